What follows belongs to an exercise in optimizing a design on an open flow for small area, a short achievable clock period and few clock cycles per item; a production flow would make more cautious choices. RTL that was checked went through simulation tests only; none was proved equivalent to the original. Runs are listed by start time; runs that overlapped did not see each other's results, and the first one shown may already differ from the original design. Not every run is shown, and edits may drop behaviour that the tests do not exercise. The RTL of run 5 was laid out without a check of its function. Power is estimated from default activity; no workload was simulated.

==> flow/run.sh <==
#!/bin/bash
# synth_recipe.tcl (not shown) runs the flow's synth.tcl, then flattens the netlist and writes it again
# the make line also repeats each setting of config.mk as NAME=value (left out here)
make -C /OpenROAD-flow-scripts/flow DESIGN_CONFIG=/design/flow/config.mk WORK_HOME=/design/flow/orfs CLKGATE_MAP_FILE= SYNTH_SCRIPT=/design/flow/synth_recipe.tcl finish
==> flow/config.mk <==
export PLATFORM = sky130hd
export DESIGN_NAME = conv_top
export DESIGN_NICKNAME = conv_top
export VERILOG_FILES = /design/flow/design.v
export SDC_FILE = /design/flow/constraint.sdc
export NUM_CORES = 4
export LEC_CHECK = 0
export CAP_MARGIN = 20
export CORE_MARGIN = 2
export CORE_UTILIZATION = 40
export SLEW_MARGIN = 20
==> flow/constraint.sdc <==
create_clock -name core_clock -period 10.0 [get_ports {clk}]
set_input_delay 2.0000 -clock core_clock [delete_from_list [all_inputs] [get_ports {clk}]]
set_output_delay 2.0000 -clock core_clock [all_outputs]
set_load 0.01 [all_outputs]
==> flow/design.v <==
module conv_top(
    input           clk,
    input           rst_n,
    input           start,
    input   [127:0] feature,
    input   [71:0]  weight,
    output          ready,
    output          done,
    output  [7:0]   c11_sa,
    output  [7:0]   c12_sa,
    output  [7:0]   c21_sa,
    output  [7:0]   c22_sa,
    output  [7:0]   c11_custom,
    output  [7:0]   c12_custom,
    output  [7:0]   c21_custom,
    output  [7:0]   c22_custom,
    output  [7:0]   c11_serial,
    output  [7:0]   c12_serial,
    output  [7:0]   c21_serial,
    output  [7:0]   c22_serial
);
    reg       done_r;
    reg [7:0] top_l, top_r;    
    wire sel = done_r;
    wire [95:0] fwin = sel ? feature[127:32] : feature[95:0];
    wire [7:0] sum_l, sum_r;
    conv_dot3x3 #(.C(0)) dot_l(.f(fwin), .w(weight), .s(sum_l));
    conv_dot3x3 #(.C(1)) dot_r(.f(fwin), .w(weight), .s(sum_r));
    always @(posedge clk) begin
        done_r <= rst_n & start & ~done_r;
        top_l  <= sum_l;
        top_r  <= sum_r;
    end
    assign ready = ~done_r;
    assign done  = done_r;
    assign c11_sa = top_l;     assign c11_custom = top_l;     assign c11_serial = top_l;
    assign c12_sa = top_r;     assign c12_custom = top_r;     assign c12_serial = top_r;
    assign c21_sa = sum_l;     assign c21_custom = sum_l;     assign c21_serial = sum_l;
    assign c22_sa = sum_r;     assign c22_custom = sum_r;     assign c22_serial = sum_r;
endmodule
module conv_dot3x3 #(parameter C = 0) (
    input  [95:0] f,
    input  [71:0] w,
    output [7:0]  s
);
    wire [7:0] p [0:8];
    genvar i, j;
    generate
        for (i = 0; i < 3; i = i + 1) begin : g_r
            for (j = 0; j < 3; j = j + 1) begin : g_c
                assign p[3*i+j] = f[8*(4*i+j+C) +: 8] * w[8*(3*i+j) +: 8];
            end
        end
    endgenerate
    assign s = p[0] + p[1] + p[2] + p[3] + p[4] + p[5] + p[6] + p[7] + p[8];
endmodule
==> run summary, run 1 <==
clk buf depth 2; XOR/XNOR Fraction of Synth Area 12.1%; count of cell types in the netlist 39; Antenna Violating Nets Remaining 0; final setup fails 30; CTS H-tree lvls 1; Synth area leaders fa_1 33%, ha_1 17%, xnor2_1 9.7%; FF+latch count, synth 17; Synth async-reset ratio 0%; cell area after synthesis 0.0208 mm²; Mapped Cells 2327; status complete, but fails checks; ys flop type dfxtp_1; chip height 232 µm; num ports 301; fmax 83.7 MHz; Post-Synth Simple-Gate Area 16.2%; CTS hold repair buffers 0; max-slew violations 0; unrepaired setup endpoints after global routing true; DR pass1 iterations 5; CORE AREA 0.0513 mm²; adder-cell share of the synthesized area 50.4%; final net count 3776; first-pass GRT wire length 126 mm; Final WS setup -1.95 ns; vias in the first global route 19.5k; cts bufs inserted 3; Clk Latency, worst-skew pair 0.26 ns; final instance area 0.0290 mm²; CP startpoint kind input port; Detailed Place HPWL 77.6 mm; Fail Reasons setup timing; I/O Buffers 300; via count 17.9k; placed inst area 0.0265 mm²; WL per Instance 24.3 µm; CTS tree done; Slew @ Worst Pin 0.766 ns; CTS clk-pin slew, worst paths 0.05 ns; multiplexer share of the synthesized area 5.68%; Worst Path Buf+Inv 8; Worst Setup End Kind output port; Worst path top cell family by delay adder cells; Area Overhead vs Synth 39.6%; Hold WC Path Type reg2reg; Slowest cell on crit path fa_1; min Tclk post-route 11.95 ns; Final Hold Fails 0; skew final 0.00434 ns; Max-Cap Viols 0; proportion of layout cells with a drive suffix above 1 29.7%; drt total wl 88.0 mm; Crit path arrival time 9.95 ns; top-area cell type share of the netlist area 33.1%; GP Congestion 1.00; Crit Path Max Fanout 3; Crit path top cell by count fa_1; most frequent cell after synthesis inv_1; die area 0.0538 mm²; Sum Neg Setup Slack -28.49 ns; Avg Cell Area, Syn 8.93 µm²; initial antenna violation count 0; max_slew headroom 48.9%; DRC 0; Via density 4.94; Post-synth EDFFs 0; Synth area leader fa_1; root buf cell clkbuf_16; DR iter-0 viols 1155; Initial Util 40.5%; Max stage delay on crit path 0.60 ns; DIE WIDTH 232 µm; WS Path Type in2out; sequential share of the synthesized area 1.64%; Critical Path RT 8.00 ns; largest net degree at the start of global routing 21; main combinational cell family by area after synthesis adder cells; gr ovfl total 0; final period utilization 120%; YS warnings 3; post-synthesis compound-gate area fraction 1.38%; Fill cells 4700; GR Util All Layers 33.0%; FP Rows 83; Commonest cells post-synth 472 x inv_1, 344 x fa_1, 306 x nand2_1; # clock sinks 17
## state kept, by name, indices dropped and copies added, names as in the netlist
| name | flops |
|---|---|
| done_r | 1 |
| top_l | 8 |
| top_r | 8 |
## logic make-up after synthesis
| family | count (synthesis) |
|---|---|
| muxes | 103 |
| DFF | 17 |
| buffers and inverters | 604 |
| xor gates and xnor gates | 274 |
| AOI/OAI and AO/OA | 39 |
| adders and majority gates | 630 |
| and+or+nand+nor | 660 |
## per-stage QoR
| stage | util [%] | setup WS, ns | std cells | hold WS, ns |
|---|---|---|---|---|
| floorplan | - | -1.18 | 2327 | 1.44 |
| global placement | 51.6 | -2.69 | 3496 | 1.36 |
| detailed placement | 51.6 | -2.75 | 3496 | 1.35 |
| CTS | 55.3 | -1.90 | 3600 | 1.38 |
| global route | 56.5 | -2.08 | 3622 | 1.42 |
| finish | 56.6 | -1.95 | 3623 | 1.40 |
## what timing repair did
| action | in CTS | in global routing |
|---|---|---|
| setup buffers | 100 | 28 |
| pin swaps | 196 | 107 |
| endpoints found under the setup margin | 37 | 35 |
| gates resized for setup | 691 | 169 |
## routing by layer
metal	routed length (µm)	GRT usage (%)
met2	41400	55.9
met5	0	0
met1	35400	40.9
met4	5250	16.5
met3	5880	4.75
## layout by cell type (no fill, tap or decap), drive strengths merged, types with 20 or more instances in the layout
cell / synthesis / final
mux2: 83 / 83
fa: 344 / 344
dlygate4sd2: 0 / 64
and2: 234 / 234
nand2: 306 / 306
buf: 80 / 494
mux2i: 20 / 20
xor2: 36 / 36
clkdlybuf4s50: 0 / 137
inv: 473 / 473
xnor2: 230 / 230
nor2b: 91 / 91
ha: 286 / 286
## worst reg2reg max path, delay by kind of cell, from the launching register on
| family | cells | cell delay, ns |
|---|---|---|
| compound gates | 2 | 0.31 |
| xor+xnor | 4 | 0.99 |
| fa+ha+maj | 11 | 5.23 |
| buf+inv | 9 | 1.18 |
| flops | 1 | 0.45 |
| mux | 1 | 0.28 |
| simple gates | 1 | 0.05 |
## layout make-up
cell class	count	area, µm²	share of cell area [%]
sequential	17	344	1.19
tap	680	851	2.93
timing repair buffer	742	6880	23.7
inverter	473	1780	6.14
antenna	1	2.50	0.00863
multi-input combinational	1706	19100	65.8
clock buffer	4	78.8	0.272
## worst paths after layout
check               from             to  slack (ns)  depth (start not counted)
max          feature[41]  c22_serial[7]       -1.95                         27
min               done_r         done_r        1.40                          5
max reg2reg       done_r       top_r[7]        1.40                         28
min reg2reg       done_r         done_r        1.40                          5
Testbench counts, summed over its fixed seeds: cycles 512, items 256.
Power of run 1 is left out: the tool's default activity adds up to more than one toggle a clock period on the data nets, which glitch-free logic cannot reach.
## Run 2: large edit since run 1, in outline
flow/design.v: 56 -> 4189 lines; modules unchanged: 0
  conv_top: edited, 40 -> 4178 lines, shown in part
  conv_fa: new, 4 lines
  conv_ha: new, 4 lines
  conv_xor2: new, 3 lines
  removed: conv_dot3x3
==> module conv_top, changes in run 2, first 109 of 4173 lines <==
@@ -20,21 +20,4159 @@
     output  [7:0]   c22_serial
 );
-    reg       done_r;
-    reg [7:0] top_l, top_r;    
-    wire sel = done_r;
-    wire [95:0] fwin = sel ? feature[127:32] : feature[95:0];
-    wire [7:0] sum_l, sum_r;
-    conv_dot3x3 #(.C(0)) dot_l(.f(fwin), .w(weight), .s(sum_l));
-    conv_dot3x3 #(.C(1)) dot_r(.f(fwin), .w(weight), .s(sum_r));
+    reg        done_r;
+    wire       sel = done_r;
+    wire [7:0] r11, r12, r21, r22;
+    reg q0;
+    reg q1;
+    reg q2;
+    reg q3;
+    reg q4;
+    reg q5;
+    reg q6;
+    reg q7;
+    reg q8;
+    reg q9;
+    reg q10;
+    reg q11;
+    reg q12;
+    reg q13;
+    reg q14;
+    reg q15;
+    reg q16;
+    reg q17;
+    reg q18;
+    reg q19;
+    reg q20;
+    reg q21;
+    reg q22;
+    reg q23;
+    reg q24;
+    reg q25;
+    reg q26;
+    reg q27;
+    reg q28;
+    reg q29;
+    reg q30;
+    reg q31;
+    reg q32;
+    reg q33;
+    reg q34;
+    reg q35;
+    reg q36;
+    reg q37;
+    reg q38;
+    reg q39;
+    reg q40;
+    reg q41;
+    reg q42;
+    reg q43;
+    reg q44;
+    reg q45;
+    reg q46;
+    reg q47;
+    reg q48;
+    reg q49;
+    reg q50;
+    reg q51;
+    reg q52;
+    reg q53;
+    reg q54;
+    reg q55;
+    reg q56;
+    reg q57;
+    reg q58;
+    reg q59;
+    reg q60;
+    reg q61;
+    reg q62;
+    reg q63;
+    reg q64;
+    reg q65;
+    reg q66;
+    reg q67;
+    reg q68;
+    reg q69;
+    reg q70;
+    reg q71;
+    reg q72;
+    reg q73;
+    reg q74;
+    reg q75;
+    reg q76;
+    reg q77;
+    reg q78;
+    reg q79;
+    reg q80;
+    reg q81;
+    reg q82;
+    reg q83;
+    reg q84;
+    reg q85;
+    reg q86;
+    reg q87;
+    reg q88;
+    reg q89;
+    reg q90;
+    reg q91;
+    reg q92;
+    reg q93;
+    reg q94;
+    reg q95;
==> module conv_fa as of run 2 <==
module conv_fa(input a, input b, input c, output s, output co);
    assign s  = a ^ b ^ c;
    assign co = (a & b) | (a & c) | (b & c);
endmodule
==> module conv_ha as of run 2 <==
module conv_ha(input a, input b, output s, output co);
    assign s  = a ^ b;
    assign co = a & b;
endmodule
==> module conv_xor2 as of run 2 <==
module conv_xor2(input a, input b, output y);
    assign y = a ^ b;
endmodule
--- a/flow/config.mk
+++ b/flow/config.mk
@@ -10,2 +10,4 @@
 export CORE_UTILIZATION = 40
 export SLEW_MARGIN = 20
+export SYNTH_HIERARCHICAL = 1
+export SYNTH_MINIMUM_KEEP_SIZE = 0
==> run 2 against run 1 <==
Effect of this change:
- the run now finishes clean
- synthesized area up 44%
- via count increased by 36%
- first-iteration DRC count increased to 3.0 times the previous value
- cell area increased by 15%
- worst setup slack better by 6.2 ns
- synthesized cell count grew 35%
- sequential share of layout area is 7.5 points higher
- utilization fell by 12 points
==> run summary, run 2 <==
status finished clean; vias in the first global route 25.9k (+33%); Antenna Violating Nets Remaining 0 (unchanged); Max stage delay on crit path 0.60 ns (about the same); chip height 277 µm (+20%); Detailed Place HPWL 86.3 mm (+11%); Hold WC Path Type reg2reg; Max-Cap Viols 0 (unchanged); Synth async-reset ratio 0% (unchanged); Critical Path RT 8.00 ns (about the same); DRC 0 (unchanged); placed inst area 0.0328 mm² (+24%); CTS hold repair buffers 0 (unchanged); initial antenna violation count 6 (+6); CTS tree done; worst hold margin 0.527 ns (-0.868 ns); die area 0.0769 mm² (+43%); Mapped Cells 3130 (+35%); sequential share of the synthesized area 9.72% (+8.1 points); proportion of layout cells with a drive suffix above 1 3.12% (-27 points); top-area cell type share of the netlist area 51.5% (+18 points); I/O Buffers 300 (unchanged); FP Rows 100 (+20%); DIE WIDTH 277 µm (+20%); Initial Util 40.2% (-0.26 points); most common cell after layout, fill and taps aside nand2_1; skew final 0 ns (-0.00434 ns); count of cell types in the netlist 24 (-38%); Post-CTS Setup Inserts 0 (-100%); clk buf depth 2 (unchanged); most frequent cell after synthesis nand2_1; min Tclk post-route 5.78 ns (-6.17 ns); gr ovfl total 0 (unchanged); cts bufs inserted 17 (+14); max_slew headroom 9.96% (-39 points); Area Overhead vs Synth 11.8%; YS warnings 7 (+4); Worst path top cell family by delay adder cells; largest net degree at the start of global routing 33 (+57%); ys flop type dfxtp_1; cell area after synthesis 0.0299 mm² (+44%); # clock sinks 145 (+128); Worst Path Buf+Inv 1 (-7); CP startpoint kind flop; via count 24.3k (+36%); Crit path top cell by count fa_1; final instance area 0.0334 mm² (+15%); first-pass GRT wire length 179 mm (+42%); GR Util All Layers 32.9% (-0.091 points); FF+latch count, synth 145 (+128); Final Hold Fails 0 (unchanged); Sum Neg Setup Slack 0 ns (+28.49 ns); Avg Cell Area, Syn 9.54 µm² (+6.8%); Worst Setup End Kind output port; WS Path Type reg2out; CTS resizes 0 (-100%); WL per Instance 29.7 µm (+23%); unrepaired setup endpoints after global routing false; Slew @ Worst Pin 1.35 ns (+0.581 ns); Crit path arrival time 3.78 ns (-6.17 ns); GP Congestion 0.946 (-5.6%); Slowest cell on crit path clkdlybuf4s50_1; Post-synth EDFFs 0 (unchanged); Commonest cells post-synth 1292 x nand2_1, 768 x fa_1, 505 x xor2_1; max-slew violations 0 (unchanged); CTS clk-pin slew, worst paths 0.06 ns (about the same); final period utilization 57.8% (-62 points); Synth area leader fa_1; Via density 5.82 (+18%); root buf cell clkbuf_16; Clk Latency, worst-skew pair 0.49 ns (+0.23 ns); drt total wl 124 mm (+41%); fmax 173 MHz (+110%); CTS H-tree lvls 4 (+3); CORE AREA 0.0742 mm² (+45%); final setup fails 0 (-100%); Crit Path Max Fanout 5 (+2); Synth area leaders fa_1 51%, nand2_1 16%, xor2_1 15%; final net count 4189 (+11%); DR iter-0 viols 3505 (+200%); cells along the critical path fa_1, fa_1, fa_1, ha_1, a211oi_1, a21oi_1, xnor2_1, clkdlybuf4s50_1; most frequent cells in the layout 1292 x nand2_1, 768 x fa_1, 505 x xor2_1, 277 x clkdlybuf4s50_1, 145 x dfxtp_1; Fill cells 7098 (+51%); num ports 301 (unchanged); DR pass1 iterations 9 (+4)
## run 2: cell types whose count changed in the layout (fill, tap and decap cells not counted), sizes merged, moves of 230 or more
cell   delta
nand2   +986
xor2    +469
inv     -429
buf     -428
fa      +424
ha      -266
and2    -230
## run 2: kinds of logic after synthesis
family | after synthesis | share of synthesized area, %
AND/OR/NAND/NOR | 1322 | 16.8
adder cells (fa/ha/maj) | 788 | 52.3
XOR/XNOR | 520 | 15.3
buffers and inverters | 337 | 5.50
flip-flops | 145 | 9.72
AO/OA/AOI/OAI | 18 | 0.390
## run 2: path summary, 6_finish.rpt
| path | slack [ns] | from | endpoint | cells past startpoint |
|---|---|---|---|---|
| setup reg to reg | 9.39 | done_r | done_r | 2 |
| hold reg to reg | 0.53 | done_r | done_r | 2 |
| setup / recovery | 4.22 | q82 | c21_serial[7] | 8 |
| hold / removal | 0.53 | done_r | done_r | 2 |
## run 2: layout make-up
type / instances / area, µm² / share of cell area (%)
inverters: 42 / 158 / 0.472
repair buffers: 344 / 3220 / 9.64
clock buffers: 19 / 443 / 1.33
well taps: 969 / 1210 / 3.63
clock inverters: 12 / 134 / 0.401
multi-input cells: 2648 / 25300 / 75.8
flip-flops and latches: 145 / 2900 / 8.69
diodes: 3 / 7.51 / 0.0225
## run 2: worst register-to-register path, cell delays in order, from the launching register on
cell and delay (ns):
dfxtp_1 0.33, inv_1 0.05, and3_1 0.13
## run 2: metal layers
metal | up-vias | global-route usage, % | part of all wire (%) | wire [µm]
met4 | 4 | 18.4 | 6.8 | 8490
li1 | 9273 | - | - | -
met3 | 581 | 13.3 | 16 | 19500
met5 | - | 0 | 0.028 | 35
met2 | 2249 | 48.7 | 43 | 53000
met1 | 12200 | 40.8 | 35 | 43400
## run 2: per-stage QoR
| stage | worst slack, ns | cells | util (%) |
|---|---|---|---|
| after CTS | 4.14 | 4179 | 45.0 |
| after floorplan | 5.21 | 3130 | - |
| final | 4.22 | 4182 | 45.0 |
| after global routing | 4.05 | 4181 | 45.0 |
| after global placement | 4.24 | 4148 | 44.2 |
| after detailed placement | 4.23 | 4148 | 44.2 |
## run 2: modules after synthesis, one instance, submodules excluded
module / cells / flops+latches
conv_fa: 1 / 0
conv_top: 1866 / 145
conv_xor2: 1 / 0
Testbench counts for the RTL of run 2, summed over its fixed seeds: cycles 512, items 256.
Power of run 2 is not shown: the default activity estimate is doubtful for this run.
==> run 3: too many edits to list; what changed since run 2 <==
flow/design.v: 4189 -> 1990 lines; modules unchanged: 3
  conv_top: edited, 4178 -> 1979 lines, shown in part
==> module conv_top as of run 3, first 44 of 1979 lines <==
module conv_top(
    input           clk,
    input           rst_n,
    input           start,
    input   [127:0] feature,
    input   [71:0]  weight,
    output          ready,
    output          done,
    output  [7:0]   c11_sa,
    output  [7:0]   c12_sa,
    output  [7:0]   c21_sa,
    output  [7:0]   c22_sa,
    output  [7:0]   c11_custom,
    output  [7:0]   c12_custom,
    output  [7:0]   c21_custom,
    output  [7:0]   c22_custom,
    output  [7:0]   c11_serial,
    output  [7:0]   c12_serial,
    output  [7:0]   c21_serial,
    output  [7:0]   c22_serial
);
    reg        done_r;
    wire       sel = done_r;
    wire [7:0] r11, r12, r21, r22;
    reg  [7:0] top_l, top_r;    
    wire [7:0] fw_0_0 = sel ? feature[32 +: 8] : feature[0 +: 8];
    wire [7:0] fw_0_1 = sel ? feature[40 +: 8] : feature[8 +: 8];
    wire [7:0] fw_0_2 = sel ? feature[48 +: 8] : feature[16 +: 8];
    wire [7:0] fw_0_3 = sel ? feature[56 +: 8] : feature[24 +: 8];
    wire [7:0] fw_1_0 = sel ? feature[64 +: 8] : feature[32 +: 8];
    wire [7:0] fw_1_1 = sel ? feature[72 +: 8] : feature[40 +: 8];
    wire [7:0] fw_1_2 = sel ? feature[80 +: 8] : feature[48 +: 8];
    wire [7:0] fw_1_3 = sel ? feature[88 +: 8] : feature[56 +: 8];
    wire [7:0] fw_2_0 = sel ? feature[96 +: 8] : feature[64 +: 8];
    wire [7:0] fw_2_1 = sel ? feature[104 +: 8] : feature[72 +: 8];
    wire [7:0] fw_2_2 = sel ? feature[112 +: 8] : feature[80 +: 8];
    wire [7:0] fw_2_3 = sel ? feature[120 +: 8] : feature[88 +: 8];
    wire pp0 = ~(fw_0_0[0] & weight[0]);
    wire pp1 = ~(fw_0_0[0] & weight[1]);
    wire pp2 = ~(fw_0_0[0] & weight[2]);
    wire pp3 = ~(fw_0_0[0] & weight[3]);
    wire pp4 = ~(fw_0_0[0] & weight[4]);
    wire pp5 = ~(fw_0_0[0] & weight[5]);
    wire pp6 = ~(fw_0_0[0] & weight[6]);
==> run 3 against run 2 <==
Effect of this change:
- largest cell class unchanged
- first-iteration DRC count fell by 62%
- clock skew rose by 0.0021 ns
- global-route usage up 0.25 points
- via count down 46%
- register-to-register slack worse by 5.6 ns
- worst setup slack got worse by 4.1 ns
- non-clock buffer count grew 67
- synthesized cell count decreased by 49%
- die area fell by 48%
- cell area decreased by 42%
- hold slack better by 0.57 ns
- routed wire length fell by 48%
==> run summary, run 3 <==
status finished clean; I/O Buffers 300 (unchanged); Via density 5.48 (-5.8%); # clock sinks 17 (-88%); FF+latch count, synth 17 (-88%); most common cell after layout, fill and taps aside nand2_1; Clk Latency, worst-skew pair 0.26 ns (-0.23 ns); ys flop type dfxtp_1; top flop regs top_l (8), top_r (8), done_r (1); root buf cell clkbuf_16; Max-Cap Viols 0 (unchanged); Synth area leader fa_1; Mapped Cells 1606 (-49%); CTS hold repair buffers 0 (unchanged); Crit path arrival time 7.90 ns (+4.12 ns); Slew @ Worst Pin 0.542 ns (-0.805 ns); vias in the first global route 14.1k (-45%); clk buf depth 2 (unchanged); max-slew violations 0 (unchanged); cts bufs inserted 3 (-14); initial antenna violation count 0 (-6); final setup fails 0 (unchanged); cell area after synthesis 0.0153 mm² (-49%); first-pass GRT wire length 92.4 mm (-48%); CORE AREA 0.0377 mm² (-49%); die area 0.0397 mm² (-48%); # diodes 0 (-3); final period utilization 99.0% (+41 points); CTS tree done; Detailed Place HPWL 52.4 mm (-39%); DIE WIDTH 199 µm (-28%); placed inst area 0.0192 mm² (-41%); Inst Count DP 2374 (-43%); GP Congestion 1.00 (+5.9%); YS warnings 7 (unchanged); met2 Use GR 52.5% (+3.8 points); Post-synth EDFFs 0 (unchanged); most frequent cell after synthesis nand2_1; unrepaired setup endpoints after global routing true; Most Crowded Layer GR met2; chip height 199 µm (-28%); Worst Setup End Kind output port; Synth async-reset ratio 0% (unchanged); Worst R2R Setup Slack 3.78 ns (-5.61 ns); Area Overhead vs Synth 27.6%; largest net degree at the start of global routing 30 (-9.1%); Commonest cells post-synth 646 x nand2_1, 384 x fa_1, 253 x xor2_1; gr ovfl total 0 (unchanged); DRC 0 (unchanged); Crit Path Max Fanout 14 (+9); CTS H-tree lvls 1 (-3); drt total wl 64.6 mm (-48%); met1 Use GR 44.0% (+3.3 points); WL per Instance 27.1 µm (-8.9%); CP startpoint kind input port; DR pass1 iterations 6 (-3); Antenna Violating Nets Remaining 0 (unchanged); max_slew headroom 63.9% (+54 points); Hold WC Path Type reg2reg; Final Hold Fails 0 (unchanged); met3 Use GR 7.65% (-5.6 points); top-area cell type share of the netlist area 50.4% (-1.1 points); num ports 301 (unchanged); final net count 2473 (-41%); final instance area 0.0195 mm² (-42%); WS Path Type in2out; GR Util All Layers 33.1% (+0.25 points); FP Rows 71 (-29%); fmax 101 MHz (-42%); Critical Path RT 8.00 ns (about the same); most frequent cells in the layout 645 x nand2_1, 381 x fa_1, 294 x clkdlybuf4s50_1, 250 x xor2_1, 70 x buf_4; count of cell types in the netlist 29 (+21%); CTS clk-pin slew, worst paths 0.05 ns (about the same); skew final 0.00213 ns (+0.00213 ns); Synth area leaders fa_1 50%, nand2_1 16%, xor2_1 15%; proportion of layout cells with a drive suffix above 1 11.9% (+8.8 points); via count 13.1k (-46%); sequential share of the synthesized area 2.23% (-7.5 points); Cell Count, Final, Fillers Out 2386 (-43%); Avg Cell Area, Syn 9.51 µm² (-0.37%); DR iter-0 viols 1329 (-62%); Initial Util 40.5% (+0.28 points); min Tclk post-route 9.90 ns (+4.12 ns)
==> run 3: changes by cell type in the layout (fill, tap and decap cells not counted), sizes merged, moves of 6 or more <==
cell and change:
dfxtp -128, clkbuf -16, nand2 -646, fa -384, clkinv -6, dlymetal6s2s +6
inv -22, clkdlybuf4s50 +17, mux2 +97, buf +45, xnor2 -8, xor2 -252
ha -10
==> run 3: through the flow <==
step / utilization [%] / hold slack, ns / setup WS (ns) / setup TNS, ns
2_1_floorplan: - / 1.01 / 1.05 / 0
3_3_place_gp: 51.0 / 1.04 / -0.0000249 / -0.0000249
3_5_place_dp: 51.0 / 1.03 / -0.0196 / -0.0734
4_1_cts: 51.3 / 1.05 / 0.0123 / 0
5_1_grt: 51.7 / 1.11 / -0.0610 / -0.199
6_report: 51.7 / 1.09 / 0.0978 / 0
==> run 3: repair_timing <==
action,CTS,global route
gates resized for setup,2,28
endpoints found under the setup margin,7,15
buffers inserted,2,5
endpoints found under the hold margin,0,0
gates cloned,0,1
pin swaps,2,6
==> run 3: final timing paths <==
| path | from | endpoint | depth (start not counted) |
|---|---|---|---|
| min | done_r | done_r | 2 |
| max reg2reg | done_r | top_r[7] | 15 |
| min reg2reg | done_r | done_r | 2 |
| max | feature[72] | c22_sa[7] | 16 |
==> run 3: area by class of cell <==
| cell class | count | area, µm² |
|---|---|---|
| fillers | 3543 | 18200 |
| multi-input cells | 1421 | 14000 |
| repair buffers | 411 | 4360 |
| well taps | 511 | 639 |
| flip-flops and latches | 17 | 344 |
| inverters | 22 | 82.6 |
| clock buffers | 4 | 78.8 |
==> run 3: per-module statistics from Yosys, one instance, submodules excluded <==
module | flip-flops and latches | cells | times used | cell area (µm²)
conv_top | 17 | 974 | 1 | 5430
conv_fa | 0 | 1 | 382 | 20.0
conv_xor2 | 0 | 1 | 250 | 8.76
==> run 3: logic make-up (layout without fill, tap and decap cells) <==
| kind of cell | after synthesis | in the layout | synth area share [%] |
|---|---|---|---|
| buf+inv | 169 | 437 | 7.00 |
| fa+ha+maj | 394 | 394 | 51.2 |
| simple gates | 660 | 660 | 16.4 |
| flops | 17 | 17 | 2.23 |
| mux | 96 | 97 | 7.89 |
| xor+xnor | 260 | 260 | 14.9 |
| compound gates | 10 | 10 | 0.369 |
==> run 3: critical path, cell delays in order <==
cell and delay, ns:
clkdlybuf4s50_1 0.49, mux2_4 0.36, nand2_1 0.15, fa_1 0.52, fa_1 0.55, fa_1 0.47, fa_1 0.44, fa_1 0.53
fa_1 0.55, fa_1 0.42, ha_1 0.32, nor2_1 0.06, a211oi_2 0.23, xnor2_1 0.14, buf_4 0.14, clkdlybuf4s50_1 0.53
==> run 3: routing by layer <==
layer | routed length [µm] | vias to the layer above
li1 | - | 5335
met5 | 0 | -
met1 | 24600 | 6516
met2 | 28300 | 1051
met3 | 8610 | 162
met4 | 3160 | 0
Testbench counts for the RTL of run 3, summed over its fixed seeds: cycles 512, items 256.
Power of run 3 is not shown: default switching activity piles up to over one toggle a cycle in this logic, so the estimate is an artifact.
==> inputs of run 4 (changes only) <==
==> flow/design.v: back to that of run 2 <==
--- a/flow/config.mk
+++ b/flow/config.mk
@@ -9,4 +9,5 @@
 export CORE_MARGIN = 2
 export CORE_UTILIZATION = 40
+export SETUP_SLACK_MARGIN = 5.0
 export SLEW_MARGIN = 20
 export SYNTH_HIERARCHICAL = 1
==> run 4 against run 3 <==
Effect of this change:
- still clean on timing, DRC and antenna
- sequential share of layout area rose by 6.8 points
- synthesized area rose by 96%
- register-to-register slack improved by 5.6 ns
- utilization fell by 5.8 points
- flip-flop and latch count rose by 128
- clock-buffer cell count rose by 15
- non-clock buffer count fell by 57
- fmax rose by 87%
- clock skew fell by 0.0021 ns
- via count rose by 87%
- routed wire length rose by 94%
- worst setup slack improved by 4.6 ns
- critical endpoint is now c12_custom[6]
==> run summary, run 4 <==
YS warnings 7 (unchanged); Post-synth EDFFs 0 (unchanged); Max-Cap Viols 0 (unchanged); GR Util All Layers 33.0% (-0.11 points); drt total wl 125 mm (+94%); clk buf depth 2 (unchanged); max-slew violations 0 (unchanged); I/O Buffers 300 (unchanged); initial antenna violation count 6 (+6); CTS hold repair buffers 0 (unchanged); final net count 4199 (+70%); vias in the first global route 26.0k (+84%); skew final 0 ns (-0.00213 ns); Via density 5.83 (+6.5%); cts bufs inserted 17 (+14); CTS clk-pin slew, worst paths 0.06 ns (about the same); num ports 301 (unchanged); Initial Util 40.2% (-0.28 points); Crit path top cell by count fa_1; Clk Latency, worst-skew pair 0.49 ns (+0.23 ns); Slew @ Worst Pin 1.17 ns (+0.630 ns); Commonest cells post-synth 1292 x nand2_1, 768 x fa_1, 505 x xor2_1; chip height 277 µm (+39%); Detailed Place HPWL 86.3 mm (+65%); final period utilization 52.8% (-46 points); Worst Path Buf+Inv 4 (+1); FF+latch count, synth 145 (+128); Synth async-reset ratio 0% (unchanged); max_slew headroom 21.9% (-42 points); DRC 0 (unchanged); sequential share of the synthesized area 9.72% (+7.5 points); via count 24.4k (+87%); WL per Instance 29.8 µm (+10%); GP Congestion 0.946 (-5.6%); Slowest cell on crit path fa_1; Worst Setup End Kind output port; Synth area leaders fa_1 51%, nand2_1 16%, xor2_1 15%; DIE WIDTH 277 µm (+39%); largest net degree at the start of global routing 33 (+10%); Crit path arrival time 3.28 ns (-4.62 ns); placed inst area 0.0328 mm² (+71%); first-pass GRT wire length 180 mm (+94%); min Tclk post-route 5.28 ns (-4.62 ns); Hold WC Path Type reg2reg; DR pass1 iterations 8 (+2); root buf cell clkbuf_16; Antenna Violating Nets Remaining 0 (unchanged); # clock sinks 145 (+128); Avg Cell Area, Syn 9.54 µm² (+0.37%); status finished clean; final setup fails 0 (unchanged); Area Overhead vs Synth 14.1%; cell area after synthesis 0.0299 mm² (+96%); WS Path Type reg2out; final instance area 0.0341 mm² (+75%); proportion of layout cells with a drive suffix above 1 7.33% (-4.6 points); Max stage delay on crit path 0.58 ns (+0.03 ns); CORE AREA 0.0742 mm² (+97%); fmax 189 MHz (+87%); count of cell types in the netlist 24 (-17%); most frequent cell after synthesis nand2_1; most frequent cells in the layout 1292 x nand2_1, 764 x fa_1, 500 x xor2_1, 174 x clkdlybuf4s50_1, 130 x dfxtp_1; top-area cell type share of the netlist area 51.5% (+1.1 points); die area 0.0769 mm² (+93%); FP Rows 100 (+41%); DR iter-0 viols 3359 (+150%); unrepaired setup endpoints after global routing true; CTS H-tree lvls 4 (+3); CTS tree done; Worst R2R Setup Slack 9.39 ns (+5.61 ns); Final Hold Fails 0 (unchanged); Crit Path Max Fanout 3 (-11); most common cell after layout, fill and taps aside nand2_1; ys flop type dfxtp_1; Critical Path RT 8.00 ns (about the same); Synth area leader fa_1; gr ovfl total 0 (unchanged); cells along the critical path fa_1, fa_1, fa_1, ha_4, buf_4, xnor2_4, buf_4, buf_6, buf_6; Sum Neg Setup Slack 0 ns (unchanged); Mapped Cells 3130 (+95%); CP startpoint kind flop; Worst path top cell family by delay adder cells
## run 4: changes by cell type after synthesis, sizes merged, moves of 20 or more
cell    delta
buf       +55
clkbuf    +93
dfxtp    +128
fa       +384
inv       +20
mux2      -96
nand2    +646
xor2     +252
## run 4: cell families (layout without fill, tap and decap cells)
group           Yosys count  after routing  synth area share (%)
compound gates           18             18                 0.390
xor+xnor                520            520                  15.3
fa+ha+maj               788            788                  52.3
buf+inv                 337            427                  5.50
flops                   145            145                  9.72
other cells               0              3                     0
simple gates           1322           1322                  16.8
## run 4: area by class of cell
| type | instances | area (µm²) |
|---|---|---|
| sequential | 145 | 2920 |
| clock buffer | 19 | 443 |
| fill | 7038 | 40100 |
| tap | 969 | 1210 |
| clock inverter | 12 | 134 |
| timing repair buffer | 354 | 3330 |
| antenna | 3 | 7.51 |
| inverter | 42 | 158 |
| multi-input combinational | 2648 | 25900 |
## run 4: worst paths after layout
check        startpoint            end  cells after the start
max                 q61  c12_custom[6]                      9
min              done_r         done_r                      2
max reg2reg      done_r         done_r                      2
min reg2reg      done_r         done_r                      2
## run 4: layer usage
layer	routed length (µm)	global-route usage, %
met2	53300	49.1
met3	19800	13.3
met5	41	0
met4	8580	18.1
met1	43300	40.9
## run 4: timing repair
item | 4_1_cts | 5_1_grt
cloned | 0 | 0
resized for setup | 227 | 181
pin swaps | 39 | 38
setup endpoints to repair | 79 | 57
setup buffers | 6 | 4
## run 4: worst register-to-register path: cells and delay by family (launching register included)
kind	cells	cell delay, ns
flops	1	0.33
buf+inv	1	0.05
simple gates	1	0.13
## run 4: modules after synthesis (local to each module, per instance)
module / times used / cells
conv_fa: 764 / 1
conv_top: 1 / 1866
conv_xor2: 500 / 1
## run 4: per-stage QoR
| stage | hold slack, ns | util, % | cells | setup slack, ns |
|---|---|---|---|---|
| 2_1_floorplan | 0.599 | - | 3130 | 5.21 |
| 3_3_place_gp | 0.520 | 44.2 | 4148 | 4.24 |
| 3_5_place_dp | 0.517 | 44.2 | 4148 | 4.23 |
| 4_1_cts | 0.531 | 45.3 | 4185 | 4.64 |
| 5_1_grt | 0.560 | 45.9 | 4191 | 4.59 |
| 6_report | 0.527 | 45.9 | 4192 | 4.72 |
Testbench counts for the RTL of run 4, summed over its fixed seeds: cycles 512, items 256.
Power of run 4 is not shown: the default activity estimate is doubtful for this run.
--- run 5: outline of the changes from run 4 ---
flow/design.v: 4189 -> 1642 lines; modules unchanged: 3
  conv_top: edited, 4178 -> 1628 lines, shown in part
  conv_pp3: new, 3 lines
==> module conv_top as of run 5, first 44 of 1628 lines <==
module conv_top(
    input           clk,
    input           rst_n,
    input           start,
    input   [127:0] feature,
    input   [71:0]  weight,
    output          ready,
    output          done,
    output  [7:0]   c11_sa,
    output  [7:0]   c12_sa,
    output  [7:0]   c21_sa,
    output  [7:0]   c22_sa,
    output  [7:0]   c11_custom,
    output  [7:0]   c12_custom,
    output  [7:0]   c21_custom,
    output  [7:0]   c22_custom,
    output  [7:0]   c11_serial,
    output  [7:0]   c12_serial,
    output  [7:0]   c21_serial,
    output  [7:0]   c22_serial
);
    reg        done_r;
    wire       sel = done_r;
    wire [7:0] r11, r12, r21, r22;
    reg  [7:0] top_l, top_r;    
    wire [7:0] fw_0_0 = sel ? feature[32 +: 8] : feature[0 +: 8];
    wire [7:0] fw_0_1 = sel ? feature[40 +: 8] : feature[8 +: 8];
    wire [7:0] fw_0_2 = sel ? feature[48 +: 8] : feature[16 +: 8];
    wire [7:0] fw_0_3 = sel ? feature[56 +: 8] : feature[24 +: 8];
    wire [7:0] fw_1_0 = sel ? feature[64 +: 8] : feature[32 +: 8];
    wire [7:0] fw_1_1 = sel ? feature[72 +: 8] : feature[40 +: 8];
    wire [7:0] fw_1_2 = sel ? feature[80 +: 8] : feature[48 +: 8];
    wire [7:0] fw_1_3 = sel ? feature[88 +: 8] : feature[56 +: 8];
    wire [7:0] fw_2_0 = sel ? feature[96 +: 8] : feature[64 +: 8];
    wire [7:0] fw_2_1 = sel ? feature[104 +: 8] : feature[72 +: 8];
    wire [7:0] fw_2_2 = sel ? feature[112 +: 8] : feature[80 +: 8];
    wire [7:0] fw_2_3 = sel ? feature[120 +: 8] : feature[88 +: 8];
    wire [7:0] w3_0 = weight[0 +: 8] + {weight[0 +: 7], 1'b0};
    wire d0 = fw_0_0[0] & ~fw_0_0[1];
    wire d1 = ~fw_0_0[0] & fw_0_0[1];
    wire d2 = fw_0_0[0] & fw_0_0[1];
    wire pp3;
    conv_pp3 upp3(.s1(d0), .a(weight[0]), .s2(d1), .b(1'b0), .s3(d2), .c(w3_0[0]), .y(pp3));
    wire pp4;
==> module conv_pp3 as of run 5 <==
module conv_pp3(input s1, input a, input s2, input b, input s3, input c, output y);
    assign y = ~((s1 & a) | (s2 & b) | (s3 & c));
endmodule
removed: flow/run.sh
==> flow/flow/run.sh (new file) <==
#!/bin/bash
# Own flow: the standard layout (standard.sh) unchanged, except that the
# port buffers are plain buffers (buf_2) rather than the cell buffer_ports
# picks by default (clkdlybuf4s50_1, a slow delay cell).
set -euo pipefail
bash standard.sh synth > synth.log 2>&1
bash standard.sh BUFFER_PORTS_ARGS="-buffer_cell sky130_fd_sc_hd__buf_2" finish > layout.log 2>&1
==> flow/standard.sh (new file) <==
#!/bin/bash
# synth_recipe.tcl (not shown) runs the flow's synth.tcl, then flattens the netlist and writes it again
# the make line also repeats each setting of config.mk as NAME=value (left out here)
make -C /OpenROAD-flow-scripts/flow DESIGN_CONFIG=/design/flow/config.mk WORK_HOME=/design/flow/orfs CLKGATE_MAP_FILE= SYNTH_SCRIPT=/design/flow/synth_recipe.tcl "${@:-finish}"
--- a/flow/config.mk
+++ b/flow/config.mk
@@ -9,5 +9,4 @@
 export CORE_MARGIN = 2
 export CORE_UTILIZATION = 40
-export SETUP_SLACK_MARGIN = 5.0
 export SLEW_MARGIN = 20
 export SYNTH_HIERARCHICAL = 1
==> run 5 against run 4 <==
Effect of this change:
- critical path depth is 10 higher
- cell area is 49% lower
- worst setup slack worse by 4.5 ns
- synthesized cell count is 53% lower
- non-clock buffer count is 86 higher
- global-route usage is 4.4 points higher
- via count is 32% lower
- still clean on timing, DRC and antenna
==> run summary, run 5 <==
CTS tree done; fmax 102 MHz (-46%); top-area cell type share of the netlist area 31.2% (-20 points); WL per Instance 31.1 µm (+4.1%); Commonest cells post-synth 358 x a222oi_1, 225 x fa_1, 154 x xor2_1; DRC 0 (unchanged); first-pass GRT wire length 104 mm (-42%); WS Path Type in2out; cts bufs inserted 3 (-14); GR Util All Layers 37.4% (+4.4 points); max_slew headroom 22.0% (+0.15 points); chip height 194 µm (-30%); Antenna Violating Nets Remaining 0 (unchanged); final net count 2385 (-43%); most frequent cells in the layout 358 x a222oi_1, 300 x buf_2, 225 x fa_1, 153 x xor2_1, 138 x buf_4; final setup fails 0 (unchanged); Critical Path RT 8.00 ns (about the same); cell area after synthesis 0.0144 mm² (-52%); ys flop type dfxtp_1; YS warnings 7 (unchanged); CP startpoint kind input port; Crit Path Max Fanout 5 (+2); Final Hold Fails 0 (unchanged); worst hold margin 1.64 ns (+1.11 ns); # clock sinks 17 (-88%); Mapped Cells 1472 (-53%); min Tclk post-route 9.78 ns (+4.50 ns); Hold Path Sink done_r; final period utilization 97.8% (+45 points); num ports 301 (unchanged); Cell Count, Final, Fillers Out 2353 (-44%); I/O Buffers 300 (unchanged); DR pass1 iterations 15 (+7); via count 16.5k (-32%); Worst Hold Depth 4 (+2); CTS clk-pin slew, worst paths 0.05 ns (about the same); Slew @ Worst Pin 1.16 ns (-0.0144 ns); Inst Count DP 2349 (-43%); Initial Util 40.6% (+0.32 points); Avg Cell Area, Syn 9.80 µm² (+2.7%); Via density 7.02 (+20%); most common cell after layout, fill and taps aside a222oi_1; gr ovfl total 0 (unchanged); sequential share of the synthesized area 2.36% (-7.4 points); initial antenna violation count 0 (-6); FF+latch count, synth 17 (-88%); unrepaired setup endpoints after global routing false; # diodes 0 (-3); Detailed Place HPWL 60.3 mm (-30%); Sum Neg Setup Slack 0 ns (unchanged); count of cell types in the netlist 37 (+54%); DIE WIDTH 194 µm (-30%); largest net degree at the start of global routing 115 (+250%); skew final 0.00557 ns (+0.00557 ns); drt total wl 73.1 mm (-42%); max-slew violations 0 (unchanged); CORE AREA 0.0356 mm² (-52%); Worst R2R Setup Slack 3.23 ns (-6.16 ns); status finished clean; top flop regs top_l (8), top_r (8), done_r (1); Synth area leader fa_1; root buf cell clkbuf_16; Max-Cap Viols 0 (unchanged); Synth area leaders fa_1 31%, a222oi_1 25%, xor2_1 9.3%; proportion of layout cells with a drive suffix above 1 24.3% (+17 points); Area Overhead vs Synth 20.4%; Crit Reg-Reg Endpoint top_r[7]; worst reg2reg path depth 13 (+11); CTS hold repair buffers 0 (unchanged); Hold WC Path Type reg2reg; die area 0.0376 mm² (-51%); CTS H-tree lvls 1 (-3); Util after Layout 48.8% (+2.9 points); Crit path arrival time 7.78 ns (+4.50 ns); FP Rows 69 (-31%); Post-synth EDFFs 0 (unchanged); clk buf depth 2 (unchanged); most frequent cell after synthesis a222oi_1; DR iter-0 viols 4206 (+25%); hold_sp done_r; Worst Setup End Kind output port; Synth async-reset ratio 0% (unchanged); RR Startpoint done_r; Clk Latency, worst-skew pair 0.26 ns (-0.23 ns); Post-CTS Setup Inserts 0 (-6); vias in the first global route 15.7k (-40%); GP Congestion 1.04 (+9.9%)
[run 5: cell families after synthesis]
| group | after synthesis | synth area share (%) |
|---|---|---|
| other cells | 1 | 0.0260 |
| xor+xnor | 192 | 11.7 |
| flops | 17 | 2.36 |
| simple gates | 200 | 6.73 |
| mux | 13 | 1.01 |
| buf+inv | 166 | 6.16 |
| compound gates | 594 | 35.3 |
| fa+ha+maj | 289 | 36.8 |
[run 5: through the flow]
stage | instance area (µm²) | worst slack, ns
2_1_floorplan | 14700 | 0.753
4_1_cts | 17300 | 0.274
6_report | 17400 | 0.217
5_1_grt | 17400 | 0.0422
3_5_place_dp | 17300 | 0.287
3_3_place_gp | 17300 | 0.360
[run 5: cell type report]
type | instances | area [µm²]
tap | 461 | 577
inverter | 71 | 268
sequential | 17 | 344
multi-input combinational | 1360 | 13500
clock buffer | 4 | 78.8
fill | 3411 | 18200
timing repair buffer | 440 | 2580
[run 5: per-layer routing]
metal,vias up,track usage (%),part of all wire [%]
li1,6988,-,-
met1,7951,50.1,37
met2,1366,57.3,43
met3,203,6.49,13
met4,0,20.8,7.0
met5,-,0,0
[run 5: worst max path at each step]
stage / depth (start not counted) / from / endpoint
after floorplan: 14 / feature[42] / c22_sa[7]
after global placement: 16 / weight[0] / c22_custom[7]
after detailed placement: 16 / weight[0] / c22_custom[7]
after CTS: 16 / weight[0] / c22_custom[7]
after global routing: 25 / weight[49] / c22_serial[7]
final: 19 / weight[25] / c22_custom[7]
[run 5: worst max-delay path, stage by stage]
cell and delay (ns):
buf_2 0.18, ha_1 0.24, fa_1 0.41, a21o_1 0.18
a21oi_1 0.24, xnor2_1 0.19, a222oi_1 0.51, buf_4 0.21
fa_1 0.47, fa_1 0.54, fa_1 0.44, fa_1 0.57
fa_1 0.46, ha_1 0.31, inv_1 0.09, o21bai_1 0.08
a21oi_1 0.17, xor2_1 0.28, buf_2 0.19
[run 5: repair_timing]
action	4_1_cts	5_1_grt
gates resized for setup	0	2
endpoints found under the hold margin	0	0
endpoints found under the setup margin	0	3
[run 5: per-module statistics from Yosys, one instance, submodules excluded]
module,copies in the design,cells inside
conv_xor2,130,1
conv_top,1,770
conv_fa,214,1
conv_pp3,358,1
Power of run 5 is not shown: default switching activity piles up to over one toggle a cycle in this logic, so the estimate is an artifact.
==> run 6: too many edits to list; what changed since run 5 <==
flow/design.v: 1642 -> 1993 lines; modules unchanged: 4
  conv_top: edited, 1628 -> 1979 lines, shown in part
==> module conv_top as of run 6, first 44 of 1979 lines <==
module conv_top(
    input           clk,
    input           rst_n,
    input           start,
    input   [127:0] feature,
    input   [71:0]  weight,
    output          ready,
    output          done,
    output  [7:0]   c11_sa,
    output  [7:0]   c12_sa,
    output  [7:0]   c21_sa,
    output  [7:0]   c22_sa,
    output  [7:0]   c11_custom,
    output  [7:0]   c12_custom,
    output  [7:0]   c21_custom,
    output  [7:0]   c22_custom,
    output  [7:0]   c11_serial,
    output  [7:0]   c12_serial,
    output  [7:0]   c21_serial,
    output  [7:0]   c22_serial
);
    reg        done_r;
    wire       sel = done_r;
    wire [7:0] r11, r12, r21, r22;
    reg  [7:0] top_l, top_r;    
    wire [7:0] fw_0_0 = sel ? feature[32 +: 8] : feature[0 +: 8];
    wire [7:0] fw_0_1 = sel ? feature[40 +: 8] : feature[8 +: 8];
    wire [7:0] fw_0_2 = sel ? feature[48 +: 8] : feature[16 +: 8];
    wire [7:0] fw_0_3 = sel ? feature[56 +: 8] : feature[24 +: 8];
    wire [7:0] fw_1_0 = sel ? feature[64 +: 8] : feature[32 +: 8];
    wire [7:0] fw_1_1 = sel ? feature[72 +: 8] : feature[40 +: 8];
    wire [7:0] fw_1_2 = sel ? feature[80 +: 8] : feature[48 +: 8];
    wire [7:0] fw_1_3 = sel ? feature[88 +: 8] : feature[56 +: 8];
    wire [7:0] fw_2_0 = sel ? feature[96 +: 8] : feature[64 +: 8];
    wire [7:0] fw_2_1 = sel ? feature[104 +: 8] : feature[72 +: 8];
    wire [7:0] fw_2_2 = sel ? feature[112 +: 8] : feature[80 +: 8];
    wire [7:0] fw_2_3 = sel ? feature[120 +: 8] : feature[88 +: 8];
    wire pp0 = ~(fw_0_0[0] & weight[0]);
    wire pp1 = ~(fw_0_0[0] & weight[1]);
    wire pp2 = ~(fw_0_0[0] & weight[2]);
    wire pp3 = ~(fw_0_0[0] & weight[3]);
    wire pp4 = ~(fw_0_0[0] & weight[4]);
    wire pp5 = ~(fw_0_0[0] & weight[5]);
    wire pp6 = ~(fw_0_0[0] & weight[6]);
==> run 6 against run 5 <==
Effect of this change:
- still clean on timing, DRC and antenna
- routed wire length is 14% lower
- global-route usage decreased by 5.1 points
- register-to-register slack better by 0.23 ns
- worst setup slack improved by 0.51 ns
- critical path depth is 3 lower
- via count is 22% lower
- synthesized area grew 5.8%
- cell area fell by 4.5%
- die area rose by 5.7%
- highest routed layer unchanged
==> run summary, run 6 <==
drt total wl 63.1 mm (-14%); Post-synth EDFFs 0 (unchanged); top-area cell type share of the netlist area 50.4% (+19 points); final setup fails 0 (unchanged); DR pass1 iterations 6 (-9); # clock sinks 17 (unchanged); Synth area leader fa_1; CORE AREA 0.0377 mm² (+5.9%); root buf cell clkbuf_16; fmax 108 MHz (+5.5%); CTS clk-pin slew, worst paths 0.05 ns (about the same); cell area after synthesis 0.0153 mm² (+5.8%); Final Hold Fails 0 (unchanged); max-slew violations 0 (unchanged); YS warnings 7 (unchanged); hold_sp done_r; Max-Cap Viols 0 (unchanged); via count 12.9k (-22%); Hold WC Path Type reg2reg; Fill cells 3741 (+9.7%); Antenna Violating Nets Remaining 0 (unchanged); WL per Instance 27.6 µm (-11%); status finished clean; Worst Hold Depth 3 (-1); top flop regs top_l (8), top_r (8), done_r (1); DR iter-0 viols 1453 (-65%); most common cell after layout, fill and taps aside nand2_1; Hold Path Sink done_r; Avg Cell Area, Syn 9.51 µm² (-3.0%); vias in the first global route 13.7k (-12%); first-pass GRT wire length 90.2 mm (-14%); Crit Path Max Fanout 10 (+5); final net count 2372 (-0.55%); Detailed Place HPWL 49.8 mm (-17%); Crit path arrival time 7.27 ns (-0.51 ns); I/O Buffers 300 (unchanged); Clk Latency, worst-skew pair 0.26 ns (about the same); CTS resizes 0 (unchanged); unrepaired setup endpoints after global routing false; count of cell types in the netlist 29 (-22%); Synth area leaders fa_1 50%, nand2_1 16%, xor2_1 15%; GR Util All Layers 32.3% (-5.1 points); Synth async-reset ratio 0% (unchanged); initial antenna violation count 1 (+1); Worst Setup End Kind output port; most frequent cells in the layout 646 x nand2_1, 384 x fa_1, 300 x buf_2, 253 x xor2_1, 63 x mux2_2; die area 0.0397 mm² (+5.7%); Post-Synth Simple-Gate Area 16.4% (+9.7 points); ys flop type dfxtp_1; DRC 0 (unchanged); clk buf depth 2 (unchanged); max_slew headroom 28.1% (+6.1 points); WS Path Type in2out; min Tclk post-route 9.27 ns (-0.509 ns); final period utilization 92.7% (-5.1 points); num ports 301 (unchanged); Sum Neg Setup Slack 0 ns (unchanged); cts bufs inserted 3 (unchanged); RR Startpoint done_r; DIE WIDTH 199 µm (+2.8%); post-synthesis compound-gate area fraction 0.369% (-35 points); sequential share of the synthesized area 2.23% (-0.13 points); main combinational cell family by area after synthesis adder cells; Initial Util 40.5% (about the same); footprint of the multi-input gates 0.0139 mm² (+2.5%); Commonest cells post-synth 646 x nand2_1, 384 x fa_1, 253 x xor2_1; Worst R2R Setup Slack 3.46 ns (+0.23 ns); Post-CTS Setup Inserts 0 (unchanged); gr ovfl total 0 (unchanged); CTS tree done; chip height 199 µm (+2.8%); multiplexer share of the synthesized area 7.89% (+6.9 points); Mapped Cells 1606 (+9.1%); GP Congestion 0.971 (-6.6%); most frequent cell after synthesis nand2_1; skew final 0.00340 ns (-0.00218 ns); Critical Path RT 8.00 ns (about the same); Slew @ Worst Pin 1.08 ns (-0.0795 ns); FP Rows 71 (+2.9%); CTS hold repair buffers 0 (unchanged); Crit Reg-Reg Endpoint top_l[7]; proportion of layout cells with a drive suffix above 1 23.2% (-1.1 points); Seq. cell area 344 µm² (unchanged); CP startpoint kind input port; worst reg2reg path depth 22 (+9); CTS H-tree lvls 1 (unchanged); Area Overhead vs Synth 8.66%; adder-cell share of the synthesized area 51.2% (+14 points); largest net degree at the start of global routing 72 (-37%); FF+latch count, synth 17 (unchanged); Via density 5.63 (-20%); XOR/XNOR Fraction of Synth Area 14.9% (+3.3 points)
-- run 6: stage by stage --
step	std cells	area [µm²]	setup slack (ns)	util [%]	hold WS, ns
floorplan	1606	15300	1.05	-	1.01
global placement	2281	16500	0.803	43.8	1.54
detailed placement	2281	16500	0.714	43.8	1.54
CTS	2285	16600	0.713	44.0	1.55
global route	2285	16600	0.424	44.0	1.66
finish	2286	16600	0.726	44.0	1.61
-- run 6: logic make-up after synthesis --
| kind of cell | count (synthesis) |
|---|---|
| AOI/OAI and AO/OA | 10 |
| DFF | 17 |
| buffers and inverters | 169 |
| and+or+nand+nor | 660 |
| muxes | 96 |
| adders and majority gates | 394 |
| xor gates and xnor gates | 260 |
-- run 6: how the worst max path moves through the flow --
stage,start,end,slack [ns],cells after the start
2_1_floorplan,weight[40],c22_sa[7],1.05,15
3_3_place_gp,weight[0],c22_custom[7],0.80,14
3_5_place_dp,feature[80],c21_serial[7],0.71,16
4_1_cts,feature[80],c21_serial[7],0.71,16
5_1_grt,feature[80],c21_serial[7],0.42,16
6_report,feature[80],c21_serial[7],0.73,16
-- run 6: critical path, cell delays in order --
cell and delay (ns):
buf_2 0.09, mux2_2 0.38, buf_4 0.25, nand2_1 0.10
fa_1 0.51, fa_1 0.44, fa_1 0.43, fa_1 0.55
fa_1 0.44, fa_1 0.51, fa_1 0.42, ha_1 0.36
a211oi_1 0.27, a21oi_1 0.11, xnor2_1 0.23, buf_2 0.18
-- run 6: layout make-up --
type                            instances  area share, %
Timing Repair Buffer                  311           9.55
Sequential cell                        17           2.07
Tap cell                              511           3.85
Inverter                               22          0.498
Clock buffer                            4          0.475
Antenna cell                            1         0.0151
Multi-Input combinational cell       1420           83.5
-- run 6: modules after synthesis, one instance, submodules excluded --
module	area, µm²	copies in the design
conv_top	5430	1
conv_fa	20.0	382
conv_xor2	8.76	250
-- run 6: per-layer routing --
layer  vias to the layer above  share of wire (%)  global-route usage [%]
met4                         0                5.2                    13.7
met5                         -                  0                       0
met3                       221                 15                    10.6
met2                      1174                 42                    48.4
met1                      6351                 37                    43.0
li1                       5120                  -                       -
Testbench counts for the RTL of run 6, summed over its fixed seeds: cycles 512, items 256.
Power of run 6 is left out for the same reason.
==> inputs of run 7 (changes only) <==
--- a/flow/config.mk
+++ b/flow/config.mk
@@ -8,5 +8,5 @@
 export CAP_MARGIN = 20
 export CORE_MARGIN = 2
-export CORE_UTILIZATION = 40
+export CORE_UTILIZATION = 60
 export SLEW_MARGIN = 20
 export SYNTH_HIERARCHICAL = 1
==> run 7 against run 6 <==
Effect of this change:
- worst setup slack lost 0.024 ns
- die area decreased by 33%
- synthesized area unchanged
- hold slack lost 0.75 ns
- clock skew decreased by 0.0012 ns
- global-route usage grew 12 points
- routed wire length is 8.1% lower
- critical path depth decreased by 1
- cell count fell by 8.1%
- critical endpoint is now c22_serial[7]
==> run summary, run 7 <==
Max-Cap Viols 0 (unchanged); Area Overhead vs Synth 7.03%; Max stage delay on crit path 0.62 ns (+0.07 ns); max_slew headroom 56.1% (+28 points); CTS H-tree lvls 1 (unchanged); Via density 6.13 (+8.9%); first-pass GRT wire length 83.5 mm (-7.4%); most common cell after layout, fill and taps aside nand2_1; ys flop type dfxtp_1; Clk Latency, worst-skew pair 0.25 ns (about the same); Mapped Cells 1606 (unchanged); Crit Path Max Fanout 12 (+2); status finished clean; FP Rows 58 (-18%); Sum Neg Setup Slack 0 ns (unchanged); DRC 0 (unchanged); Synth area leader fa_1; sequential share of the synthesized area 2.23% (unchanged); initial antenna violation count 2 (+1); final period utilization 93.0% (+0.24 points); Final Hold Fails 0 (unchanged); I/O Buffers 300 (unchanged); crit path launch feature[74]; Hold WC Path Type reg2reg; Synth async-reset ratio 0% (unchanged); CORE AREA 0.0251 mm² (-33%); WS Path Type in2out; Post-synth EDFFs 0 (unchanged); GR Util All Layers 44.5% (+12 points); Worst path top cell family by delay adder cells; hold_sp done_r; Detailed Place HPWL 45.1 mm (-9.5%); Slew @ Worst Pin 0.659 ns (-0.419 ns); skew final 0.00220 ns (-0.00120 ns); count of cell types in the netlist 29 (unchanged); GP Congestion 1.00 (+3.3%); gr ovfl total 0 (unchanged); min Tclk post-route 9.30 ns (+0.0236 ns); Critical Path RT 8.00 ns (about the same); proportion of layout cells with a drive suffix above 1 23.0% (-0.22 points); Antenna Violating Nets Remaining 0 (unchanged); Worst Path Buf+Inv 2 (-1); top-area cell type share of the netlist area 50.4% (unchanged); cell area after synthesis 0.0153 mm² (unchanged); CP startpoint kind input port; CTS hold repair buffers 0 (unchanged); DR pass1 iterations 6 (unchanged); clk buf depth 2 (unchanged); most frequent cells in the layout 646 x nand2_1, 384 x fa_1, 300 x buf_2, 253 x xor2_1, 63 x mux2_2; final net count 2367 (-0.21%); unrepaired setup endpoints after global routing false; largest net degree at the start of global routing 48 (-33%); Crit path arrival time 7.30 ns (+0.03 ns); YS warnings 7 (unchanged); Slowest cell on crit path fa_1; top flop regs top_l (8), top_r (8), done_r (1); final setup fails 0 (unchanged); Post-CTS Setup Inserts 0 (unchanged); chip height 164 µm (-18%); max-slew violations 0 (unchanged); CTS tree done; WL per Instance 27.6 µm (about the same); CTS clk-pin slew, worst paths 0.05 ns (about the same); via count 12.9k (+0.047%); die area 0.0267 mm² (-33%); DR iter-0 viols 1452 (-0.069%); cts bufs inserted 3 (unchanged); Initial Util 60.8% (+20 points); Avg Cell Area, Syn 9.51 µm² (unchanged); Synth area leaders fa_1 50%, nand2_1 16%, xor2_1 15%; Crit path top cell by count fa_1; DIE WIDTH 164 µm (-18%); # clock sinks 17 (unchanged); Worst Setup End Kind output port; cells along the critical path buf_2, mux2_2, nand2_1, fa_1, fa_1, fa_1, fa_1, fa_1, fa_1, fa_1, ha_1, nor2_1, a211oi_1, xnor2_1, buf_2; FF+latch count, synth 17 (unchanged); most frequent cell after synthesis nand2_1; vias in the first global route 13.6k (-0.44%); CTS resizes 0 (unchanged); root buf cell clkbuf_16; Commonest cells post-synth 646 x nand2_1, 384 x fa_1, 253 x xor2_1; RR Startpoint done_r; num ports 301 (unchanged); fmax 108 MHz (-0.25%); drt total wl 58.0 mm (-8.1%)
[run 7: cell count changes in the layout (fill, tap and decap cells not counted), sizes merged]
cell,delta
buf,-5
diode,+1
[run 7: path summary, 6_finish.rpt]
path	slack (ns)	end	cells after the start
hold reg to reg	0.85	done_r	2
setup / recovery	0.70	c22_serial[7]	15
hold / removal	0.85	done_r	2
setup reg to reg	3.70	top_r[7]	14
[run 7: modules after synthesis (local to each module, per instance)]
| module | flops+latches | cell area (µm²) |
|---|---|---|
| conv_fa | 0 | 20.0 |
| conv_xor2 | 0 | 8.76 |
| conv_top | 17 | 5430 |
[run 7: cell families (layout without fill, tap and decap cells)]
group           count (synthesis)  count (layout)  synth area share (%)
mux                            96              96                  7.89
other cells                     0               2                     0
simple gates                  660             660                  16.4
xor+xnor                      260             260                  14.9
flops                          17              17                  2.23
compound gates                 10              10                 0.369
fa+ha+maj                     394             394                  51.2
buf+inv                       169             332                  7.00
[run 7: worst reg2reg max path: stages (launching register included)]
cell	delay [ns]
dfxtp_4	0.77
buf_12	0.33
mux2_2	0.57
nand2_1	0.16
fa_1	0.50
fa_1	0.55
fa_1	0.46
fa_1	0.47
fa_1	0.62
fa_1	0.46
fa_1	0.45
ha_1	0.34
nor2_1	0.05
a211oi_1	0.26
xnor2_1	0.21
[run 7: layout make-up]
type | instances | area, µm²
diodes | 2 | 5.00
clock buffers | 4 | 78.8
fillers | 2197 | 8770
inverters | 22 | 82.6
multi-input cells | 1420 | 13900
flip-flops and latches | 17 | 344
well taps | 330 | 413
repair buffers | 306 | 1560
[run 7: stage by stage]
step | hold slack (ns) | instance area, µm² | utilization [%] | instances | setup WS [ns]
detailed placement | 0.836 | 16300 | 64.7 | 2095 | 0.776
global route | 0.904 | 16300 | 65.1 | 2101 | 0.525
finish | 0.854 | 16300 | 65.1 | 2101 | 0.702
floorplan | 1.01 | 15300 | - | 1606 | 1.05
global placement | 0.841 | 16300 | 64.7 | 2095 | 0.829
CTS | 0.863 | 16300 | 65.1 | 2099 | 0.775
[run 7: metal layers]
| metal | GRT usage, % | share of wire (%) | vias up |
|---|---|---|---|
| li1 | - | - | 5113 |
| met3 | 13.8 | 15 | 259 |
| met4 | 26.2 | 7.5 | 0 |
| met2 | 68.8 | 43 | 1267 |
| met1 | 55.5 | 34 | 6233 |
| met5 | 0 | 0 | - |
Power of run 7 is left out for the same reason.
## Run 8: large edit since run 7, in outline
flow/design.v: 1993 -> 2061 lines; modules unchanged: 4
  conv_top: edited, 1979 -> 2035 lines, shown in part
  conv_pp2: new, 3 lines
  conv_bpp: new, 3 lines
  conv_bpp0: new, 3 lines
  conv_cy: new, 3 lines
==> module conv_top, changes in run 8, first 36 of 1859 lines <==
@@ -482,521 +482,549 @@
     wire fs57, fc57;
     conv_fa fa57(.a(fs53), .b(fs54), .c(fs55), .s(fs57), .co(fc57));
-    wire fs58, fc58;
-    conv_fa fa58(.a(fc31), .b(fs56), .c(fs57), .s(fs58), .co(fc58));
-    wire fs59, fc59;
-    conv_fa fa59(.a(pp11), .b(pp112), .c(pp119), .s(fs59), .co(fc59));
-    wire fs60, fc60;
-    conv_fa fa60(.a(pp125), .b(pp130), .c(pp134), .s(fs60), .co(fc60));
+    wire xo58;
+    conv_xor2 xr58(.a(fc31), .b(fs56), .y(xo58));
+    wire xo59;
+    conv_xor2 xr59(.a(xo58), .b(fs57), .y(xo59));
+    wire cy60;
+    conv_cy ucy60(.a(fc31), .b(fs56), .t(xo58), .c(fs57), .co(cy60));
     wire fs61, fc61;
-    conv_fa fa61(.a(pp148), .b(pp155), .c(pp161), .s(fs61), .co(fc61));
+    conv_fa fa61(.a(pp11), .b(pp112), .c(pp119), .s(fs61), .co(fc61));
     wire fs62, fc62;
-    conv_fa fa62(.a(pp166), .b(pp17), .c(pp170), .s(fs62), .co(fc62));
+    conv_fa fa62(.a(pp125), .b(pp130), .c(pp134), .s(fs62), .co(fc62));
     wire fs63, fc63;
-    conv_fa fa63(.a(pp184), .b(pp191), .c(pp197), .s(fs63), .co(fc63));
+    conv_fa fa63(.a(pp148), .b(pp155), .c(pp161), .s(fs63), .co(fc63));
     wire fs64, fc64;
-    conv_fa fa64(.a(pp202), .b(pp206), .c(pp22), .s(fs64), .co(fc64));
+    conv_fa fa64(.a(pp166), .b(pp17), .c(pp170), .s(fs64), .co(fc64));
     wire fs65, fc65;
-    conv_fa fa65(.a(pp220), .b(pp227), .c(pp233), .s(fs65), .co(fc65));
+    conv_fa fa65(.a(pp184), .b(pp191), .c(pp197), .s(fs65), .co(fc65));
     wire fs66, fc66;
-    conv_fa fa66(.a(pp238), .b(pp242), .c(pp256), .s(fs66), .co(fc66));
+    conv_fa fa66(.a(pp202), .b(pp206), .c(pp22), .s(fs66), .co(fc66));
     wire fs67, fc67;
-    conv_fa fa67(.a(pp26), .b(pp263), .c(pp269), .s(fs67), .co(fc67));
+    conv_fa fa67(.a(pp220), .b(pp227), .c(pp233), .s(fs67), .co(fc67));
==> module conv_pp2 as of run 8 <==
module conv_pp2(input s1, input a, input s3, input c, output y);
    assign y = ~((s1 & a) | (s3 & c));
endmodule
==> module conv_bpp as of run 8 <==
module conv_bpp(input one, input two, input neg, input a, input b, output y);
    assign y = ((a & one) | (b & two)) ^ neg;
endmodule
==> module conv_bpp0 as of run 8 <==
module conv_bpp0(input one, input neg, input a, output y);
    assign y = (a & one) ^ neg;
endmodule
==> module conv_cy as of run 8 <==
module conv_cy(input a, input b, input t, input c, output co);
    assign co = (a & b) | (t & c);
endmodule
==> run 8 against run 7 <==
Effect of this change:
- register-to-register slack better by 0.14 ns
- clock-buffer cell count unchanged
- utilization up 0.071 points
- cell count up 1.2%
- critical path depth up 6
- routed wire length up 1.2%
- worst setup slack better by 0.22 ns
- fmax up 2.4%
- cell area up 0.40%
- die area up 0.56%
- global-route usage up 0.49 points
- via count up 2.0%
- largest cell class unchanged
==> run summary, run 8 <==
status finished clean; Crit Reg-Reg Endpoint top_l[7]; Post-synth EDFFs 0 (unchanged); Slew @ Worst Pin 0.689 ns (+0.0304 ns); Initial Util 61.0% (+0.17 points); CTS tree done; Fill cells 2165 (-1.5%); footprint of the multi-input gates 0.0139 mm² (+0.63%); CTS clk-pin slew, worst paths 0.05 ns (about the same); ys flop type dfxtp_1; root buf cell clkbuf_16; chip height 164 µm (+0.28%); Synth async-reset ratio 0% (unchanged); Crit Path Max Fanout 12 (unchanged); die area 0.0269 mm² (+0.56%); CORE AREA 0.0252 mm² (+0.29%); sequential share of the synthesized area 2.22% (-0.013 points); Synth area leader fa_1; Max stage delay on crit path 0.50 ns (-0.12 ns); Seq. cell area 344 µm² (unchanged); most common cell after layout, fill and taps aside nand2_1; Crit path top cell by count xor2_1; cts bufs inserted 3 (unchanged); Worst path top cell family by delay XOR/XNOR gates; most frequent cell after synthesis nand2_1; max-slew violations 0 (unchanged); FP Rows 58 (unchanged); final net count 2378 (+0.46%); # clock sinks 17 (unchanged); CTS hold repair buffers 0 (unchanged); proportion of layout cells with a drive suffix above 1 22.5% (-0.49 points); Sum Neg Setup Slack 0 ns (unchanged); Mapped Cells 1634 (+1.7%); Worst Hold Depth 3 (+1); final setup fails 0 (unchanged); via count 13.1k (+2.0%); hold_sp done_r; RR Startpoint done_r; Hold WC Path Type reg2reg; largest net degree at the start of global routing 42 (-13%); worst hold margin 1.12 ns (+0.261 ns); max_slew headroom 54.1% (-2.0 points); vias in the first global route 13.8k (+0.97%); Final Hold Fails 0 (unchanged); WL per Instance 27.6 µm (about the same); Commonest cells post-synth 646 x nand2_1, 370 x fa_1, 281 x xor2_1; skew final 0.00100 ns (-0.00120 ns); top-area cell type share of the netlist area 48.2% (-2.1 points); Synth area leaders fa_1 48%, xor2_1 16%, nand2_1 16%; worst reg2reg path depth 20 (+6); GP Congestion 1.02 (+1.7%); I/O Buffers 300 (unchanged); Critical Path RT 8.00 ns (about the same); Detailed Place HPWL 45.1 mm (+0.20%); final period utilization 90.8% (-2.2 points); Crit path arrival time 7.08 ns (-0.22 ns); Hold Path Sink done_r; cell area after synthesis 0.0154 mm² (+0.57%); Area Overhead vs Synth 6.85%; CP startpoint kind input port; Post-CTS Setup Inserts 0 (unchanged); WS Path Type in2out; Max-Cap Viols 0 (unchanged); top flop regs top_l (8), top_r (8), done_r (1); most frequent cells in the layout 646 x nand2_1, 370 x fa_1, 300 x buf_2, 281 x xor2_1, 63 x mux2_2; count of cell types in the netlist 30 (+3.4%); Clk Latency, worst-skew pair 0.26 ns (about the same); DR pass1 iterations 7 (+1); unrepaired setup endpoints after global routing false; Avg Cell Area, Syn 9.40 µm² (-1.1%); cells along the critical path buf_2, mux2_2, nand2_1, fa_1, xor2_1, xor2_1, xor2_1, xor2_1, xor2_1, xor2_1, xor2_1, xor2_1, xor2_1, xor2_1, xor2_1, xor2_1, xor2_1, xor2_1, xor2_1, xnor2_1, buf_2; Util after Layout 65.1% (+0.071 points); CTS H-tree lvls 1 (unchanged); Via density 6.18 (+0.84%); fmax 110 MHz (+2.4%); Worst Path Buf+Inv 2 (unchanged); min Tclk post-route 9.08 ns (-0.219 ns); num ports 301 (unchanged); DIE WIDTH 164 µm (+0.28%); YS warnings 7 (unchanged); DP Worst Slack 1.04 ns (+0.260 ns); initial antenna violation count 3 (+1); drt total wl 58.7 mm (+1.2%); first-pass GRT wire length 84.8 mm (+1.6%); GR Util All Layers 45.0% (+0.49 points); Slowest cell on crit path mux2_2; Worst R2R Setup Slack 3.84 ns (+0.14 ns); clk buf depth 2 (unchanged); Antenna Violating Nets Remaining 0 (unchanged); CTS resizes 0 (unchanged); Worst Setup End Kind output port; DR iter-0 viols 1420 (-2.2%); Final WS setup 0.921 ns (+0.219 ns); DRC 0 (unchanged); gr ovfl total 0 (unchanged); FF+latch count, synth 17 (unchanged)
[run 8: cell type report]
cell class              count  share of cell area, %
flip-flops and latches     17                   2.10
clock buffers               4                  0.481
inverters                  22                  0.503
repair buffers            303                   9.37
diodes                      2                 0.0305
multi-input cells        1448                   85.0
well taps                 330                   2.52
[run 8: cells by family after synthesis]
group                    count (synthesis)  share of synthesized area [%]
multiplexers                            96                           7.85
XOR/XNOR                               288                           16.4
AND/OR/NAND/NOR                        660                           16.3
AO/OA/AOI/OAI                           24                           1.17
flip-flops                              17                           2.22
buffers and inverters                  169                           6.96
adder cells (fa/ha/maj)                380                           49.1
[run 8: Yosys stat by module, one instance, submodules excluded]
module	flip-flops and latches	area, µm²	cells	times used
conv_top	17	5430	974	1
conv_fa	0	20.0	1	368
conv_xor2	0	8.76	1	278
conv_cy	0	8.76	1	14
[run 8: metrics by stage]
stage / cell area, µm² / instances
global placement: 16300 / 2120
floorplan: 15400 / 1634
detailed placement: 16300 / 2120
finish: 16400 / 2126
global route: 16400 / 2126
CTS: 16400 / 2124
[run 8: worst max-delay path by stage]
stage | slack, ns | to | cells past startpoint | start
floorplan | 1.35 | c22_sa[7] | 17 | weight[40]
global route | 0.71 | c21_serial[7] | 21 | feature[74]
finish | 0.92 | c21_custom[7] | 21 | feature[74]
CTS | 1.04 | c22_custom[7] | 17 | feature[50]
detailed placement | 1.04 | c22_custom[7] | 17 | feature[50]
global placement | 1.18 | c22_custom[7] | 17 | feature[50]
[run 8: per-layer routing]
layer / routed length [µm] / vias to the layer above / track usage, %
li1: - / 5226 / -
met1: 20900 / 6483 / 57.6
met2: 25300 / 1151 / 68.3
met3: 8270 / 270 / 13.5
met4: 4060 / 4 / 26.1
met5: 43 / - / 0.947
[run 8: worst reg2reg max path: stages (launching register included)]
cell and delay (ns):
dfxtp_4 0.77, buf_4 0.42, mux2_2 0.56, nand2_1 0.19, fa_1 0.45, xor2_1 0.22
xor2_1 0.33, xor2_1 0.25, xor2_1 0.24, xor2_1 0.26, xor2_1 0.20, xor2_1 0.20
xor2_1 0.20, xor2_1 0.20, xor2_1 0.19, xor2_1 0.18, xor2_1 0.32, xor2_1 0.31
xor2_1 0.21, xor2_1 0.19, xnor2_1 0.18
Testbench counts for the RTL of run 8, summed over its fixed seeds: cycles 512, items 256.
Power of run 8 is left out for the same reason.
==> inputs of run 9 (changes only) <==
--- a/flow/config.mk
+++ b/flow/config.mk
@@ -8,5 +8,5 @@
 export CAP_MARGIN = 20
 export CORE_MARGIN = 2
-export CORE_UTILIZATION = 60
+export CORE_UTILIZATION = 70
 export SLEW_MARGIN = 20
 export SYNTH_HIERARCHICAL = 1
==> run 9 against run 8 <==
Effect of this change:
- register-to-register slack lost 0.03 ns
- sequential share of layout area about the same
- hold slack improved by 0.15 ns
- highest routed layer unchanged
==> run summary, run 9 <==
status finished clean; cell area after synthesis 0.0154 mm² (unchanged); max_slew headroom 43.0% (-11 points); cells along the critical path buf_2, mux2_2, nand2_1, fa_1, fa_1, fa_1, fa_1, fa_1, xor2_1, xor2_1, xor2_1, xor2_1, ha_1, nor3_1, a211oi_1, xnor2_1, buf_2; Via density 6.48 (+4.8%); via count 13.5k (+2.5%); most frequent cell after synthesis nand2_1; count of cell types in the netlist 30 (unchanged); RR Startpoint done_r; Final Hold Fails 0 (unchanged); Slew @ Worst Pin 0.856 ns (+0.166 ns); chip height 152 µm (-7.2%); DIE WIDTH 152 µm (-7.2%); skew final 0.00316 ns (+0.00216 ns); Crit path arrival time 7.13 ns (+0.05 ns); hold_sp done_r; Sum Neg Setup Slack 0 ns (unchanged); Avg Cell Area, Syn 9.40 µm² (unchanged); Crit Path Max Fanout 12 (unchanged); Post-CTS Setup Inserts 0 (unchanged); CP startpoint kind input port; # clock sinks 17 (unchanged); CORE AREA 0.0217 mm² (-14%); largest net degree at the start of global routing 50 (+19%); WS Path Type in2out; clk buf depth 2 (unchanged); fmax 110 MHz (-0.58%); vias in the first global route 14.5k (+5.3%); die area 0.0231 mm² (-14%); Area Overhead vs Synth 6.44%; FP Rows 54 (-6.9%); Slowest cell on crit path fa_1; Max-Cap Viols 0 (unchanged); final net count 2379 (+0.042%); most frequent cells in the layout 646 x nand2_1, 370 x fa_1, 300 x buf_2, 281 x xor2_1, 63 x mux2_2; I/O Buffers 300 (unchanged); ys flop type dfxtp_1; unrepaired setup endpoints after global routing false; drt total wl 57.5 mm (-2.0%); Initial Util 70.8% (+9.8 points); DR iter-0 viols 1637 (+15%); Critical Path RT 8.00 ns (about the same); top-area cell type share of the netlist area 48.2% (unchanged); Worst Path Buf+Inv 2 (unchanged); Worst path top cell family by delay adder cells; Util after Layout 75.3% (+10 points); FF+latch count, synth 17 (unchanged); Max stage delay on crit path 0.53 ns (+0.03 ns); Detailed Place HPWL 44.0 mm (-2.5%); Hold WC Path Type reg2reg; num ports 301 (unchanged); Worst Setup End Kind output port; Antenna Violating Nets Remaining 0 (unchanged); YS warnings 7 (unchanged); most common cell after layout, fill and taps aside nand2_1; DRC 0 (unchanged); GR Util All Layers 50.1% (+5.1 points); min Tclk post-route 9.13 ns (+0.0534 ns); Clk Latency, worst-skew pair 0.25 ns (about the same); CTS tree done; top flop regs top_l (8), top_r (8), done_r (1); Mapped Cells 1634 (unchanged); CTS clk-pin slew, worst paths 0.05 ns (about the same); crit path launch feature[50]; final setup fails 0 (unchanged); gr ovfl total 0 (unchanged); GP Congestion 1.05 (+3.2%); Crit path top cell by count fa_1; Synth area leaders fa_1 48%, xor2_1 16%, nand2_1 16%; CTS resizes 0 (unchanged); Commonest cells post-synth 646 x nand2_1, 370 x fa_1, 281 x xor2_1; DP Worst Slack 0.979 ns (-0.0568 ns); Final WS setup 0.868 ns (-0.0534 ns); Synth area leader fa_1; max-slew violations 0 (unchanged); Post-synth EDFFs 0 (unchanged); CTS H-tree lvls 1 (unchanged); final period utilization 91.3% (+0.53 points); sequential share of the synthesized area 2.22% (unchanged); initial antenna violation count 5 (+2); proportion of layout cells with a drive suffix above 1 22.5% (+0.043 points); root buf cell clkbuf_16; cts bufs inserted 3 (unchanged); first-pass GRT wire length 84.7 mm (about the same); DR pass1 iterations 5 (-2); WL per Instance 27.6 µm (+0.18%); Synth async-reset ratio 0% (unchanged); CTS hold repair buffers 0 (unchanged)
-- run 9: cell counts after synthesis --
Identical to the previous run, type by type.
-- run 9: worst paths after layout --
kind | endpoint | slack [ns] | cells after the start
hold reg to reg | done_r | 1.26 | 2
setup / recovery | c22_custom[7] | 0.87 | 17
setup reg to reg | top_r[7] | 3.81 | 16
hold / removal | done_r | 1.26 | 2
-- run 9: kinds of logic after synthesis --
group,Yosys count,share of synthesized area (%)
simple gates,660,16.3
fa+ha+maj,380,49.1
xor+xnor,288,16.4
buf+inv,169,6.96
mux,96,7.85
compound gates,24,1.17
flops,17,2.22
-- run 9: per-module statistics from Yosys (local to each module, per instance) --
| module | flops+latches | cells |
|---|---|---|
| conv_xor2 | 0 | 1 |
| conv_cy | 0 | 1 |
| conv_top | 17 | 974 |
| conv_fa | 0 | 1 |
-- run 9: through the flow --
step | cell area [µm²] | hold WS (ns) | cells
global placement | 16300 | 1.23 | 2071
CTS | 16300 | 1.24 | 2075
finish | 16300 | 1.26 | 2079
detailed placement | 16300 | 1.23 | 2071
floorplan | 15400 | 1.01 | 1634
global route | 16300 | 1.32 | 2078
-- run 9: routing by layer --
layer  GRT usage (%)  vias to the layer above  wire [µm]
met5               0                        -         19
met4            37.5                        2       5720
met3            21.1                      418       9890
met2            74.5                     1419      24200
met1            58.2                     6395      17600
li1                -                     5232          -
-- run 9: layout make-up --
class | instances | area, µm²
clock buffer | 4 | 78.8
multi-input combinational | 1448 | 13900
sequential | 17 | 344
antenna | 4 | 10.0
tap | 280 | 350
inverter | 22 | 82.6
timing repair buffer | 304 | 1530
fill | 1675 | 5350
-- run 9: worst register-to-register path, cell delays in order (launching register included) --
cell and delay, ns:
dfxtp_4 0.90, buf_4 0.39, mux2_2 0.51, nand2_1 0.15
fa_1 0.45, fa_1 0.43, fa_1 0.47, fa_1 0.49
fa_1 0.45, xor2_1 0.28, xor2_1 0.29, xor2_1 0.28
xor2_1 0.22, ha_1 0.22, nor3_1 0.06, a211oi_1 0.28
xnor2_1 0.20
Power of run 9 is left out for the same reason.
==> inputs of run 10 (changes only) <==
--- a/flow/design.v
+++ b/flow/design.v
@@ -885,43 +885,43 @@
     conv_xor2 xr258(.a(xo238), .b(xo239), .y(xo258));
     wire xo259;
-    conv_xor2 xr259(.a(xo240), .b(xo241), .y(xo259));
+    conv_xor2 xr259(.a(xo240), .b(fc146), .y(xo259));
     wire xo260;
-    conv_xor2 xr260(.a(xo242), .b(xo243), .y(xo260));
+    conv_xor2 xr260(.a(fc147), .b(fc148), .y(xo260));
     wire xo261;
-    conv_xor2 xr261(.a(xo244), .b(xo245), .y(xo261));
+    conv_xor2 xr261(.a(fc149), .b(fc150), .y(xo261));
     wire xo262;
-    conv_xor2 xr262(.a(xo246), .b(xo247), .y(xo262));
+    conv_xor2 xr262(.a(fc151), .b(fc152), .y(xo262));
     wire xo263;
-    conv_xor2 xr263(.a(xo248), .b(xo249), .y(xo263));
+    conv_xor2 xr263(.a(fc153), .b(fc154), .y(xo263));
     wire xo264;
-    conv_xor2 xr264(.a(xo250), .b(xo251), .y(xo264));
+    conv_xor2 xr264(.a(fc155), .b(fc156), .y(xo264));
     wire xo265;
-    conv_xor2 xr265(.a(xo252), .b(xo253), .y(xo265));
+    conv_xor2 xr265(.a(fc157), .b(fc158), .y(xo265));
     wire xo266;
-    conv_xor2 xr266(.a(xo254), .b(xo255), .y(xo266));
+    conv_xor2 xr266(.a(fc159), .b(fc160), .y(xo266));
     wire xo267;
-    conv_xor2 xr267(.a(xo256), .b(xo257), .y(xo267));
+    conv_xor2 xr267(.a(fc161), .b(fc162), .y(xo267));
     wire xo268;
-    conv_xor2 xr268(.a(xo258), .b(fc146), .y(xo268));
+    conv_xor2 xr268(.a(fc163), .b(fc164), .y(xo268));
     wire xo269;
-    conv_xor2 xr269(.a(fc147), .b(fc148), .y(xo269));
+    conv_xor2 xr269(.a(fc165), .b(fc166), .y(xo269));
     wire xo270;
-    conv_xor2 xr270(.a(fc149), .b(fc150), .y(xo270));
+    conv_xor2 xr270(.a(xo241), .b(xo242), .y(xo270));
     wire xo271;
-    conv_xor2 xr271(.a(fc151), .b(fc152), .y(xo271));
+    conv_xor2 xr271(.a(xo243), .b(xo244), .y(xo271));
     wire xo272;
-    conv_xor2 xr272(.a(fc153), .b(fc154), .y(xo272));
+    conv_xor2 xr272(.a(xo245), .b(xo246), .y(xo272));
     wire xo273;
-    conv_xor2 xr273(.a(fc155), .b(fc156), .y(xo273));
+    conv_xor2 xr273(.a(xo247), .b(xo248), .y(xo273));
     wire xo274;
-    conv_xor2 xr274(.a(fc157), .b(fc158), .y(xo274));
+    conv_xor2 xr274(.a(xo249), .b(xo250), .y(xo274));
     wire xo275;
-    conv_xor2 xr275(.a(fc159), .b(fc160), .y(xo275));
+    conv_xor2 xr275(.a(xo251), .b(xo252), .y(xo275));
     wire xo276;
-    conv_xor2 xr276(.a(fc161), .b(fc162), .y(xo276));
+    conv_xor2 xr276(.a(xo253), .b(xo254), .y(xo276));
     wire xo277;
-    conv_xor2 xr277(.a(fc163), .b(fc164), .y(xo277));
+    conv_xor2 xr277(.a(xo255), .b(xo256), .y(xo277));
     wire xo278;
-    conv_xor2 xr278(.a(fc165), .b(fc166), .y(xo278));
+    conv_xor2 xr278(.a(xo257), .b(xo258), .y(xo278));
     wire xo279;
     conv_xor2 xr279(.a(xo259), .b(xo260), .y(xo279));
@@ -945,29 +945,29 @@
     conv_xor2 xr288(.a(xo277), .b(xo278), .y(xo288));
     wire xo289;
-    conv_xor2 xr289(.a(xo279), .b(xo280), .y(xo289));
+    conv_xor2 xr289(.a(fc167), .b(fc168), .y(xo289));
     wire xo290;
-    conv_xor2 xr290(.a(xo281), .b(xo282), .y(xo290));
+    conv_xor2 xr290(.a(fc169), .b(fc170), .y(xo290));
     wire xo291;
-    conv_xor2 xr291(.a(xo283), .b(xo284), .y(xo291));
+    conv_xor2 xr291(.a(fc171), .b(fc172), .y(xo291));
     wire xo292;
-    conv_xor2 xr292(.a(xo285), .b(xo286), .y(xo292));
+    conv_xor2 xr292(.a(fc173), .b(fc174), .y(xo292));
     wire xo293;
-    conv_xor2 xr293(.a(xo287), .b(xo288), .y(xo293));
+    conv_xor2 xr293(.a(fc175), .b(fc176), .y(xo293));
     wire xo294;
-    conv_xor2 xr294(.a(fc167), .b(fc168), .y(xo294));
+    conv_xor2 xr294(.a(fc177), .b(fc178), .y(xo294));
     wire xo295;
-    conv_xor2 xr295(.a(fc169), .b(fc170), .y(xo295));
+    conv_xor2 xr295(.a(fc179), .b(xo279), .y(xo295));
     wire xo296;
-    conv_xor2 xr296(.a(fc171), .b(fc172), .y(xo296));
+    conv_xor2 xr296(.a(xo280), .b(xo281), .y(xo296));
     wire xo297;
-    conv_xor2 xr297(.a(xo289), .b(xo290), .y(xo297));
+    conv_xor2 xr297(.a(xo282), .b(xo283), .y(xo297));
     wire xo298;
-    conv_xor2 xr298(.a(fc173), .b(fc174), .y(xo298));
+    conv_xor2 xr298(.a(xo284), .b(xo285), .y(xo298));
     wire xo299;
-    conv_xor2 xr299(.a(fc175), .b(fc176), .y(xo299));
+    conv_xor2 xr299(.a(xo286), .b(xo287), .y(xo299));
     wire xo300;
-    conv_xor2 xr300(.a(fc177), .b(fc178), .y(xo300));
+    conv_xor2 xr300(.a(xo288), .b(xo289), .y(xo300));
     wire xo301;
-    conv_xor2 xr301(.a(fc179), .b(xo291), .y(xo301));
+    conv_xor2 xr301(.a(xo290), .b(xo291), .y(xo301));
     wire xo302;
     conv_xor2 xr302(.a(xo292), .b(xo293), .y(xo302));
@@ -979,19 +979,19 @@
     conv_xor2 xr305(.a(xo298), .b(xo299), .y(xo305));
     wire xo306;
-    conv_xor2 xr306(.a(xo300), .b(xo301), .y(xo306));
+    conv_xor2 xr306(.a(fc180), .b(fc181), .y(xo306));
     wire xo307;
-    conv_xor2 xr307(.a(xo302), .b(xo303), .y(xo307));
+    conv_xor2 xr307(.a(fc182), .b(fc183), .y(xo307));
     wire xo308;
-    conv_xor2 xr308(.a(xo304), .b(fc180), .y(xo308));
+    conv_xor2 xr308(.a(fc184), .b(fc185), .y(xo308));
     wire xo309;
-    conv_xor2 xr309(.a(fc181), .b(xo305), .y(xo309));
+    conv_xor2 xr309(.a(xo300), .b(xo301), .y(xo309));
     wire xo310;
-    conv_xor2 xr310(.a(xo306), .b(fc182), .y(xo310));
+    conv_xor2 xr310(.a(fc186), .b(fc187), .y(xo310));
     wire xo311;
-    conv_xor2 xr311(.a(fc183), .b(fc184), .y(xo311));
+    conv_xor2 xr311(.a(xo302), .b(xo303), .y(xo311));
     wire xo312;
-    conv_xor2 xr312(.a(fc185), .b(xo307), .y(xo312));
+    conv_xor2 xr312(.a(xo304), .b(xo305), .y(xo312));
     wire xo313;
-    conv_xor2 xr313(.a(fc186), .b(fc187), .y(xo313));
+    conv_xor2 xr313(.a(xo306), .b(xo307), .y(xo313));
     wire xo314;
     conv_xor2 xr314(.a(xo308), .b(xo309), .y(xo314));
@@ -999,27 +999,27 @@
     conv_xor2 xr315(.a(xo310), .b(xo311), .y(xo315));
     wire xo316;
-    conv_xor2 xr316(.a(xo312), .b(xo313), .y(xo316));
+    conv_xor2 xr316(.a(xo312), .b(fc188), .y(xo316));
     wire xo317;
-    conv_xor2 xr317(.a(xo314), .b(xo315), .y(xo317));
+    conv_xor2 xr317(.a(fc189), .b(xo313), .y(xo317));
     wire xo318;
-    conv_xor2 xr318(.a(fc188), .b(fc189), .y(xo318));
+    conv_xor2 xr318(.a(xo314), .b(fc190), .y(xo318));
     wire xo319;
-    conv_xor2 xr319(.a(xo316), .b(fc190), .y(xo319));
+    conv_xor2 xr319(.a(fc191), .b(fc192), .y(xo319));
     wire xo320;
-    conv_xor2 xr320(.a(fc191), .b(xo317), .y(xo320));
+    conv_xor2 xr320(.a(xo315), .b(xo316), .y(xo320));
     wire xo321;
-    conv_xor2 xr321(.a(fc192), .b(xo318), .y(xo321));
+    conv_xor2 xr321(.a(xo317), .b(xo318), .y(xo321));
     wire xo322;
-    conv_xor2 xr322(.a(xo319), .b(xo320), .y(xo322));
+    conv_xor2 xr322(.a(xo319), .b(fc193), .y(xo322));
     wire xo323;
-    conv_xor2 xr323(.a(xo321), .b(xo322), .y(xo323));
+    conv_xor2 xr323(.a(fc194), .b(xo320), .y(xo323));
     wire xo324;
-    conv_xor2 xr324(.a(fc193), .b(fc194), .y(xo324));
+    conv_xor2 xr324(.a(fc195), .b(xo321), .y(xo324));
     wire xo325;
-    conv_xor2 xr325(.a(fc195), .b(xo323), .y(xo325));
+    conv_xor2 xr325(.a(xo322), .b(xo323), .y(xo325));
     wire xo326;
-    conv_xor2 xr326(.a(xo324), .b(xo325), .y(xo326));
+    conv_xor2 xr326(.a(xo324), .b(cy198), .y(xo326));
     wire xo327;
-    conv_xor2 xr327(.a(cy198), .b(cy201), .y(xo327));
+    conv_xor2 xr327(.a(cy201), .b(xo325), .y(xo327));
     wire xo328;
     conv_xor2 xr328(.a(xo326), .b(xo327), .y(xo328));
@@ -1876,43 +1876,43 @@
     conv_xor2 xr589(.a(xo569), .b(xo570), .y(xo589));
     wire xo590;
-    conv_xor2 xr590(.a(xo571), .b(xo572), .y(xo590));
+    conv_xor2 xr590(.a(xo571), .b(fc477), .y(xo590));
     wire xo591;
-    conv_xor2 xr591(.a(xo573), .b(xo574), .y(xo591));
+    conv_xor2 xr591(.a(fc478), .b(fc479), .y(xo591));
     wire xo592;
-    conv_xor2 xr592(.a(xo575), .b(xo576), .y(xo592));
+    conv_xor2 xr592(.a(fc480), .b(fc481), .y(xo592));
     wire xo593;
-    conv_xor2 xr593(.a(xo577), .b(xo578), .y(xo593));
+    conv_xor2 xr593(.a(fc482), .b(fc483), .y(xo593));
     wire xo594;
-    conv_xor2 xr594(.a(xo579), .b(xo580), .y(xo594));
+    conv_xor2 xr594(.a(fc484), .b(fc485), .y(xo594));
     wire xo595;
-    conv_xor2 xr595(.a(xo581), .b(xo582), .y(xo595));
+    conv_xor2 xr595(.a(fc486), .b(fc487), .y(xo595));
     wire xo596;
-    conv_xor2 xr596(.a(xo583), .b(xo584), .y(xo596));
+    conv_xor2 xr596(.a(fc488), .b(fc489), .y(xo596));
     wire xo597;
-    conv_xor2 xr597(.a(xo585), .b(xo586), .y(xo597));
+    conv_xor2 xr597(.a(fc490), .b(fc491), .y(xo597));
     wire xo598;
-    conv_xor2 xr598(.a(xo587), .b(xo588), .y(xo598));
+    conv_xor2 xr598(.a(fc492), .b(fc493), .y(xo598));
     wire xo599;
-    conv_xor2 xr599(.a(xo589), .b(fc477), .y(xo599));
+    conv_xor2 xr599(.a(fc494), .b(fc495), .y(xo599));
     wire xo600;
-    conv_xor2 xr600(.a(fc478), .b(fc479), .y(xo600));
+    conv_xor2 xr600(.a(fc496), .b(fc497), .y(xo600));
     wire xo601;
-    conv_xor2 xr601(.a(fc480), .b(fc481), .y(xo601));
+    conv_xor2 xr601(.a(xo572), .b(xo573), .y(xo601));
     wire xo602;
-    conv_xor2 xr602(.a(fc482), .b(fc483), .y(xo602));
+    conv_xor2 xr602(.a(xo574), .b(xo575), .y(xo602));
     wire xo603;
-    conv_xor2 xr603(.a(fc484), .b(fc485), .y(xo603));
+    conv_xor2 xr603(.a(xo576), .b(xo577), .y(xo603));
     wire xo604;
-    conv_xor2 xr604(.a(fc486), .b(fc487), .y(xo604));
+    conv_xor2 xr604(.a(xo578), .b(xo579), .y(xo604));
     wire xo605;
-    conv_xor2 xr605(.a(fc488), .b(fc489), .y(xo605));
+    conv_xor2 xr605(.a(xo580), .b(xo581), .y(xo605));
     wire xo606;
-    conv_xor2 xr606(.a(fc490), .b(fc491), .y(xo606));
+    conv_xor2 xr606(.a(xo582), .b(xo583), .y(xo606));
     wire xo607;
-    conv_xor2 xr607(.a(fc492), .b(fc493), .y(xo607));
+    conv_xor2 xr607(.a(xo584), .b(xo585), .y(xo607));
     wire xo608;
-    conv_xor2 xr608(.a(fc494), .b(fc495), .y(xo608));
+    conv_xor2 xr608(.a(xo586), .b(xo587), .y(xo608));
     wire xo609;
-    conv_xor2 xr609(.a(fc496), .b(fc497), .y(xo609));
+    conv_xor2 xr609(.a(xo588), .b(xo589), .y(xo609));
     wire xo610;
     conv_xor2 xr610(.a(xo590), .b(xo591), .y(xo610));
@@ -1936,29 +1936,29 @@
     conv_xor2 xr619(.a(xo608), .b(xo609), .y(xo619));
     wire xo620;
-    conv_xor2 xr620(.a(xo610), .b(xo611), .y(xo620));
+    conv_xor2 xr620(.a(fc498), .b(fc499), .y(xo620));
     wire xo621;
-    conv_xor2 xr621(.a(xo612), .b(xo613), .y(xo621));
+    conv_xor2 xr621(.a(fc500), .b(fc501), .y(xo621));
     wire xo622;
-    conv_xor2 xr622(.a(xo614), .b(xo615), .y(xo622));
+    conv_xor2 xr622(.a(fc502), .b(fc503), .y(xo622));
     wire xo623;
-    conv_xor2 xr623(.a(xo616), .b(xo617), .y(xo623));
+    conv_xor2 xr623(.a(fc504), .b(fc505), .y(xo623));
     wire xo624;
-    conv_xor2 xr624(.a(xo618), .b(xo619), .y(xo624));
+    conv_xor2 xr624(.a(fc506), .b(fc507), .y(xo624));
     wire xo625;
-    conv_xor2 xr625(.a(fc498), .b(fc499), .y(xo625));
+    conv_xor2 xr625(.a(fc508), .b(fc509), .y(xo625));
     wire xo626;
-    conv_xor2 xr626(.a(fc500), .b(fc501), .y(xo626));
+    conv_xor2 xr626(.a(fc510), .b(xo610), .y(xo626));
     wire xo627;
-    conv_xor2 xr627(.a(fc502), .b(fc503), .y(xo627));
+    conv_xor2 xr627(.a(xo611), .b(xo612), .y(xo627));
     wire xo628;
-    conv_xor2 xr628(.a(xo620), .b(xo621), .y(xo628));
+    conv_xor2 xr628(.a(xo613), .b(xo614), .y(xo628));
     wire xo629;
-    conv_xor2 xr629(.a(fc504), .b(fc505), .y(xo629));
+    conv_xor2 xr629(.a(xo615), .b(xo616), .y(xo629));
     wire xo630;
-    conv_xor2 xr630(.a(fc506), .b(fc507), .y(xo630));
+    conv_xor2 xr630(.a(xo617), .b(xo618), .y(xo630));
     wire xo631;
-    conv_xor2 xr631(.a(fc508), .b(fc509), .y(xo631));
+    conv_xor2 xr631(.a(xo619), .b(xo620), .y(xo631));
     wire xo632;
-    conv_xor2 xr632(.a(fc510), .b(xo622), .y(xo632));
+    conv_xor2 xr632(.a(xo621), .b(xo622), .y(xo632));
     wire xo633;
     conv_xor2 xr633(.a(xo623), .b(xo624), .y(xo633));
@@ -1970,19 +1970,19 @@
     conv_xor2 xr636(.a(xo629), .b(xo630), .y(xo636));
     wire xo637;
-    conv_xor2 xr637(.a(xo631), .b(xo632), .y(xo637));
+    conv_xor2 xr637(.a(fc511), .b(fc512), .y(xo637));
     wire xo638;
-    conv_xor2 xr638(.a(xo633), .b(xo634), .y(xo638));
+    conv_xor2 xr638(.a(fc513), .b(fc514), .y(xo638));
     wire xo639;
-    conv_xor2 xr639(.a(xo635), .b(fc511), .y(xo639));
+    conv_xor2 xr639(.a(fc515), .b(fc516), .y(xo639));
     wire xo640;
-    conv_xor2 xr640(.a(fc512), .b(xo636), .y(xo640));
+    conv_xor2 xr640(.a(xo631), .b(xo632), .y(xo640));
     wire xo641;
-    conv_xor2 xr641(.a(xo637), .b(fc513), .y(xo641));
+    conv_xor2 xr641(.a(fc517), .b(fc518), .y(xo641));
     wire xo642;
-    conv_xor2 xr642(.a(fc514), .b(fc515), .y(xo642));
+    conv_xor2 xr642(.a(xo633), .b(xo634), .y(xo642));
     wire xo643;
-    conv_xor2 xr643(.a(fc516), .b(xo638), .y(xo643));
+    conv_xor2 xr643(.a(xo635), .b(xo636), .y(xo643));
     wire xo644;
-    conv_xor2 xr644(.a(fc517), .b(fc518), .y(xo644));
+    conv_xor2 xr644(.a(xo637), .b(xo638), .y(xo644));
     wire xo645;
     conv_xor2 xr645(.a(xo639), .b(xo640), .y(xo645));
@@ -1990,27 +1990,27 @@
     conv_xor2 xr646(.a(xo641), .b(xo642), .y(xo646));
     wire xo647;
-    conv_xor2 xr647(.a(xo643), .b(xo644), .y(xo647));
+    conv_xor2 xr647(.a(xo643), .b(fc519), .y(xo647));
     wire xo648;
-    conv_xor2 xr648(.a(xo645), .b(xo646), .y(xo648));
+    conv_xor2 xr648(.a(fc520), .b(xo644), .y(xo648));
     wire xo649;
-    conv_xor2 xr649(.a(fc519), .b(fc520), .y(xo649));
+    conv_xor2 xr649(.a(xo645), .b(fc521), .y(xo649));
     wire xo650;
-    conv_xor2 xr650(.a(xo647), .b(fc521), .y(xo650));
+    conv_xor2 xr650(.a(fc522), .b(fc523), .y(xo650));
     wire xo651;
-    conv_xor2 xr651(.a(fc522), .b(xo648), .y(xo651));
+    conv_xor2 xr651(.a(xo646), .b(xo647), .y(xo651));
     wire xo652;
-    conv_xor2 xr652(.a(fc523), .b(xo649), .y(xo652));
+    conv_xor2 xr652(.a(xo648), .b(xo649), .y(xo652));
     wire xo653;
-    conv_xor2 xr653(.a(xo650), .b(xo651), .y(xo653));
+    conv_xor2 xr653(.a(xo650), .b(fc524), .y(xo653));
     wire xo654;
-    conv_xor2 xr654(.a(xo652), .b(xo653), .y(xo654));
+    conv_xor2 xr654(.a(fc525), .b(xo651), .y(xo654));
     wire xo655;
-    conv_xor2 xr655(.a(fc524), .b(fc525), .y(xo655));
+    conv_xor2 xr655(.a(fc526), .b(xo652), .y(xo655));
     wire xo656;
-    conv_xor2 xr656(.a(fc526), .b(xo654), .y(xo656));
+    conv_xor2 xr656(.a(xo653), .b(xo654), .y(xo656));
     wire xo657;
-    conv_xor2 xr657(.a(xo655), .b(xo656), .y(xo657));
+    conv_xor2 xr657(.a(xo655), .b(cy529), .y(xo657));
     wire xo658;
-    conv_xor2 xr658(.a(cy529), .b(cy532), .y(xo658));
+    conv_xor2 xr658(.a(cy532), .b(xo656), .y(xo658));
     wire xo659;
     conv_xor2 xr659(.a(xo657), .b(xo658), .y(xo659));
--- a/flow/config.mk
+++ b/flow/config.mk
@@ -8,5 +8,5 @@
 export CAP_MARGIN = 20
 export CORE_MARGIN = 2
-export CORE_UTILIZATION = 70
+export CORE_UTILIZATION = 60
 export SLEW_MARGIN = 20
 export SYNTH_HIERARCHICAL = 1
==> run 10 against run 9 <==
Effect of this change:
- clock-buffer cell count stayed put
- still clean
- highest routed layer is now met4
- first-iteration DRC count is 26% lower
- utilization is 10 points lower
- synthesized cell count stayed put
- fmax is 1.4% higher
- largest cell class unchanged
- flip-flop and latch count stayed put
==> run summary, run 10 <==
status finished clean; final period utilization 90.0% (-1.3 points); via count 13.0k (-3.4%); CTS hold repair buffers 0 (unchanged); Crit path top cell by count fa_1; cts bufs inserted 3 (unchanged); Worst path top cell family by delay adder cells; final setup fails 0 (unchanged); cell area after synthesis 0.0154 mm² (unchanged); Slowest cell on crit path fa_1; chip height 164 µm (+7.8%); DP Worst Slack 1.06 ns (+0.0851 ns); DIE WIDTH 164 µm (+7.8%); clk buf depth 2 (unchanged); post-synthesis compound-gate area fraction 1.17% (unchanged); Commonest cells post-synth 646 x nand2_1, 370 x fa_1, 281 x xor2_1; Synth area leader fa_1; FP Rows 58 (+7.4%); most common cell after layout, fill and taps aside nand2_1; Post-synth EDFFs 0 (unchanged); first-pass GRT wire length 84.2 mm (-0.57%); Mapped Cells 1634 (unchanged); Crit Path Max Fanout 16 (+4); DRC 0 (unchanged); Post-Synth Simple-Gate Area 16.3% (unchanged); Clk Latency, worst-skew pair 0.25 ns (about the same); CTS H-tree lvls 1 (unchanged); CP startpoint kind input port; num ports 301 (unchanged); largest net degree at the start of global routing 55 (+10%); Final Hold Fails 0 (unchanged); DR pass1 iterations 5 (unchanged); multiplexer share of the synthesized area 7.85% (unchanged); top flop regs top_l (8), top_r (8), done_r (1); WL per Instance 27.6 µm (-0.17%); proportion of layout cells with a drive suffix above 1 22.5% (-0.043 points); GR Util All Layers 44.9% (-5.3 points); Antenna Violating Nets Remaining 0 (unchanged); FF+latch count, synth 17 (unchanged); Max stage delay on crit path 0.58 ns (+0.05 ns); Crit path arrival time 7.00 ns (-0.13 ns); GP Congestion 1.01 (-4.0%); CTS resizes 0 (unchanged); unrepaired setup endpoints after global routing false; Slew @ Worst Pin 0.813 ns (-0.0424 ns); root buf cell clkbuf_16; I/O Buffers 300 (unchanged); Hold WC Path Type reg2reg; final net count 2378 (-0.042%); Initial Util 61.0% (-9.8 points); Max-Cap Viols 0 (unchanged); Synth area leaders fa_1 48%, xor2_1 16%, nand2_1 16%; Final WS setup 0.996 ns (+0.128 ns); CTS clk-pin slew, worst paths 0.05 ns (about the same); min Tclk post-route 9.00 ns (-0.128 ns); initial antenna violation count 3 (-2); max_slew headroom 45.8% (+2.8 points); adder-cell share of the synthesized area 49.1% (unchanged); Worst Path Buf+Inv 2 (unchanged); main combinational cell family by area after synthesis adder cells; Post-CTS Setup Inserts 0 (unchanged); Synth async-reset ratio 0% (unchanged); Avg Cell Area, Syn 9.40 µm² (unchanged); skew final 0.00109 ns (-0.00207 ns); WS Path Type in2out; drt total wl 58.7 mm (+2.1%); Critical Path RT 8.00 ns (about the same); # clock sinks 17 (unchanged); CORE AREA 0.0252 mm² (+16%); Sum Neg Setup Slack 0 ns (unchanged); Worst Setup End Kind output port; CTS tree done; die area 0.0269 mm² (+16%); sequential share of the synthesized area 2.22% (unchanged); most frequent cells in the layout 646 x nand2_1, 370 x fa_1, 300 x buf_2, 281 x xor2_1, 63 x mux2_2; count of cell types in the netlist 30 (unchanged); Via density 6.12 (-5.5%); Detailed Place HPWL 45.0 mm (+2.1%); gr ovfl total 0 (unchanged); Util after Layout 65.1% (-10 points); most frequent cell after synthesis nand2_1; fmax 111 MHz (+1.4%); max-slew violations 0 (unchanged); ys flop type dfxtp_1; YS warnings 7 (unchanged); DR iter-0 viols 1208 (-26%); Area Overhead vs Synth 6.78%; vias in the first global route 13.6k (-6.3%); top-area cell type share of the netlist area 48.2% (unchanged); XOR/XNOR Fraction of Synth Area 16.4% (unchanged); cells along the critical path buf_2, mux2_2, nand2_1, fa_1, fa_1, fa_1, fa_1, fa_1, xor2_1, xor2_1, xor2_1, ha_1, nor3_1, a211oi_1, xnor2_1, buf_2
-- run 10: cell counts after synthesis --
No cell type changed its count.
-- run 10: worst paths after layout --
path	startpoint	end	slack [ns]	depth (start not counted)
worst max-delay path	feature[48]	c22_custom[7]	1.0	16
worst max register to register	done_r	top_r[7]	3.88	15
worst min-delay path	done_r	done_r	1.17	3
worst min register to register	done_r	done_r	1.17	3
-- run 10: cell type report --
| cell class | count | area [µm²] |
|---|---|---|
| repair buffers | 303 | 1520 |
| fillers | 2181 | 8790 |
| diodes | 3 | 7.51 |
| flip-flops and latches | 17 | 344 |
| well taps | 330 | 413 |
| inverters | 22 | 82.6 |
| multi-input cells | 1448 | 13900 |
| clock buffers | 4 | 78.8 |
-- run 10: cell families (layout without fill, tap and decap cells) --
| logic type | Yosys count | after routing |
|---|---|---|
| adder cells (fa/ha/maj) | 380 | 380 |
| AND/OR/NAND/NOR | 660 | 660 |
| buffers and inverters | 169 | 329 |
| AO/OA/AOI/OAI | 24 | 24 |
| XOR/XNOR | 288 | 288 |
| other | 0 | 3 |
| multiplexers | 96 | 96 |
| flip-flops | 17 | 17 |
-- run 10: worst reg2reg max path: cells and delay by family (launching register included) --
family	cells	cell delay (ns)
fa+ha+maj	6	2.78
xor+xnor	4	0.94
flops	1	0.84
buf+inv	1	0.49
mux	1	0.49
compound gates	1	0.28
simple gates	2	0.22
-- run 10: through the flow --
stage | instance area, µm² | hold WS, ns | cells
floorplan | 15400 | 1.01 | 1634
global placement | 16300 | 1.17 | 2120
detailed placement | 16300 | 1.16 | 2120
CTS | 16400 | 1.19 | 2124
global route | 16400 | 1.25 | 2126
finish | 16400 | 1.17 | 2127
-- run 10: routing by layer --
layer  wire length (µm)  global-route usage [%]  vias up
met3               9040                    14.1      240
met1              20100                    56.9     6346
li1                   -                       -     5229
met5                  0                       0        -
met4               4640                    28.6        0
met2              24900                    66.9     1199
-- run 10: per-module statistics from Yosys (local to each module, per instance) --
| module | times used | cells | flops+latches | area (µm²) |
|---|---|---|---|---|
| conv_xor2 | 278 | 1 | 0 | 8.76 |
| conv_cy | 14 | 1 | 0 | 8.76 |
| conv_top | 1 | 974 | 17 | 5430 |
| conv_fa | 368 | 1 | 0 | 20.0 |
Testbench counts for the RTL of run 10, summed over its fixed seeds: cycles 512, items 256.
Power of run 10 is left out for the same reason.
--- run 11: outline of the changes from run 10 ---
flow/design.v: 2061 -> 2111 lines; modules unchanged: 8
  conv_top: edited, 2035 -> 2085 lines, shown in part
==> module conv_top, changes in run 11, first 79 of 2017 lines <==
@@ -21,7 +21,60 @@
 );
     reg        done_r;
-    wire       sel = done_r;
     wire [7:0] r11, r12, r21, r22;
+    reg        busy_r;           
+    wire       sel = busy_r;
     reg  [7:0] top_l, top_r;    
+    reg q0;
+    reg q1;
+    reg q2;
+    reg q3;
+    reg q4;
+    reg q5;
+    reg q6;
+    reg q7;
+    reg q8;
+    reg q9;
+    reg q10;
+    reg q11;
+    reg q12;
+    reg q13;
+    reg q14;
+    reg q15;
+    reg q16;
+    reg q17;
+    reg q18;
+    reg q19;
+    reg q20;
+    reg q21;
+    reg q22;
+    reg q23;
+    reg q24;
+    reg q25;
+    reg q26;
+    reg q27;
+    reg q28;
+    reg q29;
+    reg q30;
+    reg q31;
+    reg q32;
+    reg q33;
+    reg q34;
+    reg q35;
+    reg q36;
+    reg q37;
+    reg q38;
+    reg q39;
+    reg q40;
+    reg q41;
+    reg q42;
+    reg q43;
+    reg q44;
+    reg q45;
+    reg q46;
+    reg q47;
+    reg q48;
+    reg q49;
+    reg q50;
+    reg q51;
     wire [7:0] fw_0_0 = sel ? feature[32 +: 8] : feature[0 +: 8];
     wire [7:0] fw_0_1 = sel ? feature[40 +: 8] : feature[8 +: 8];
@@ -482,549 +535,521 @@
     wire fs57, fc57;
     conv_fa fa57(.a(fs53), .b(fs54), .c(fs55), .s(fs57), .co(fc57));
-    wire xo58;
-    conv_xor2 xr58(.a(fc31), .b(fs56), .y(xo58));
-    wire xo59;
-    conv_xor2 xr59(.a(xo58), .b(fs57), .y(xo59));
-    wire cy60;
-    conv_cy ucy60(.a(fc31), .b(fs56), .t(xo58), .c(fs57), .co(cy60));
+    wire fs58, fc58;
+    conv_fa fa58(.a(pp11), .b(pp112), .c(pp119), .s(fs58), .co(fc58));
+    wire fs59, fc59;
+    conv_fa fa59(.a(pp125), .b(pp130), .c(pp134), .s(fs59), .co(fc59));
+    wire fs60, fc60;
+    conv_fa fa60(.a(pp148), .b(pp155), .c(pp161), .s(fs60), .co(fc60));
     wire fs61, fc61;
-    conv_fa fa61(.a(pp11), .b(pp112), .c(pp119), .s(fs61), .co(fc61));
==> run 11 against run 10 <==
Effect of this change:
- die area is 6.1% higher
- critical path depth decreased by 7
- clock-buffer cell count increased by 5
- non-clock buffer count decreased by 2
- sequential share of layout area rose by 5.9 points
- utilization rose by 0.65 points
- routed wire length increased by 2.8%
- highest routed layer is now met5
==> run summary, run 11 <==
top-area cell type share of the netlist area 47.1% (-1.1 points); GR Util All Layers 43.5% (-1.3 points); most common cell after layout, fill and taps aside nand2_1; Synth async-reset ratio 0% (unchanged); min Tclk post-route 5.16 ns (-3.85 ns); die area 0.0285 mm² (+6.1%); GP Congestion 1.02 (+0.98%); most frequent cells in the layout 646 x nand2_1, 384 x fa_1, 300 x buf_2, 253 x xor2_1, 69 x dfxtp_1; Crit Path Max Fanout 16 (unchanged); initial antenna violation count 2 (-1); footprint of the multi-input gates 0.0139 mm² (-0.58%); Final WS setup 4.84 ns (+3.85 ns); Peak VDD IR 0.396 mV; CTS tree done; I/O Buffers 300 (unchanged); proportion of layout cells with a drive suffix above 1 22.6% (+0.12 points); FP Rows 60 (+3.4%); Via density 6.13 (+0.18%); first-pass GRT wire length 87.8 mm (+4.2%); WL per Instance 27.8 µm (+0.71%); Inst Count DP 2155 (+1.7%); CORE AREA 0.0268 mm² (+6.4%); most frequent cell after synthesis nand2_1; drt total wl 60.3 mm (+2.8%); total power 6.06 mW; DRC 0 (unchanged); via count 13.3k (+2.3%); placed inst area 0.0173 mm² (+6.0%); # clock sinks 70 (+53); chip height 169 µm (+3.0%); vias in the first global route 14.1k (+4.0%); Crit path top cell by count fa_1; WS Path Type in2reg; root buf cell clkbuf_16; cts bufs inserted 9 (+6); Seq. cell area 0.00141 mm² (+310%); status finished clean; Pleak 7.23 nW; clk buf depth 2 (unchanged); CTS hold repair buffers 0 (unchanged); final instance area 0.0176 mm² (+7.5%); Max-Cap Viols 0 (unchanged); top flop regs top_l (8), top_r (8); cells along the critical path buf_2, mux2_2, nand2_1, fa_1, fa_1, fa_1, fa_1, fa_1, xor2_1; final net count 2422 (+1.9%); ys flop type dfxtp_1; Worst Path Buf+Inv 1 (-1); largest net degree at the start of global routing 67 (+22%); Sum Neg Setup Slack 0 ns (unchanged); worst hold margin 0.407 ns (-0.765 ns); Crit path arrival time 5.39 ns (-1.61 ns); CTS resizes 0 (unchanged); Avg Cell Area, Syn 9.83 µm² (+4.6%); Max stage delay on crit path 0.57 ns (about the same); Post-CTS Setup Inserts 0 (unchanged); sequential share of the synthesized area 8.59% (+6.4 points); CP startpoint kind input port; fmax 194 MHz (+75%); skew final 0.0136 ns (+0.0126 ns); Hold WC Path Type reg2reg; Mapped Cells 1660 (+1.6%); Post-synth EDFFs 0 (unchanged); Clk Latency, worst-skew pair 0.35 ns (+0.10 ns); num ports 301 (unchanged); DP Worst Slack 4.54 ns (+3.47 ns); Detailed Place HPWL 46.5 mm (+3.5%); DR iter-0 viols 1669 (+38%); Synth area leaders fa_1 47%, nand2_1 15%, xor2_1 14%; Final Hold Fails 0 (unchanged); FF+latch count, synth 70 (+53); DIE WIDTH 169 µm (+3.0%); Synth area leader fa_1; Worst Setup End Kind flop; Area Overhead vs Synth 8.01%; Commonest cells post-synth 646 x nand2_1, 384 x fa_1, 253 x xor2_1; Cell Count, Final, Fillers Out 2172 (+2.1%); unrepaired setup endpoints after global routing false; gr ovfl total 0 (unchanged); max_slew headroom 39.0% (-6.8 points); final setup fails 0 (unchanged); Slew @ Worst Pin 0.915 ns (+0.102 ns); YS warnings 7 (unchanged); final period utilization 51.6% (-38 points); CTS clk-pin slew, worst paths 0.07 ns (+0.02 ns); Util after Layout 65.8% (+0.65 points); cell area after synthesis 0.0163 mm² (+6.3%); Critical Path RT 10.23 ns (+2.23 ns); CTS H-tree lvls 3 (+2); Worst path top cell family by delay adder cells; count of cell types in the netlist 28 (-6.7%); Antenna Violating Nets Remaining 0 (unchanged); Slowest cell on crit path mux2_2; Fill cells 2239 (+2.7%); Initial Util 60.9% (-0.089 points); PwrDens 344 mW/mm²; max-slew violations 0 (unchanged); DR pass1 iterations 7 (+2)
==> run 11: layout make-up <==
cell class | count | share of cell area [%]
antenna | 2 | 0.0284
clock buffer | 9 | 1.28
clock inverter | 6 | 0.625
inverter | 21 | 0.447
multi-input combinational | 1422 | 78.7
sequential | 70 | 7.97
tap | 341 | 2.42
timing repair buffer | 301 | 8.56
==> run 11: per-module statistics from Yosys (local to each module, per instance) <==
module     area [µm²]  cells
conv_xor2        8.76      1
conv_fa          20.0      1
conv_top         6480   1028
==> run 11: cells by family after synthesis <==
| kind of cell | after synthesis | share of synthesized area (%) |
|---|---|---|
| simple gates | 662 | 15.4 |
| mux | 96 | 7.36 |
| xor+xnor | 260 | 14.0 |
| buf+inv | 168 | 6.45 |
| fa+ha+maj | 394 | 47.9 |
| compound gates | 10 | 0.345 |
| flops | 70 | 8.59 |
==> run 11: report_power, final <==
part | leakage [nW] | internal, mW | switching (mW) | total, mW
Clock | 0.166 | 0.243 | 0.150 | 0.393
Combinational | 6.47 | 2.22 | 2.86 | 5.07
Sequential | 0.591 | 0.510 | 0.0780 | 0.588
==> run 11: worst reg2reg max path, stage by stage (launching register included) <==
cell,delay [ns]
dfxtp_4,0.65
buf_4,0.78
mux2_2,0.62
nand2_1,0.17
xor2_1,0.21
xor2_1,0.20
xor2_1,0.33
xor2_1,0.21
xor2_1,0.26
xor2_1,0.20
xor2_1,0.19
xor2_1,0.20
xor2_1,0.19
xor2_1,0.20
xor2_1,0.19
xor2_1,0.19
xor2_1,0.16
==> run 11: final timing paths <==
| check | cells after the start | slack [ns] | endpoint | start |
|---|---|---|---|---|
| worst max-delay path | 9 | 4.84 | q51 | feature[40] |
| worst min-delay path | 1 | 0.41 | top_l[0] | q0 |
| worst max register to register | 16 | 4.99 | q50 | busy_r |
| worst min register to register | 1 | 0.41 | top_l[0] | q0 |
==> run 11: metal layers <==
| layer | global-route usage (%) | part of all wire [%] | vias up |
|---|---|---|---|
| li1 | - | - | 5288 |
| met1 | 56.3 | 35 | 6552 |
| met2 | 65.9 | 43 | 1200 |
| met3 | 11.5 | 14 | 271 |
| met4 | 26.9 | 8.0 | 2 |
| met5 | 0 | 0.022 | - |
Testbench counts for the RTL of run 11, summed over its fixed seeds: cycles 768, items 256.
==> inputs of run 12 (changes only) <==
--- a/flow/design.v
+++ b/flow/design.v
@@ -77,4 +77,12 @@
     reg q50;
     reg q51;
+    reg q52;
+    reg q53;
+    reg q54;
+    reg q55;
+    reg q56;
+    reg q57;
+    reg q58;
+    reg q59;
     wire [7:0] fw_0_0 = sel ? feature[32 +: 8] : feature[0 +: 8];
     wire [7:0] fw_0_1 = sel ? feature[40 +: 8] : feature[8 +: 8];
@@ -684,372 +692,372 @@
     conv_fa fa131(.a(fc87), .b(fs127), .c(fc88), .s(fs131), .co(fc131));
     wire fs132, fc132;
-    conv_fa fa132(.a(fc89), .b(fs128), .c(fs129), .s(fs132), .co(fc132));
+    conv_fa fa132(.a(pp100), .b(pp103), .c(pp105), .s(fs132), .co(fc132));
     wire fs133, fc133;
-    conv_fa fa133(.a(pp100), .b(pp103), .c(pp105), .s(fs133), .co(fc133));
+    conv_fa fa133(.a(pp114), .b(pp121), .c(pp127), .s(fs133), .co(fc133));
     wire fs134, fc134;
-    conv_fa fa134(.a(pp114), .b(pp121), .c(pp127), .s(fs134), .co(fc134));
+    conv_fa fa134(.a(pp13), .b(pp132), .c(pp136), .s(fs134), .co(fc134));
     wire fs135, fc135;
-    conv_fa fa135(.a(pp13), .b(pp132), .c(pp136), .s(fs135), .co(fc135));
+    conv_fa fa135(.a(pp139), .b(pp141), .c(pp150), .s(fs135), .co(fc135));
     wire fs136, fc136;
-    conv_fa fa136(.a(pp139), .b(pp141), .c(pp150), .s(fs136), .co(fc136));
+    conv_fa fa136(.a(pp157), .b(pp163), .c(pp168), .s(fs136), .co(fc136));
     wire fs137, fc137;
-    conv_fa fa137(.a(pp157), .b(pp163), .c(pp168), .s(fs137), .co(fc137));
+    conv_fa fa137(.a(pp172), .b(pp175), .c(pp177), .s(fs137), .co(fc137));
     wire fs138, fc138;
-    conv_fa fa138(.a(pp172), .b(pp175), .c(pp177), .s(fs138), .co(fc138));
+    conv_fa fa138(.a(pp186), .b(pp19), .c(pp193), .s(fs138), .co(fc138));
     wire fs139, fc139;
-    conv_fa fa139(.a(pp186), .b(pp19), .c(pp193), .s(fs139), .co(fc139));
+    conv_fa fa139(.a(pp199), .b(pp204), .c(pp208), .s(fs139), .co(fc139));
     wire fs140, fc140;
-    conv_fa fa140(.a(pp199), .b(pp204), .c(pp208), .s(fs140), .co(fc140));
+    conv_fa fa140(.a(pp211), .b(pp213), .c(pp222), .s(fs140), .co(fc140));
     wire fs141, fc141;
-    conv_fa fa141(.a(pp211), .b(pp213), .c(pp222), .s(fs141), .co(fc141));
+    conv_fa fa141(.a(pp229), .b(pp235), .c(pp24), .s(fs141), .co(fc141));
     wire fs142, fc142;
-    conv_fa fa142(.a(pp229), .b(pp235), .c(pp24), .s(fs142), .co(fc142));
+    conv_fa fa142(.a(pp240), .b(pp244), .c(pp247), .s(fs142), .co(fc142));
     wire fs143, fc143;
-    conv_fa fa143(.a(pp240), .b(pp244), .c(pp247), .s(fs143), .co(fc143));
+    conv_fa fa143(.a(pp249), .b(pp258), .c(pp265), .s(fs143), .co(fc143));
     wire fs144, fc144;
-    conv_fa fa144(.a(pp249), .b(pp258), .c(pp265), .s(fs144), .co(fc144));
+    conv_fa fa144(.a(pp271), .b(pp276), .c(pp28), .s(fs144), .co(fc144));
     wire fs145, fc145;
-    conv_fa fa145(.a(pp271), .b(pp276), .c(pp28), .s(fs145), .co(fc145));
+    conv_fa fa145(.a(pp280), .b(pp283), .c(pp285), .s(fs145), .co(fc145));
     wire fs146, fc146;
-    conv_fa fa146(.a(pp280), .b(pp283), .c(pp285), .s(fs146), .co(fc146));
+    conv_fa fa146(.a(pp294), .b(pp301), .c(pp307), .s(fs146), .co(fc146));
     wire fs147, fc147;
-    conv_fa fa147(.a(pp294), .b(pp301), .c(pp307), .s(fs147), .co(fc147));
+    conv_fa fa147(.a(pp31), .b(pp312), .c(pp316), .s(fs147), .co(fc147));
     wire fs148, fc148;
-    conv_fa fa148(.a(pp31), .b(pp312), .c(pp316), .s(fs148), .co(fc148));
+    conv_fa fa148(.a(pp319), .b(pp321), .c(pp328), .s(fs148), .co(fc148));
     wire fs149, fc149;
-    conv_fa fa149(.a(pp319), .b(pp321), .c(pp328), .s(fs149), .co(fc149));
+    conv_fa fa149(.a(pp33), .b(pp42), .c(pp49), .s(fs149), .co(fc149));
     wire fs150, fc150;
-    conv_fa fa150(.a(pp33), .b(pp42), .c(pp49), .s(fs150), .co(fc150));
+    conv_fa fa150(.a(pp5), .b(pp55), .c(pp60), .s(fs150), .co(fc150));
     wire fs151, fc151;
-    conv_fa fa151(.a(pp5), .b(pp55), .c(pp60), .s(fs151), .co(fc151));
+    conv_fa fa151(.a(pp64), .b(pp67), .c(pp69), .s(fs151), .co(fc151));
     wire fs152, fc152;
-    conv_fa fa152(.a(pp64), .b(pp67), .c(pp69), .s(fs152), .co(fc152));
+    conv_fa fa152(.a(pp78), .b(pp85), .c(pp91), .s(fs152), .co(fc152));
     wire fs153, fc153;
-    conv_fa fa153(.a(pp78), .b(pp85), .c(pp91), .s(fs153), .co(fc153));
+    conv_fa fa153(.a(pp96), .b(fc100), .c(fc101), .s(fs153), .co(fc153));
     wire fs154, fc154;
-    conv_fa fa154(.a(pp96), .b(fc100), .c(fc101), .s(fs154), .co(fc154));
+    conv_fa fa154(.a(fc102), .b(fc103), .c(fc104), .s(fs154), .co(fc154));
     wire fs155, fc155;
-    conv_fa fa155(.a(fc102), .b(fc103), .c(fc104), .s(fs155), .co(fc155));
+    conv_fa fa155(.a(fc105), .b(fc106), .c(fc107), .s(fs155), .co(fc155));
     wire fs156, fc156;
-    conv_fa fa156(.a(fc105), .b(fc106), .c(fc107), .s(fs156), .co(fc156));
+    conv_fa fa156(.a(fc108), .b(fc91), .c(fc92), .s(fs156), .co(fc156));
     wire fs157, fc157;
-    conv_fa fa157(.a(fc108), .b(fc91), .c(fc92), .s(fs157), .co(fc157));
+    conv_fa fa157(.a(fc93), .b(fc94), .c(fc95), .s(fs157), .co(fc157));
     wire fs158, fc158;
-    conv_fa fa158(.a(fc93), .b(fc94), .c(fc95), .s(fs158), .co(fc158));
+    conv_fa fa158(.a(fc96), .b(fc97), .c(fc98), .s(fs158), .co(fc158));
     wire fs159, fc159;
-    conv_fa fa159(.a(fc96), .b(fc97), .c(fc98), .s(fs159), .co(fc159));
+    conv_fa fa159(.a(fc99), .b(fs132), .c(fs133), .s(fs159), .co(fc159));
     wire fs160, fc160;
-    conv_fa fa160(.a(fc99), .b(fs133), .c(fs134), .s(fs160), .co(fc160));
+    conv_fa fa160(.a(fs134), .b(fs135), .c(fs136), .s(fs160), .co(fc160));
     wire fs161, fc161;
-    conv_fa fa161(.a(fs135), .b(fs136), .c(fs137), .s(fs161), .co(fc161));
+    conv_fa fa161(.a(fs137), .b(fs138), .c(fs139), .s(fs161), .co(fc161));
     wire fs162, fc162;
-    conv_fa fa162(.a(fs138), .b(fs139), .c(fs140), .s(fs162), .co(fc162));
+    conv_fa fa162(.a(fs140), .b(fs141), .c(fs142), .s(fs162), .co(fc162));
     wire fs163, fc163;
-    conv_fa fa163(.a(fs141), .b(fs142), .c(fs143), .s(fs163), .co(fc163));
+    conv_fa fa163(.a(fs143), .b(fs144), .c(fs145), .s(fs163), .co(fc163));
     wire fs164, fc164;
-    conv_fa fa164(.a(fs144), .b(fs145), .c(fs146), .s(fs164), .co(fc164));
+    conv_fa fa164(.a(fs146), .b(fs147), .c(fs148), .s(fs164), .co(fc164));
     wire fs165, fc165;
-    conv_fa fa165(.a(fs147), .b(fs148), .c(fs149), .s(fs165), .co(fc165));
+    conv_fa fa165(.a(fs149), .b(fs150), .c(fs151), .s(fs165), .co(fc165));
     wire fs166, fc166;
-    conv_fa fa166(.a(fs150), .b(fs151), .c(fs152), .s(fs166), .co(fc166));
+    conv_fa fa166(.a(fs152), .b(fc109), .c(fc110), .s(fs166), .co(fc166));
     wire fs167, fc167;
-    conv_fa fa167(.a(fs153), .b(fc109), .c(fc110), .s(fs167), .co(fc167));
+    conv_fa fa167(.a(fc111), .b(fc112), .c(fc113), .s(fs167), .co(fc167));
     wire fs168, fc168;
-    conv_fa fa168(.a(fc111), .b(fc112), .c(fc113), .s(fs168), .co(fc168));
+    conv_fa fa168(.a(fc114), .b(fc115), .c(fc116), .s(fs168), .co(fc168));
     wire fs169, fc169;
-    conv_fa fa169(.a(fc114), .b(fc115), .c(fc116), .s(fs169), .co(fc169));
+    conv_fa fa169(.a(fc117), .b(fc118), .c(fc119), .s(fs169), .co(fc169));
     wire fs170, fc170;
-    conv_fa fa170(.a(fc117), .b(fc118), .c(fc119), .s(fs170), .co(fc170));
+    conv_fa fa170(.a(fs153), .b(fs154), .c(fs155), .s(fs170), .co(fc170));
     wire fs171, fc171;
-    conv_fa fa171(.a(fs154), .b(fs155), .c(fs156), .s(fs171), .co(fc171));
+    conv_fa fa171(.a(fs156), .b(fs157), .c(fs158), .s(fs171), .co(fc171));
     wire fs172, fc172;
-    conv_fa fa172(.a(fs157), .b(fs158), .c(fs159), .s(fs172), .co(fc172));
+    conv_fa fa172(.a(fs159), .b(fs160), .c(fs161), .s(fs172), .co(fc172));
     wire fs173, fc173;
-    conv_fa fa173(.a(fs160), .b(fs161), .c(fs162), .s(fs173), .co(fc173));
+    conv_fa fa173(.a(fs162), .b(fs163), .c(fs164), .s(fs173), .co(fc173));
     wire fs174, fc174;
-    conv_fa fa174(.a(fs163), .b(fs164), .c(fs165), .s(fs174), .co(fc174));
+    conv_fa fa174(.a(fs165), .b(fc120), .c(fc121), .s(fs174), .co(fc174));
     wire fs175, fc175;
-    conv_fa fa175(.a(fs166), .b(fc120), .c(fc121), .s(fs175), .co(fc175));
+    conv_fa fa175(.a(fc122), .b(fc123), .c(fc124), .s(fs175), .co(fc175));
     wire fs176, fc176;
-    conv_fa fa176(.a(fc122), .b(fc123), .c(fc124), .s(fs176), .co(fc176));
+    conv_fa fa176(.a(fs166), .b(fs167), .c(fc125), .s(fs176), .co(fc176));
     wire fs177, fc177;
-    conv_fa fa177(.a(fs167), .b(fs168), .c(fc125), .s(fs177), .co(fc177));
+    conv_fa fa177(.a(fc126), .b(fs168), .c(fs169), .s(fs177), .co(fc177));
     wire fs178, fc178;
-    conv_fa fa178(.a(fc126), .b(fs169), .c(fs170), .s(fs178), .co(fc178));
+    conv_fa fa178(.a(fs170), .b(fs171), .c(fs172), .s(fs178), .co(fc178));
     wire fs179, fc179;
-    conv_fa fa179(.a(fs171), .b(fs172), .c(fs173), .s(fs179), .co(fc179));
+    conv_fa fa179(.a(fs173), .b(fc127), .c(fs174), .s(fs179), .co(fc179));
     wire fs180, fc180;
-    conv_fa fa180(.a(fs174), .b(fc127), .c(fs175), .s(fs180), .co(fc180));
-    wire fs181, fc181;
-    conv_fa fa181(.a(fs176), .b(fc128), .c(fc129), .s(fs181), .co(fc181));
-    wire fs182, fc182;
-    conv_fa fa182(.a(fc130), .b(fs177), .c(fs178), .s(fs182), .co(fc182));
+    conv_fa fa180(.a(fs175), .b(fc128), .c(fc129), .s(fs180), .co(fc180));
+    wire xo181;
+    conv_xor2 xr181(.a(pp101), .b(pp104), .y(xo181));
+    wire xo182;
+    conv_xor2 xr182(.a(pp106), .b(pp107), .y(xo182));
     wire xo183;
-    conv_xor2 xr183(.a(pp101), .b(pp104), .y(xo183));
+    conv_xor2 xr183(.a(pp115), .b(pp122), .y(xo183));
     wire xo184;
-    conv_xor2 xr184(.a(pp106), .b(pp107), .y(xo184));
+    conv_xor2 xr184(.a(pp128), .b(pp133), .y(xo184));
     wire xo185;
-    conv_xor2 xr185(.a(pp115), .b(pp122), .y(xo185));
+    conv_xor2 xr185(.a(pp137), .b(pp14), .y(xo185));
     wire xo186;
-    conv_xor2 xr186(.a(pp128), .b(pp133), .y(xo186));
+    conv_xor2 xr186(.a(pp140), .b(pp142), .y(xo186));
     wire xo187;
-    conv_xor2 xr187(.a(pp137), .b(pp14), .y(xo187));
+    conv_xor2 xr187(.a(pp143), .b(pp151), .y(xo187));
     wire xo188;
-    conv_xor2 xr188(.a(pp140), .b(pp142), .y(xo188));
+    conv_xor2 xr188(.a(pp158), .b(pp164), .y(xo188));
     wire xo189;
-    conv_xor2 xr189(.a(pp143), .b(pp151), .y(xo189));
+    conv_xor2 xr189(.a(pp169), .b(pp173), .y(xo189));
     wire xo190;
-    conv_xor2 xr190(.a(pp158), .b(pp164), .y(xo190));
+    conv_xor2 xr190(.a(pp176), .b(pp178), .y(xo190));
     wire xo191;
-    conv_xor2 xr191(.a(pp169), .b(pp173), .y(xo191));
+    conv_xor2 xr191(.a(pp179), .b(pp187), .y(xo191));
     wire xo192;
-    conv_xor2 xr192(.a(pp176), .b(pp178), .y(xo192));
+    conv_xor2 xr192(.a(pp194), .b(pp20), .y(xo192));
     wire xo193;
-    conv_xor2 xr193(.a(pp179), .b(pp187), .y(xo193));
+    conv_xor2 xr193(.a(pp200), .b(pp205), .y(xo193));
     wire xo194;
-    conv_xor2 xr194(.a(pp194), .b(pp20), .y(xo194));
+    conv_xor2 xr194(.a(pp209), .b(pp212), .y(xo194));
     wire xo195;
-    conv_xor2 xr195(.a(pp200), .b(pp205), .y(xo195));
+    conv_xor2 xr195(.a(pp214), .b(pp215), .y(xo195));
     wire xo196;
-    conv_xor2 xr196(.a(pp209), .b(pp212), .y(xo196));
+    conv_xor2 xr196(.a(pp223), .b(pp230), .y(xo196));
     wire xo197;
-    conv_xor2 xr197(.a(pp214), .b(pp215), .y(xo197));
+    conv_xor2 xr197(.a(pp236), .b(pp241), .y(xo197));
     wire xo198;
-    conv_xor2 xr198(.a(pp223), .b(pp230), .y(xo198));
+    conv_xor2 xr198(.a(pp245), .b(pp248), .y(xo198));
     wire xo199;
-    conv_xor2 xr199(.a(pp236), .b(pp241), .y(xo199));
+    conv_xor2 xr199(.a(pp25), .b(pp250), .y(xo199));
     wire xo200;
-    conv_xor2 xr200(.a(pp245), .b(pp248), .y(xo200));
+    conv_xor2 xr200(.a(pp251), .b(pp259), .y(xo200));
     wire xo201;
-    conv_xor2 xr201(.a(pp25), .b(pp250), .y(xo201));
+    conv_xor2 xr201(.a(pp266), .b(pp272), .y(xo201));
     wire xo202;
-    conv_xor2 xr202(.a(pp251), .b(pp259), .y(xo202));
+    conv_xor2 xr202(.a(pp277), .b(pp281), .y(xo202));
     wire xo203;
-    conv_xor2 xr203(.a(pp266), .b(pp272), .y(xo203));
+    conv_xor2 xr203(.a(pp284), .b(pp286), .y(xo203));
     wire xo204;
-    conv_xor2 xr204(.a(pp277), .b(pp281), .y(xo204));
+    conv_xor2 xr204(.a(pp287), .b(pp29), .y(xo204));
     wire xo205;
-    conv_xor2 xr205(.a(pp284), .b(pp286), .y(xo205));
+    conv_xor2 xr205(.a(pp295), .b(pp302), .y(xo205));
     wire xo206;
-    conv_xor2 xr206(.a(pp287), .b(pp29), .y(xo206));
+    conv_xor2 xr206(.a(pp308), .b(pp313), .y(xo206));
     wire xo207;
-    conv_xor2 xr207(.a(pp295), .b(pp302), .y(xo207));
+    conv_xor2 xr207(.a(pp317), .b(pp32), .y(xo207));
     wire xo208;
-    conv_xor2 xr208(.a(pp308), .b(pp313), .y(xo208));
+    conv_xor2 xr208(.a(pp320), .b(pp322), .y(xo208));
     wire xo209;
-    conv_xor2 xr209(.a(pp317), .b(pp32), .y(xo209));
+    conv_xor2 xr209(.a(pp323), .b(pp329), .y(xo209));
     wire xo210;
-    conv_xor2 xr210(.a(pp320), .b(pp322), .y(xo210));
+    conv_xor2 xr210(.a(pp34), .b(pp35), .y(xo210));
     wire xo211;
-    conv_xor2 xr211(.a(pp323), .b(pp329), .y(xo211));
+    conv_xor2 xr211(.a(pp43), .b(pp50), .y(xo211));
     wire xo212;
-    conv_xor2 xr212(.a(pp34), .b(pp35), .y(xo212));
+    conv_xor2 xr212(.a(pp56), .b(pp6), .y(xo212));
     wire xo213;
-    conv_xor2 xr213(.a(pp43), .b(pp50), .y(xo213));
+    conv_xor2 xr213(.a(pp61), .b(pp65), .y(xo213));
     wire xo214;
-    conv_xor2 xr214(.a(pp56), .b(pp6), .y(xo214));
+    conv_xor2 xr214(.a(pp68), .b(pp70), .y(xo214));
     wire xo215;
-    conv_xor2 xr215(.a(pp61), .b(pp65), .y(xo215));
+    conv_xor2 xr215(.a(pp71), .b(pp79), .y(xo215));
     wire xo216;
-    conv_xor2 xr216(.a(pp68), .b(pp70), .y(xo216));
+    conv_xor2 xr216(.a(pp86), .b(pp92), .y(xo216));
     wire xo217;
-    conv_xor2 xr217(.a(pp71), .b(pp79), .y(xo217));
+    conv_xor2 xr217(.a(pp97), .b(xo181), .y(xo217));
     wire xo218;
-    conv_xor2 xr218(.a(pp86), .b(pp92), .y(xo218));
+    conv_xor2 xr218(.a(xo182), .b(xo183), .y(xo218));
     wire xo219;
-    conv_xor2 xr219(.a(pp97), .b(xo183), .y(xo219));
+    conv_xor2 xr219(.a(xo184), .b(xo185), .y(xo219));
     wire xo220;
-    conv_xor2 xr220(.a(xo184), .b(xo185), .y(xo220));
+    conv_xor2 xr220(.a(xo186), .b(xo187), .y(xo220));
     wire xo221;
-    conv_xor2 xr221(.a(xo186), .b(xo187), .y(xo221));
+    conv_xor2 xr221(.a(xo188), .b(xo189), .y(xo221));
     wire xo222;
-    conv_xor2 xr222(.a(xo188), .b(xo189), .y(xo222));
+    conv_xor2 xr222(.a(xo190), .b(xo191), .y(xo222));
     wire xo223;
-    conv_xor2 xr223(.a(xo190), .b(xo191), .y(xo223));
+    conv_xor2 xr223(.a(xo192), .b(xo193), .y(xo223));
     wire xo224;
-    conv_xor2 xr224(.a(xo192), .b(xo193), .y(xo224));
+    conv_xor2 xr224(.a(xo194), .b(xo195), .y(xo224));
     wire xo225;
-    conv_xor2 xr225(.a(xo194), .b(xo195), .y(xo225));
+    conv_xor2 xr225(.a(xo196), .b(xo197), .y(xo225));
     wire xo226;
-    conv_xor2 xr226(.a(xo196), .b(xo197), .y(xo226));
+    conv_xor2 xr226(.a(xo198), .b(xo199), .y(xo226));
     wire xo227;
-    conv_xor2 xr227(.a(xo198), .b(xo199), .y(xo227));
+    conv_xor2 xr227(.a(xo200), .b(xo201), .y(xo227));
     wire xo228;
-    conv_xor2 xr228(.a(xo200), .b(xo201), .y(xo228));
+    conv_xor2 xr228(.a(xo202), .b(xo203), .y(xo228));
     wire xo229;
-    conv_xor2 xr229(.a(xo202), .b(xo203), .y(xo229));
+    conv_xor2 xr229(.a(xo204), .b(xo205), .y(xo229));
     wire xo230;
-    conv_xor2 xr230(.a(xo204), .b(xo205), .y(xo230));
+    conv_xor2 xr230(.a(xo206), .b(xo207), .y(xo230));
     wire xo231;
-    conv_xor2 xr231(.a(xo206), .b(xo207), .y(xo231));
+    conv_xor2 xr231(.a(xo208), .b(xo209), .y(xo231));
     wire xo232;
-    conv_xor2 xr232(.a(xo208), .b(xo209), .y(xo232));
+    conv_xor2 xr232(.a(xo210), .b(xo211), .y(xo232));
     wire xo233;
-    conv_xor2 xr233(.a(xo210), .b(xo211), .y(xo233));
+    conv_xor2 xr233(.a(xo212), .b(xo213), .y(xo233));
     wire xo234;
-    conv_xor2 xr234(.a(xo212), .b(xo213), .y(xo234));
+    conv_xor2 xr234(.a(xo214), .b(xo215), .y(xo234));
     wire xo235;
-    conv_xor2 xr235(.a(xo214), .b(xo215), .y(xo235));
+    conv_xor2 xr235(.a(xo216), .b(xo217), .y(xo235));
     wire xo236;
-    conv_xor2 xr236(.a(xo216), .b(xo217), .y(xo236));
+    conv_xor2 xr236(.a(xo218), .b(xo219), .y(xo236));
     wire xo237;
-    conv_xor2 xr237(.a(xo218), .b(xo219), .y(xo237));
+    conv_xor2 xr237(.a(xo220), .b(xo221), .y(xo237));
     wire xo238;
-    conv_xor2 xr238(.a(xo220), .b(xo221), .y(xo238));
+    conv_xor2 xr238(.a(xo222), .b(xo223), .y(xo238));
     wire xo239;
-    conv_xor2 xr239(.a(xo222), .b(xo223), .y(xo239));
+    conv_xor2 xr239(.a(xo224), .b(xo225), .y(xo239));
     wire xo240;
-    conv_xor2 xr240(.a(xo224), .b(xo225), .y(xo240));
+    conv_xor2 xr240(.a(xo226), .b(xo227), .y(xo240));
     wire xo241;
-    conv_xor2 xr241(.a(xo226), .b(xo227), .y(xo241));
+    conv_xor2 xr241(.a(xo228), .b(xo229), .y(xo241));
     wire xo242;
-    conv_xor2 xr242(.a(xo228), .b(xo229), .y(xo242));
+    conv_xor2 xr242(.a(xo230), .b(xo231), .y(xo242));
     wire xo243;
-    conv_xor2 xr243(.a(xo230), .b(xo231), .y(xo243));
+    conv_xor2 xr243(.a(xo232), .b(xo233), .y(xo243));
     wire xo244;
-    conv_xor2 xr244(.a(xo232), .b(xo233), .y(xo244));
+    conv_xor2 xr244(.a(xo234), .b(fc132), .y(xo244));
     wire xo245;
-    conv_xor2 xr245(.a(xo234), .b(xo235), .y(xo245));
+    conv_xor2 xr245(.a(fc133), .b(fc134), .y(xo245));
     wire xo246;
-    conv_xor2 xr246(.a(xo236), .b(fc133), .y(xo246));
+    conv_xor2 xr246(.a(fc135), .b(fc136), .y(xo246));
     wire xo247;
-    conv_xor2 xr247(.a(fc134), .b(fc135), .y(xo247));
+    conv_xor2 xr247(.a(fc137), .b(fc138), .y(xo247));
     wire xo248;
-    conv_xor2 xr248(.a(fc136), .b(fc137), .y(xo248));
+    conv_xor2 xr248(.a(fc139), .b(fc140), .y(xo248));
     wire xo249;
-    conv_xor2 xr249(.a(fc138), .b(fc139), .y(xo249));
+    conv_xor2 xr249(.a(fc141), .b(fc142), .y(xo249));
     wire xo250;
-    conv_xor2 xr250(.a(fc140), .b(fc141), .y(xo250));
+    conv_xor2 xr250(.a(fc143), .b(fc144), .y(xo250));
     wire xo251;
-    conv_xor2 xr251(.a(fc142), .b(fc143), .y(xo251));
+    conv_xor2 xr251(.a(fc145), .b(fc146), .y(xo251));
     wire xo252;
-    conv_xor2 xr252(.a(fc144), .b(fc145), .y(xo252));
+    conv_xor2 xr252(.a(fc147), .b(fc148), .y(xo252));
     wire xo253;
-    conv_xor2 xr253(.a(fc146), .b(fc147), .y(xo253));
+    conv_xor2 xr253(.a(fc149), .b(fc150), .y(xo253));
     wire xo254;
-    conv_xor2 xr254(.a(fc148), .b(fc149), .y(xo254));
+    conv_xor2 xr254(.a(fc151), .b(fc152), .y(xo254));
     wire xo255;
-    conv_xor2 xr255(.a(fc150), .b(fc151), .y(xo255));
+    conv_xor2 xr255(.a(xo235), .b(xo236), .y(xo255));
     wire xo256;
-    conv_xor2 xr256(.a(fc152), .b(fc153), .y(xo256));
+    conv_xor2 xr256(.a(xo237), .b(xo238), .y(xo256));
     wire xo257;
-    conv_xor2 xr257(.a(xo237), .b(xo238), .y(xo257));
+    conv_xor2 xr257(.a(xo239), .b(xo240), .y(xo257));
     wire xo258;
-    conv_xor2 xr258(.a(xo239), .b(xo240), .y(xo258));
+    conv_xor2 xr258(.a(xo241), .b(xo242), .y(xo258));
     wire xo259;
-    conv_xor2 xr259(.a(xo241), .b(xo242), .y(xo259));
+    conv_xor2 xr259(.a(xo243), .b(xo244), .y(xo259));
     wire xo260;
-    conv_xor2 xr260(.a(xo243), .b(xo244), .y(xo260));
+    conv_xor2 xr260(.a(xo245), .b(xo246), .y(xo260));
     wire xo261;
-    conv_xor2 xr261(.a(xo245), .b(xo246), .y(xo261));
+    conv_xor2 xr261(.a(xo247), .b(xo248), .y(xo261));
     wire xo262;
-    conv_xor2 xr262(.a(xo247), .b(xo248), .y(xo262));
+    conv_xor2 xr262(.a(xo249), .b(xo250), .y(xo262));
     wire xo263;
-    conv_xor2 xr263(.a(xo249), .b(xo250), .y(xo263));
+    conv_xor2 xr263(.a(xo251), .b(xo252), .y(xo263));
     wire xo264;
-    conv_xor2 xr264(.a(xo251), .b(xo252), .y(xo264));
+    conv_xor2 xr264(.a(xo253), .b(xo254), .y(xo264));
     wire xo265;
-    conv_xor2 xr265(.a(xo253), .b(xo254), .y(xo265));
+    conv_xor2 xr265(.a(xo255), .b(xo256), .y(xo265));
     wire xo266;
-    conv_xor2 xr266(.a(xo255), .b(xo256), .y(xo266));
+    conv_xor2 xr266(.a(xo257), .b(xo258), .y(xo266));
     wire xo267;
-    conv_xor2 xr267(.a(xo257), .b(xo258), .y(xo267));
+    conv_xor2 xr267(.a(xo259), .b(xo260), .y(xo267));
     wire xo268;
-    conv_xor2 xr268(.a(xo259), .b(xo260), .y(xo268));
+    conv_xor2 xr268(.a(xo261), .b(xo262), .y(xo268));
     wire xo269;
-    conv_xor2 xr269(.a(xo261), .b(xo262), .y(xo269));
+    conv_xor2 xr269(.a(xo263), .b(xo264), .y(xo269));
     wire xo270;
-    conv_xor2 xr270(.a(xo263), .b(xo264), .y(xo270));
+    conv_xor2 xr270(.a(fc153), .b(fc154), .y(xo270));
     wire xo271;
-    conv_xor2 xr271(.a(xo265), .b(xo266), .y(xo271));
+    conv_xor2 xr271(.a(fc155), .b(fc156), .y(xo271));
     wire xo272;
-    conv_xor2 xr272(.a(fc154), .b(fc155), .y(xo272));
+    conv_xor2 xr272(.a(fc157), .b(fc158), .y(xo272));
     wire xo273;
-    conv_xor2 xr273(.a(fc156), .b(fc157), .y(xo273));
+    conv_xor2 xr273(.a(xo265), .b(xo266), .y(xo273));
     wire xo274;
-    conv_xor2 xr274(.a(fc158), .b(fc159), .y(xo274));
+    conv_xor2 xr274(.a(fc159), .b(fc160), .y(xo274));
     wire xo275;
-    conv_xor2 xr275(.a(xo267), .b(xo268), .y(xo275));
+    conv_xor2 xr275(.a(fc161), .b(fc162), .y(xo275));
     wire xo276;
-    conv_xor2 xr276(.a(fc160), .b(fc161), .y(xo276));
+    conv_xor2 xr276(.a(fc163), .b(fc164), .y(xo276));
     wire xo277;
-    conv_xor2 xr277(.a(fc162), .b(fc163), .y(xo277));
+    conv_xor2 xr277(.a(fc165), .b(xo267), .y(xo277));
     wire xo278;
-    conv_xor2 xr278(.a(fc164), .b(fc165), .y(xo278));
+    conv_xor2 xr278(.a(xo268), .b(xo269), .y(xo278));
     wire xo279;
-    conv_xor2 xr279(.a(fc166), .b(xo269), .y(xo279));
+    conv_xor2 xr279(.a(xo270), .b(xo271), .y(xo279));
     wire xo280;
-    conv_xor2 xr280(.a(xo270), .b(xo271), .y(xo280));
+    conv_xor2 xr280(.a(xo272), .b(xo273), .y(xo280));
     wire xo281;
-    conv_xor2 xr281(.a(xo272), .b(xo273), .y(xo281));
+    conv_xor2 xr281(.a(xo274), .b(xo275), .y(xo281));
     wire xo282;
-    conv_xor2 xr282(.a(xo274), .b(xo275), .y(xo282));
+    conv_xor2 xr282(.a(xo276), .b(xo277), .y(xo282));
     wire xo283;
-    conv_xor2 xr283(.a(xo276), .b(xo277), .y(xo283));
+    conv_xor2 xr283(.a(xo278), .b(xo279), .y(xo283));
     wire xo284;
-    conv_xor2 xr284(.a(xo278), .b(xo279), .y(xo284));
+    conv_xor2 xr284(.a(xo280), .b(fc166), .y(xo284));
     wire xo285;
-    conv_xor2 xr285(.a(xo280), .b(xo281), .y(xo285));
+    conv_xor2 xr285(.a(fc167), .b(xo281), .y(xo285));
     wire xo286;
-    conv_xor2 xr286(.a(xo282), .b(fc167), .y(xo286));
+    conv_xor2 xr286(.a(xo282), .b(fc168), .y(xo286));
     wire xo287;
-    conv_xor2 xr287(.a(fc168), .b(xo283), .y(xo287));
+    conv_xor2 xr287(.a(fc169), .b(fc170), .y(xo287));
     wire xo288;
-    conv_xor2 xr288(.a(xo284), .b(fc169), .y(xo288));
+    conv_xor2 xr288(.a(fc171), .b(xo283), .y(xo288));
     wire xo289;
-    conv_xor2 xr289(.a(fc170), .b(fc171), .y(xo289));
+    conv_xor2 xr289(.a(fc172), .b(fc173), .y(xo289));
     wire xo290;
-    conv_xor2 xr290(.a(fc172), .b(xo285), .y(xo290));
+    conv_xor2 xr290(.a(xo284), .b(xo285), .y(xo290));
     wire xo291;
-    conv_xor2 xr291(.a(fc173), .b(fc174), .y(xo291));
+    conv_xor2 xr291(.a(xo286), .b(xo287), .y(xo291));
     wire xo292;
-    conv_xor2 xr292(.a(xo286), .b(xo287), .y(xo292));
+    conv_xor2 xr292(.a(xo288), .b(xo289), .y(xo292));
     wire xo293;
-    conv_xor2 xr293(.a(xo288), .b(xo289), .y(xo293));
+    conv_xor2 xr293(.a(xo290), .b(xo291), .y(xo293));
     wire xo294;
-    conv_xor2 xr294(.a(xo290), .b(xo291), .y(xo294));
+    conv_xor2 xr294(.a(fc174), .b(fc175), .y(xo294));
     wire xo295;
-    conv_xor2 xr295(.a(xo292), .b(xo293), .y(xo295));
+    conv_xor2 xr295(.a(xo292), .b(fc176), .y(xo295));
     wire xo296;
-    conv_xor2 xr296(.a(fc175), .b(fc176), .y(xo296));
+    conv_xor2 xr296(.a(fc177), .b(xo293), .y(xo296));
     wire xo297;
-    conv_xor2 xr297(.a(xo294), .b(fc177), .y(xo297));
+    conv_xor2 xr297(.a(fc178), .b(xo294), .y(xo297));
     wire xo298;
-    conv_xor2 xr298(.a(fc178), .b(xo295), .y(xo298));
-    wire xo299;
-    conv_xor2 xr299(.a(fc179), .b(xo296), .y(xo299));
-    wire xo300;
-    conv_xor2 xr300(.a(xo297), .b(xo298), .y(xo300));
-    wire xo301;
-    conv_xor2 xr301(.a(xo299), .b(xo300), .y(xo301));
-    wire xo302;
-    conv_xor2 xr302(.a(fc180), .b(fc181), .y(xo302));
+    conv_xor2 xr298(.a(xo295), .b(xo296), .y(xo298));
+    wire fs299, fc299;
+    conv_fa fa299(.a(q5), .b(q6), .c(q7), .s(fs299), .co(fc299));
+    wire fs300, fc300;
+    conv_fa fa300(.a(q10), .b(q11), .c(q12), .s(fs300), .co(fc300));
+    wire fs301, fc301;
+    conv_fa fa301(.a(q8), .b(q9), .c(fc299), .s(fs301), .co(fc301));
+    wire fs302, fc302;
+    conv_fa fa302(.a(q13), .b(q14), .c(q15), .s(fs302), .co(fc302));
     wire fs303, fc303;
-    conv_fa fa303(.a(q5), .b(q6), .c(q7), .s(fs303), .co(fc303));
+    conv_fa fa303(.a(q16), .b(q17), .c(q18), .s(fs303), .co(fc303));
     wire fs304, fc304;
-    conv_fa fa304(.a(q10), .b(q11), .c(q12), .s(fs304), .co(fc304));
+    conv_fa fa304(.a(fc300), .b(fs302), .c(fs303), .s(fs304), .co(fc304));
     wire fs305, fc305;
-    conv_fa fa305(.a(q8), .b(q9), .c(fc303), .s(fs305), .co(fc305));
+    conv_fa fa305(.a(q19), .b(q20), .c(q21), .s(fs305), .co(fc305));
     wire fs306, fc306;
-    conv_fa fa306(.a(q13), .b(q14), .c(q15), .s(fs306), .co(fc306));
+    conv_fa fa306(.a(q22), .b(q23), .c(q24), .s(fs306), .co(fc306));
     wire fs307, fc307;
-    conv_fa fa307(.a(q16), .b(fc304), .c(fs306), .s(fs307), .co(fc307));
+    conv_fa fa307(.a(q25), .b(fc302), .c(fc303), .s(fs307), .co(fc307));
     wire fs308, fc308;
-    conv_fa fa308(.a(q17), .b(q18), .c(q19), .s(fs308), .co(fc308));
-    wire fs309, fc309;
-    conv_fa fa309(.a(q20), .b(q21), .c(q22), .s(fs309), .co(fc309));
-    wire fs310, fc310;
-    conv_fa fa310(.a(fc306), .b(fs308), .c(fs309), .s(fs310), .co(fc310));
+    conv_fa fa308(.a(fs305), .b(fs306), .c(fc304), .s(fs308), .co(fc308));
+    wire xo309;
+    conv_xor2 xr309(.a(q26), .b(q27), .y(xo309));
+    wire xo310;
+    conv_xor2 xr310(.a(q28), .b(q29), .y(xo310));
     wire xo311;
-    conv_xor2 xr311(.a(q23), .b(q24), .y(xo311));
+    conv_xor2 xr311(.a(xo309), .b(xo310), .y(xo311));
     wire xo312;
-    conv_xor2 xr312(.a(q25), .b(xo311), .y(xo312));
+    conv_xor2 xr312(.a(xo311), .b(fc305), .y(xo312));
     wire xo313;
-    conv_xor2 xr313(.a(xo312), .b(fc308), .y(xo313));
+    conv_xor2 xr313(.a(fc306), .b(xo312), .y(xo313));
     wire xo314;
-    conv_xor2 xr314(.a(fc309), .b(xo313), .y(xo314));
+    conv_xor2 xr314(.a(xo313), .b(fc307), .y(xo314));
     wire xo315;
-    conv_xor2 xr315(.a(xo314), .b(fc310), .y(xo315));
-    wire [7:0] fin330 = ~({xo315, fc307, fc305, fs304, fs303, q3, q1, q0} + {1'b0, fs310, fs307, fs305, 1'b0, q4, q2, 1'b0});
+    conv_xor2 xr315(.a(xo314), .b(fc308), .y(xo315));
+    wire [7:0] fin330 = ~({xo315, fs307, fc301, fs300, fs299, q3, q1, q0} + {1'b0, fs308, fs304, fs301, 1'b0, q4, q2, 1'b0});
     wire pp331 = ~(fw_0_1[0] & weight[0]);
     wire pp332 = ~(fw_0_1[0] & weight[1]);
@@ -1647,372 +1655,372 @@
     conv_fa fa448(.a(fc404), .b(fs444), .c(fc405), .s(fs448), .co(fc448));
     wire fs449, fc449;
-    conv_fa fa449(.a(fc406), .b(fs445), .c(fs446), .s(fs449), .co(fc449));
+    conv_fa fa449(.a(pp336), .b(pp344), .c(pp350), .s(fs449), .co(fc449));
     wire fs450, fc450;
-    conv_fa fa450(.a(pp336), .b(pp344), .c(pp350), .s(fs450), .co(fc450));
+    conv_fa fa450(.a(pp355), .b(pp359), .c(pp362), .s(fs450), .co(fc450));
     wire fs451, fc451;
-    conv_fa fa451(.a(pp355), .b(pp359), .c(pp362), .s(fs451), .co(fc451));
+    conv_fa fa451(.a(pp364), .b(pp373), .c(pp380), .s(fs451), .co(fc451));
     wire fs452, fc452;
-    conv_fa fa452(.a(pp364), .b(pp373), .c(pp380), .s(fs452), .co(fc452));
+    conv_fa fa452(.a(pp386), .b(pp391), .c(pp395), .s(fs452), .co(fc452));
     wire fs453, fc453;
-    conv_fa fa453(.a(pp386), .b(pp391), .c(pp395), .s(fs453), .co(fc453));
+    conv_fa fa453(.a(pp398), .b(pp400), .c(pp409), .s(fs453), .co(fc453));
     wire fs454, fc454;
-    conv_fa fa454(.a(pp398), .b(pp400), .c(pp409), .s(fs454), .co(fc454));
+    conv_fa fa454(.a(pp416), .b(pp422), .c(pp427), .s(fs454), .co(fc454));
     wire fs455, fc455;
-    conv_fa fa455(.a(pp416), .b(pp422), .c(pp427), .s(fs455), .co(fc455));
+    conv_fa fa455(.a(pp431), .b(pp434), .c(pp436), .s(fs455), .co(fc455));
     wire fs456, fc456;
-    conv_fa fa456(.a(pp431), .b(pp434), .c(pp436), .s(fs456), .co(fc456));
+    conv_fa fa456(.a(pp445), .b(pp452), .c(pp458), .s(fs456), .co(fc456));
     wire fs457, fc457;
-    conv_fa fa457(.a(pp445), .b(pp452), .c(pp458), .s(fs457), .co(fc457));
+    conv_fa fa457(.a(pp463), .b(pp467), .c(pp470), .s(fs457), .co(fc457));
     wire fs458, fc458;
-    conv_fa fa458(.a(pp463), .b(pp467), .c(pp470), .s(fs458), .co(fc458));
+    conv_fa fa458(.a(pp472), .b(pp481), .c(pp488), .s(fs458), .co(fc458));
     wire fs459, fc459;
-    conv_fa fa459(.a(pp472), .b(pp481), .c(pp488), .s(fs459), .co(fc459));
+    conv_fa fa459(.a(pp494), .b(pp499), .c(pp503), .s(fs459), .co(fc459));
     wire fs460, fc460;
-    conv_fa fa460(.a(pp494), .b(pp499), .c(pp503), .s(fs460), .co(fc460));
+    conv_fa fa460(.a(pp506), .b(pp508), .c(pp517), .s(fs460), .co(fc460));
     wire fs461, fc461;
-    conv_fa fa461(.a(pp506), .b(pp508), .c(pp517), .s(fs461), .co(fc461));
+    conv_fa fa461(.a(pp524), .b(pp530), .c(pp535), .s(fs461), .co(fc461));
     wire fs462, fc462;
-    conv_fa fa462(.a(pp524), .b(pp530), .c(pp535), .s(fs462), .co(fc462));
+    conv_fa fa462(.a(pp539), .b(pp542), .c(pp544), .s(fs462), .co(fc462));
     wire fs463, fc463;
-    conv_fa fa463(.a(pp539), .b(pp542), .c(pp544), .s(fs463), .co(fc463));
+    conv_fa fa463(.a(pp553), .b(pp560), .c(pp566), .s(fs463), .co(fc463));
     wire fs464, fc464;
-    conv_fa fa464(.a(pp553), .b(pp560), .c(pp566), .s(fs464), .co(fc464));
+    conv_fa fa464(.a(pp571), .b(pp575), .c(pp578), .s(fs464), .co(fc464));
     wire fs465, fc465;
-    conv_fa fa465(.a(pp571), .b(pp575), .c(pp578), .s(fs465), .co(fc465));
+    conv_fa fa465(.a(pp580), .b(pp589), .c(pp596), .s(fs465), .co(fc465));
     wire fs466, fc466;
-    conv_fa fa466(.a(pp580), .b(pp589), .c(pp596), .s(fs466), .co(fc466));
+    conv_fa fa466(.a(pp602), .b(pp607), .c(pp611), .s(fs466), .co(fc466));
     wire fs467, fc467;
-    conv_fa fa467(.a(pp602), .b(pp607), .c(pp611), .s(fs467), .co(fc467));
+    conv_fa fa467(.a(pp614), .b(pp616), .c(pp625), .s(fs467), .co(fc467));
     wire fs468, fc468;
-    conv_fa fa468(.a(pp614), .b(pp616), .c(pp625), .s(fs468), .co(fc468));
+    conv_fa fa468(.a(pp632), .b(pp638), .c(pp643), .s(fs468), .co(fc468));
     wire fs469, fc469;
-    conv_fa fa469(.a(pp632), .b(pp638), .c(pp643), .s(fs469), .co(fc469));
+    conv_fa fa469(.a(pp647), .b(pp650), .c(pp652), .s(fs469), .co(fc469));
     wire fs470, fc470;
-    conv_fa fa470(.a(pp647), .b(pp650), .c(pp652), .s(fs470), .co(fc470));
+    conv_fa fa470(.a(pp659), .b(fc408), .c(fc409), .s(fs470), .co(fc470));
     wire fs471, fc471;
-    conv_fa fa471(.a(pp659), .b(fc408), .c(fc409), .s(fs471), .co(fc471));
+    conv_fa fa471(.a(fc410), .b(fc411), .c(fc412), .s(fs471), .co(fc471));
     wire fs472, fc472;
-    conv_fa fa472(.a(fc410), .b(fc411), .c(fc412), .s(fs472), .co(fc472));
+    conv_fa fa472(.a(fc413), .b(fc414), .c(fc415), .s(fs472), .co(fc472));
     wire fs473, fc473;
-    conv_fa fa473(.a(fc413), .b(fc414), .c(fc415), .s(fs473), .co(fc473));
+    conv_fa fa473(.a(fc416), .b(fc417), .c(fc418), .s(fs473), .co(fc473));
     wire fs474, fc474;
-    conv_fa fa474(.a(fc416), .b(fc417), .c(fc418), .s(fs474), .co(fc474));
+    conv_fa fa474(.a(fc419), .b(fc420), .c(fc421), .s(fs474), .co(fc474));
     wire fs475, fc475;
-    conv_fa fa475(.a(fc419), .b(fc420), .c(fc421), .s(fs475), .co(fc475));
+    conv_fa fa475(.a(fc422), .b(fc423), .c(fc424), .s(fs475), .co(fc475));
     wire fs476, fc476;
-    conv_fa fa476(.a(fc422), .b(fc423), .c(fc424), .s(fs476), .co(fc476));
+    conv_fa fa476(.a(fc425), .b(fs449), .c(fs450), .s(fs476), .co(fc476));
     wire fs477, fc477;
-    conv_fa fa477(.a(fc425), .b(fs450), .c(fs451), .s(fs477), .co(fc477));
+    conv_fa fa477(.a(fs451), .b(fs452), .c(fs453), .s(fs477), .co(fc477));
     wire fs478, fc478;
-    conv_fa fa478(.a(fs452), .b(fs453), .c(fs454), .s(fs478), .co(fc478));
+    conv_fa fa478(.a(fs454), .b(fs455), .c(fs456), .s(fs478), .co(fc478));
     wire fs479, fc479;
-    conv_fa fa479(.a(fs455), .b(fs456), .c(fs457), .s(fs479), .co(fc479));
+    conv_fa fa479(.a(fs457), .b(fs458), .c(fs459), .s(fs479), .co(fc479));
     wire fs480, fc480;
-    conv_fa fa480(.a(fs458), .b(fs459), .c(fs460), .s(fs480), .co(fc480));
+    conv_fa fa480(.a(fs460), .b(fs461), .c(fs462), .s(fs480), .co(fc480));
     wire fs481, fc481;
-    conv_fa fa481(.a(fs461), .b(fs462), .c(fs463), .s(fs481), .co(fc481));
+    conv_fa fa481(.a(fs463), .b(fs464), .c(fs465), .s(fs481), .co(fc481));
     wire fs482, fc482;
-    conv_fa fa482(.a(fs464), .b(fs465), .c(fs466), .s(fs482), .co(fc482));
+    conv_fa fa482(.a(fs466), .b(fs467), .c(fs468), .s(fs482), .co(fc482));
     wire fs483, fc483;
-    conv_fa fa483(.a(fs467), .b(fs468), .c(fs469), .s(fs483), .co(fc483));
+    conv_fa fa483(.a(fs469), .b(fc426), .c(fc427), .s(fs483), .co(fc483));
     wire fs484, fc484;
-    conv_fa fa484(.a(fs470), .b(fc426), .c(fc427), .s(fs484), .co(fc484));
+    conv_fa fa484(.a(fc428), .b(fc429), .c(fc430), .s(fs484), .co(fc484));
     wire fs485, fc485;
-    conv_fa fa485(.a(fc428), .b(fc429), .c(fc430), .s(fs485), .co(fc485));
+    conv_fa fa485(.a(fc431), .b(fc432), .c(fc433), .s(fs485), .co(fc485));
     wire fs486, fc486;
-    conv_fa fa486(.a(fc431), .b(fc432), .c(fc433), .s(fs486), .co(fc486));
+    conv_fa fa486(.a(fc434), .b(fc435), .c(fc436), .s(fs486), .co(fc486));
     wire fs487, fc487;
-    conv_fa fa487(.a(fc434), .b(fc435), .c(fc436), .s(fs487), .co(fc487));
+    conv_fa fa487(.a(fs470), .b(fs471), .c(fs472), .s(fs487), .co(fc487));
     wire fs488, fc488;
-    conv_fa fa488(.a(fs471), .b(fs472), .c(fs473), .s(fs488), .co(fc488));
+    conv_fa fa488(.a(fs473), .b(fs474), .c(fs475), .s(fs488), .co(fc488));
     wire fs489, fc489;
-    conv_fa fa489(.a(fs474), .b(fs475), .c(fs476), .s(fs489), .co(fc489));
+    conv_fa fa489(.a(fs476), .b(fs477), .c(fs478), .s(fs489), .co(fc489));
     wire fs490, fc490;
-    conv_fa fa490(.a(fs477), .b(fs478), .c(fs479), .s(fs490), .co(fc490));
+    conv_fa fa490(.a(fs479), .b(fs480), .c(fs481), .s(fs490), .co(fc490));
     wire fs491, fc491;
-    conv_fa fa491(.a(fs480), .b(fs481), .c(fs482), .s(fs491), .co(fc491));
+    conv_fa fa491(.a(fs482), .b(fc437), .c(fc438), .s(fs491), .co(fc491));
     wire fs492, fc492;
-    conv_fa fa492(.a(fs483), .b(fc437), .c(fc438), .s(fs492), .co(fc492));
+    conv_fa fa492(.a(fc439), .b(fc440), .c(fc441), .s(fs492), .co(fc492));
     wire fs493, fc493;
-    conv_fa fa493(.a(fc439), .b(fc440), .c(fc441), .s(fs493), .co(fc493));
+    conv_fa fa493(.a(fs483), .b(fs484), .c(fc442), .s(fs493), .co(fc493));
     wire fs494, fc494;
-    conv_fa fa494(.a(fs484), .b(fs485), .c(fc442), .s(fs494), .co(fc494));
+    conv_fa fa494(.a(fc443), .b(fs485), .c(fs486), .s(fs494), .co(fc494));
     wire fs495, fc495;
-    conv_fa fa495(.a(fc443), .b(fs486), .c(fs487), .s(fs495), .co(fc495));
+    conv_fa fa495(.a(fs487), .b(fs488), .c(fs489), .s(fs495), .co(fc495));
     wire fs496, fc496;
-    conv_fa fa496(.a(fs488), .b(fs489), .c(fs490), .s(fs496), .co(fc496));
+    conv_fa fa496(.a(fs490), .b(fc444), .c(fs491), .s(fs496), .co(fc496));
     wire fs497, fc497;
-    conv_fa fa497(.a(fs491), .b(fc444), .c(fs492), .s(fs497), .co(fc497));
-    wire fs498, fc498;
-    conv_fa fa498(.a(fs493), .b(fc445), .c(fc446), .s(fs498), .co(fc498));
-    wire fs499, fc499;
-    conv_fa fa499(.a(fc447), .b(fs494), .c(fs495), .s(fs499), .co(fc499));
+    conv_fa fa497(.a(fs492), .b(fc445), .c(fc446), .s(fs497), .co(fc497));
+    wire xo498;
+    conv_xor2 xr498(.a(pp337), .b(pp345), .y(xo498));
+    wire xo499;
+    conv_xor2 xr499(.a(pp351), .b(pp356), .y(xo499));
     wire xo500;
-    conv_xor2 xr500(.a(pp337), .b(pp345), .y(xo500));
+    conv_xor2 xr500(.a(pp360), .b(pp363), .y(xo500));
     wire xo501;
-    conv_xor2 xr501(.a(pp351), .b(pp356), .y(xo501));
+    conv_xor2 xr501(.a(pp365), .b(pp366), .y(xo501));
     wire xo502;
-    conv_xor2 xr502(.a(pp360), .b(pp363), .y(xo502));
+    conv_xor2 xr502(.a(pp374), .b(pp381), .y(xo502));
     wire xo503;
-    conv_xor2 xr503(.a(pp365), .b(pp366), .y(xo503));
+    conv_xor2 xr503(.a(pp387), .b(pp392), .y(xo503));
     wire xo504;
-    conv_xor2 xr504(.a(pp374), .b(pp381), .y(xo504));
+    conv_xor2 xr504(.a(pp396), .b(pp399), .y(xo504));
     wire xo505;
-    conv_xor2 xr505(.a(pp387), .b(pp392), .y(xo505));
+    conv_xor2 xr505(.a(pp401), .b(pp402), .y(xo505));
     wire xo506;
-    conv_xor2 xr506(.a(pp396), .b(pp399), .y(xo506));
+    conv_xor2 xr506(.a(pp410), .b(pp417), .y(xo506));
     wire xo507;
-    conv_xor2 xr507(.a(pp401), .b(pp402), .y(xo507));
+    conv_xor2 xr507(.a(pp423), .b(pp428), .y(xo507));
     wire xo508;
-    conv_xor2 xr508(.a(pp410), .b(pp417), .y(xo508));
+    conv_xor2 xr508(.a(pp432), .b(pp435), .y(xo508));
     wire xo509;
-    conv_xor2 xr509(.a(pp423), .b(pp428), .y(xo509));
+    conv_xor2 xr509(.a(pp437), .b(pp438), .y(xo509));
     wire xo510;
-    conv_xor2 xr510(.a(pp432), .b(pp435), .y(xo510));
+    conv_xor2 xr510(.a(pp446), .b(pp453), .y(xo510));
     wire xo511;
-    conv_xor2 xr511(.a(pp437), .b(pp438), .y(xo511));
+    conv_xor2 xr511(.a(pp459), .b(pp464), .y(xo511));
     wire xo512;
-    conv_xor2 xr512(.a(pp446), .b(pp453), .y(xo512));
+    conv_xor2 xr512(.a(pp468), .b(pp471), .y(xo512));
     wire xo513;
-    conv_xor2 xr513(.a(pp459), .b(pp464), .y(xo513));
+    conv_xor2 xr513(.a(pp473), .b(pp474), .y(xo513));
     wire xo514;
-    conv_xor2 xr514(.a(pp468), .b(pp471), .y(xo514));
+    conv_xor2 xr514(.a(pp482), .b(pp489), .y(xo514));
     wire xo515;
-    conv_xor2 xr515(.a(pp473), .b(pp474), .y(xo515));
+    conv_xor2 xr515(.a(pp495), .b(pp500), .y(xo515));
     wire xo516;
-    conv_xor2 xr516(.a(pp482), .b(pp489), .y(xo516));
+    conv_xor2 xr516(.a(pp504), .b(pp507), .y(xo516));
     wire xo517;
-    conv_xor2 xr517(.a(pp495), .b(pp500), .y(xo517));
+    conv_xor2 xr517(.a(pp509), .b(pp510), .y(xo517));
     wire xo518;
-    conv_xor2 xr518(.a(pp504), .b(pp507), .y(xo518));
+    conv_xor2 xr518(.a(pp518), .b(pp525), .y(xo518));
     wire xo519;
-    conv_xor2 xr519(.a(pp509), .b(pp510), .y(xo519));
+    conv_xor2 xr519(.a(pp531), .b(pp536), .y(xo519));
     wire xo520;
-    conv_xor2 xr520(.a(pp518), .b(pp525), .y(xo520));
+    conv_xor2 xr520(.a(pp540), .b(pp543), .y(xo520));
     wire xo521;
-    conv_xor2 xr521(.a(pp531), .b(pp536), .y(xo521));
+    conv_xor2 xr521(.a(pp545), .b(pp546), .y(xo521));
     wire xo522;
-    conv_xor2 xr522(.a(pp540), .b(pp543), .y(xo522));
+    conv_xor2 xr522(.a(pp554), .b(pp561), .y(xo522));
     wire xo523;
-    conv_xor2 xr523(.a(pp545), .b(pp546), .y(xo523));
+    conv_xor2 xr523(.a(pp567), .b(pp572), .y(xo523));
     wire xo524;
-    conv_xor2 xr524(.a(pp554), .b(pp561), .y(xo524));
+    conv_xor2 xr524(.a(pp576), .b(pp579), .y(xo524));
     wire xo525;
-    conv_xor2 xr525(.a(pp567), .b(pp572), .y(xo525));
+    conv_xor2 xr525(.a(pp581), .b(pp582), .y(xo525));
     wire xo526;
-    conv_xor2 xr526(.a(pp576), .b(pp579), .y(xo526));
+    conv_xor2 xr526(.a(pp590), .b(pp597), .y(xo526));
     wire xo527;
-    conv_xor2 xr527(.a(pp581), .b(pp582), .y(xo527));
+    conv_xor2 xr527(.a(pp603), .b(pp608), .y(xo527));
     wire xo528;
-    conv_xor2 xr528(.a(pp590), .b(pp597), .y(xo528));
+    conv_xor2 xr528(.a(pp612), .b(pp615), .y(xo528));
     wire xo529;
-    conv_xor2 xr529(.a(pp603), .b(pp608), .y(xo529));
+    conv_xor2 xr529(.a(pp617), .b(pp618), .y(xo529));
     wire xo530;
-    conv_xor2 xr530(.a(pp612), .b(pp615), .y(xo530));
+    conv_xor2 xr530(.a(pp626), .b(pp633), .y(xo530));
     wire xo531;
-    conv_xor2 xr531(.a(pp617), .b(pp618), .y(xo531));
+    conv_xor2 xr531(.a(pp639), .b(pp644), .y(xo531));
     wire xo532;
-    conv_xor2 xr532(.a(pp626), .b(pp633), .y(xo532));
+    conv_xor2 xr532(.a(pp648), .b(pp651), .y(xo532));
     wire xo533;
-    conv_xor2 xr533(.a(pp639), .b(pp644), .y(xo533));
+    conv_xor2 xr533(.a(pp653), .b(pp654), .y(xo533));
     wire xo534;
-    conv_xor2 xr534(.a(pp648), .b(pp651), .y(xo534));
+    conv_xor2 xr534(.a(pp660), .b(xo498), .y(xo534));
     wire xo535;
-    conv_xor2 xr535(.a(pp653), .b(pp654), .y(xo535));
+    conv_xor2 xr535(.a(xo499), .b(xo500), .y(xo535));
     wire xo536;
-    conv_xor2 xr536(.a(pp660), .b(xo500), .y(xo536));
+    conv_xor2 xr536(.a(xo501), .b(xo502), .y(xo536));
     wire xo537;
-    conv_xor2 xr537(.a(xo501), .b(xo502), .y(xo537));
+    conv_xor2 xr537(.a(xo503), .b(xo504), .y(xo537));
     wire xo538;
-    conv_xor2 xr538(.a(xo503), .b(xo504), .y(xo538));
+    conv_xor2 xr538(.a(xo505), .b(xo506), .y(xo538));
     wire xo539;
-    conv_xor2 xr539(.a(xo505), .b(xo506), .y(xo539));
+    conv_xor2 xr539(.a(xo507), .b(xo508), .y(xo539));
     wire xo540;
-    conv_xor2 xr540(.a(xo507), .b(xo508), .y(xo540));
+    conv_xor2 xr540(.a(xo509), .b(xo510), .y(xo540));
     wire xo541;
-    conv_xor2 xr541(.a(xo509), .b(xo510), .y(xo541));
+    conv_xor2 xr541(.a(xo511), .b(xo512), .y(xo541));
     wire xo542;
-    conv_xor2 xr542(.a(xo511), .b(xo512), .y(xo542));
+    conv_xor2 xr542(.a(xo513), .b(xo514), .y(xo542));
     wire xo543;
-    conv_xor2 xr543(.a(xo513), .b(xo514), .y(xo543));
+    conv_xor2 xr543(.a(xo515), .b(xo516), .y(xo543));
     wire xo544;
-    conv_xor2 xr544(.a(xo515), .b(xo516), .y(xo544));
+    conv_xor2 xr544(.a(xo517), .b(xo518), .y(xo544));
     wire xo545;
-    conv_xor2 xr545(.a(xo517), .b(xo518), .y(xo545));
+    conv_xor2 xr545(.a(xo519), .b(xo520), .y(xo545));
     wire xo546;
-    conv_xor2 xr546(.a(xo519), .b(xo520), .y(xo546));
+    conv_xor2 xr546(.a(xo521), .b(xo522), .y(xo546));
     wire xo547;
-    conv_xor2 xr547(.a(xo521), .b(xo522), .y(xo547));
+    conv_xor2 xr547(.a(xo523), .b(xo524), .y(xo547));
     wire xo548;
-    conv_xor2 xr548(.a(xo523), .b(xo524), .y(xo548));
+    conv_xor2 xr548(.a(xo525), .b(xo526), .y(xo548));
     wire xo549;
-    conv_xor2 xr549(.a(xo525), .b(xo526), .y(xo549));
+    conv_xor2 xr549(.a(xo527), .b(xo528), .y(xo549));
     wire xo550;
-    conv_xor2 xr550(.a(xo527), .b(xo528), .y(xo550));
+    conv_xor2 xr550(.a(xo529), .b(xo530), .y(xo550));
     wire xo551;
-    conv_xor2 xr551(.a(xo529), .b(xo530), .y(xo551));
+    conv_xor2 xr551(.a(xo531), .b(xo532), .y(xo551));
     wire xo552;
-    conv_xor2 xr552(.a(xo531), .b(xo532), .y(xo552));
+    conv_xor2 xr552(.a(xo533), .b(xo534), .y(xo552));
     wire xo553;
-    conv_xor2 xr553(.a(xo533), .b(xo534), .y(xo553));
+    conv_xor2 xr553(.a(xo535), .b(xo536), .y(xo553));
     wire xo554;
-    conv_xor2 xr554(.a(xo535), .b(xo536), .y(xo554));
+    conv_xor2 xr554(.a(xo537), .b(xo538), .y(xo554));
     wire xo555;
-    conv_xor2 xr555(.a(xo537), .b(xo538), .y(xo555));
+    conv_xor2 xr555(.a(xo539), .b(xo540), .y(xo555));
     wire xo556;
-    conv_xor2 xr556(.a(xo539), .b(xo540), .y(xo556));
+    conv_xor2 xr556(.a(xo541), .b(xo542), .y(xo556));
     wire xo557;
-    conv_xor2 xr557(.a(xo541), .b(xo542), .y(xo557));
+    conv_xor2 xr557(.a(xo543), .b(xo544), .y(xo557));
     wire xo558;
-    conv_xor2 xr558(.a(xo543), .b(xo544), .y(xo558));
+    conv_xor2 xr558(.a(xo545), .b(xo546), .y(xo558));
     wire xo559;
-    conv_xor2 xr559(.a(xo545), .b(xo546), .y(xo559));
+    conv_xor2 xr559(.a(xo547), .b(xo548), .y(xo559));
     wire xo560;
-    conv_xor2 xr560(.a(xo547), .b(xo548), .y(xo560));
+    conv_xor2 xr560(.a(xo549), .b(xo550), .y(xo560));
     wire xo561;
-    conv_xor2 xr561(.a(xo549), .b(xo550), .y(xo561));
+    conv_xor2 xr561(.a(xo551), .b(fc449), .y(xo561));
     wire xo562;
-    conv_xor2 xr562(.a(xo551), .b(xo552), .y(xo562));
+    conv_xor2 xr562(.a(fc450), .b(fc451), .y(xo562));
     wire xo563;
-    conv_xor2 xr563(.a(xo553), .b(fc450), .y(xo563));
+    conv_xor2 xr563(.a(fc452), .b(fc453), .y(xo563));
     wire xo564;
-    conv_xor2 xr564(.a(fc451), .b(fc452), .y(xo564));
+    conv_xor2 xr564(.a(fc454), .b(fc455), .y(xo564));
     wire xo565;
-    conv_xor2 xr565(.a(fc453), .b(fc454), .y(xo565));
+    conv_xor2 xr565(.a(fc456), .b(fc457), .y(xo565));
     wire xo566;
-    conv_xor2 xr566(.a(fc455), .b(fc456), .y(xo566));
+    conv_xor2 xr566(.a(fc458), .b(fc459), .y(xo566));
     wire xo567;
-    conv_xor2 xr567(.a(fc457), .b(fc458), .y(xo567));
+    conv_xor2 xr567(.a(fc460), .b(fc461), .y(xo567));
     wire xo568;
-    conv_xor2 xr568(.a(fc459), .b(fc460), .y(xo568));
+    conv_xor2 xr568(.a(fc462), .b(fc463), .y(xo568));
     wire xo569;
-    conv_xor2 xr569(.a(fc461), .b(fc462), .y(xo569));
+    conv_xor2 xr569(.a(fc464), .b(fc465), .y(xo569));
     wire xo570;
-    conv_xor2 xr570(.a(fc463), .b(fc464), .y(xo570));
+    conv_xor2 xr570(.a(fc466), .b(fc467), .y(xo570));
     wire xo571;
-    conv_xor2 xr571(.a(fc465), .b(fc466), .y(xo571));
+    conv_xor2 xr571(.a(fc468), .b(fc469), .y(xo571));
     wire xo572;
-    conv_xor2 xr572(.a(fc467), .b(fc468), .y(xo572));
+    conv_xor2 xr572(.a(xo552), .b(xo553), .y(xo572));
     wire xo573;
-    conv_xor2 xr573(.a(fc469), .b(fc470), .y(xo573));
+    conv_xor2 xr573(.a(xo554), .b(xo555), .y(xo573));
     wire xo574;
-    conv_xor2 xr574(.a(xo554), .b(xo555), .y(xo574));
+    conv_xor2 xr574(.a(xo556), .b(xo557), .y(xo574));
     wire xo575;
-    conv_xor2 xr575(.a(xo556), .b(xo557), .y(xo575));
+    conv_xor2 xr575(.a(xo558), .b(xo559), .y(xo575));
     wire xo576;
-    conv_xor2 xr576(.a(xo558), .b(xo559), .y(xo576));
+    conv_xor2 xr576(.a(xo560), .b(xo561), .y(xo576));
     wire xo577;
-    conv_xor2 xr577(.a(xo560), .b(xo561), .y(xo577));
+    conv_xor2 xr577(.a(xo562), .b(xo563), .y(xo577));
     wire xo578;
-    conv_xor2 xr578(.a(xo562), .b(xo563), .y(xo578));
+    conv_xor2 xr578(.a(xo564), .b(xo565), .y(xo578));
     wire xo579;
-    conv_xor2 xr579(.a(xo564), .b(xo565), .y(xo579));
+    conv_xor2 xr579(.a(xo566), .b(xo567), .y(xo579));
     wire xo580;
-    conv_xor2 xr580(.a(xo566), .b(xo567), .y(xo580));
+    conv_xor2 xr580(.a(xo568), .b(xo569), .y(xo580));
     wire xo581;
-    conv_xor2 xr581(.a(xo568), .b(xo569), .y(xo581));
+    conv_xor2 xr581(.a(xo570), .b(xo571), .y(xo581));
     wire xo582;
-    conv_xor2 xr582(.a(xo570), .b(xo571), .y(xo582));
+    conv_xor2 xr582(.a(xo572), .b(xo573), .y(xo582));
     wire xo583;
-    conv_xor2 xr583(.a(xo572), .b(xo573), .y(xo583));
+    conv_xor2 xr583(.a(xo574), .b(xo575), .y(xo583));
     wire xo584;
-    conv_xor2 xr584(.a(xo574), .b(xo575), .y(xo584));
+    conv_xor2 xr584(.a(xo576), .b(xo577), .y(xo584));
     wire xo585;
-    conv_xor2 xr585(.a(xo576), .b(xo577), .y(xo585));
+    conv_xor2 xr585(.a(xo578), .b(xo579), .y(xo585));
     wire xo586;
-    conv_xor2 xr586(.a(xo578), .b(xo579), .y(xo586));
+    conv_xor2 xr586(.a(xo580), .b(xo581), .y(xo586));
     wire xo587;
-    conv_xor2 xr587(.a(xo580), .b(xo581), .y(xo587));
+    conv_xor2 xr587(.a(fc470), .b(fc471), .y(xo587));
     wire xo588;
-    conv_xor2 xr588(.a(xo582), .b(xo583), .y(xo588));
+    conv_xor2 xr588(.a(fc472), .b(fc473), .y(xo588));
     wire xo589;
-    conv_xor2 xr589(.a(fc471), .b(fc472), .y(xo589));
+    conv_xor2 xr589(.a(fc474), .b(fc475), .y(xo589));
     wire xo590;
-    conv_xor2 xr590(.a(fc473), .b(fc474), .y(xo590));
+    conv_xor2 xr590(.a(xo582), .b(xo583), .y(xo590));
     wire xo591;
-    conv_xor2 xr591(.a(fc475), .b(fc476), .y(xo591));
+    conv_xor2 xr591(.a(fc476), .b(fc477), .y(xo591));
     wire xo592;
-    conv_xor2 xr592(.a(xo584), .b(xo585), .y(xo592));
+    conv_xor2 xr592(.a(fc478), .b(fc479), .y(xo592));
     wire xo593;
-    conv_xor2 xr593(.a(fc477), .b(fc478), .y(xo593));
+    conv_xor2 xr593(.a(fc480), .b(fc481), .y(xo593));
     wire xo594;
-    conv_xor2 xr594(.a(fc479), .b(fc480), .y(xo594));
+    conv_xor2 xr594(.a(fc482), .b(xo584), .y(xo594));
     wire xo595;
-    conv_xor2 xr595(.a(fc481), .b(fc482), .y(xo595));
+    conv_xor2 xr595(.a(xo585), .b(xo586), .y(xo595));
     wire xo596;
-    conv_xor2 xr596(.a(fc483), .b(xo586), .y(xo596));
+    conv_xor2 xr596(.a(xo587), .b(xo588), .y(xo596));
     wire xo597;
-    conv_xor2 xr597(.a(xo587), .b(xo588), .y(xo597));
+    conv_xor2 xr597(.a(xo589), .b(xo590), .y(xo597));
     wire xo598;
-    conv_xor2 xr598(.a(xo589), .b(xo590), .y(xo598));
+    conv_xor2 xr598(.a(xo591), .b(xo592), .y(xo598));
     wire xo599;
-    conv_xor2 xr599(.a(xo591), .b(xo592), .y(xo599));
+    conv_xor2 xr599(.a(xo593), .b(xo594), .y(xo599));
     wire xo600;
-    conv_xor2 xr600(.a(xo593), .b(xo594), .y(xo600));
+    conv_xor2 xr600(.a(xo595), .b(xo596), .y(xo600));
     wire xo601;
-    conv_xor2 xr601(.a(xo595), .b(xo596), .y(xo601));
+    conv_xor2 xr601(.a(xo597), .b(fc483), .y(xo601));
     wire xo602;
-    conv_xor2 xr602(.a(xo597), .b(xo598), .y(xo602));
+    conv_xor2 xr602(.a(fc484), .b(xo598), .y(xo602));
     wire xo603;
-    conv_xor2 xr603(.a(xo599), .b(fc484), .y(xo603));
+    conv_xor2 xr603(.a(xo599), .b(fc485), .y(xo603));
     wire xo604;
-    conv_xor2 xr604(.a(fc485), .b(xo600), .y(xo604));
+    conv_xor2 xr604(.a(fc486), .b(fc487), .y(xo604));
     wire xo605;
-    conv_xor2 xr605(.a(xo601), .b(fc486), .y(xo605));
+    conv_xor2 xr605(.a(fc488), .b(xo600), .y(xo605));
     wire xo606;
-    conv_xor2 xr606(.a(fc487), .b(fc488), .y(xo606));
+    conv_xor2 xr606(.a(fc489), .b(fc490), .y(xo606));
     wire xo607;
-    conv_xor2 xr607(.a(fc489), .b(xo602), .y(xo607));
+    conv_xor2 xr607(.a(xo601), .b(xo602), .y(xo607));
     wire xo608;
-    conv_xor2 xr608(.a(fc490), .b(fc491), .y(xo608));
+    conv_xor2 xr608(.a(xo603), .b(xo604), .y(xo608));
     wire xo609;
-    conv_xor2 xr609(.a(xo603), .b(xo604), .y(xo609));
+    conv_xor2 xr609(.a(xo605), .b(xo606), .y(xo609));
     wire xo610;
-    conv_xor2 xr610(.a(xo605), .b(xo606), .y(xo610));
+    conv_xor2 xr610(.a(xo607), .b(xo608), .y(xo610));
     wire xo611;
-    conv_xor2 xr611(.a(xo607), .b(xo608), .y(xo611));
+    conv_xor2 xr611(.a(fc491), .b(fc492), .y(xo611));
     wire xo612;
-    conv_xor2 xr612(.a(xo609), .b(xo610), .y(xo612));
+    conv_xor2 xr612(.a(xo609), .b(fc493), .y(xo612));
     wire xo613;
-    conv_xor2 xr613(.a(fc492), .b(fc493), .y(xo613));
+    conv_xor2 xr613(.a(fc494), .b(xo610), .y(xo613));
     wire xo614;
-    conv_xor2 xr614(.a(xo611), .b(fc494), .y(xo614));
+    conv_xor2 xr614(.a(fc495), .b(xo611), .y(xo614));
     wire xo615;
-    conv_xor2 xr615(.a(fc495), .b(xo612), .y(xo615));
-    wire xo616;
-    conv_xor2 xr616(.a(fc496), .b(xo613), .y(xo616));
-    wire xo617;
-    conv_xor2 xr617(.a(xo614), .b(xo615), .y(xo617));
-    wire xo618;
-    conv_xor2 xr618(.a(xo616), .b(xo617), .y(xo618));
-    wire xo619;
-    conv_xor2 xr619(.a(fc497), .b(fc498), .y(xo619));
+    conv_xor2 xr615(.a(xo612), .b(xo613), .y(xo615));
+    wire fs616, fc616;
+    conv_fa fa616(.a(q35), .b(q36), .c(q37), .s(fs616), .co(fc616));
+    wire fs617, fc617;
+    conv_fa fa617(.a(q38), .b(q39), .c(q40), .s(fs617), .co(fc617));
+    wire fs618, fc618;
+    conv_fa fa618(.a(q41), .b(q42), .c(fc616), .s(fs618), .co(fc618));
+    wire fs619, fc619;
+    conv_fa fa619(.a(q43), .b(q44), .c(q45), .s(fs619), .co(fc619));
     wire fs620, fc620;
-    conv_fa fa620(.a(q31), .b(q32), .c(q33), .s(fs620), .co(fc620));
+    conv_fa fa620(.a(q46), .b(q47), .c(q48), .s(fs620), .co(fc620));
     wire fs621, fc621;
-    conv_fa fa621(.a(q34), .b(q35), .c(q36), .s(fs621), .co(fc621));
+    conv_fa fa621(.a(fc617), .b(fs619), .c(fs620), .s(fs621), .co(fc621));
     wire fs622, fc622;
-    conv_fa fa622(.a(q37), .b(q38), .c(fc620), .s(fs622), .co(fc622));
+    conv_fa fa622(.a(q49), .b(q50), .c(q51), .s(fs622), .co(fc622));
     wire fs623, fc623;
-    conv_fa fa623(.a(q39), .b(q40), .c(q41), .s(fs623), .co(fc623));
+    conv_fa fa623(.a(q52), .b(q53), .c(q54), .s(fs623), .co(fc623));
     wire fs624, fc624;
-    conv_fa fa624(.a(q42), .b(fc621), .c(fs623), .s(fs624), .co(fc624));
+    conv_fa fa624(.a(q55), .b(fc619), .c(fc620), .s(fs624), .co(fc624));
     wire fs625, fc625;
-    conv_fa fa625(.a(q43), .b(q44), .c(q45), .s(fs625), .co(fc625));
-    wire fs626, fc626;
-    conv_fa fa626(.a(q46), .b(q47), .c(q48), .s(fs626), .co(fc626));
-    wire fs627, fc627;
-    conv_fa fa627(.a(fc623), .b(fs625), .c(fs626), .s(fs627), .co(fc627));
+    conv_fa fa625(.a(fs622), .b(fs623), .c(fc621), .s(fs625), .co(fc625));
+    wire xo626;
+    conv_xor2 xr626(.a(q56), .b(q57), .y(xo626));
+    wire xo627;
+    conv_xor2 xr627(.a(q58), .b(q59), .y(xo627));
     wire xo628;
-    conv_xor2 xr628(.a(q49), .b(q50), .y(xo628));
+    conv_xor2 xr628(.a(xo626), .b(xo627), .y(xo628));
     wire xo629;
-    conv_xor2 xr629(.a(q51), .b(xo628), .y(xo629));
+    conv_xor2 xr629(.a(xo628), .b(fc622), .y(xo629));
     wire xo630;
-    conv_xor2 xr630(.a(xo629), .b(fc625), .y(xo630));
+    conv_xor2 xr630(.a(fc623), .b(xo629), .y(xo630));
     wire xo631;
-    conv_xor2 xr631(.a(fc626), .b(xo630), .y(xo631));
+    conv_xor2 xr631(.a(xo630), .b(fc624), .y(xo631));
     wire xo632;
-    conv_xor2 xr632(.a(xo631), .b(fc627), .y(xo632));
-    wire [7:0] fin661 = ~({xo632, fc624, fc622, fs621, fs620, q29, q27, q26} + {1'b0, fs627, fs624, fs622, 1'b0, q30, q28, 1'b0});
+    conv_xor2 xr632(.a(xo631), .b(fc625), .y(xo632));
+    wire [7:0] fin661 = ~({xo632, fs624, fc618, fs617, fs616, q33, q31, q30} + {1'b0, fs625, fs621, fs618, 1'b0, q34, q32, 1'b0});
     always @(posedge clk) begin
         busy_r <= rst_n & start & ready;
@@ -2031,43 +2039,51 @@
         q11 <= fc57;
         q12 <= fs90;
-        q13 <= fs130;
-        q14 <= fc90;
-        q15 <= fs131;
-        q16 <= fs132;
-        q17 <= fs179;
-        q18 <= fc132;
-        q19 <= fc131;
-        q20 <= fs180;
-        q21 <= fs181;
-        q22 <= fs182;
-        q23 <= fc182;
-        q24 <= xo301;
-        q25 <= xo302;
-        q26 <= fs320;
-        q27 <= fs329;
-        q28 <= fs330;
-        q29 <= fs347;
-        q30 <= fs348;
-        q31 <= fc348;
-        q32 <= fs373;
-        q33 <= fs374;
-        q34 <= fc373;
-        q35 <= fs406;
-        q36 <= fs405;
-        q37 <= fc374;
-        q38 <= fs407;
-        q39 <= fs447;
-        q40 <= fc407;
-        q41 <= fs448;
-        q42 <= fs449;
-        q43 <= fs496;
-        q44 <= fc449;
-        q45 <= fc448;
-        q46 <= fs497;
-        q47 <= fs498;
-        q48 <= fs499;
-        q49 <= fc499;
-        q50 <= xo618;
-        q51 <= xo619;
+        q13 <= fc89;
+        q14 <= fs129;
+        q15 <= fs128;
+        q16 <= fc90;
+        q17 <= fs130;
+        q18 <= fs131;
+        q19 <= fc130;
+        q20 <= fs177;
+        q21 <= fs176;
+        q22 <= fs178;
+        q23 <= fc131;
+        q24 <= fs179;
+        q25 <= fs180;
+        q26 <= xo297;
+        q27 <= xo298;
+        q28 <= fc179;
+        q29 <= fc180;
+        q30 <= fs320;
+        q31 <= fs329;
+        q32 <= fs330;
+        q33 <= fs347;
+        q34 <= fs348;
+        q35 <= fc348;
+        q36 <= fs373;
+        q37 <= fs374;
+        q38 <= fc373;
+        q39 <= fs406;
+        q40 <= fs405;
+        q41 <= fc374;
+        q42 <= fs407;
+        q43 <= fc406;
+        q44 <= fs446;
+        q45 <= fs445;
+        q46 <= fc407;
+        q47 <= fs447;
+        q48 <= fs448;
+        q49 <= fc447;
+        q50 <= fs494;
+        q51 <= fs493;
+        q52 <= fs495;
+        q53 <= fc448;
+        q54 <= fs496;
+        q55 <= fs497;
+        q56 <= xo614;
+        q57 <= xo615;
+        q58 <= fc496;
+        q59 <= fc497;
         top_l  <= {fin330[7], fin330[6], fin330[5], fin330[4], fin330[3], fin330[2], fin330[1], fin330[0]};
         top_r  <= {fin661[7], fin661[6], fin661[5], fin661[4], fin661[3], fin661[2], fin661[1], fin661[0]};
==> run 12 against run 11 <==
Effect of this change:
- still clean on timing, DRC and antenna
- clock-buffer cell count grew 1
- non-clock buffer count unchanged
- first-iteration DRC count decreased by 12%
- critical path type is now reg2out
- largest cell class unchanged
==> run summary, run 12 <==
status finished clean; Clk Latency, worst-skew pair 0.36 ns (about the same); Hold WC Path Type reg2reg; Post-synth EDFFs 0 (unchanged); PwrDens 363 mW/mm² (+5.5%); Max-Cap Viols 0 (unchanged); most frequent cell after synthesis nand2_1; top-area cell type share of the netlist area 46.7% (-0.46 points); initial antenna violation count 1 (-1); proportion of layout cells with a drive suffix above 1 22.5% (-0.11 points); Critical Path RT 8.00 ns (-2.23 ns); Final Hold Fails 0 (unchanged); FF+latch count, synth 78 (+11%); GR Util All Layers 43.2% (-0.29 points); final period utilization 51.4% (-0.20 points); clk buf depth 2 (unchanged); Worst path top cell family by delay adder cells; Commonest cells post-synth 646 x nand2_1, 384 x fa_1, 253 x xor2_1; drt total wl 60.5 mm (+0.17%); top flop regs top_l (8), top_r (8); GP Congestion 1.02 (-0.28%); via count 13.4k (+0.76%); max-slew violations 0 (unchanged); root buf cell clkbuf_16; Worst Setup End Kind output port; Via density 6.15 (+0.39%); Peak VDD IR 0.597 mV (+51%); CTS clk-pin slew, worst paths 0.08 ns (about the same); cell area after synthesis 0.0165 mm² (+0.98%); CTS hold repair buffers 0 (unchanged); first-pass GRT wire length 87.9 mm (+0.10%); met3 Use GR 12.8% (+1.3 points); YS warnings 7 (unchanged); WL per Instance 27.7 µm (-0.20%); vias in the first global route 14.2k (+0.40%); Crit path top cell by count fa_1; cts bufs inserted 9 (unchanged); min Tclk post-route 5.14 ns (-0.0203 ns); FP Rows 60 (unchanged); CTS H-tree lvls 3 (unchanged); I/O Buffers 300 (unchanged); largest net degree at the start of global routing 71 (+6.0%); count of cell types in the netlist 28 (unchanged); Sum Neg Setup Slack 0 ns (unchanged); met2 Use GR 66.6% (+0.76 points); # clock sinks 78 (+11%); Post-Synth Simple-Gate Area 15.3% (-0.15 points); cells along the critical path fa_1, fa_1, fa_1, ha_1, nor2_1, a211oi_1, xnor2_1, buf_2; Worst Hold Depth 1 (unchanged); Avg Cell Area, Syn 9.88 µm² (+0.50%); multiplexer share of the synthesized area 7.29% (-0.072 points); final net count 2430 (+0.33%); DR pass1 iterations 7 (unchanged); CTS resizes 0 (unchanged); main combinational cell family by area after synthesis adder cells; Area Overhead vs Synth 7.69%; CP startpoint kind flop; most common cell after layout, fill and taps aside nand2_1; Synth async-reset ratio 0% (unchanged); Detailed Place HPWL 46.4 mm (-0.23%); Crit path arrival time 3.14 ns (-2.25 ns); skew final 0.00954 ns (-0.00410 ns); fmax 195 MHz (+0.40%); adder-cell share of the synthesized area 47.4% (-0.47 points); Synth area leader fa_1; chip height 170 µm (+0.48%); Synth area leaders fa_1 47%, nand2_1 15%, xor2_1 13%; Post-CTS Setup Inserts 0 (unchanged); sequential share of the synthesized area 9.48% (+0.89 points); Initial Util 61.1% (+0.26 points); Util after Layout 65.8% (+0.084 points); Pleak 7.26 nW (+0.53%); Crit Path Max Fanout 4 (-12); Worst Path Buf+Inv 1 (unchanged); Slew @ Worst Pin 1.04 ns (+0.122 ns); CTS tree done; post-synthesis compound-gate area fraction 0.342% (-0.0034 points); Max stage delay on crit path 0.51 ns (-0.06 ns); die area 0.0288 mm² (+0.96%); met1 Use GR 55.8% (-0.48 points); CORE AREA 0.0270 mm² (+0.56%); Worst path depth 8 (-1); DIE WIDTH 170 µm (+0.48%); gr ovfl total 0 (unchanged); WS Path Type reg2out; DRC 0 (unchanged); most frequent cells in the layout 646 x nand2_1, 384 x fa_1, 300 x buf_2, 253 x xor2_1, 77 x dfxtp_1; worst hold margin 0.412 ns (+0.00516 ns); Antenna Violating Nets Remaining 0 (unchanged); XOR/XNOR Fraction of Synth Area 13.8% (-0.14 points); final setup fails 0 (unchanged); DR iter-0 viols 1465 (-12%); Mapped Cells 1668 (+0.48%); max_slew headroom 30.9% (-8.1 points); worst reg2reg path depth 8 (-8); Slowest cell on crit path fa_1; num ports 301 (unchanged); unrepaired setup endpoints after global routing false; Most Crowded Layer GR met2; ys flop type dfxtp_1
run 12: layer usage:
metal / part of all wire [%] / up-vias
met2: 43 / 1244
met4: 6.6 / 0
met1: 36 / 6592
met5: 0 / -
li1: - / 5313
met3: 14 / 265
run 12: worst paths after layout:
kind	start	endpoint	slack [ns]
setup / recovery	q43	c22_serial[7]	4.86
hold / removal	q0	top_l[0]	0.41
setup reg to reg	busy_r	q55	4.98
hold reg to reg	q0	top_l[0]	0.41
run 12: kinds of logic (layout without fill, tap and decap cells):
kind of cell               Yosys count  after routing
xor gates and xnor gates           260            260
buffers and inverters              168            338
and+or+nand+nor                    662            662
other                                0              1
muxes                               96             96
AOI/OAI and AO/OA                   10             10
adders and majority gates          394            394
DFF                                 78             78
run 12: cell type report:
cell class                 count  area (µm²)
sequential                    78        1570
clock inverter                 6        70.1
timing repair buffer         301        1510
antenna                        1        2.50
fill                        2241        9210
multi-input combinational   1422       13900
clock buffer                  10         229
tap                          341         427
inverter                      21        78.8
run 12: per-module statistics from Yosys, one instance, submodules excluded:
module     flip-flops and latches  copies in the design  area (µm²)
conv_fa                         0                   382        20.0
conv_top                       78                     1        6640
conv_xor2                       0                   250        8.76
run 12: through the flow:
step	cells	instance area (µm²)	setup slack [ns]	total power, mW
after floorplan	1668	16500	4.93	5.13
after global placement	2163	17400	4.70	5.94
after detailed placement	2163	17400	4.63	6.07
after CTS	2179	17700	4.81	6.44
after global routing	2180	17700	4.67	7.04
final	2180	17700	4.86	6.43
run 12: power breakdown:
part           internal (mW)  total, mW  switching (mW)
registers              0.559      0.645          0.0866
logic                   2.35       5.43            3.08
clock network          0.196      0.359           0.163
Testbench counts for the RTL of run 12, summed over its fixed seeds: cycles 768, items 256.
==> inputs of run 13 (changes only) <==
--- a/flow/config.mk
+++ b/flow/config.mk
@@ -8,5 +8,5 @@
 export CAP_MARGIN = 20
 export CORE_MARGIN = 2
-export CORE_UTILIZATION = 60
+export CORE_UTILIZATION = 70
 export SLEW_MARGIN = 20
 export SYNTH_HIERARCHICAL = 1
==> run 13 against run 12 <==
Effect of this change:
- hold slack improved by 0.014 ns
- synthesized cell count unchanged
- combinational power increased by 2%
- flip-flop and latch count unchanged
- clock power increased by 6.1%
- critical path depth unchanged
- global-route usage increased by 7.8 points
- utilization increased by 10 points
- clock skew increased by 0.0013 ns
- critical path type unchanged
- critical endpoint is now c22_custom[7]
- highest routed layer is now met5
==> run summary, run 13 <==
Final WS setup 4.90 ns (+0.0419 ns); cts bufs inserted 9 (unchanged); Seq. cell area 0.00157 mm² (unchanged); max_slew headroom 35.9% (+5.0 points); max-slew violations 0 (unchanged); Hold WC Path Type reg2reg; most frequent cells in the layout 646 x nand2_1, 384 x fa_1, 300 x buf_2, 253 x xor2_1, 77 x dfxtp_1; YS warnings 7 (unchanged); proportion of layout cells with a drive suffix above 1 22.5% (unchanged); count of cell types in the netlist 28 (unchanged); DR iter-0 viols 1739 (+19%); CTS tree done; Sum Neg Setup Slack 0 ns (unchanged); most frequent cell after synthesis nand2_1; chip height 157 µm (-7.2%); combinational fraction of design power 84.2% (-0.2 points); cell area after synthesis 0.0165 mm² (unchanged); ys flop type dfxtp_1; die area 0.0248 mm² (-14%); Antenna Violating Nets Remaining 0 (unchanged); DRC 0 (unchanged); Synth area leaders fa_1 47%, nand2_1 15%, xor2_1 13%; Detailed Place HPWL 46.1 mm (-0.82%); WS Path Type reg2out; Worst Hold Depth 1 (unchanged); top-area cell type share of the netlist area 46.7% (unchanged); Synth async-reset ratio 0% (unchanged); final period utilization 51.0% (-0.42 points); # clock sinks 78 (unchanged); GR Util All Layers 51.0% (+7.8 points); CTS clk-pin slew, worst paths 0.07 ns (about the same); vias in the first global route 14.8k (+4.6%); Area Overhead vs Synth 7.68% (about the same); via count 13.9k (+3.8%); unrepaired setup endpoints after global routing false; fmax 196 MHz (+0.82%); CTS resizes 0 (unchanged); num ports 301 (unchanged); PwrDens 370 mW/mm² (+2.2%); Sw Share 52.1% (+0.34 points); Pleak 7.28 nW (+0.19%); skew final 0.0109 ns (+0.00135 ns); first-pass GRT wire length 88.2 mm (+0.29%); FF+latch count, synth 78 (unchanged); Clk Latency, worst-skew pair 0.36 ns (about the same); Critical Path RT 8.00 ns (about the same); initial antenna violation count 2 (+1); Crit Path Max Fanout 4 (unchanged); I/O Buffers 300 (unchanged); Avg Cell Area, Syn 9.88 µm² (unchanged); Util after Layout 76.3% (+10 points); worst reg2reg path depth 8 (unchanged); gr ovfl total 0 (unchanged); Mapped Cells 1668 (unchanged); Commonest cells post-synth 646 x nand2_1, 384 x fa_1, 253 x xor2_1; DIE WIDTH 157 µm (-7.2%); DR pass1 iterations 6 (-1); CTS hold repair buffers 0 (unchanged); GP Congestion 1.04 (+1.7%); final setup fails 0 (unchanged); Post-synth EDFFs 0 (unchanged); Post-CTS Setup Inserts 0 (unchanged); sequential share of the synthesized area 9.48% (unchanged); clk buf depth 2 (unchanged); CP startpoint kind flop; DP Worst Slack 4.66 ns (+0.0235 ns); final net count 2430 (unchanged); status finished clean; Max-Cap Viols 0 (unchanged); footprint of the multi-input gates 0.0139 mm² (unchanged); part of the power in registers 10.0% (about the same); Fill cells 1633 (-27%); top flop regs top_l (8), top_r (8); Initial Util 70.8% (+9.7 points); Crit path arrival time 3.10 ns (-0.04 ns); Synth area leader fa_1; root buf cell clkbuf_16; min Tclk post-route 5.10 ns (-0.0419 ns); Final Hold Fails 0 (unchanged); WL per Instance 28.3 µm (+2.0%); Int Pwr 3.15 mW (+1.4%); Via density 6.45 (+4.8%); NetSw 3.43 mW (+2.8%); drt total wl 61.1 mm (+1.1%); Worst Setup End Kind output port; Slew @ Worst Pin 0.962 ns (-0.0754 ns); largest net degree at the start of global routing 70 (-1.4%); CTS H-tree lvls 3 (unchanged); Clk pwr share 5.8% (+0.2 points); CORE AREA 0.0233 mm² (-14%); FP Rows 56 (-6.7%); Peak VDD IR 0.890 mV (+49%); most common cell after layout, fill and taps aside nand2_1
==> run 13: cell count changes in the layout (fill, tap and decap cells not counted) <==
cell,change
bufinv_16,+1
clkinvlp_4,-1
diode_2,+1
==> run 13: final cells by class <==
type / instances / area share, %
Clock inverter: 6 / 0.522
Antenna cell: 2 / 0.0282
Timing Repair Buffer: 301 / 8.50
Sequential cell: 78 / 8.82
Clock buffer: 10 / 1.29
Multi-Input combinational cell: 1422 / 78.1
Tap cell: 319 / 2.25
Inverter: 21 / 0.444
==> run 13: cells by family after synthesis <==
logic type,count (synthesis),synth area share (%)
buf+inv,168,6.39
flops,78,9.48
xor+xnor,260,13.8
simple gates,662,15.3
mux,96,7.29
compound gates,10,0.342
fa+ha+maj,394,47.4
==> run 13: final timing paths <==
path	start	to	slack, ns
hold reg to reg	q0	top_l[0]	0.43
hold / removal	q0	top_l[0]	0.43
setup / recovery	q43	c22_custom[7]	4.90
setup reg to reg	busy_r	q25	5.01
==> run 13: per-layer routing <==
metal,global-route usage (%),up-vias,routed length [µm]
met5,0,-,12
met4,35.1,2,5560
met3,23.0,426,10500
met2,75.2,1514,25600
met1,59.8,6665,19400
li1,-,5319,-
==> run 13: critical path, stage by stage, from the launching register on <==
cell and delay, ns:
dfxtp_1 0.32, fa_1 0.51, fa_1 0.42, fa_1 0.45
ha_1 0.33, nor2_1 0.05, a211oi_1 0.26, xnor2_1 0.21
buf_2 0.19
==> run 13: Yosys stat by module (local to each module, per instance) <==
module	flops+latches	cell area (µm²)	times used
conv_xor2	0	8.76	250
conv_fa	0	20.0	382
conv_top	78	6640	1
==> run 13: power groups by stage <==
stage	registers [mW]	logic (mW)	clock network (mW)
2_1_floorplan	0.658	4.47	0
3_3_place_gp	0.649	5.24	0
3_5_place_dp	0.663	5.49	0
4_1_cts	0.657	5.51	0.381
5_1_grt	0.677	6.05	0.393
6_report	0.655	5.54	0.381
==> run 13: stage by stage <==
step | hold slack [ns] | cells | instance area (µm²) | power [mW]
finish | 0.426 | 2159 | 17700 | 6.57
global route | 0.439 | 2157 | 17700 | 7.12
CTS | 0.419 | 2157 | 17700 | 6.54
detailed placement | 0.410 | 2141 | 17400 | 6.15
global placement | 0.393 | 2141 | 17400 | 5.89
floorplan | 0.436 | 1668 | 16500 | 5.13
==> inputs of run 14 (changes only) <==
--- a/flow/design.v
+++ b/flow/design.v
@@ -85,4 +85,6 @@
     reg q58;
     reg q59;
+    reg q60;
+    reg q61;
     wire [7:0] fw_0_0 = sel ? feature[32 +: 8] : feature[0 +: 8];
     wire [7:0] fw_0_1 = sel ? feature[40 +: 8] : feature[8 +: 8];
@@ -898,43 +900,43 @@
     conv_xor2 xr234(.a(xo214), .b(xo215), .y(xo234));
     wire xo235;
-    conv_xor2 xr235(.a(xo216), .b(xo217), .y(xo235));
+    conv_xor2 xr235(.a(xo216), .b(fc132), .y(xo235));
     wire xo236;
-    conv_xor2 xr236(.a(xo218), .b(xo219), .y(xo236));
+    conv_xor2 xr236(.a(fc133), .b(fc134), .y(xo236));
     wire xo237;
-    conv_xor2 xr237(.a(xo220), .b(xo221), .y(xo237));
+    conv_xor2 xr237(.a(fc135), .b(fc136), .y(xo237));
     wire xo238;
-    conv_xor2 xr238(.a(xo222), .b(xo223), .y(xo238));
+    conv_xor2 xr238(.a(fc137), .b(fc138), .y(xo238));
     wire xo239;
-    conv_xor2 xr239(.a(xo224), .b(xo225), .y(xo239));
+    conv_xor2 xr239(.a(fc139), .b(fc140), .y(xo239));
     wire xo240;
-    conv_xor2 xr240(.a(xo226), .b(xo227), .y(xo240));
+    conv_xor2 xr240(.a(fc141), .b(fc142), .y(xo240));
     wire xo241;
-    conv_xor2 xr241(.a(xo228), .b(xo229), .y(xo241));
+    conv_xor2 xr241(.a(fc143), .b(fc144), .y(xo241));
     wire xo242;
-    conv_xor2 xr242(.a(xo230), .b(xo231), .y(xo242));
+    conv_xor2 xr242(.a(fc145), .b(fc146), .y(xo242));
     wire xo243;
-    conv_xor2 xr243(.a(xo232), .b(xo233), .y(xo243));
+    conv_xor2 xr243(.a(fc147), .b(fc148), .y(xo243));
     wire xo244;
-    conv_xor2 xr244(.a(xo234), .b(fc132), .y(xo244));
+    conv_xor2 xr244(.a(fc149), .b(fc150), .y(xo244));
     wire xo245;
-    conv_xor2 xr245(.a(fc133), .b(fc134), .y(xo245));
+    conv_xor2 xr245(.a(fc151), .b(fc152), .y(xo245));
     wire xo246;
-    conv_xor2 xr246(.a(fc135), .b(fc136), .y(xo246));
+    conv_xor2 xr246(.a(xo217), .b(xo218), .y(xo246));
     wire xo247;
-    conv_xor2 xr247(.a(fc137), .b(fc138), .y(xo247));
+    conv_xor2 xr247(.a(xo219), .b(xo220), .y(xo247));
     wire xo248;
-    conv_xor2 xr248(.a(fc139), .b(fc140), .y(xo248));
+    conv_xor2 xr248(.a(xo221), .b(xo222), .y(xo248));
     wire xo249;
-    conv_xor2 xr249(.a(fc141), .b(fc142), .y(xo249));
+    conv_xor2 xr249(.a(xo223), .b(xo224), .y(xo249));
     wire xo250;
-    conv_xor2 xr250(.a(fc143), .b(fc144), .y(xo250));
+    conv_xor2 xr250(.a(xo225), .b(xo226), .y(xo250));
     wire xo251;
-    conv_xor2 xr251(.a(fc145), .b(fc146), .y(xo251));
+    conv_xor2 xr251(.a(xo227), .b(xo228), .y(xo251));
     wire xo252;
-    conv_xor2 xr252(.a(fc147), .b(fc148), .y(xo252));
+    conv_xor2 xr252(.a(xo229), .b(xo230), .y(xo252));
     wire xo253;
-    conv_xor2 xr253(.a(fc149), .b(fc150), .y(xo253));
+    conv_xor2 xr253(.a(xo231), .b(xo232), .y(xo253));
     wire xo254;
-    conv_xor2 xr254(.a(fc151), .b(fc152), .y(xo254));
+    conv_xor2 xr254(.a(xo233), .b(xo234), .y(xo254));
     wire xo255;
     conv_xor2 xr255(.a(xo235), .b(xo236), .y(xo255));
@@ -958,29 +960,29 @@
     conv_xor2 xr264(.a(xo253), .b(xo254), .y(xo264));
     wire xo265;
-    conv_xor2 xr265(.a(xo255), .b(xo256), .y(xo265));
+    conv_xor2 xr265(.a(fc153), .b(fc154), .y(xo265));
     wire xo266;
-    conv_xor2 xr266(.a(xo257), .b(xo258), .y(xo266));
+    conv_xor2 xr266(.a(fc155), .b(fc156), .y(xo266));
     wire xo267;
-    conv_xor2 xr267(.a(xo259), .b(xo260), .y(xo267));
+    conv_xor2 xr267(.a(fc157), .b(fc158), .y(xo267));
     wire xo268;
-    conv_xor2 xr268(.a(xo261), .b(xo262), .y(xo268));
+    conv_xor2 xr268(.a(fc159), .b(fc160), .y(xo268));
     wire xo269;
-    conv_xor2 xr269(.a(xo263), .b(xo264), .y(xo269));
+    conv_xor2 xr269(.a(fc161), .b(fc162), .y(xo269));
     wire xo270;
-    conv_xor2 xr270(.a(fc153), .b(fc154), .y(xo270));
+    conv_xor2 xr270(.a(fc163), .b(fc164), .y(xo270));
     wire xo271;
-    conv_xor2 xr271(.a(fc155), .b(fc156), .y(xo271));
+    conv_xor2 xr271(.a(fc165), .b(xo255), .y(xo271));
     wire xo272;
-    conv_xor2 xr272(.a(fc157), .b(fc158), .y(xo272));
+    conv_xor2 xr272(.a(xo256), .b(xo257), .y(xo272));
     wire xo273;
-    conv_xor2 xr273(.a(xo265), .b(xo266), .y(xo273));
+    conv_xor2 xr273(.a(xo258), .b(xo259), .y(xo273));
     wire xo274;
-    conv_xor2 xr274(.a(fc159), .b(fc160), .y(xo274));
+    conv_xor2 xr274(.a(xo260), .b(xo261), .y(xo274));
     wire xo275;
-    conv_xor2 xr275(.a(fc161), .b(fc162), .y(xo275));
+    conv_xor2 xr275(.a(xo262), .b(xo263), .y(xo275));
     wire xo276;
-    conv_xor2 xr276(.a(fc163), .b(fc164), .y(xo276));
+    conv_xor2 xr276(.a(xo264), .b(xo265), .y(xo276));
     wire xo277;
-    conv_xor2 xr277(.a(fc165), .b(xo267), .y(xo277));
+    conv_xor2 xr277(.a(xo266), .b(xo267), .y(xo277));
     wire xo278;
     conv_xor2 xr278(.a(xo268), .b(xo269), .y(xo278));
@@ -992,19 +994,19 @@
     conv_xor2 xr281(.a(xo274), .b(xo275), .y(xo281));
     wire xo282;
-    conv_xor2 xr282(.a(xo276), .b(xo277), .y(xo282));
+    conv_xor2 xr282(.a(fc166), .b(fc167), .y(xo282));
     wire xo283;
-    conv_xor2 xr283(.a(xo278), .b(xo279), .y(xo283));
+    conv_xor2 xr283(.a(fc168), .b(fc169), .y(xo283));
     wire xo284;
-    conv_xor2 xr284(.a(xo280), .b(fc166), .y(xo284));
+    conv_xor2 xr284(.a(fc170), .b(fc171), .y(xo284));
     wire xo285;
-    conv_xor2 xr285(.a(fc167), .b(xo281), .y(xo285));
+    conv_xor2 xr285(.a(xo276), .b(xo277), .y(xo285));
     wire xo286;
-    conv_xor2 xr286(.a(xo282), .b(fc168), .y(xo286));
+    conv_xor2 xr286(.a(fc172), .b(fc173), .y(xo286));
     wire xo287;
-    conv_xor2 xr287(.a(fc169), .b(fc170), .y(xo287));
+    conv_xor2 xr287(.a(xo278), .b(xo279), .y(xo287));
     wire xo288;
-    conv_xor2 xr288(.a(fc171), .b(xo283), .y(xo288));
+    conv_xor2 xr288(.a(xo280), .b(xo281), .y(xo288));
     wire xo289;
-    conv_xor2 xr289(.a(fc172), .b(fc173), .y(xo289));
+    conv_xor2 xr289(.a(xo282), .b(xo283), .y(xo289));
     wire xo290;
     conv_xor2 xr290(.a(xo284), .b(xo285), .y(xo290));
@@ -1012,52 +1014,52 @@
     conv_xor2 xr291(.a(xo286), .b(xo287), .y(xo291));
     wire xo292;
-    conv_xor2 xr292(.a(xo288), .b(xo289), .y(xo292));
+    conv_xor2 xr292(.a(xo288), .b(fc174), .y(xo292));
     wire xo293;
-    conv_xor2 xr293(.a(xo290), .b(xo291), .y(xo293));
+    conv_xor2 xr293(.a(fc175), .b(xo289), .y(xo293));
     wire xo294;
-    conv_xor2 xr294(.a(fc174), .b(fc175), .y(xo294));
+    conv_xor2 xr294(.a(xo290), .b(fc176), .y(xo294));
     wire xo295;
-    conv_xor2 xr295(.a(xo292), .b(fc176), .y(xo295));
+    conv_xor2 xr295(.a(fc177), .b(fc178), .y(xo295));
     wire xo296;
-    conv_xor2 xr296(.a(fc177), .b(xo293), .y(xo296));
+    conv_xor2 xr296(.a(xo291), .b(xo292), .y(xo296));
     wire xo297;
-    conv_xor2 xr297(.a(fc178), .b(xo294), .y(xo297));
-    wire xo298;
-    conv_xor2 xr298(.a(xo295), .b(xo296), .y(xo298));
+    conv_xor2 xr297(.a(xo293), .b(xo294), .y(xo297));
+    wire fs298, fc298;
+    conv_fa fa298(.a(q5), .b(q6), .c(q7), .s(fs298), .co(fc298));
     wire fs299, fc299;
-    conv_fa fa299(.a(q5), .b(q6), .c(q7), .s(fs299), .co(fc299));
+    conv_fa fa299(.a(q10), .b(q11), .c(q12), .s(fs299), .co(fc299));
     wire fs300, fc300;
-    conv_fa fa300(.a(q10), .b(q11), .c(q12), .s(fs300), .co(fc300));
+    conv_fa fa300(.a(q8), .b(q9), .c(fc298), .s(fs300), .co(fc300));
     wire fs301, fc301;
-    conv_fa fa301(.a(q8), .b(q9), .c(fc299), .s(fs301), .co(fc301));
+    conv_fa fa301(.a(q13), .b(q14), .c(q15), .s(fs301), .co(fc301));
     wire fs302, fc302;
-    conv_fa fa302(.a(q13), .b(q14), .c(q15), .s(fs302), .co(fc302));
+    conv_fa fa302(.a(q16), .b(q17), .c(q18), .s(fs302), .co(fc302));
     wire fs303, fc303;
-    conv_fa fa303(.a(q16), .b(q17), .c(q18), .s(fs303), .co(fc303));
+    conv_fa fa303(.a(fc299), .b(fs301), .c(fs302), .s(fs303), .co(fc303));
     wire fs304, fc304;
-    conv_fa fa304(.a(fc300), .b(fs302), .c(fs303), .s(fs304), .co(fc304));
+    conv_fa fa304(.a(q19), .b(q20), .c(q21), .s(fs304), .co(fc304));
     wire fs305, fc305;
-    conv_fa fa305(.a(q19), .b(q20), .c(q21), .s(fs305), .co(fc305));
+    conv_fa fa305(.a(q22), .b(q23), .c(q24), .s(fs305), .co(fc305));
     wire fs306, fc306;
-    conv_fa fa306(.a(q22), .b(q23), .c(q24), .s(fs306), .co(fc306));
+    conv_fa fa306(.a(q25), .b(fc301), .c(fc302), .s(fs306), .co(fc306));
     wire fs307, fc307;
-    conv_fa fa307(.a(q25), .b(fc302), .c(fc303), .s(fs307), .co(fc307));
-    wire fs308, fc308;
-    conv_fa fa308(.a(fs305), .b(fs306), .c(fc304), .s(fs308), .co(fc308));
+    conv_fa fa307(.a(fs304), .b(fs305), .c(fc303), .s(fs307), .co(fc307));
+    wire xo308;
+    conv_xor2 xr308(.a(q26), .b(q27), .y(xo308));
     wire xo309;
-    conv_xor2 xr309(.a(q26), .b(q27), .y(xo309));
+    conv_xor2 xr309(.a(q28), .b(q29), .y(xo309));
     wire xo310;
-    conv_xor2 xr310(.a(q28), .b(q29), .y(xo310));
+    conv_xor2 xr310(.a(q30), .b(xo308), .y(xo310));
     wire xo311;
-    conv_xor2 xr311(.a(xo309), .b(xo310), .y(xo311));
+    conv_xor2 xr311(.a(xo309), .b(fc304), .y(xo311));
     wire xo312;
-    conv_xor2 xr312(.a(xo311), .b(fc305), .y(xo312));
+    conv_xor2 xr312(.a(fc305), .b(xo310), .y(xo312));
     wire xo313;
-    conv_xor2 xr313(.a(fc306), .b(xo312), .y(xo313));
+    conv_xor2 xr313(.a(xo311), .b(xo312), .y(xo313));
     wire xo314;
-    conv_xor2 xr314(.a(xo313), .b(fc307), .y(xo314));
+    conv_xor2 xr314(.a(fc306), .b(xo313), .y(xo314));
     wire xo315;
-    conv_xor2 xr315(.a(xo314), .b(fc308), .y(xo315));
-    wire [7:0] fin330 = ~({xo315, fs307, fc301, fs300, fs299, q3, q1, q0} + {1'b0, fs308, fs304, fs301, 1'b0, q4, q2, 1'b0});
+    conv_xor2 xr315(.a(xo314), .b(fc307), .y(xo315));
+    wire [7:0] fin330 = ~({xo315, fs306, fc300, fs299, fs298, q3, q1, q0} + {1'b0, fs307, fs303, fs300, 1'b0, q4, q2, 1'b0});
     wire pp331 = ~(fw_0_1[0] & weight[0]);
     wire pp332 = ~(fw_0_1[0] & weight[1]);
@@ -1861,43 +1863,43 @@
     conv_xor2 xr551(.a(xo531), .b(xo532), .y(xo551));
     wire xo552;
-    conv_xor2 xr552(.a(xo533), .b(xo534), .y(xo552));
+    conv_xor2 xr552(.a(xo533), .b(fc449), .y(xo552));
     wire xo553;
-    conv_xor2 xr553(.a(xo535), .b(xo536), .y(xo553));
+    conv_xor2 xr553(.a(fc450), .b(fc451), .y(xo553));
     wire xo554;
-    conv_xor2 xr554(.a(xo537), .b(xo538), .y(xo554));
+    conv_xor2 xr554(.a(fc452), .b(fc453), .y(xo554));
     wire xo555;
-    conv_xor2 xr555(.a(xo539), .b(xo540), .y(xo555));
+    conv_xor2 xr555(.a(fc454), .b(fc455), .y(xo555));
     wire xo556;
-    conv_xor2 xr556(.a(xo541), .b(xo542), .y(xo556));
+    conv_xor2 xr556(.a(fc456), .b(fc457), .y(xo556));
     wire xo557;
-    conv_xor2 xr557(.a(xo543), .b(xo544), .y(xo557));
+    conv_xor2 xr557(.a(fc458), .b(fc459), .y(xo557));
     wire xo558;
-    conv_xor2 xr558(.a(xo545), .b(xo546), .y(xo558));
+    conv_xor2 xr558(.a(fc460), .b(fc461), .y(xo558));
     wire xo559;
-    conv_xor2 xr559(.a(xo547), .b(xo548), .y(xo559));
+    conv_xor2 xr559(.a(fc462), .b(fc463), .y(xo559));
     wire xo560;
-    conv_xor2 xr560(.a(xo549), .b(xo550), .y(xo560));
+    conv_xor2 xr560(.a(fc464), .b(fc465), .y(xo560));
     wire xo561;
-    conv_xor2 xr561(.a(xo551), .b(fc449), .y(xo561));
+    conv_xor2 xr561(.a(fc466), .b(fc467), .y(xo561));
     wire xo562;
-    conv_xor2 xr562(.a(fc450), .b(fc451), .y(xo562));
+    conv_xor2 xr562(.a(fc468), .b(fc469), .y(xo562));
     wire xo563;
-    conv_xor2 xr563(.a(fc452), .b(fc453), .y(xo563));
+    conv_xor2 xr563(.a(xo534), .b(xo535), .y(xo563));
     wire xo564;
-    conv_xor2 xr564(.a(fc454), .b(fc455), .y(xo564));
+    conv_xor2 xr564(.a(xo536), .b(xo537), .y(xo564));
     wire xo565;
-    conv_xor2 xr565(.a(fc456), .b(fc457), .y(xo565));
+    conv_xor2 xr565(.a(xo538), .b(xo539), .y(xo565));
     wire xo566;
-    conv_xor2 xr566(.a(fc458), .b(fc459), .y(xo566));
+    conv_xor2 xr566(.a(xo540), .b(xo541), .y(xo566));
     wire xo567;
-    conv_xor2 xr567(.a(fc460), .b(fc461), .y(xo567));
+    conv_xor2 xr567(.a(xo542), .b(xo543), .y(xo567));
     wire xo568;
-    conv_xor2 xr568(.a(fc462), .b(fc463), .y(xo568));
+    conv_xor2 xr568(.a(xo544), .b(xo545), .y(xo568));
     wire xo569;
-    conv_xor2 xr569(.a(fc464), .b(fc465), .y(xo569));
+    conv_xor2 xr569(.a(xo546), .b(xo547), .y(xo569));
     wire xo570;
-    conv_xor2 xr570(.a(fc466), .b(fc467), .y(xo570));
+    conv_xor2 xr570(.a(xo548), .b(xo549), .y(xo570));
     wire xo571;
-    conv_xor2 xr571(.a(fc468), .b(fc469), .y(xo571));
+    conv_xor2 xr571(.a(xo550), .b(xo551), .y(xo571));
     wire xo572;
     conv_xor2 xr572(.a(xo552), .b(xo553), .y(xo572));
@@ -1921,29 +1923,29 @@
     conv_xor2 xr581(.a(xo570), .b(xo571), .y(xo581));
     wire xo582;
-    conv_xor2 xr582(.a(xo572), .b(xo573), .y(xo582));
+    conv_xor2 xr582(.a(fc470), .b(fc471), .y(xo582));
     wire xo583;
-    conv_xor2 xr583(.a(xo574), .b(xo575), .y(xo583));
+    conv_xor2 xr583(.a(fc472), .b(fc473), .y(xo583));
     wire xo584;
-    conv_xor2 xr584(.a(xo576), .b(xo577), .y(xo584));
+    conv_xor2 xr584(.a(fc474), .b(fc475), .y(xo584));
     wire xo585;
-    conv_xor2 xr585(.a(xo578), .b(xo579), .y(xo585));
+    conv_xor2 xr585(.a(fc476), .b(fc477), .y(xo585));
     wire xo586;
-    conv_xor2 xr586(.a(xo580), .b(xo581), .y(xo586));
+    conv_xor2 xr586(.a(fc478), .b(fc479), .y(xo586));
     wire xo587;
-    conv_xor2 xr587(.a(fc470), .b(fc471), .y(xo587));
+    conv_xor2 xr587(.a(fc480), .b(fc481), .y(xo587));
     wire xo588;
-    conv_xor2 xr588(.a(fc472), .b(fc473), .y(xo588));
+    conv_xor2 xr588(.a(fc482), .b(xo572), .y(xo588));
     wire xo589;
-    conv_xor2 xr589(.a(fc474), .b(fc475), .y(xo589));
+    conv_xor2 xr589(.a(xo573), .b(xo574), .y(xo589));
     wire xo590;
-    conv_xor2 xr590(.a(xo582), .b(xo583), .y(xo590));
+    conv_xor2 xr590(.a(xo575), .b(xo576), .y(xo590));
     wire xo591;
-    conv_xor2 xr591(.a(fc476), .b(fc477), .y(xo591));
+    conv_xor2 xr591(.a(xo577), .b(xo578), .y(xo591));
     wire xo592;
-    conv_xor2 xr592(.a(fc478), .b(fc479), .y(xo592));
+    conv_xor2 xr592(.a(xo579), .b(xo580), .y(xo592));
     wire xo593;
-    conv_xor2 xr593(.a(fc480), .b(fc481), .y(xo593));
+    conv_xor2 xr593(.a(xo581), .b(xo582), .y(xo593));
     wire xo594;
-    conv_xor2 xr594(.a(fc482), .b(xo584), .y(xo594));
+    conv_xor2 xr594(.a(xo583), .b(xo584), .y(xo594));
     wire xo595;
     conv_xor2 xr595(.a(xo585), .b(xo586), .y(xo595));
@@ -1955,19 +1957,19 @@
     conv_xor2 xr598(.a(xo591), .b(xo592), .y(xo598));
     wire xo599;
-    conv_xor2 xr599(.a(xo593), .b(xo594), .y(xo599));
+    conv_xor2 xr599(.a(fc483), .b(fc484), .y(xo599));
     wire xo600;
-    conv_xor2 xr600(.a(xo595), .b(xo596), .y(xo600));
+    conv_xor2 xr600(.a(fc485), .b(fc486), .y(xo600));
     wire xo601;
-    conv_xor2 xr601(.a(xo597), .b(fc483), .y(xo601));
+    conv_xor2 xr601(.a(fc487), .b(fc488), .y(xo601));
     wire xo602;
-    conv_xor2 xr602(.a(fc484), .b(xo598), .y(xo602));
+    conv_xor2 xr602(.a(xo593), .b(xo594), .y(xo602));
     wire xo603;
-    conv_xor2 xr603(.a(xo599), .b(fc485), .y(xo603));
+    conv_xor2 xr603(.a(fc489), .b(fc490), .y(xo603));
     wire xo604;
-    conv_xor2 xr604(.a(fc486), .b(fc487), .y(xo604));
+    conv_xor2 xr604(.a(xo595), .b(xo596), .y(xo604));
     wire xo605;
-    conv_xor2 xr605(.a(fc488), .b(xo600), .y(xo605));
+    conv_xor2 xr605(.a(xo597), .b(xo598), .y(xo605));
     wire xo606;
-    conv_xor2 xr606(.a(fc489), .b(fc490), .y(xo606));
+    conv_xor2 xr606(.a(xo599), .b(xo600), .y(xo606));
     wire xo607;
     conv_xor2 xr607(.a(xo601), .b(xo602), .y(xo607));
@@ -1975,52 +1977,52 @@
     conv_xor2 xr608(.a(xo603), .b(xo604), .y(xo608));
     wire xo609;
-    conv_xor2 xr609(.a(xo605), .b(xo606), .y(xo609));
+    conv_xor2 xr609(.a(xo605), .b(fc491), .y(xo609));
     wire xo610;
-    conv_xor2 xr610(.a(xo607), .b(xo608), .y(xo610));
+    conv_xor2 xr610(.a(fc492), .b(xo606), .y(xo610));
     wire xo611;
-    conv_xor2 xr611(.a(fc491), .b(fc492), .y(xo611));
+    conv_xor2 xr611(.a(xo607), .b(fc493), .y(xo611));
     wire xo612;
-    conv_xor2 xr612(.a(xo609), .b(fc493), .y(xo612));
+    conv_xor2 xr612(.a(fc494), .b(fc495), .y(xo612));
     wire xo613;
-    conv_xor2 xr613(.a(fc494), .b(xo610), .y(xo613));
+    conv_xor2 xr613(.a(xo608), .b(xo609), .y(xo613));
     wire xo614;
-    conv_xor2 xr614(.a(fc495), .b(xo611), .y(xo614));
-    wire xo615;
-    conv_xor2 xr615(.a(xo612), .b(xo613), .y(xo615));
+    conv_xor2 xr614(.a(xo610), .b(xo611), .y(xo614));
+    wire fs615, fc615;
+    conv_fa fa615(.a(q36), .b(q37), .c(q38), .s(fs615), .co(fc615));
     wire fs616, fc616;
-    conv_fa fa616(.a(q35), .b(q36), .c(q37), .s(fs616), .co(fc616));
+    conv_fa fa616(.a(q39), .b(q40), .c(q41), .s(fs616), .co(fc616));
     wire fs617, fc617;
-    conv_fa fa617(.a(q38), .b(q39), .c(q40), .s(fs617), .co(fc617));
+    conv_fa fa617(.a(q42), .b(q43), .c(fc615), .s(fs617), .co(fc617));
     wire fs618, fc618;
-    conv_fa fa618(.a(q41), .b(q42), .c(fc616), .s(fs618), .co(fc618));
+    conv_fa fa618(.a(q44), .b(q45), .c(q46), .s(fs618), .co(fc618));
     wire fs619, fc619;
-    conv_fa fa619(.a(q43), .b(q44), .c(q45), .s(fs619), .co(fc619));
+    conv_fa fa619(.a(q47), .b(q48), .c(q49), .s(fs619), .co(fc619));
     wire fs620, fc620;
-    conv_fa fa620(.a(q46), .b(q47), .c(q48), .s(fs620), .co(fc620));
+    conv_fa fa620(.a(fc616), .b(fs618), .c(fs619), .s(fs620), .co(fc620));
     wire fs621, fc621;
-    conv_fa fa621(.a(fc617), .b(fs619), .c(fs620), .s(fs621), .co(fc621));
+    conv_fa fa621(.a(q50), .b(q51), .c(q52), .s(fs621), .co(fc621));
     wire fs622, fc622;
-    conv_fa fa622(.a(q49), .b(q50), .c(q51), .s(fs622), .co(fc622));
+    conv_fa fa622(.a(q53), .b(q54), .c(q55), .s(fs622), .co(fc622));
     wire fs623, fc623;
-    conv_fa fa623(.a(q52), .b(q53), .c(q54), .s(fs623), .co(fc623));
+    conv_fa fa623(.a(q56), .b(fc618), .c(fc619), .s(fs623), .co(fc623));
     wire fs624, fc624;
-    conv_fa fa624(.a(q55), .b(fc619), .c(fc620), .s(fs624), .co(fc624));
-    wire fs625, fc625;
-    conv_fa fa625(.a(fs622), .b(fs623), .c(fc621), .s(fs625), .co(fc625));
+    conv_fa fa624(.a(fs621), .b(fs622), .c(fc620), .s(fs624), .co(fc624));
+    wire xo625;
+    conv_xor2 xr625(.a(q57), .b(q58), .y(xo625));
     wire xo626;
-    conv_xor2 xr626(.a(q56), .b(q57), .y(xo626));
+    conv_xor2 xr626(.a(q59), .b(q60), .y(xo626));
     wire xo627;
-    conv_xor2 xr627(.a(q58), .b(q59), .y(xo627));
+    conv_xor2 xr627(.a(q61), .b(xo625), .y(xo627));
     wire xo628;
-    conv_xor2 xr628(.a(xo626), .b(xo627), .y(xo628));
+    conv_xor2 xr628(.a(xo626), .b(fc621), .y(xo628));
     wire xo629;
-    conv_xor2 xr629(.a(xo628), .b(fc622), .y(xo629));
+    conv_xor2 xr629(.a(fc622), .b(xo627), .y(xo629));
     wire xo630;
-    conv_xor2 xr630(.a(fc623), .b(xo629), .y(xo630));
+    conv_xor2 xr630(.a(xo628), .b(xo629), .y(xo630));
     wire xo631;
-    conv_xor2 xr631(.a(xo630), .b(fc624), .y(xo631));
+    conv_xor2 xr631(.a(fc623), .b(xo630), .y(xo631));
     wire xo632;
-    conv_xor2 xr632(.a(xo631), .b(fc625), .y(xo632));
-    wire [7:0] fin661 = ~({xo632, fs624, fc618, fs617, fs616, q33, q31, q30} + {1'b0, fs625, fs621, fs618, 1'b0, q34, q32, 1'b0});
+    conv_xor2 xr632(.a(xo631), .b(fc624), .y(xo632));
+    wire [7:0] fin661 = ~({xo632, fs623, fc617, fs616, fs615, q34, q32, q31} + {1'b0, fs624, fs620, fs617, 1'b0, q35, q33, 1'b0});
     always @(posedge clk) begin
         busy_r <= rst_n & start & ready;
@@ -2052,38 +2054,40 @@
         q24 <= fs179;
         q25 <= fs180;
-        q26 <= xo297;
-        q27 <= xo298;
+        q26 <= xo295;
+        q27 <= fc180;
         q28 <= fc179;
-        q29 <= fc180;
-        q30 <= fs320;
-        q31 <= fs329;
-        q32 <= fs330;
-        q33 <= fs347;
-        q34 <= fs348;
-        q35 <= fc348;
-        q36 <= fs373;
-        q37 <= fs374;
-        q38 <= fc373;
-        q39 <= fs406;
-        q40 <= fs405;
-        q41 <= fc374;
-        q42 <= fs407;
-        q43 <= fc406;
-        q44 <= fs446;
-        q45 <= fs445;
-        q46 <= fc407;
-        q47 <= fs447;
-        q48 <= fs448;
-        q49 <= fc447;
-        q50 <= fs494;
-        q51 <= fs493;
-        q52 <= fs495;
-        q53 <= fc448;
-        q54 <= fs496;
-        q55 <= fs497;
-        q56 <= xo614;
-        q57 <= xo615;
-        q58 <= fc496;
-        q59 <= fc497;
+        q29 <= xo296;
+        q30 <= xo297;
+        q31 <= fs320;
+        q32 <= fs329;
+        q33 <= fs330;
+        q34 <= fs347;
+        q35 <= fs348;
+        q36 <= fc348;
+        q37 <= fs373;
+        q38 <= fs374;
+        q39 <= fc373;
+        q40 <= fs406;
+        q41 <= fs405;
+        q42 <= fc374;
+        q43 <= fs407;
+        q44 <= fc406;
+        q45 <= fs446;
+        q46 <= fs445;
+        q47 <= fc407;
+        q48 <= fs447;
+        q49 <= fs448;
+        q50 <= fc447;
+        q51 <= fs494;
+        q52 <= fs493;
+        q53 <= fs495;
+        q54 <= fc448;
+        q55 <= fs496;
+        q56 <= fs497;
+        q57 <= xo612;
+        q58 <= fc497;
+        q59 <= fc496;
+        q60 <= xo613;
+        q61 <= xo614;
         top_l  <= {fin330[7], fin330[6], fin330[5], fin330[4], fin330[3], fin330[2], fin330[1], fin330[0]};
         top_r  <= {fin661[7], fin661[6], fin661[5], fin661[4], fin661[3], fin661[2], fin661[1], fin661[0]};
--- a/flow/config.mk
+++ b/flow/config.mk
@@ -8,5 +8,6 @@
 export CAP_MARGIN = 20
 export CORE_MARGIN = 2
-export CORE_UTILIZATION = 70
+export CORE_UTILIZATION = 60
+export SETUP_SLACK_MARGIN = 5.0
 export SLEW_MARGIN = 20
 export SYNTH_HIERARCHICAL = 1
==> run 14 against run 13 <==
Effect of this change:
- clock power barely moved
- first-iteration DRC count decreased by 13%
- synthesized cell count rose by 0.12%
- combinational power increased by 2%
- routed wire length is 1.2% lower
- flip-flop and latch count grew 2
- worst setup slack better by 0.16 ns
- utilization decreased by 10 points
- die area grew 16%
- fmax is 3.2% higher
- sequential share of layout area up 0.15 points
==> run summary, run 14 <==
Sw Share 51.0% (-1.1 points); most frequent cell after synthesis nand2_1; PwrDens 375 mW/mm² (+1.1%); skew final 0.00829 ns (-0.00260 ns); WL per Instance 27.6 µm (-2.3%); Sum Neg Setup Slack 0 ns (unchanged); top-area cell type share of the netlist area 46.5% (-0.11 points); sequential share of the synthesized area 9.70% (+0.22 points); Crit Path Max Fanout 16 (+12); Mapped Cells 1670 (+0.12%); most common cell after layout, fill and taps aside nand2_1; Slew @ Worst Pin 0.672 ns (-0.289 ns); Util after Layout 66.3% (-10 points); CP startpoint kind input port; Avg Cell Area, Syn 9.89 µm² (+0.12%); min Tclk post-route 4.94 ns (-0.159 ns); gr ovfl total 0 (unchanged); DIE WIDTH 170 µm (+7.9%); max-slew violations 0 (unchanged); YS warnings 7 (unchanged); GP Congestion 0.977 (-5.7%); Antenna Violating Nets Remaining 0 (unchanged); combinational fraction of design power 84.4% (+0.2 points); die area 0.0289 mm² (+16%); Final Hold Fails 0 (unchanged); CTS clk-pin slew, worst paths 0.07 ns (about the same); DR iter-0 viols 1520 (-13%); Crit path arrival time 5.16 ns (+2.06 ns); Commonest cells post-synth 646 x nand2_1, 384 x fa_1, 253 x xor2_1; root buf cell clkbuf_16; FF+latch count, synth 80 (+2.6%); drt total wl 60.4 mm (-1.2%); first-pass GRT wire length 87.2 mm (-1.1%); most frequent cells in the layout 646 x nand2_1, 382 x fa_1, 300 x buf_2, 253 x xor2_1, 77 x dfxtp_1; via count 13.2k (-5.0%); largest net degree at the start of global routing 66 (-5.7%); Peak VDD IR 0.705 mV (-21%); Area Overhead vs Synth 8.43%; final instance area 0.0179 mm² (+0.95%); fmax 203 MHz (+3.2%); Max stage delay on crit path 0.52 ns (about the same); clk buf depth 2 (unchanged); count of cell types in the netlist 28 (unchanged); I/O Buffers 300 (unchanged); Inst Count DP 2165 (+1.1%); status finished clean; Clk Latency, worst-skew pair 0.35 ns (about the same); FP Rows 60 (+7.1%); part of the power in registers 9.9% (about the same); WS Path Type in2reg; cts bufs inserted 9 (unchanged); CTS hold repair buffers 0 (unchanged); Int Pwr 3.29 mW (+4.4%); vias in the first global route 14.0k (-5.8%); Slowest cell on crit path fa_1; Post-synth EDFFs 0 (unchanged); proportion of layout cells with a drive suffix above 1 23.3% (+0.79 points); Detailed Place HPWL 46.1 mm (about the same); Worst Setup End Kind flop; ys flop type dfxtp_1; placed inst area 0.0175 mm² (+0.39%); max_slew headroom 55.2% (+19 points); cells along the critical path buf_2, mux2_2, nand2_1, fa_1, fa_1, fa_1, fa_1, fa_1; Clk pwr share 5.7% (about the same); initial antenna violation count 0 (-2); final net count 2432 (+0.082%); CTS H-tree lvls 3 (unchanged); CORE AREA 0.0270 mm² (+16%); Max-Cap Viols 0 (unchanged); Crit path top cell by count fa_1; Hold WC Path Type reg2reg; final setup fails 0 (unchanged); cell area after synthesis 0.0165 mm² (+0.24%); top flop regs top_l (8), top_r (8); Via density 6.06 (-6.1%); unrepaired setup endpoints after global routing true; # clock sinks 80 (+2.6%); Cell Count, Final, Fillers Out 2184 (+1.2%); Pleak 7.32 nW (+0.62%); final period utilization 49.4% (-1.6 points); chip height 170 µm (+7.9%); Post-CTS Setup Inserts 0 (unchanged); Critical Path RT 10.23 ns (+2.23 ns); DRC 0 (unchanged); Synth async-reset ratio 0% (unchanged); GR Util All Layers 43.0% (-8.0 points); NetSw 3.43 mW (about the same); DR pass1 iterations 6 (unchanged); num ports 301 (unchanged); Initial Util 61.1% (-9.7 points); Synth area leader fa_1; Synth area leaders fa_1 47%, nand2_1 15%, xor2_1 13%; CTS tree done
[run 14: changes by cell type in the layout (fill, tap and decap cells not counted), sizes merged]
cell    before  now
inv         23   22
diode        2    3
dfxtp       78   80
clkinv       0    1
[run 14: path summary, 6_finish.rpt]
| kind | start | to | slack (ns) | depth (start not counted) |
|---|---|---|---|---|
| setup / recovery | feature[72] | q49 | 5.06 | 8 |
| hold / removal | q31 | top_r[0] | 0.41 | 1 |
| setup reg to reg | busy_r | q56 | 5.34 | 8 |
| hold reg to reg | q31 | top_r[0] | 0.41 | 1 |
[run 14: cell type report]
class | count | area [µm²]
Sequential cell | 80 | 1610
Inverter | 21 | 78.8
Multi-Input combinational cell | 1422 | 14000
Fill cell | 2258 | 9120
Antenna cell | 3 | 7.51
Clock buffer | 10 | 229
Timing Repair Buffer | 301 | 1510
Clock inverter | 6 | 92.6
Tap cell | 341 | 427
[run 14: modules after synthesis, one instance, submodules excluded]
module | area (µm²) | flip-flops and latches
conv_top | 6680 | 80
conv_fa | 20.0 | 0
conv_xor2 | 8.76 | 0
[run 14: cell families after synthesis]
logic type / after synthesis / share of synthesized area (%)
and+or+nand+nor: 662 / 15.2
adders and majority gates: 394 / 47.3
xor gates and xnor gates: 260 / 13.8
buffers and inverters: 168 / 6.37
muxes: 96 / 7.27
DFF: 80 / 9.70
AOI/OAI and AO/OA: 10 / 0.341
[run 14: repair_timing]
| item | 4_1_cts | 5_1_grt |
|---|---|---|
| gates resized for setup | 6 | 15 |
| hold endpoints to repair | 0 | 0 |
| endpoints found under the setup margin | 4 | 17 |
| pin swaps | 3 | 7 |
[run 14: worst max-delay path: cells and delay by family]
kind                       cells  cell delay, ns
adders and majority gates      5            2.40
buffers and inverters          1            0.10
muxes                          1            0.50
and+or+nand+nor                1            0.15
[run 14: power groups by stage]
stage | clock, mW | sequential (mW) | combinational [mW]
2_1_floorplan | 0 | 0.672 | 4.36
3_3_place_gp | 0 | 0.667 | 5.18
3_5_place_dp | 0 | 0.672 | 5.27
4_1_cts | 0.388 | 0.665 | 5.35
5_1_grt | 0.401 | 0.687 | 6.26
6_report | 0.383 | 0.663 | 5.67
[run 14: per-layer routing]
metal	GRT usage (%)	routed length, µm	vias up
met4	26.5	4410	0
li1	-	-	5325
met2	64.3	25900	1170
met1	54.1	21400	6510
met3	14.9	8670	226
met5	0	0	-
[run 14: stage by stage]
| stage | total power [mW] | hold WS, ns | setup WS, ns |
|---|---|---|---|
| floorplan | 5.03 | 0.436 | 5.02 |
| global placement | 5.84 | 0.391 | 4.70 |
| detailed placement | 5.94 | 0.399 | 4.66 |
| CTS | 6.40 | 0.411 | 5.03 |
| global route | 7.34 | 0.424 | 4.96 |
| finish | 6.71 | 0.408 | 5.06 |
Testbench counts for the RTL of run 14, summed over its fixed seeds: cycles 768, items 256.
==> inputs of run 15 (changes only) <==
--- a/flow/design.v
+++ b/flow/design.v
@@ -2108,23 +2108,4 @@
     assign co = (a & b) | (a & c) | (b & c);
 endmodule
-module conv_ha(input a, input b, output s, output co);
-    assign s  = a ^ b;
-    assign co = a & b;
-endmodule
-module conv_pp3(input s1, input a, input s2, input b, input s3, input c, output y);
-    assign y = ~((s1 & a) | (s2 & b) | (s3 & c));
-endmodule
-module conv_pp2(input s1, input a, input s3, input c, output y);
-    assign y = ~((s1 & a) | (s3 & c));
-endmodule
-module conv_bpp(input one, input two, input neg, input a, input b, output y);
-    assign y = ((a & one) | (b & two)) ^ neg;
-endmodule
-module conv_bpp0(input one, input neg, input a, output y);
-    assign y = (a & one) ^ neg;
-endmodule
-module conv_cy(input a, input b, input t, input c, output co);
-    assign co = (a & b) | (t & c);
-endmodule
 module conv_xor2(input a, input b, output y);
     assign y = a ^ b;
==> run 15 against run 14 <==
Effect of this change:
- still clean on timing, DRC and antenna
- synthesized cell count unchanged
- worst setup slack unchanged
- critical path depth unchanged
- critical path type unchanged
- largest power group unchanged
==> run summary, run 15 <==
Max-Cap Viols 0 (unchanged); min Tclk post-route 4.94 ns (unchanged); most frequent cell after synthesis nand2_1; Initial Util 61.1% (unchanged); drt total wl 60.4 mm (unchanged); num ports 301 (unchanged); final period utilization 49.4% (unchanged); GP Congestion 0.977 (unchanged); Slew @ Worst Pin 0.672 ns (unchanged); FF+latch count, synth 80 (unchanged); Sum Neg Setup Slack 0 ns (unchanged); crit path launch feature[72]; first-pass GRT wire length 87.2 mm (unchanged); CORE AREA 0.0270 mm² (unchanged); CTS clk-pin slew, worst paths 0.07 ns (about the same); chip height 170 µm (unchanged); ys flop type dfxtp_1; cts bufs inserted 9 (unchanged); I/O Buffers 300 (unchanged); max-slew violations 0 (unchanged); CTS hold repair buffers 0 (unchanged); Post-synth EDFFs 0 (unchanged); hold_sp q31; CP startpoint kind input port; Crit Path Max Fanout 16 (unchanged); final setup fails 0 (unchanged); worst hold margin 0.408 ns (unchanged); Commonest cells post-synth 646 x nand2_1, 384 x fa_1, 253 x xor2_1; top-area cell type share of the netlist area 46.5% (unchanged); DIE WIDTH 170 µm (unchanged); Crit path arrival time 5.16 ns (about the same); most frequent cells in the layout 646 x nand2_1, 382 x fa_1, 300 x buf_2, 253 x xor2_1, 77 x dfxtp_1; # clock sinks 80 (unchanged); WL per Instance 27.6 µm (unchanged); sequential share of the synthesized area 9.70% (unchanged); Final Hold Fails 0 (unchanged); Antenna Violating Nets Remaining 0 (unchanged); Clk Latency, worst-skew pair 0.35 ns (about the same); Detailed Place HPWL 46.1 mm (unchanged); Hold WC Path Type reg2reg; Post-CTS Setup Inserts 0 (unchanged); vias in the first global route 14.0k (unchanged); Synth area leader fa_1; Critical Path RT 10.23 ns (about the same); initial antenna violation count 0 (unchanged); DR iter-0 viols 1520 (unchanged); fmax 203 MHz (unchanged); clk buf depth 2 (unchanged); final net count 2432 (unchanged); proportion of layout cells with a drive suffix above 1 23.3% (unchanged); RR Startpoint busy_r; largest net degree at the start of global routing 66 (unchanged); GR Util All Layers 43.0% (unchanged); Area Overhead vs Synth 8.43% (unchanged); DR pass1 iterations 6 (unchanged); FP Rows 60 (unchanged); skew final 0.00829 ns (unchanged); PwrDens 375 mW/mm² (unchanged); most common cell after layout, fill and taps aside nand2_1; Avg Cell Area, Syn 9.89 µm² (unchanged); Synth async-reset ratio 0% (unchanged); count of cell types in the netlist 28 (unchanged); CTS tree done; Via density 6.06 (unchanged); Pleak 7.32 nW (unchanged); unrepaired setup endpoints after global routing true; max_slew headroom 55.2% (unchanged); CTS H-tree lvls 3 (unchanged); die area 0.0289 mm² (unchanged); status finished clean; top flop regs top_l (8), top_r (8); gr ovfl total 0 (unchanged); Synth area leaders fa_1 47%, nand2_1 15%, xor2_1 13%; root buf cell clkbuf_16; Peak VDD IR 0.705 mV (unchanged); YS warnings 7 (unchanged); cell area after synthesis 0.0165 mm² (unchanged); via count 13.2k (unchanged); Worst Setup End Kind flop; Mapped Cells 1670 (unchanged); WS Path Type in2reg; DRC 0 (unchanged)
[run 15: metal layers]
| metal | wire [µm] | vias to the layer above | share of wire [%] | track usage [%] |
|---|---|---|---|---|
| met4 | 4410 | 0 | 7.3 | 26.5 |
| met1 | 21400 | 6510 | 35 | 54.1 |
| li1 | - | 5325 | - | - |
| met3 | 8670 | 226 | 14 | 14.9 |
| met5 | 0 | - | 0 | 0 |
| met2 | 25900 | 1170 | 43 | 64.3 |
[run 15: per-stage QoR]
step	std cells	cell area [µm²]	power (mW)	util (%)	setup WS, ns
after floorplan	1670	16500	5.03	-	5.02
after global placement	2165	17500	5.84	64.7	4.70
after detailed placement	2165	17500	5.94	64.7	4.66
after CTS	2181	17800	6.40	66.0	5.03
after global routing	2181	17900	7.34	66.2	4.96
final	2184	17900	6.71	66.3	5.06
[run 15: cell type report]
type | count | area [µm²]
Timing Repair Buffer | 301 | 1510
Fill cell | 2258 | 9120
Clock inverter | 6 | 92.6
Inverter | 21 | 78.8
Antenna cell | 3 | 7.51
Sequential cell | 80 | 1610
Tap cell | 341 | 427
Clock buffer | 10 | 229
Multi-Input combinational cell | 1422 | 14000
[run 15: what timing repair did]
item | in CTS | in global routing
setup endpoints to repair | 4 | 17
pin swaps | 3 | 7
resized for setup | 6 | 15
[run 15: worst paths after layout]
kind	end	slack, ns	cells after the start
min reg2reg	top_r[0]	0.41	1
max	q49	5.06	8
min	top_r[0]	0.41	1
max reg2reg	q56	5.34	8
[run 15: logic make-up (layout without fill, tap and decap cells)]
kind of cell | count (synthesis) | after routing | synth area share, %
XOR/XNOR | 260 | 260 | 13.8
adder cells (fa/ha/maj) | 394 | 394 | 47.3
flip-flops | 80 | 80 | 9.70
multiplexers | 96 | 96 | 7.27
buffers and inverters | 168 | 338 | 6.37
AND/OR/NAND/NOR | 662 | 662 | 15.2
AO/OA/AOI/OAI | 10 | 10 | 0.341
other | 0 | 3 | 0
[run 15: Yosys stat by module, one instance, submodules excluded]
module	cell area [µm²]	times used	cells inside	flip-flops and latches
conv_xor2	8.76	250	1	0
conv_top	6680	1	1038	80
conv_fa	20.0	382	1	0
[run 15: report_power, final]
group / switching, mW / internal, mW / leakage (nW)
registers: 0.0909 / 0.572 / 0.675
logic: 3.17 / 2.49 / 6.50
clock network: 0.162 / 0.221 / 0.149
total: 3.43 / 3.29 / 7.32
[run 15: critical path, stage by stage]
cell	delay (ns)
buf_2	0.10
mux2_2	0.50
nand2_1	0.15
fa_1	0.51
fa_1	0.49
fa_1	0.46
fa_1	0.52
fa_1	0.42
Testbench counts for the RTL of run 15, summed over its fixed seeds: cycles 768, items 256.
==> inputs of run 16 (changes only) <==
--- a/flow/design.v
+++ b/flow/design.v
@@ -83,8 +83,4 @@
     reg q56;
     reg q57;
-    reg q58;
-    reg q59;
-    reg q60;
-    reg q61;
     wire [7:0] fw_0_0 = sel ? feature[32 +: 8] : feature[0 +: 8];
     wire [7:0] fw_0_1 = sel ? feature[40 +: 8] : feature[8 +: 8];
@@ -694,372 +690,372 @@
     conv_fa fa131(.a(fc87), .b(fs127), .c(fc88), .s(fs131), .co(fc131));
     wire fs132, fc132;
-    conv_fa fa132(.a(pp100), .b(pp103), .c(pp105), .s(fs132), .co(fc132));
+    conv_fa fa132(.a(fc89), .b(fs128), .c(fs129), .s(fs132), .co(fc132));
     wire fs133, fc133;
-    conv_fa fa133(.a(pp114), .b(pp121), .c(pp127), .s(fs133), .co(fc133));
+    conv_fa fa133(.a(pp100), .b(pp103), .c(pp105), .s(fs133), .co(fc133));
     wire fs134, fc134;
-    conv_fa fa134(.a(pp13), .b(pp132), .c(pp136), .s(fs134), .co(fc134));
+    conv_fa fa134(.a(pp114), .b(pp121), .c(pp127), .s(fs134), .co(fc134));
     wire fs135, fc135;
-    conv_fa fa135(.a(pp139), .b(pp141), .c(pp150), .s(fs135), .co(fc135));
+    conv_fa fa135(.a(pp13), .b(pp132), .c(pp136), .s(fs135), .co(fc135));
     wire fs136, fc136;
-    conv_fa fa136(.a(pp157), .b(pp163), .c(pp168), .s(fs136), .co(fc136));
+    conv_fa fa136(.a(pp139), .b(pp141), .c(pp150), .s(fs136), .co(fc136));
     wire fs137, fc137;
-    conv_fa fa137(.a(pp172), .b(pp175), .c(pp177), .s(fs137), .co(fc137));
+    conv_fa fa137(.a(pp157), .b(pp163), .c(pp168), .s(fs137), .co(fc137));
     wire fs138, fc138;
-    conv_fa fa138(.a(pp186), .b(pp19), .c(pp193), .s(fs138), .co(fc138));
+    conv_fa fa138(.a(pp172), .b(pp175), .c(pp177), .s(fs138), .co(fc138));
     wire fs139, fc139;
-    conv_fa fa139(.a(pp199), .b(pp204), .c(pp208), .s(fs139), .co(fc139));
+    conv_fa fa139(.a(pp186), .b(pp19), .c(pp193), .s(fs139), .co(fc139));
     wire fs140, fc140;
-    conv_fa fa140(.a(pp211), .b(pp213), .c(pp222), .s(fs140), .co(fc140));
+    conv_fa fa140(.a(pp199), .b(pp204), .c(pp208), .s(fs140), .co(fc140));
     wire fs141, fc141;
-    conv_fa fa141(.a(pp229), .b(pp235), .c(pp24), .s(fs141), .co(fc141));
+    conv_fa fa141(.a(pp211), .b(pp213), .c(pp222), .s(fs141), .co(fc141));
     wire fs142, fc142;
-    conv_fa fa142(.a(pp240), .b(pp244), .c(pp247), .s(fs142), .co(fc142));
+    conv_fa fa142(.a(pp229), .b(pp235), .c(pp24), .s(fs142), .co(fc142));
     wire fs143, fc143;
-    conv_fa fa143(.a(pp249), .b(pp258), .c(pp265), .s(fs143), .co(fc143));
+    conv_fa fa143(.a(pp240), .b(pp244), .c(pp247), .s(fs143), .co(fc143));
     wire fs144, fc144;
-    conv_fa fa144(.a(pp271), .b(pp276), .c(pp28), .s(fs144), .co(fc144));
+    conv_fa fa144(.a(pp249), .b(pp258), .c(pp265), .s(fs144), .co(fc144));
     wire fs145, fc145;
-    conv_fa fa145(.a(pp280), .b(pp283), .c(pp285), .s(fs145), .co(fc145));
+    conv_fa fa145(.a(pp271), .b(pp276), .c(pp28), .s(fs145), .co(fc145));
     wire fs146, fc146;
-    conv_fa fa146(.a(pp294), .b(pp301), .c(pp307), .s(fs146), .co(fc146));
+    conv_fa fa146(.a(pp280), .b(pp283), .c(pp285), .s(fs146), .co(fc146));
     wire fs147, fc147;
-    conv_fa fa147(.a(pp31), .b(pp312), .c(pp316), .s(fs147), .co(fc147));
+    conv_fa fa147(.a(pp294), .b(pp301), .c(pp307), .s(fs147), .co(fc147));
     wire fs148, fc148;
-    conv_fa fa148(.a(pp319), .b(pp321), .c(pp328), .s(fs148), .co(fc148));
+    conv_fa fa148(.a(pp31), .b(pp312), .c(pp316), .s(fs148), .co(fc148));
     wire fs149, fc149;
-    conv_fa fa149(.a(pp33), .b(pp42), .c(pp49), .s(fs149), .co(fc149));
+    conv_fa fa149(.a(pp319), .b(pp321), .c(pp328), .s(fs149), .co(fc149));
     wire fs150, fc150;
-    conv_fa fa150(.a(pp5), .b(pp55), .c(pp60), .s(fs150), .co(fc150));
+    conv_fa fa150(.a(pp33), .b(pp42), .c(pp49), .s(fs150), .co(fc150));
     wire fs151, fc151;
-    conv_fa fa151(.a(pp64), .b(pp67), .c(pp69), .s(fs151), .co(fc151));
+    conv_fa fa151(.a(pp5), .b(pp55), .c(pp60), .s(fs151), .co(fc151));
     wire fs152, fc152;
-    conv_fa fa152(.a(pp78), .b(pp85), .c(pp91), .s(fs152), .co(fc152));
+    conv_fa fa152(.a(pp64), .b(pp67), .c(pp69), .s(fs152), .co(fc152));
     wire fs153, fc153;
-    conv_fa fa153(.a(pp96), .b(fc100), .c(fc101), .s(fs153), .co(fc153));
+    conv_fa fa153(.a(pp78), .b(pp85), .c(pp91), .s(fs153), .co(fc153));
     wire fs154, fc154;
-    conv_fa fa154(.a(fc102), .b(fc103), .c(fc104), .s(fs154), .co(fc154));
+    conv_fa fa154(.a(pp96), .b(fc100), .c(fc101), .s(fs154), .co(fc154));
     wire fs155, fc155;
-    conv_fa fa155(.a(fc105), .b(fc106), .c(fc107), .s(fs155), .co(fc155));
+    conv_fa fa155(.a(fc102), .b(fc103), .c(fc104), .s(fs155), .co(fc155));
     wire fs156, fc156;
-    conv_fa fa156(.a(fc108), .b(fc91), .c(fc92), .s(fs156), .co(fc156));
+    conv_fa fa156(.a(fc105), .b(fc106), .c(fc107), .s(fs156), .co(fc156));
     wire fs157, fc157;
-    conv_fa fa157(.a(fc93), .b(fc94), .c(fc95), .s(fs157), .co(fc157));
+    conv_fa fa157(.a(fc108), .b(fc91), .c(fc92), .s(fs157), .co(fc157));
     wire fs158, fc158;
-    conv_fa fa158(.a(fc96), .b(fc97), .c(fc98), .s(fs158), .co(fc158));
+    conv_fa fa158(.a(fc93), .b(fc94), .c(fc95), .s(fs158), .co(fc158));
     wire fs159, fc159;
-    conv_fa fa159(.a(fc99), .b(fs132), .c(fs133), .s(fs159), .co(fc159));
+    conv_fa fa159(.a(fc96), .b(fc97), .c(fc98), .s(fs159), .co(fc159));
     wire fs160, fc160;
-    conv_fa fa160(.a(fs134), .b(fs135), .c(fs136), .s(fs160), .co(fc160));
+    conv_fa fa160(.a(fc99), .b(fs133), .c(fs134), .s(fs160), .co(fc160));
     wire fs161, fc161;
-    conv_fa fa161(.a(fs137), .b(fs138), .c(fs139), .s(fs161), .co(fc161));
+    conv_fa fa161(.a(fs135), .b(fs136), .c(fs137), .s(fs161), .co(fc161));
     wire fs162, fc162;
-    conv_fa fa162(.a(fs140), .b(fs141), .c(fs142), .s(fs162), .co(fc162));
+    conv_fa fa162(.a(fs138), .b(fs139), .c(fs140), .s(fs162), .co(fc162));
     wire fs163, fc163;
-    conv_fa fa163(.a(fs143), .b(fs144), .c(fs145), .s(fs163), .co(fc163));
+    conv_fa fa163(.a(fs141), .b(fs142), .c(fs143), .s(fs163), .co(fc163));
     wire fs164, fc164;
-    conv_fa fa164(.a(fs146), .b(fs147), .c(fs148), .s(fs164), .co(fc164));
+    conv_fa fa164(.a(fs144), .b(fs145), .c(fs146), .s(fs164), .co(fc164));
     wire fs165, fc165;
-    conv_fa fa165(.a(fs149), .b(fs150), .c(fs151), .s(fs165), .co(fc165));
+    conv_fa fa165(.a(fs147), .b(fs148), .c(fs149), .s(fs165), .co(fc165));
     wire fs166, fc166;
-    conv_fa fa166(.a(fs152), .b(fc109), .c(fc110), .s(fs166), .co(fc166));
+    conv_fa fa166(.a(fs150), .b(fs151), .c(fs152), .s(fs166), .co(fc166));
     wire fs167, fc167;
-    conv_fa fa167(.a(fc111), .b(fc112), .c(fc113), .s(fs167), .co(fc167));
+    conv_fa fa167(.a(fs153), .b(fc109), .c(fc110), .s(fs167), .co(fc167));
     wire fs168, fc168;
-    conv_fa fa168(.a(fc114), .b(fc115), .c(fc116), .s(fs168), .co(fc168));
+    conv_fa fa168(.a(fc111), .b(fc112), .c(fc113), .s(fs168), .co(fc168));
     wire fs169, fc169;
-    conv_fa fa169(.a(fc117), .b(fc118), .c(fc119), .s(fs169), .co(fc169));
+    conv_fa fa169(.a(fc114), .b(fc115), .c(fc116), .s(fs169), .co(fc169));
     wire fs170, fc170;
-    conv_fa fa170(.a(fs153), .b(fs154), .c(fs155), .s(fs170), .co(fc170));
+    conv_fa fa170(.a(fc117), .b(fc118), .c(fc119), .s(fs170), .co(fc170));
     wire fs171, fc171;
-    conv_fa fa171(.a(fs156), .b(fs157), .c(fs158), .s(fs171), .co(fc171));
+    conv_fa fa171(.a(fs154), .b(fs155), .c(fs156), .s(fs171), .co(fc171));
     wire fs172, fc172;
-    conv_fa fa172(.a(fs159), .b(fs160), .c(fs161), .s(fs172), .co(fc172));
+    conv_fa fa172(.a(fs157), .b(fs158), .c(fs159), .s(fs172), .co(fc172));
     wire fs173, fc173;
-    conv_fa fa173(.a(fs162), .b(fs163), .c(fs164), .s(fs173), .co(fc173));
+    conv_fa fa173(.a(fs160), .b(fs161), .c(fs162), .s(fs173), .co(fc173));
     wire fs174, fc174;
-    conv_fa fa174(.a(fs165), .b(fc120), .c(fc121), .s(fs174), .co(fc174));
+    conv_fa fa174(.a(fs163), .b(fs164), .c(fs165), .s(fs174), .co(fc174));
     wire fs175, fc175;
-    conv_fa fa175(.a(fc122), .b(fc123), .c(fc124), .s(fs175), .co(fc175));
+    conv_fa fa175(.a(fs166), .b(fc120), .c(fc121), .s(fs175), .co(fc175));
     wire fs176, fc176;
-    conv_fa fa176(.a(fs166), .b(fs167), .c(fc125), .s(fs176), .co(fc176));
+    conv_fa fa176(.a(fc122), .b(fc123), .c(fc124), .s(fs176), .co(fc176));
     wire fs177, fc177;
-    conv_fa fa177(.a(fc126), .b(fs168), .c(fs169), .s(fs177), .co(fc177));
+    conv_fa fa177(.a(fs167), .b(fs168), .c(fc125), .s(fs177), .co(fc177));
     wire fs178, fc178;
-    conv_fa fa178(.a(fs170), .b(fs171), .c(fs172), .s(fs178), .co(fc178));
+    conv_fa fa178(.a(fc126), .b(fs169), .c(fs170), .s(fs178), .co(fc178));
     wire fs179, fc179;
-    conv_fa fa179(.a(fs173), .b(fc127), .c(fs174), .s(fs179), .co(fc179));
+    conv_fa fa179(.a(fs171), .b(fs172), .c(fs173), .s(fs179), .co(fc179));
     wire fs180, fc180;
-    conv_fa fa180(.a(fs175), .b(fc128), .c(fc129), .s(fs180), .co(fc180));
-    wire xo181;
-    conv_xor2 xr181(.a(pp101), .b(pp104), .y(xo181));
-    wire xo182;
-    conv_xor2 xr182(.a(pp106), .b(pp107), .y(xo182));
+    conv_fa fa180(.a(fs174), .b(fc127), .c(fs175), .s(fs180), .co(fc180));
+    wire fs181, fc181;
+    conv_fa fa181(.a(fs176), .b(fc128), .c(fc129), .s(fs181), .co(fc181));
+    wire fs182, fc182;
+    conv_fa fa182(.a(fc130), .b(fs177), .c(fs178), .s(fs182), .co(fc182));
     wire xo183;
-    conv_xor2 xr183(.a(pp115), .b(pp122), .y(xo183));
+    conv_xor2 xr183(.a(pp101), .b(pp104), .y(xo183));
     wire xo184;
-    conv_xor2 xr184(.a(pp128), .b(pp133), .y(xo184));
+    conv_xor2 xr184(.a(pp106), .b(pp107), .y(xo184));
     wire xo185;
-    conv_xor2 xr185(.a(pp137), .b(pp14), .y(xo185));
+    conv_xor2 xr185(.a(pp115), .b(pp122), .y(xo185));
     wire xo186;
-    conv_xor2 xr186(.a(pp140), .b(pp142), .y(xo186));
+    conv_xor2 xr186(.a(pp128), .b(pp133), .y(xo186));
     wire xo187;
-    conv_xor2 xr187(.a(pp143), .b(pp151), .y(xo187));
+    conv_xor2 xr187(.a(pp137), .b(pp14), .y(xo187));
     wire xo188;
-    conv_xor2 xr188(.a(pp158), .b(pp164), .y(xo188));
+    conv_xor2 xr188(.a(pp140), .b(pp142), .y(xo188));
     wire xo189;
-    conv_xor2 xr189(.a(pp169), .b(pp173), .y(xo189));
+    conv_xor2 xr189(.a(pp143), .b(pp151), .y(xo189));
     wire xo190;
-    conv_xor2 xr190(.a(pp176), .b(pp178), .y(xo190));
+    conv_xor2 xr190(.a(pp158), .b(pp164), .y(xo190));
     wire xo191;
-    conv_xor2 xr191(.a(pp179), .b(pp187), .y(xo191));
+    conv_xor2 xr191(.a(pp169), .b(pp173), .y(xo191));
     wire xo192;
-    conv_xor2 xr192(.a(pp194), .b(pp20), .y(xo192));
+    conv_xor2 xr192(.a(pp176), .b(pp178), .y(xo192));
     wire xo193;
-    conv_xor2 xr193(.a(pp200), .b(pp205), .y(xo193));
+    conv_xor2 xr193(.a(pp179), .b(pp187), .y(xo193));
     wire xo194;
-    conv_xor2 xr194(.a(pp209), .b(pp212), .y(xo194));
+    conv_xor2 xr194(.a(pp194), .b(pp20), .y(xo194));
     wire xo195;
-    conv_xor2 xr195(.a(pp214), .b(pp215), .y(xo195));
+    conv_xor2 xr195(.a(pp200), .b(pp205), .y(xo195));
     wire xo196;
-    conv_xor2 xr196(.a(pp223), .b(pp230), .y(xo196));
+    conv_xor2 xr196(.a(pp209), .b(pp212), .y(xo196));
     wire xo197;
-    conv_xor2 xr197(.a(pp236), .b(pp241), .y(xo197));
+    conv_xor2 xr197(.a(pp214), .b(pp215), .y(xo197));
     wire xo198;
-    conv_xor2 xr198(.a(pp245), .b(pp248), .y(xo198));
+    conv_xor2 xr198(.a(pp223), .b(pp230), .y(xo198));
     wire xo199;
-    conv_xor2 xr199(.a(pp25), .b(pp250), .y(xo199));
+    conv_xor2 xr199(.a(pp236), .b(pp241), .y(xo199));
     wire xo200;
-    conv_xor2 xr200(.a(pp251), .b(pp259), .y(xo200));
+    conv_xor2 xr200(.a(pp245), .b(pp248), .y(xo200));
     wire xo201;
-    conv_xor2 xr201(.a(pp266), .b(pp272), .y(xo201));
+    conv_xor2 xr201(.a(pp25), .b(pp250), .y(xo201));
     wire xo202;
-    conv_xor2 xr202(.a(pp277), .b(pp281), .y(xo202));
+    conv_xor2 xr202(.a(pp251), .b(pp259), .y(xo202));
     wire xo203;
-    conv_xor2 xr203(.a(pp284), .b(pp286), .y(xo203));
+    conv_xor2 xr203(.a(pp266), .b(pp272), .y(xo203));
     wire xo204;
-    conv_xor2 xr204(.a(pp287), .b(pp29), .y(xo204));
+    conv_xor2 xr204(.a(pp277), .b(pp281), .y(xo204));
     wire xo205;
-    conv_xor2 xr205(.a(pp295), .b(pp302), .y(xo205));
+    conv_xor2 xr205(.a(pp284), .b(pp286), .y(xo205));
     wire xo206;
-    conv_xor2 xr206(.a(pp308), .b(pp313), .y(xo206));
+    conv_xor2 xr206(.a(pp287), .b(pp29), .y(xo206));
     wire xo207;
-    conv_xor2 xr207(.a(pp317), .b(pp32), .y(xo207));
+    conv_xor2 xr207(.a(pp295), .b(pp302), .y(xo207));
     wire xo208;
-    conv_xor2 xr208(.a(pp320), .b(pp322), .y(xo208));
+    conv_xor2 xr208(.a(pp308), .b(pp313), .y(xo208));
     wire xo209;
-    conv_xor2 xr209(.a(pp323), .b(pp329), .y(xo209));
+    conv_xor2 xr209(.a(pp317), .b(pp32), .y(xo209));
     wire xo210;
-    conv_xor2 xr210(.a(pp34), .b(pp35), .y(xo210));
+    conv_xor2 xr210(.a(pp320), .b(pp322), .y(xo210));
     wire xo211;
-    conv_xor2 xr211(.a(pp43), .b(pp50), .y(xo211));
+    conv_xor2 xr211(.a(pp323), .b(pp329), .y(xo211));
     wire xo212;
-    conv_xor2 xr212(.a(pp56), .b(pp6), .y(xo212));
+    conv_xor2 xr212(.a(pp34), .b(pp35), .y(xo212));
     wire xo213;
-    conv_xor2 xr213(.a(pp61), .b(pp65), .y(xo213));
+    conv_xor2 xr213(.a(pp43), .b(pp50), .y(xo213));
     wire xo214;
-    conv_xor2 xr214(.a(pp68), .b(pp70), .y(xo214));
+    conv_xor2 xr214(.a(pp56), .b(pp6), .y(xo214));
     wire xo215;
-    conv_xor2 xr215(.a(pp71), .b(pp79), .y(xo215));
+    conv_xor2 xr215(.a(pp61), .b(pp65), .y(xo215));
     wire xo216;
-    conv_xor2 xr216(.a(pp86), .b(pp92), .y(xo216));
+    conv_xor2 xr216(.a(pp68), .b(pp70), .y(xo216));
     wire xo217;
-    conv_xor2 xr217(.a(pp97), .b(xo181), .y(xo217));
+    conv_xor2 xr217(.a(pp71), .b(pp79), .y(xo217));
     wire xo218;
-    conv_xor2 xr218(.a(xo182), .b(xo183), .y(xo218));
+    conv_xor2 xr218(.a(pp86), .b(pp92), .y(xo218));
     wire xo219;
-    conv_xor2 xr219(.a(xo184), .b(xo185), .y(xo219));
+    conv_xor2 xr219(.a(pp97), .b(xo183), .y(xo219));
     wire xo220;
-    conv_xor2 xr220(.a(xo186), .b(xo187), .y(xo220));
+    conv_xor2 xr220(.a(xo184), .b(xo185), .y(xo220));
     wire xo221;
-    conv_xor2 xr221(.a(xo188), .b(xo189), .y(xo221));
+    conv_xor2 xr221(.a(xo186), .b(xo187), .y(xo221));
     wire xo222;
-    conv_xor2 xr222(.a(xo190), .b(xo191), .y(xo222));
+    conv_xor2 xr222(.a(xo188), .b(xo189), .y(xo222));
     wire xo223;
-    conv_xor2 xr223(.a(xo192), .b(xo193), .y(xo223));
+    conv_xor2 xr223(.a(xo190), .b(xo191), .y(xo223));
     wire xo224;
-    conv_xor2 xr224(.a(xo194), .b(xo195), .y(xo224));
+    conv_xor2 xr224(.a(xo192), .b(xo193), .y(xo224));
     wire xo225;
-    conv_xor2 xr225(.a(xo196), .b(xo197), .y(xo225));
+    conv_xor2 xr225(.a(xo194), .b(xo195), .y(xo225));
     wire xo226;
-    conv_xor2 xr226(.a(xo198), .b(xo199), .y(xo226));
+    conv_xor2 xr226(.a(xo196), .b(xo197), .y(xo226));
     wire xo227;
-    conv_xor2 xr227(.a(xo200), .b(xo201), .y(xo227));
+    conv_xor2 xr227(.a(xo198), .b(xo199), .y(xo227));
     wire xo228;
-    conv_xor2 xr228(.a(xo202), .b(xo203), .y(xo228));
+    conv_xor2 xr228(.a(xo200), .b(xo201), .y(xo228));
     wire xo229;
-    conv_xor2 xr229(.a(xo204), .b(xo205), .y(xo229));
+    conv_xor2 xr229(.a(xo202), .b(xo203), .y(xo229));
     wire xo230;
-    conv_xor2 xr230(.a(xo206), .b(xo207), .y(xo230));
+    conv_xor2 xr230(.a(xo204), .b(xo205), .y(xo230));
     wire xo231;
-    conv_xor2 xr231(.a(xo208), .b(xo209), .y(xo231));
+    conv_xor2 xr231(.a(xo206), .b(xo207), .y(xo231));
     wire xo232;
-    conv_xor2 xr232(.a(xo210), .b(xo211), .y(xo232));
+    conv_xor2 xr232(.a(xo208), .b(xo209), .y(xo232));
     wire xo233;
-    conv_xor2 xr233(.a(xo212), .b(xo213), .y(xo233));
+    conv_xor2 xr233(.a(xo210), .b(xo211), .y(xo233));
     wire xo234;
-    conv_xor2 xr234(.a(xo214), .b(xo215), .y(xo234));
+    conv_xor2 xr234(.a(xo212), .b(xo213), .y(xo234));
     wire xo235;
-    conv_xor2 xr235(.a(xo216), .b(fc132), .y(xo235));
+    conv_xor2 xr235(.a(xo214), .b(xo215), .y(xo235));
     wire xo236;
-    conv_xor2 xr236(.a(fc133), .b(fc134), .y(xo236));
+    conv_xor2 xr236(.a(xo216), .b(xo217), .y(xo236));
     wire xo237;
-    conv_xor2 xr237(.a(fc135), .b(fc136), .y(xo237));
+    conv_xor2 xr237(.a(xo218), .b(fc133), .y(xo237));
     wire xo238;
-    conv_xor2 xr238(.a(fc137), .b(fc138), .y(xo238));
+    conv_xor2 xr238(.a(fc134), .b(fc135), .y(xo238));
     wire xo239;
-    conv_xor2 xr239(.a(fc139), .b(fc140), .y(xo239));
+    conv_xor2 xr239(.a(fc136), .b(fc137), .y(xo239));
     wire xo240;
-    conv_xor2 xr240(.a(fc141), .b(fc142), .y(xo240));
+    conv_xor2 xr240(.a(fc138), .b(fc139), .y(xo240));
     wire xo241;
-    conv_xor2 xr241(.a(fc143), .b(fc144), .y(xo241));
+    conv_xor2 xr241(.a(fc140), .b(fc141), .y(xo241));
     wire xo242;
-    conv_xor2 xr242(.a(fc145), .b(fc146), .y(xo242));
+    conv_xor2 xr242(.a(fc142), .b(fc143), .y(xo242));
     wire xo243;
-    conv_xor2 xr243(.a(fc147), .b(fc148), .y(xo243));
+    conv_xor2 xr243(.a(fc144), .b(fc145), .y(xo243));
     wire xo244;
-    conv_xor2 xr244(.a(fc149), .b(fc150), .y(xo244));
+    conv_xor2 xr244(.a(fc146), .b(fc147), .y(xo244));
     wire xo245;
-    conv_xor2 xr245(.a(fc151), .b(fc152), .y(xo245));
+    conv_xor2 xr245(.a(fc148), .b(fc149), .y(xo245));
     wire xo246;
-    conv_xor2 xr246(.a(xo217), .b(xo218), .y(xo246));
+    conv_xor2 xr246(.a(fc150), .b(fc151), .y(xo246));
     wire xo247;
-    conv_xor2 xr247(.a(xo219), .b(xo220), .y(xo247));
+    conv_xor2 xr247(.a(fc152), .b(fc153), .y(xo247));
     wire xo248;
-    conv_xor2 xr248(.a(xo221), .b(xo222), .y(xo248));
+    conv_xor2 xr248(.a(xo219), .b(xo220), .y(xo248));
     wire xo249;
-    conv_xor2 xr249(.a(xo223), .b(xo224), .y(xo249));
+    conv_xor2 xr249(.a(xo221), .b(xo222), .y(xo249));
     wire xo250;
-    conv_xor2 xr250(.a(xo225), .b(xo226), .y(xo250));
+    conv_xor2 xr250(.a(xo223), .b(xo224), .y(xo250));
     wire xo251;
-    conv_xor2 xr251(.a(xo227), .b(xo228), .y(xo251));
+    conv_xor2 xr251(.a(xo225), .b(xo226), .y(xo251));
     wire xo252;
-    conv_xor2 xr252(.a(xo229), .b(xo230), .y(xo252));
+    conv_xor2 xr252(.a(xo227), .b(xo228), .y(xo252));
     wire xo253;
-    conv_xor2 xr253(.a(xo231), .b(xo232), .y(xo253));
+    conv_xor2 xr253(.a(xo229), .b(xo230), .y(xo253));
     wire xo254;
-    conv_xor2 xr254(.a(xo233), .b(xo234), .y(xo254));
+    conv_xor2 xr254(.a(xo231), .b(xo232), .y(xo254));
     wire xo255;
-    conv_xor2 xr255(.a(xo235), .b(xo236), .y(xo255));
+    conv_xor2 xr255(.a(xo233), .b(xo234), .y(xo255));
     wire xo256;
-    conv_xor2 xr256(.a(xo237), .b(xo238), .y(xo256));
+    conv_xor2 xr256(.a(xo235), .b(xo236), .y(xo256));
     wire xo257;
-    conv_xor2 xr257(.a(xo239), .b(xo240), .y(xo257));
+    conv_xor2 xr257(.a(xo237), .b(xo238), .y(xo257));
     wire xo258;
-    conv_xor2 xr258(.a(xo241), .b(xo242), .y(xo258));
+    conv_xor2 xr258(.a(xo239), .b(xo240), .y(xo258));
     wire xo259;
-    conv_xor2 xr259(.a(xo243), .b(xo244), .y(xo259));
+    conv_xor2 xr259(.a(xo241), .b(xo242), .y(xo259));
     wire xo260;
-    conv_xor2 xr260(.a(xo245), .b(xo246), .y(xo260));
+    conv_xor2 xr260(.a(xo243), .b(xo244), .y(xo260));
     wire xo261;
-    conv_xor2 xr261(.a(xo247), .b(xo248), .y(xo261));
+    conv_xor2 xr261(.a(xo245), .b(xo246), .y(xo261));
     wire xo262;
-    conv_xor2 xr262(.a(xo249), .b(xo250), .y(xo262));
+    conv_xor2 xr262(.a(xo247), .b(xo248), .y(xo262));
     wire xo263;
-    conv_xor2 xr263(.a(xo251), .b(xo252), .y(xo263));
+    conv_xor2 xr263(.a(xo249), .b(xo250), .y(xo263));
     wire xo264;
-    conv_xor2 xr264(.a(xo253), .b(xo254), .y(xo264));
+    conv_xor2 xr264(.a(xo251), .b(xo252), .y(xo264));
     wire xo265;
-    conv_xor2 xr265(.a(fc153), .b(fc154), .y(xo265));
+    conv_xor2 xr265(.a(xo253), .b(xo254), .y(xo265));
     wire xo266;
-    conv_xor2 xr266(.a(fc155), .b(fc156), .y(xo266));
+    conv_xor2 xr266(.a(xo255), .b(xo256), .y(xo266));
     wire xo267;
-    conv_xor2 xr267(.a(fc157), .b(fc158), .y(xo267));
+    conv_xor2 xr267(.a(fc154), .b(fc155), .y(xo267));
     wire xo268;
-    conv_xor2 xr268(.a(fc159), .b(fc160), .y(xo268));
+    conv_xor2 xr268(.a(fc156), .b(fc157), .y(xo268));
     wire xo269;
-    conv_xor2 xr269(.a(fc161), .b(fc162), .y(xo269));
+    conv_xor2 xr269(.a(fc158), .b(fc159), .y(xo269));
     wire xo270;
-    conv_xor2 xr270(.a(fc163), .b(fc164), .y(xo270));
+    conv_xor2 xr270(.a(fc160), .b(fc161), .y(xo270));
     wire xo271;
-    conv_xor2 xr271(.a(fc165), .b(xo255), .y(xo271));
+    conv_xor2 xr271(.a(fc162), .b(fc163), .y(xo271));
     wire xo272;
-    conv_xor2 xr272(.a(xo256), .b(xo257), .y(xo272));
+    conv_xor2 xr272(.a(fc164), .b(fc165), .y(xo272));
     wire xo273;
-    conv_xor2 xr273(.a(xo258), .b(xo259), .y(xo273));
+    conv_xor2 xr273(.a(fc166), .b(xo257), .y(xo273));
     wire xo274;
-    conv_xor2 xr274(.a(xo260), .b(xo261), .y(xo274));
+    conv_xor2 xr274(.a(xo258), .b(xo259), .y(xo274));
     wire xo275;
-    conv_xor2 xr275(.a(xo262), .b(xo263), .y(xo275));
+    conv_xor2 xr275(.a(xo260), .b(xo261), .y(xo275));
     wire xo276;
-    conv_xor2 xr276(.a(xo264), .b(xo265), .y(xo276));
+    conv_xor2 xr276(.a(xo262), .b(xo263), .y(xo276));
     wire xo277;
-    conv_xor2 xr277(.a(xo266), .b(xo267), .y(xo277));
+    conv_xor2 xr277(.a(xo264), .b(xo265), .y(xo277));
     wire xo278;
-    conv_xor2 xr278(.a(xo268), .b(xo269), .y(xo278));
+    conv_xor2 xr278(.a(xo266), .b(xo267), .y(xo278));
     wire xo279;
-    conv_xor2 xr279(.a(xo270), .b(xo271), .y(xo279));
+    conv_xor2 xr279(.a(xo268), .b(xo269), .y(xo279));
     wire xo280;
-    conv_xor2 xr280(.a(xo272), .b(xo273), .y(xo280));
+    conv_xor2 xr280(.a(xo270), .b(xo271), .y(xo280));
     wire xo281;
-    conv_xor2 xr281(.a(xo274), .b(xo275), .y(xo281));
+    conv_xor2 xr281(.a(xo272), .b(xo273), .y(xo281));
     wire xo282;
-    conv_xor2 xr282(.a(fc166), .b(fc167), .y(xo282));
+    conv_xor2 xr282(.a(xo274), .b(xo275), .y(xo282));
     wire xo283;
-    conv_xor2 xr283(.a(fc168), .b(fc169), .y(xo283));
+    conv_xor2 xr283(.a(xo276), .b(xo277), .y(xo283));
     wire xo284;
-    conv_xor2 xr284(.a(fc170), .b(fc171), .y(xo284));
+    conv_xor2 xr284(.a(fc167), .b(fc168), .y(xo284));
     wire xo285;
-    conv_xor2 xr285(.a(xo276), .b(xo277), .y(xo285));
+    conv_xor2 xr285(.a(fc169), .b(fc170), .y(xo285));
     wire xo286;
-    conv_xor2 xr286(.a(fc172), .b(fc173), .y(xo286));
+    conv_xor2 xr286(.a(fc171), .b(fc172), .y(xo286));
     wire xo287;
     conv_xor2 xr287(.a(xo278), .b(xo279), .y(xo287));
     wire xo288;
-    conv_xor2 xr288(.a(xo280), .b(xo281), .y(xo288));
+    conv_xor2 xr288(.a(fc173), .b(fc174), .y(xo288));
     wire xo289;
-    conv_xor2 xr289(.a(xo282), .b(xo283), .y(xo289));
+    conv_xor2 xr289(.a(xo280), .b(xo281), .y(xo289));
     wire xo290;
-    conv_xor2 xr290(.a(xo284), .b(xo285), .y(xo290));
+    conv_xor2 xr290(.a(xo282), .b(xo283), .y(xo290));
     wire xo291;
-    conv_xor2 xr291(.a(xo286), .b(xo287), .y(xo291));
+    conv_xor2 xr291(.a(xo284), .b(xo285), .y(xo291));
     wire xo292;
-    conv_xor2 xr292(.a(xo288), .b(fc174), .y(xo292));
+    conv_xor2 xr292(.a(xo286), .b(xo287), .y(xo292));
     wire xo293;
-    conv_xor2 xr293(.a(fc175), .b(xo289), .y(xo293));
+    conv_xor2 xr293(.a(xo288), .b(xo289), .y(xo293));
     wire xo294;
-    conv_xor2 xr294(.a(xo290), .b(fc176), .y(xo294));
+    conv_xor2 xr294(.a(xo290), .b(fc175), .y(xo294));
     wire xo295;
-    conv_xor2 xr295(.a(fc177), .b(fc178), .y(xo295));
+    conv_xor2 xr295(.a(fc176), .b(xo291), .y(xo295));
     wire xo296;
-    conv_xor2 xr296(.a(xo291), .b(xo292), .y(xo296));
+    conv_xor2 xr296(.a(xo292), .b(fc177), .y(xo296));
     wire xo297;
-    conv_xor2 xr297(.a(xo293), .b(xo294), .y(xo297));
-    wire fs298, fc298;
-    conv_fa fa298(.a(q5), .b(q6), .c(q7), .s(fs298), .co(fc298));
-    wire fs299, fc299;
-    conv_fa fa299(.a(q10), .b(q11), .c(q12), .s(fs299), .co(fc299));
+    conv_xor2 xr297(.a(fc178), .b(fc179), .y(xo297));
+    wire xo298;
+    conv_xor2 xr298(.a(xo293), .b(xo294), .y(xo298));
+    wire xo299;
+    conv_xor2 xr299(.a(xo295), .b(xo296), .y(xo299));
     wire fs300, fc300;
-    conv_fa fa300(.a(q8), .b(q9), .c(fc298), .s(fs300), .co(fc300));
+    conv_fa fa300(.a(q5), .b(q6), .c(q7), .s(fs300), .co(fc300));
     wire fs301, fc301;
-    conv_fa fa301(.a(q13), .b(q14), .c(q15), .s(fs301), .co(fc301));
+    conv_fa fa301(.a(q10), .b(q11), .c(q12), .s(fs301), .co(fc301));
     wire fs302, fc302;
-    conv_fa fa302(.a(q16), .b(q17), .c(q18), .s(fs302), .co(fc302));
+    conv_fa fa302(.a(q8), .b(q9), .c(fc300), .s(fs302), .co(fc302));
     wire fs303, fc303;
-    conv_fa fa303(.a(fc299), .b(fs301), .c(fs302), .s(fs303), .co(fc303));
+    conv_fa fa303(.a(q13), .b(q14), .c(q15), .s(fs303), .co(fc303));
     wire fs304, fc304;
-    conv_fa fa304(.a(q19), .b(q20), .c(q21), .s(fs304), .co(fc304));
+    conv_fa fa304(.a(q16), .b(fc301), .c(fs303), .s(fs304), .co(fc304));
     wire fs305, fc305;
-    conv_fa fa305(.a(q22), .b(q23), .c(q24), .s(fs305), .co(fc305));
+    conv_fa fa305(.a(q17), .b(q18), .c(q19), .s(fs305), .co(fc305));
     wire fs306, fc306;
-    conv_fa fa306(.a(q25), .b(fc301), .c(fc302), .s(fs306), .co(fc306));
+    conv_fa fa306(.a(q20), .b(q21), .c(q22), .s(fs306), .co(fc306));
     wire fs307, fc307;
-    conv_fa fa307(.a(fs304), .b(fs305), .c(fc303), .s(fs307), .co(fc307));
+    conv_fa fa307(.a(fc303), .b(fs305), .c(fs306), .s(fs307), .co(fc307));
     wire xo308;
-    conv_xor2 xr308(.a(q26), .b(q27), .y(xo308));
+    conv_xor2 xr308(.a(q23), .b(q24), .y(xo308));
     wire xo309;
-    conv_xor2 xr309(.a(q28), .b(q29), .y(xo309));
+    conv_xor2 xr309(.a(q25), .b(q26), .y(xo309));
     wire xo310;
-    conv_xor2 xr310(.a(q30), .b(xo308), .y(xo310));
+    conv_xor2 xr310(.a(q27), .b(q28), .y(xo310));
     wire xo311;
-    conv_xor2 xr311(.a(xo309), .b(fc304), .y(xo311));
+    conv_xor2 xr311(.a(xo308), .b(xo309), .y(xo311));
     wire xo312;
-    conv_xor2 xr312(.a(fc305), .b(xo310), .y(xo312));
+    conv_xor2 xr312(.a(xo310), .b(fc305), .y(xo312));
     wire xo313;
-    conv_xor2 xr313(.a(xo311), .b(xo312), .y(xo313));
+    conv_xor2 xr313(.a(fc306), .b(xo311), .y(xo313));
     wire xo314;
-    conv_xor2 xr314(.a(fc306), .b(xo313), .y(xo314));
+    conv_xor2 xr314(.a(xo312), .b(xo313), .y(xo314));
     wire xo315;
-    conv_xor2 xr315(.a(xo314), .b(fc307), .y(xo315));
-    wire [7:0] fin330 = ~({xo315, fs306, fc300, fs299, fs298, q3, q1, q0} + {1'b0, fs307, fs303, fs300, 1'b0, q4, q2, 1'b0});
+    conv_xor2 xr315(.a(fc307), .b(xo314), .y(xo315));
+    wire [7:0] fin330 = ~({xo315, fc304, fc302, fs301, fs300, q3, q1, q0} + {1'b0, fs307, fs304, fs302, 1'b0, q4, q2, 1'b0});
     wire pp331 = ~(fw_0_1[0] & weight[0]);
     wire pp332 = ~(fw_0_1[0] & weight[1]);
@@ -1657,372 +1653,372 @@
     conv_fa fa448(.a(fc404), .b(fs444), .c(fc405), .s(fs448), .co(fc448));
     wire fs449, fc449;
-    conv_fa fa449(.a(pp336), .b(pp344), .c(pp350), .s(fs449), .co(fc449));
+    conv_fa fa449(.a(fc406), .b(fs445), .c(fs446), .s(fs449), .co(fc449));
     wire fs450, fc450;
-    conv_fa fa450(.a(pp355), .b(pp359), .c(pp362), .s(fs450), .co(fc450));
+    conv_fa fa450(.a(pp336), .b(pp344), .c(pp350), .s(fs450), .co(fc450));
     wire fs451, fc451;
-    conv_fa fa451(.a(pp364), .b(pp373), .c(pp380), .s(fs451), .co(fc451));
+    conv_fa fa451(.a(pp355), .b(pp359), .c(pp362), .s(fs451), .co(fc451));
     wire fs452, fc452;
-    conv_fa fa452(.a(pp386), .b(pp391), .c(pp395), .s(fs452), .co(fc452));
+    conv_fa fa452(.a(pp364), .b(pp373), .c(pp380), .s(fs452), .co(fc452));
     wire fs453, fc453;
-    conv_fa fa453(.a(pp398), .b(pp400), .c(pp409), .s(fs453), .co(fc453));
+    conv_fa fa453(.a(pp386), .b(pp391), .c(pp395), .s(fs453), .co(fc453));
     wire fs454, fc454;
-    conv_fa fa454(.a(pp416), .b(pp422), .c(pp427), .s(fs454), .co(fc454));
+    conv_fa fa454(.a(pp398), .b(pp400), .c(pp409), .s(fs454), .co(fc454));
     wire fs455, fc455;
-    conv_fa fa455(.a(pp431), .b(pp434), .c(pp436), .s(fs455), .co(fc455));
+    conv_fa fa455(.a(pp416), .b(pp422), .c(pp427), .s(fs455), .co(fc455));
     wire fs456, fc456;
-    conv_fa fa456(.a(pp445), .b(pp452), .c(pp458), .s(fs456), .co(fc456));
+    conv_fa fa456(.a(pp431), .b(pp434), .c(pp436), .s(fs456), .co(fc456));
     wire fs457, fc457;
-    conv_fa fa457(.a(pp463), .b(pp467), .c(pp470), .s(fs457), .co(fc457));
+    conv_fa fa457(.a(pp445), .b(pp452), .c(pp458), .s(fs457), .co(fc457));
     wire fs458, fc458;
-    conv_fa fa458(.a(pp472), .b(pp481), .c(pp488), .s(fs458), .co(fc458));
+    conv_fa fa458(.a(pp463), .b(pp467), .c(pp470), .s(fs458), .co(fc458));
     wire fs459, fc459;
-    conv_fa fa459(.a(pp494), .b(pp499), .c(pp503), .s(fs459), .co(fc459));
+    conv_fa fa459(.a(pp472), .b(pp481), .c(pp488), .s(fs459), .co(fc459));
     wire fs460, fc460;
-    conv_fa fa460(.a(pp506), .b(pp508), .c(pp517), .s(fs460), .co(fc460));
+    conv_fa fa460(.a(pp494), .b(pp499), .c(pp503), .s(fs460), .co(fc460));
     wire fs461, fc461;
-    conv_fa fa461(.a(pp524), .b(pp530), .c(pp535), .s(fs461), .co(fc461));
+    conv_fa fa461(.a(pp506), .b(pp508), .c(pp517), .s(fs461), .co(fc461));
     wire fs462, fc462;
-    conv_fa fa462(.a(pp539), .b(pp542), .c(pp544), .s(fs462), .co(fc462));
+    conv_fa fa462(.a(pp524), .b(pp530), .c(pp535), .s(fs462), .co(fc462));
     wire fs463, fc463;
-    conv_fa fa463(.a(pp553), .b(pp560), .c(pp566), .s(fs463), .co(fc463));
+    conv_fa fa463(.a(pp539), .b(pp542), .c(pp544), .s(fs463), .co(fc463));
     wire fs464, fc464;
-    conv_fa fa464(.a(pp571), .b(pp575), .c(pp578), .s(fs464), .co(fc464));
+    conv_fa fa464(.a(pp553), .b(pp560), .c(pp566), .s(fs464), .co(fc464));
     wire fs465, fc465;
-    conv_fa fa465(.a(pp580), .b(pp589), .c(pp596), .s(fs465), .co(fc465));
+    conv_fa fa465(.a(pp571), .b(pp575), .c(pp578), .s(fs465), .co(fc465));
     wire fs466, fc466;
-    conv_fa fa466(.a(pp602), .b(pp607), .c(pp611), .s(fs466), .co(fc466));
+    conv_fa fa466(.a(pp580), .b(pp589), .c(pp596), .s(fs466), .co(fc466));
     wire fs467, fc467;
-    conv_fa fa467(.a(pp614), .b(pp616), .c(pp625), .s(fs467), .co(fc467));
+    conv_fa fa467(.a(pp602), .b(pp607), .c(pp611), .s(fs467), .co(fc467));
     wire fs468, fc468;
-    conv_fa fa468(.a(pp632), .b(pp638), .c(pp643), .s(fs468), .co(fc468));
+    conv_fa fa468(.a(pp614), .b(pp616), .c(pp625), .s(fs468), .co(fc468));
     wire fs469, fc469;
-    conv_fa fa469(.a(pp647), .b(pp650), .c(pp652), .s(fs469), .co(fc469));
+    conv_fa fa469(.a(pp632), .b(pp638), .c(pp643), .s(fs469), .co(fc469));
     wire fs470, fc470;
-    conv_fa fa470(.a(pp659), .b(fc408), .c(fc409), .s(fs470), .co(fc470));
+    conv_fa fa470(.a(pp647), .b(pp650), .c(pp652), .s(fs470), .co(fc470));
     wire fs471, fc471;
-    conv_fa fa471(.a(fc410), .b(fc411), .c(fc412), .s(fs471), .co(fc471));
+    conv_fa fa471(.a(pp659), .b(fc408), .c(fc409), .s(fs471), .co(fc471));
     wire fs472, fc472;
-    conv_fa fa472(.a(fc413), .b(fc414), .c(fc415), .s(fs472), .co(fc472));
+    conv_fa fa472(.a(fc410), .b(fc411), .c(fc412), .s(fs472), .co(fc472));
     wire fs473, fc473;
-    conv_fa fa473(.a(fc416), .b(fc417), .c(fc418), .s(fs473), .co(fc473));
+    conv_fa fa473(.a(fc413), .b(fc414), .c(fc415), .s(fs473), .co(fc473));
     wire fs474, fc474;
-    conv_fa fa474(.a(fc419), .b(fc420), .c(fc421), .s(fs474), .co(fc474));
+    conv_fa fa474(.a(fc416), .b(fc417), .c(fc418), .s(fs474), .co(fc474));
     wire fs475, fc475;
-    conv_fa fa475(.a(fc422), .b(fc423), .c(fc424), .s(fs475), .co(fc475));
+    conv_fa fa475(.a(fc419), .b(fc420), .c(fc421), .s(fs475), .co(fc475));
     wire fs476, fc476;
-    conv_fa fa476(.a(fc425), .b(fs449), .c(fs450), .s(fs476), .co(fc476));
+    conv_fa fa476(.a(fc422), .b(fc423), .c(fc424), .s(fs476), .co(fc476));
     wire fs477, fc477;
-    conv_fa fa477(.a(fs451), .b(fs452), .c(fs453), .s(fs477), .co(fc477));
+    conv_fa fa477(.a(fc425), .b(fs450), .c(fs451), .s(fs477), .co(fc477));
     wire fs478, fc478;
-    conv_fa fa478(.a(fs454), .b(fs455), .c(fs456), .s(fs478), .co(fc478));
+    conv_fa fa478(.a(fs452), .b(fs453), .c(fs454), .s(fs478), .co(fc478));
     wire fs479, fc479;
-    conv_fa fa479(.a(fs457), .b(fs458), .c(fs459), .s(fs479), .co(fc479));
+    conv_fa fa479(.a(fs455), .b(fs456), .c(fs457), .s(fs479), .co(fc479));
     wire fs480, fc480;
-    conv_fa fa480(.a(fs460), .b(fs461), .c(fs462), .s(fs480), .co(fc480));
+    conv_fa fa480(.a(fs458), .b(fs459), .c(fs460), .s(fs480), .co(fc480));
     wire fs481, fc481;
-    conv_fa fa481(.a(fs463), .b(fs464), .c(fs465), .s(fs481), .co(fc481));
+    conv_fa fa481(.a(fs461), .b(fs462), .c(fs463), .s(fs481), .co(fc481));
     wire fs482, fc482;
-    conv_fa fa482(.a(fs466), .b(fs467), .c(fs468), .s(fs482), .co(fc482));
+    conv_fa fa482(.a(fs464), .b(fs465), .c(fs466), .s(fs482), .co(fc482));
     wire fs483, fc483;
-    conv_fa fa483(.a(fs469), .b(fc426), .c(fc427), .s(fs483), .co(fc483));
+    conv_fa fa483(.a(fs467), .b(fs468), .c(fs469), .s(fs483), .co(fc483));
     wire fs484, fc484;
-    conv_fa fa484(.a(fc428), .b(fc429), .c(fc430), .s(fs484), .co(fc484));
+    conv_fa fa484(.a(fs470), .b(fc426), .c(fc427), .s(fs484), .co(fc484));
     wire fs485, fc485;
-    conv_fa fa485(.a(fc431), .b(fc432), .c(fc433), .s(fs485), .co(fc485));
+    conv_fa fa485(.a(fc428), .b(fc429), .c(fc430), .s(fs485), .co(fc485));
     wire fs486, fc486;
-    conv_fa fa486(.a(fc434), .b(fc435), .c(fc436), .s(fs486), .co(fc486));
+    conv_fa fa486(.a(fc431), .b(fc432), .c(fc433), .s(fs486), .co(fc486));
     wire fs487, fc487;
-    conv_fa fa487(.a(fs470), .b(fs471), .c(fs472), .s(fs487), .co(fc487));
+    conv_fa fa487(.a(fc434), .b(fc435), .c(fc436), .s(fs487), .co(fc487));
     wire fs488, fc488;
-    conv_fa fa488(.a(fs473), .b(fs474), .c(fs475), .s(fs488), .co(fc488));
+    conv_fa fa488(.a(fs471), .b(fs472), .c(fs473), .s(fs488), .co(fc488));
     wire fs489, fc489;
-    conv_fa fa489(.a(fs476), .b(fs477), .c(fs478), .s(fs489), .co(fc489));
+    conv_fa fa489(.a(fs474), .b(fs475), .c(fs476), .s(fs489), .co(fc489));
     wire fs490, fc490;
-    conv_fa fa490(.a(fs479), .b(fs480), .c(fs481), .s(fs490), .co(fc490));
+    conv_fa fa490(.a(fs477), .b(fs478), .c(fs479), .s(fs490), .co(fc490));
     wire fs491, fc491;
-    conv_fa fa491(.a(fs482), .b(fc437), .c(fc438), .s(fs491), .co(fc491));
+    conv_fa fa491(.a(fs480), .b(fs481), .c(fs482), .s(fs491), .co(fc491));
     wire fs492, fc492;
-    conv_fa fa492(.a(fc439), .b(fc440), .c(fc441), .s(fs492), .co(fc492));
+    conv_fa fa492(.a(fs483), .b(fc437), .c(fc438), .s(fs492), .co(fc492));
     wire fs493, fc493;
-    conv_fa fa493(.a(fs483), .b(fs484), .c(fc442), .s(fs493), .co(fc493));
+    conv_fa fa493(.a(fc439), .b(fc440), .c(fc441), .s(fs493), .co(fc493));
     wire fs494, fc494;
-    conv_fa fa494(.a(fc443), .b(fs485), .c(fs486), .s(fs494), .co(fc494));
+    conv_fa fa494(.a(fs484), .b(fs485), .c(fc442), .s(fs494), .co(fc494));
     wire fs495, fc495;
-    conv_fa fa495(.a(fs487), .b(fs488), .c(fs489), .s(fs495), .co(fc495));
+    conv_fa fa495(.a(fc443), .b(fs486), .c(fs487), .s(fs495), .co(fc495));
     wire fs496, fc496;
-    conv_fa fa496(.a(fs490), .b(fc444), .c(fs491), .s(fs496), .co(fc496));
+    conv_fa fa496(.a(fs488), .b(fs489), .c(fs490), .s(fs496), .co(fc496));
     wire fs497, fc497;
-    conv_fa fa497(.a(fs492), .b(fc445), .c(fc446), .s(fs497), .co(fc497));
-    wire xo498;
-    conv_xor2 xr498(.a(pp337), .b(pp345), .y(xo498));
-    wire xo499;
-    conv_xor2 xr499(.a(pp351), .b(pp356), .y(xo499));
+    conv_fa fa497(.a(fs491), .b(fc444), .c(fs492), .s(fs497), .co(fc497));
+    wire fs498, fc498;
+    conv_fa fa498(.a(fs493), .b(fc445), .c(fc446), .s(fs498), .co(fc498));
+    wire fs499, fc499;
+    conv_fa fa499(.a(fc447), .b(fs494), .c(fs495), .s(fs499), .co(fc499));
     wire xo500;
-    conv_xor2 xr500(.a(pp360), .b(pp363), .y(xo500));
+    conv_xor2 xr500(.a(pp337), .b(pp345), .y(xo500));
     wire xo501;
-    conv_xor2 xr501(.a(pp365), .b(pp366), .y(xo501));
+    conv_xor2 xr501(.a(pp351), .b(pp356), .y(xo501));
     wire xo502;
-    conv_xor2 xr502(.a(pp374), .b(pp381), .y(xo502));
+    conv_xor2 xr502(.a(pp360), .b(pp363), .y(xo502));
     wire xo503;
-    conv_xor2 xr503(.a(pp387), .b(pp392), .y(xo503));
+    conv_xor2 xr503(.a(pp365), .b(pp366), .y(xo503));
     wire xo504;
-    conv_xor2 xr504(.a(pp396), .b(pp399), .y(xo504));
+    conv_xor2 xr504(.a(pp374), .b(pp381), .y(xo504));
     wire xo505;
-    conv_xor2 xr505(.a(pp401), .b(pp402), .y(xo505));
+    conv_xor2 xr505(.a(pp387), .b(pp392), .y(xo505));
     wire xo506;
-    conv_xor2 xr506(.a(pp410), .b(pp417), .y(xo506));
+    conv_xor2 xr506(.a(pp396), .b(pp399), .y(xo506));
     wire xo507;
-    conv_xor2 xr507(.a(pp423), .b(pp428), .y(xo507));
+    conv_xor2 xr507(.a(pp401), .b(pp402), .y(xo507));
     wire xo508;
-    conv_xor2 xr508(.a(pp432), .b(pp435), .y(xo508));
+    conv_xor2 xr508(.a(pp410), .b(pp417), .y(xo508));
     wire xo509;
-    conv_xor2 xr509(.a(pp437), .b(pp438), .y(xo509));
+    conv_xor2 xr509(.a(pp423), .b(pp428), .y(xo509));
     wire xo510;
-    conv_xor2 xr510(.a(pp446), .b(pp453), .y(xo510));
+    conv_xor2 xr510(.a(pp432), .b(pp435), .y(xo510));
     wire xo511;
-    conv_xor2 xr511(.a(pp459), .b(pp464), .y(xo511));
+    conv_xor2 xr511(.a(pp437), .b(pp438), .y(xo511));
     wire xo512;
-    conv_xor2 xr512(.a(pp468), .b(pp471), .y(xo512));
+    conv_xor2 xr512(.a(pp446), .b(pp453), .y(xo512));
     wire xo513;
-    conv_xor2 xr513(.a(pp473), .b(pp474), .y(xo513));
+    conv_xor2 xr513(.a(pp459), .b(pp464), .y(xo513));
     wire xo514;
-    conv_xor2 xr514(.a(pp482), .b(pp489), .y(xo514));
+    conv_xor2 xr514(.a(pp468), .b(pp471), .y(xo514));
     wire xo515;
-    conv_xor2 xr515(.a(pp495), .b(pp500), .y(xo515));
+    conv_xor2 xr515(.a(pp473), .b(pp474), .y(xo515));
     wire xo516;
-    conv_xor2 xr516(.a(pp504), .b(pp507), .y(xo516));
+    conv_xor2 xr516(.a(pp482), .b(pp489), .y(xo516));
     wire xo517;
-    conv_xor2 xr517(.a(pp509), .b(pp510), .y(xo517));
+    conv_xor2 xr517(.a(pp495), .b(pp500), .y(xo517));
     wire xo518;
-    conv_xor2 xr518(.a(pp518), .b(pp525), .y(xo518));
+    conv_xor2 xr518(.a(pp504), .b(pp507), .y(xo518));
     wire xo519;
-    conv_xor2 xr519(.a(pp531), .b(pp536), .y(xo519));
+    conv_xor2 xr519(.a(pp509), .b(pp510), .y(xo519));
     wire xo520;
-    conv_xor2 xr520(.a(pp540), .b(pp543), .y(xo520));
+    conv_xor2 xr520(.a(pp518), .b(pp525), .y(xo520));
     wire xo521;
-    conv_xor2 xr521(.a(pp545), .b(pp546), .y(xo521));
+    conv_xor2 xr521(.a(pp531), .b(pp536), .y(xo521));
     wire xo522;
-    conv_xor2 xr522(.a(pp554), .b(pp561), .y(xo522));
+    conv_xor2 xr522(.a(pp540), .b(pp543), .y(xo522));
     wire xo523;
-    conv_xor2 xr523(.a(pp567), .b(pp572), .y(xo523));
+    conv_xor2 xr523(.a(pp545), .b(pp546), .y(xo523));
     wire xo524;
-    conv_xor2 xr524(.a(pp576), .b(pp579), .y(xo524));
+    conv_xor2 xr524(.a(pp554), .b(pp561), .y(xo524));
     wire xo525;
-    conv_xor2 xr525(.a(pp581), .b(pp582), .y(xo525));
+    conv_xor2 xr525(.a(pp567), .b(pp572), .y(xo525));
     wire xo526;
-    conv_xor2 xr526(.a(pp590), .b(pp597), .y(xo526));
+    conv_xor2 xr526(.a(pp576), .b(pp579), .y(xo526));
     wire xo527;
-    conv_xor2 xr527(.a(pp603), .b(pp608), .y(xo527));
+    conv_xor2 xr527(.a(pp581), .b(pp582), .y(xo527));
     wire xo528;
-    conv_xor2 xr528(.a(pp612), .b(pp615), .y(xo528));
+    conv_xor2 xr528(.a(pp590), .b(pp597), .y(xo528));
     wire xo529;
-    conv_xor2 xr529(.a(pp617), .b(pp618), .y(xo529));
+    conv_xor2 xr529(.a(pp603), .b(pp608), .y(xo529));
     wire xo530;
-    conv_xor2 xr530(.a(pp626), .b(pp633), .y(xo530));
+    conv_xor2 xr530(.a(pp612), .b(pp615), .y(xo530));
     wire xo531;
-    conv_xor2 xr531(.a(pp639), .b(pp644), .y(xo531));
+    conv_xor2 xr531(.a(pp617), .b(pp618), .y(xo531));
     wire xo532;
-    conv_xor2 xr532(.a(pp648), .b(pp651), .y(xo532));
+    conv_xor2 xr532(.a(pp626), .b(pp633), .y(xo532));
     wire xo533;
-    conv_xor2 xr533(.a(pp653), .b(pp654), .y(xo533));
+    conv_xor2 xr533(.a(pp639), .b(pp644), .y(xo533));
     wire xo534;
-    conv_xor2 xr534(.a(pp660), .b(xo498), .y(xo534));
+    conv_xor2 xr534(.a(pp648), .b(pp651), .y(xo534));
     wire xo535;
-    conv_xor2 xr535(.a(xo499), .b(xo500), .y(xo535));
+    conv_xor2 xr535(.a(pp653), .b(pp654), .y(xo535));
     wire xo536;
-    conv_xor2 xr536(.a(xo501), .b(xo502), .y(xo536));
+    conv_xor2 xr536(.a(pp660), .b(xo500), .y(xo536));
     wire xo537;
-    conv_xor2 xr537(.a(xo503), .b(xo504), .y(xo537));
+    conv_xor2 xr537(.a(xo501), .b(xo502), .y(xo537));
     wire xo538;
-    conv_xor2 xr538(.a(xo505), .b(xo506), .y(xo538));
+    conv_xor2 xr538(.a(xo503), .b(xo504), .y(xo538));
     wire xo539;
-    conv_xor2 xr539(.a(xo507), .b(xo508), .y(xo539));
+    conv_xor2 xr539(.a(xo505), .b(xo506), .y(xo539));
     wire xo540;
-    conv_xor2 xr540(.a(xo509), .b(xo510), .y(xo540));
+    conv_xor2 xr540(.a(xo507), .b(xo508), .y(xo540));
     wire xo541;
-    conv_xor2 xr541(.a(xo511), .b(xo512), .y(xo541));
+    conv_xor2 xr541(.a(xo509), .b(xo510), .y(xo541));
     wire xo542;
-    conv_xor2 xr542(.a(xo513), .b(xo514), .y(xo542));
+    conv_xor2 xr542(.a(xo511), .b(xo512), .y(xo542));
     wire xo543;
-    conv_xor2 xr543(.a(xo515), .b(xo516), .y(xo543));
+    conv_xor2 xr543(.a(xo513), .b(xo514), .y(xo543));
     wire xo544;
-    conv_xor2 xr544(.a(xo517), .b(xo518), .y(xo544));
+    conv_xor2 xr544(.a(xo515), .b(xo516), .y(xo544));
     wire xo545;
-    conv_xor2 xr545(.a(xo519), .b(xo520), .y(xo545));
+    conv_xor2 xr545(.a(xo517), .b(xo518), .y(xo545));
     wire xo546;
-    conv_xor2 xr546(.a(xo521), .b(xo522), .y(xo546));
+    conv_xor2 xr546(.a(xo519), .b(xo520), .y(xo546));
     wire xo547;
-    conv_xor2 xr547(.a(xo523), .b(xo524), .y(xo547));
+    conv_xor2 xr547(.a(xo521), .b(xo522), .y(xo547));
     wire xo548;
-    conv_xor2 xr548(.a(xo525), .b(xo526), .y(xo548));
+    conv_xor2 xr548(.a(xo523), .b(xo524), .y(xo548));
     wire xo549;
-    conv_xor2 xr549(.a(xo527), .b(xo528), .y(xo549));
+    conv_xor2 xr549(.a(xo525), .b(xo526), .y(xo549));
     wire xo550;
-    conv_xor2 xr550(.a(xo529), .b(xo530), .y(xo550));
+    conv_xor2 xr550(.a(xo527), .b(xo528), .y(xo550));
     wire xo551;
-    conv_xor2 xr551(.a(xo531), .b(xo532), .y(xo551));
+    conv_xor2 xr551(.a(xo529), .b(xo530), .y(xo551));
     wire xo552;
-    conv_xor2 xr552(.a(xo533), .b(fc449), .y(xo552));
+    conv_xor2 xr552(.a(xo531), .b(xo532), .y(xo552));
     wire xo553;
-    conv_xor2 xr553(.a(fc450), .b(fc451), .y(xo553));
+    conv_xor2 xr553(.a(xo533), .b(xo534), .y(xo553));
     wire xo554;
-    conv_xor2 xr554(.a(fc452), .b(fc453), .y(xo554));
+    conv_xor2 xr554(.a(xo535), .b(fc450), .y(xo554));
     wire xo555;
-    conv_xor2 xr555(.a(fc454), .b(fc455), .y(xo555));
+    conv_xor2 xr555(.a(fc451), .b(fc452), .y(xo555));
     wire xo556;
-    conv_xor2 xr556(.a(fc456), .b(fc457), .y(xo556));
+    conv_xor2 xr556(.a(fc453), .b(fc454), .y(xo556));
     wire xo557;
-    conv_xor2 xr557(.a(fc458), .b(fc459), .y(xo557));
+    conv_xor2 xr557(.a(fc455), .b(fc456), .y(xo557));
     wire xo558;
-    conv_xor2 xr558(.a(fc460), .b(fc461), .y(xo558));
+    conv_xor2 xr558(.a(fc457), .b(fc458), .y(xo558));
     wire xo559;
-    conv_xor2 xr559(.a(fc462), .b(fc463), .y(xo559));
+    conv_xor2 xr559(.a(fc459), .b(fc460), .y(xo559));
     wire xo560;
-    conv_xor2 xr560(.a(fc464), .b(fc465), .y(xo560));
+    conv_xor2 xr560(.a(fc461), .b(fc462), .y(xo560));
     wire xo561;
-    conv_xor2 xr561(.a(fc466), .b(fc467), .y(xo561));
+    conv_xor2 xr561(.a(fc463), .b(fc464), .y(xo561));
     wire xo562;
-    conv_xor2 xr562(.a(fc468), .b(fc469), .y(xo562));
+    conv_xor2 xr562(.a(fc465), .b(fc466), .y(xo562));
     wire xo563;
-    conv_xor2 xr563(.a(xo534), .b(xo535), .y(xo563));
+    conv_xor2 xr563(.a(fc467), .b(fc468), .y(xo563));
     wire xo564;
-    conv_xor2 xr564(.a(xo536), .b(xo537), .y(xo564));
+    conv_xor2 xr564(.a(fc469), .b(fc470), .y(xo564));
     wire xo565;
-    conv_xor2 xr565(.a(xo538), .b(xo539), .y(xo565));
+    conv_xor2 xr565(.a(xo536), .b(xo537), .y(xo565));
     wire xo566;
-    conv_xor2 xr566(.a(xo540), .b(xo541), .y(xo566));
+    conv_xor2 xr566(.a(xo538), .b(xo539), .y(xo566));
     wire xo567;
-    conv_xor2 xr567(.a(xo542), .b(xo543), .y(xo567));
+    conv_xor2 xr567(.a(xo540), .b(xo541), .y(xo567));
     wire xo568;
-    conv_xor2 xr568(.a(xo544), .b(xo545), .y(xo568));
+    conv_xor2 xr568(.a(xo542), .b(xo543), .y(xo568));
     wire xo569;
-    conv_xor2 xr569(.a(xo546), .b(xo547), .y(xo569));
+    conv_xor2 xr569(.a(xo544), .b(xo545), .y(xo569));
     wire xo570;
-    conv_xor2 xr570(.a(xo548), .b(xo549), .y(xo570));
+    conv_xor2 xr570(.a(xo546), .b(xo547), .y(xo570));
     wire xo571;
-    conv_xor2 xr571(.a(xo550), .b(xo551), .y(xo571));
+    conv_xor2 xr571(.a(xo548), .b(xo549), .y(xo571));
     wire xo572;
-    conv_xor2 xr572(.a(xo552), .b(xo553), .y(xo572));
+    conv_xor2 xr572(.a(xo550), .b(xo551), .y(xo572));
     wire xo573;
-    conv_xor2 xr573(.a(xo554), .b(xo555), .y(xo573));
+    conv_xor2 xr573(.a(xo552), .b(xo553), .y(xo573));
     wire xo574;
-    conv_xor2 xr574(.a(xo556), .b(xo557), .y(xo574));
+    conv_xor2 xr574(.a(xo554), .b(xo555), .y(xo574));
     wire xo575;
-    conv_xor2 xr575(.a(xo558), .b(xo559), .y(xo575));
+    conv_xor2 xr575(.a(xo556), .b(xo557), .y(xo575));
     wire xo576;
-    conv_xor2 xr576(.a(xo560), .b(xo561), .y(xo576));
+    conv_xor2 xr576(.a(xo558), .b(xo559), .y(xo576));
     wire xo577;
-    conv_xor2 xr577(.a(xo562), .b(xo563), .y(xo577));
+    conv_xor2 xr577(.a(xo560), .b(xo561), .y(xo577));
     wire xo578;
-    conv_xor2 xr578(.a(xo564), .b(xo565), .y(xo578));
+    conv_xor2 xr578(.a(xo562), .b(xo563), .y(xo578));
     wire xo579;
-    conv_xor2 xr579(.a(xo566), .b(xo567), .y(xo579));
+    conv_xor2 xr579(.a(xo564), .b(xo565), .y(xo579));
     wire xo580;
-    conv_xor2 xr580(.a(xo568), .b(xo569), .y(xo580));
+    conv_xor2 xr580(.a(xo566), .b(xo567), .y(xo580));
     wire xo581;
-    conv_xor2 xr581(.a(xo570), .b(xo571), .y(xo581));
+    conv_xor2 xr581(.a(xo568), .b(xo569), .y(xo581));
     wire xo582;
-    conv_xor2 xr582(.a(fc470), .b(fc471), .y(xo582));
+    conv_xor2 xr582(.a(xo570), .b(xo571), .y(xo582));
     wire xo583;
-    conv_xor2 xr583(.a(fc472), .b(fc473), .y(xo583));
+    conv_xor2 xr583(.a(xo572), .b(xo573), .y(xo583));
     wire xo584;
-    conv_xor2 xr584(.a(fc474), .b(fc475), .y(xo584));
+    conv_xor2 xr584(.a(fc471), .b(fc472), .y(xo584));
     wire xo585;
-    conv_xor2 xr585(.a(fc476), .b(fc477), .y(xo585));
+    conv_xor2 xr585(.a(fc473), .b(fc474), .y(xo585));
     wire xo586;
-    conv_xor2 xr586(.a(fc478), .b(fc479), .y(xo586));
+    conv_xor2 xr586(.a(fc475), .b(fc476), .y(xo586));
     wire xo587;
-    conv_xor2 xr587(.a(fc480), .b(fc481), .y(xo587));
+    conv_xor2 xr587(.a(fc477), .b(fc478), .y(xo587));
     wire xo588;
-    conv_xor2 xr588(.a(fc482), .b(xo572), .y(xo588));
+    conv_xor2 xr588(.a(fc479), .b(fc480), .y(xo588));
     wire xo589;
-    conv_xor2 xr589(.a(xo573), .b(xo574), .y(xo589));
+    conv_xor2 xr589(.a(fc481), .b(fc482), .y(xo589));
     wire xo590;
-    conv_xor2 xr590(.a(xo575), .b(xo576), .y(xo590));
+    conv_xor2 xr590(.a(fc483), .b(xo574), .y(xo590));
     wire xo591;
-    conv_xor2 xr591(.a(xo577), .b(xo578), .y(xo591));
+    conv_xor2 xr591(.a(xo575), .b(xo576), .y(xo591));
     wire xo592;
-    conv_xor2 xr592(.a(xo579), .b(xo580), .y(xo592));
+    conv_xor2 xr592(.a(xo577), .b(xo578), .y(xo592));
     wire xo593;
-    conv_xor2 xr593(.a(xo581), .b(xo582), .y(xo593));
+    conv_xor2 xr593(.a(xo579), .b(xo580), .y(xo593));
     wire xo594;
-    conv_xor2 xr594(.a(xo583), .b(xo584), .y(xo594));
+    conv_xor2 xr594(.a(xo581), .b(xo582), .y(xo594));
     wire xo595;
-    conv_xor2 xr595(.a(xo585), .b(xo586), .y(xo595));
+    conv_xor2 xr595(.a(xo583), .b(xo584), .y(xo595));
     wire xo596;
-    conv_xor2 xr596(.a(xo587), .b(xo588), .y(xo596));
+    conv_xor2 xr596(.a(xo585), .b(xo586), .y(xo596));
     wire xo597;
-    conv_xor2 xr597(.a(xo589), .b(xo590), .y(xo597));
+    conv_xor2 xr597(.a(xo587), .b(xo588), .y(xo597));
     wire xo598;
-    conv_xor2 xr598(.a(xo591), .b(xo592), .y(xo598));
+    conv_xor2 xr598(.a(xo589), .b(xo590), .y(xo598));
     wire xo599;
-    conv_xor2 xr599(.a(fc483), .b(fc484), .y(xo599));
+    conv_xor2 xr599(.a(xo591), .b(xo592), .y(xo599));
     wire xo600;
-    conv_xor2 xr600(.a(fc485), .b(fc486), .y(xo600));
+    conv_xor2 xr600(.a(xo593), .b(xo594), .y(xo600));
     wire xo601;
-    conv_xor2 xr601(.a(fc487), .b(fc488), .y(xo601));
+    conv_xor2 xr601(.a(fc484), .b(fc485), .y(xo601));
     wire xo602;
-    conv_xor2 xr602(.a(xo593), .b(xo594), .y(xo602));
+    conv_xor2 xr602(.a(fc486), .b(fc487), .y(xo602));
     wire xo603;
-    conv_xor2 xr603(.a(fc489), .b(fc490), .y(xo603));
+    conv_xor2 xr603(.a(fc488), .b(fc489), .y(xo603));
     wire xo604;
     conv_xor2 xr604(.a(xo595), .b(xo596), .y(xo604));
     wire xo605;
-    conv_xor2 xr605(.a(xo597), .b(xo598), .y(xo605));
+    conv_xor2 xr605(.a(fc490), .b(fc491), .y(xo605));
     wire xo606;
-    conv_xor2 xr606(.a(xo599), .b(xo600), .y(xo606));
+    conv_xor2 xr606(.a(xo597), .b(xo598), .y(xo606));
     wire xo607;
-    conv_xor2 xr607(.a(xo601), .b(xo602), .y(xo607));
+    conv_xor2 xr607(.a(xo599), .b(xo600), .y(xo607));
     wire xo608;
-    conv_xor2 xr608(.a(xo603), .b(xo604), .y(xo608));
+    conv_xor2 xr608(.a(xo601), .b(xo602), .y(xo608));
     wire xo609;
-    conv_xor2 xr609(.a(xo605), .b(fc491), .y(xo609));
+    conv_xor2 xr609(.a(xo603), .b(xo604), .y(xo609));
     wire xo610;
-    conv_xor2 xr610(.a(fc492), .b(xo606), .y(xo610));
+    conv_xor2 xr610(.a(xo605), .b(xo606), .y(xo610));
     wire xo611;
-    conv_xor2 xr611(.a(xo607), .b(fc493), .y(xo611));
+    conv_xor2 xr611(.a(xo607), .b(fc492), .y(xo611));
     wire xo612;
-    conv_xor2 xr612(.a(fc494), .b(fc495), .y(xo612));
+    conv_xor2 xr612(.a(fc493), .b(xo608), .y(xo612));
     wire xo613;
-    conv_xor2 xr613(.a(xo608), .b(xo609), .y(xo613));
+    conv_xor2 xr613(.a(xo609), .b(fc494), .y(xo613));
     wire xo614;
-    conv_xor2 xr614(.a(xo610), .b(xo611), .y(xo614));
-    wire fs615, fc615;
-    conv_fa fa615(.a(q36), .b(q37), .c(q38), .s(fs615), .co(fc615));
-    wire fs616, fc616;
-    conv_fa fa616(.a(q39), .b(q40), .c(q41), .s(fs616), .co(fc616));
+    conv_xor2 xr614(.a(fc495), .b(fc496), .y(xo614));
+    wire xo615;
+    conv_xor2 xr615(.a(xo610), .b(xo611), .y(xo615));
+    wire xo616;
+    conv_xor2 xr616(.a(xo612), .b(xo613), .y(xo616));
     wire fs617, fc617;
-    conv_fa fa617(.a(q42), .b(q43), .c(fc615), .s(fs617), .co(fc617));
+    conv_fa fa617(.a(q34), .b(q35), .c(q36), .s(fs617), .co(fc617));
     wire fs618, fc618;
-    conv_fa fa618(.a(q44), .b(q45), .c(q46), .s(fs618), .co(fc618));
+    conv_fa fa618(.a(q37), .b(q38), .c(q39), .s(fs618), .co(fc618));
     wire fs619, fc619;
-    conv_fa fa619(.a(q47), .b(q48), .c(q49), .s(fs619), .co(fc619));
+    conv_fa fa619(.a(q40), .b(q41), .c(fc617), .s(fs619), .co(fc619));
     wire fs620, fc620;
-    conv_fa fa620(.a(fc616), .b(fs618), .c(fs619), .s(fs620), .co(fc620));
+    conv_fa fa620(.a(q42), .b(q43), .c(q44), .s(fs620), .co(fc620));
     wire fs621, fc621;
-    conv_fa fa621(.a(q50), .b(q51), .c(q52), .s(fs621), .co(fc621));
+    conv_fa fa621(.a(q45), .b(fc618), .c(fs620), .s(fs621), .co(fc621));
     wire fs622, fc622;
-    conv_fa fa622(.a(q53), .b(q54), .c(q55), .s(fs622), .co(fc622));
+    conv_fa fa622(.a(q46), .b(q47), .c(q48), .s(fs622), .co(fc622));
     wire fs623, fc623;
-    conv_fa fa623(.a(q56), .b(fc618), .c(fc619), .s(fs623), .co(fc623));
+    conv_fa fa623(.a(q49), .b(q50), .c(q51), .s(fs623), .co(fc623));
     wire fs624, fc624;
-    conv_fa fa624(.a(fs621), .b(fs622), .c(fc620), .s(fs624), .co(fc624));
+    conv_fa fa624(.a(fc620), .b(fs622), .c(fs623), .s(fs624), .co(fc624));
     wire xo625;
-    conv_xor2 xr625(.a(q57), .b(q58), .y(xo625));
+    conv_xor2 xr625(.a(q52), .b(q53), .y(xo625));
     wire xo626;
-    conv_xor2 xr626(.a(q59), .b(q60), .y(xo626));
+    conv_xor2 xr626(.a(q54), .b(q55), .y(xo626));
     wire xo627;
-    conv_xor2 xr627(.a(q61), .b(xo625), .y(xo627));
+    conv_xor2 xr627(.a(q56), .b(q57), .y(xo627));
     wire xo628;
-    conv_xor2 xr628(.a(xo626), .b(fc621), .y(xo628));
+    conv_xor2 xr628(.a(xo625), .b(xo626), .y(xo628));
     wire xo629;
-    conv_xor2 xr629(.a(fc622), .b(xo627), .y(xo629));
+    conv_xor2 xr629(.a(xo627), .b(fc622), .y(xo629));
     wire xo630;
-    conv_xor2 xr630(.a(xo628), .b(xo629), .y(xo630));
+    conv_xor2 xr630(.a(fc623), .b(xo628), .y(xo630));
     wire xo631;
-    conv_xor2 xr631(.a(fc623), .b(xo630), .y(xo631));
+    conv_xor2 xr631(.a(xo629), .b(xo630), .y(xo631));
     wire xo632;
-    conv_xor2 xr632(.a(xo631), .b(fc624), .y(xo632));
-    wire [7:0] fin661 = ~({xo632, fs623, fc617, fs616, fs615, q34, q32, q31} + {1'b0, fs624, fs620, fs617, 1'b0, q35, q33, 1'b0});
+    conv_xor2 xr632(.a(fc624), .b(xo631), .y(xo632));
+    wire [7:0] fin661 = ~({xo632, fc621, fc619, fs618, fs617, q32, q30, q29} + {1'b0, fs624, fs621, fs619, 1'b0, q33, q31, 1'b0});
     always @(posedge clk) begin
         busy_r <= rst_n & start & ready;
@@ -2041,53 +2037,49 @@
         q11 <= fc57;
         q12 <= fs90;
-        q13 <= fc89;
-        q14 <= fs129;
-        q15 <= fs128;
-        q16 <= fc90;
-        q17 <= fs130;
-        q18 <= fs131;
-        q19 <= fc130;
-        q20 <= fs177;
-        q21 <= fs176;
-        q22 <= fs178;
-        q23 <= fc131;
-        q24 <= fs179;
-        q25 <= fs180;
-        q26 <= xo295;
-        q27 <= fc180;
-        q28 <= fc179;
-        q29 <= xo296;
-        q30 <= xo297;
-        q31 <= fs320;
-        q32 <= fs329;
-        q33 <= fs330;
-        q34 <= fs347;
-        q35 <= fs348;
-        q36 <= fc348;
-        q37 <= fs373;
-        q38 <= fs374;
-        q39 <= fc373;
-        q40 <= fs406;
-        q41 <= fs405;
-        q42 <= fc374;
-        q43 <= fs407;
-        q44 <= fc406;
-        q45 <= fs446;
-        q46 <= fs445;
-        q47 <= fc407;
-        q48 <= fs447;
-        q49 <= fs448;
-        q50 <= fc447;
-        q51 <= fs494;
-        q52 <= fs493;
-        q53 <= fs495;
-        q54 <= fc448;
-        q55 <= fs496;
-        q56 <= fs497;
-        q57 <= xo612;
-        q58 <= fc497;
-        q59 <= fc496;
-        q60 <= xo613;
-        q61 <= xo614;
+        q13 <= fs130;
+        q14 <= fc90;
+        q15 <= fs131;
+        q16 <= fs132;
+        q17 <= fs179;
+        q18 <= fc132;
+        q19 <= fc131;
+        q20 <= fs180;
+        q21 <= fs181;
+        q22 <= fs182;
+        q23 <= xo297;
+        q24 <= fc180;
+        q25 <= fc181;
+        q26 <= fc182;
+        q27 <= xo298;
+        q28 <= xo299;
+        q29 <= fs320;
+        q30 <= fs329;
+        q31 <= fs330;
+        q32 <= fs347;
+        q33 <= fs348;
+        q34 <= fc348;
+        q35 <= fs373;
+        q36 <= fs374;
+        q37 <= fc373;
+        q38 <= fs406;
+        q39 <= fs405;
+        q40 <= fc374;
+        q41 <= fs407;
+        q42 <= fs447;
+        q43 <= fc407;
+        q44 <= fs448;
+        q45 <= fs449;
+        q46 <= fs496;
+        q47 <= fc449;
+        q48 <= fc448;
+        q49 <= fs497;
+        q50 <= fs498;
+        q51 <= fs499;
+        q52 <= xo614;
+        q53 <= fc497;
+        q54 <= fc498;
+        q55 <= fc499;
+        q56 <= xo615;
+        q57 <= xo616;
         top_l  <= {fin330[7], fin330[6], fin330[5], fin330[4], fin330[3], fin330[2], fin330[1], fin330[0]};
         top_r  <= {fin661[7], fin661[6], fin661[5], fin661[4], fin661[3], fin661[2], fin661[1], fin661[0]};
==> run 16 against run 15 <==
Effect of this change:
- still clean on timing, DRC and antenna
- cell count down 0.32%
- sequential power down 4.5%
- non-clock buffer count unchanged
- flip-flop and latch count down 4
- power down 12%
- clock-buffer cell count unchanged
- die area down 0.47%
- highest routed layer unchanged
==> run summary, run 16 <==
Avg Cell Area, Syn 9.87 µm² (-0.25%); Worst Path Buf+Inv 1 (unchanged); Synth area leaders fa_1 47%, nand2_1 15%, xor2_1 13%; skew final 0.0103 ns (+0.00204 ns); part of the power in registers 10.7% (+0.8 points); DR pass1 iterations 6 (unchanged); most frequent cells in the layout 645 x nand2_1, 383 x fa_1, 299 x buf_2, 253 x xor2_1, 75 x dfxtp_1; max-slew violations 0 (unchanged); count of cell types in the netlist 28 (unchanged); total power 5.91 mW (-12%); I/O Buffers 300 (unchanged); GR Util All Layers 43.4% (+0.43 points); CTS clk-pin slew, worst paths 0.07 ns (about the same); Via density 6.13 (+1.2%); WS Path Type in2reg; most frequent cell after synthesis nand2_1; Hold WC Path Type reg2reg; CTS tree done; Crit path top cell by count fa_1; final net count 2428 (-0.16%); Crit Path Max Fanout 12 (-4); min Tclk post-route 4.95 ns (+0.00925 ns); Worst Setup End Kind flop; Commonest cells post-synth 646 x nand2_1, 384 x fa_1, 253 x xor2_1; Detailed Place HPWL 46.2 mm (+0.29%); Sw Share 51.1% (about the same); FP Rows 60 (unchanged); GP Congestion 1.01 (+2.9%); CORE AREA 0.0270 mm² (-0.28%); Worst R2R Setup Slack 5.38 ns (+0.04 ns); Initial Util 61.0% (-0.13 points); root buf cell clkbuf_16; Seq. cell area 0.00153 mm² (-5.1%); proportion of layout cells with a drive suffix above 1 22.6% (-0.65 points); most common cell after layout, fill and taps aside nand2_1; NetSw 3.02 mW (-12%); initial antenna violation count 0 (unchanged); Worst path top cell family by delay adder cells; num ports 301 (unchanged); Synth async-reset ratio 0% (unchanged); Pleak 7.31 nW (-0.24%); Int Pwr 2.89 mW (-12%); PwrDens 332 mW/mm² (-11%); fmax 202 MHz (-0.19%); status finished clean; Synth area leader fa_1; ys flop type dfxtp_1; DR iter-0 viols 1566 (+3.0%); # clock sinks 76 (-5.0%); CP startpoint kind input port; Mapped Cells 1666 (-0.24%); cell area after synthesis 0.0164 mm² (-0.48%); FF+latch count, synth 76 (-5.0%); Hold Path Sink top_r[0]; Crit path arrival time 5.18 ns (+0.02 ns); top flop regs top_l (8), top_r (8); top-area cell type share of the netlist area 46.8% (+0.23 points); Fill cells 2243 (-0.66%); die area 0.0287 mm² (-0.47%); combinational fraction of design power 82.7% (-1.7 points); DP Worst Slack 4.64 ns (-0.0273 ns); Final Hold Fails 0 (unchanged); Antenna Violating Nets Remaining 0 (unchanged); Crit Reg-Reg Endpoint q45; first-pass GRT wire length 87.1 mm (-0.14%); clk buf depth 2 (unchanged); final period utilization 49.5% (+0.093 points); Max stage delay on crit path 0.58 ns (+0.06 ns); Critical Path RT 10.23 ns (about the same); cts bufs inserted 9 (unchanged); gr ovfl total 0 (unchanged); RR Startpoint busy_r; sequential share of the synthesized area 9.26% (-0.44 points); Worst Hold Depth 1 (unchanged); max_slew headroom 49.9% (-5.3 points); Area Overhead vs Synth 8.17%; footprint of the multi-input gates 0.0139 mm² (-0.40%); Slew @ Worst Pin 0.751 ns (+0.0790 ns); Clk Latency, worst-skew pair 0.36 ns (about the same); DIE WIDTH 170 µm (-0.24%); Slowest cell on crit path fa_1; CTS H-tree lvls 3 (unchanged); DRC 0 (unchanged); unrepaired setup endpoints after global routing true; cells along the critical path buf_2, mux2_2, nand2_1, fa_1, fa_1, fa_1, fa_1, fa_1; vias in the first global route 13.8k (-1.0%); chip height 170 µm (-0.24%); largest net degree at the start of global routing 74 (+12%); final setup fails 0 (unchanged); hold_sp q29; via count 13.4k (+0.91%); WL per Instance 27.9 µm (+1.0%); Final WS setup 5.05 ns (-0.00925 ns); Post-synth EDFFs 0 (unchanged); CTS hold repair buffers 0 (unchanged); YS warnings 7 (unchanged); Max-Cap Viols 0 (unchanged); Clk pwr share 6.6% (+0.9 points); Peak VDD IR 0.491 mV (-30%); Sum Neg Setup Slack 0 ns (unchanged); worst reg2reg path depth 8 (unchanged); drt total wl 60.8 mm (+0.72%)
[run 16: layer usage]
| metal | GRT usage, % | vias up | part of all wire (%) |
|---|---|---|---|
| met1 | 56.3 | 6542 | 36 |
| met3 | 15.9 | 268 | 15 |
| met2 | 63.6 | 1234 | 42 |
| met4 | 24.0 | 0 | 7.1 |
| li1 | - | 5308 | - |
| met5 | 0 | - | 0 |
[run 16: cells by family after synthesis]
logic type      share of synthesized area (%)
compound gates                          0.343
xor+xnor                                 13.9
fa+ha+maj                                47.5
buf+inv                                  6.40
flops                                    9.26
mux                                      7.31
simple gates                             15.3
[run 16: power groups by stage]
stage	Sequential (mW)	Combinational (mW)	Clock (mW)
after detailed placement	0.642	4.90	0
after CTS	0.635	4.91	0.393
after global placement	0.637	4.78	0
after floorplan	0.643	4.02	0
after global routing	0.655	5.45	0.404
final	0.633	4.89	0.388
[run 16: per-module statistics from Yosys (local to each module, per instance)]
| module | area, µm² | cells inside | flops+latches | times used |
|---|---|---|---|---|
| conv_top | 6600 | 1034 | 76 | 1 |
| conv_xor2 | 8.76 | 1 | 0 | 250 |
| conv_fa | 20.0 | 1 | 0 | 382 |
[run 16: worst max path at each step]
stage / startpoint / end / cells past startpoint
after detailed placement: feature[40] / q51 / 8
after CTS: feature[48] / q50 / 8
after floorplan: feature[50] / q22 / 8
final: feature[42] / q45 / 8
after global routing: feature[76] / q51 / 8
after global placement: feature[80] / q51 / 8
[run 16: what timing repair did]
action                                  4_1_cts  5_1_grt
setup buffers                                 0        0
resized for setup                             1       10
endpoints found under the setup margin        1       13
[run 16: worst reg2reg max path, delay by kind of cell (launching register included)]
kind          cells  cell delay [ns]
fa+ha+maj         5             2.47
buf+inv           1             0.63
mux               1             0.63
flops             1             0.60
simple gates      1             0.16
[run 16: area by class of cell]
class	instances	share of cell area [%]
inverter	21	0.443
tap	341	2.40
sequential	76	8.58
clock buffer	10	1.41
clock inverter	5	0.464
antenna	1	0.0141
multi-input combinational	1422	78.2
timing repair buffer	301	8.52
[run 16: metrics by stage]
step                      util, %  std cells  hold WS (ns)  instance area [µm²]
after floorplan                 -       1666         0.436                16500
after global placement       64.6       2161         0.392                17400
after detailed placement     64.6       2161         0.396                17400
after CTS                    65.8       2176         0.408                17700
after global routing         66.0       2176         0.433                17800
final                        66.0       2177         0.406                17800
Testbench counts for the RTL of run 16, summed over its fixed seeds: cycles 768, items 256.

-- re-timing with driven ports --
Ports are ideal in the flow. The routed layouts listed here were re-timed in OpenROAD.
Step 1 assumes that a clkbuf_16 drives the clock port and a buf_2 every other input.
Step 2 also shifts input and output timing later by t, the mid clock arrival at the registers, as if the neighbouring blocks saw the same clock.
a / b / c = no drivers / after step 1 / after step 2; a / b = the first two.
| run | shift t [ns] | slack for setup (ns) | worst hold slack (ns) |
|---|---|---|---|
| run 1 | 0.299 | -1.953 / -1.995 / -1.995 | 1.395 / 1.395 / 1.395 |
| run 2 | 0.561 | 4.216 / 4.149 / 4.066 | 0.527 / 0.527 / 0.527 |
| run 3 | 0.295 | 0.098 / 0.069 / 0.069 | 1.094 / 1.094 / 1.094 |
| run 4 | 0.560 | 4.716 / 4.649 / 4.389 | 0.527 / 0.527 / 0.527 |
| run 5 | 0.294 | 0.217 / 0.198 / 0.198 | 1.639 / 1.639 / 1.639 |
| run 6 | 0.293 | 0.726 / 0.701 / 0.701 | 1.608 / 1.608 / 1.608 |
| run 7 | 0.290 | 0.702 / 0.673 / 0.673 | 0.854 / 0.854 / 0.854 |
| run 8 | 0.298 | 0.921 / 0.899 / 0.899 | 1.115 / 1.115 / 1.115 |
| run 9 | 0.291 | 0.868 / 0.840 / 0.840 | 1.261 / 1.261 / 1.261 |
| run 10 | 0.289 | 0.996 / 0.972 / 0.972 | 1.171 / 1.171 / 1.171 |
| run 11 | 0.395 | 4.842 / 4.870 / 4.475 | 0.407 / 0.407 / 0.407 |
| run 12 | 0.396 | 4.862 / 4.816 / 4.570 | 0.412 / 0.412 / 0.412 |
| run 13 | 0.402 | 4.904 / 4.855 / 4.534 | 0.426 / 0.426 / 0.426 |
| run 14 | 0.400 | 5.063 / 5.023 / 4.684 | 0.408 / 0.408 / 0.408 |
| run 15 | 0.400 | 5.063 / 5.023 / 4.684 | 0.408 / 0.408 / 0.408 |
| run 16 | 0.403 | 5.054 / 5.078 / 4.675 | 0.406 / 0.406 / 0.406 |
